From an optimization exercise on the open Yosys and OpenROAD flow, aimed at small area, a short achievable clock period and few clock cycles; shortcuts taken in it are not production practice. At most, simulation tests tie the RTL to the original design; equivalence was not proved. Order is by start time. A run may have started before the one above it ended, and the first run may already hold edits. Not every run is shown, and edits may drop behaviour that the tests do not exercise. For runs 8, 9 and 11 to 14, only the layout was checked, not whether the RTL still works.

## design/flow/config.mk

```make
export PLATFORM = sky130hd
export DESIGN_NAME = Top_convolution
export DESIGN_NICKNAME = Top_convolution
export VERILOG_FILES = /design/flow/design.v
export SDC_FILE = /design/flow/constraint.sdc
export NUM_CORES = 4
export LEC_CHECK = 0
export CAP_MARGIN = 20
export CORE_MARGIN = 2
export CORE_UTILIZATION = 40
export SLEW_MARGIN = 20
```

## design/flow/constraint.sdc

```tcl
create_clock -name core_clock -period 11.0 [get_ports {clk}]
set_input_delay 2.2000 -clock core_clock [delete_from_list [all_inputs] [get_ports {clk}]]
set_output_delay 2.2000 -clock core_clock [all_outputs]
set_load 0.01 [all_outputs]
```

## design/flow/design.v

```verilog
`timescale 1ns / 1ps
module Filter(
  	input clk,
	input rst,
	input en,
	input [3:0] addr,
	output reg [8:0] out
    );
reg signed [8:0] sobel_val;
always @(*) begin
	case(addr)
		4'd1, 4'd3, 4'd5, 4'd7: sobel_val = -9'sd1;
		4'd4: sobel_val = 9'sd4;
		default: sobel_val = 9'sd0;
	endcase
end
always@(posedge clk) begin
		if(rst) begin
			out <= 0;
		end
		if(en) begin
			out <= sobel_val;
		end
	end
endmodule
`timescale 1ns / 1ps
module convolution(
  	input clk,
	input signed [8:0] in1,  
	input signed [8:0] in2,
	input [8:0] height,
	input [8:0] width,
	input rst,
	input en,
	input clear,
	output reg [20:0] out,
	output reg done
    );
	reg signed [26:0] data;
	reg [9:0] counter;
	always@(posedge clk) begin
		if(rst || clear)
			counter <= 0;
		else if(en) begin
			if(counter < (height*width)) begin
				counter <= counter + 1;
			end
			else begin
				counter <= 1;
			end
		end
	end
	always@(posedge clk) begin
		if(rst || clear) begin
			data <= 0;
			done <= 0;
		end
		else if(en) begin
			if(counter < (height*width)) begin
				data <= data + in1*in2;
				done <= 0;
			end
			else begin
				if(data > 1048575)
					out <= 1048575;
				else if (data < -1048576) 
					out <= -1048576;
				else
					out <= data; 
				data <= in1*in2;
				done <= 1; 
			end
		end
	end
endmodule
`timescale 1ns / 1ps
module maxpool(
   	input signed [20:0] in,
	input clk,
	input rst,
	input en,
	input [3:0] factor,
	output reg done,
	output reg [20:0] out,
	output [20:0] max
    );
	reg signed [20:0] cur_max;
	reg signed [20:0] abs_max;
	reg [7:0] counter;
	wire [7:0] size;
	wire [4:0] addr;
	wire [20:0] tempout;
	assign addr = counter;
	assign size = factor*factor;
	assign tempout = cur_max;
	assign max = abs_max;
	always@(posedge clk) begin
		if(rst) begin
			cur_max <= 21'b100000000000000000000;
			abs_max <= 0;
			counter <= 0;
			done <= 0;
		end
		else begin
		done <= 0;
		if(en) begin
			if(counter < size) begin
				counter <= counter + 1;
				if(in > cur_max) begin
					cur_max <= in;
				end
			end
			else begin
				done <= 1;
				counter <= 1;
				out <= cur_max;
				cur_max <= in;
			end
			if(in > abs_max) begin
				abs_max <= in;
			end
		end
		end
	end
endmodule
`timescale 1ns / 1ps
module address_l1(
  	input clk,
	input rst,
	input en,
	input [8:0] ht_sm,
	input [8:0] ht_lg,
	input [8:0] wt_sm,
	input [8:0] wt_lg,
	input [9:0] count,
	output [17:0] address_lg,
	output reg conv_done
    );
	wire [8:0] addrx, addry;
	reg [8:0] ADDRX, ADDRY;
	reg [8:0] OFFSET_X, OFFSET_Y;
	assign addrx = ADDRX + OFFSET_X;
	assign addry = ADDRY + OFFSET_Y;
	assign address_lg = addrx + addry*wt_lg;
	always@(posedge clk) begin
		if(rst) begin
			ADDRX <= 0;
			ADDRY <= 0;
			OFFSET_X <= 0;
			OFFSET_Y <= 0;
			conv_done <= 0;
		end
		else if(en) begin
			if(ADDRX < (wt_sm-1)) begin
				ADDRX <= ADDRX + 1;
				conv_done <= 0;
			end
			else begin
				ADDRX <= 0;
				if(ADDRY < (ht_sm-1)) begin
					ADDRY <= ADDRY + 1;
				end
				else begin
					ADDRY <= 0;
				end
			end
			if (count==(ht_sm*wt_sm-1)) begin
				if(OFFSET_X < (wt_lg-wt_sm)) begin
					OFFSET_X <= OFFSET_X + 1;
				end
				else begin
					OFFSET_X <= 0;
					if(OFFSET_Y < (ht_lg-ht_sm)) begin
						OFFSET_Y <= OFFSET_Y + 1;
					end
					else begin
						ADDRX <= 0;
						ADDRY <= 0;
						OFFSET_X <= 0;
						OFFSET_Y <= 0;
						conv_done <= 1;
					end
				end
			end
		end
	end
endmodule
`timescale 1ns / 1ps
module address_l2(
	input clk,
	input rst,
	input en,
	input [8:0] ht_sm,
	input [8:0] ht_lg,
	input [8:0] wt_sm,
	input [8:0] wt_lg,
	input [9:0] count1,
	input [8:0] factor,
	output [17:0] address_lg,
	output reg conv_done
    );
	wire [8:0] addrx, addry;
	reg [8:0] ADDRX, ADDRY;
	reg [8:0] OFFSET_X1, OFFSET_Y1, OFFSET_X2, OFFSET_Y2;
	wire [9:0] limit1;
	wire [9:0] limit2;
	assign limit1 = ht_sm*wt_sm-1;
	assign limit2 = factor*factor-1;
	assign addrx = ADDRX + OFFSET_X1 + OFFSET_X2;
	assign addry = ADDRY + OFFSET_Y1 + OFFSET_Y2;
	assign address_lg = addrx + addry*wt_lg;
	reg [9:0] count2;
	always @(posedge clk) begin
		if (rst) begin
			count2 <= 0;
		end
		else if (en) begin
			if(count1 == limit1) begin
				if(count2 < limit2) begin
					count2 <= count2 + 1;
				end
				else 
					count2 <= 0;
			end
		end
	end
	always@(posedge clk) begin
		if(rst) begin
			ADDRX <= 0;
			ADDRY <= 0;
			OFFSET_X1 <= 0;
			OFFSET_Y1 <= 0;
			OFFSET_X2 <= 0;
			OFFSET_Y2 <= 0;
			conv_done <= 0; 
		end
		else if(en) begin
			if(ADDRX < (wt_sm-1)) begin
				ADDRX <= ADDRX + 1;
				conv_done <= 0;
			end
			else begin
				ADDRX <= 0;
				if(ADDRY < (ht_sm-1)) begin
					ADDRY <= ADDRY + 1;
				end
				else begin
					ADDRY <= 0;
				end
			end
			if (count1==limit1) begin
				if(OFFSET_X1 < factor-1) begin
					OFFSET_X1 <= OFFSET_X1 + 1;
				end
				else begin
					OFFSET_X1 <= 0;
					if(OFFSET_Y1 < factor-1) begin
						OFFSET_Y1 <= OFFSET_Y1 + 1;
					end
					else begin
						OFFSET_X1 <= 0;
						OFFSET_Y1 <= 0;
					end
				end
				if (count2==limit2) begin
					if(OFFSET_X2 < (wt_lg-wt_sm-factor*2+1)) begin
						OFFSET_X2 <= OFFSET_X2 + factor;
					end
					else begin
						OFFSET_X2 <= 0;
						if(OFFSET_Y2 < (ht_lg-ht_sm-factor*2+1)) begin
							OFFSET_Y2 <= OFFSET_Y2 + factor;
						end
						else begin
							ADDRX <= 0;
							ADDRY <= 0;
							OFFSET_X1 <= 0;
							OFFSET_Y1 <= 0;
							OFFSET_Y2 <= 0;
							conv_done <= 1;
						end
					end
				end
			end
		end
	end
endmodule
`timescale 1ns / 1ps
module Top_convolution(
 input clk,
	input rst,
	input start,
	input en,
	input [12:0] addr,
	output [20:0] out,
	output [20:0] max_pl,
	output reg done,
	output pat_en,
	output [9:0] pat_addr,
	input [7:0] pat_dout,
	output img_en,
	output [17:0] img_addr,
	input [7:0] img_dout,
	output pc_en,
	output pc_we,
	output [9:0] pc_addr,
	output [10:0] pc_din,
	input [10:0] pc_dout,
	output ic_en,
	output ic_we,
	output [17:0] ic_addr,
	output [10:0] ic_din,
	input [10:0] ic_dout,
	output pl_en,
	output pl_we,
	output [12:0] pl_addr,
	output [20:0] pl_din,
	input [20:0] pl_dout
    );
	assign out = out_pl;
	reg [8:0] HT_SM, WT_SM;
	wire [8:0] ht_sm, wt_sm; 
	reg [8:0] HT_LG, WT_LG;
	wire [8:0] ht_lg, wt_lg;
	assign ht_sm = HT_SM;
	assign wt_sm = WT_SM;
	assign ht_lg = HT_LG;
	assign wt_lg = WT_LG;
	parameter [8:0] height_fil = 10, width_fil = 8, side_lap = 3, height_filpro = 8, width_filpro = 6,
	height_image = 48, width_image = 40, height_impro = 46, width_impro = 38, factor = 5;
	parameter [3:0] idle = 0, setup = 1, conv_p1 = 2, conv_p2 = 3, delay_p1 = 4, delay_p2 = 5, maxpl = 6, read = 15;
	reg [3:0] current_state, next_state;
	wire done_conv, done_maxpl;
	reg en_conv;
	wire en_maxpl;
	reg en_cnt_l1, en_cnt_l2, en_cnt_sm;
	reg clear;
	wire conv_done_l1, conv_done_l2;
	reg [1:0] conv_sel;
	assign en_maxpl = (conv_sel==3)? done_conv:0;
	wire signed [8:0] in1, in2;
	wire [20:0] out_conv;
	assign in1 = (conv_sel==2'b00)? 0: 
					(conv_sel==2'b01)? out_f: 
					(conv_sel==2'b10)? out_i:out_ip[10:2];
	assign in2 = (conv_sel==2'b00)? 0: 
					(conv_sel==2'b11)? out_fp[10:2]: out_lap;
	wire signed [20:0] in_maxpl, out_maxpl;
	assign in_maxpl = out_conv;
	reg [9:0] ADDR_SM;
	wire [17:0] addr_lg_l1;
	wire [17:0] addr_lg_l2;
	reg [17:0] ADDR_OUT;
	wire en_f, en_i, en_fp, en_ip, en_lap, en_pl;
	reg wr_ip, wr_fp, wr_pl;
	wire [9:0] addr_f;
	wire [17:0] addr_i;
	wire [9:0] addr_fp;
	wire [17:0] addr_ip;
	wire [12:0] addr_pl;
	wire [3:0] addr_lap;
	wire [10:0] in_fp, in_ip;
	wire [10:0] out_fp, out_ip;
	wire signed [20:0] in_pl;
	assign in_fp = out_conv[10:0];
	assign in_ip = out_conv[10:0];
	assign in_pl = out_maxpl;
	wire signed [8:0] out_lap;
	wire signed [7:0] out_i, out_f;	
	wire signed [20:0] out_pl;
	assign en_lap = (conv_sel==3||conv_sel==0)? 0:1;
	assign en_f = (conv_sel==1)? 1:0;
	assign en_i = (conv_sel==2)? 1:0;
	assign en_fp = (conv_sel==0)? 0:
						(conv_sel==1)? done_conv:
						(conv_sel==3)? 1:0;
	assign en_ip = (conv_sel==0)? 0:
						(conv_sel==2)? done_conv:
						(conv_sel==3)? 1:0;
	assign en_pl = (done)? en:done_maxpl;
	assign addr_f = (conv_sel==1)? addr_lg_l1:0;
	assign addr_i = (conv_sel==2)? addr_lg_l1:0;
	assign addr_lap = (conv_sel==0||conv_sel==3)? 0:ADDR_SM;
	assign addr_ip = (conv_sel==0)? 0: 
						  (conv_sel==3)? addr_lg_l2:ADDR_OUT; 
	assign addr_fp = (conv_sel==0)? 0: 
						  (conv_sel==1)? ADDR_OUT[9:0]:ADDR_SM;
	assign addr_pl = (done)? addr:ADDR_OUT[12:0];
	Filter Sobel (
    .clk(clk), 
    .rst(rst), 
    .en(en_lap), 
    .addr(addr_lap),  
    .out(out_lap)
    );
	assign pat_en = en_f;
	assign pat_addr = addr_f;
	assign out_f = pat_dout;
	assign img_en = en_i;
	assign img_addr = addr_i;
	assign out_i = img_dout;
	assign pc_en = en_fp;
	assign pc_we = wr_fp;
	assign pc_addr = addr_fp;
	assign pc_din = in_fp;
	assign out_fp = pc_dout;
	assign ic_en = en_ip;
	assign ic_we = wr_ip;
	assign ic_addr = addr_ip;
	assign ic_din = in_ip;
	assign out_ip = ic_dout;
	assign pl_en = en_pl;
	assign pl_we = wr_pl;
	assign pl_addr = addr_pl;
	assign pl_din = in_pl;
	assign out_pl = pl_dout;
	wire out_trig;
	assign out_trig = (conv_sel==2'b11)? done_maxpl:done_conv;
	always@(posedge clk) begin
		if(rst || clear) begin
			ADDR_OUT <= 0;
		end
		else if(out_trig) begin
			ADDR_OUT <= ADDR_OUT + 1;
		end	
	end
	address_l1 addr_l1 (
    .clk(clk), 
    .rst(rst||clear), 
    .en(en_cnt_l1), 
    .ht_sm(ht_sm), 
    .ht_lg(ht_lg), 
    .wt_sm(wt_sm), 
    .wt_lg(wt_lg), 
    .count(ADDR_SM), 
    .address_lg(addr_lg_l1), 
    .conv_done(conv_done_l1)
    );
	address_l2 addr_l2 (
    .clk(clk), 
    .rst(rst||clear), 
    .en(en_cnt_l2), 
    .ht_sm(ht_sm), 
    .ht_lg(ht_lg), 
    .wt_sm(wt_sm), 
    .wt_lg(wt_lg), 
	 .count1(ADDR_SM),
    .factor(factor), 
    .address_lg(addr_lg_l2), 
    .conv_done(conv_done_l2)
    );
	always@(posedge clk) begin
		if(rst||clear) begin
			ADDR_SM <= 0;
		end
		else if(en_cnt_l1||en_cnt_l2) begin
			if(ADDR_SM < (ht_sm*wt_sm-1)) begin
				ADDR_SM <= ADDR_SM + 1;
			end
			else begin
				ADDR_SM <= 0;
			end	
		end
	end
	convolution convolution (
	 .clk(clk),
    .in1(in1), 
    .in2(in2), 
    .height(ht_sm), 
    .width(wt_sm), 
    .rst(rst), 
    .en(en_conv), 
	 .clear(clear),
    .out(out_conv), 
    .done(done_conv)
    );
	maxpool maxpool (
    .in(in_maxpl), 
    .clk(clk), 
    .rst(rst), 
    .en(en_maxpl), 
    .factor(factor), 
    .done(done_maxpl), 
    .out(out_maxpl),
	 .max(max_pl)
    );
	always @(posedge clk) begin 
		if (rst) begin
			HT_SM <= 0;
			WT_SM <= 0;
			HT_LG <= 0;
			WT_SM <= 0;
			en_conv <= 0;
			en_cnt_l1 <= 0;
			en_cnt_l2 <= 0;
			wr_ip <= 0;
			wr_fp <= 0;
			wr_pl <= 0;
			clear <= 0;
			conv_sel <= 2'b00;
			done <= 0;
			current_state <= idle;
		end
		else
		case(current_state)
			idle: begin
				if(start)
					current_state <= setup;
				else
					current_state <= idle;
			end
			setup: begin
				case(conv_sel) 
					0: begin
						HT_SM <= side_lap;
						WT_SM <= side_lap;
						HT_LG <= height_fil;
						WT_LG <= width_fil;
						en_cnt_l1 <= 1;
						wr_fp <= 1;
						conv_sel <= 2'b01;
					end
					1: begin
						HT_SM <= side_lap;
						WT_SM <= side_lap;
						HT_LG <= height_image;
						WT_LG <= width_image;
						en_cnt_l1 <= 1;
						wr_ip <= 1;
						conv_sel <= 2'b10;
					end
					2: begin
						HT_SM <= height_filpro;
						WT_SM <= width_filpro;
						HT_LG <= height_impro;
						WT_LG <= width_impro;
						en_cnt_l2 <= 1;
						wr_pl <= 1;
						conv_sel <= 2'b11;
					end
				endcase
				current_state <= conv_p1;
			end
			conv_p1: begin
				en_conv <= 1;
				if(conv_done_l1) begin
					en_cnt_l1 <= 0;
					current_state <= conv_p2;
				end
				else if(conv_sel != 3)
					current_state <= conv_p1;
				else
					current_state <= maxpl;
			end
			conv_p2: begin
				en_conv <= 0;
				current_state <= delay_p1;
			end
			maxpl: begin
				if(conv_done_l2) begin
					en_cnt_l2 <= 0;
					current_state <= delay_p1;
				end
				else
					current_state <= maxpl;
			end
			delay_p1: begin
				if(conv_sel==3) begin
					if(done_maxpl) begin
						clear <= 1;
						wr_pl <= 0;
						current_state <= delay_p2;
					end
					else 
						current_state <= delay_p1;
				end
				else begin
					clear <= 1;
					wr_fp <= 0;
					wr_ip <= 0;
					current_state <= delay_p2;
				end
			end
			delay_p2: begin
				clear <= 0;
				if (conv_sel != 3) 
					current_state <= setup;
				else begin
					current_state <= read;
					conv_sel <= 2'b00;
				end
			end
			read: begin
				conv_sel <= 2'b00;
				done <= 1;
			end
		endcase
	end
endmodule
```

## design/flow/run.sh

```bash
#!/bin/bash
# synth_recipe.tcl (not shown) runs the flow's synth.tcl, then flattens the netlist and writes it again
# the make line also repeats each setting of config.mk as NAME=value (left out here)
make -C /OpenROAD-flow-scripts/flow DESIGN_CONFIG=/design/flow/config.mk WORK_HOME=/design/flow/orfs CLKGATE_MAP_FILE= SYNTH_SCRIPT=/design/flow/synth_recipe.tcl finish
```

==> flow_metrics.py, run 1 <==
metrics = {
    "status": {
        "status": "no timing/DRC/antenna violations",
    },
    "yosys": {
        "yosysWarnings": 6,
        "synth_top_family_by_area": "adder cells",
        "ys_types": 90,
        "synth_area_um2": 26480,
        "synth_xor_area_frac": 0.05986,
        "post_synth.cell_area_avg_um2": 8.644,
        "synthSimpleGateAreaFrac": 0.1855,
        "synthMuxAreaShare": 0.03690,
        "synth_compound_area_frac": 0.1332,
        "yosysSeqAreaShare": 0.2339,
        "synth-edff-count": 47,
        "synthArstFlopShare": 0,
        "ys_seq_elements": 286,
        "synthAdderAreaFrac": 0.2809,
        "synth_ff_type": "dfxtp_1",
        "syn-instance-count": 3064,
    },
    "sta": {
        "slew_headroom": 0.3519,
        "period_share": 0.8868,
        "finalClockSkew_ns": 0.02233,
        "hold_viol": 0,
        "setup_viol": 0,
        "drv_slew": 0,
        "tightestPinTransition_ns": 0.9710,
        "timing.fmax_mhz": 102.5,
        "tns_ns": 0,
        "post-route-min-period_ns": 9.754,
        "rsz0062_at_grt": "false",
    },
    "placement": {
        "dp_hpwl_um": 51870,
        "portBuffers": 190,
        "placed_area_um2": 28960,
        "place_congestion": 0.8517,
    },
    "clock_network": {
        "insertion_delay_ns": 0.60,
        "clkTransAtPathRegs_ns": 0.06,
        "postCtsHoldBufs": 0,
        "postCtsSetupBuffers": 0,
        "cts.repair.resized": 0,
        "cts_root_buf": "clkbuf_16",
        "cts_buffers": 31,
        "cts.sinks": 286,
        "tritoncts": "built",
        "htree_levels": 1,
        "clk_path_buf_depth": 3,
    },
    "die": {
        "die_w_um": 261.3,
        "start_util": 0.4035,
        "ios": 239,
        "core_area_um2": 65630,
        "rows": 94,
        "dieArea_um2": 68290,
        "die_h_um": 261.3,
    },
    "setup_path": {
        "path_buf_inv": 3,
        "critPathMostFrequentCell": "ha_1",
        "cp_max_fo": 8,
        "cp.required_ns": 8.80,
        "crit_family": "adder cells",
        "cp_slowest_cell": "xnor2_1",
        "slowest_delay_ns": 0.56,
        "end_kind": "output pin",
        "worstSetupPathType": "register to output pin",
        "crit_arrival_ns": 7.55,
        "startpoint_type": "register",
    },
    "routing": {
        "initialDrtViolationCount": 1175,
        "post_drt_wl_per_cell_um": 16.16,
        "avgViaCountPerCell": 5.220,
        "drc": 0,
        "postRouteWirelength_um": 65520,
        "vias": 21167,
        "ant_nets": 0,
        "first_pass_iters": 5,
    },
    "global_route": {
        "grt_pass1_wl_um": 105900,
        "antenna_found_initial": 0,
        "grt_pass1_vias": 20207,
        "grt-ovfl-total": 0,
        "track_usage": 0.1900,
        "grt_max_degree": 68,
    },
    "final_layout": {
        "n_fill_cell": 6469,
        "nets": 3758,
        "final_util": 0.4580,
        "design_area_um2": 30060,
        "antennaDiodeCount": 0,
        "drive_above_1_share": 0.04669,
        "synthToLayoutAreaGrowth_pct": 13.50,
    },
    "worst_hold_path": {
        "hold_path.class": "register to register",
    },
    "flow_run": {
        "drv_cap": 0,
    },
}
cell usage in the layout (no fill, tap or decap), types with 33 or more instances in the layout:
master,synthesis,final
clkdlybuf4s50_1,0,189
mux2i_1,83,83
and2_1,88,88
nand3_1,66,66
nand4_1,49,49
dfxtp_1,239,238
a21o_1,63,63
a21oi_1,162,162
fa_1,131,131
xnor2_1,109,109
ha_1,385,381
nor2b_1,33,33
nor2_1,317,314
xor2_1,72,72
edfxtp_1,47,47
o21ai_0,108,107
and3_1,49,49
inv_1,288,288
nor3_1,44,44
nand2_1,207,207
worst register-to-register path: cells and delay by family, from the launching register on:
kind | cells | cell delay (ns)
AO/OA/AOI/OAI | 8 | 1.87
flip-flops | 1 | 0.46
AND/OR/NAND/NOR | 9 | 2.65
buffers and inverters | 4 | 0.27
adder cells (fa/ha/maj) | 8 | 3.53
XOR/XNOR | 1 | 0.17
cell usage after synthesis (7+ instances only):
master	instances	share of area
inv_1	288	0.041
nor2b_1	33	0.0078
and3_1	49	0.012
nor3_1	44	0.0083
fa_1	131	0.099
mux2_2	13	0.0055
and2_1	88	0.021
xnor2_1	109	0.036
xor2_1	72	0.024
a31oi_1	26	0.0061
buf_4	48	0.014
nand3b_1	8	0.0023
o21ai_0	108	0.020
a21oi_1	162	0.031
nor3b_1	15	0.0043
nand3_1	66	0.012
buf_1	12	0.0017
clkbuf_1	82	0.012
nand4_1	49	0.012
nor4_1	21	0.0050
dfxtp_1	239	0.18
or2_2	17	0.0040
o21a_1	22	0.0062
o21bai_1	21	0.0060
o21ai_1	11	0.0021
nor4b_1	8	0.0026
or3_1	17	0.0040
a21o_1	63	0.018
nand2_1	207	0.029
ha_1	385	0.18
nor2_1	317	0.045
mux2i_1	83	0.031
o211ai_1	20	0.0057
edfxtp_1	47	0.053
a211o_1	7	0.0023
buf_2	9	0.0017
nand2b_1	26	0.0061
a211oi_1	32	0.0091
state kept, by name (all words and copies together), names as in the netlist, 10 cells and up:
signal,cells
ADDR_OUT,18
convolution.counter,10
maxpool.out,21
ADDR_SM,10
convolution.out,21
maxpool.cur_max,21
maxpool.abs_max,21
convolution.data,27
addr_l2.count2,10
final cells by class:
type	count	area, um2	share of cell area
Multi-Input combinational cell	2339	18490	0.6152
Sequential cell	286	6197	0.2062
Timing Repair Buffer	219	2115	0.07035
Inverter	289	1085	0.03609
Tap cell	864	1081	0.03596
Clock buffer	38	852.1	0.02835
Clock inverter	20	236.5	0.007867
per-stage QoR:
stage / setup WS (ns) / instances / hold WS [ns]
2_1_floorplan: 1.871 / 3065 / 0.4082
3_3_place_gp: 0.7181 / 3997 / 0.4434
3_5_place_dp: 0.7026 / 3997 / 0.4404
4_1_cts: 1.188 / 4055 / 0.4612
5_1_grt: 0.7592 / 4055 / 0.4712
6_report: 1.246 / 4055 / 0.4539
per-layer routing:
layer / GRT usage / up-vias / part of all wire
li1: - / 10725 / -
met5: 0 / - / 0
met3: 0.01558 / 73 / 0.039
met4: 0.04908 / 0 / 0.022
met2: 0.3020 / 379 / 0.43
met1: 0.2774 / 9990 / 0.51
path summary, 6_finish.rpt:
| check | to | slack (ns) | start | depth (start not counted) |
|---|---|---|---|---|
| worst max-delay path | ic_addr[12] | 1.25 | addr_l2.ADDRY[2] | 25 |
| worst min-delay path | maxpool.out[13] | 0.45 | maxpool.cur_max[13] | 0 |
| worst max register to register | convolution.data[26] | 1.95 | conv_sel[0] | 30 |
| worst min register to register | maxpool.out[13] | 0.45 | maxpool.cur_max[13] | 0 |
cells by family after synthesis:
| logic type | after synthesis |
|---|---|
| flip-flops | 286 |
| buffers and inverters | 440 |
| adder cells (fa/ha/maj) | 516 |
| multiplexers | 96 |
| other | 1 |
| XOR/XNOR | 181 |
| AND/OR/NAND/NOR | 994 |
| AO/OA/AOI/OAI | 550 |
Testbench counts, summed over its fixed seeds: cycles 1,599,120.
Power of run 1 is not shown: the default activity estimate is doubtful for this run.
==> run 2, diff against run 1 <==
==> design/flow/design.v (replaced) <==
module Filter(
	input [7:0] up,
	input [7:0] left,
	input [7:0] center,
	input [7:0] right,
	input [7:0] down,
	output [8:0] out
    );
	wire [10:0] lap = {1'b0, center, 2'b00} - {3'b0, up} - {3'b0, left} - {3'b0, right} - {3'b0, down};
	assign out = lap[10:2];
endmodule
module convolution(
	input clk,
	input signed [8:0] a,
	input signed [8:0] b,
	input restart,
	output reg signed [22:0] acc
    );
	reg signed [17:0] prod;
	always @(posedge clk) begin
		prod <= a * b;
		if (restart)
			acc <= {{5{prod[17]}}, prod};
		else
			acc <= acc + {{5{prod[17]}}, prod};
	end
endmodule
module maxpool(
	input signed [22:0] in,
	output [20:0] out
    );
	wire ovf = (in[22:20] != 3'b000) && (in[22:20] != 3'b111);
	assign out = ovf ? (in[22] ? 21'h100000 : 21'h0fffff) : in[20:0];
endmodule
`timescale 1ns / 1ps
module Top_convolution(
	input clk,
	input rst,
	input start,
	input en,
	input [12:0] addr,
	output [20:0] out,
	output [20:0] max_pl,
	output reg done,
	output reg pat_en,
	output [9:0] pat_addr,
	input [7:0] pat_dout,
	output reg img_en,
	output [17:0] img_addr,
	input [7:0] img_dout,
	output reg pc_en,
	output reg pc_we,
	output reg [9:0] pc_addr,
	output reg [10:0] pc_din,
	input [10:0] pc_dout,
	output reg ic_en,
	output reg ic_we,
	output reg [17:0] ic_addr,
	output reg [10:0] ic_din,
	input [10:0] ic_dout,
	output pl_en,
	output pl_we,
	output [12:0] pl_addr,
	output [20:0] pl_din,
	input [20:0] pl_dout
    );
	localparam [2:0] S_IDLE = 0, S_FILT = 1, S_DRAIN = 2, S_CORR = 3, S_FIN = 4, S_DONE = 5;
	reg [2:0] state;
	reg pl_en_r, pl_we_r;
	reg [12:0] pl_addr_r;
	reg [20:0] pl_din_r;
	assign pl_en = done ? en : pl_en_r;
	assign pl_addr = done ? addr : pl_addr_r;
	assign pl_we = pl_we_r;
	assign pl_din = pl_din_r;
	assign out = pl_dout;
	reg fph;               
	reg [4:0] fb;          
	reg [5:0] fr;          
	reg [1:0] fk;          
	reg [10:0] ra;         
	assign pat_addr = ra[9:0];
	assign img_addr = {7'b0, ra};
	wire [5:0] f_hlast = fph ? 6'd47 : 6'd9;
	wire [4:0] f_blast = fph ? 5'd18 : 5'd2;
	wire [5:0] f_wm3 = fph ? 6'd37 : 6'd5;
	reg t1_v, t1_ph, t1_k3;
	reg t2_v, t2_ph, t2_s, t2_rok;
	reg [4:0] t1_b, t2_b;
	reg [5:0] t1_r, t2_r;
	reg [1:0] t1_k;
	reg [7:0] sh0, sh1, sh2;       
	reg [7:0] m0, m1, m2, m3;      
	reg [7:0] u1, u2;              
	wire [7:0] pix = t1_ph ? img_dout : pat_dout;
	wire [8:0] fval;
	Filter lap (
		.up(t2_s ? u2 : u1),
		.left(t2_s ? m1 : m0),
		.center(t2_s ? m2 : m1),
		.right(t2_s ? m3 : m2),
		.down(sh2),
		.out(fval)
	);
	wire f_wr = t2_v && t2_rok;
	wire [5:0] f_col = {t2_b, t2_s};
	wire [5:0] f_row = t2_r - 6'd2;
	always @(posedge clk) begin
		if (t1_v) begin
			sh0 <= sh1; sh1 <= sh2; sh2 <= pix;
			if (t1_k3) begin
				m0 <= sh0; m1 <= sh1; m2 <= sh2; m3 <= pix;
				u1 <= m1; u2 <= m2;
			end
		end
	end
	reg [2:0] ci;          
	reg [2:0] cj;          
	reg [4:0] cx;          
	reg [5:0] cy;          
	reg gpass, flush;
	reg [1:0] pkind;       
	reg [5:0] cprev, yprev;
	wire [5:0] ccur = {1'b0, cx} + {3'b0, cj};
	wire [5:0] tailrow = yprev + 6'd8 + {3'b0, ci};
	wire ctail = ~ci[2];
	wire corr_issue = (state == S_CORR);
	reg c1_v, c2_v;
	reg [2:0] c1_i, c2_i, c3_i;
	reg [2:0] c1_l, c2_l, c3_l, c4_l;     
	reg [1:0] c1_k, c2_k, c3_k, c4_k;
	reg [1:0] pend_wr;     
	reg [5:0] blk;
	reg [20:0] wdata;
	wire pl_wr_now = pend_wr[0] && !(corr_issue && ctail);
	reg [2:0] dcnt;
	always @(posedge clk) begin
		if (rst) begin
			state <= S_IDLE;
			done <= 0;
			pat_en <= 0; img_en <= 0;
			fph <= 0; fb <= 0; fr <= 0; fk <= 0; ra <= 0;
			ci <= 0; cj <= 0; cx <= 0; cy <= 0; gpass <= 0; flush <= 0; pkind <= 0;
			dcnt <= 0;
		end else begin
			case (state)
			S_IDLE: if (start) begin
				state <= S_FILT;
				pat_en <= 1;
				fph <= 0; fb <= 0; fr <= 0; fk <= 0; ra <= 0;
			end
			S_FILT: begin
				if (fk != 2'd3) begin
					fk <= fk + 2'd1;
					ra <= ra + 11'd1;
				end else begin
					fk <= 0;
					if (fr != f_hlast) begin
						fr <= fr + 6'd1;
						ra <= ra + {5'b0, f_wm3};
					end else begin
						fr <= 0;
						if (fb != f_blast) begin
							fb <= fb + 5'd1;
							ra <= {5'b0, fb + 5'd1, 1'b0};
						end else begin
							fb <= 0;
							ra <= 0;
							if (!fph) begin
								fph <= 1;
								pat_en <= 0; img_en <= 1;
							end else begin
								img_en <= 0;
								state <= S_DRAIN;
								dcnt <= 0;
							end
						end
					end
				end
			end
			S_DRAIN: begin
				dcnt <= dcnt + 3'd1;
				if (dcnt == 3'd3) begin
					state <= S_CORR;
					ci <= 0; cj <= 0; cx <= 0; cy <= 0;
					gpass <= 1; flush <= 0; pkind <= 0;
				end
			end
			S_CORR: begin
				if (flush && ci == 3'd4) begin
					state <= S_FIN;
				end
				ci <= ci + 3'd1;
				if (ci == 3'd7) begin
					cprev <= ccur;
					yprev <= cy;
					if (cj != 3'd5)
						cj <= cj + 3'd1;
					else begin
						cj <= 0;
						if (gpass) begin
							gpass <= 0;
							pkind <= 2'd1;
						end else begin
							pkind <= 2'd2;
							if (cx != 5'd29)
								cx <= cx + 5'd1;
							else begin
								cx <= 0;
								if (cy != 6'd30)
									cy <= cy + 6'd5;
								else
									flush <= 1;
							end
						end
					end
				end
			end
			S_FIN: begin
				if (blk == 6'd42 && !pend_wr[0] && !pl_we_r)
					state <= S_DONE;
			end
			S_DONE: done <= 1;
			default: state <= S_IDLE;
			endcase
		end
	end
	always @(posedge clk) begin
		if (rst) begin
			t1_v <= 0; t2_v <= 0;
			c1_v <= 0; c2_v <= 0;
			c1_l <= 3'd7; c2_l <= 3'd7; c3_l <= 3'd7; c4_l <= 3'd7;
			c1_k <= 0; c2_k <= 0; c3_k <= 0; c4_k <= 0;
			pc_en <= 0; pc_we <= 0; ic_en <= 0; ic_we <= 0;
			pl_en_r <= 0; pl_we_r <= 0;
		end else begin
			t1_v <= (state == S_FILT);
			t1_ph <= fph; t1_b <= fb; t1_r <= fr; t1_k <= fk; t1_k3 <= (fk == 2'd3);
			t2_v <= t1_v && (t1_k == 2'd1 || t1_k == 2'd2);
			t2_ph <= t1_ph; t2_b <= t1_b; t2_r <= t1_r; t2_s <= (t1_k == 2'd2);
			t2_rok <= (t1_r >= 6'd2);
			c1_v <= corr_issue;
			c1_i <= ci;
			c1_l <= (corr_issue && cj == 3'd0 && ci <= 3'd4) ? ci : 3'd7;
			c1_k <= pkind;
			c2_v <= c1_v; c2_i <= c1_i; c2_l <= c1_l; c2_k <= c1_k;
			c3_i <= c2_i; c3_l <= c2_l; c3_k <= c2_k;
			c4_l <= c3_l; c4_k <= c3_k;
			if (f_wr) begin
				if (!t2_ph) begin
					pc_en <= 1; pc_we <= 1;
					pc_addr <= {4'b0, f_col[2:0], f_row[2:0]};
					pc_din <= {fval[8], fval[8], fval};
					ic_en <= 0; ic_we <= 0;
				end else begin
					pc_en <= 0; pc_we <= 0;
					ic_en <= 1; ic_we <= 1;
					ic_addr <= {6'b0, f_col, f_row};
					ic_din <= {fval[8], fval[8], fval};
				end
			end else if (corr_issue) begin
				pc_en <= 1; pc_we <= 0;
				ic_en <= 1; ic_we <= 0;
				if (gpass) begin
					pc_addr <= {6'b0, (cj != 3'd0 || ci != 3'd0), 3'b0};
					ic_addr <= {11'b0, (cj != 3'd0 || ci != 3'd0), 6'b0};
				end else begin
					pc_addr <= {4'b0, cj, ci};
					ic_addr <= {6'b0, ccur, cy + {3'b0, ci}};
				end
			end else begin
				pc_en <= 0; pc_we <= 0; ic_en <= 0; ic_we <= 0;
			end
			if (f_wr && t2_ph) begin
				pl_en_r <= 1; pl_we_r <= 1;
				pl_addr_r <= {1'b1, f_col, f_row};
				pl_din_r <= {{12{fval[8]}}, fval};
			end else if (corr_issue && ctail) begin
				pl_en_r <= 1; pl_we_r <= 0;
				pl_addr_r <= {1'b1, cprev, tailrow};
			end else if (pl_wr_now) begin
				pl_en_r <= 1; pl_we_r <= 1;
				pl_addr_r <= {7'b0, blk};
				pl_din_r <= wdata;
			end else begin
				pl_en_r <= 0; pl_we_r <= 0;
			end
		end
	end
	reg signed [8:0] icr, plr, pcr;
	reg signed [8:0] pch1, pch2, pch3, pch4;
	always @(posedge clk) begin
		icr <= ic_dout[8:0];
		plr <= pl_dout[8:0];
		pcr <= pc_dout[8:0];
		pch1 <= pcr; pch2 <= pch1; pch3 <= pch2; pch4 <= pch3;
	end
	wire signed [22:0] acc0, acc1, acc2, acc3, acc4;
	convolution lane0 (.clk(clk), .a(icr), .b(pcr), .restart(c4_l == 3'd0), .acc(acc0));
	convolution lane1 (.clk(clk), .a(c3_i < 3'd1 ? plr : icr), .b(pch1), .restart(c4_l == 3'd1), .acc(acc1));
	convolution lane2 (.clk(clk), .a(c3_i < 3'd2 ? plr : icr), .b(pch2), .restart(c4_l == 3'd2), .acc(acc2));
	convolution lane3 (.clk(clk), .a(c3_i < 3'd3 ? plr : icr), .b(pch3), .restart(c4_l == 3'd3), .acc(acc3));
	convolution lane4 (.clk(clk), .a(c3_i < 3'd4 ? plr : icr), .b(pch4), .restart(c4_l == 3'd4), .acc(acc4));
	reg signed [22:0] res;
	reg [2:0] r_l, s_l;
	reg [1:0] r_k, s_k;
	reg signed [20:0] sv;
	wire [20:0] satv;
	maxpool sat (.in(res), .out(satv));
	reg signed [20:0] cur_max, abs_max;
	reg [4:0] pcnt;
	assign max_pl = abs_max;
	wire s_blk = (s_k == 2'd2);
	wire s_abs = s_blk || (s_k == 2'd1 && s_l == 3'd0);
	wire signed [20:0] newmax = (pcnt == 5'd0 || sv > cur_max) ? sv : cur_max;
	always @(posedge clk) begin
		case (c4_l)
			3'd0: res <= acc0;
			3'd1: res <= acc1;
			3'd2: res <= acc2;
			3'd3: res <= acc3;
			default: res <= acc4;
		endcase
		sv <= satv;
		if (rst) begin
			r_l <= 3'd7; r_k <= 0; s_l <= 3'd7; s_k <= 0;
			pcnt <= 0; abs_max <= 0; pend_wr <= 0; blk <= 0;
		end else begin
			r_l <= c4_l; r_k <= (c4_l == 3'd7) ? 2'd0 : c4_k;
			s_l <= r_l; s_k <= r_k;
			if (s_blk) begin
				cur_max <= newmax;
				if (pcnt == 5'd24) begin
					pcnt <= 0;
					wdata <= newmax;
					pend_wr[0] <= 1;
				end else
					pcnt <= pcnt + 5'd1;
			end
			if (pl_wr_now && !(f_wr && t2_ph)) begin
				if (!(s_blk && pcnt == 5'd24))
					pend_wr[0] <= 0;
				blk <= blk + 6'd1;
			end
			if (s_abs && sv > abs_max)
				abs_max <= sv;
		end
	end
endmodule
==> run 2 against run 1 <==
- still clean on timing, DRC and antenna
- design area is 71% higher
- sequential share of layout area up 10 points
- clock skew up 0.0036 ns
- critical path depth down 3
- maximum frequency grew 40%
- cell count rose by 51%
- worst setup slack improved by 2.8 ns
- clock-buffer cell count rose by 72
- hold slack got worse by 0.047 ns
- via count up 44%
==> flow_metrics.py, run 2 <==
metrics = {
    "sta": {
        "tns_ns": 0,
        "timing.fmax_mhz": 143.7,
        "post-route-min-period_ns": 6.959,
        "period_share": 0.6327,
        "setup_viol": 0,
        "hold_viol": 0,
        "drv_slew": 0,
        "finalClockSkew_ns": 0.02593,
        "rsz0062_at_grt": "false",
        "tightestPinTransition_ns": 0.9972,
        "slew_headroom": 0.3162,
    },
    "global_route": {
        "antenna_found_initial": 2,
        "track_usage": 0.1771,
        "grt-ovfl-total": 0,
        "grt_pass1_wl_um": 165200,
        "grt_pass1_vias": 30475,
        "grt_max_degree": 60,
    },
    "setup_path": {
        "worstSetupPathType": "register to register",
        "crit_arrival_ns": 7.47,
        "path_depth": 22,
        "worst-r2r-cell-count": 22,
        "end_kind": "register",
        "crit_family": "adder cells",
        "crit_chain": "nor2_1 > mux2_2 > nand2_1 > fa_1 > fa_1 > inv_1 > ha_1 > inv_1 > fa_1 > inv_1 > ha_1 > ha_1 > fa_1 > a21o_1 > a21oi_1 > o21bai_1 > a21oi_1 > nor2b_1 > o21a_1 > o31a_1 > o41ai_1 > xnor2_1",
        "critPathMostFrequentCell": "fa_1",
        "cp.required_ns": 11.51,
        "cp_slowest_cell": "nor2_1",
        "cp_max_fo": 12,
        "path_buf_inv": 3,
        "startpoint_type": "register",
        "slowest_delay_ns": 0.84,
    },
    "status": {
        "status": "no timing/DRC/antenna violations",
    },
    "yosys": {
        "netlist_top_cells_area": "dfxtp_1, fa_1, edfxtp_1",
        "post_synth.cell_area_avg_um2": 10.29,
        "synth_area_um2": 45540,
        "syn-instance-count": 4427,
        "ys_top_cells_by_count": "inv_1, dfxtp_1, ha_1",
        "ys_types": 92,
        "synthMostInstantiatedCell": "inv_1",
        "synth_ff_type": "dfxtp_1",
        "synth_top_area_cell": "dfxtp_1",
        "synth-edff-count": 234,
        "ys_seq_elements": 672,
        "yosysWarnings": 2,
        "yosysSeqAreaShare": 0.3469,
        "synthArstFlopShare": 0,
        "synth_top_area_share": 0.1925,
    },
    "routing": {
        "first_pass_iters": 5,
        "dr_wl_met3_um": 4412,
        "drc": 0,
        "met2_length_um": 47220,
        "initialDrtViolationCount": 1745,
        "postRouteWirelength_um": 102900,
        "top_layer_used": "met4",
        "vias": 30537,
        "post_drt_wl_per_cell_um": 16.81,
        "ant_nets": 0,
        "drt-met1-wl_um": 48000,
        "avgViaCountPerCell": 4.990,
    },
    "die": {
        "rows": 123,
        "start_util": 0.4042,
        "die_w_um": 341.4,
        "die_h_um": 341.4,
        "core_area_um2": 112700,
        "dieArea_um2": 116600,
        "ios": 239,
    },
    "clock_network": {
        "cts.repair.resized": 0,
        "clk_path_buf_depth": 3,
        "tritoncts": "built",
        "cts.sinks": 672,
        "clkTransAtPathRegs_ns": 0.06,
        "postCtsSetupBuffers": 0,
        "insertion_delay_ns": 0.65,
        "postCtsHoldBufs": 0,
        "cts_buffers": 78,
        "htree_levels": 3,
        "cts_root_buf": "clkbuf_16",
    },
    "final_layout": {
        "drive_above_1_share": 0.08187,
        "final_util": 0.4563,
        "layout_common_cells": "inv_1, dfxtp_1, ha_1, fa_1, nand2_1",
        "final_common_cell": "inv_1",
        "nets": 5393,
        "synthToLayoutAreaGrowth_pct": 12.87,
    },
    "placement": {
        "dp_hpwl_um": 79680,
        "portBuffers": 193,
        "place_congestion": 0.8408,
    },
    "worst_hold_path": {
        "min_path_cells": 1,
        "hold_path.class": "register to register",
    },
    "flow_run": {
        "drv_cap": 0,
    },
}
run 2: layout make-up:
cell class                 instances  area (um2)
tap                             1500        1877
clock inverter                    33       439.2
inverter                         523        1963
antenna                            3       7.507
sequential                       672       15800
timing repair buffer             211        2068
fill                           10651       61250
clock buffer                     110        2277
multi-input combinational       3068       26970
run 2: cells by family after synthesis:
kind of cell / count (synthesis) / share of synthesized area
muxes: 191 / 0.05256
xor gates and xnor gates: 220 / 0.04231
buffers and inverters: 703 / 0.06306
DFF: 672 / 0.3469
other: 1 / 0.00008235
adders and majority gates: 764 / 0.2727
AOI/OAI and AO/OA: 646 / 0.09224
and+or+nand+nor: 1230 / 0.1302
run 2: path summary, 6_finish.rpt:
kind,startpoint,end,slack (ns)
min reg2reg,r_l[2],s_l[2],0.41
min,r_l[2],s_l[2],0.41
max,c3_i[2],lane2.prod[17],4.04
max reg2reg,c3_i[2],lane2.prod[17],4.04
run 2: metrics by stage:
stage          hold WS [ns]  cell area [um2]  setup WS (ns)  std cells
3_5_place_dp         0.3896            48660          4.140       5973
2_1_floorplan        0.3258            45600          4.988       4443
3_3_place_gp         0.3821            48660          4.238       5973
4_1_cts              0.4000            51370          4.101       6116
6_report             0.4066            51400          4.041       6120
5_1_grt              0.4154            51390          3.772       6117
run 2: per-layer routing:
metal,up-vias,global-route usage
met5,-,0
met4,0,0.05819
met3,151,0.02589
met2,588,0.2883
met1,14775,0.2420
li1,15023,-
run 2: worst reg2reg max path, delay by kind of cell, from the launching register on:
| kind | cells | cell delay, ns |
|---|---|---|
| AO/OA/AOI/OAI | 7 | 1.60 |
| XOR/XNOR | 1 | 0.14 |
| adder cells (fa/ha/maj) | 7 | 2.68 |
| buffers and inverters | 3 | 0.13 |
| flip-flops | 1 | 0.68 |
| multiplexers | 1 | 0.51 |
| AND/OR/NAND/NOR | 3 | 1.07 |
Testbench counts for the RTL of run 2, summed over its fixed seeds: cycles 333,984.
Power of run 2 is not shown: the default activity estimate is doubtful for this run.
==> run 3, diff against run 2 <==
==> design/flow/design.v (replaced) <==
module Filter(
	input [7:0] up,
	input [7:0] left,
	input [7:0] center,
	input [7:0] right,
	input [7:0] down,
	output [8:0] out
    );
	wire [10:0] lap = {1'b0, center, 2'b00} - ({3'b0, up} + {3'b0, left} + {3'b0, right} + {3'b0, down});
	assign out = lap[10:2];
endmodule
module convolution(
	input clk,
	input [8:0] a,
	input [8:0] b,
	input restart,
	output reg [22:0] s,
	output reg [22:0] c
    );
	wire [22:0] sa = restart ? 23'h206000 : s;
	wire [22:0] ca = restart ? 23'h0 : c;
	wire t0;
	wire t1;
	wire t2;
	wire t3;
	wire t4;
	wire t5;
	wire t6;
	wire t7;
	wire t8;
	wire t9;
	wire t10;
	wire t11;
	wire t12;
	wire t13;
	wire t14;
	wire t15;
	wire t16;
	wire t17;
	wire t18;
	wire t19;
	wire t20;
	wire t21;
	wire t22;
	wire t23;
	wire t24;
	wire t25;
	wire t26;
	wire t27;
	wire t28;
	wire t29;
	wire t30;
	wire t31;
	wire t32;
	wire t33;
	wire t34;
	wire t35;
	wire t36;
	wire t37;
	wire t38;
	wire t39;
	wire t40;
	wire t41;
	wire t42;
	wire t43;
	wire t44;
	wire t45;
	wire t46;
	wire t47;
	wire t48;
	wire t49;
	wire t50;
	wire t51;
	wire t52;
	wire t53;
	wire t54;
	wire t55;
	wire t56;
	wire t57;
	wire t58;
	wire t59;
	wire t60;
	wire t61;
	wire t62;
	wire t63;
	wire t64;
	wire t65;
	wire t66;
	wire t67;
	wire t68;
	wire t69;
	wire t70;
	wire t71;
	wire t72;
	wire t73;
	wire t74;
	wire t75;
	wire t76;
	wire t77;
	wire t78;
	wire t79;
	wire t80;
	wire t81;
	wire t82;
	wire t83;
	wire t84;
	wire t85;
	wire t86;
	wire t87;
	wire t88;
	wire t89;
	wire t90;
	wire t91;
	wire t92;
	wire t93;
	wire t94;
	wire t95;
	wire t96;
	wire t97;
	wire t98;
	wire t99;
	wire t100;
	wire t101;
	wire t102;
	wire t103;
	wire t104;
	wire t105;
	wire t106;
	wire t107;
	wire t108;
	wire t109;
	wire t110;
	wire t111;
	wire t112;
	wire t113;
	wire t114;
	wire t115;
	wire t116;
	wire t117;
	wire t118;
	wire t119;
	wire t120;
	wire t121;
	wire t122;
	wire t123;
	wire t124;
	wire t125;
	wire t126;
	wire t127;
	wire t128;
	wire t129;
	wire t130;
	wire t131;
	wire t132;
	wire t133;
	wire t134;
	wire t135;
	wire t136;
	wire t137;
	wire t138;
	wire t139;
	wire t140;
	wire t141;
	wire t142;
	wire t143;
	wire t144;
	wire t145;
	wire t146;
	wire t147;
	wire t148;
	wire t149;
	wire t150;
	wire t151;
	wire t152;
	wire t153;
	wire t154;
	wire t155;
	wire t156;
	wire t157;
	wire t158;
	wire t159;
	wire t160;
	wire t161;
	wire t162;
	wire t163;
	wire t164;
	wire t165;
	wire t166;
	wire t167;
	wire t168;
	wire t169;
	wire t170;
	wire t171;
	wire t172;
	wire t173;
	wire t174;
	wire t175;
	wire t176;
	wire t177;
	wire t178;
	wire t179;
	wire t180;
	wire t181;
	wire t182;
	wire t183;
	wire t184;
	wire t185;
	wire t186;
	wire t187;
	wire t188;
	wire t189;
	assign t0 = (a[0] & b[7]) ^ (a[1] & b[6]);
	assign t1 = (a[0] & b[7]) & (a[1] & b[6]);
	assign t2 = (a[1] & b[7]) ^ (a[2] & b[6]) ^ (a[3] & b[5]);
	assign t3 = ((a[1] & b[7]) & (a[2] & b[6])) | ((a[1] & b[7]) & (a[3] & b[5])) | ((a[2] & b[6]) & (a[3] & b[5]));
	assign t4 = (a[4] & b[4]) ^ (a[5] & b[3]);
	assign t5 = (a[4] & b[4]) & (a[5] & b[3]);
	assign t6 = (a[2] & b[7]) ^ (a[3] & b[6]) ^ (a[4] & b[5]);
	assign t7 = ((a[2] & b[7]) & (a[3] & b[6])) | ((a[2] & b[7]) & (a[4] & b[5])) | ((a[3] & b[6]) & (a[4] & b[5]));
	assign t8 = (a[5] & b[4]) ^ (a[6] & b[3]);
	assign t9 = (a[5] & b[4]) & (a[6] & b[3]);
	assign t10 = (a[3] & b[7]) ^ (a[4] & b[6]) ^ (a[5] & b[5]);
	assign t11 = ((a[3] & b[7]) & (a[4] & b[6])) | ((a[3] & b[7]) & (a[5] & b[5])) | ((a[4] & b[6]) & (a[5] & b[5]));
	assign t12 = (a[0] & b[4]) ^ (a[1] & b[3]);
	assign t13 = (a[0] & b[4]) & (a[1] & b[3]);
	assign t14 = (a[0] & b[5]) ^ (a[1] & b[4]) ^ (a[2] & b[3]);
	assign t15 = ((a[0] & b[5]) & (a[1] & b[4])) | ((a[0] & b[5]) & (a[2] & b[3])) | ((a[1] & b[4]) & (a[2] & b[3]));
	assign t16 = (a[3] & b[2]) ^ (a[4] & b[1]);
	assign t17 = (a[3] & b[2]) & (a[4] & b[1]);
	assign t18 = (a[0] & b[6]) ^ (a[1] & b[5]) ^ (a[2] & b[4]);
	assign t19 = ((a[0] & b[6]) & (a[1] & b[5])) | ((a[0] & b[6]) & (a[2] & b[4])) | ((a[1] & b[5]) & (a[2] & b[4]));
	assign t20 = (a[3] & b[3]) ^ (a[4] & b[2]) ^ (a[5] & b[1]);
	assign t21 = ((a[3] & b[3]) & (a[4] & b[2])) | ((a[3] & b[3]) & (a[5] & b[1])) | ((a[4] & b[2]) & (a[5] & b[1]));
	assign t22 = (a[6] & b[0]) ^ sa[6];
	assign t23 = (a[6] & b[0]) & sa[6];
	assign t24 = t0 ^ (a[2] & b[5]) ^ (a[3] & b[4]);
	assign t25 = (t0 & (a[2] & b[5])) | (t0 & (a[3] & b[4])) | ((a[2] & b[5]) & (a[3] & b[4]));
	assign t26 = (a[4] & b[3]) ^ (a[5] & b[2]) ^ (a[6] & b[1]);
	assign t27 = ((a[4] & b[3]) & (a[5] & b[2])) | ((a[4] & b[3]) & (a[6] & b[1])) | ((a[5] & b[2]) & (a[6] & b[1]));
	assign t28 = (a[7] & b[0]) ^ sa[7] ^ ca[7];
	assign t29 = ((a[7] & b[0]) & sa[7]) | ((a[7] & b[0]) & ca[7]) | (sa[7] & ca[7]);
	assign t30 = t1 ^ t2 ^ t4;
	assign t31 = (t1 & t2) | (t1 & t4) | (t2 & t4);
	assign t32 = (a[6] & b[2]) ^ (a[7] & b[1]) ^ ~(a[0] & b[8]);
	assign t33 = ((a[6] & b[2]) & (a[7] & b[1])) | ((a[6] & b[2]) & ~(a[0] & b[8])) | ((a[7] & b[1]) & ~(a[0] & b[8]));
	assign t34 = ~(a[8] & b[0]) ^ sa[8] ^ ca[8];
	assign t35 = (~(a[8] & b[0]) & sa[8]) | (~(a[8] & b[0]) & ca[8]) | (sa[8] & ca[8]);
	assign t36 = t3 ^ t5 ^ t6;
	assign t37 = (t3 & t5) | (t3 & t6) | (t5 & t6);
	assign t38 = t8 ^ (a[7] & b[2]) ^ ~(a[1] & b[8]);
	assign t39 = (t8 & (a[7] & b[2])) | (t8 & ~(a[1] & b[8])) | ((a[7] & b[2]) & ~(a[1] & b[8]));
	assign t40 = ~(a[8] & b[1]) ^ sa[9] ^ ca[9];
	assign t41 = (~(a[8] & b[1]) & sa[9]) | (~(a[8] & b[1]) & ca[9]) | (sa[9] & ca[9]);
	assign t42 = t7 ^ t9 ^ t10;
	assign t43 = (t7 & t9) | (t7 & t10) | (t9 & t10);
	assign t44 = (a[6] & b[4]) ^ (a[7] & b[3]) ^ ~(a[2] & b[8]);
	assign t45 = ((a[6] & b[4]) & (a[7] & b[3])) | ((a[6] & b[4]) & ~(a[2] & b[8])) | ((a[7] & b[3]) & ~(a[2] & b[8]));
	assign t46 = ~(a[8] & b[2]) ^ sa[10] ^ ca[10];
	assign t47 = (~(a[8] & b[2]) & sa[10]) | (~(a[8] & b[2]) & ca[10]) | (sa[10] & ca[10]);
	assign t48 = t11 ^ (a[4] & b[7]) ^ (a[5] & b[6]);
	assign t49 = (t11 & (a[4] & b[7])) | (t11 & (a[5] & b[6])) | ((a[4] & b[7]) & (a[5] & b[6]));
	assign t50 = (a[6] & b[5]) ^ (a[7] & b[4]) ^ ~(a[3] & b[8]);
	assign t51 = ((a[6] & b[5]) & (a[7] & b[4])) | ((a[6] & b[5]) & ~(a[3] & b[8])) | ((a[7] & b[4]) & ~(a[3] & b[8]));
	assign t52 = ~(a[8] & b[3]) ^ sa[11] ^ ca[11];
	assign t53 = (~(a[8] & b[3]) & sa[11]) | (~(a[8] & b[3]) & ca[11]) | (sa[11] & ca[11]);
	assign t54 = (a[5] & b[7]) ^ (a[6] & b[6]) ^ (a[7] & b[5]);
	assign t55 = ((a[5] & b[7]) & (a[6] & b[6])) | ((a[5] & b[7]) & (a[7] & b[5])) | ((a[6] & b[6]) & (a[7] & b[5]));
	assign t56 = ~(a[4] & b[8]) ^ ~(a[8] & b[4]) ^ sa[12];
	assign t57 = (~(a[4] & b[8]) & ~(a[8] & b[4])) | (~(a[4] & b[8]) & sa[12]) | (~(a[8] & b[4]) & sa[12]);
	assign t58 = (a[6] & b[7]) ^ (a[7] & b[6]) ^ ~(a[5] & b[8]);
	assign t59 = ((a[6] & b[7]) & (a[7] & b[6])) | ((a[6] & b[7]) & ~(a[5] & b[8])) | ((a[7] & b[6]) & ~(a[5] & b[8]));
	assign t60 = (a[0] & b[2]) ^ (a[1] & b[1]);
	assign t61 = (a[0] & b[2]) & (a[1] & b[1]);
	assign t62 = (a[0] & b[3]) ^ (a[1] & b[2]) ^ (a[2] & b[1]);
	assign t63 = ((a[0] & b[3]) & (a[1] & b[2])) | ((a[0] & b[3]) & (a[2] & b[1])) | ((a[1] & b[2]) & (a[2] & b[1]));
	assign t64 = (a[3] & b[0]) ^ sa[3];
	assign t65 = (a[3] & b[0]) & sa[3];
	assign t66 = t12 ^ (a[2] & b[2]) ^ (a[3] & b[1]);
	assign t67 = (t12 & (a[2] & b[2])) | (t12 & (a[3] & b[1])) | ((a[2] & b[2]) & (a[3] & b[1]));
	assign t68 = (a[4] & b[0]) ^ sa[4] ^ ca[4];
	assign t69 = ((a[4] & b[0]) & sa[4]) | ((a[4] & b[0]) & ca[4]) | (sa[4] & ca[4]);
	assign t70 = t13 ^ t14 ^ t16;
	assign t71 = (t13 & t14) | (t13 & t16) | (t14 & t16);
	assign t72 = (a[5] & b[0]) ^ sa[5] ^ ca[5];
	assign t73 = ((a[5] & b[0]) & sa[5]) | ((a[5] & b[0]) & ca[5]) | (sa[5] & ca[5]);
	assign t74 = t15 ^ t17 ^ t18;
	assign t75 = (t15 & t17) | (t15 & t18) | (t17 & t18);
	assign t76 = t20 ^ t22 ^ ca[6];
	assign t77 = (t20 & t22) | (t20 & ca[6]) | (t22 & ca[6]);
	assign t78 = t19 ^ t21 ^ t23;
	assign t79 = (t19 & t21) | (t19 & t23) | (t21 & t23);
	assign t80 = t24 ^ t26 ^ t28;
	assign t81 = (t24 & t26) | (t24 & t28) | (t26 & t28);
	assign t82 = t25 ^ t27 ^ t29;
	assign t83 = (t25 & t27) | (t25 & t29) | (t27 & t29);
	assign t84 = t30 ^ t32 ^ t34;
	assign t85 = (t30 & t32) | (t30 & t34) | (t32 & t34);
	assign t86 = t31 ^ t33 ^ t35;
	assign t87 = (t31 & t33) | (t31 & t35) | (t33 & t35);
	assign t88 = t36 ^ t38 ^ t40;
	assign t89 = (t36 & t38) | (t36 & t40) | (t38 & t40);
	assign t90 = t37 ^ t39 ^ t41;
	assign t91 = (t37 & t39) | (t37 & t41) | (t39 & t41);
	assign t92 = t42 ^ t44 ^ t46;
	assign t93 = (t42 & t44) | (t42 & t46) | (t44 & t46);
	assign t94 = t43 ^ t45 ^ t47;
	assign t95 = (t43 & t45) | (t43 & t47) | (t45 & t47);
	assign t96 = t48 ^ t50 ^ t52;
	assign t97 = (t48 & t50) | (t48 & t52) | (t50 & t52);
	assign t98 = t49 ^ t51 ^ t53;
	assign t99 = (t49 & t51) | (t49 & t53) | (t51 & t53);
	assign t100 = t54 ^ t56 ^ ca[12];
	assign t101 = (t54 & t56) | (t54 & ca[12]) | (t56 & ca[12]);
	assign t102 = t55 ^ t57 ^ t58;
	assign t103 = (t55 & t57) | (t55 & t58) | (t57 & t58);
	assign t104 = ~(a[8] & b[5]) ^ sa[13] ^ ca[13];
	assign t105 = (~(a[8] & b[5]) & sa[13]) | (~(a[8] & b[5]) & ca[13]) | (sa[13] & ca[13]);
	assign t106 = t59 ^ (a[7] & b[7]) ^ ~(a[6] & b[8]);
	assign t107 = (t59 & (a[7] & b[7])) | (t59 & ~(a[6] & b[8])) | ((a[7] & b[7]) & ~(a[6] & b[8]));
	assign t108 = ~(a[8] & b[6]) ^ sa[14] ^ ca[14];
	assign t109 = (~(a[8] & b[6]) & sa[14]) | (~(a[8] & b[6]) & ca[14]) | (sa[14] & ca[14]);
	assign t110 = ~(a[7] & b[8]) ^ ~(a[8] & b[7]) ^ sa[15];
	assign t111 = (~(a[7] & b[8]) & ~(a[8] & b[7])) | (~(a[7] & b[8]) & sa[15]) | (~(a[8] & b[7]) & sa[15]);
	assign t112 = (a[0] & b[1]) ^ (a[1] & b[0]);
	assign t113 = (a[0] & b[1]) & (a[1] & b[0]);
	assign t114 = t60 ^ (a[2] & b[0]) ^ sa[2];
	assign t115 = (t60 & (a[2] & b[0])) | (t60 & sa[2]) | ((a[2] & b[0]) & sa[2]);
	assign t116 = t61 ^ t62 ^ t64;
	assign t117 = (t61 & t62) | (t61 & t64) | (t62 & t64);
	assign t118 = t63 ^ t65 ^ t66;
	assign t119 = (t63 & t65) | (t63 & t66) | (t65 & t66);
	assign t120 = t67 ^ t69 ^ t70;
	assign t121 = (t67 & t69) | (t67 & t70) | (t69 & t70);
	assign t122 = t71 ^ t73 ^ t74;
	assign t123 = (t71 & t73) | (t71 & t74) | (t73 & t74);
	assign t124 = t75 ^ t77 ^ t78;
	assign t125 = (t75 & t77) | (t75 & t78) | (t77 & t78);
	assign t126 = t79 ^ t81 ^ t82;
	assign t127 = (t79 & t81) | (t79 & t82) | (t81 & t82);
	assign t128 = t83 ^ t85 ^ t86;
	assign t129 = (t83 & t85) | (t83 & t86) | (t85 & t86);
	assign t130 = t87 ^ t89 ^ t90;
	assign t131 = (t87 & t89) | (t87 & t90) | (t89 & t90);
	assign t132 = t91 ^ t93 ^ t94;
	assign t133 = (t91 & t93) | (t91 & t94) | (t93 & t94);
	assign t134 = t95 ^ t97 ^ t98;
	assign t135 = (t95 & t97) | (t95 & t98) | (t97 & t98);
	assign t136 = t99 ^ t101 ^ t102;
	assign t137 = (t99 & t101) | (t99 & t102) | (t101 & t102);
	assign t138 = t103 ^ t105 ^ t106;
	assign t139 = (t103 & t105) | (t103 & t106) | (t105 & t106);
	assign t140 = t107 ^ t109 ^ t110;
	assign t141 = (t107 & t109) | (t107 & t110) | (t109 & t110);
	assign t142 = t111 ^ (a[8] & b[8]) ^ sa[16];
	assign t143 = (t111 & (a[8] & b[8])) | (t111 & sa[16]) | ((a[8] & b[8]) & sa[16]);
	assign t144 = (a[0] & b[0]) ^ sa[0];
	assign t145 = (a[0] & b[0]) & sa[0];
	assign t146 = t112 ^ sa[1] ^ ca[1];
	assign t147 = (t112 & sa[1]) | (t112 & ca[1]) | (sa[1] & ca[1]);
	assign t148 = t113 ^ t114 ^ ca[2];
	assign t149 = (t113 & t114) | (t113 & ca[2]) | (t114 & ca[2]);
	assign t150 = t115 ^ t116 ^ ca[3];
	assign t151 = (t115 & t116) | (t115 & ca[3]) | (t116 & ca[3]);
	assign t152 = t117 ^ t118 ^ t68;
	assign t153 = (t117 & t118) | (t117 & t68) | (t118 & t68);
	assign t154 = t119 ^ t120 ^ t72;
	assign t155 = (t119 & t120) | (t119 & t72) | (t120 & t72);
	assign t156 = t121 ^ t122 ^ t76;
	assign t157 = (t121 & t122) | (t121 & t76) | (t122 & t76);
	assign t158 = t123 ^ t124 ^ t80;
	assign t159 = (t123 & t124) | (t123 & t80) | (t124 & t80);
	assign t160 = t125 ^ t126 ^ t84;
	assign t161 = (t125 & t126) | (t125 & t84) | (t126 & t84);
	assign t162 = t127 ^ t128 ^ t88;
	assign t163 = (t127 & t128) | (t127 & t88) | (t128 & t88);
	assign t164 = t129 ^ t130 ^ t92;
	assign t165 = (t129 & t130) | (t129 & t92) | (t130 & t92);
	assign t166 = t131 ^ t132 ^ t96;
	assign t167 = (t131 & t132) | (t131 & t96) | (t132 & t96);
	assign t168 = t133 ^ t134 ^ t100;
	assign t169 = (t133 & t134) | (t133 & t100) | (t134 & t100);
	assign t170 = t135 ^ t136 ^ t104;
	assign t171 = (t135 & t136) | (t135 & t104) | (t136 & t104);
	assign t172 = t137 ^ t138 ^ t108;
	assign t173 = (t137 & t138) | (t137 & t108) | (t138 & t108);
	assign t174 = t139 ^ t140 ^ ca[15];
	assign t175 = (t139 & t140) | (t139 & ca[15]) | (t140 & ca[15]);
	assign t176 = t141 ^ t142 ^ ca[16];
	assign t177 = (t141 & t142) | (t141 & ca[16]) | (t142 & ca[16]);
	assign t178 = t143 ^ sa[17] ^ ca[17];
	assign t179 = (t143 & sa[17]) | (t143 & ca[17]) | (sa[17] & ca[17]);
	assign t180 = sa[18] ^ ca[18];
	assign t181 = sa[18] & ca[18];
	assign t182 = sa[19] ^ ca[19];
	assign t183 = sa[19] & ca[19];
	assign t184 = sa[20] ^ ca[20];
	assign t185 = sa[20] & ca[20];
	assign t186 = sa[21] ^ ca[21];
	assign t187 = sa[21] & ca[21];
	assign t188 = sa[22] ^ ca[22];
	assign t189 = sa[22] & ca[22];
	always @(posedge clk) begin
		s <= {t187, t185, t183, t181, t179, t177, t175, t173, t171, t169, t167, t165, t163, t161, t159, t157, t155, t153, t151, t149, t147, t145, t144};
		c <= {t188, t186, t184, t182, t180, t178, t176, t174, t172, t170, t168, t166, t164, t162, t160, t158, t156, t154, t152, t150, t148, t146, ca[0]};
	end
endmodule
module maxpool(
	input signed [22:0] in,
	output [20:0] out
    );
	wire ovf = (in[22:20] != 3'b000) && (in[22:20] != 3'b111);
	assign out = ovf ? (in[22] ? 21'h100000 : 21'h0fffff) : in[20:0];
endmodule
`timescale 1ns / 1ps
module Top_convolution(
	input clk,
	input rst,
	input start,
	input en,
	input [12:0] addr,
	output [20:0] out,
	output [20:0] max_pl,
	output reg done,
	output reg pat_en,
	output [9:0] pat_addr,
	input [7:0] pat_dout,
	output reg img_en,
	output [17:0] img_addr,
	input [7:0] img_dout,
	output reg pc_en,
	output reg pc_we,
	output [9:0] pc_addr,
	output [10:0] pc_din,
	input [10:0] pc_dout,
	output reg ic_en,
	output reg ic_we,
	output [17:0] ic_addr,
	output [10:0] ic_din,
	input [10:0] ic_dout,
	output pl_en,
	output pl_we,
	output [12:0] pl_addr,
	output [20:0] pl_din,
	input [20:0] pl_dout
    );
	localparam [2:0] S_IDLE = 0, S_FILT = 1, S_DRAIN = 2, S_CORR = 3, S_FIN = 4, S_DONE = 5;
	reg [2:0] state;
	reg [5:0] pc_a;
	reg [11:0] ic_a;
	reg pl_en_r, pl_we_r, pl_res;
	reg [12:0] pl_a;
	reg [8:0] fr_d;                  
	reg signed [20:0] cur_max, abs_max;
	assign pc_addr = {4'b0, pc_a};
	assign ic_addr = {6'b0, ic_a};
	assign pc_din = {fr_d[8], fr_d[8], fr_d};
	assign ic_din = {fr_d[8], fr_d[8], fr_d};
	assign pl_en = done ? en : pl_en_r;
	assign pl_addr = done ? addr : pl_a;
	assign pl_we = pl_we_r;
	assign pl_din = {cur_max[20:9], pl_res ? cur_max[8:0] : fr_d};
	assign out = pl_dout;
	assign max_pl = abs_max;
	reg fph;               
	reg [2:0] fb;          
	reg [5:0] fr;          
	reg [2:0] fk;          
	reg [10:0] ra;         
	reg [5:0] fbase;       
	assign pat_addr = ra[9:0];
	assign img_addr = {7'b0, ra};
	wire [5:0] f_hlast = fph ? 6'd43 : 6'd9;
	wire [2:0] f_blast = fph ? 3'd6 : 3'd1;
	wire [5:0] f_wm6 = fph ? 6'd34 : 6'd2;
	reg t1_v, t1_ph, t1_rok;
	reg [2:0] t1_k;
	reg [5:0] t1_base, t1_r;
	reg t2_wr, t2_ph;
	reg [5:0] t2_col, t2_row;
	reg [119:0] T;
	wire [7:0] pix = t1_ph ? img_dout : pat_dout;
	always @(posedge clk)
		T <= {T[111:0], pix};
	wire [8:0] fval;
	Filter lap (
		.up(T[119:112]),
		.left(T[71:64]),
		.center(T[63:56]),
		.right(T[55:48]),
		.down(T[7:0]),
		.out(fval)
	);
	reg [2:0] ci;          
	reg [2:0] cj;          
	reg [4:0] cx;          
	reg [5:0] cy;          
	reg gpass, flush;
	reg [1:0] pkind;       
	reg [5:0] cprev, yprev;
	wire [5:0] ccur = {1'b0, cx} + {3'b0, cj};
	wire [5:0] tailrow = yprev + 6'd8 + {3'b0, ci};
	wire ctail = ~ci[2];
	wire corr_issue = (state == S_CORR);
	reg [2:0] c1_i, c2_i;
	reg [4:1] c3_sel;                   
	reg [2:0] c1_l, c2_l, c3_l;         
	reg [1:0] c1_k, c2_k, c3_k;
	reg pend;              
	reg [5:0] blk;
	wire pl_wr_now = pend && !(corr_issue && ctail);
	reg [1:0] dcnt;
	always @(posedge clk) begin
		if (rst) begin
			state <= S_IDLE;
			done <= 0;
			pat_en <= 0; img_en <= 0;
			fph <= 0; fb <= 0; fr <= 0; fk <= 0; ra <= 0; fbase <= 0;
			ci <= 0; cj <= 0; cx <= 0; cy <= 0; gpass <= 0; flush <= 0; pkind <= 0;
			dcnt <= 0;
		end else begin
			case (state)
			S_IDLE: if (start) begin
				state <= S_FILT;
				pat_en <= 1;
				fph <= 0; fb <= 0; fr <= 0; fk <= 0; ra <= 0; fbase <= 0;
			end
			S_FILT: begin
				if (fk != 3'd6) begin
					fk <= fk + 3'd1;
					ra <= ra + 11'd1;
				end else begin
					fk <= 0;
					if (fr != f_hlast) begin
						fr <= fr + 6'd1;
						ra <= ra + {5'b0, f_wm6};
					end else begin
						fr <= 0;
						if (fb != f_blast) begin
							fb <= fb + 3'd1;
							fbase <= fbase + 6'd5;
							ra <= {5'b0, fbase + 6'd5};
						end else begin
							fb <= 0;
							fbase <= 0;
							ra <= 0;
							if (!fph) begin
								fph <= 1;
								pat_en <= 0; img_en <= 1;
							end else begin
								img_en <= 0;
								state <= S_DRAIN;
								dcnt <= 0;
							end
						end
					end
				end
			end
			S_DRAIN: begin
				dcnt <= dcnt + 2'd1;
				if (dcnt == 2'd2) begin
					state <= S_CORR;
					ci <= 0; cj <= 0; cx <= 0; cy <= 0;
					gpass <= 1; flush <= 0; pkind <= 0;
				end
			end
			S_CORR: begin
				if (flush && ci == 3'd4)
					state <= S_FIN;
				ci <= ci + 3'd1;
				if (ci == 3'd7) begin
					cprev <= ccur;
					yprev <= cy;
					if (cj != 3'd5)
						cj <= cj + 3'd1;
					else begin
						cj <= 0;
						if (gpass) begin
							gpass <= 0;
							pkind <= 2'd1;
						end else begin
							pkind <= 2'd2;
							if (cx != 5'd29)
								cx <= cx + 5'd1;
							else begin
								cx <= 0;
								if (cy != 6'd30)
									cy <= cy + 6'd5;
								else
									flush <= 1;
							end
						end
					end
				end
			end
			S_FIN: begin
				if (blk == 6'd42 && !pend && !pl_we_r)
					state <= S_DONE;
			end
			S_DONE: done <= 1;
			default: state <= S_IDLE;
			endcase
		end
	end
	wire [5:0] t1_col = t1_base + {3'b0, t1_k} - 6'd1;
	always @(posedge clk) begin
		t1_ph <= fph; t1_base <= fbase; t1_r <= fr; t1_k <= fk;
		t1_rok <= (fr >= 6'd2);
		t2_ph <= t1_ph; t2_col <= t1_col; t2_row <= t1_r - 6'd2;
		c1_i <= ci; c2_i <= c1_i;
		c3_sel <= {c2_i < 3'd4, c2_i < 3'd3, c2_i < 3'd2, c2_i < 3'd1};
		c1_k <= pkind; c2_k <= c1_k; c3_k <= c2_k;
		if (rst) begin
			t1_v <= 0; t2_wr <= 0;
			c1_l <= 3'd7; c2_l <= 3'd7; c3_l <= 3'd7;
			pc_en <= 0; pc_we <= 0; ic_en <= 0; ic_we <= 0;
			pl_en_r <= 0; pl_we_r <= 0; pl_res <= 0;
		end else begin
			t1_v <= (state == S_FILT);
			t2_wr <= t1_v && t1_rok && (t1_k != 3'd0) && (t1_k != 3'd6) && (t1_ph || t1_col < 6'd6);
			c1_l <= (corr_issue && cj == 3'd0 && ci <= 3'd4) ? ci : 3'd7;
			c2_l <= c1_l; c3_l <= c2_l;
			fr_d <= fval;
			pl_res <= corr_issue || state == S_FIN;
			if (t2_wr) begin
				pc_en <= !t2_ph; pc_we <= !t2_ph;
				ic_en <= t2_ph; ic_we <= t2_ph;
				pc_a <= {t2_col[2:0], t2_row[2:0]};
				ic_a <= {t2_col, t2_row};
			end else begin
				pc_en <= corr_issue; pc_we <= 0;
				ic_en <= corr_issue; ic_we <= 0;
				if (gpass) begin
					pc_a <= {2'b0, (cj != 3'd0 || ci != 3'd0), 3'b0};
					ic_a <= {5'b0, (cj != 3'd0 || ci != 3'd0), 6'b0};
				end else begin
					pc_a <= {cj, ci};
					ic_a <= {ccur, cy + {3'b0, ci}};
				end
			end
			if (t2_wr) begin
				pl_en_r <= t2_ph; pl_we_r <= t2_ph;
				pl_a <= {1'b1, t2_col, t2_row};
			end else if (corr_issue && ctail) begin
				pl_en_r <= 1; pl_we_r <= 0;
				pl_a <= {1'b1, cprev, tailrow};
			end else begin
				pl_en_r <= pl_wr_now; pl_we_r <= pl_wr_now;
				pl_a <= {7'b0, blk};
			end
		end
	end
	reg [8:0] icr, plr, pcr;
	reg [8:0] pch1, pch2, pch3, pch4;
	always @(posedge clk) begin
		icr <= ic_dout[8:0];
		plr <= pl_dout[8:0];
		pcr <= pc_dout[8:0];
		pch1 <= pcr; pch2 <= pch1; pch3 <= pch2; pch4 <= pch3;
	end
	wire [22:0] s0, s1, s2, s3, s4, k0, k1, k2, k3, k4;
	convolution lane0 (.clk(clk), .a(icr), .b(pcr), .restart(c3_l == 3'd0), .s(s0), .c(k0));
	convolution lane1 (.clk(clk), .a(c3_sel[1] ? plr : icr), .b(pch1), .restart(c3_l == 3'd1), .s(s1), .c(k1));
	convolution lane2 (.clk(clk), .a(c3_sel[2] ? plr : icr), .b(pch2), .restart(c3_l == 3'd2), .s(s2), .c(k2));
	convolution lane3 (.clk(clk), .a(c3_sel[3] ? plr : icr), .b(pch3), .restart(c3_l == 3'd3), .s(s3), .c(k3));
	convolution lane4 (.clk(clk), .a(c3_sel[4] ? plr : icr), .b(pch4), .restart(c3_l == 3'd4), .s(s4), .c(k4));
	reg [22:0] ssel, csel;
	always @(*) begin
		case (c3_l)
			3'd0: begin ssel = s0; csel = k0; end
			3'd1: begin ssel = s1; csel = k1; end
			3'd2: begin ssel = s2; csel = k2; end
			3'd3: begin ssel = s3; csel = k3; end
			default: begin ssel = s4; csel = k4; end
		endcase
	end
	reg [22:0] res;
	reg [2:0] r_l;
	reg [1:0] r_k;
	wire [20:0] satv;
	maxpool sat (.in(res), .out(satv));
	wire signed [20:0] sv = satv;
	reg [4:0] pcnt;
	wire r_blk = (r_k == 2'd2);
	wire r_abs = r_blk || (r_k == 2'd1 && r_l == 3'd0);
	wire signed [20:0] newmax = (pcnt == 5'd0 || sv > cur_max) ? sv : cur_max;
	always @(posedge clk) begin
		res <= ssel + csel;
		if (rst) begin
			r_l <= 3'd7; r_k <= 0;
			pcnt <= 0; abs_max <= 0; pend <= 0; blk <= 0;
		end else begin
			r_l <= c3_l; r_k <= (c3_l == 3'd7) ? 2'd0 : c3_k;
			if (r_blk) begin
				cur_max <= newmax;
				pcnt <= (pcnt == 5'd24) ? 5'd0 : pcnt + 5'd1;
			end
			if (r_blk && pcnt == 5'd24)
				pend <= 1;
			else if (pl_wr_now && !t2_wr)
				pend <= 0;
			if (pl_wr_now && !t2_wr)
				blk <= blk + 6'd1;
			if (r_abs && sv > abs_max)
				abs_max <= sv;
		end
	end
endmodule
==> run 3 against run 2 <==
- via count down 22%
- cell count down 19%
- design area down 15%
- core utilization up 0.26 points
- global-route usage up 1.2 points
- clock skew up 0.026 ns
- hold slack worse by 0.10 ns
- sequential share of layout area up 1.6 points
- non-clock buffer count up 1
==> flow_metrics.py, run 3 <==
metrics = {
    "final_layout": {
        "synthToLayoutAreaGrowth_pct": 14.11,
        "final_common_cell": "dfxtp_1",
        "layout_common_cells": "dfxtp_1, inv_1, fa_1, and2_1, nand2_1",
        "largest_reg_flops": 120,
        "drive_above_1_share": 0.08730,
        "nets": 4326,
        "largest_register": "T",
    },
    "sta": {
        "finalClockSkew_ns": 0.05231,
        "setup_viol": 0,
        "hold_viol": 0,
        "post-route-min-period_ns": 5.557,
        "slew_headroom": 0.2613,
        "rsz0062_at_grt": "false",
        "period_share": 0.5052,
        "tightestPinTransition_ns": 1.077,
        "tns_ns": 0,
        "timing.fmax_mhz": 180.0,
        "drv_slew": 0,
    },
    "yosys": {
        "synth_top_area_cell": "dfxtp_1",
        "synth_ff_type": "dfxtp_1",
        "synthArstFlopShare": 0,
        "netlist_top_cells_area": "dfxtp_1, fa_1, ha_1",
        "yosysWarnings": 2,
        "post_synth.cell_area_avg_um2": 10.85,
        "syn-instance-count": 3510,
        "ys_types": 84,
        "synth-edff-count": 73,
        "yosysSeqAreaShare": 0.3687,
        "synth_area_um2": 38090,
        "synthMostInstantiatedCell": "dfxtp_1",
        "ys_seq_elements": 665,
        "synth_top_area_share": 0.3111,
        "ys_top_cells_by_count": "dfxtp_1, inv_1, fa_1",
    },
    "die": {
        "die_w_um": 312.6,
        "ios": 239,
        "start_util": 0.4021,
        "die_h_um": 312.6,
        "core_area_um2": 94730,
        "dieArea_um2": 97720,
        "rows": 113,
    },
    "global_route": {
        "grt-ovfl-total": 0,
        "antenna_found_initial": 4,
        "grt_pass1_vias": 25472,
        "track_usage": 0.1894,
        "grt_pass1_wl_um": 145300,
        "grt_max_degree": 61,
    },
    "flow_run": {
        "drv_cap": 0,
    },
    "worst_hold_path": {
        "hold_path.class": "register to register",
    },
    "clock_network": {
        "htree_levels": 3,
        "clkTransAtPathRegs_ns": 0.06,
        "cts_buffers": 75,
        "clk_path_buf_depth": 3,
        "insertion_delay_ns": 0.66,
        "cts_root_buf": "clkbuf_16",
        "tritoncts": "built",
        "cts.repair.resized": 0,
        "postCtsSetupBuffers": 0,
        "cts.sinks": 665,
        "postCtsHoldBufs": 0,
    },
    "placement": {
        "place_congestion": 0.8911,
        "dp_hpwl_um": 69430,
        "portBuffers": 193,
    },
    "setup_path": {
        "cp.required_ns": 8.80,
        "cp_slowest_cell": "clkdlybuf4s50_1",
        "crit_family": "buffers and inverters",
        "startpoint_type": "input port",
        "end_kind": "output pin",
        "critPathMostFrequentCell": "clkdlybuf4s50_1",
        "crit_chain": "clkdlybuf4s50_1 > mux2_2 > clkdlybuf4s50_1",
        "crit_arrival_ns": 3.36,
        "slowest_delay_ns": 0.48,
        "cp_max_fo": 1,
        "worstSetupPathType": "input port to output pin",
        "path_buf_inv": 2,
    },
    "status": {
        "status": "no timing/DRC/antenna violations",
    },
    "routing": {
        "vias": 23907,
        "drc": 0,
        "postRouteWirelength_um": 88940,
        "post_drt_wl_per_cell_um": 17.91,
        "first_pass_iters": 5,
        "avgViaCountPerCell": 4.814,
        "initialDrtViolationCount": 1312,
        "ant_nets": 0,
    },
}
[run 3: changes by cell type in the layout (fill, tap and decap cells not counted), sizes merged, moves of 104 or more]
| cell | change |
|---|---|
| nor2 | -175 |
| nand2 | -107 |
| dfxtp | +154 |
| and2 | +173 |
| edfxtp | -161 |
| ha | -195 |
| xnor2 | -104 |
[run 3: logic make-up (layout without fill, tap and decap cells)]
logic type | after synthesis | count (layout) | share of synthesized area
and+or+nand+nor | 1045 | 1045 | 0.1442
DFF | 665 | 665 | 0.3687
buffers and inverters | 640 | 814 | 0.07170
adders and majority gates | 608 | 608 | 0.2827
AOI/OAI and AO/OA | 290 | 290 | 0.04868
muxes | 182 | 182 | 0.06579
xor gates and xnor gates | 79 | 79 | 0.01816
other | 1 | 18 | 0.00009844
[run 3: layout make-up]
cell class / count / area, um2
Antenna cell: 1 / 2.502
Clock buffer: 100 / 2146
Clock inverter: 35 / 454.2
Fill cell: 8796 / 51260
Inverter: 467 / 1753
Multi-Input combinational cell: 2221 / 21390
Sequential cell: 665 / 14050
Tap cell: 1265 / 1583
Timing Repair Buffer: 212 / 2090
[run 3: per-layer routing]
layer,global-route usage,wire [um]
met3,0.02694,4304
met4,0.05165,1885
met5,0,0
met2,0.3096,41810
met1,0.2636,40940
[run 3: stage by stage]
stage,worst slack (ns),hold WS [ns],utilization,cell area [um2],cells
finish,5.443,0.3035,0.4589,43470,4966
global route,5.411,0.3163,0.4589,43470,4965
CTS,5.433,0.3017,0.4587,43450,4965
detailed placement,5.434,0.3121,0.4313,40850,4830
global placement,5.468,0.3097,0.4310,40830,4829
floorplan,6.325,0.3096,-,38150,3526
[run 3: worst paths after layout]
kind	start	to	slack, ns	cells after the start
max	addr[0]	pl_addr[0]	5.44	3
max reg2reg	c3_sel[4]	lane4.c[11]	6.50	9
min reg2reg	c1_k[1]	c2_k[1]	0.30	0
min	c1_k[1]	c2_k[1]	0.30	0
Testbench counts for the RTL of run 3, summed over its fixed seeds: cycles 298,584.
Power of run 3 is not shown: the default activity estimate is doubtful for this run.
==> run 4, diff against run 3 <==
--- a/design/flow/config.mk
+++ b/design/flow/config.mk
@@ -8,4 +8,4 @@
 export CAP_MARGIN = 20
 export CORE_MARGIN = 2
-export CORE_UTILIZATION = 40
+export CORE_UTILIZATION = 70
 export SLEW_MARGIN = 20
==> run 4 against run 3 <==
- first-iteration DRC count is 41% higher
- register-to-register slack worse by 0.07 ns
- clock skew is 0.031 ns lower
- design area is 2.2% lower
- worst setup slack worse by 0.020 ns
- global-route usage is 14 points higher
- sequential share of layout area is 0.71 points higher
- still clean on timing, DRC and antenna
- flip-flop and latch count stayed put
- core utilization is 33 points higher
- maximum frequency is 0.36% lower
==> flow_metrics.py, run 4 <==
metrics = {
    "placement": {
        "place_congestion": 0.9782,
        "pre_cts_ws_ns": 5.428,
        "portBuffers": 193,
        "dp_hpwl_um": 67100,
    },
    "yosys": {
        "ys_top_cells_by_count": "dfxtp_1, inv_1, fa_1",
        "yosysSeqAreaShare": 0.3687,
        "ys_types": 84,
        "post_synth.cell_area_avg_um2": 10.85,
        "ys_seq_elements": 665,
        "synth_area_um2": 38090,
        "synth_top_area_cell": "dfxtp_1",
        "synthArstFlopShare": 0,
        "syn-instance-count": 3510,
        "synth_top_area_share": 0.3111,
        "netlist_top_cells_area": "dfxtp_1, fa_1, ha_1",
        "yosysWarnings": 2,
        "synth-edff-count": 73,
        "synthMostInstantiatedCell": "dfxtp_1",
        "synth_ff_type": "dfxtp_1",
    },
    "setup_path": {
        "crit_family": "buffers and inverters",
        "worst-r2r-cell-count": 9,
        "end_kind": "output pin",
        "worstReg2RegStart": "c3_sel[2]",
        "rrSetupSlack_ns": 6.43,
        "cp_slowest_cell": "clkdlybuf4s50_1",
        "path_depth": 3,
        "cp.required_ns": 8.80,
        "critPathMostFrequentCell": "clkdlybuf4s50_1",
        "path_buf_inv": 2,
        "startpoint_type": "input port",
        "crit_start": "addr[2]",
        "r2r-end": "lane2.c[11]",
        "slowest_delay_ns": 0.50,
        "crit_arrival_ns": 3.38,
        "cp_max_fo": 1,
        "crit_chain": "clkdlybuf4s50_1 > mux2_2 > clkdlybuf4s50_1",
        "worstSetupPathType": "input port to output pin",
    },
    "clock_network": {
        "clk_path_buf_depth": 3,
        "cts.repair.resized": 0,
        "postCtsSetupBuffers": 0,
        "cts.sinks": 665,
        "insertion_delay_ns": 0.62,
        "htree_levels": 3,
        "cts_buffers": 71,
        "clkTransAtPathRegs_ns": 0.06,
        "tritoncts": "built",
        "cts_root_buf": "clkbuf_16",
        "postCtsHoldBufs": 0,
    },
    "worst_hold_path": {
        "hold_path.class": "register to register",
        "min_path_cells": 0,
        "holdPathEnd": "T[107]",
        "min_from": "T[99]",
    },
    "sta": {
        "period_share": 0.5070,
        "finalClockSkew_ns": 0.02158,
        "hold_viol": 0,
        "fin_ws_ns": 5.423,
        "tightestPinTransition_ns": 1.138,
        "setup_viol": 0,
        "drv_slew": 0,
        "timing.fmax_mhz": 179.3,
        "slew_headroom": 0.2199,
        "post-route-min-period_ns": 5.577,
        "rsz0062_at_grt": "false",
        "tns_ns": 0,
    },
    "die": {
        "die_h_um": 237.3,
        "ios": 239,
        "rows": 85,
        "core_area_um2": 53810,
        "dieArea_um2": 56300,
        "start_util": 0.7079,
        "die_w_um": 237.3,
    },
    "final_layout": {
        "layout_common_cells": "dfxtp_1, inv_1, fa_1, and2_1, nand2_1",
        "nets": 4318,
        "final_common_cell": "dfxtp_1",
        "n_fill_cell": 3406,
        "largest_reg_flops": 120,
        "synthToLayoutAreaGrowth_pct": 11.64,
        "drive_above_1_share": 0.08268,
        "largest_register": "T",
    },
    "routing": {
        "post_drt_wl_per_cell_um": 20.33,
        "avgViaCountPerCell": 5.750,
        "ant_nets": 0,
        "initialDrtViolationCount": 1847,
        "first_pass_iters": 5,
        "drc": 0,
        "vias": 25218,
        "postRouteWirelength_um": 89160,
    },
    "global_route": {
        "grt_pass1_vias": 26929,
        "grt-ovfl-total": 0,
        "antenna_found_initial": 6,
        "grt_pass1_wl_um": 144200,
        "track_usage": 0.3283,
        "grt_max_degree": 77,
    },
    "flow_run": {
        "drv_cap": 0,
    },
    "status": {
        "status": "no timing/DRC/antenna violations",
    },
}
-- run 4: cell counts after synthesis --
No cell type changed its count.
-- run 4: cells by family after synthesis --
family | synth area share
multiplexers | 0.06579
XOR/XNOR | 0.01816
other | 0.00009844
flip-flops | 0.3687
AO/OA/AOI/OAI | 0.04868
buffers and inverters | 0.07170
adder cells (fa/ha/maj) | 0.2827
AND/OR/NAND/NOR | 0.1442
-- run 4: stage by stage --
stage	hold WS (ns)	utilization	instance area, um2	std cells
final	0.3109	0.7903	42530	4386
after global routing	0.3248	0.7902	42520	4385
after CTS	0.3108	0.7901	42520	4385
after detailed placement	0.3121	0.7449	40090	4257
after global placement	0.3102	0.7449	40090	4257
after floorplan	0.3096	-	38150	3526
-- run 4: layout make-up --
type | instances | area (um2) | share of cell area
timing repair buffer | 208 | 2039 | 0.04796
sequential | 665 | 14050 | 0.3303
clock buffer | 98 | 2037 | 0.04790
inverter | 467 | 1753 | 0.04122
clock inverter | 30 | 391.6 | 0.009209
multi-input combinational | 2221 | 21390 | 0.5029
tap | 696 | 870.8 | 0.02048
antenna | 1 | 2.502 | 0.00005884
-- run 4: how the worst max path moves through the flow --
stage | slack [ns] | end
global route | 5.40 | pl_addr[10]
CTS | 5.42 | pl_addr[2]
finish | 5.42 | pl_addr[2]
detailed placement | 5.43 | pl_addr[2]
floorplan | 6.32 | pl_addr[0]
global placement | 5.44 | pl_addr[12]
-- run 4: routing by layer --
layer  global-route usage  vias up  share of wire
li1                     -    11347              -
met1               0.4524    12656           0.42
met2               0.5235     1017           0.46
met3              0.07943      194          0.089
met4              0.09434        4          0.027
met5                    0        -        0.00063
Power of run 4 is not shown: the default activity estimate is doubtful for this run.
==> run 5, diff against run 4 <==
==> design/flow/flow/run.sh (new file) <==
#!/bin/bash
# Standard layout, with the port buffers made from buf_2 cells.
cp standard.sh standard_sh_copy.log
cp config.mk config_mk_copy.log
export BUFFER_PORTS_ARGS="-buffer_cell sky130_fd_sc_hd__buf_2"
bash standard.sh > standard.log 2>&1
==> design/flow/standard.sh (new file) <==
#!/bin/bash
# synth_recipe.tcl (not shown) runs the flow's synth.tcl, then flattens the netlist and writes it again
# the make line also repeats each setting of config.mk as NAME=value (left out here)
make -C /OpenROAD-flow-scripts/flow DESIGN_CONFIG=/design/flow/config.mk WORK_HOME=/design/flow/orfs CLKGATE_MAP_FILE= SYNTH_SCRIPT=/design/flow/synth_recipe.tcl "${@:-finish}"
--- a/design/flow/config.mk
+++ b/design/flow/config.mk
@@ -8,4 +8,4 @@
 export CAP_MARGIN = 20
 export CORE_MARGIN = 2
-export CORE_UTILIZATION = 70
+export CORE_UTILIZATION = 40
 export SLEW_MARGIN = 20
removed: design/flow/run.sh
==> run 5 against run 4 <==
- register-to-register slack worse by 0.24 ns
- die area is 74% higher
- area after synthesis stayed put
- critical path type unchanged
- largest cell class unchanged
- highest routed layer unchanged
==> flow_metrics.py, run 5 <==
metrics = {
    "yosys": {
        "synthMostInstantiatedCell": "dfxtp_1",
        "synthAdderAreaFrac": 0.2827,
        "synthSimpleGateAreaFrac": 0.1442,
        "synth_ff_type": "dfxtp_1",
        "synth_area_um2": 38090,
        "synthMuxAreaShare": 0.06579,
        "syn-instance-count": 3510,
        "post_synth.cell_area_avg_um2": 10.85,
        "ys_top_cells_by_count": "dfxtp_1, inv_1, fa_1",
        "synth_top_area_share": 0.3111,
        "netlist_top_cells_area": "dfxtp_1, fa_1, ha_1",
        "synth_top_area_cell": "dfxtp_1",
        "yosysWarnings": 2,
        "synth_top_family_by_area": "adder cells",
        "ys_types": 84,
        "synth-edff-count": 73,
        "yosysSeqAreaShare": 0.3687,
        "synth_xor_area_frac": 0.01816,
        "synth_compound_area_frac": 0.04868,
        "synthArstFlopShare": 0,
        "ys_seq_elements": 665,
    },
    "setup_path": {
        "worstSetupPathType": "input port to output pin",
        "worst-r2r-cell-count": 12,
        "rrSetupSlack_ns": 6.19,
        "startpoint_type": "input port",
        "end_kind": "output pin",
        "cp.required_ns": 8.80,
        "crit_arrival_ns": 2.69,
        "worstReg2RegStart": "c3_l[1]",
        "cp_max_fo": 1,
        "r2r-end": "res[15]",
    },
    "final_layout": {
        "largest_register": "T",
        "final_common_cell": "dfxtp_1",
        "synthToLayoutAreaGrowth_pct": 11.57,
        "nets": 4326,
        "drive_above_1_share": 0.1399,
        "largest_reg_flops": 120,
        "layout_common_cells": "dfxtp_1, inv_1, fa_1, and2_1, nand2_1",
        "antennaDiodeCount": 0,
    },
    "clock_network": {
        "clk_path_buf_depth": 3,
        "tritoncts": "built",
        "cts.sinks": 665,
        "postCtsSetupBuffers": 0,
        "insertion_delay_ns": 0.65,
        "postCtsHoldBufs": 0,
        "htree_levels": 3,
        "cts.repair.resized": 0,
        "clkTransAtPathRegs_ns": 0.06,
        "cts_buffers": 76,
        "cts_root_buf": "clkbuf_16",
    },
    "die": {
        "rows": 113,
        "dieArea_um2": 97720,
        "start_util": 0.4021,
        "die_w_um": 312.6,
        "ios": 239,
        "core_area_um2": 94730,
        "die_h_um": 312.6,
    },
    "routing": {
        "ant_nets": 0,
        "vias": 23999,
        "post_drt_wl_per_cell_um": 17.82,
        "postRouteWirelength_um": 88520,
        "drc": 0,
        "initialDrtViolationCount": 1336,
        "first_pass_iters": 7,
        "avgViaCountPerCell": 4.831,
    },
    "global_route": {
        "grt-ovfl-total": 0,
        "track_usage": 0.1867,
        "antenna_found_initial": 4,
        "grt_pass1_vias": 25417,
        "grt_max_degree": 75,
        "grt_pass1_wl_um": 143400,
    },
    "worst_hold_path": {
        "min_from": "c1_i[0]",
        "hold_path.class": "register to register",
        "holdPathEnd": "c2_i[0]",
        "min_path_cells": 0,
    },
    "placement": {
        "portBuffers": 193,
        "place_congestion": 0.8953,
        "dp_hpwl_um": 68470,
    },
    "sta": {
        "timing.fmax_mhz": 204.5,
        "tns_ns": 0,
        "period_share": 0.4446,
        "drv_slew": 0,
        "finalClockSkew_ns": 0.03595,
        "whs_ns": 0.3129,
        "tightestPinTransition_ns": 1.128,
        "slew_headroom": 0.2267,
        "hold_viol": 0,
        "setup_viol": 0,
        "rsz0062_at_grt": "false",
        "post-route-min-period_ns": 4.891,
    },
    "flow_run": {
        "drv_cap": 0,
    },
    "status": {
        "status": "no timing/DRC/antenna violations",
    },
}
==> run 5: per-stage QoR <==
stage,instance area (um2),std cells,setup WS (ns),utilization
floorplan,38150,3526,6.325,-
global placement,39860,4828,6.122,0.4208
detailed placement,39870,4829,6.113,0.4209
CTS,42490,4968,6.109,0.4485
global route,42500,4968,6.044,0.4486
finish,42500,4968,6.109,0.4486
==> run 5: logic make-up after synthesis <==
logic type,Yosys count
compound gates,290
other cells,1
buf+inv,640
fa+ha+maj,608
flops,665
xor+xnor,79
simple gates,1045
mux,182
==> run 5: critical path: stages <==
cell	delay (ns)
buf_2	0.10
mux2_2	0.25
buf_2	0.14
==> run 5: how the worst max path moves through the flow <==
stage	start	slack, ns	cells past startpoint	endpoint
after detailed placement	addr[6]	6.11	3	pl_addr[6]
after global routing	c3_l[1]	6.04	12	res[15]
after floorplan	addr[0]	6.32	1	pl_addr[0]
after global placement	addr[9]	6.12	3	pl_addr[9]
final	addr[6]	6.11	3	pl_addr[6]
after CTS	addr[6]	6.11	3	pl_addr[6]
==> run 5: routing by layer <==
layer	vias up	track usage	wire length, um
met1	12007	0.2573	40450
li1	11367	-	-
met4	6	0.05502	2245
met3	128	0.03026	4286
met2	491	0.3034	41500
met5	-	0	35
==> run 5: cell type report <==
type | count | area, um2
timing repair buffer | 211 | 1101
tap | 1265 | 1583
clock inverter | 35 | 412.9
multi-input combinational | 2221 | 21390
inverter | 467 | 1753
sequential | 665 | 14050
fill | 8913 | 52230
clock buffer | 104 | 2208
Power of run 5 is not shown: the default activity estimate is doubtful for this run.
==> run 6, diff against run 5 <==
--- a/design/flow/design.v
+++ b/design/flow/design.v
@@ -463,5 +463,4 @@
 	assign max_pl = abs_max;
 	reg fph;               
-	reg [2:0] fb;          
 	reg [5:0] fr;          
 	reg [2:0] fk;          
@@ -471,5 +470,5 @@
 	assign img_addr = {7'b0, ra};
 	wire [5:0] f_hlast = fph ? 6'd43 : 6'd9;
-	wire [2:0] f_blast = fph ? 3'd6 : 3'd1;
+	wire [5:0] f_blast = fph ? 6'd30 : 6'd5;
 	wire [5:0] f_wm6 = fph ? 6'd34 : 6'd2;
 	reg t1_v, t1_ph, t1_rok;
@@ -504,5 +503,5 @@
 	reg [2:0] c1_i, c2_i;
 	reg [4:1] c3_sel;                   
-	reg [2:0] c1_l, c2_l, c3_l;         
+	reg [4:0] c1_l, c2_l, c3_l, c3_r;   
 	reg [1:0] c1_k, c2_k, c3_k;
 	reg pend;              
@@ -515,5 +514,5 @@
 			done <= 0;
 			pat_en <= 0; img_en <= 0;
-			fph <= 0; fb <= 0; fr <= 0; fk <= 0; ra <= 0; fbase <= 0;
+			fph <= 0; fr <= 0; fk <= 0; ra <= 0; fbase <= 0;
 			ci <= 0; cj <= 0; cx <= 0; cy <= 0; gpass <= 0; flush <= 0; pkind <= 0;
 			dcnt <= 0;
@@ -523,5 +522,5 @@
 				state <= S_FILT;
 				pat_en <= 1;
-				fph <= 0; fb <= 0; fr <= 0; fk <= 0; ra <= 0; fbase <= 0;
+				fph <= 0; fr <= 0; fk <= 0; ra <= 0; fbase <= 0;
 			end
 			S_FILT: begin
@@ -536,10 +535,8 @@
 					end else begin
 						fr <= 0;
-						if (fb != f_blast) begin
-							fb <= fb + 3'd1;
+						if (fbase != f_blast) begin
 							fbase <= fbase + 6'd5;
 							ra <= {5'b0, fbase + 6'd5};
 						end else begin
-							fb <= 0;
 							fbase <= 0;
 							ra <= 0;
@@ -612,5 +609,5 @@
 		if (rst) begin
 			t1_v <= 0; t2_wr <= 0;
-			c1_l <= 3'd7; c2_l <= 3'd7; c3_l <= 3'd7;
+			c1_l <= 0; c2_l <= 0; c3_l <= 0; c3_r <= 0;
 			pc_en <= 0; pc_we <= 0; ic_en <= 0; ic_we <= 0;
 			pl_en_r <= 0; pl_we_r <= 0; pl_res <= 0;
@@ -618,6 +615,6 @@
 			t1_v <= (state == S_FILT);
 			t2_wr <= t1_v && t1_rok && (t1_k != 3'd0) && (t1_k != 3'd6) && (t1_ph || t1_col < 6'd6);
-			c1_l <= (corr_issue && cj == 3'd0 && ci <= 3'd4) ? ci : 3'd7;
-			c2_l <= c1_l; c3_l <= c2_l;
+			c1_l <= (corr_issue && cj == 3'd0 && ci <= 3'd4) ? (5'd1 << ci) : 5'd0;
+			c2_l <= c1_l; c3_l <= c2_l; c3_r <= c2_l;
 			fr_d <= fval;
 			pl_res <= corr_issue || state == S_FIN;
@@ -659,21 +656,15 @@
 	end
 	wire [22:0] s0, s1, s2, s3, s4, k0, k1, k2, k3, k4;
-	convolution lane0 (.clk(clk), .a(icr), .b(pcr), .restart(c3_l == 3'd0), .s(s0), .c(k0));
-	convolution lane1 (.clk(clk), .a(c3_sel[1] ? plr : icr), .b(pch1), .restart(c3_l == 3'd1), .s(s1), .c(k1));
-	convolution lane2 (.clk(clk), .a(c3_sel[2] ? plr : icr), .b(pch2), .restart(c3_l == 3'd2), .s(s2), .c(k2));
-	convolution lane3 (.clk(clk), .a(c3_sel[3] ? plr : icr), .b(pch3), .restart(c3_l == 3'd3), .s(s3), .c(k3));
-	convolution lane4 (.clk(clk), .a(c3_sel[4] ? plr : icr), .b(pch4), .restart(c3_l == 3'd4), .s(s4), .c(k4));
-	reg [22:0] ssel, csel;
-	always @(*) begin
-		case (c3_l)
-			3'd0: begin ssel = s0; csel = k0; end
-			3'd1: begin ssel = s1; csel = k1; end
-			3'd2: begin ssel = s2; csel = k2; end
-			3'd3: begin ssel = s3; csel = k3; end
-			default: begin ssel = s4; csel = k4; end
-		endcase
-	end
+	convolution lane0 (.clk(clk), .a(icr), .b(pcr), .restart(c3_l[0]), .s(s0), .c(k0));
+	convolution lane1 (.clk(clk), .a(c3_sel[1] ? plr : icr), .b(pch1), .restart(c3_l[1]), .s(s1), .c(k1));
+	convolution lane2 (.clk(clk), .a(c3_sel[2] ? plr : icr), .b(pch2), .restart(c3_l[2]), .s(s2), .c(k2));
+	convolution lane3 (.clk(clk), .a(c3_sel[3] ? plr : icr), .b(pch3), .restart(c3_l[3]), .s(s3), .c(k3));
+	convolution lane4 (.clk(clk), .a(c3_sel[4] ? plr : icr), .b(pch4), .restart(c3_l[4]), .s(s4), .c(k4));
+	wire [22:0] ssel = ({23{c3_r[0]}} & s0) | ({23{c3_r[1]}} & s1) | ({23{c3_r[2]}} & s2) |
+	                   ({23{c3_r[3]}} & s3) | ({23{c3_r[4]}} & s4);
+	wire [22:0] csel = ({23{c3_r[0]}} & k0) | ({23{c3_r[1]}} & k1) | ({23{c3_r[2]}} & k2) |
+	                   ({23{c3_r[3]}} & k3) | ({23{c3_r[4]}} & k4);
 	reg [22:0] res;
-	reg [2:0] r_l;
+	reg r_l0;
 	reg [1:0] r_k;
 	wire [20:0] satv;
@@ -682,13 +673,13 @@
 	reg [4:0] pcnt;
 	wire r_blk = (r_k == 2'd2);
-	wire r_abs = r_blk || (r_k == 2'd1 && r_l == 3'd0);
+	wire r_abs = r_blk || (r_k == 2'd1 && r_l0);
 	wire signed [20:0] newmax = (pcnt == 5'd0 || sv > cur_max) ? sv : cur_max;
 	always @(posedge clk) begin
 		res <= ssel + csel;
 		if (rst) begin
-			r_l <= 3'd7; r_k <= 0;
+			r_l0 <= 0; r_k <= 0;
 			pcnt <= 0; abs_max <= 0; pend <= 0; blk <= 0;
 		end else begin
-			r_l <= c3_l; r_k <= (c3_l == 3'd7) ? 2'd0 : c3_k;
+			r_l0 <= c3_r[0]; r_k <= (c3_r == 5'd0) ? 2'd0 : c3_k;
 			if (r_blk) begin
 				cur_max <= newmax;
==> design/flow/flow/run.sh (replaced) <==
#!/bin/bash
# The standard layout (standard.sh), with the port buffers made from
# buf_2 cells instead of the buffer cell buffer_ports picks by default.
export BUFFER_PORTS_ARGS="-buffer_cell sky130_fd_sc_hd__buf_2"
bash standard.sh > standard.log 2>&1
==> run 6 against run 5 <==
- still clean on timing, DRC and antenna
- synthesized cell count grew 0.28%
- area after synthesis is 1.7% lower
- hold slack improved by 0.0043 ns
- flip-flop and latch count rose by 1
- non-clock buffer count is 1 higher
- clock-buffer cell count rose by 5
- cell count decreased by 0.20%
- global-route usage is 0.79 points higher
- wire length increased by 2.2%
- die area decreased by 1.6%
- critical path type unchanged
- highest routed layer unchanged
==> flow_metrics.py, run 6 <==
metrics = {
    "status": {
        "status": "no timing/DRC/antenna violations",
    },
    "worst_hold_path": {
        "hold_path.class": "register to register",
    },
    "final_layout": {
        "final_common_cell": "dfxtp_1",
        "multi_input_area_um2": 20780,
        "regArea_um2": 14070,
        "nets": 4323,
        "largest_register": "T",
        "synthToLayoutAreaGrowth_pct": 11.77,
        "final_util": 0.4500,
        "layout_common_cells": "dfxtp_1, inv_1, fa_1, nor2b_1, nand2_1",
        "drive_above_1_share": 0.1186,
        "n_fill_cell": 8834,
        "largest_reg_flops": 120,
    },
    "sta": {
        "finalClockSkew_ns": 0.03341,
        "rsz0062_at_grt": "false",
        "tightestPinTransition_ns": 1.080,
        "tns_ns": 0,
        "slew_headroom": 0.2592,
        "post-route-min-period_ns": 4.878,
        "hold_viol": 0,
        "timing.fmax_mhz": 205.0,
        "setup_viol": 0,
        "drv_slew": 0,
        "period_share": 0.4435,
    },
    "yosys": {
        "ys_seq_elements": 666,
        "synth_area_um2": 37460,
        "netlist_top_cells_area": "dfxtp_1, fa_1, ha_1",
        "post_synth.cell_area_avg_um2": 10.64,
        "yosysWarnings": 2,
        "ys_types": 75,
        "yosysSeqAreaShare": 0.3754,
        "syn-instance-count": 3520,
        "synth_top_area_cell": "dfxtp_1",
        "ys_top_cells_by_count": "dfxtp_1, inv_1, fa_1",
        "synthArstFlopShare": 0,
        "synth-edff-count": 73,
        "synth_ff_type": "dfxtp_1",
        "synth_top_area_share": 0.3169,
        "synthMostInstantiatedCell": "dfxtp_1",
    },
    "global_route": {
        "grt-ovfl-total": 0,
        "grt_max_degree": 80,
        "antenna_found_initial": 4,
        "grt_pass1_vias": 25132,
        "track_usage": 0.1947,
        "grt_pass1_wl_um": 144100,
    },
    "clock_network": {
        "insertion_delay_ns": 0.66,
        "clk_path_buf_depth": 3,
        "tritoncts": "built",
        "htree_levels": 3,
        "postCtsHoldBufs": 0,
        "clkTransAtPathRegs_ns": 0.06,
        "cts_buffers": 78,
        "cts.sinks": 666,
        "cts.repair.resized": 0,
        "cts_root_buf": "clkbuf_16",
        "postCtsSetupBuffers": 0,
    },
    "placement": {
        "portBuffers": 193,
        "dp_hpwl_um": 67510,
        "place_congestion": 0.8376,
    },
    "routing": {
        "initialDrtViolationCount": 1710,
        "avgViaCountPerCell": 4.869,
        "first_pass_iters": 8,
        "vias": 24139,
        "ant_nets": 0,
        "postRouteWirelength_um": 90500,
        "drc": 0,
        "post_drt_wl_per_cell_um": 18.25,
    },
    "flow_run": {
        "drv_cap": 0,
    },
    "die": {
        "start_util": 0.4026,
        "rows": 112,
        "die_w_um": 310.0,
        "die_h_um": 310.0,
        "core_area_um2": 93050,
        "dieArea_um2": 96110,
        "ios": 239,
    },
    "setup_path": {
        "crit_arrival_ns": 2.68,
        "worstSetupPathType": "input port to output pin",
        "cp_max_fo": 1,
        "startpoint_type": "input port",
        "cp.required_ns": 8.80,
        "end_kind": "output pin",
    },
}
-- run 6: cell count changes after synthesis, moves of 7 or more --
cell | before | now
a222oi_1 | 0 | 46
o21ai_0 | 70 | 61
buf_2 | 15 | 4
nor3_1 | 27 | 18
and2_1 | 335 | 176
nor2b_1 | 105 | 268
nand2b_1 | 51 | 72
xnor2_1 | 41 | 48
inv_1 | 466 | 449
mux2_2 | 97 | 56
a22oi_1 | 4 | 51
and3_1 | 8 | 17
clkbuf_1 | 76 | 96
mux4_2 | 44 | 0
-- run 6: stage by stage --
step	hold slack, ns	worst slack (ns)	instances	instance area, um2
finish	0.3173	6.122	4958	41870
global route	0.3261	6.096	4958	41870
global placement	0.3097	6.121	4813	39200
floorplan	0.3096	5.101	3536	37520
CTS	0.3263	6.118	4956	41850
detailed placement	0.3121	6.118	4813	39200
-- run 6: final timing paths --
path | from | to | slack (ns) | cells after the start
max | addr[8] | pl_addr[8] | 6.12 | 3
max reg2reg | c3_sel[3] | lane3.c[11] | 6.63 | 9
min reg2reg | c1_i[0] | c2_i[0] | 0.32 | 0
min | c1_i[0] | c2_i[0] | 0.32 | 0
-- run 6: area by class of cell --
cell class	count	area share
antenna	1	0.00005977
timing repair buffer	212	0.02666
clock inverter	34	0.008368
clock buffer	109	0.05478
tap	1254	0.03748
sequential	666	0.3361
multi-input combinational	2233	0.4963
inverter	449	0.04025
-- run 6: cell families (layout without fill, tap and decap cells) --
kind of cell / count (synthesis) / after routing / synth area share
and+or+nand+nor: 1070 / 1070 / 0.1506
adders and majority gates: 607 / 607 / 0.2871
buffers and inverters: 637 / 804 / 0.07188
muxes: 97 / 97 / 0.02789
xor gates and xnor gates: 82 / 82 / 0.01917
DFF: 666 / 666 / 0.3754
AOI/OAI and AO/OA: 360 / 360 / 0.06774
other: 1 / 18 / 0.0001001
-- run 6: metal layers --
layer	part of all wire	track usage	routed length [um]
met1	0.45	0.2633	40330
met2	0.47	0.3144	42440
met3	0.060	0.03835	5431
met4	0.025	0.06145	2288
met5	0.00018	0	16
-- run 6: worst max-delay path, stage by stage --
cell	delay (ns)
buf_2	0.09
mux2_2	0.25
buf_2	0.14
Testbench counts for the RTL of run 6, summed over its fixed seeds: cycles 298,584.
Power of run 6 is not shown: the default activity estimate is doubtful for this run.
==> run 7, diff against run 6 <==
--- a/design/flow/config.mk
+++ b/design/flow/config.mk
@@ -8,4 +8,6 @@
 export CAP_MARGIN = 20
 export CORE_MARGIN = 2
-export CORE_UTILIZATION = 40
+export CORE_UTILIZATION = 60
+export CTS_BUF_LIST = sky130_fd_sc_hd__clkbuf_8
+export CTS_CLUSTER_SIZE = 30
 export SLEW_MARGIN = 20
==> run 7 against run 6 <==
- clock-buffer cell count increased by 27
- maximum frequency shrank 0.36%
- synthesized cell count unchanged
- highest routed layer is now met4
- core utilization increased by 22 points
- worst setup slack got worse by 0.018 ns
- largest cell class unchanged
- sequential share of layout area grew 0.67 points
- hold slack lost 0.0066 ns
- critical path type unchanged
- cell count shrank 7.3%
==> flow_metrics.py, run 7 <==
metrics = {
    "sta": {
        "slew_headroom": 0.2302,
        "period_share": 0.4451,
        "tightestPinTransition_ns": 1.123,
        "hold_viol": 0,
        "rsz0062_at_grt": "false",
        "post-route-min-period_ns": 4.896,
        "setup_viol": 0,
        "fin_ws_ns": 6.104,
        "timing.fmax_mhz": 204.2,
        "tns_ns": 0,
        "drv_slew": 0,
        "whs_ns": 0.3106,
        "finalClockSkew_ns": 0.02954,
    },
    "routing": {
        "postRouteWirelength_um": 87770,
        "avgViaCountPerCell": 5.394,
        "post_drt_wl_per_cell_um": 19.10,
        "initialDrtViolationCount": 1597,
        "ant_nets": 0,
        "first_pass_iters": 7,
        "drc": 0,
        "vias": 24792,
    },
    "placement": {
        "place_congestion": 0.9090,
        "pre_cts_ws_ns": 6.103,
        "placedCellCount": 4393,
        "dp_hpwl_um": 66140,
        "portBuffers": 193,
    },
    "clock_network": {
        "postCtsHoldBufs": 0,
        "cts.sinks": 666,
        "tritoncts": "built",
        "clk_path_buf_depth": 3,
        "postCtsSetupBuffers": 0,
        "insertion_delay_ns": 0.71,
        "cts_buffers": 109,
        "cts_root_buf": "clkbuf_8",
        "clkTransAtPathRegs_ns": 0.06,
        "cts.repair.resized": 0,
        "htree_levels": 3,
    },
    "yosys": {
        "yosysWarnings": 2,
        "synthMuxAreaShare": 0.02789,
        "synthSimpleGateAreaFrac": 0.1506,
        "synth_top_area_cell": "dfxtp_1",
        "synth_ff_type": "dfxtp_1",
        "netlist_top_cells_area": "dfxtp_1, fa_1, ha_1",
        "post_synth.cell_area_avg_um2": 10.64,
        "synth_xor_area_frac": 0.01917,
        "synth_area_um2": 37460,
        "synth-edff-count": 73,
        "yosysSeqAreaShare": 0.3754,
        "synth_compound_area_frac": 0.06774,
        "syn-instance-count": 3520,
        "ys_top_cells_by_count": "dfxtp_1, inv_1, fa_1",
        "synthMostInstantiatedCell": "dfxtp_1",
        "ys_seq_elements": 666,
        "synthArstFlopShare": 0,
        "ys_types": 75,
        "synth_top_family_by_area": "adder cells",
        "synthAdderAreaFrac": 0.2871,
        "synth_top_area_share": 0.3169,
    },
    "global_route": {
        "grt-ovfl-total": 0,
        "grt_pass1_vias": 26083,
        "gr-usage-met2": 0.4539,
        "use_met3": 0.05408,
        "grt_max_degree": 81,
        "grt_pass1_wl_um": 140500,
        "busiest_layer": "met2",
        "met1_usage": 0.3889,
        "antenna_found_initial": 1,
        "track_usage": 0.2822,
    },
    "final_layout": {
        "final_common_cell": "dfxtp_1",
        "largest_register": "T",
        "synthToLayoutAreaGrowth_pct": 9.583,
        "drive_above_1_share": 0.1262,
        "n_fill_cell": 4857,
        "layout_common_cells": "dfxtp_1, inv_1, fa_1, nor2b_1, nand2_1",
        "final_cells": 4596,
        "nets": 4350,
        "largest_reg_flops": 120,
    },
    "die": {
        "rows": 91,
        "start_util": 0.6070,
        "dieArea_um2": 64440,
        "core_area_um2": 61710,
        "ios": 239,
        "die_w_um": 253.9,
        "die_h_um": 253.9,
    },
    "setup_path": {
        "cp_slowest_cell": "mux2_2",
        "cp_max_fo": 1,
        "worst-r2r-cell-count": 9,
        "startpoint_type": "input port",
        "worstSetupPathType": "input port to output pin",
        "end_kind": "output pin",
        "cp.required_ns": 8.80,
        "critPathMostFrequentCell": "buf_2",
        "crit_family": "multiplexers",
        "path_buf_inv": 2,
        "crit_arrival_ns": 2.70,
        "crit_chain": "buf_2 > mux2_2 > buf_2",
        "rrSetupSlack_ns": 6.56,
        "worstReg2RegStart": "c3_sel[2]",
        "path_depth": 3,
        "slowest_delay_ns": 0.26,
        "r2r-end": "lane2.c[11]",
    },
    "status": {
        "status": "no timing/DRC/antenna violations",
    },
    "worst_hold_path": {
        "min_path_cells": 0,
        "holdPathEnd": "T[91]",
        "hold_path.class": "register to register",
        "min_from": "T[83]",
    },
    "flow_run": {
        "drv_cap": 0,
    },
}
## run 7: cell counts after synthesis
No cell type changed its count.
## run 7: cell families (layout without fill, tap and decap cells)
kind of cell               after synthesis  after routing
buffers and inverters                  637            858
muxes                                   97             97
other                                    1             19
DFF                                    666            666
and+or+nand+nor                       1070           1070
adders and majority gates              607            607
xor gates and xnor gates                82             82
AOI/OAI and AO/OA                      360            360
## run 7: metal layers
layer | up-vias | part of all wire
met2 | 713 | 0.47
met3 | 165 | 0.064
li1 | 11480 | -
met1 | 12434 | 0.44
met5 | - | 0
met4 | 0 | 0.029
## run 7: final cells by class
type	count	area [um2]	share of cell area
Sequential cell	666	14070	0.3428
Timing Repair Buffer	208	1079	0.02627
Clock inverter	65	508.0	0.01238
Clock buffer	136	1872	0.04560
Multi-Input combinational cell	2233	20780	0.5063
Antenna cell	2	5.005	0.0001219
Tap cell	837	1047	0.02551
Inverter	449	1685	0.04106
## run 7: worst register-to-register path, delay by kind of cell, from the launching register on
| family | cells | cell delay, ns |
|---|---|---|
| buffers and inverters | 2 | 0.12 |
| and+or+nand+nor | 1 | 0.17 |
| muxes | 1 | 0.98 |
| DFF | 1 | 0.59 |
| adders and majority gates | 5 | 2.46 |
## run 7: through the flow
step / util / cell area [um2]
floorplan: - / 37520
global placement: 0.6264 / 38660
detailed placement: 0.6264 / 38660
CTS: 0.6650 / 41040
global route: 0.6651 / 41050
finish: 0.6652 / 41050
## run 7: how the worst max path moves through the flow
stage                        endpoint  startpoint  slack [ns]
after detailed placement  pl_addr[10]    addr[10]        6.10
final                     pl_addr[10]    addr[10]        6.10
after CTS                 pl_addr[10]    addr[10]        6.10
after global routing      pl_addr[10]    addr[10]        6.08
after global placement    pl_addr[10]    addr[10]        6.11
after floorplan            cur_max[0]         rst        5.10
Power of run 7 is not shown: the default activity estimate is doubtful for this run.
==> run 8, diff against run 7 <==
--- a/design/flow/design.v
+++ b/design/flow/design.v
@@ -422,8 +422,8 @@
 	output [20:0] max_pl,
 	output reg done,
-	output reg pat_en,
+	output pat_en,
 	output [9:0] pat_addr,
 	input [7:0] pat_dout,
-	output reg img_en,
+	output img_en,
 	output [17:0] img_addr,
 	input [7:0] img_dout,
@@ -444,50 +444,60 @@
 	input [20:0] pl_dout
     );
-	localparam [2:0] S_IDLE = 0, S_FILT = 1, S_DRAIN = 2, S_CORR = 3, S_FIN = 4, S_DONE = 5;
+	localparam [2:0] S_IDLE = 0, S_PRE = 1, S_WAIT = 2, S_CORR = 3, S_FIN = 4, S_DONE = 5;
 	reg [2:0] state;
 	reg [5:0] pc_a;
-	reg [11:0] ic_a;
+	reg [8:0] ic_a;
 	reg pl_en_r, pl_we_r, pl_res;
 	reg [12:0] pl_a;
-	reg [8:0] fr_d;                  
+	reg [17:0] fdat;                 
 	reg signed [20:0] cur_max, abs_max;
 	assign pc_addr = {4'b0, pc_a};
-	assign ic_addr = {6'b0, ic_a};
-	assign pc_din = {fr_d[8], fr_d[8], fr_d};
-	assign ic_din = {fr_d[8], fr_d[8], fr_d};
+	assign ic_addr = {9'b0, ic_a};
+	assign pc_din = {fdat[17], fdat[17], fdat[17:9]};
+	assign ic_din = {fdat[17], fdat[17], fdat[17:9]};
 	assign pl_en = done ? en : pl_en_r;
 	assign pl_addr = done ? addr : pl_a;
 	assign pl_we = pl_we_r;
-	assign pl_din = {cur_max[20:9], pl_res ? cur_max[8:0] : fr_d};
+	assign pl_din = {cur_max[20:18], pl_res ? cur_max[17:0] : fdat};
 	assign out = pl_dout;
 	assign max_pl = abs_max;
+	reg fact;              
 	reg fph;               
-	reg [5:0] fr;          
+	reg [2:0] fm;          
+	reg [5:0] fc;          
 	reg [2:0] fk;          
 	reg [10:0] ra;         
-	reg [5:0] fbase;       
 	assign pat_addr = ra[9:0];
 	assign img_addr = {7'b0, ra};
-	wire [5:0] f_hlast = fph ? 6'd43 : 6'd9;
-	wire [5:0] f_blast = fph ? 6'd30 : 6'd5;
-	wire [5:0] f_wm6 = fph ? 6'd34 : 6'd2;
-	reg t1_v, t1_ph, t1_rok;
-	reg [2:0] t1_k;
-	reg [5:0] t1_base, t1_r;
-	reg t2_wr, t2_ph;
+	assign pat_en = fact & ~fph;
+	assign img_en = fact & fph;
+	wire f_lastc = fph ? (fc == 6'd36) : (fc == 6'd7);
+	wire f_lastm = fph ? (fm == 3'd6) : (fm == 3'd1);
+	wire f_plw = fph && (fc >= 6'd2) && (fk != 3'd0) && (fk != 3'd7) && (fm != 3'd0 || fk != 3'd1);
+	wire ci_free;          
+	reg pend;              
+	wire f_over = fph && (fm >= 3'd2);           
+	wire f_go = fact && (!f_over || (state == S_CORR && (!f_plw || (ci_free && !pend))));
+	reg t1_v, t1_ph, t1_out, t1_xr;
+	reg [2:0] t1_k, t1_m;
+	reg [5:0] t1_col;
+	reg t2_out, t2_ph, t2_pw, t2_pwx, t2_icw;
 	reg [5:0] t2_col, t2_row;
-	reg [119:0] T;
+	reg [2:0] t2_m;
+	reg [135:0] T;
 	wire [7:0] pix = t1_ph ? img_dout : pat_dout;
 	always @(posedge clk)
-		T <= {T[111:0], pix};
+		if (t1_v)
+			T <= {T[127:0], pix};
 	wire [8:0] fval;
 	Filter lap (
-		.up(T[119:112]),
-		.left(T[71:64]),
-		.center(T[63:56]),
-		.right(T[55:48]),
-		.down(T[7:0]),
+		.up(T[79:72]),
+		.left(T[135:128]),
+		.center(T[71:64]),
+		.right(T[7:0]),
+		.down(T[63:56]),
 		.out(fval)
 	);
+	reg [8:0] fprev;       
 	reg [2:0] ci;          
 	reg [2:0] cj;          
@@ -498,62 +508,61 @@
 	reg [5:0] cprev, yprev;
 	wire [5:0] ccur = {1'b0, cx} + {3'b0, cj};
-	wire [5:0] tailrow = yprev + 6'd8 + {3'b0, ci};
-	wire ctail = ~ci[2];
 	wire corr_issue = (state == S_CORR);
+	wire c_rd = corr_issue && (gpass || ci[0] == 1'b0 || ci == 3'd1 || ci == 3'd7);
+	wire [5:0] c_row = (ci == 3'd7) ? cy + 6'd8 : (ci == 3'd1) ? yprev + 6'd10 : cy + {3'b0, ci};
+	wire [5:0] c_col = (ci == 3'd1) ? cprev : ccur;
+	assign ci_free = !gpass && (ci == 3'd1 || ci == 3'd3);
 	reg [2:0] c1_i, c2_i;
+	reg c1_g, c2_g, c3_g, c3_odd;
 	reg [4:1] c3_sel;                   
 	reg [4:0] c1_l, c2_l, c3_l, c3_r;   
 	reg [1:0] c1_k, c2_k, c3_k;
-	reg pend;              
 	reg [5:0] blk;
-	wire pl_wr_now = pend && !(corr_issue && ctail);
-	reg [1:0] dcnt;
+	wire pl_wr_now = pend && !t2_pw && !c_rd;
+	reg [2:0] dcnt;
 	always @(posedge clk) begin
 		if (rst) begin
 			state <= S_IDLE;
 			done <= 0;
-			pat_en <= 0; img_en <= 0;
-			fph <= 0; fr <= 0; fk <= 0; ra <= 0; fbase <= 0;
+			fact <= 0;
+			fph <= 0; fm <= 0; fc <= 0; fk <= 0; ra <= 0;
 			ci <= 0; cj <= 0; cx <= 0; cy <= 0; gpass <= 0; flush <= 0; pkind <= 0;
 			dcnt <= 0;
 		end else begin
-			case (state)
-			S_IDLE: if (start) begin
-				state <= S_FILT;
-				pat_en <= 1;
-				fph <= 0; fr <= 0; fk <= 0; ra <= 0; fbase <= 0;
-			end
-			S_FILT: begin
-				if (fk != 3'd6) begin
-					fk <= fk + 3'd1;
-					ra <= ra + 11'd1;
+			if (state == S_IDLE && start) begin
+				fact <= 1;
+				fph <= 0; fm <= 0; fc <= 0; fk <= 0; ra <= 0;
+			end else if (f_go) begin
+				fk <= fk + 3'd1;
+				if (fk != 3'd7)
+					ra <= ra + (fph ? 11'd40 : 11'd8);
+				else if (!f_lastc) begin
+					fc <= fc + 6'd1;
+					ra <= ra - (fph ? 11'd279 : 11'd55);
 				end else begin
-					fk <= 0;
-					if (fr != f_hlast) begin
-						fr <= fr + 6'd1;
-						ra <= ra + {5'b0, f_wm6};
+					fc <= 0;
+					if (!f_lastm) begin
+						fm <= fm + 3'd1;
+						ra <= ra - (fph ? 11'd76 : 11'd15);
 					end else begin
-						fr <= 0;
-						if (fbase != f_blast) begin
-							fbase <= fbase + 6'd5;
-							ra <= {5'b0, fbase + 6'd5};
-						end else begin
-							fbase <= 0;
-							ra <= 0;
-							if (!fph) begin
-								fph <= 1;
-								pat_en <= 0; img_en <= 1;
-							end else begin
-								img_en <= 0;
-								state <= S_DRAIN;
-								dcnt <= 0;
-							end
+						fm <= 0;
+						ra <= 0;
+						if (!fph)
+							fph <= 1;
+						else begin
+							fact <= 0;
 						end
 					end
 				end
 			end
-			S_DRAIN: begin
-				dcnt <= dcnt + 2'd1;
-				if (dcnt == 2'd2) begin
+			case (state)
+			S_IDLE: if (start) state <= S_PRE;
+			S_PRE: if (f_go && fph && fm == 3'd1 && fk == 3'd7 && f_lastc) begin
+				state <= S_WAIT;
+				dcnt <= 0;
+			end
+			S_WAIT: begin
+				dcnt <= dcnt + 3'd1;
+				if (dcnt == 3'd3) begin
 					state <= S_CORR;
 					ci <= 0; cj <= 0; cx <= 0; cy <= 0;
@@ -599,46 +608,57 @@
 		end
 	end
-	wire [5:0] t1_col = t1_base + {3'b0, t1_k} - 6'd1;
+	wire [5:0] t1_row = {t1_m, 1'b0} + {t1_m, 2'b0} + {3'b0, t1_k} - 6'd1;    
 	always @(posedge clk) begin
-		t1_ph <= fph; t1_base <= fbase; t1_r <= fr; t1_k <= fk;
-		t1_rok <= (fr >= 6'd2);
-		t2_ph <= t1_ph; t2_col <= t1_col; t2_row <= t1_r - 6'd2;
+		t1_ph <= fph; t1_k <= fk; t1_m <= fm; t1_col <= fc - 6'd2;
+		t1_out <= (fc >= 6'd2) && (fk != 3'd0) && (fk != 3'd7);
+		t1_xr <= f_plw && fk == 3'd1;
+		t2_ph <= t1_ph; t2_col <= t1_col; t2_row <= t1_row; t2_m <= t1_m;
 		c1_i <= ci; c2_i <= c1_i;
+		c1_g <= gpass; c2_g <= c1_g; c3_g <= c2_g;
+		c3_odd <= c2_i[0];
 		c3_sel <= {c2_i < 3'd4, c2_i < 3'd3, c2_i < 3'd2, c2_i < 3'd1};
 		c1_k <= pkind; c2_k <= c1_k; c3_k <= c2_k;
 		if (rst) begin
-			t1_v <= 0; t2_wr <= 0;
+			t1_v <= 0; t2_out <= 0; t2_pw <= 0; t2_pwx <= 0; t2_icw <= 0;
 			c1_l <= 0; c2_l <= 0; c3_l <= 0; c3_r <= 0;
 			pc_en <= 0; pc_we <= 0; ic_en <= 0; ic_we <= 0;
 			pl_en_r <= 0; pl_we_r <= 0; pl_res <= 0;
 		end else begin
-			t1_v <= (state == S_FILT);
-			t2_wr <= t1_v && t1_rok && (t1_k != 3'd0) && (t1_k != 3'd6) && (t1_ph || t1_col < 6'd6);
+			t1_v <= f_go;
+			t2_out <= t1_v && t1_out && (t1_ph || t1_row < 6'd8);
+			t2_pw <= t1_v && t1_out && t1_ph && !(t1_m == 3'd0 && t1_k == 3'd1);
+			t2_pwx <= t1_xr;
+			t2_icw <= t1_v && t1_out && t1_ph && t1_k == 3'd6;
 			c1_l <= (corr_issue && cj == 3'd0 && ci <= 3'd4) ? (5'd1 << ci) : 5'd0;
 			c2_l <= c1_l; c3_l <= c2_l; c3_r <= c2_l;
-			fr_d <= fval;
-			pl_res <= corr_issue || state == S_FIN;
-			if (t2_wr) begin
-				pc_en <= !t2_ph; pc_we <= !t2_ph;
-				ic_en <= t2_ph; ic_we <= t2_ph;
+			if (t2_out)
+				fprev <= fval;
+			fdat <= {fval, t2_pwx ? ic_dout[8:0] : fprev};
+			pl_res <= !t2_pw;
+			if (t2_out && !t2_ph) begin
+				pc_en <= 1; pc_we <= 1;
 				pc_a <= {t2_col[2:0], t2_row[2:0]};
-				ic_a <= {t2_col, t2_row};
 			end else begin
 				pc_en <= corr_issue; pc_we <= 0;
-				ic_en <= corr_issue; ic_we <= 0;
-				if (gpass) begin
-					pc_a <= {2'b0, (cj != 3'd0 || ci != 3'd0), 3'b0};
-					ic_a <= {5'b0, (cj != 3'd0 || ci != 3'd0), 6'b0};
-				end else begin
-					pc_a <= {cj, ci};
-					ic_a <= {ccur, cy + {3'b0, ci}};
-				end
+				pc_a <= gpass ? {2'b0, (cj != 3'd0 || ci != 3'd0), 3'b0} : {cj, ci};
 			end
-			if (t2_wr) begin
-				pl_en_r <= t2_ph; pl_we_r <= t2_ph;
-				pl_a <= {1'b1, t2_col, t2_row};
-			end else if (corr_issue && ctail) begin
+			if (t2_icw) begin
+				ic_en <= 1; ic_we <= 1;
+				ic_a <= {t2_col, t2_m};
+			end else if (f_go && f_plw && fk == 3'd1) begin
+				ic_en <= 1; ic_we <= 0;
+				ic_a <= {fc - 6'd2, fm - 3'd1};
+			end else begin
+				ic_en <= 0; ic_we <= 0;
+			end
+			if (t2_pw) begin
+				pl_en_r <= 1; pl_we_r <= 1;
+				pl_a <= {1'b1, t2_col, t2_row - 6'd1};
+			end else if (c_rd) begin
 				pl_en_r <= 1; pl_we_r <= 0;
-				pl_a <= {1'b1, cprev, tailrow};
+				if (gpass)
+					pl_a <= {6'b100000, (cj != 3'd0 || ci != 3'd0), 6'b0};
+				else
+					pl_a <= {1'b1, c_col, c_row};
 			end else begin
 				pl_en_r <= pl_wr_now; pl_we_r <= pl_wr_now;
@@ -647,18 +667,24 @@
 		end
 	end
-	reg [8:0] icr, plr, pcr;
+	reg [17:0] pq;                   
+	reg [8:0] hb, ta, tb2;
+	reg [8:0] pcr;
 	reg [8:0] pch1, pch2, pch3, pch4;
 	always @(posedge clk) begin
-		icr <= ic_dout[8:0];
-		plr <= pl_dout[8:0];
+		pq <= pl_dout[17:0];
+		hb <= pq[17:9];
+		ta <= pq[8:0];
+		tb2 <= hb;
 		pcr <= pc_dout[8:0];
 		pch1 <= pcr; pch2 <= pch1; pch3 <= pch2; pch4 <= pch3;
 	end
+	wire [8:0] curv = (c3_odd && !c3_g) ? hb : pq[8:0];
+	wire [8:0] tailv = c3_odd ? tb2 : ta;
 	wire [22:0] s0, s1, s2, s3, s4, k0, k1, k2, k3, k4;
-	convolution lane0 (.clk(clk), .a(icr), .b(pcr), .restart(c3_l[0]), .s(s0), .c(k0));
-	convolution lane1 (.clk(clk), .a(c3_sel[1] ? plr : icr), .b(pch1), .restart(c3_l[1]), .s(s1), .c(k1));
-	convolution lane2 (.clk(clk), .a(c3_sel[2] ? plr : icr), .b(pch2), .restart(c3_l[2]), .s(s2), .c(k2));
-	convolution lane3 (.clk(clk), .a(c3_sel[3] ? plr : icr), .b(pch3), .restart(c3_l[3]), .s(s3), .c(k3));
-	convolution lane4 (.clk(clk), .a(c3_sel[4] ? plr : icr), .b(pch4), .restart(c3_l[4]), .s(s4), .c(k4));
+	convolution lane0 (.clk(clk), .a(curv), .b(pcr), .restart(c3_l[0]), .s(s0), .c(k0));
+	convolution lane1 (.clk(clk), .a(c3_sel[1] ? tailv : curv), .b(pch1), .restart(c3_l[1]), .s(s1), .c(k1));
+	convolution lane2 (.clk(clk), .a(c3_sel[2] ? tailv : curv), .b(pch2), .restart(c3_l[2]), .s(s2), .c(k2));
+	convolution lane3 (.clk(clk), .a(c3_sel[3] ? tailv : curv), .b(pch3), .restart(c3_l[3]), .s(s3), .c(k3));
+	convolution lane4 (.clk(clk), .a(c3_sel[4] ? tailv : curv), .b(pch4), .restart(c3_l[4]), .s(s4), .c(k4));
 	wire [22:0] ssel = ({23{c3_r[0]}} & s0) | ({23{c3_r[1]}} & s1) | ({23{c3_r[2]}} & s2) |
 	                   ({23{c3_r[3]}} & s3) | ({23{c3_r[4]}} & s4);
@@ -688,7 +714,7 @@
 			if (r_blk && pcnt == 5'd24)
 				pend <= 1;
-			else if (pl_wr_now && !t2_wr)
+			else if (pl_wr_now)
 				pend <= 0;
-			if (pl_wr_now && !t2_wr)
+			if (pl_wr_now)
 				blk <= blk + 6'd1;
 			if (r_abs && sv > abs_max)
@@ -696,3 +722,5 @@
 		end
 	end
+	always @(posedge clk)
+		if (!rst && t2_pw && c_rd) $display("ERROR: PL port conflict at %0t", $time);
 endmodule
==> run 8 against run 7 <==
- maximum frequency down 16%
- clock-buffer cell count increased by 9
- via count increased by 9.3%
- worst setup slack worse by 0.94 ns
- flip-flop and latch count rose by 63
- sequential share of layout area increased by 2.8 points
- cell count is 7.1% higher
- critical path depth increased by 8
- clock skew rose by 0.0080 ns
==> flow_metrics.py, run 8 <==
metrics = {
    "sta": {
        "hold_viol": 0,
        "rsz0062_at_grt": "false",
        "slew_headroom": 0.2348,
        "period_share": 0.5307,
        "timing.fmax_mhz": 171.3,
        "post-route-min-period_ns": 5.838,
        "tns_ns": 0,
        "drv_slew": 0,
        "tightestPinTransition_ns": 1.116,
        "finalClockSkew_ns": 0.03751,
        "setup_viol": 0,
    },
    "placement": {
        "place_congestion": 0.9289,
        "portBuffers": 208,
        "dp_hpwl_um": 74720,
    },
    "global_route": {
        "gr-usage-met2": 0.4664,
        "track_usage": 0.2881,
        "busiest_layer": "met2",
        "antenna_found_initial": 2,
        "met1_usage": 0.3866,
        "grt_max_degree": 72,
        "grt_pass1_vias": 28454,
        "grt-ovfl-total": 0,
        "use_met3": 0.06781,
        "grt_pass1_wl_um": 157300,
    },
    "clock_network": {
        "postCtsHoldBufs": 0,
        "cts_buffers": 120,
        "tritoncts": "built",
        "postCtsSetupBuffers": 0,
        "clkTransAtPathRegs_ns": 0.06,
        "cts_root_buf": "clkbuf_8",
        "cts.sinks": 729,
        "clk_path_buf_depth": 3,
        "insertion_delay_ns": 0.76,
        "htree_levels": 3,
        "cts.repair.resized": 0,
    },
    "routing": {
        "initialDrtViolationCount": 1973,
        "vias": 27110,
        "post_drt_wl_per_cell_um": 20.42,
        "drc": 0,
        "first_pass_iters": 9,
        "ant_nets": 0,
        "postRouteWirelength_um": 100500,
        "avgViaCountPerCell": 5.507,
    },
    "setup_path": {
        "path_buf_inv": 1,
        "cp_slowest_cell": "a21oi_1",
        "end_kind": "register",
        "cp_max_fo": 13,
        "crit_arrival_ns": 6.44,
        "startpoint_type": "register",
        "crit_chain": "nor2b_1 > mux2_2 > nor2_1 > a21oi_1 > nand2_1 > fa_1 > fa_1 > fa_1 > fa_1 > inv_1 > fa_1",
        "critPathMostFrequentCell": "fa_1",
        "cp.required_ns": 11.60,
        "slowest_delay_ns": 0.79,
        "crit_family": "adder cells",
        "worstSetupPathType": "register to register",
    },
    "die": {
        "rows": 96,
        "start_util": 0.6054,
        "core_area_um2": 68470,
        "die_h_um": 266.8,
        "ios": 239,
        "die_w_um": 266.8,
        "dieArea_um2": 71200,
    },
    "yosys": {
        "synthMostInstantiatedCell": "dfxtp_1",
        "ys_top_cells_by_count": "dfxtp_1, inv_1, fa_1",
        "yosysSeqAreaShare": 0.4062,
        "synth_area_um2": 41450,
        "synth_top_area_share": 0.2439,
        "synth_top_area_cell": "dfxtp_1",
        "ys_types": 81,
        "yosysWarnings": 2,
        "syn-instance-count": 3785,
        "ys_seq_elements": 729,
        "netlist_top_cells_area": "dfxtp_1, fa_1, edfxtp_1",
        "synth_ff_type": "dfxtp_1",
        "synth-edff-count": 224,
        "synthArstFlopShare": 0,
        "post_synth.cell_area_avg_um2": 10.95,
    },
    "final_layout": {
        "drive_above_1_share": 0.1300,
        "nets": 4641,
        "layout_common_cells": "inv_1, dfxtp_1, fa_1, nand2_1, and2_1",
        "final_common_cell": "inv_1",
        "largest_reg_flops": 136,
        "n_fill_cell": 5392,
        "largest_register": "T",
        "synthToLayoutAreaGrowth_pct": 9.632,
    },
    "worst_hold_path": {
        "hold_path.class": "register to register",
    },
    "flow_run": {
        "drv_cap": 0,
    },
    "status": {
        "status": "no timing/DRC/antenna violations",
    },
}
-- run 8: final timing paths --
| path | start | endpoint | slack [ns] | cells past startpoint |
|---|---|---|---|---|
| max | c3_odd | lane4.c[9] | 5.16 | 11 |
| max reg2reg | c3_odd | lane4.c[9] | 5.16 | 11 |
| min | pq[10] | hb[1] | 0.32 | 0 |
| min reg2reg | pq[10] | hb[1] | 0.32 | 0 |
-- run 8: routing by layer --
layer  share of wire  wire length (um)  vias to the layer above
met5               0                 0                        -
met4           0.027              2729                        0
met3           0.069              6907                      195
met2            0.47             47700                      740
met1            0.43             43180                    13619
li1                -                 -                    12556
-- run 8: cell families after synthesis --
kind of cell	count (synthesis)	synth area share
AOI/OAI and AO/OA	441	0.07414
buffers and inverters	692	0.07073
muxes	100	0.02602
adders and majority gates	629	0.2665
xor gates and xnor gates	76	0.01606
DFF	729	0.4062
and+or+nand+nor	1117	0.1403
other	1	0.00009047
-- run 8: metrics by stage --
| step | setup WS (ns) | utilization | hold slack (ns) | cells | instance area, um2 |
|---|---|---|---|---|---|
| final | 5.162 | 0.6637 | 0.3162 | 4923 | 45440 |
| after global routing | 4.907 | 0.6637 | 0.3094 | 4922 | 45440 |
| after CTS | 5.222 | 0.6636 | 0.3224 | 4921 | 45430 |
| after detailed placement | 5.268 | 0.6235 | 0.3121 | 4696 | 42690 |
| after global placement | 5.287 | 0.6234 | 0.3103 | 4696 | 42680 |
| after floorplan | 4.744 | - | 0.3096 | 3804 | 41520 |
-- run 8: area by class of cell --
| cell class | count | area [um2] | area share |
|---|---|---|---|
| Tap cell | 882 | 1104 | 0.02428 |
| Timing Repair Buffer | 227 | 1184 | 0.02605 |
| Multi-Input combinational cell | 2383 | 21770 | 0.4792 |
| Inverter | 475 | 1783 | 0.03924 |
| Clock inverter | 80 | 750.7 | 0.01652 |
| Clock buffer | 145 | 1996 | 0.04392 |
| Sequential cell | 729 | 16850 | 0.3707 |
| Antenna cell | 2 | 5.005 | 0.0001101 |
Power of run 8 is not shown: the default activity estimate is doubtful for this run.
==> run 9, diff against run 8 <==
--- a/design/flow/design.v
+++ b/design/flow/design.v
@@ -506,6 +506,7 @@
 	reg gpass, flush;
 	reg [1:0] pkind;       
-	reg [5:0] cprev, yprev;
 	wire [5:0] ccur = {1'b0, cx} + {3'b0, cj};
+	wire [5:0] cprev = (cj != 3'd0) ? ccur - 6'd1 : (cx != 5'd0) ? {1'b0, cx} + 6'd4 : 6'd34;
+	wire [5:0] yprev = (cj == 3'd0 && cx == 5'd0 && !flush) ? cy - 6'd5 : cy;
 	wire corr_issue = (state == S_CORR);
 	wire c_rd = corr_issue && (gpass || ci[0] == 1'b0 || ci == 3'd1 || ci == 3'd7);
@@ -514,5 +515,5 @@
 	assign ci_free = !gpass && (ci == 3'd1 || ci == 3'd3);
 	reg [2:0] c1_i, c2_i;
-	reg c1_g, c2_g, c3_g, c3_odd;
+	reg c1_g, c2_g;
 	reg [4:1] c3_sel;                   
 	reg [4:0] c1_l, c2_l, c3_l, c3_r;   
@@ -575,6 +576,4 @@
 				ci <= ci + 3'd1;
 				if (ci == 3'd7) begin
-					cprev <= ccur;
-					yprev <= cy;
 					if (cj != 3'd5)
 						cj <= cj + 3'd1;
@@ -615,6 +614,5 @@
 		t2_ph <= t1_ph; t2_col <= t1_col; t2_row <= t1_row; t2_m <= t1_m;
 		c1_i <= ci; c2_i <= c1_i;
-		c1_g <= gpass; c2_g <= c1_g; c3_g <= c2_g;
-		c3_odd <= c2_i[0];
+		c1_g <= gpass; c2_g <= c1_g;
 		c3_sel <= {c2_i < 3'd4, c2_i < 3'd3, c2_i < 3'd2, c2_i < 3'd1};
 		c1_k <= pkind; c2_k <= c1_k; c3_k <= c2_k;
@@ -668,5 +666,6 @@
 	end
 	reg [17:0] pq;                   
-	reg [8:0] hb, ta, tb2;
+	reg [8:0] hb;                    
+	reg [8:0] curv, tailv;           
 	reg [8:0] pcr;
 	reg [8:0] pch1, pch2, pch3, pch4;
@@ -674,11 +673,9 @@
 		pq <= pl_dout[17:0];
 		hb <= pq[17:9];
-		ta <= pq[8:0];
-		tb2 <= hb;
+		curv <= (c2_i[0] && !c2_g) ? pq[17:9] : pl_dout[8:0];
+		tailv <= c2_i[0] ? hb : pq[8:0];
 		pcr <= pc_dout[8:0];
 		pch1 <= pcr; pch2 <= pch1; pch3 <= pch2; pch4 <= pch3;
 	end
-	wire [8:0] curv = (c3_odd && !c3_g) ? hb : pq[8:0];
-	wire [8:0] tailv = c3_odd ? tb2 : ta;
 	wire [22:0] s0, s1, s2, s3, s4, k0, k1, k2, k3, k4;
 	convolution lane0 (.clk(clk), .a(curv), .b(pcr), .restart(c3_l[0]), .s(s0), .c(k0));
==> run 9 against run 8 <==
- core utilization increased by 0.10 points
- hold slack got worse by 0.0039 ns
- worst setup slack improved by 0.93 ns
- critical path type is now input port to output pin
- highest routed layer unchanged
- flip-flop and latch count decreased by 14
- cell count increased by 1.9%
- critical path depth decreased by 8
- critical endpoint is now pl_addr[10]
- via count increased by 2.7%
- clock skew decreased by 0.0022 ns
- area after synthesis increased by 0.17%
==> flow_metrics.py, run 9 <==
metrics = {
    "status": {
        "status": "no timing/DRC/antenna violations",
    },
    "clock_network": {
        "postCtsSetupBuffers": 0,
        "cts.sinks": 715,
        "tritoncts": "built",
        "cts_buffers": 118,
        "htree_levels": 3,
        "clkTransAtPathRegs_ns": 0.06,
        "cts.repair.resized": 0,
        "insertion_delay_ns": 0.75,
        "postCtsHoldBufs": 0,
        "cts_root_buf": "clkbuf_8",
        "clk_path_buf_depth": 3,
    },
    "setup_path": {
        "crit_arrival_ns": 2.70,
        "worstReg2RegStart": "T[72]",
        "cp.required_ns": 8.80,
        "worstSetupPathType": "input port to output pin",
        "r2r-end": "fdat[16]",
        "cp_max_fo": 1,
        "end_kind": "output pin",
        "startpoint_type": "input port",
        "rrSetupSlack_ns": 6.55,
        "worst-r2r-cell-count": 17,
    },
    "global_route": {
        "antenna_found_initial": 2,
        "grt_pass1_wl_um": 161900,
        "grt_pass1_vias": 29632,
        "grt-ovfl-total": 0,
        "grt_max_degree": 86,
        "track_usage": 0.2959,
    },
    "sta": {
        "drv_slew": 0,
        "rsz0062_at_grt": "false",
        "post-route-min-period_ns": 4.904,
        "tightestPinTransition_ns": 1.065,
        "period_share": 0.4458,
        "finalClockSkew_ns": 0.03530,
        "slew_headroom": 0.2888,
        "hold_viol": 0,
        "tns_ns": 0,
        "timing.fmax_mhz": 203.9,
        "setup_viol": 0,
    },
    "yosys": {
        "synth_ff_type": "dfxtp_1",
        "synthArstFlopShare": 0,
        "syn-instance-count": 3845,
        "synth-edff-count": 212,
        "yosysSeqAreaShare": 0.3959,
        "yosysWarnings": 2,
        "synthMostInstantiatedCell": "inv_1",
        "ys_top_cells_by_count": "inv_1, dfxtp_1, fa_1",
        "ys_seq_elements": 715,
        "synth_top_area_share": 0.2425,
        "ys_types": 73,
        "netlist_top_cells_area": "dfxtp_1, fa_1, edfxtp_1",
        "synth_top_area_cell": "dfxtp_1",
        "post_synth.cell_area_avg_um2": 10.80,
        "synth_area_um2": 41520,
    },
    "final_layout": {
        "nets": 4689,
        "largest_register": "T",
        "design_area_um2": 45590,
        "final_common_cell": "inv_1",
        "largest_reg_flops": 136,
        "layout_common_cells": "inv_1, dfxtp_1, fa_1, nand2_1, and2_1",
        "drive_above_1_share": 0.1382,
        "synthToLayoutAreaGrowth_pct": 9.809,
    },
    "routing": {
        "vias": 27831,
        "initialDrtViolationCount": 2051,
        "post_drt_wl_per_cell_um": 20.47,
        "drc": 0,
        "first_pass_iters": 7,
        "postRouteWirelength_um": 102700,
        "ant_nets": 0,
        "avgViaCountPerCell": 5.550,
    },
    "placement": {
        "portBuffers": 208,
        "place_congestion": 0.9073,
        "dp_hpwl_um": 75980,
        "placed_area_um2": 42780,
    },
    "flow_run": {
        "drv_cap": 0,
    },
    "die": {
        "ios": 239,
        "start_util": 0.6054,
        "die_h_um": 267.1,
        "rows": 96,
        "die_w_um": 267.1,
        "dieArea_um2": 71320,
        "core_area_um2": 68590,
    },
    "worst_hold_path": {
        "holdPathEnd": "t2_col[4]",
        "hold_path.class": "register to register",
        "min_path_cells": 0,
        "min_from": "t1_col[4]",
    },
}
run 9: cell count changes in the layout (fill, tap and decap cells not counted), sizes merged, moves of 25 or more:
cell	change
a21oi	-35
and2	-27
inv	+39
mux2	+45
mux2i	-34
nand2	+25
nor2	-40
run 9: cells by family after synthesis:
family                     after synthesis  share of synthesized area
and+or+nand+nor                       1087                     0.1372
adders and majority gates              635                     0.2678
muxes                                  111                    0.02998
DFF                                    715                     0.3959
other                                    1                 0.00009032
buffers and inverters                  760                    0.07579
AOI/OAI and AO/OA                      457                    0.07657
xor gates and xnor gates                79                    0.01666
run 9: worst max path at each step:
stage                              to     start  slack [ns]
after floorplan            pl_addr[0]   addr[0]        6.32
after global placement    pl_addr[10]  addr[10]        6.10
after detailed placement   pl_addr[4]   addr[4]        6.10
after CTS                  pl_addr[4]   addr[4]        6.10
after global routing      pl_addr[10]  addr[10]        6.09
final                     pl_addr[10]  addr[10]        6.10
run 9: area by class of cell:
type | instances | area [um2]
Fill cell | 5407 | 22990
Clock inverter | 80 | 790.8
Multi-Input combinational cell | 2389 | 22030
Clock buffer | 144 | 1982
Timing Repair Buffer | 225 | 1189
Inverter | 529 | 1986
Tap cell | 931 | 1165
Sequential cell | 715 | 16450
Antenna cell | 2 | 5.005
run 9: layer usage:
| metal | wire length [um] | GRT usage | up-vias |
|---|---|---|---|
| li1 | - | - | 12710 |
| met1 | 43370 | 0.3988 | 14038 |
| met2 | 49470 | 0.4839 | 878 |
| met3 | 6487 | 0.05498 | 205 |
| met4 | 3335 | 0.1005 | 0 |
| met5 | 0 | 0 | - |
run 9: critical path, stage by stage:
cell and delay [ns]:
buf_2 0.09, mux2_2 0.27, buf_2 0.14
run 9: per-stage QoR:
step	setup WS, ns	hold slack, ns	util	std cells
after floorplan	6.325	0.3096	-	3864
after global placement	6.104	0.3126	0.6236	4788
after detailed placement	6.100	0.3143	0.6238	4788
after CTS	6.099	0.2967	0.6642	5012
after global routing	6.091	0.3012	0.6647	5014
final	6.096	0.3122	0.6648	5015
Power of run 9 is not shown: the default activity estimate is doubtful for this run.
==> run 10, diff against run 9 <==
==> design/flow/design.v: back to that of run 6 <==
==> design/flow/flow/run.sh (replaced) <==
#!/bin/bash
# The standard layout (standard.sh), with the port buffers made from
# buf_2 cells, and clock tree synthesis without dummy loads.
export BUFFER_PORTS_ARGS="-buffer_cell sky130_fd_sc_hd__buf_2"
export CTS_ARGS="-sink_clustering_enable -repair_clock_nets -dont_use_dummy_load -sink_clustering_size 30 -buf_list sky130_fd_sc_hd__clkbuf_8"
bash standard.sh > standard.log 2>&1
==> run 10 against run 9 <==
- clock skew rose by 0.043 ns
- highest routed layer unchanged
- core utilization fell by 1.4 points
- die area fell by 9.6%
- synthesized cell count fell by 8.5%
- maximum frequency rose by 0.11%
- design area fell by 12%
==> flow_metrics.py, run 10 <==
metrics = {
    "status": {
        "status": "no timing/DRC/antenna violations",
    },
    "yosys": {
        "synth_top_area_share": 0.3169,
        "ys_types": 75,
        "ys_seq_elements": 666,
        "synthArstFlopShare": 0,
        "synth-edff-count": 73,
        "syn-instance-count": 3520,
        "synth_ff_type": "dfxtp_1",
        "synthMostInstantiatedCell": "dfxtp_1",
        "yosysWarnings": 2,
        "yosysSeqAreaShare": 0.3754,
        "ys_top_cells_by_count": "dfxtp_1, inv_1, fa_1",
        "post_synth.cell_area_avg_um2": 10.64,
        "netlist_top_cells_area": "dfxtp_1, fa_1, ha_1",
        "synth_area_um2": 37460,
        "synth_top_area_cell": "dfxtp_1",
    },
    "routing": {
        "avgViaCountPerCell": 5.453,
        "post_drt_wl_per_cell_um": 19.33,
        "drc": 0,
        "ant_nets": 0,
        "postRouteWirelength_um": 87080,
        "initialDrtViolationCount": 1725,
        "first_pass_iters": 9,
        "vias": 24561,
    },
    "die": {
        "die_w_um": 253.9,
        "dieArea_um2": 64440,
        "start_util": 0.6070,
        "ios": 239,
        "die_h_um": 253.9,
        "rows": 91,
        "core_area_um2": 61710,
    },
    "clock_network": {
        "clkTransAtPathRegs_ns": 0.05,
        "cts_root_buf": "clkbuf_8",
        "postCtsHoldBufs": 0,
        "clk_path_buf_depth": 3,
        "insertion_delay_ns": 0.71,
        "htree_levels": 3,
        "cts.repair.resized": 0,
        "cts.sinks": 666,
        "tritoncts": "built",
        "postCtsSetupBuffers": 0,
        "cts_buffers": 109,
    },
    "setup_path": {
        "cp.required_ns": 8.80,
        "startpoint_type": "input port",
        "end_kind": "output pin",
        "critPathMostFrequentCell": "buf_2",
        "worst-r2r-cell-count": 9,
        "crit_arrival_ns": 2.70,
        "slowest_delay_ns": 0.26,
        "crit_family": "multiplexers",
        "crit_chain": "buf_2 > mux2_2 > buf_2",
        "path_depth": 3,
        "cp_slowest_cell": "mux2_2",
        "path_buf_inv": 2,
        "worstSetupPathType": "input port to output pin",
        "cp_max_fo": 1,
    },
    "placement": {
        "place_congestion": 0.9090,
        "dp_hpwl_um": 66140,
        "portBuffers": 193,
        "pre_cts_ws_ns": 6.103,
    },
    "final_layout": {
        "multi_input_area_um2": 20780,
        "regArea_um2": 14070,
        "drive_above_1_share": 0.1132,
        "final_util": 0.6509,
        "final_common_cell": "dfxtp_1",
        "largest_reg_flops": 120,
        "n_fill_cell": 4936,
        "largest_register": "T",
        "nets": 4350,
        "synthToLayoutAreaGrowth_pct": 7.235,
        "layout_common_cells": "dfxtp_1, inv_1, fa_1, nor2b_1, nand2_1",
    },
    "sta": {
        "tightestPinTransition_ns": 1.105,
        "setup_viol": 0,
        "whs_ns": 0.2881,
        "period_share": 0.4453,
        "hold_viol": 0,
        "post-route-min-period_ns": 4.898,
        "rsz0062_at_grt": "false",
        "drv_slew": 0,
        "finalClockSkew_ns": 0.07826,
        "slew_headroom": 0.2474,
        "tns_ns": 0,
        "timing.fmax_mhz": 204.2,
        "fin_ws_ns": 6.102,
    },
    "worst_hold_path": {
        "hold_path.class": "register to register",
        "min_path_cells": 0,
    },
    "global_route": {
        "grt-ovfl-total": 0,
        "grt_max_degree": 81,
        "grt_pass1_vias": 25943,
        "antenna_found_initial": 2,
        "track_usage": 0.2807,
        "grt_pass1_wl_um": 139700,
    },
    "flow_run": {
        "drv_cap": 0,
    },
}
## run 10: changes by cell type after synthesis, moves of 34 or more
cell,change
mux2_2,-51
dfxtp_1,+90
and2_1,-54
nor2b_1,+75
clkbuf_1,-34
mux2i_1,+36
nand2_1,-53
inv_1,-78
edfxtp_1,-139
## run 10: cell type report
class	count	share of cell area
antenna	2	0.0001246
multi-input combinational	2233	0.5174
inverter	449	0.04196
tap	837	0.02607
sequential	666	0.3503
timing repair buffer	208	0.02685
clock buffer	109	0.03735
## run 10: metal layers
| layer | global-route usage | up-vias | part of all wire |
|---|---|---|---|
| met5 | 0 | - | 0 |
| met4 | 0.08286 | 0 | 0.028 |
| met3 | 0.05377 | 157 | 0.062 |
| met2 | 0.4522 | 721 | 0.47 |
| met1 | 0.3875 | 12301 | 0.44 |
| li1 | - | 11382 | - |
## run 10: worst paths after layout
kind              from     endpoint  slack [ns]
max           addr[10]  pl_addr[10]        6.10
min              T[83]        T[91]        0.29
max reg2reg  c3_sel[2]  lane2.c[11]        6.64
min reg2reg      T[83]        T[91]        0.29
## run 10: worst register-to-register path, stage by stage (launching register included)
cell     delay (ns)
dfxtp_1        0.58
mux2i_1        0.92
nor2b_1        0.16
fa_1           0.48
fa_1           0.55
inv_1          0.07
fa_1           0.45
fa_1           0.52
inv_1          0.05
fa_1           0.45
## run 10: per-stage QoR
| stage | instance area (um2) | std cells |
|---|---|---|
| after floorplan | 37520 | 3536 |
| after global placement | 38660 | 4393 |
| after detailed placement | 38660 | 4393 |
| after CTS | 40160 | 4502 |
| after global routing | 40170 | 4503 |
| final | 40170 | 4504 |
## run 10: logic make-up after synthesis
| family | synth area share |
|---|---|
| AOI/OAI and AO/OA | 0.06774 |
| and+or+nand+nor | 0.1506 |
| adders and majority gates | 0.2871 |
| buffers and inverters | 0.07188 |
| muxes | 0.02789 |
| xor gates and xnor gates | 0.01917 |
| DFF | 0.3754 |
| other | 0.0001001 |
Testbench counts for the RTL of run 10, summed over its fixed seeds: cycles 298,584.
Power of run 10 is not shown: the default activity estimate is doubtful for this run.
==> run 11, diff against run 10 <==
==> design/flow/design.v (replaced) <==
module Filter(
	input [7:0] up,
	input [7:0] left,
	input [7:0] center,
	input [7:0] right,
	input [7:0] down,
	output [8:0] out
    );
	wire [10:0] lap = {1'b0, center, 2'b00} - ({3'b0, up} + {3'b0, left} + {3'b0, right} + {3'b0, down});
	assign out = lap[10:2];
endmodule
module convolution(
	input clk,
	input [8:0] a,
	input [8:0] b,
	input restart,
	output reg [22:0] s,
	output reg [22:0] c
    );
	wire [22:0] sa = restart ? 23'h206000 : s;
	wire [22:0] ca = restart ? 23'h0 : c;
	wire t0;
	wire t1;
	wire t2;
	wire t3;
	wire t4;
	wire t5;
	wire t6;
	wire t7;
	wire t8;
	wire t9;
	wire t10;
	wire t11;
	wire t12;
	wire t13;
	wire t14;
	wire t15;
	wire t16;
	wire t17;
	wire t18;
	wire t19;
	wire t20;
	wire t21;
	wire t22;
	wire t23;
	wire t24;
	wire t25;
	wire t26;
	wire t27;
	wire t28;
	wire t29;
	wire t30;
	wire t31;
	wire t32;
	wire t33;
	wire t34;
	wire t35;
	wire t36;
	wire t37;
	wire t38;
	wire t39;
	wire t40;
	wire t41;
	wire t42;
	wire t43;
	wire t44;
	wire t45;
	wire t46;
	wire t47;
	wire t48;
	wire t49;
	wire t50;
	wire t51;
	wire t52;
	wire t53;
	wire t54;
	wire t55;
	wire t56;
	wire t57;
	wire t58;
	wire t59;
	wire t60;
	wire t61;
	wire t62;
	wire t63;
	wire t64;
	wire t65;
	wire t66;
	wire t67;
	wire t68;
	wire t69;
	wire t70;
	wire t71;
	wire t72;
	wire t73;
	wire t74;
	wire t75;
	wire t76;
	wire t77;
	wire t78;
	wire t79;
	wire t80;
	wire t81;
	wire t82;
	wire t83;
	wire t84;
	wire t85;
	wire t86;
	wire t87;
	wire t88;
	wire t89;
	wire t90;
	wire t91;
	wire t92;
	wire t93;
	wire t94;
	wire t95;
	wire t96;
	wire t97;
	wire t98;
	wire t99;
	wire t100;
	wire t101;
	wire t102;
	wire t103;
	wire t104;
	wire t105;
	wire t106;
	wire t107;
	wire t108;
	wire t109;
	wire t110;
	wire t111;
	wire t112;
	wire t113;
	wire t114;
	wire t115;
	wire t116;
	wire t117;
	wire t118;
	wire t119;
	wire t120;
	wire t121;
	wire t122;
	wire t123;
	wire t124;
	wire t125;
	wire t126;
	wire t127;
	wire t128;
	wire t129;
	wire t130;
	wire t131;
	wire t132;
	wire t133;
	wire t134;
	wire t135;
	wire t136;
	wire t137;
	wire t138;
	wire t139;
	wire t140;
	wire t141;
	wire t142;
	wire t143;
	wire t144;
	wire t145;
	wire t146;
	wire t147;
	wire t148;
	wire t149;
	wire t150;
	wire t151;
	wire t152;
	wire t153;
	wire t154;
	wire t155;
	wire t156;
	wire t157;
	wire t158;
	wire t159;
	wire t160;
	wire t161;
	wire t162;
	wire t163;
	wire t164;
	wire t165;
	wire t166;
	wire t167;
	wire t168;
	wire t169;
	wire t170;
	wire t171;
	wire t172;
	wire t173;
	wire t174;
	wire t175;
	wire t176;
	wire t177;
	wire t178;
	wire t179;
	wire t180;
	wire t181;
	wire t182;
	wire t183;
	wire t184;
	wire t185;
	wire t186;
	wire t187;
	wire t188;
	wire t189;
	hadd u1 (.a((a[0] & b[7])), .b((a[1] & b[6])), .s(t0), .co(t1));
	fadd u2 (.a((a[1] & b[7])), .b((a[2] & b[6])), .c((a[3] & b[5])), .s(t2), .co(t3));
	hadd u3 (.a((a[4] & b[4])), .b((a[5] & b[3])), .s(t4), .co(t5));
	fadd u4 (.a((a[2] & b[7])), .b((a[3] & b[6])), .c((a[4] & b[5])), .s(t6), .co(t7));
	hadd u5 (.a((a[5] & b[4])), .b((a[6] & b[3])), .s(t8), .co(t9));
	fadd u6 (.a((a[3] & b[7])), .b((a[4] & b[6])), .c((a[5] & b[5])), .s(t10), .co(t11));
	hadd u7 (.a((a[0] & b[4])), .b((a[1] & b[3])), .s(t12), .co(t13));
	fadd u8 (.a((a[0] & b[5])), .b((a[1] & b[4])), .c((a[2] & b[3])), .s(t14), .co(t15));
	hadd u9 (.a((a[3] & b[2])), .b((a[4] & b[1])), .s(t16), .co(t17));
	fadd u10 (.a((a[0] & b[6])), .b((a[1] & b[5])), .c((a[2] & b[4])), .s(t18), .co(t19));
	fadd u11 (.a((a[3] & b[3])), .b((a[4] & b[2])), .c((a[5] & b[1])), .s(t20), .co(t21));
	hadd u12 (.a((a[6] & b[0])), .b(sa[6]), .s(t22), .co(t23));
	fadd u13 (.a(t0), .b((a[2] & b[5])), .c((a[3] & b[4])), .s(t24), .co(t25));
	fadd u14 (.a((a[4] & b[3])), .b((a[5] & b[2])), .c((a[6] & b[1])), .s(t26), .co(t27));
	fadd u15 (.a((a[7] & b[0])), .b(sa[7]), .c(ca[7]), .s(t28), .co(t29));
	fadd u16 (.a(t1), .b(t2), .c(t4), .s(t30), .co(t31));
	fadd u17 (.a((a[6] & b[2])), .b((a[7] & b[1])), .c(~(a[0] & b[8])), .s(t32), .co(t33));
	fadd u18 (.a(~(a[8] & b[0])), .b(sa[8]), .c(ca[8]), .s(t34), .co(t35));
	fadd u19 (.a(t3), .b(t5), .c(t6), .s(t36), .co(t37));
	fadd u20 (.a(t8), .b((a[7] & b[2])), .c(~(a[1] & b[8])), .s(t38), .co(t39));
	fadd u21 (.a(~(a[8] & b[1])), .b(sa[9]), .c(ca[9]), .s(t40), .co(t41));
	fadd u22 (.a(t7), .b(t9), .c(t10), .s(t42), .co(t43));
	fadd u23 (.a((a[6] & b[4])), .b((a[7] & b[3])), .c(~(a[2] & b[8])), .s(t44), .co(t45));
	fadd u24 (.a(~(a[8] & b[2])), .b(sa[10]), .c(ca[10]), .s(t46), .co(t47));
	fadd u25 (.a(t11), .b((a[4] & b[7])), .c((a[5] & b[6])), .s(t48), .co(t49));
	fadd u26 (.a((a[6] & b[5])), .b((a[7] & b[4])), .c(~(a[3] & b[8])), .s(t50), .co(t51));
	fadd u27 (.a(~(a[8] & b[3])), .b(sa[11]), .c(ca[11]), .s(t52), .co(t53));
	fadd u28 (.a((a[5] & b[7])), .b((a[6] & b[6])), .c((a[7] & b[5])), .s(t54), .co(t55));
	fadd u29 (.a(~(a[4] & b[8])), .b(~(a[8] & b[4])), .c(sa[12]), .s(t56), .co(t57));
	fadd u30 (.a((a[6] & b[7])), .b((a[7] & b[6])), .c(~(a[5] & b[8])), .s(t58), .co(t59));
	hadd u31 (.a((a[0] & b[2])), .b((a[1] & b[1])), .s(t60), .co(t61));
	fadd u32 (.a((a[0] & b[3])), .b((a[1] & b[2])), .c((a[2] & b[1])), .s(t62), .co(t63));
	hadd u33 (.a((a[3] & b[0])), .b(sa[3]), .s(t64), .co(t65));
	fadd u34 (.a(t12), .b((a[2] & b[2])), .c((a[3] & b[1])), .s(t66), .co(t67));
	fadd u35 (.a((a[4] & b[0])), .b(sa[4]), .c(ca[4]), .s(t68), .co(t69));
	fadd u36 (.a(t13), .b(t14), .c(t16), .s(t70), .co(t71));
	fadd u37 (.a((a[5] & b[0])), .b(sa[5]), .c(ca[5]), .s(t72), .co(t73));
	fadd u38 (.a(t15), .b(t17), .c(t18), .s(t74), .co(t75));
	fadd u39 (.a(t20), .b(t22), .c(ca[6]), .s(t76), .co(t77));
	fadd u40 (.a(t19), .b(t21), .c(t23), .s(t78), .co(t79));
	fadd u41 (.a(t24), .b(t26), .c(t28), .s(t80), .co(t81));
	fadd u42 (.a(t25), .b(t27), .c(t29), .s(t82), .co(t83));
	fadd u43 (.a(t30), .b(t32), .c(t34), .s(t84), .co(t85));
	fadd u44 (.a(t31), .b(t33), .c(t35), .s(t86), .co(t87));
	fadd u45 (.a(t36), .b(t38), .c(t40), .s(t88), .co(t89));
	fadd u46 (.a(t37), .b(t39), .c(t41), .s(t90), .co(t91));
	fadd u47 (.a(t42), .b(t44), .c(t46), .s(t92), .co(t93));
	fadd u48 (.a(t43), .b(t45), .c(t47), .s(t94), .co(t95));
	fadd u49 (.a(t48), .b(t50), .c(t52), .s(t96), .co(t97));
	fadd u50 (.a(t49), .b(t51), .c(t53), .s(t98), .co(t99));
	fadd u51 (.a(t54), .b(t56), .c(ca[12]), .s(t100), .co(t101));
	fadd u52 (.a(t55), .b(t57), .c(t58), .s(t102), .co(t103));
	fadd u53 (.a(~(a[8] & b[5])), .b(sa[13]), .c(ca[13]), .s(t104), .co(t105));
	fadd u54 (.a(t59), .b((a[7] & b[7])), .c(~(a[6] & b[8])), .s(t106), .co(t107));
	fadd u55 (.a(~(a[8] & b[6])), .b(sa[14]), .c(ca[14]), .s(t108), .co(t109));
	fadd u56 (.a(~(a[7] & b[8])), .b(~(a[8] & b[7])), .c(sa[15]), .s(t110), .co(t111));
	hadd u57 (.a((a[0] & b[1])), .b((a[1] & b[0])), .s(t112), .co(t113));
	fadd u58 (.a(t60), .b((a[2] & b[0])), .c(sa[2]), .s(t114), .co(t115));
	fadd u59 (.a(t61), .b(t62), .c(t64), .s(t116), .co(t117));
	fadd u60 (.a(t63), .b(t65), .c(t66), .s(t118), .co(t119));
	fadd u61 (.a(t67), .b(t69), .c(t70), .s(t120), .co(t121));
	fadd u62 (.a(t71), .b(t73), .c(t74), .s(t122), .co(t123));
	fadd u63 (.a(t75), .b(t77), .c(t78), .s(t124), .co(t125));
	fadd u64 (.a(t79), .b(t81), .c(t82), .s(t126), .co(t127));
	fadd u65 (.a(t83), .b(t85), .c(t86), .s(t128), .co(t129));
	fadd u66 (.a(t87), .b(t89), .c(t90), .s(t130), .co(t131));
	fadd u67 (.a(t91), .b(t93), .c(t94), .s(t132), .co(t133));
	fadd u68 (.a(t95), .b(t97), .c(t98), .s(t134), .co(t135));
	fadd u69 (.a(t99), .b(t101), .c(t102), .s(t136), .co(t137));
	fadd u70 (.a(t103), .b(t105), .c(t106), .s(t138), .co(t139));
	fadd u71 (.a(t107), .b(t109), .c(t110), .s(t140), .co(t141));
	fadd u72 (.a(t111), .b((a[8] & b[8])), .c(sa[16]), .s(t142), .co(t143));
	hadd u73 (.a((a[0] & b[0])), .b(sa[0]), .s(t144), .co(t145));
	fadd u74 (.a(t112), .b(sa[1]), .c(ca[1]), .s(t146), .co(t147));
	fadd u75 (.a(t113), .b(t114), .c(ca[2]), .s(t148), .co(t149));
	fadd u76 (.a(t115), .b(t116), .c(ca[3]), .s(t150), .co(t151));
	fadd u77 (.a(t117), .b(t118), .c(t68), .s(t152), .co(t153));
	fadd u78 (.a(t119), .b(t120), .c(t72), .s(t154), .co(t155));
	fadd u79 (.a(t121), .b(t122), .c(t76), .s(t156), .co(t157));
	fadd u80 (.a(t123), .b(t124), .c(t80), .s(t158), .co(t159));
	fadd u81 (.a(t125), .b(t126), .c(t84), .s(t160), .co(t161));
	fadd u82 (.a(t127), .b(t128), .c(t88), .s(t162), .co(t163));
	fadd u83 (.a(t129), .b(t130), .c(t92), .s(t164), .co(t165));
	fadd u84 (.a(t131), .b(t132), .c(t96), .s(t166), .co(t167));
	fadd u85 (.a(t133), .b(t134), .c(t100), .s(t168), .co(t169));
	fadd u86 (.a(t135), .b(t136), .c(t104), .s(t170), .co(t171));
	fadd u87 (.a(t137), .b(t138), .c(t108), .s(t172), .co(t173));
	fadd u88 (.a(t139), .b(t140), .c(ca[15]), .s(t174), .co(t175));
	fadd u89 (.a(t141), .b(t142), .c(ca[16]), .s(t176), .co(t177));
	fadd u90 (.a(t143), .b(sa[17]), .c(ca[17]), .s(t178), .co(t179));
	hadd u91 (.a(sa[18]), .b(ca[18]), .s(t180), .co(t181));
	hadd u92 (.a(sa[19]), .b(ca[19]), .s(t182), .co(t183));
	hadd u93 (.a(sa[20]), .b(ca[20]), .s(t184), .co(t185));
	hadd u94 (.a(sa[21]), .b(ca[21]), .s(t186), .co(t187));
	hadd u95 (.a(sa[22]), .b(ca[22]), .s(t188), .co(t189));
	always @(posedge clk) begin
		s <= {t187, t185, t183, t181, t179, t177, t175, t173, t171, t169, t167, t165, t163, t161, t159, t157, t155, t153, t151, t149, t147, t145, t144};
		c <= {t188, t186, t184, t182, t180, t178, t176, t174, t172, t170, t168, t166, t164, t162, t160, t158, t156, t154, t152, t150, t148, t146, ca[0]};
	end
endmodule
module fadd(input a, input b, input c, output s, output co);
	assign s = a ^ b ^ c;
	assign co = (a & b) | (a & c) | (b & c);
endmodule
module hadd(input a, input b, output s, output co);
	assign s = a ^ b;
	assign co = a & b;
endmodule
module maxpool(
	input signed [22:0] in,
	output [20:0] out
    );
	wire ovf = (in[22:20] != 3'b000) && (in[22:20] != 3'b111);
	assign out = ovf ? (in[22] ? 21'h100000 : 21'h0fffff) : in[20:0];
endmodule
`timescale 1ns / 1ps
module Top_convolution(
	input clk,
	input rst,
	input start,
	input en,
	input [12:0] addr,
	output [20:0] out,
	output [20:0] max_pl,
	output reg done,
	output pat_en,
	output [9:0] pat_addr,
	input [7:0] pat_dout,
	output img_en,
	output [17:0] img_addr,
	input [7:0] img_dout,
	output reg pc_en,
	output reg pc_we,
	output [9:0] pc_addr,
	output [10:0] pc_din,
	input [10:0] pc_dout,
	output reg ic_en,
	output reg ic_we,
	output [17:0] ic_addr,
	output [10:0] ic_din,
	input [10:0] ic_dout,
	output pl_en,
	output pl_we,
	output [12:0] pl_addr,
	output [20:0] pl_din,
	input [20:0] pl_dout
    );
	localparam [2:0] S_IDLE = 0, S_PRE = 1, S_WAIT = 2, S_CORR = 3, S_FIN = 4, S_DONE = 5;
	reg [2:0] state;
	reg [5:0] pc_a;
	reg [8:0] ic_a;
	reg pl_en_r, pl_we_r, pl_res;
	reg [12:0] pl_a;
	reg [17:0] fdat;                 
	reg signed [20:0] cur_max, abs_max;
	assign pc_addr = {4'b0, pc_a};
	assign ic_addr = {9'b0, ic_a};
	assign pc_din = {fdat[17], fdat[17], fdat[17:9]};
	assign ic_din = {fdat[17], fdat[17], fdat[17:9]};
	assign pl_en = done ? en : pl_en_r;
	assign pl_addr = done ? addr : pl_a;
	assign pl_we = pl_we_r;
	assign pl_din = {cur_max[20:18], pl_res ? cur_max[17:0] : fdat};
	assign out = pl_dout;
	assign max_pl = abs_max;
	reg fact;              
	reg fph;               
	reg [2:0] fm;          
	reg [5:0] fc;          
	reg [2:0] fk;          
	reg [10:0] ra;         
	assign pat_addr = ra[9:0];
	assign img_addr = {7'b0, ra};
	assign pat_en = fact & ~fph;
	assign img_en = fact & fph;
	wire f_lastc = fph ? (fc == 6'd36) : (fc == 6'd7);
	wire f_lastm = fph ? (fm == 3'd6) : (fm == 3'd1);
	wire f_plw = fph && (fc >= 6'd2) && (fk != 3'd0) && (fk != 3'd7) && (fm != 3'd0 || fk != 3'd1);
	wire ci_free;          
	reg pend;              
	wire f_over = fph && (fm >= 3'd2);           
	wire f_go = fact && (!f_over || (state == S_CORR && (!f_plw || (ci_free && !pend))));
	reg t1_v, t1_ph, t1_out, t1_xr;
	reg [2:0] t1_k, t1_m;
	reg [5:0] t1_col;
	reg t2_out, t2_ph, t2_pw, t2_pwx, t2_icw;
	reg [5:0] t2_col, t2_row;
	reg [2:0] t2_m;
	reg [135:0] T;
	wire [7:0] pix = t1_ph ? img_dout : pat_dout;
	always @(posedge clk)
		if (t1_v)
			T <= {T[127:0], pix};
	wire [8:0] fval;
	Filter lap (
		.up(T[79:72]),
		.left(T[135:128]),
		.center(T[71:64]),
		.right(T[7:0]),
		.down(T[63:56]),
		.out(fval)
	);
	reg [8:0] fprev;       
	reg [2:0] ci;          
	reg [2:0] cj;          
	reg [4:0] cx;          
	reg [5:0] cy;          
	reg gpass, flush;
	reg [1:0] pkind;       
	wire [5:0] ccur = {1'b0, cx} + {3'b0, cj};
	wire [5:0] cprev = (cj != 3'd0) ? ccur - 6'd1 : (cx != 5'd0) ? {1'b0, cx} + 6'd4 : 6'd34;
	wire [5:0] yprev = (cj == 3'd0 && cx == 5'd0 && !flush) ? cy - 6'd5 : cy;
	wire corr_issue = (state == S_CORR);
	wire c_rd = corr_issue && (gpass || ci[0] == 1'b0 || ci == 3'd1 || ci == 3'd7);
	wire [5:0] c_row = (ci == 3'd7) ? cy + 6'd8 : (ci == 3'd1) ? yprev + 6'd10 : cy + {3'b0, ci};
	wire [5:0] c_col = (ci == 3'd1) ? cprev : ccur;
	assign ci_free = !gpass && (ci == 3'd1 || ci == 3'd3);
	reg [2:0] c1_i, c2_i;
	reg c1_g, c2_g;
	reg [4:1] c3_sel;                   
	reg [4:0] c1_l, c2_l, c3_l, c3_r;   
	reg [1:0] c1_k, c2_k, c3_k;
	reg [5:0] blk;
	wire pl_wr_now = pend && !t2_pw && !c_rd;
	reg [2:0] dcnt;
	always @(posedge clk) begin
		if (rst) begin
			state <= S_IDLE;
			done <= 0;
			fact <= 0;
			fph <= 0; fm <= 0; fc <= 0; fk <= 0; ra <= 0;
			ci <= 0; cj <= 0; cx <= 0; cy <= 0; gpass <= 0; flush <= 0; pkind <= 0;
			dcnt <= 0;
		end else begin
			if (state == S_IDLE && start) begin
				fact <= 1;
				fph <= 0; fm <= 0; fc <= 0; fk <= 0; ra <= 0;
			end else if (f_go) begin
				fk <= fk + 3'd1;
				if (fk != 3'd7)
					ra <= ra + (fph ? 11'd40 : 11'd8);
				else if (!f_lastc) begin
					fc <= fc + 6'd1;
					ra <= ra - (fph ? 11'd279 : 11'd55);
				end else begin
					fc <= 0;
					if (!f_lastm) begin
						fm <= fm + 3'd1;
						ra <= ra - (fph ? 11'd76 : 11'd15);
					end else begin
						fm <= 0;
						ra <= 0;
						if (!fph)
							fph <= 1;
						else begin
							fact <= 0;
						end
					end
				end
			end
			case (state)
			S_IDLE: if (start) state <= S_PRE;
			S_PRE: if (f_go && fph && fm == 3'd1 && fk == 3'd7 && f_lastc) begin
				state <= S_WAIT;
				dcnt <= 0;
			end
			S_WAIT: begin
				dcnt <= dcnt + 3'd1;
				if (dcnt == 3'd3) begin
					state <= S_CORR;
					ci <= 0; cj <= 0; cx <= 0; cy <= 0;
					gpass <= 1; flush <= 0; pkind <= 0;
				end
			end
			S_CORR: begin
				if (flush && ci == 3'd4)
					state <= S_FIN;
				ci <= ci + 3'd1;
				if (ci == 3'd7) begin
					if (cj != 3'd5)
						cj <= cj + 3'd1;
					else begin
						cj <= 0;
						if (gpass) begin
							gpass <= 0;
							pkind <= 2'd1;
						end else begin
							pkind <= 2'd2;
							if (cx != 5'd29)
								cx <= cx + 5'd1;
							else begin
								cx <= 0;
								if (cy != 6'd30)
									cy <= cy + 6'd5;
								else
									flush <= 1;
							end
						end
					end
				end
			end
			S_FIN: begin
				if (blk == 6'd42 && !pend && !pl_we_r)
					state <= S_DONE;
			end
			S_DONE: done <= 1;
			default: state <= S_IDLE;
			endcase
		end
	end
	wire [5:0] t1_row = {t1_m, 1'b0} + {t1_m, 2'b0} + {3'b0, t1_k} - 6'd1;    
	always @(posedge clk) begin
		t1_ph <= fph; t1_k <= fk; t1_m <= fm; t1_col <= fc - 6'd2;
		t1_out <= (fc >= 6'd2) && (fk != 3'd0) && (fk != 3'd7);
		t1_xr <= f_plw && fk == 3'd1;
		t2_ph <= t1_ph; t2_col <= t1_col; t2_row <= t1_row; t2_m <= t1_m;
		c1_i <= ci; c2_i <= c1_i;
		c1_g <= gpass; c2_g <= c1_g;
		c3_sel <= {c2_i < 3'd4, c2_i < 3'd3, c2_i < 3'd2, c2_i < 3'd1};
		c1_k <= pkind; c2_k <= c1_k; c3_k <= c2_k;
		if (rst) begin
			t1_v <= 0; t2_out <= 0; t2_pw <= 0; t2_pwx <= 0; t2_icw <= 0;
			c1_l <= 0; c2_l <= 0; c3_l <= 0; c3_r <= 0;
			pc_en <= 0; pc_we <= 0; ic_en <= 0; ic_we <= 0;
			pl_en_r <= 0; pl_we_r <= 0; pl_res <= 0;
		end else begin
			t1_v <= f_go;
			t2_out <= t1_v && t1_out && (t1_ph || t1_row < 6'd8);
			t2_pw <= t1_v && t1_out && t1_ph && !(t1_m == 3'd0 && t1_k == 3'd1);
			t2_pwx <= t1_xr;
			t2_icw <= t1_v && t1_out && t1_ph && t1_k == 3'd6;
			c1_l <= (corr_issue && cj == 3'd0 && ci <= 3'd4) ? (5'd1 << ci) : 5'd0;
			c2_l <= c1_l; c3_l <= c2_l; c3_r <= c2_l;
			if (t2_out)
				fprev <= fval;
			fdat <= {fval, t2_pwx ? ic_dout[8:0] : fprev};
			pl_res <= !t2_pw;
			if (t2_out && !t2_ph) begin
				pc_en <= 1; pc_we <= 1;
				pc_a <= {t2_col[2:0], t2_row[2:0]};
			end else begin
				pc_en <= corr_issue; pc_we <= 0;
				pc_a <= gpass ? {2'b0, (cj != 3'd0 || ci != 3'd0), 3'b0} : {cj, ci};
			end
			if (t2_icw) begin
				ic_en <= 1; ic_we <= 1;
				ic_a <= {t2_col, t2_m};
			end else if (f_go && f_plw && fk == 3'd1) begin
				ic_en <= 1; ic_we <= 0;
				ic_a <= {fc - 6'd2, fm - 3'd1};
			end else begin
				ic_en <= 0; ic_we <= 0;
			end
			if (t2_pw) begin
				pl_en_r <= 1; pl_we_r <= 1;
				pl_a <= {1'b1, t2_col, t2_row - 6'd1};
			end else if (c_rd) begin
				pl_en_r <= 1; pl_we_r <= 0;
				if (gpass)
					pl_a <= {6'b100000, (cj != 3'd0 || ci != 3'd0), 6'b0};
				else
					pl_a <= {1'b1, c_col, c_row};
			end else begin
				pl_en_r <= pl_wr_now; pl_we_r <= pl_wr_now;
				pl_a <= {7'b0, blk};
			end
		end
	end
	reg [17:0] pq;                   
	reg [8:0] hb;                    
	reg [8:0] curv, tailv;           
	reg [8:0] pcr;
	reg [8:0] pch1, pch2, pch3, pch4;
	always @(posedge clk) begin
		pq <= pl_dout[17:0];
		hb <= pq[17:9];
		curv <= (c2_i[0] && !c2_g) ? pq[17:9] : pl_dout[8:0];
		tailv <= c2_i[0] ? hb : pq[8:0];
		pcr <= pc_dout[8:0];
		pch1 <= pcr; pch2 <= pch1; pch3 <= pch2; pch4 <= pch3;
	end
	wire [22:0] s0, s1, s2, s3, s4, k0, k1, k2, k3, k4;
	convolution lane0 (.clk(clk), .a(curv), .b(pcr), .restart(c3_l[0]), .s(s0), .c(k0));
	convolution lane1 (.clk(clk), .a(c3_sel[1] ? tailv : curv), .b(pch1), .restart(c3_l[1]), .s(s1), .c(k1));
	convolution lane2 (.clk(clk), .a(c3_sel[2] ? tailv : curv), .b(pch2), .restart(c3_l[2]), .s(s2), .c(k2));
	convolution lane3 (.clk(clk), .a(c3_sel[3] ? tailv : curv), .b(pch3), .restart(c3_l[3]), .s(s3), .c(k3));
	convolution lane4 (.clk(clk), .a(c3_sel[4] ? tailv : curv), .b(pch4), .restart(c3_l[4]), .s(s4), .c(k4));
	wire [22:0] ssel = ({23{c3_r[0]}} & s0) | ({23{c3_r[1]}} & s1) | ({23{c3_r[2]}} & s2) |
	                   ({23{c3_r[3]}} & s3) | ({23{c3_r[4]}} & s4);
	wire [22:0] csel = ({23{c3_r[0]}} & k0) | ({23{c3_r[1]}} & k1) | ({23{c3_r[2]}} & k2) |
	                   ({23{c3_r[3]}} & k3) | ({23{c3_r[4]}} & k4);
	reg [22:0] res;
	reg r_l0;
	reg [1:0] r_k;
	wire [20:0] satv;
	maxpool sat (.in(res), .out(satv));
	wire signed [20:0] sv = satv;
	reg [4:0] pcnt;
	wire r_blk = (r_k == 2'd2);
	wire r_abs = r_blk || (r_k == 2'd1 && r_l0);
	wire signed [20:0] newmax = (pcnt == 5'd0 || sv > cur_max) ? sv : cur_max;
	always @(posedge clk) begin
		res <= ssel + csel;
		if (rst) begin
			r_l0 <= 0; r_k <= 0;
			pcnt <= 0; abs_max <= 0; pend <= 0; blk <= 0;
		end else begin
			r_l0 <= c3_r[0]; r_k <= (c3_r == 5'd0) ? 2'd0 : c3_k;
			if (r_blk) begin
				cur_max <= newmax;
				pcnt <= (pcnt == 5'd24) ? 5'd0 : pcnt + 5'd1;
			end
			if (r_blk && pcnt == 5'd24)
				pend <= 1;
			else if (pl_wr_now)
				pend <= 0;
			if (pl_wr_now)
				blk <= blk + 6'd1;
			if (r_abs && sv > abs_max)
				abs_max <= sv;
		end
	end
	always @(posedge clk)
		if (!rst && t2_pw && c_rd) $display("ERROR: PL port conflict at %0t", $time);
endmodule
--- a/design/flow/config.mk
+++ b/design/flow/config.mk
@@ -12,2 +12,4 @@
 export CTS_CLUSTER_SIZE = 30
 export SLEW_MARGIN = 20
+export SYNTH_HIERARCHICAL = 1
+export SYNTH_MINIMUM_KEEP_SIZE = 0
==> run 11 against run 10 <==
- still clean on timing, DRC and antenna
- clock skew is 0.033 ns higher
- first-iteration DRC count increased by 19%
- hold slack improved by 0.027 ns
- core utilization down 0.25 points
==> flow_metrics.py, run 11 <==
metrics = {
    "status": {
        "status": "no timing/DRC/antenna violations",
    },
    "global_route": {
        "track_usage": 0.2908,
        "use_met3": 0.07862,
        "busiest_layer": "met2",
        "grt_pass1_wl_um": 159800,
        "grt_max_degree": 98,
        "grt-ovfl-total": 0,
        "gr-usage-met2": 0.4569,
        "antenna_found_initial": 2,
        "grt_pass1_vias": 28861,
        "met1_usage": 0.3882,
    },
    "yosys": {
        "post_synth.cell_area_avg_um2": 11.49,
        "yosysSeqAreaShare": 0.3930,
        "synth_area_um2": 41820,
        "synth_ff_type": "dfxtp_1",
        "synth_top_area_cell": "dfxtp_1",
        "synthMostInstantiatedCell": "dfxtp_1",
        "synth_top_area_share": 0.2408,
        "syn-instance-count": 3641,
        "ys_seq_elements": 715,
        "synth-edff-count": 212,
        "yosysWarnings": 8,
        "ys_types": 97,
        "ys_top_cells_by_count": "dfxtp_1, fa_1, and2_1",
        "netlist_top_cells_area": "dfxtp_1, fa_1, edfxtp_1",
        "synthArstFlopShare": 0,
    },
    "setup_path": {
        "worstSetupPathType": "input port to output pin",
        "slowest_delay_ns": 0.25,
        "cp.required_ns": 8.80,
        "crit_arrival_ns": 2.69,
        "path_buf_inv": 2,
        "crit_family": "multiplexers",
        "cp_slowest_cell": "mux2_2",
        "end_kind": "output pin",
        "crit_chain": "buf_2 > mux2_2 > buf_2",
        "critPathMostFrequentCell": "buf_2",
        "startpoint_type": "input port",
        "cp_max_fo": 1,
    },
    "clock_network": {
        "clk_path_buf_depth": 3,
        "cts.repair.resized": 0,
        "htree_levels": 3,
        "cts.sinks": 715,
        "tritoncts": "built",
        "clkTransAtPathRegs_ns": 0.06,
        "postCtsHoldBufs": 0,
        "insertion_delay_ns": 0.76,
        "cts_buffers": 119,
        "postCtsSetupBuffers": 0,
        "cts_root_buf": "clkbuf_8",
    },
    "routing": {
        "post_drt_wl_per_cell_um": 21.65,
        "avgViaCountPerCell": 5.779,
        "vias": 27250,
        "first_pass_iters": 7,
        "ant_nets": 0,
        "initialDrtViolationCount": 2060,
        "postRouteWirelength_um": 102100,
        "drc": 0,
    },
    "final_layout": {
        "final_util": 0.6484,
        "largest_register": "T",
        "drive_above_1_share": 0.1409,
        "nets": 4500,
        "layout_common_cells": "dfxtp_1, fa_1, and2_1, nor2b_1, nand2_1",
        "synthToLayoutAreaGrowth_pct": 6.717,
        "largest_reg_flops": 136,
        "final_common_cell": "dfxtp_1",
        "n_fill_cell": 5447,
    },
    "sta": {
        "whs_ns": 0.3153,
        "finalClockSkew_ns": 0.1111,
        "timing.fmax_mhz": 204.6,
        "tightestPinTransition_ns": 1.076,
        "rsz0062_at_grt": "false",
        "drv_slew": 0,
        "slew_headroom": 0.2826,
        "post-route-min-period_ns": 4.888,
        "tns_ns": 0,
        "fin_ws_ns": 6.112,
        "setup_viol": 0,
        "hold_viol": 0,
        "period_share": 0.4444,
    },
    "placement": {
        "place_congestion": 0.9205,
        "pre_cts_ws_ns": 6.111,
        "dp_hpwl_um": 75330,
        "portBuffers": 208,
    },
    "die": {
        "die_w_um": 268,
        "dieArea_um2": 71820,
        "die_h_um": 268,
        "start_util": 0.6076,
        "core_area_um2": 68830,
        "ios": 239,
        "rows": 96,
    },
    "worst_hold_path": {
        "hold_path.class": "register to register",
    },
    "flow_run": {
        "drv_cap": 0,
    },
}
[run 11: changes by cell type after synthesis, sizes merged, moves of 53 or more]
| cell | delta |
|---|---|
| buf | +57 |
| dfxtp | -90 |
| edfxtp | +139 |
| mux2 | +53 |
| inv | -279 |
| and2 | +160 |
| nand2b | -59 |
[run 11: through the flow]
step | cell area [um2] | cells
4_1_cts | 44610 | 4712
2_1_floorplan | 41890 | 3660
6_report | 44630 | 4715
3_5_place_dp | 42970 | 4593
3_3_place_gp | 42960 | 4593
5_1_grt | 44620 | 4714
[run 11: worst reg2reg max path, delay by kind of cell (launching register included)]
kind                     cells  cell delay (ns)
AO/OA/AOI/OAI                8             2.72
flip-flops                   1             0.91
adder cells (fa/ha/maj)      1             0.38
AND/OR/NAND/NOR              1             0.73
[run 11: cell type report]
class / count / area, um2 / share of cell area
Multi-Input combinational cell: 2551 / 23540 / 0.5276
Sequential cell: 715 / 16450 / 0.3685
Clock buffer: 119 / 1638 / 0.03670
Timing Repair Buffer: 226 / 1184 / 0.02652
Tap cell: 931 / 1165 / 0.02610
Inverter: 171 / 644.4 / 0.01444
Antenna cell: 2 / 5.005 / 0.0001121
[run 11: kinds of logic (layout without fill, tap and decap cells)]
family | Yosys count | after routing | share of synthesized area
muxes | 114 | 114 | 0.03055
buffers and inverters | 394 | 516 | 0.04578
and+or+nand+nor | 1204 | 1204 | 0.1566
other | 6 | 27 | 0.0005385
adders and majority gates | 640 | 640 | 0.2685
AOI/OAI and AO/OA | 500 | 500 | 0.09075
DFF | 715 | 715 | 0.3930
xor gates and xnor gates | 68 | 68 | 0.01424
[run 11: per-layer routing]
layer  routed length (um)  vias to the layer above  share of wire
met5                   13                        -        0.00013
met4                 3830                        2          0.038
met3                 7688                      221          0.075
met2                47090                      847           0.46
met1                43450                    13687           0.43
li1                     -                    12493              -
[run 11: modules after synthesis, one instance, submodules excluded]
module           cell area (um2)  cells inside
Top_convolution            22720          2079
convolution                 1694           179
Filter                      1050           120
maxpool                    633.1            72
fadd                       20.02             1
hadd                       12.51             1
[run 11: worst paths after layout]
kind                               from    endpoint  slack (ns)  cells past startpoint
worst max-delay path            addr[8]  pl_addr[8]        6.11                      3
worst min-delay path            c1_i[1]     c2_i[1]        0.32                      0
worst max register to register  res[22]  abs_max[2]        6.18                     10
worst min register to register  c1_i[1]     c2_i[1]        0.32                      0
Power of run 11 is not shown: the default activity estimate is doubtful for this run.
==> run 12, diff against run 11 <==
--- a/design/flow/design.v
+++ b/design/flow/design.v
@@ -335,8 +335,8 @@
 	output [20:0] max_pl,
 	output reg done,
-	output pat_en,
+	output reg pat_en,
 	output [9:0] pat_addr,
 	input [7:0] pat_dout,
-	output img_en,
+	output reg img_en,
 	output [17:0] img_addr,
 	input [7:0] img_dout,
@@ -357,60 +357,50 @@
 	input [20:0] pl_dout
     );
-	localparam [2:0] S_IDLE = 0, S_PRE = 1, S_WAIT = 2, S_CORR = 3, S_FIN = 4, S_DONE = 5;
+	localparam [2:0] S_IDLE = 0, S_FILT = 1, S_DRAIN = 2, S_CORR = 3, S_FIN = 4, S_DONE = 5;
 	reg [2:0] state;
 	reg [5:0] pc_a;
-	reg [8:0] ic_a;
+	reg [11:0] ic_a;
 	reg pl_en_r, pl_we_r, pl_res;
 	reg [12:0] pl_a;
-	reg [17:0] fdat;                 
+	reg [8:0] fr_d;                  
 	reg signed [20:0] cur_max, abs_max;
 	assign pc_addr = {4'b0, pc_a};
-	assign ic_addr = {9'b0, ic_a};
-	assign pc_din = {fdat[17], fdat[17], fdat[17:9]};
-	assign ic_din = {fdat[17], fdat[17], fdat[17:9]};
+	assign ic_addr = {6'b0, ic_a};
+	assign pc_din = {fr_d[8], fr_d[8], fr_d};
+	assign ic_din = {fr_d[8], fr_d[8], fr_d};
 	assign pl_en = done ? en : pl_en_r;
 	assign pl_addr = done ? addr : pl_a;
 	assign pl_we = pl_we_r;
-	assign pl_din = {cur_max[20:18], pl_res ? cur_max[17:0] : fdat};
+	assign pl_din = {cur_max[20:9], pl_res ? cur_max[8:0] : fr_d};
 	assign out = pl_dout;
 	assign max_pl = abs_max;
-	reg fact;              
 	reg fph;               
-	reg [2:0] fm;          
-	reg [5:0] fc;          
+	reg [5:0] fr;          
 	reg [2:0] fk;          
 	reg [10:0] ra;         
+	reg [5:0] fbase;       
 	assign pat_addr = ra[9:0];
 	assign img_addr = {7'b0, ra};
-	assign pat_en = fact & ~fph;
-	assign img_en = fact & fph;
-	wire f_lastc = fph ? (fc == 6'd36) : (fc == 6'd7);
-	wire f_lastm = fph ? (fm == 3'd6) : (fm == 3'd1);
-	wire f_plw = fph && (fc >= 6'd2) && (fk != 3'd0) && (fk != 3'd7) && (fm != 3'd0 || fk != 3'd1);
-	wire ci_free;          
-	reg pend;              
-	wire f_over = fph && (fm >= 3'd2);           
-	wire f_go = fact && (!f_over || (state == S_CORR && (!f_plw || (ci_free && !pend))));
-	reg t1_v, t1_ph, t1_out, t1_xr;
-	reg [2:0] t1_k, t1_m;
-	reg [5:0] t1_col;
-	reg t2_out, t2_ph, t2_pw, t2_pwx, t2_icw;
+	wire [5:0] f_hlast = fph ? 6'd43 : 6'd9;
+	wire [5:0] f_blast = fph ? 6'd30 : 6'd5;
+	wire [5:0] f_wm6 = fph ? 6'd34 : 6'd2;
+	reg t1_v, t1_ph, t1_rok;
+	reg [2:0] t1_k;
+	reg [5:0] t1_base, t1_r;
+	reg t2_wr, t2_ph;
 	reg [5:0] t2_col, t2_row;
-	reg [2:0] t2_m;
-	reg [135:0] T;
+	reg [119:0] T;
 	wire [7:0] pix = t1_ph ? img_dout : pat_dout;
 	always @(posedge clk)
-		if (t1_v)
-			T <= {T[127:0], pix};
+		T <= {T[111:0], pix};
 	wire [8:0] fval;
 	Filter lap (
-		.up(T[79:72]),
-		.left(T[135:128]),
-		.center(T[71:64]),
-		.right(T[7:0]),
-		.down(T[63:56]),
+		.up(T[119:112]),
+		.left(T[71:64]),
+		.center(T[63:56]),
+		.right(T[55:48]),
+		.down(T[7:0]),
 		.out(fval)
 	);
-	reg [8:0] fprev;       
 	reg [2:0] ci;          
 	reg [2:0] cj;          
@@ -419,64 +409,64 @@
 	reg gpass, flush;
 	reg [1:0] pkind;       
+	reg [5:0] cprev, yprev;
 	wire [5:0] ccur = {1'b0, cx} + {3'b0, cj};
-	wire [5:0] cprev = (cj != 3'd0) ? ccur - 6'd1 : (cx != 5'd0) ? {1'b0, cx} + 6'd4 : 6'd34;
-	wire [5:0] yprev = (cj == 3'd0 && cx == 5'd0 && !flush) ? cy - 6'd5 : cy;
+	wire [5:0] tailrow = yprev + 6'd8 + {3'b0, ci};
+	wire ctail = ~ci[2];
 	wire corr_issue = (state == S_CORR);
-	wire c_rd = corr_issue && (gpass || ci[0] == 1'b0 || ci == 3'd1 || ci == 3'd7);
-	wire [5:0] c_row = (ci == 3'd7) ? cy + 6'd8 : (ci == 3'd1) ? yprev + 6'd10 : cy + {3'b0, ci};
-	wire [5:0] c_col = (ci == 3'd1) ? cprev : ccur;
-	assign ci_free = !gpass && (ci == 3'd1 || ci == 3'd3);
 	reg [2:0] c1_i, c2_i;
-	reg c1_g, c2_g;
 	reg [4:1] c3_sel;                   
 	reg [4:0] c1_l, c2_l, c3_l, c3_r;   
 	reg [1:0] c1_k, c2_k, c3_k;
+	reg pend;              
 	reg [5:0] blk;
-	wire pl_wr_now = pend && !t2_pw && !c_rd;
-	reg [2:0] dcnt;
+	wire pl_wr_now = pend && !(corr_issue && ctail);
+	reg [1:0] dcnt;
 	always @(posedge clk) begin
 		if (rst) begin
 			state <= S_IDLE;
 			done <= 0;
-			fact <= 0;
-			fph <= 0; fm <= 0; fc <= 0; fk <= 0; ra <= 0;
+			pat_en <= 0; img_en <= 0;
+			fph <= 0; fr <= 0; fk <= 0; ra <= 0; fbase <= 0;
 			ci <= 0; cj <= 0; cx <= 0; cy <= 0; gpass <= 0; flush <= 0; pkind <= 0;
 			dcnt <= 0;
 		end else begin
-			if (state == S_IDLE && start) begin
-				fact <= 1;
-				fph <= 0; fm <= 0; fc <= 0; fk <= 0; ra <= 0;
-			end else if (f_go) begin
-				fk <= fk + 3'd1;
-				if (fk != 3'd7)
-					ra <= ra + (fph ? 11'd40 : 11'd8);
-				else if (!f_lastc) begin
-					fc <= fc + 6'd1;
-					ra <= ra - (fph ? 11'd279 : 11'd55);
+			case (state)
+			S_IDLE: if (start) begin
+				state <= S_FILT;
+				pat_en <= 1;
+				fph <= 0; fr <= 0; fk <= 0; ra <= 0; fbase <= 0;
+			end
+			S_FILT: begin
+				if (fk != 3'd6) begin
+					fk <= fk + 3'd1;
+					ra <= ra + 11'd1;
 				end else begin
-					fc <= 0;
-					if (!f_lastm) begin
-						fm <= fm + 3'd1;
-						ra <= ra - (fph ? 11'd76 : 11'd15);
+					fk <= 0;
+					if (fr != f_hlast) begin
+						fr <= fr + 6'd1;
+						ra <= ra + {5'b0, f_wm6};
 					end else begin
-						fm <= 0;
-						ra <= 0;
-						if (!fph)
-							fph <= 1;
-						else begin
-							fact <= 0;
+						fr <= 0;
+						if (fbase != f_blast) begin
+							fbase <= fbase + 6'd5;
+							ra <= {5'b0, fbase + 6'd5};
+						end else begin
+							fbase <= 0;
+							ra <= 0;
+							if (!fph) begin
+								fph <= 1;
+								pat_en <= 0; img_en <= 1;
+							end else begin
+								img_en <= 0;
+								state <= S_DRAIN;
+								dcnt <= 0;
+							end
 						end
 					end
 				end
 			end
-			case (state)
-			S_IDLE: if (start) state <= S_PRE;
-			S_PRE: if (f_go && fph && fm == 3'd1 && fk == 3'd7 && f_lastc) begin
-				state <= S_WAIT;
-				dcnt <= 0;
-			end
-			S_WAIT: begin
-				dcnt <= dcnt + 3'd1;
-				if (dcnt == 3'd3) begin
+			S_DRAIN: begin
+				dcnt <= dcnt + 2'd1;
+				if (dcnt == 2'd2) begin
 					state <= S_CORR;
 					ci <= 0; cj <= 0; cx <= 0; cy <= 0;
@@ -489,4 +479,6 @@
 				ci <= ci + 3'd1;
 				if (ci == 3'd7) begin
+					cprev <= ccur;
+					yprev <= cy;
 					if (cj != 3'd5)
 						cj <= cj + 3'd1;
@@ -520,56 +512,46 @@
 		end
 	end
-	wire [5:0] t1_row = {t1_m, 1'b0} + {t1_m, 2'b0} + {3'b0, t1_k} - 6'd1;    
+	wire [5:0] t1_col = t1_base + {3'b0, t1_k} - 6'd1;
 	always @(posedge clk) begin
-		t1_ph <= fph; t1_k <= fk; t1_m <= fm; t1_col <= fc - 6'd2;
-		t1_out <= (fc >= 6'd2) && (fk != 3'd0) && (fk != 3'd7);
-		t1_xr <= f_plw && fk == 3'd1;
-		t2_ph <= t1_ph; t2_col <= t1_col; t2_row <= t1_row; t2_m <= t1_m;
+		t1_ph <= fph; t1_base <= fbase; t1_r <= fr; t1_k <= fk;
+		t1_rok <= (fr >= 6'd2);
+		t2_ph <= t1_ph; t2_col <= t1_col; t2_row <= t1_r - 6'd2;
 		c1_i <= ci; c2_i <= c1_i;
-		c1_g <= gpass; c2_g <= c1_g;
 		c3_sel <= {c2_i < 3'd4, c2_i < 3'd3, c2_i < 3'd2, c2_i < 3'd1};
 		c1_k <= pkind; c2_k <= c1_k; c3_k <= c2_k;
 		if (rst) begin
-			t1_v <= 0; t2_out <= 0; t2_pw <= 0; t2_pwx <= 0; t2_icw <= 0;
+			t1_v <= 0; t2_wr <= 0;
 			c1_l <= 0; c2_l <= 0; c3_l <= 0; c3_r <= 0;
 			pc_en <= 0; pc_we <= 0; ic_en <= 0; ic_we <= 0;
 			pl_en_r <= 0; pl_we_r <= 0; pl_res <= 0;
 		end else begin
-			t1_v <= f_go;
-			t2_out <= t1_v && t1_out && (t1_ph || t1_row < 6'd8);
-			t2_pw <= t1_v && t1_out && t1_ph && !(t1_m == 3'd0 && t1_k == 3'd1);
-			t2_pwx <= t1_xr;
-			t2_icw <= t1_v && t1_out && t1_ph && t1_k == 3'd6;
+			t1_v <= (state == S_FILT);
+			t2_wr <= t1_v && t1_rok && (t1_k != 3'd0) && (t1_k != 3'd6) && (t1_ph || t1_col < 6'd6);
 			c1_l <= (corr_issue && cj == 3'd0 && ci <= 3'd4) ? (5'd1 << ci) : 5'd0;
 			c2_l <= c1_l; c3_l <= c2_l; c3_r <= c2_l;
-			if (t2_out)
-				fprev <= fval;
-			fdat <= {fval, t2_pwx ? ic_dout[8:0] : fprev};
-			pl_res <= !t2_pw;
-			if (t2_out && !t2_ph) begin
-				pc_en <= 1; pc_we <= 1;
+			fr_d <= fval;
+			pl_res <= corr_issue || state == S_FIN;
+			if (t2_wr) begin
+				pc_en <= !t2_ph; pc_we <= !t2_ph;
+				ic_en <= t2_ph; ic_we <= t2_ph;
 				pc_a <= {t2_col[2:0], t2_row[2:0]};
+				ic_a <= {t2_col, t2_row};
 			end else begin
 				pc_en <= corr_issue; pc_we <= 0;
-				pc_a <= gpass ? {2'b0, (cj != 3'd0 || ci != 3'd0), 3'b0} : {cj, ci};
-			end
-			if (t2_icw) begin
-				ic_en <= 1; ic_we <= 1;
-				ic_a <= {t2_col, t2_m};
-			end else if (f_go && f_plw && fk == 3'd1) begin
-				ic_en <= 1; ic_we <= 0;
-				ic_a <= {fc - 6'd2, fm - 3'd1};
-			end else begin
-				ic_en <= 0; ic_we <= 0;
+				ic_en <= corr_issue; ic_we <= 0;
+				if (gpass) begin
+					pc_a <= {2'b0, (cj != 3'd0 || ci != 3'd0), 3'b0};
+					ic_a <= {5'b0, (cj != 3'd0 || ci != 3'd0), 6'b0};
+				end else begin
+					pc_a <= {cj, ci};
+					ic_a <= {ccur, cy + {3'b0, ci}};
+				end
 			end
-			if (t2_pw) begin
-				pl_en_r <= 1; pl_we_r <= 1;
-				pl_a <= {1'b1, t2_col, t2_row - 6'd1};
-			end else if (c_rd) begin
+			if (t2_wr) begin
+				pl_en_r <= t2_ph; pl_we_r <= t2_ph;
+				pl_a <= {1'b1, t2_col, t2_row};
+			end else if (corr_issue && ctail) begin
 				pl_en_r <= 1; pl_we_r <= 0;
-				if (gpass)
-					pl_a <= {6'b100000, (cj != 3'd0 || ci != 3'd0), 6'b0};
-				else
-					pl_a <= {1'b1, c_col, c_row};
+				pl_a <= {1'b1, cprev, tailrow};
 			end else begin
 				pl_en_r <= pl_wr_now; pl_we_r <= pl_wr_now;
@@ -578,23 +560,18 @@
 		end
 	end
-	reg [17:0] pq;                   
-	reg [8:0] hb;                    
-	reg [8:0] curv, tailv;           
-	reg [8:0] pcr;
+	reg [8:0] icr, plr, pcr;
 	reg [8:0] pch1, pch2, pch3, pch4;
 	always @(posedge clk) begin
-		pq <= pl_dout[17:0];
-		hb <= pq[17:9];
-		curv <= (c2_i[0] && !c2_g) ? pq[17:9] : pl_dout[8:0];
-		tailv <= c2_i[0] ? hb : pq[8:0];
+		icr <= ic_dout[8:0];
+		plr <= pl_dout[8:0];
 		pcr <= pc_dout[8:0];
 		pch1 <= pcr; pch2 <= pch1; pch3 <= pch2; pch4 <= pch3;
 	end
 	wire [22:0] s0, s1, s2, s3, s4, k0, k1, k2, k3, k4;
-	convolution lane0 (.clk(clk), .a(curv), .b(pcr), .restart(c3_l[0]), .s(s0), .c(k0));
-	convolution lane1 (.clk(clk), .a(c3_sel[1] ? tailv : curv), .b(pch1), .restart(c3_l[1]), .s(s1), .c(k1));
-	convolution lane2 (.clk(clk), .a(c3_sel[2] ? tailv : curv), .b(pch2), .restart(c3_l[2]), .s(s2), .c(k2));
-	convolution lane3 (.clk(clk), .a(c3_sel[3] ? tailv : curv), .b(pch3), .restart(c3_l[3]), .s(s3), .c(k3));
-	convolution lane4 (.clk(clk), .a(c3_sel[4] ? tailv : curv), .b(pch4), .restart(c3_l[4]), .s(s4), .c(k4));
+	convolution lane0 (.clk(clk), .a(icr), .b(pcr), .restart(c3_l[0]), .s(s0), .c(k0));
+	convolution lane1 (.clk(clk), .a(c3_sel[1] ? plr : icr), .b(pch1), .restart(c3_l[1]), .s(s1), .c(k1));
+	convolution lane2 (.clk(clk), .a(c3_sel[2] ? plr : icr), .b(pch2), .restart(c3_l[2]), .s(s2), .c(k2));
+	convolution lane3 (.clk(clk), .a(c3_sel[3] ? plr : icr), .b(pch3), .restart(c3_l[3]), .s(s3), .c(k3));
+	convolution lane4 (.clk(clk), .a(c3_sel[4] ? plr : icr), .b(pch4), .restart(c3_l[4]), .s(s4), .c(k4));
 	wire [22:0] ssel = ({23{c3_r[0]}} & s0) | ({23{c3_r[1]}} & s1) | ({23{c3_r[2]}} & s2) |
 	                   ({23{c3_r[3]}} & s3) | ({23{c3_r[4]}} & s4);
@@ -624,7 +601,7 @@
 			if (r_blk && pcnt == 5'd24)
 				pend <= 1;
-			else if (pl_wr_now)
+			else if (pl_wr_now && !t2_wr)
 				pend <= 0;
-			if (pl_wr_now)
+			if (pl_wr_now && !t2_wr)
 				blk <= blk + 6'd1;
 			if (r_abs && sv > abs_max)
@@ -632,5 +609,3 @@
 		end
 	end
-	always @(posedge clk)
-		if (!rst && t2_pw && c_rd) $display("ERROR: PL port conflict at %0t", $time);
 endmodule
==> run 12 against run 11 <==
- still clean
- non-clock buffer count fell by 21
- cell count fell by 11%
- design area fell by 11%
- clock skew fell by 0.025 ns
- maximum frequency barely moved
- die area fell by 11%
- first-iteration DRC count fell by 27%
- flip-flop and latch count fell by 49
- clock-buffer cell count fell by 9
- register-to-register slack improved by 0.71 ns
- critical path type unchanged
==> flow_metrics.py, run 12 <==
metrics = {
    "status": {
        "status": "no timing/DRC/antenna violations",
    },
    "die": {
        "core_area_um2": 61480,
        "die_w_um": 252.9,
        "dieArea_um2": 63940,
        "die_h_um": 252.9,
        "start_util": 0.6044,
        "rows": 91,
        "ios": 239,
    },
    "yosys": {
        "ys_seq_elements": 666,
        "yosysWarnings": 8,
        "synth_area_um2": 37160,
        "synth_top_area_cell": "dfxtp_1",
        "netlist_top_cells_area": "dfxtp_1, fa_1, ha_1",
        "post_synth.cell_area_avg_um2": 11.40,
        "synth_ff_type": "dfxtp_1",
        "syn-instance-count": 3259,
        "synthSimpleGateAreaFrac": 0.1561,
        "ys_types": 79,
        "yosysSeqAreaShare": 0.3785,
        "synthArstFlopShare": 0,
        "ys_top_cells_by_count": "dfxtp_1, fa_1, and2_1",
        "synthMuxAreaShare": 0.02818,
        "synth-edff-count": 73,
        "synth_top_family_by_area": "adder cells",
        "synth_xor_area_frac": 0.01579,
        "synth_top_area_share": 0.3195,
        "synthAdderAreaFrac": 0.2923,
        "synth_compound_area_frac": 0.08307,
        "synthMostInstantiatedCell": "dfxtp_1",
    },
    "final_layout": {
        "largest_reg_flops": 120,
        "largest_register": "T",
        "layout_common_cells": "dfxtp_1, fa_1, and2_1, nor2b_1, nand2_1",
        "synthToLayoutAreaGrowth_pct": 6.778,
        "final_common_cell": "dfxtp_1",
        "nets": 4089,
        "drive_above_1_share": 0.1324,
    },
    "routing": {
        "avgViaCountPerCell": 5.651,
        "drc": 0,
        "first_pass_iters": 8,
        "post_drt_wl_per_cell_um": 20.30,
        "postRouteWirelength_um": 85060,
        "initialDrtViolationCount": 1506,
        "ant_nets": 0,
        "vias": 23677,
    },
    "clock_network": {
        "htree_levels": 3,
        "cts_root_buf": "clkbuf_8",
        "clk_path_buf_depth": 3,
        "insertion_delay_ns": 0.72,
        "cts.sinks": 666,
        "clkTransAtPathRegs_ns": 0.05,
        "postCtsHoldBufs": 0,
        "postCtsSetupBuffers": 0,
        "cts_buffers": 110,
        "cts.repair.resized": 0,
        "tritoncts": "built",
    },
    "setup_path": {
        "crit_arrival_ns": 2.69,
        "worstSetupPathType": "input port to output pin",
        "worst-r2r-cell-count": 12,
        "cp_max_fo": 1,
        "end_kind": "output pin",
        "startpoint_type": "input port",
        "rrSetupSlack_ns": 6.89,
        "cp.required_ns": 8.80,
    },
    "global_route": {
        "grt-ovfl-total": 0,
        "grt_max_degree": 93,
        "grt_pass1_vias": 25322,
        "track_usage": 0.2763,
        "grt_pass1_wl_um": 137400,
        "antenna_found_initial": 2,
    },
    "sta": {
        "rsz0062_at_grt": "false",
        "tns_ns": 0,
        "hold_viol": 0,
        "period_share": 0.4443,
        "finalClockSkew_ns": 0.08568,
        "tightestPinTransition_ns": 1.070,
        "slew_headroom": 0.2860,
        "timing.fmax_mhz": 204.6,
        "drv_slew": 0,
        "setup_viol": 0,
        "post-route-min-period_ns": 4.887,
    },
    "worst_hold_path": {
        "min_path_cells": 0,
        "hold_path.class": "register to register",
    },
    "placement": {
        "portBuffers": 193,
        "place_congestion": 0.9185,
        "dp_hpwl_um": 64730,
    },
    "flow_run": {
        "drv_cap": 0,
    },
}
## run 12: cell count changes after synthesis, moves of 17 or more
cell,before,now
nand2_1,229,212
edfxtp_1,212,73
ha_1,211,185
a211oi_1,29,8
mux2_2,109,69
o22ai_1,26,2
mux2i_1,5,27
dfxtp_1,503,593
nor2_1,183,145
nor2b_1,276,230
## run 12: metrics by stage
step                      hold slack [ns]  instances  setup WS [ns]  instance area, um2    util
after detailed placement           0.3121       4079          6.111               38160  0.6206
final                              0.2756       4190          6.113               39680  0.6453
after global placement             0.3097       4079          6.118               38160  0.6206
after floorplan                    0.3096       3275          6.066               37220       -
after CTS                          0.2721       4189          6.111               39670  0.6453
after global routing               0.2809       4190          6.090               39680  0.6453
## run 12: cells by family after synthesis
family                     count (synthesis)
and+or+nand+nor                         1067
DFF                                      666
adders and majority gates                612
AOI/OAI and AO/OA                        401
buffers and inverters                    344
muxes                                     96
xor gates and xnor gates                  67
other                                      6
## run 12: worst max-delay path, cell delays in order
cell and delay (ns):
buf_2 0.10, mux2_2 0.25, buf_2 0.14
## run 12: worst paths after layout
check / startpoint / endpoint
worst max-delay path: addr[1] / pl_addr[1]
worst min-delay path: T[46] / T[54]
worst max register to register: c3_r[1] / res[22]
worst min register to register: T[46] / T[54]
## run 12: final cells by class
type                            instances  area [um2]
Tap cell                              790       988.4
Sequential cell                       666       14070
Fill cell                            4948       21810
Timing Repair Buffer                  205        1056
Multi-Input combinational cell       2265       21470
Clock buffer                          110        1514
Inverter                              153       574.3
Antenna cell                            1       2.502
## run 12: layer usage
layer,global-route usage,wire length (um)
met2,0.4516,40980
met3,0.06116,5050
met4,0.07439,1976
met1,0.3735,37050
met5,0,0
## run 12: modules after synthesis, one instance, submodules excluded
module	flops+latches	cells
maxpool	0	72
Filter	0	120
fadd	0	1
Top_convolution	441	1697
convolution	45	179
hadd	0	1
Power of run 12 is not shown: the default activity estimate is doubtful for this run.
==> run 13, diff against run 12 <==
--- a/design/flow/design.v
+++ b/design/flow/design.v
@@ -335,8 +335,8 @@
 	output [20:0] max_pl,
 	output reg done,
-	output reg pat_en,
+	output pat_en,
 	output [9:0] pat_addr,
 	input [7:0] pat_dout,
-	output reg img_en,
+	output img_en,
 	output [17:0] img_addr,
 	input [7:0] img_dout,
@@ -357,50 +357,60 @@
 	input [20:0] pl_dout
     );
-	localparam [2:0] S_IDLE = 0, S_FILT = 1, S_DRAIN = 2, S_CORR = 3, S_FIN = 4, S_DONE = 5;
+	localparam [2:0] S_IDLE = 0, S_PRE = 1, S_WAIT = 2, S_CORR = 3, S_FIN = 4, S_DONE = 5;
 	reg [2:0] state;
 	reg [5:0] pc_a;
-	reg [11:0] ic_a;
+	reg [8:0] ic_a;
 	reg pl_en_r, pl_we_r, pl_res;
 	reg [12:0] pl_a;
-	reg [8:0] fr_d;                  
+	reg [17:0] fdat;                 
 	reg signed [20:0] cur_max, abs_max;
 	assign pc_addr = {4'b0, pc_a};
-	assign ic_addr = {6'b0, ic_a};
-	assign pc_din = {fr_d[8], fr_d[8], fr_d};
-	assign ic_din = {fr_d[8], fr_d[8], fr_d};
+	assign ic_addr = {9'b0, ic_a};
+	assign pc_din = {fdat[17], fdat[17], fdat[17:9]};
+	assign ic_din = {fdat[17], fdat[17], fdat[17:9]};
 	assign pl_en = done ? en : pl_en_r;
 	assign pl_addr = done ? addr : pl_a;
 	assign pl_we = pl_we_r;
-	assign pl_din = {cur_max[20:9], pl_res ? cur_max[8:0] : fr_d};
+	assign pl_din = {cur_max[20:18], pl_res ? cur_max[17:0] : fdat};
 	assign out = pl_dout;
 	assign max_pl = abs_max;
+	reg fact;              
 	reg fph;               
-	reg [5:0] fr;          
+	reg [2:0] fm;          
+	reg [5:0] fc;          
 	reg [2:0] fk;          
 	reg [10:0] ra;         
-	reg [5:0] fbase;       
 	assign pat_addr = ra[9:0];
 	assign img_addr = {7'b0, ra};
-	wire [5:0] f_hlast = fph ? 6'd43 : 6'd9;
-	wire [5:0] f_blast = fph ? 6'd30 : 6'd5;
-	wire [5:0] f_wm6 = fph ? 6'd34 : 6'd2;
-	reg t1_v, t1_ph, t1_rok;
-	reg [2:0] t1_k;
-	reg [5:0] t1_base, t1_r;
-	reg t2_wr, t2_ph;
+	assign pat_en = fact & ~fph;
+	assign img_en = fact & fph;
+	wire f_lastc = fph ? (fc == 6'd36) : (fc == 6'd7);
+	wire f_lastm = fph ? (fm == 3'd6) : (fm == 3'd1);
+	wire f_plw = fph && (fc >= 6'd2) && (fk != 3'd0) && (fk != 3'd7) && (fm != 3'd0 || fk != 3'd1);
+	wire ci_free;          
+	reg pend;              
+	wire f_over = fph && (fm >= 3'd2);           
+	wire f_go = fact && (!f_over || (state == S_CORR && (!f_plw || (ci_free && !pend))));
+	reg t1_v, t1_ph, t1_out, t1_xr;
+	reg [2:0] t1_k, t1_m;
+	reg [5:0] t1_col;
+	reg t2_out, t2_ph, t2_pw, t2_pwx, t2_icw;
 	reg [5:0] t2_col, t2_row;
-	reg [119:0] T;
+	reg [2:0] t2_m;
+	reg [135:0] T;
 	wire [7:0] pix = t1_ph ? img_dout : pat_dout;
 	always @(posedge clk)
-		T <= {T[111:0], pix};
+		if (t1_v)
+			T <= {T[127:0], pix};
 	wire [8:0] fval;
 	Filter lap (
-		.up(T[119:112]),
-		.left(T[71:64]),
-		.center(T[63:56]),
-		.right(T[55:48]),
-		.down(T[7:0]),
+		.up(T[79:72]),
+		.left(T[135:128]),
+		.center(T[71:64]),
+		.right(T[7:0]),
+		.down(T[63:56]),
 		.out(fval)
 	);
+	reg [8:0] fprev;       
 	reg [2:0] ci;          
 	reg [2:0] cj;          
@@ -409,64 +419,64 @@
 	reg gpass, flush;
 	reg [1:0] pkind;       
-	reg [5:0] cprev, yprev;
 	wire [5:0] ccur = {1'b0, cx} + {3'b0, cj};
-	wire [5:0] tailrow = yprev + 6'd8 + {3'b0, ci};
-	wire ctail = ~ci[2];
+	wire [5:0] cprev = (cj != 3'd0) ? ccur - 6'd1 : (cx != 5'd0) ? {1'b0, cx} + 6'd4 : 6'd34;
+	wire [5:0] yprev = (cj == 3'd0 && cx == 5'd0 && !flush) ? cy - 6'd5 : cy;
 	wire corr_issue = (state == S_CORR);
+	wire c_rd = corr_issue && (gpass || ci[0] == 1'b0 || ci == 3'd1 || ci == 3'd7);
+	wire [5:0] c_row = (ci == 3'd7) ? cy + 6'd8 : (ci == 3'd1) ? yprev + 6'd10 : cy + {3'b0, ci};
+	wire [5:0] c_col = (ci == 3'd1) ? cprev : ccur;
+	assign ci_free = !gpass && (ci == 3'd1 || ci == 3'd3);
 	reg [2:0] c1_i, c2_i;
+	reg c1_g, c2_g;
 	reg [4:1] c3_sel;                   
 	reg [4:0] c1_l, c2_l, c3_l, c3_r;   
 	reg [1:0] c1_k, c2_k, c3_k;
-	reg pend;              
 	reg [5:0] blk;
-	wire pl_wr_now = pend && !(corr_issue && ctail);
-	reg [1:0] dcnt;
+	wire pl_wr_now = pend && !t2_pw && !c_rd;
+	reg [2:0] dcnt;
 	always @(posedge clk) begin
 		if (rst) begin
 			state <= S_IDLE;
 			done <= 0;
-			pat_en <= 0; img_en <= 0;
-			fph <= 0; fr <= 0; fk <= 0; ra <= 0; fbase <= 0;
+			fact <= 0;
+			fph <= 0; fm <= 0; fc <= 0; fk <= 0; ra <= 0;
 			ci <= 0; cj <= 0; cx <= 0; cy <= 0; gpass <= 0; flush <= 0; pkind <= 0;
 			dcnt <= 0;
 		end else begin
-			case (state)
-			S_IDLE: if (start) begin
-				state <= S_FILT;
-				pat_en <= 1;
-				fph <= 0; fr <= 0; fk <= 0; ra <= 0; fbase <= 0;
-			end
-			S_FILT: begin
-				if (fk != 3'd6) begin
-					fk <= fk + 3'd1;
-					ra <= ra + 11'd1;
+			if (state == S_IDLE && start) begin
+				fact <= 1;
+				fph <= 0; fm <= 0; fc <= 0; fk <= 0; ra <= 0;
+			end else if (f_go) begin
+				fk <= fk + 3'd1;
+				if (fk != 3'd7)
+					ra <= ra + (fph ? 11'd40 : 11'd8);
+				else if (!f_lastc) begin
+					fc <= fc + 6'd1;
+					ra <= ra - (fph ? 11'd279 : 11'd55);
 				end else begin
-					fk <= 0;
-					if (fr != f_hlast) begin
-						fr <= fr + 6'd1;
-						ra <= ra + {5'b0, f_wm6};
+					fc <= 0;
+					if (!f_lastm) begin
+						fm <= fm + 3'd1;
+						ra <= ra - (fph ? 11'd76 : 11'd15);
 					end else begin
-						fr <= 0;
-						if (fbase != f_blast) begin
-							fbase <= fbase + 6'd5;
-							ra <= {5'b0, fbase + 6'd5};
-						end else begin
-							fbase <= 0;
-							ra <= 0;
-							if (!fph) begin
-								fph <= 1;
-								pat_en <= 0; img_en <= 1;
-							end else begin
-								img_en <= 0;
-								state <= S_DRAIN;
-								dcnt <= 0;
-							end
+						fm <= 0;
+						ra <= 0;
+						if (!fph)
+							fph <= 1;
+						else begin
+							fact <= 0;
 						end
 					end
 				end
 			end
-			S_DRAIN: begin
-				dcnt <= dcnt + 2'd1;
-				if (dcnt == 2'd2) begin
+			case (state)
+			S_IDLE: if (start) state <= S_PRE;
+			S_PRE: if (f_go && fph && fm == 3'd1 && fk == 3'd7 && f_lastc) begin
+				state <= S_WAIT;
+				dcnt <= 0;
+			end
+			S_WAIT: begin
+				dcnt <= dcnt + 3'd1;
+				if (dcnt == 3'd3) begin
 					state <= S_CORR;
 					ci <= 0; cj <= 0; cx <= 0; cy <= 0;
@@ -479,6 +489,4 @@
 				ci <= ci + 3'd1;
 				if (ci == 3'd7) begin
-					cprev <= ccur;
-					yprev <= cy;
 					if (cj != 3'd5)
 						cj <= cj + 3'd1;
@@ -512,46 +520,56 @@
 		end
 	end
-	wire [5:0] t1_col = t1_base + {3'b0, t1_k} - 6'd1;
+	wire [5:0] t1_row = {t1_m, 1'b0} + {t1_m, 2'b0} + {3'b0, t1_k} - 6'd1;    
 	always @(posedge clk) begin
-		t1_ph <= fph; t1_base <= fbase; t1_r <= fr; t1_k <= fk;
-		t1_rok <= (fr >= 6'd2);
-		t2_ph <= t1_ph; t2_col <= t1_col; t2_row <= t1_r - 6'd2;
+		t1_ph <= fph; t1_k <= fk; t1_m <= fm; t1_col <= fc - 6'd2;
+		t1_out <= (fc >= 6'd2) && (fk != 3'd0) && (fk != 3'd7);
+		t1_xr <= f_plw && fk == 3'd1;
+		t2_ph <= t1_ph; t2_col <= t1_col; t2_row <= t1_row; t2_m <= t1_m;
 		c1_i <= ci; c2_i <= c1_i;
+		c1_g <= gpass; c2_g <= c1_g;
 		c3_sel <= {c2_i < 3'd4, c2_i < 3'd3, c2_i < 3'd2, c2_i < 3'd1};
 		c1_k <= pkind; c2_k <= c1_k; c3_k <= c2_k;
 		if (rst) begin
-			t1_v <= 0; t2_wr <= 0;
+			t1_v <= 0; t2_out <= 0; t2_pw <= 0; t2_pwx <= 0; t2_icw <= 0;
 			c1_l <= 0; c2_l <= 0; c3_l <= 0; c3_r <= 0;
 			pc_en <= 0; pc_we <= 0; ic_en <= 0; ic_we <= 0;
 			pl_en_r <= 0; pl_we_r <= 0; pl_res <= 0;
 		end else begin
-			t1_v <= (state == S_FILT);
-			t2_wr <= t1_v && t1_rok && (t1_k != 3'd0) && (t1_k != 3'd6) && (t1_ph || t1_col < 6'd6);
+			t1_v <= f_go;
+			t2_out <= t1_v && t1_out && (t1_ph || t1_row < 6'd8);
+			t2_pw <= t1_v && t1_out && t1_ph && !(t1_m == 3'd0 && t1_k == 3'd1);
+			t2_pwx <= t1_xr;
+			t2_icw <= t1_v && t1_out && t1_ph && t1_k == 3'd6;
 			c1_l <= (corr_issue && cj == 3'd0 && ci <= 3'd4) ? (5'd1 << ci) : 5'd0;
 			c2_l <= c1_l; c3_l <= c2_l; c3_r <= c2_l;
-			fr_d <= fval;
-			pl_res <= corr_issue || state == S_FIN;
-			if (t2_wr) begin
-				pc_en <= !t2_ph; pc_we <= !t2_ph;
-				ic_en <= t2_ph; ic_we <= t2_ph;
+			if (t2_out)
+				fprev <= fval;
+			fdat <= {fval, t2_pwx ? ic_dout[8:0] : fprev};
+			pl_res <= !t2_pw;
+			if (t2_out && !t2_ph) begin
+				pc_en <= 1; pc_we <= 1;
 				pc_a <= {t2_col[2:0], t2_row[2:0]};
-				ic_a <= {t2_col, t2_row};
 			end else begin
 				pc_en <= corr_issue; pc_we <= 0;
-				ic_en <= corr_issue; ic_we <= 0;
-				if (gpass) begin
-					pc_a <= {2'b0, (cj != 3'd0 || ci != 3'd0), 3'b0};
-					ic_a <= {5'b0, (cj != 3'd0 || ci != 3'd0), 6'b0};
-				end else begin
-					pc_a <= {cj, ci};
-					ic_a <= {ccur, cy + {3'b0, ci}};
-				end
+				pc_a <= gpass ? {2'b0, (cj != 3'd0 || ci != 3'd0), 3'b0} : {cj, ci};
 			end
-			if (t2_wr) begin
-				pl_en_r <= t2_ph; pl_we_r <= t2_ph;
-				pl_a <= {1'b1, t2_col, t2_row};
-			end else if (corr_issue && ctail) begin
+			if (t2_icw) begin
+				ic_en <= 1; ic_we <= 1;
+				ic_a <= {t2_col, t2_m};
+			end else if (f_go && f_plw && fk == 3'd1) begin
+				ic_en <= 1; ic_we <= 0;
+				ic_a <= {fc - 6'd2, fm - 3'd1};
+			end else begin
+				ic_en <= 0; ic_we <= 0;
+			end
+			if (t2_pw) begin
+				pl_en_r <= 1; pl_we_r <= 1;
+				pl_a <= {1'b1, t2_col, t2_row - 6'd1};
+			end else if (c_rd) begin
 				pl_en_r <= 1; pl_we_r <= 0;
-				pl_a <= {1'b1, cprev, tailrow};
+				if (gpass)
+					pl_a <= {6'b100000, (cj != 3'd0 || ci != 3'd0), 6'b0};
+				else
+					pl_a <= {1'b1, c_col, c_row};
 			end else begin
 				pl_en_r <= pl_wr_now; pl_we_r <= pl_wr_now;
@@ -560,18 +578,23 @@
 		end
 	end
-	reg [8:0] icr, plr, pcr;
+	reg [17:0] pq;                   
+	reg [8:0] hb;                    
+	reg [8:0] curv, tailv;           
+	reg [8:0] pcr;
 	reg [8:0] pch1, pch2, pch3, pch4;
 	always @(posedge clk) begin
-		icr <= ic_dout[8:0];
-		plr <= pl_dout[8:0];
+		pq <= pl_dout[17:0];
+		hb <= pq[17:9];
+		curv <= (c2_i[0] && !c2_g) ? pq[17:9] : pl_dout[8:0];
+		tailv <= c2_i[0] ? hb : pq[8:0];
 		pcr <= pc_dout[8:0];
 		pch1 <= pcr; pch2 <= pch1; pch3 <= pch2; pch4 <= pch3;
 	end
 	wire [22:0] s0, s1, s2, s3, s4, k0, k1, k2, k3, k4;
-	convolution lane0 (.clk(clk), .a(icr), .b(pcr), .restart(c3_l[0]), .s(s0), .c(k0));
-	convolution lane1 (.clk(clk), .a(c3_sel[1] ? plr : icr), .b(pch1), .restart(c3_l[1]), .s(s1), .c(k1));
-	convolution lane2 (.clk(clk), .a(c3_sel[2] ? plr : icr), .b(pch2), .restart(c3_l[2]), .s(s2), .c(k2));
-	convolution lane3 (.clk(clk), .a(c3_sel[3] ? plr : icr), .b(pch3), .restart(c3_l[3]), .s(s3), .c(k3));
-	convolution lane4 (.clk(clk), .a(c3_sel[4] ? plr : icr), .b(pch4), .restart(c3_l[4]), .s(s4), .c(k4));
+	convolution lane0 (.clk(clk), .a(curv), .b(pcr), .restart(c3_l[0]), .s(s0), .c(k0));
+	convolution lane1 (.clk(clk), .a(c3_sel[1] ? tailv : curv), .b(pch1), .restart(c3_l[1]), .s(s1), .c(k1));
+	convolution lane2 (.clk(clk), .a(c3_sel[2] ? tailv : curv), .b(pch2), .restart(c3_l[2]), .s(s2), .c(k2));
+	convolution lane3 (.clk(clk), .a(c3_sel[3] ? tailv : curv), .b(pch3), .restart(c3_l[3]), .s(s3), .c(k3));
+	convolution lane4 (.clk(clk), .a(c3_sel[4] ? tailv : curv), .b(pch4), .restart(c3_l[4]), .s(s4), .c(k4));
 	wire [22:0] ssel = ({23{c3_r[0]}} & s0) | ({23{c3_r[1]}} & s1) | ({23{c3_r[2]}} & s2) |
 	                   ({23{c3_r[3]}} & s3) | ({23{c3_r[4]}} & s4);
@@ -586,10 +609,11 @@
 	reg [4:0] pcnt;
 	wire r_blk = (r_k == 2'd2);
-	wire r_abs = r_blk || (r_k == 2'd1 && r_l0);
+	wire r_g = (r_k == 2'd1 && r_l0);    
+	reg blkdone;
 	wire signed [20:0] newmax = (pcnt == 5'd0 || sv > cur_max) ? sv : cur_max;
 	always @(posedge clk) begin
 		res <= ssel + csel;
 		if (rst) begin
-			r_l0 <= 0; r_k <= 0;
+			r_l0 <= 0; r_k <= 0; blkdone <= 0;
 			pcnt <= 0; abs_max <= 0; pend <= 0; blk <= 0;
 		end else begin
@@ -601,11 +625,16 @@
 			if (r_blk && pcnt == 5'd24)
 				pend <= 1;
-			else if (pl_wr_now && !t2_wr)
+			else if (pl_wr_now)
 				pend <= 0;
-			if (pl_wr_now && !t2_wr)
+			if (pl_wr_now)
 				blk <= blk + 6'd1;
-			if (r_abs && sv > abs_max)
-				abs_max <= sv;
+			blkdone <= r_blk && pcnt == 5'd24;
+			if (r_g)
+				abs_max <= sv[20] ? 21'd0 : sv;
+			else if (blkdone && cur_max > abs_max)
+				abs_max <= cur_max;
 		end
 	end
+	always @(posedge clk)
+		if (!rst && t2_pw && c_rd) $display("ERROR: PL port conflict at %0t", $time);
 endmodule
==> run 13 against run 12 <==
- global-route usage increased by 1.8 points
- still clean
- clock-buffer cell count grew 6
- critical path type unchanged
- via count increased by 14%
- highest routed layer is now met5
- register-to-register slack lost 0.29 ns
- hold slack improved by 0.042 ns
- flip-flop and latch count is 50 higher
- critical endpoint is now pl_addr[9]
- wire length increased by 21%
- synthesized cell count increased by 9.7%
- die area grew 11%
- sequential share of layout area rose by 1.8 points
- cell count increased by 10%
- design area up 11%
==> flow_metrics.py, run 13 <==
metrics = {
    "placement": {
        "placedCellCount": 4496,
        "placed_area_um2": 42590,
        "dp_hpwl_um": 76930,
        "portBuffers": 208,
        "place_congestion": 0.8992,
    },
    "routing": {
        "met2_length_um": 47070,
        "dr_wl_met3_um": 6763,
        "ant_nets": 0,
        "postRouteWirelength_um": 102700,
        "initialDrtViolationCount": 2137,
        "avgViaCountPerCell": 5.852,
        "first_pass_iters": 6,
        "post_drt_wl_per_cell_um": 22.25,
        "vias": 27006,
        "drt-met1-wl_um": 45340,
        "top_layer_used": "met5",
        "drc": 0,
    },
    "clock_network": {
        "insertion_delay_ns": 0.75,
        "cts.repair.resized": 0,
        "tritoncts": "built",
        "cts_buffers": 116,
        "postCtsHoldBufs": 0,
        "cts.sinks": 716,
        "htree_levels": 3,
        "clkTransAtPathRegs_ns": 0.06,
        "postCtsSetupBuffers": 0,
        "clk_path_buf_depth": 3,
        "cts_root_buf": "clkbuf_8",
    },
    "setup_path": {
        "cp_slowest_cell": "mux2_2",
        "cp_max_fo": 1,
        "crit_chain": "buf_2 > mux2_2 > buf_2",
        "worstSetupPathType": "input port to output pin",
        "critPathMostFrequentCell": "buf_2",
        "end_kind": "output pin",
        "path_depth": 3,
        "crit_arrival_ns": 2.69,
        "worstReg2RegStart": "c3_r[2]",
        "worst-r2r-cell-count": 12,
        "startpoint_type": "input port",
        "crit_family": "multiplexers",
        "slowest_delay_ns": 0.25,
        "cp.required_ns": 8.80,
        "crit_start": "addr[9]",
        "path_buf_inv": 2,
    },
    "yosys": {
        "syn-instance-count": 3574,
        "synth_ff_type": "dfxtp_1",
        "netlist_top_cells_area": "dfxtp_1, fa_1, edfxtp_1",
        "yosysSeqAreaShare": 0.3979,
        "synthArstFlopShare": 0,
        "ys_types": 86,
        "ys_top_cells_by_count": "dfxtp_1, fa_1, and2_1",
        "post_synth.cell_area_avg_um2": 11.57,
        "yosysWarnings": 8,
        "synth_top_area_share": 0.2440,
        "synth_area_um2": 41350,
        "synth-edff-count": 212,
        "synth_top_area_cell": "dfxtp_1",
        "synthMostInstantiatedCell": "dfxtp_1",
        "ys_seq_elements": 716,
    },
    "sta": {
        "setup_viol": 0,
        "finalClockSkew_ns": 0.08313,
        "hold_viol": 0,
        "rsz0062_at_grt": "false",
        "tns_ns": 0,
        "post-route-min-period_ns": 4.890,
        "period_share": 0.4445,
        "slew_headroom": 0.2684,
        "drv_slew": 0,
        "whs_ns": 0.3173,
        "timing.fmax_mhz": 204.5,
        "tightestPinTransition_ns": 1.070,
    },
    "status": {
        "status": "no timing/DRC/antenna violations",
    },
    "global_route": {
        "grt_max_degree": 93,
        "grt_pass1_vias": 28242,
        "grt_pass1_wl_um": 159900,
        "track_usage": 0.2946,
        "grt-ovfl-total": 0,
        "antenna_found_initial": 4,
    },
    "die": {
        "die_w_um": 266.5,
        "die_h_um": 266.5,
        "core_area_um2": 68470,
        "dieArea_um2": 71040,
        "rows": 96,
        "ios": 239,
        "start_util": 0.6040,
    },
    "final_layout": {
        "largest_register": "T",
        "synthToLayoutAreaGrowth_pct": 6.895,
        "nets": 4449,
        "n_fill_cell": 5372,
        "final_cells": 4615,
        "layout_common_cells": "dfxtp_1, fa_1, and2_1, nand2_1, nor2b_1",
        "design_area_um2": 44210,
        "drive_above_1_share": 0.1431,
        "largest_reg_flops": 136,
        "final_common_cell": "dfxtp_1",
    },
    "flow_run": {
        "drv_cap": 0,
    },
    "worst_hold_path": {
        "hold_path.class": "register to register",
        "min_path_cells": 0,
        "min_from": "c1_i[2]",
    },
}
-- run 13: cell count changes after synthesis, moves of 25 or more --
| cell | before | now |
|---|---|---|
| ha_1 | 185 | 211 |
| mux2_2 | 69 | 107 |
| nand2_1 | 212 | 255 |
| edfxtp_1 | 73 | 212 |
| dfxtp_1 | 593 | 504 |
| mux2i_1 | 27 | 2 |
-- run 13: per-module statistics from Yosys (local to each module, per instance) --
module / flip-flops and latches / times used / cells
convolution: 45 / 5 / 179
maxpool: 0 / 1 / 72
fadd: 0 / 400 / 1
Filter: 0 / 1 / 120
hadd: 0 / 75 / 1
Top_convolution: 491 / 1 / 2012
-- run 13: worst register-to-register path: stages (launching register included) --
cell       delay [ns]
dfxtp_2          0.60
buf_4            0.65
a22oi_1          0.47
nand4_1          0.25
inv_1            0.08
fa_1             0.46
nor2b_1          0.18
o2111ai_1        0.16
a31oi_1          0.31
a221oi_1         0.24
a211oi_1         0.50
nor4_1           0.09
nor4bb_1         0.26
-- run 13: cells by family after synthesis --
kind of cell             count (synthesis)  synth area share
AO/OA/AOI/OAI                          475           0.08711
XOR/XNOR                                66           0.01398
adder cells (fa/ha/maj)                640            0.2715
buffers and inverters                  379           0.04411
flip-flops                             716            0.3979
multiplexers                           110           0.02989
other                                    6         0.0005446
AND/OR/NAND/NOR                       1182            0.1549
-- run 13: layout make-up --
type / count / area, um2 / area share
Multi-Input combinational cell: 2498 / 23170 / 0.5242
Sequential cell: 716 / 16470 / 0.3725
Clock buffer: 116 / 1597 / 0.03612
Timing Repair Buffer: 234 / 1236 / 0.02796
Tap cell: 882 / 1104 / 0.02496
Inverter: 167 / 626.9 / 0.01418
Antenna cell: 2 / 5.005 / 0.0001132
-- run 13: path summary, 6_finish.rpt --
path                endpoint  slack (ns)
setup / recovery  pl_addr[9]        6.11
setup reg to reg     res[22]        6.60
hold reg to reg      c2_i[2]        0.32
hold / removal       c2_i[2]        0.32
-- run 13: metal layers --
layer,vias to the layer above,GRT usage
li1,12338,-
met4,2,0.1049
met2,837,0.4536
met5,-,0
met3,198,0.06228
met1,13631,0.4146
-- run 13: through the flow --
step | util | worst slack (ns)
floorplan | - | 5.823
global placement | 0.6220 | 6.120
detailed placement | 0.6220 | 6.108
CTS | 0.6453 | 6.108
global route | 0.6457 | 6.089
finish | 0.6457 | 6.110
Power of run 13 is not shown: the default activity estimate is doubtful for this run.
==> run 14, diff against run 13 <==
--- a/design/flow/design.v
+++ b/design/flow/design.v
@@ -543,21 +543,14 @@
 			c1_l <= (corr_issue && cj == 3'd0 && ci <= 3'd4) ? (5'd1 << ci) : 5'd0;
 			c2_l <= c1_l; c3_l <= c2_l; c3_r <= c2_l;
-			if (t2_out)
-				fprev <= fval;
-			fdat <= {fval, t2_pwx ? ic_dout[8:0] : fprev};
 			pl_res <= !t2_pw;
 			if (t2_out && !t2_ph) begin
 				pc_en <= 1; pc_we <= 1;
-				pc_a <= {t2_col[2:0], t2_row[2:0]};
 			end else begin
 				pc_en <= corr_issue; pc_we <= 0;
-				pc_a <= gpass ? {2'b0, (cj != 3'd0 || ci != 3'd0), 3'b0} : {cj, ci};
 			end
 			if (t2_icw) begin
 				ic_en <= 1; ic_we <= 1;
-				ic_a <= {t2_col, t2_m};
 			end else if (f_go && f_plw && fk == 3'd1) begin
 				ic_en <= 1; ic_we <= 0;
-				ic_a <= {fc - 6'd2, fm - 3'd1};
 			end else begin
 				ic_en <= 0; ic_we <= 0;
@@ -565,17 +558,30 @@
 			if (t2_pw) begin
 				pl_en_r <= 1; pl_we_r <= 1;
-				pl_a <= {1'b1, t2_col, t2_row - 6'd1};
 			end else if (c_rd) begin
 				pl_en_r <= 1; pl_we_r <= 0;
-				if (gpass)
-					pl_a <= {6'b100000, (cj != 3'd0 || ci != 3'd0), 6'b0};
-				else
-					pl_a <= {1'b1, c_col, c_row};
 			end else begin
 				pl_en_r <= pl_wr_now; pl_we_r <= pl_wr_now;
-				pl_a <= {7'b0, blk};
 			end
 		end
 	end
+	always @(posedge clk) begin
+		if (t2_out)
+			fprev <= fval;
+		fdat <= {fval, t2_pwx ? ic_dout[8:0] : fprev};
+		if (t2_out && !t2_ph)
+			pc_a <= {t2_col[2:0], t2_row[2:0]};
+		else
+			pc_a <= gpass ? {2'b0, (cj != 3'd0 || ci != 3'd0), 3'b0} : {cj, ci};
+		if (t2_icw)
+			ic_a <= {t2_col, t2_m};
+		else
+			ic_a <= {fc - 6'd2, fm - 3'd1};
+		if (t2_pw)
+			pl_a <= {1'b1, t2_col, t2_row - 6'd1};
+		else if (c_rd)
+			pl_a <= gpass ? {6'b100000, (cj != 3'd0 || ci != 3'd0), 6'b0} : {1'b1, c_col, c_row};
+		else
+			pl_a <= {7'b0, blk};
+	end
 	reg [17:0] pq;                   
 	reg [8:0] hb;                    
==> run 14 against run 13 <==
- worst setup slack got worse by 0.011 ns
- flip-flop and latch count unchanged
- critical path depth unchanged
- non-clock buffer count decreased by 11
- via count decreased by 2.3%
- design area decreased by 1.5%
- cell count decreased by 1.3%
- register-to-register slack improved by 0.23 ns
- sequential share of layout area decreased by 0.50 points
- maximum frequency decreased by 0.23%
- wire length decreased by 3.4%
- global-route usage decreased by 0.53 points
- highest routed layer is now met4
==> flow_metrics.py, run 14 <==
metrics = {
    "sta": {
        "tightestPinTransition_ns": 1.050,
        "drv_slew": 0,
        "period_share": 0.4455,
        "setup_viol": 0,
        "finalClockSkew_ns": 0.1268,
        "slew_headroom": 0.2850,
        "timing.fmax_mhz": 204.1,
        "rsz0062_at_grt": "false",
        "tns_ns": 0,
        "hold_viol": 0,
        "post-route-min-period_ns": 4.901,
    },
    "final_layout": {
        "layout_common_cells": "dfxtp_1, fa_1, and2_1, nand2_1, nor2b_1",
        "final_common_cell": "dfxtp_1",
        "largest_register": "T",
        "largest_reg_flops": 136,
        "drive_above_1_share": 0.1420,
        "nets": 4400,
        "synthToLayoutAreaGrowth_pct": 6.744,
        "n_fill_cell": 5351,
    },
    "clock_network": {
        "postCtsHoldBufs": 0,
        "tritoncts": "built",
        "postCtsSetupBuffers": 0,
        "cts_buffers": 117,
        "htree_levels": 3,
        "cts.sinks": 716,
        "clk_path_buf_depth": 3,
        "cts_root_buf": "clkbuf_8",
        "cts.repair.resized": 0,
        "clkTransAtPathRegs_ns": 0.06,
        "insertion_delay_ns": 0.74,
    },
    "flow_run": {
        "drv_cap": 0,
    },
    "global_route": {
        "grt_max_degree": 85,
        "antenna_found_initial": 1,
        "track_usage": 0.2893,
        "grt-ovfl-total": 0,
        "grt_pass1_vias": 27815,
        "grt_pass1_wl_um": 156400,
    },
    "routing": {
        "postRouteWirelength_um": 99160,
        "first_pass_iters": 6,
        "ant_nets": 0,
        "post_drt_wl_per_cell_um": 21.77,
        "vias": 26387,
        "drc": 0,
        "initialDrtViolationCount": 1906,
        "avgViaCountPerCell": 5.792,
    },
    "yosys": {
        "synth_top_area_share": 0.2699,
        "netlist_top_cells_area": "dfxtp_1, fa_1, edfxtp_1",
        "synth_ff_type": "dfxtp_1",
        "synthMostInstantiatedCell": "dfxtp_1",
        "synthArstFlopShare": 0,
        "syn-instance-count": 3533,
        "ys_types": 88,
        "yosysWarnings": 8,
        "post_synth.cell_area_avg_um2": 11.55,
        "ys_top_cells_by_count": "dfxtp_1, fa_1, and2_1",
        "synth_area_um2": 40800,
        "synth_top_area_cell": "dfxtp_1",
        "ys_seq_elements": 716,
        "synth-edff-count": 166,
        "yosysSeqAreaShare": 0.3921,
    },
    "setup_path": {
        "worstSetupPathType": "input port to output pin",
        "cp.required_ns": 8.80,
        "startpoint_type": "input port",
        "end_kind": "output pin",
        "crit_arrival_ns": 2.70,
        "cp_max_fo": 1,
    },
    "placement": {
        "portBuffers": 208,
        "dp_hpwl_um": 74640,
        "place_congestion": 0.9137,
    },
    "status": {
        "status": "no timing/DRC/antenna violations",
    },
    "die": {
        "die_w_um": 264.8,
        "dieArea_um2": 70100,
        "ios": 239,
        "start_util": 0.6064,
        "core_area_um2": 67280,
        "die_h_um": 264.8,
        "rows": 95,
    },
    "worst_hold_path": {
        "hold_path.class": "register to register",
    },
}
## run 14: cell types whose count changed after synthesis, moves of 15 or more
cell,change
dfxtp_1,+46
edfxtp_1,-46
mux2i_1,+30
o21ai_0,+28
nand4_1,-25
o211ai_1,-20
nor3_1,-18
clkbuf_1,-15
## run 14: worst max-delay path, cell delays in order
cell and delay (ns):
buf_2 0.10, mux2_2 0.26, buf_2 0.14
## run 14: Yosys stat by module (local to each module, per instance)
module | cells | flops+latches
convolution | 179 | 45
hadd | 1 | 0
Top_convolution | 1971 | 491
maxpool | 72 | 0
fadd | 1 | 0
Filter | 120 | 0
## run 14: kinds of logic (layout without fill, tap and decap cells)
kind of cell             count (synthesis)  count (layout)  synth area share
AND/OR/NAND/NOR                       1130            1130            0.1516
flip-flops                             716             716            0.3921
adder cells (fa/ha/maj)                640             640            0.2752
AO/OA/AOI/OAI                          458             458           0.08376
buffers and inverters                  378             508           0.04536
multiplexers                           138             138           0.03711
XOR/XNOR                                67              67           0.01438
other                                    6              26         0.0005520
## run 14: routing by layer
metal,share of wire,routed length [um],up-vias,track usage
li1,-,-,12056,-
met1,0.45,44470,13319,0.4083
met3,0.064,6387,169,0.05555
met4,0.026,2625,0,0.09116
met5,0,0,-,0
met2,0.46,45680,843,0.4549
## run 14: area by class of cell
class                           count  area, um2  area share
Tap cell                          873       1092     0.02508
Clock buffer                      117       1610     0.03698
Inverter                          168      630.6     0.01448
Sequential cell                   716      16010      0.3676
Multi-Input combinational cell   2458      23050      0.5294
Timing Repair Buffer              223       1154     0.02649
Antenna cell                        1      2.502  0.00005746
## run 14: worst paths after layout
| check | from | to | slack, ns | cells past startpoint |
|---|---|---|---|---|
| max | en | pl_en | 6.10 | 3 |
| max reg2reg | curv[2] | lane1.c[9] | 6.83 | 7 |
| min | t1_col[2] | t2_col[2] | 0.30 | 0 |
| min reg2reg | t1_col[2] | t2_col[2] | 0.30 | 0 |
## run 14: per-stage QoR
step                area (um2)  worst slack [ns]  hold slack, ns  cells  utilization
floorplan                40870             6.325          0.3096   3552            -
global route             43550             6.090          0.3115   4556       0.6473
CTS                      43550             6.100          0.2967   4555       0.6473
global placement         41930             6.119          0.3114   4438       0.6232
detailed placement       41940             6.102          0.3121   4438       0.6233
finish                   43550             6.099          0.3012   4556       0.6473
Power of run 14 is not shown: the default activity estimate is doubtful for this run.
==> run 15, diff against run 14 <==
--- a/design/flow/design.v
+++ b/design/flow/design.v
@@ -543,14 +543,21 @@
 			c1_l <= (corr_issue && cj == 3'd0 && ci <= 3'd4) ? (5'd1 << ci) : 5'd0;
 			c2_l <= c1_l; c3_l <= c2_l; c3_r <= c2_l;
+			if (t2_out)
+				fprev <= fval;
+			fdat <= {fval, t2_pwx ? ic_dout[8:0] : fprev};
 			pl_res <= !t2_pw;
 			if (t2_out && !t2_ph) begin
 				pc_en <= 1; pc_we <= 1;
+				pc_a <= {t2_col[2:0], t2_row[2:0]};
 			end else begin
 				pc_en <= corr_issue; pc_we <= 0;
+				pc_a <= gpass ? {2'b0, (cj != 3'd0 || ci != 3'd0), 3'b0} : {cj, ci};
 			end
 			if (t2_icw) begin
 				ic_en <= 1; ic_we <= 1;
+				ic_a <= {t2_col, t2_m};
 			end else if (f_go && f_plw && fk == 3'd1) begin
 				ic_en <= 1; ic_we <= 0;
+				ic_a <= {fc - 6'd2, fm - 3'd1};
 			end else begin
 				ic_en <= 0; ic_we <= 0;
@@ -558,30 +565,17 @@
 			if (t2_pw) begin
 				pl_en_r <= 1; pl_we_r <= 1;
+				pl_a <= {1'b1, t2_col, t2_row - 6'd1};
 			end else if (c_rd) begin
 				pl_en_r <= 1; pl_we_r <= 0;
+				if (gpass)
+					pl_a <= {6'b100000, (cj != 3'd0 || ci != 3'd0), 6'b0};
+				else
+					pl_a <= {1'b1, c_col, c_row};
 			end else begin
 				pl_en_r <= pl_wr_now; pl_we_r <= pl_wr_now;
+				pl_a <= {7'b0, blk};
 			end
 		end
 	end
-	always @(posedge clk) begin
-		if (t2_out)
-			fprev <= fval;
-		fdat <= {fval, t2_pwx ? ic_dout[8:0] : fprev};
-		if (t2_out && !t2_ph)
-			pc_a <= {t2_col[2:0], t2_row[2:0]};
-		else
-			pc_a <= gpass ? {2'b0, (cj != 3'd0 || ci != 3'd0), 3'b0} : {cj, ci};
-		if (t2_icw)
-			ic_a <= {t2_col, t2_m};
-		else
-			ic_a <= {fc - 6'd2, fm - 3'd1};
-		if (t2_pw)
-			pl_a <= {1'b1, t2_col, t2_row - 6'd1};
-		else if (c_rd)
-			pl_a <= gpass ? {6'b100000, (cj != 3'd0 || ci != 3'd0), 6'b0} : {1'b1, c_col, c_row};
-		else
-			pl_a <= {7'b0, blk};
-	end
 	reg [17:0] pq;                   
 	reg [8:0] hb;                    
@@ -642,5 +636,3 @@
 		end
 	end
-	always @(posedge clk)
-		if (!rst && t2_pw && c_rd) $display("ERROR: PL port conflict at %0t", $time);
 endmodule
==> run 15 against run 14 <==
- still clean on timing, DRC and antenna
- global-route usage fell by 0.38 points
- area after synthesis up 0.75%
- critical path depth stayed put
- via count is 0.35% lower
- non-clock buffer count unchanged
- clock-buffer cell count grew 1
- highest routed layer unchanged
==> flow_metrics.py, run 15 <==
metrics = {
    "status": {
        "status": "no timing/DRC/antenna violations",
    },
    "yosys": {
        "synth_area_um2": 41100,
        "ys_types": 99,
        "synth_top_area_cell": "dfxtp_1",
        "ys_seq_elements": 716,
        "post_synth.cell_area_avg_um2": 11.69,
        "netlist_top_cells_area": "dfxtp_1, fa_1, edfxtp_1",
        "synthArstFlopShare": 0,
        "synth_top_area_share": 0.2455,
        "synth_ff_type": "dfxtp_1",
        "syn-instance-count": 3516,
        "yosysSeqAreaShare": 0.4003,
        "synthMostInstantiatedCell": "dfxtp_1",
        "ys_top_cells_by_count": "dfxtp_1, fa_1, and2_1",
        "yosysWarnings": 8,
        "synth-edff-count": 212,
    },
    "routing": {
        "initialDrtViolationCount": 1946,
        "first_pass_iters": 7,
        "drc": 0,
        "vias": 26294,
        "postRouteWirelength_um": 97890,
        "ant_nets": 0,
        "avgViaCountPerCell": 5.784,
        "post_drt_wl_per_cell_um": 21.53,
    },
    "final_layout": {
        "largest_reg_flops": 136,
        "final_common_cell": "dfxtp_1",
        "n_fill_cell": 5318,
        "synthToLayoutAreaGrowth_pct": 6.764,
        "largest_register": "T",
        "drive_above_1_share": 0.1417,
        "nets": 4387,
        "layout_common_cells": "dfxtp_1, fa_1, and2_1, nor2b_1, nand2_1",
    },
    "setup_path": {
        "cp_slowest_cell": "mux2_2",
        "crit_arrival_ns": 2.71,
        "crit_chain": "buf_2 > mux2_2 > buf_2",
        "slowest_delay_ns": 0.26,
        "worstReg2RegStart": "c3_r[4]",
        "cp.required_ns": 8.80,
        "worstSetupPathType": "input port to output pin",
        "end_kind": "output pin",
        "critPathMostFrequentCell": "buf_2",
        "cp_max_fo": 1,
        "worst-r2r-cell-count": 11,
        "crit_end": "pl_addr[11]",
        "r2r-end": "res[22]",
        "crit_start": "addr[11]",
        "startpoint_type": "input port",
        "rrSetupSlack_ns": 6.68,
    },
    "sta": {
        "slew_headroom": 0.2967,
        "post-route-min-period_ns": 4.907,
        "tns_ns": 0,
        "setup_viol": 0,
        "rsz0062_at_grt": "false",
        "period_share": 0.4461,
        "whs_ns": 0.3236,
        "timing.fmax_mhz": 203.8,
        "hold_viol": 0,
        "tightestPinTransition_ns": 1.047,
        "drv_slew": 0,
        "finalClockSkew_ns": 0.09085,
    },
    "placement": {
        "dp_hpwl_um": 74640,
        "portBuffers": 208,
        "place_congestion": 0.9401,
    },
    "clock_network": {
        "cts_root_buf": "clkbuf_8",
        "clkTransAtPathRegs_ns": 0.06,
        "postCtsHoldBufs": 0,
        "cts_buffers": 118,
        "tritoncts": "built",
        "htree_levels": 3,
        "postCtsSetupBuffers": 0,
        "cts.repair.resized": 0,
        "clk_path_buf_depth": 3,
        "cts.sinks": 716,
        "insertion_delay_ns": 0.73,
    },
    "flow_run": {
        "drv_cap": 0,
    },
    "global_route": {
        "grt_pass1_wl_um": 156200,
        "grt-ovfl-total": 0,
        "track_usage": 0.2854,
        "grt_max_degree": 74,
        "grt_pass1_vias": 27910,
        "antenna_found_initial": 3,
    },
    "die": {
        "start_util": 0.6088,
        "ios": 239,
        "die_w_um": 265.7,
        "core_area_um2": 67510,
        "die_h_um": 265.7,
        "dieArea_um2": 70620,
        "rows": 95,
    },
    "worst_hold_path": {
        "hold_path.class": "register to register",
    },
}
## run 15: cell types whose count changed in the layout (fill, tap and decap cells not counted), sizes merged, moves of 8 or more
cell / previous run / this run
a31oi: 19 / 10
nor3: 22 / 32
inv: 167 / 175
o21bai: 2 / 11
edfxtp: 166 / 212
nand3: 34 / 26
dfxtp: 550 / 504
mux2i: 32 / 22
## run 15: metal layers
metal / up-vias / GRT usage / share of wire
li1: 12043 / - / -
met2: 712 / 0.4571 / 0.47
met3: 170 / 0.05813 / 0.058
met1: 13369 / 0.3965 / 0.44
met5: - / 0 / 0
met4: 0 / 0.08230 / 0.028
## run 15: stage by stage
stage | area, um2 | util | cells | setup slack, ns
floorplan | 41180 | - | 3535 | 6.325
global placement | 42250 | 0.6258 | 4425 | 6.119
detailed placement | 42250 | 0.6258 | 4425 | 6.096
CTS | 43880 | 0.6499 | 4543 | 6.094
global route | 43880 | 0.6500 | 4545 | 6.088
finish | 43880 | 0.6500 | 4546 | 6.093
## run 15: how the worst min path moves through the flow
stage                          from         to  slack [ns]  cells past startpoint
after global routing      t1_col[0]  t2_col[0]        0.33                      0
after detailed placement    c1_k[1]    c2_k[1]        0.31                      0
after global placement    t1_col[1]  t2_col[1]        0.31                      0
after floorplan                c1_g       c2_g        0.31                      0
after CTS                 t1_col[1]  t2_col[1]        0.32                      0
final                       c1_k[1]    c2_k[1]        0.32                      0
## run 15: area by class of cell
| class | count | area, um2 | area share |
|---|---|---|---|
| well taps | 873 | 1092 | 0.02489 |
| diodes | 3 | 7.507 | 0.0001711 |
| multi-input cells | 2438 | 22880 | 0.5214 |
| clock buffers | 118 | 1624 | 0.03701 |
| repair buffers | 223 | 1154 | 0.02629 |
| flip-flops and latches | 716 | 16470 | 0.3753 |
| inverters | 175 | 656.9 | 0.01497 |
## run 15: cell families (layout without fill, tap and decap cells)
logic type                 count (synthesis)  after routing  share of synthesized area
DFF                                      716            716                     0.4003
muxes                                    129            129                    0.03467
other                                      6             28                  0.0005479
and+or+nand+nor                         1114           1114                     0.1477
AOI/OAI and AO/OA                        462            462                    0.08404
adders and majority gates                639            639                     0.2729
xor gates and xnor gates                  69             69                    0.01470
buffers and inverters                    381            516                    0.04514
## run 15: modules after synthesis (local to each module, per instance)
module           area (um2)  flops+latches
Filter                 1050              0
Top_convolution       22000            491
convolution            1694             45
fadd                  20.02              0
hadd                  12.51              0
maxpool               633.1              0
## run 15: critical path: cells and delay by family
| family | cells | cell delay [ns] |
|---|---|---|
| buffers and inverters | 2 | 0.24 |
| muxes | 1 | 0.26 |
Testbench counts for the RTL of run 15, summed over its fixed seeds: cycles 260,784.
Power of run 15 is not shown: the default activity estimate is doubtful for this run.
==> run 16, diff against run 15 <==
--- a/design/flow/design.v
+++ b/design/flow/design.v
@@ -360,5 +360,5 @@
 	reg [2:0] state;
 	reg [5:0] pc_a;
-	reg [8:0] ic_a;
+	reg [9:0] ic_a;
 	reg pl_en_r, pl_we_r, pl_res;
 	reg [12:0] pl_a;
@@ -366,5 +366,5 @@
 	reg signed [20:0] cur_max, abs_max;
 	assign pc_addr = {4'b0, pc_a};
-	assign ic_addr = {9'b0, ic_a};
+	assign ic_addr = {8'b0, ic_a};
 	assign pc_din = {fdat[17], fdat[17], fdat[17:9]};
 	assign ic_din = {fdat[17], fdat[17], fdat[17:9]};
@@ -377,5 +377,5 @@
 	reg fact;              
 	reg fph;               
-	reg [2:0] fm;          
+	reg [3:0] fm;          
 	reg [5:0] fc;          
 	reg [2:0] fk;          
@@ -386,28 +386,29 @@
 	assign img_en = fact & fph;
 	wire f_lastc = fph ? (fc == 6'd36) : (fc == 6'd7);
-	wire f_lastm = fph ? (fm == 3'd6) : (fm == 3'd1);
-	wire f_plw = fph && (fc >= 6'd2) && (fk != 3'd0) && (fk != 3'd7) && (fm != 3'd0 || fk != 3'd1);
+	wire f_lastm = fph ? (fm == 4'd10) : (fm == 4'd1);
+	wire f_plw = fph && (fc >= 6'd2) && (fk != 3'd0) && (fk != 3'd5) && (fm != 4'd0 || fk != 3'd1);
 	wire ci_free;          
 	reg pend;              
-	wire f_over = fph && (fm >= 3'd2);           
+	wire f_over = fph && (fm >= 4'd3);           
 	wire f_go = fact && (!f_over || (state == S_CORR && (!f_plw || (ci_free && !pend))));
 	reg t1_v, t1_ph, t1_out, t1_xr;
-	reg [2:0] t1_k, t1_m;
+	reg [2:0] t1_k;
+	reg [3:0] t1_m;
 	reg [5:0] t1_col;
 	reg t2_out, t2_ph, t2_pw, t2_pwx, t2_icw;
 	reg [5:0] t2_col, t2_row;
-	reg [2:0] t2_m;
-	reg [135:0] T;
+	reg [3:0] t2_m;
+	reg [103:0] T;
 	wire [7:0] pix = t1_ph ? img_dout : pat_dout;
 	always @(posedge clk)
 		if (t1_v)
-			T <= {T[127:0], pix};
+			T <= {T[95:0], pix};
 	wire [8:0] fval;
 	Filter lap (
-		.up(T[79:72]),
-		.left(T[135:128]),
-		.center(T[71:64]),
+		.up(T[63:56]),
+		.left(T[103:96]),
+		.center(T[55:48]),
 		.right(T[7:0]),
-		.down(T[63:56]),
+		.down(T[47:40]),
 		.out(fval)
 	);
@@ -448,14 +449,14 @@
 				fph <= 0; fm <= 0; fc <= 0; fk <= 0; ra <= 0;
 			end else if (f_go) begin
-				fk <= fk + 3'd1;
-				if (fk != 3'd7)
+				fk <= (fk == 3'd5) ? 3'd0 : fk + 3'd1;
+				if (fk != 3'd5)
 					ra <= ra + (fph ? 11'd40 : 11'd8);
 				else if (!f_lastc) begin
 					fc <= fc + 6'd1;
-					ra <= ra - (fph ? 11'd279 : 11'd55);
+					ra <= ra - (fph ? 11'd199 : 11'd39);
 				end else begin
 					fc <= 0;
 					if (!f_lastm) begin
-						fm <= fm + 3'd1;
+						fm <= fm + 4'd1;
 						ra <= ra - (fph ? 11'd76 : 11'd15);
 					end else begin
@@ -472,5 +473,5 @@
 			case (state)
 			S_IDLE: if (start) state <= S_PRE;
-			S_PRE: if (f_go && fph && fm == 3'd1 && fk == 3'd7 && f_lastc) begin
+			S_PRE: if (f_go && fph && fm == 4'd2 && fk == 3'd5 && f_lastc) begin
 				state <= S_WAIT;
 				dcnt <= 0;
@@ -520,8 +521,8 @@
 		end
 	end
-	wire [5:0] t1_row = {t1_m, 1'b0} + {t1_m, 2'b0} + {3'b0, t1_k} - 6'd1;    
+	wire [5:0] t1_row = {t1_m, 2'b0} + {3'b0, t1_k} - 6'd1;    
 	always @(posedge clk) begin
 		t1_ph <= fph; t1_k <= fk; t1_m <= fm; t1_col <= fc - 6'd2;
-		t1_out <= (fc >= 6'd2) && (fk != 3'd0) && (fk != 3'd7);
+		t1_out <= (fc >= 6'd2) && (fk != 3'd0) && (fk != 3'd5);
 		t1_xr <= f_plw && fk == 3'd1;
 		t2_ph <= t1_ph; t2_col <= t1_col; t2_row <= t1_row; t2_m <= t1_m;
@@ -538,26 +539,19 @@
 			t1_v <= f_go;
 			t2_out <= t1_v && t1_out && (t1_ph || t1_row < 6'd8);
-			t2_pw <= t1_v && t1_out && t1_ph && !(t1_m == 3'd0 && t1_k == 3'd1);
+			t2_pw <= t1_v && t1_out && t1_ph && !(t1_m == 4'd0 && t1_k == 3'd1);
 			t2_pwx <= t1_xr;
-			t2_icw <= t1_v && t1_out && t1_ph && t1_k == 3'd6;
+			t2_icw <= t1_v && t1_out && t1_ph && t1_k == 3'd4;
 			c1_l <= (corr_issue && cj == 3'd0 && ci <= 3'd4) ? (5'd1 << ci) : 5'd0;
 			c2_l <= c1_l; c3_l <= c2_l; c3_r <= c2_l;
-			if (t2_out)
-				fprev <= fval;
-			fdat <= {fval, t2_pwx ? ic_dout[8:0] : fprev};
 			pl_res <= !t2_pw;
 			if (t2_out && !t2_ph) begin
 				pc_en <= 1; pc_we <= 1;
-				pc_a <= {t2_col[2:0], t2_row[2:0]};
 			end else begin
 				pc_en <= corr_issue; pc_we <= 0;
-				pc_a <= gpass ? {2'b0, (cj != 3'd0 || ci != 3'd0), 3'b0} : {cj, ci};
 			end
 			if (t2_icw) begin
 				ic_en <= 1; ic_we <= 1;
-				ic_a <= {t2_col, t2_m};
 			end else if (f_go && f_plw && fk == 3'd1) begin
 				ic_en <= 1; ic_we <= 0;
-				ic_a <= {fc - 6'd2, fm - 3'd1};
 			end else begin
 				ic_en <= 0; ic_we <= 0;
@@ -565,17 +559,30 @@
 			if (t2_pw) begin
 				pl_en_r <= 1; pl_we_r <= 1;
-				pl_a <= {1'b1, t2_col, t2_row - 6'd1};
 			end else if (c_rd) begin
 				pl_en_r <= 1; pl_we_r <= 0;
-				if (gpass)
-					pl_a <= {6'b100000, (cj != 3'd0 || ci != 3'd0), 6'b0};
-				else
-					pl_a <= {1'b1, c_col, c_row};
 			end else begin
 				pl_en_r <= pl_wr_now; pl_we_r <= pl_wr_now;
-				pl_a <= {7'b0, blk};
 			end
 		end
 	end
+	always @(posedge clk) begin
+		if (t2_out)
+			fprev <= fval;
+		fdat <= {fval, t2_pwx ? ic_dout[8:0] : fprev};
+		if (t2_out && !t2_ph)
+			pc_a <= {t2_col[2:0], t2_row[2:0]};
+		else
+			pc_a <= gpass ? {2'b0, (cj != 3'd0 || ci != 3'd0), 3'b0} : {cj, ci};
+		if (t2_icw)
+			ic_a <= {t2_col, t2_m};
+		else
+			ic_a <= {fc - 6'd2, fm - 4'd1};
+		if (t2_pw)
+			pl_a <= {1'b1, t2_col, t2_row - 6'd1};
+		else if (c_rd)
+			pl_a <= gpass ? {6'b100000, (cj != 3'd0 || ci != 3'd0), 6'b0} : {1'b1, c_col, c_row};
+		else
+			pl_a <= {7'b0, blk};
+	end
 	reg [17:0] pq;                   
 	reg [8:0] hb;                    
--- a/design/flow/config.mk
+++ b/design/flow/config.mk
@@ -8,7 +8,5 @@
 export CAP_MARGIN = 20
 export CORE_MARGIN = 2
-export CORE_UTILIZATION = 60
-export CTS_BUF_LIST = sky130_fd_sc_hd__clkbuf_8
-export CTS_CLUSTER_SIZE = 30
+export CORE_UTILIZATION = 72
 export SLEW_MARGIN = 20
 export SYNTH_HIERARCHICAL = 1
==> run 16 against run 15 <==
- register-to-register slack gained 0.18 ns
- cell count shrank 2.1%
- worst setup slack lost 0.013 ns
- sequential share of layout area shrank 2.0 points
- die area shrank 19%
- flip-flop and latch count shrank 28
- critical path depth is the same
- design area shrank 3.0%
- area after synthesis shrank 2.6%
- clock-buffer cell count shrank 7
- via count grew 3.1%
- non-clock buffer count grew 2
- critical endpoint is now pl_en
- largest cell class unchanged
- highest routed layer unchanged
==> flow_metrics.py, run 16 <==
metrics = {
    "yosys": {
        "synth_compound_area_frac": 0.09412,
        "ys_types": 83,
        "synth_top_family_by_area": "adder cells",
        "synthMostInstantiatedCell": "dfxtp_1",
        "post_synth.cell_area_avg_um2": 11.24,
        "ys_top_cells_by_count": "dfxtp_1, fa_1, and2_1",
        "yosysWarnings": 8,
        "synth_ff_type": "dfxtp_1",
        "synthMuxAreaShare": 0.03237,
        "synthAdderAreaFrac": 0.2778,
        "synthSimpleGateAreaFrac": 0.1564,
        "synth_xor_area_frac": 0.01597,
        "synthArstFlopShare": 0,
        "yosysSeqAreaShare": 0.3775,
        "synth_top_area_cell": "dfxtp_1",
        "syn-instance-count": 3562,
        "netlist_top_cells_area": "dfxtp_1, fa_1, edfxtp_1",
        "ys_seq_elements": 688,
        "synth_area_um2": 40040,
        "synth-edff-count": 134,
        "synth_top_area_share": 0.2770,
    },
    "global_route": {
        "antenna_found_initial": 2,
        "grt_pass1_wl_um": 152800,
        "grt_pass1_vias": 28149,
        "grt_max_degree": 80,
        "track_usage": 0.3457,
        "grt-ovfl-total": 0,
    },
    "worst_hold_path": {
        "min_from": "t1_col[4]",
        "holdPathEnd": "t2_col[4]",
        "min_path_cells": 0,
        "hold_path.class": "register to register",
    },
    "routing": {
        "ant_nets": 0,
        "vias": 27107,
        "drc": 0,
        "post_drt_wl_per_cell_um": 21.81,
        "first_pass_iters": 9,
        "avgViaCountPerCell": 6.093,
        "initialDrtViolationCount": 1968,
        "postRouteWirelength_um": 97020,
    },
    "clock_network": {
        "postCtsSetupBuffers": 0,
        "tritoncts": "built",
        "postCtsHoldBufs": 0,
        "cts.repair.resized": 0,
        "htree_levels": 3,
        "clk_path_buf_depth": 3,
        "insertion_delay_ns": 0.71,
        "cts_buffers": 111,
        "cts_root_buf": "clkbuf_8",
        "cts.sinks": 688,
        "clkTransAtPathRegs_ns": 0.06,
    },
    "final_layout": {
        "final_util": 0.7726,
        "largest_reg_flops": 104,
        "layout_common_cells": "dfxtp_1, fa_1, and2_1, nand2_1, nor2b_1",
        "antennaDiodeCount": 0,
        "final_common_cell": "dfxtp_1",
        "drive_above_1_share": 0.1386,
        "largest_register": "T",
        "synthToLayoutAreaGrowth_pct": 6.306,
        "nets": 4412,
    },
    "sta": {
        "fin_ws_ns": 6.080,
        "post-route-min-period_ns": 4.920,
        "slew_headroom": 0.2794,
        "tightestPinTransition_ns": 1.069,
        "timing.fmax_mhz": 203.3,
        "rsz0062_at_grt": "false",
        "finalClockSkew_ns": 0.06542,
        "period_share": 0.4473,
        "drv_slew": 0,
        "whs_ns": 0.3221,
        "tns_ns": 0,
        "hold_viol": 0,
        "setup_viol": 0,
    },
    "placement": {
        "dp_hpwl_um": 72510,
        "place_congestion": 0.9790,
        "pre_cts_ws_ns": 6.087,
        "portBuffers": 209,
    },
    "setup_path": {
        "end_kind": "output pin",
        "worstReg2RegStart": "curv[4]",
        "rrSetupSlack_ns": 6.86,
        "crit_arrival_ns": 2.72,
        "cp.required_ns": 8.80,
        "worstSetupPathType": "input port to output pin",
        "cp_max_fo": 1,
        "r2r-end": "lane2.c[11]",
        "worst-r2r-cell-count": 7,
        "startpoint_type": "input port",
    },
    "die": {
        "ios": 239,
        "die_w_um": 239.8,
        "rows": 86,
        "core_area_um2": 55090,
        "start_util": 0.7268,
        "die_h_um": 239.8,
        "dieArea_um2": 57520,
    },
    "status": {
        "status": "no timing/DRC/antenna violations",
    },
    "flow_run": {
        "drv_cap": 0,
    },
}
-- run 16: kinds of logic (layout without fill, tap and decap cells) --
logic type / after synthesis / count (layout)
compound gates: 521 / 521
buf+inv: 374 / 495
xor+xnor: 73 / 73
fa+ha+maj: 633 / 633
mux: 116 / 116
simple gates: 1151 / 1151
other cells: 6 / 24
flops: 688 / 688
-- run 16: final cells by class --
class	instances	area, um2
multi-input combinational	2518	23220
sequential	688	15120
fill	3728	12530
clock buffer	111	1528
timing repair buffer	225	1166
tap	748	935.9
inverter	159	596.8
-- run 16: how the worst max path moves through the flow --
stage / startpoint / end / slack, ns / cells after the start
5_1_grt: en / pl_en / 6.07 / 3
4_1_cts: en / pl_en / 6.08 / 3
6_report: en / pl_en / 6.08 / 3
3_3_place_gp: en / pl_en / 6.08 / 3
2_1_floorplan: addr[0] / pl_addr[0] / 6.32 / 1
3_5_place_dp: en / pl_en / 6.09 / 3
-- run 16: per-module statistics from Yosys (local to each module, per instance) --
module / area [um2] / cells / times used
convolution: 1694 / 179 / 5
hadd: 12.51 / 1 / 75
Top_convolution: 20940 / 2000 / 1
maxpool: 633.1 / 72 / 1
fadd: 20.02 / 1 / 400
Filter: 1050 / 120 / 1
-- run 16: routing by layer --
layer	share of wire	track usage	wire length (um)
met1	0.41	0.4772	40030
met2	0.47	0.5479	45820
met3	0.080	0.06765	7782
met4	0.035	0.1261	3390
met5	0	0	0
-- run 16: through the flow --
stage | instance area, um2 | instances
6_report | 42570 | 4449
5_1_grt | 42570 | 4449
4_1_cts | 42570 | 4449
3_5_place_dp | 41040 | 4338
3_3_place_gp | 41020 | 4338
2_1_floorplan | 40110 | 3580
-- run 16: critical path, cell delays in order --
cell    delay [ns]
buf_2         0.10
mux2_2        0.28
buf_2         0.14
Testbench counts for the RTL of run 16, summed over its fixed seeds: cycles 261,792.
Power of run 16 is not shown: the default activity estimate is doubtful for this run.
==> run 17, diff against run 16 <==
--- a/design/flow/config.mk
+++ b/design/flow/config.mk
@@ -8,5 +8,7 @@
 export CAP_MARGIN = 20
 export CORE_MARGIN = 2
-export CORE_UTILIZATION = 72
+export CORE_UTILIZATION = 60
+export CTS_BUF_LIST = sky130_fd_sc_hd__clkbuf_8
+export CTS_CLUSTER_SIZE = 30
 export SLEW_MARGIN = 20
 export SYNTH_HIERARCHICAL = 1
==> run 17 against run 16 <==
- still clean
- design area up 0.51%
- area after synthesis unchanged
- sequential share of layout area down 0.18 points
- clock skew up 0.0079 ns
- first-iteration DRC count down 2.6%
- cell count increased by 2.8%
- maximum frequency grew 0.73%
- critical path depth did not move
- hold slack got worse by 0.0063 ns
- critical path type unchanged
- largest cell class unchanged
==> flow_metrics.py, run 17 <==
metrics = {
    "status": {
        "status": "no timing/DRC/antenna violations",
    },
    "routing": {
        "ant_nets": 0,
        "avgViaCountPerCell": 5.798,
        "postRouteWirelength_um": 98450,
        "first_pass_iters": 6,
        "initialDrtViolationCount": 1916,
        "drc": 0,
        "post_drt_wl_per_cell_um": 21.53,
        "vias": 26512,
    },
    "placement": {
        "place_congestion": 0.9049,
        "portBuffers": 209,
        "dp_hpwl_um": 74010,
        "placed_area_um2": 41180,
        "placedCellCount": 4455,
    },
    "yosys": {
        "ys_top_cells_by_count": "dfxtp_1, fa_1, and2_1",
        "synthAdderAreaFrac": 0.2778,
        "synthSimpleGateAreaFrac": 0.1564,
        "synth_top_area_share": 0.2770,
        "synth_ff_type": "dfxtp_1",
        "ys_types": 83,
        "synth_area_um2": 40040,
        "synth_top_area_cell": "dfxtp_1",
        "synth-edff-count": 134,
        "synthArstFlopShare": 0,
        "ys_seq_elements": 688,
        "synthMuxAreaShare": 0.03237,
        "synth_compound_area_frac": 0.09412,
        "yosysWarnings": 8,
        "synthMostInstantiatedCell": "dfxtp_1",
        "synth_xor_area_frac": 0.01597,
        "yosysSeqAreaShare": 0.3775,
        "synth_top_family_by_area": "adder cells",
        "post_synth.cell_area_avg_um2": 11.24,
        "netlist_top_cells_area": "dfxtp_1, fa_1, edfxtp_1",
        "syn-instance-count": 3562,
    },
    "die": {
        "die_h_um": 262.3,
        "start_util": 0.6080,
        "dieArea_um2": 68820,
        "rows": 94,
        "core_area_um2": 65860,
        "die_w_um": 262.3,
        "ios": 239,
    },
    "final_layout": {
        "largest_reg_flops": 104,
        "final_util": 0.6496,
        "synthToLayoutAreaGrowth_pct": 6.852,
        "final_cells": 4573,
        "drive_above_1_share": 0.1400,
        "final_common_cell": "dfxtp_1",
        "regArea_um2": 15120,
        "multi_input_area_um2": 23220,
        "largest_register": "T",
        "nets": 4417,
        "n_fill_cell": 5173,
        "design_area_um2": 42790,
        "layout_common_cells": "dfxtp_1, fa_1, and2_1, nand2_1, nor2b_1",
    },
    "sta": {
        "tns_ns": 0,
        "period_share": 0.4440,
        "drv_slew": 0,
        "post-route-min-period_ns": 4.884,
        "finalClockSkew_ns": 0.07332,
        "timing.fmax_mhz": 204.7,
        "hold_viol": 0,
        "tightestPinTransition_ns": 1.029,
        "rsz0062_at_grt": "false",
        "slew_headroom": 0.3065,
        "setup_viol": 0,
    },
    "setup_path": {
        "cp_max_fo": 1,
        "cp.required_ns": 8.80,
        "startpoint_type": "input port",
        "crit_arrival_ns": 2.68,
        "worstSetupPathType": "input port to output pin",
        "path_buf_inv": 2,
        "cp_slowest_cell": "mux2_2",
        "crit_family": "multiplexers",
        "critPathMostFrequentCell": "buf_2",
        "end_kind": "output pin",
        "crit_chain": "buf_2 > mux2_2 > buf_2",
        "slowest_delay_ns": 0.25,
    },
    "flow_run": {
        "drv_cap": 0,
    },
    "global_route": {
        "antenna_found_initial": 3,
        "grt-ovfl-total": 0,
        "track_usage": 0.2899,
        "grt_pass1_vias": 28194,
        "grt_pass1_wl_um": 156700,
        "grt_max_degree": 93,
    },
    "worst_hold_path": {
        "hold_path.class": "register to register",
    },
    "clock_network": {
        "cts_root_buf": "clkbuf_8",
        "cts.sinks": 688,
        "cts.repair.resized": 0,
        "htree_levels": 3,
        "postCtsHoldBufs": 0,
        "clk_path_buf_depth": 3,
        "cts_buffers": 115,
        "postCtsSetupBuffers": 0,
        "tritoncts": "built",
        "clkTransAtPathRegs_ns": 0.05,
        "insertion_delay_ns": 0.72,
    },
}
[run 17: cell counts after synthesis]
Identical to the previous run, type by type.
[run 17: metal layers]
layer  GRT usage  part of all wire  routed length (um)
met3     0.04929             0.063                6173
met5           0           0.00013                  13
met4      0.1096             0.034                3354
met1      0.4047              0.44               43390
met2      0.4562              0.46               45510
[run 17: per-module statistics from Yosys, one instance, submodules excluded]
| module | cells | cell area [um2] | copies in the design |
|---|---|---|---|
| maxpool | 72 | 633.1 | 1 |
| convolution | 179 | 1694 | 5 |
| Top_convolution | 2000 | 20940 | 1 |
| fadd | 1 | 20.02 | 400 |
| Filter | 120 | 1050 | 1 |
| hadd | 1 | 12.51 | 75 |
[run 17: final cells by class]
class | instances | area share
inverter | 159 | 0.01395
multi-input combinational | 2518 | 0.5427
clock buffer | 115 | 0.03699
timing repair buffer | 226 | 0.02743
antenna | 3 | 0.0001755
tap | 864 | 0.02527
sequential | 688 | 0.3535
[run 17: cell families (layout without fill, tap and decap cells)]
logic type	count (synthesis)	after routing
flops	688	688
xor+xnor	73	73
compound gates	521	521
buf+inv	374	500
mux	116	116
fa+ha+maj	633	633
other cells	6	27
simple gates	1151	1151
[run 17: path summary, 6_finish.rpt]
| path | cells after the start | slack [ns] | to | start |
|---|---|---|---|---|
| max | 3 | 6.12 | pl_addr[6] | addr[6] |
| min reg2reg | 0 | 0.32 | c2_i[0] | c1_i[0] |
| min | 0 | 0.32 | c2_i[0] | c1_i[0] |
| max reg2reg | 7 | 6.86 | lane1.c[11] | curv[4] |
[run 17: worst reg2reg max path, cell delays in order (launching register included)]
cell	delay [ns]
dfxtp_1	0.97
mux2_2	0.46
and2_1	0.19
fa_1	0.44
fa_1	0.48
fa_1	0.45
fa_1	0.55
fa_1	0.42
[run 17: metrics by stage]
step | hold WS, ns | setup WS (ns)
final | 0.3158 | 6.116
after CTS | 0.3172 | 6.111
after floorplan | 0.3096 | 6.325
after global placement | 0.3115 | 6.119
after detailed placement | 0.3121 | 6.113
after global routing | 0.3185 | 6.092
Power of run 17 is not shown: the default activity estimate is doubtful for this run.
==> run 18, diff against run 17 <==
--- a/design/flow/design.v
+++ b/design/flow/design.v
@@ -387,4 +387,6 @@
 	wire f_lastc = fph ? (fc == 6'd36) : (fc == 6'd7);
 	wire f_lastm = fph ? (fm == 4'd10) : (fm == 4'd1);
+	wire [10:0] ra_inc = (fk != 3'd5) ? (fph ? 11'd40 : 11'd8) :
+	                     !f_lastc ? (fph ? 11'd1849 : 11'd2009) : (fph ? 11'd1972 : 11'd2033);
 	wire f_plw = fph && (fc >= 6'd2) && (fk != 3'd0) && (fk != 3'd5) && (fm != 4'd0 || fk != 3'd1);
 	wire ci_free;          
@@ -420,11 +422,11 @@
 	reg gpass, flush;
 	reg [1:0] pkind;       
-	wire [5:0] ccur = {1'b0, cx} + {3'b0, cj};
-	wire [5:0] cprev = (cj != 3'd0) ? ccur - 6'd1 : (cx != 5'd0) ? {1'b0, cx} + 6'd4 : 6'd34;
-	wire [5:0] yprev = (cj == 3'd0 && cx == 5'd0 && !flush) ? cy - 6'd5 : cy;
+	wire c_newstrip = (cj == 3'd0 && cx == 5'd0 && !flush);
+	wire [2:0] c_coff = (ci != 3'd1) ? cj : (cj != 3'd0) ? cj - 3'd1 : 3'd4;
+	wire [5:0] c_col = (ci == 3'd1 && cj == 3'd0 && cx == 5'd0) ? 6'd34 : {1'b0, cx} + {3'b0, c_coff};
 	wire corr_issue = (state == S_CORR);
 	wire c_rd = corr_issue && (gpass || ci[0] == 1'b0 || ci == 3'd1 || ci == 3'd7);
-	wire [5:0] c_row = (ci == 3'd7) ? cy + 6'd8 : (ci == 3'd1) ? yprev + 6'd10 : cy + {3'b0, ci};
-	wire [5:0] c_col = (ci == 3'd1) ? cprev : ccur;
+	wire [3:0] c_roff = (ci == 3'd7) ? 4'd9 : (ci == 3'd1) ? (c_newstrip ? 4'd6 : 4'd11) : {1'b0, ci} + 4'd1;
+	wire [5:0] c_row = cy + {2'b0, c_roff};
 	assign ci_free = !gpass && (ci == 3'd1 || ci == 3'd3);
 	reg [2:0] c1_i, c2_i;
@@ -450,14 +452,12 @@
 			end else if (f_go) begin
 				fk <= (fk == 3'd5) ? 3'd0 : fk + 3'd1;
-				if (fk != 3'd5)
-					ra <= ra + (fph ? 11'd40 : 11'd8);
-				else if (!f_lastc) begin
+				if (fk != 3'd5 || !f_lastc || !f_lastm)
+					ra <= ra + ra_inc;
+				if (fk == 3'd5 && !f_lastc)
 					fc <= fc + 6'd1;
-					ra <= ra - (fph ? 11'd199 : 11'd39);
-				end else begin
+				else if (fk == 3'd5) begin
 					fc <= 0;
 					if (!f_lastm) begin
 						fm <= fm + 4'd1;
-						ra <= ra - (fph ? 11'd76 : 11'd15);
 					end else begin
 						fm <= 0;
@@ -579,7 +579,7 @@
 			ic_a <= {fc - 6'd2, fm - 4'd1};
 		if (t2_pw)
-			pl_a <= {1'b1, t2_col, t2_row - 6'd1};
+			pl_a <= {1'b1, t2_col, t2_row};
 		else if (c_rd)
-			pl_a <= gpass ? {6'b100000, (cj != 3'd0 || ci != 3'd0), 6'b0} : {1'b1, c_col, c_row};
+			pl_a <= gpass ? {6'b100000, (cj != 3'd0 || ci != 3'd0), 6'b1} : {1'b1, c_col, c_row};
 		else
 			pl_a <= {7'b0, blk};
==> run 18 against run 17 <==
- clock skew fell by 0.013 ns
- synthesized cell count fell by 6.0%
- sequential share of layout area rose by 0.94 points
- critical endpoint is now pl_addr[0]
==> flow_metrics.py, run 18 <==
metrics = {
    "status": {
        "status": "no timing/DRC/antenna violations",
    },
    "routing": {
        "vias": 24522,
        "first_pass_iters": 6,
        "postRouteWirelength_um": 90840,
        "post_drt_wl_per_cell_um": 20.80,
        "avgViaCountPerCell": 5.614,
        "ant_nets": 0,
        "drc": 0,
        "initialDrtViolationCount": 1841,
    },
    "yosys": {
        "synthArstFlopShare": 0,
        "synth_top_area_share": 0.2851,
        "synth_area_um2": 38900,
        "yosysWarnings": 8,
        "netlist_top_cells_area": "dfxtp_1, fa_1, edfxtp_1",
        "synth_ff_type": "dfxtp_1",
        "syn-instance-count": 3350,
        "synth-edff-count": 134,
        "ys_top_cells_by_count": "dfxtp_1, fa_1, and2_1",
        "synthMostInstantiatedCell": "dfxtp_1",
        "post_synth.cell_area_avg_um2": 11.61,
        "yosysSeqAreaShare": 0.3885,
        "ys_seq_elements": 688,
        "ys_types": 80,
        "synth_top_area_cell": "dfxtp_1",
    },
    "global_route": {
        "grt_pass1_wl_um": 146000,
        "grt-ovfl-total": 0,
        "grt_pass1_vias": 26375,
        "track_usage": 0.2800,
        "antenna_found_initial": 1,
        "grt_max_degree": 80,
    },
    "placement": {
        "place_congestion": 0.9259,
        "portBuffers": 209,
        "dp_hpwl_um": 70290,
        "pre_cts_ws_ns": 6.097,
    },
    "sta": {
        "fin_ws_ns": 6.102,
        "drv_slew": 0,
        "tns_ns": 0,
        "setup_viol": 0,
        "slew_headroom": 0.2775,
        "rsz0062_at_grt": "false",
        "post-route-min-period_ns": 4.898,
        "timing.fmax_mhz": 204.1,
        "tightestPinTransition_ns": 1.067,
        "finalClockSkew_ns": 0.06054,
        "period_share": 0.4453,
        "hold_viol": 0,
    },
    "clock_network": {
        "postCtsHoldBufs": 0,
        "clk_path_buf_depth": 3,
        "cts.sinks": 688,
        "postCtsSetupBuffers": 0,
        "clkTransAtPathRegs_ns": 0.05,
        "htree_levels": 3,
        "cts.repair.resized": 0,
        "cts_root_buf": "clkbuf_8",
        "cts_buffers": 116,
        "tritoncts": "built",
        "insertion_delay_ns": 0.72,
    },
    "setup_path": {
        "slowest_delay_ns": 0.26,
        "cp_slowest_cell": "mux2_2",
        "worst-r2r-cell-count": 13,
        "worstSetupPathType": "input port to output pin",
        "path_buf_inv": 2,
        "crit_arrival_ns": 2.70,
        "startpoint_type": "input port",
        "cp_max_fo": 1,
        "cp.required_ns": 8.80,
        "path_depth": 3,
        "crit_chain": "buf_2 > mux2_2 > buf_2",
        "end_kind": "output pin",
        "critPathMostFrequentCell": "buf_2",
        "crit_family": "multiplexers",
    },
    "die": {
        "die_h_um": 258.6,
        "die_w_um": 258.6,
        "start_util": 0.6057,
        "ios": 239,
        "rows": 93,
        "core_area_um2": 64230,
        "dieArea_um2": 66890,
    },
    "final_layout": {
        "largest_reg_flops": 104,
        "largest_register": "T",
        "n_fill_cell": 5166,
        "drive_above_1_share": 0.1484,
        "synthToLayoutAreaGrowth_pct": 7.140,
        "layout_common_cells": "dfxtp_1, fa_1, and2_1, nor2b_1, buf_2",
        "final_common_cell": "dfxtp_1",
        "nets": 4213,
    },
    "worst_hold_path": {
        "hold_path.class": "register to register",
        "min_path_cells": 0,
    },
    "flow_run": {
        "drv_cap": 0,
    },
}
[run 18: changes by cell type in the layout (fill, tap and decap cells not counted), moves of 11 or more]
cell / previous run / this run
a211oi_1: 13 / 25
o31ai_1: 27 / 7
mux2i_1: 8 / 22
nand2_1: 243 / 198
nand3_1: 40 / 18
o21ai_0: 78 / 48
a22oi_1: 49 / 60
a21oi_1: 139 / 90
[run 18: cell type report]
cell class                      instances  area [um2]  share of cell area
Clock buffer                          116        1597             0.03830
Inverter                              155       581.8             0.01396
Timing Repair Buffer                  226        1174             0.02816
Antenna cell                            3       7.507           0.0001801
Tap cell                              855        1070             0.02566
Sequential cell                       688       15120              0.3629
Multi-Input combinational cell       2325       22130              0.5309
[run 18: path summary, 6_finish.rpt]
kind	start	endpoint	slack [ns]
setup / recovery	addr[0]	pl_addr[0]	6.10
hold reg to reg	t1_col[2]	t2_col[2]	0.32
hold / removal	t1_col[2]	t2_col[2]	0.32
setup reg to reg	c3_r[0]	res[21]	6.25
[run 18: routing by layer]
layer	track usage	share of wire
met5	0	0
met2	0.4274	0.45
met1	0.4014	0.46
met4	0.08269	0.028
met3	0.06416	0.061
[run 18: logic make-up after synthesis]
logic type,after synthesis,synth area share
AND/OR/NAND/NOR,1056,0.1482
flip-flops,688,0.3885
adder cells (fa/ha/maj),625,0.2832
AO/OA/AOI/OAI,417,0.08137
buffers and inverters,355,0.04474
multiplexers,131,0.03721
XOR/XNOR,72,0.01621
other,6,0.0005788
[run 18: stage by stage]
stage	hold slack (ns)	util	instance area, um2	instances
after floorplan	0.3096	-	38970	3368
after global placement	0.3101	0.6239	40070	4249
after detailed placement	0.3121	0.6240	40080	4249
after CTS	0.3244	0.6488	41680	4365
after global routing	0.3306	0.6489	41680	4367
final	0.3237	0.6489	41680	4368
[run 18: Yosys stat by module, one instance, submodules excluded]
module / copies in the design / flip-flops and latches / area [um2] / cells inside
Top_convolution: 1 / 463 / 19810 / 1788
maxpool: 1 / 0 / 633.1 / 72
convolution: 5 / 45 / 1694 / 179
hadd: 75 / 0 / 12.51 / 1
fadd: 400 / 0 / 20.02 / 1
Filter: 1 / 0 / 1050 / 120
Testbench counts for the RTL of run 18, summed over its fixed seeds: cycles 261,792.
Power of run 18 is not shown: the default activity estimate is doubtful for this run.
==> run 19, diff against run 18 <==
==> design/flow/flow/run.sh (replaced) <==
#!/bin/bash
# The standard layout (standard.sh), with the port buffers made from
# buf_2 cells, and clock tree synthesis without dummy loads.
export BUFFER_PORTS_ARGS="-buffer_cell sky130_fd_sc_hd__buf_2"
export CTS_ARGS="-sink_clustering_enable -repair_clock_nets -dont_use_dummy_load -sink_clustering_size 20 -sink_clustering_max_diameter 100 -buf_list sky130_fd_sc_hd__clkbuf_16"
bash standard.sh > standard.log 2>&1
==> run 19 against run 18 <==
- still clean on timing, DRC and antenna
- cell count down 1.8%
- via count down 1.5%
- area after synthesis unchanged
- flip-flop and latch count unchanged
- critical path depth unchanged
- clock skew down 0.00058 ns
- critical path type unchanged
- critical endpoint unchanged
==> flow_metrics.py, run 19 <==
metrics = {
    "sta": {
        "setup_viol": 0,
        "slew_headroom": 0.3183,
        "drv_slew": 0,
        "timing.fmax_mhz": 204.2,
        "finalClockSkew_ns": 0.05996,
        "tns_ns": 0,
        "hold_viol": 0,
        "post-route-min-period_ns": 4.896,
        "rsz0062_at_grt": "false",
        "tightestPinTransition_ns": 1.007,
        "fin_ws_ns": 6.104,
        "period_share": 0.4451,
    },
    "clock_network": {
        "postCtsHoldBufs": 0,
        "cts.sinks": 688,
        "cts_root_buf": "clkbuf_16",
        "postCtsSetupBuffers": 0,
        "cts_buffers": 40,
        "htree_levels": 2,
        "tritoncts": "built",
        "clk_path_buf_depth": 3,
        "insertion_delay_ns": 0.60,
        "clkTransAtPathRegs_ns": 0.08,
        "cts.repair.resized": 0,
    },
    "yosys": {
        "synth-edff-count": 134,
        "synth_top_area_cell": "dfxtp_1",
        "netlist_top_cells_area": "dfxtp_1, fa_1, edfxtp_1",
        "ys_top_cells_by_count": "dfxtp_1, fa_1, and2_1",
        "yosysWarnings": 8,
        "yosysSeqAreaShare": 0.3885,
        "ys_seq_elements": 688,
        "synth_top_area_share": 0.2851,
        "ys_types": 80,
        "synthMostInstantiatedCell": "dfxtp_1",
        "synthArstFlopShare": 0,
        "synth_area_um2": 38900,
        "synth_ff_type": "dfxtp_1",
        "post_synth.cell_area_avg_um2": 11.61,
        "syn-instance-count": 3350,
    },
    "setup_path": {
        "critPathMostFrequentCell": "buf_2",
        "startpoint_type": "input port",
        "crit_family": "multiplexers",
        "end_kind": "output pin",
        "worstSetupPathType": "input port to output pin",
        "crit_arrival_ns": 2.70,
        "cp.required_ns": 8.80,
        "path_depth": 3,
        "worst-r2r-cell-count": 13,
        "path_buf_inv": 2,
        "cp_max_fo": 1,
        "slowest_delay_ns": 0.26,
        "cp_slowest_cell": "mux2_2",
        "crit_chain": "buf_2 > mux2_2 > buf_2",
    },
    "routing": {
        "postRouteWirelength_um": 89580,
        "initialDrtViolationCount": 1933,
        "drc": 0,
        "first_pass_iters": 6,
        "post_drt_wl_per_cell_um": 20.88,
        "avgViaCountPerCell": 5.632,
        "ant_nets": 0,
        "vias": 24162,
    },
    "die": {
        "die_h_um": 258.6,
        "die_w_um": 258.6,
        "rows": 93,
        "start_util": 0.6057,
        "core_area_um2": 64230,
        "ios": 239,
        "dieArea_um2": 66890,
    },
    "global_route": {
        "met1_usage": 0.4044,
        "grt_pass1_wl_um": 144200,
        "antenna_found_initial": 1,
        "use_met3": 0.04969,
        "track_usage": 0.2760,
        "grt_max_degree": 80,
        "grt_pass1_vias": 25709,
        "grt-ovfl-total": 0,
        "gr-usage-met2": 0.4286,
        "busiest_layer": "met2",
    },
    "flow_run": {
        "drv_cap": 0,
    },
    "status": {
        "status": "no timing/DRC/antenna violations",
    },
    "worst_hold_path": {
        "hold_path.class": "register to register",
        "min_path_cells": 0,
    },
    "final_layout": {
        "largest_register": "T",
        "final_common_cell": "dfxtp_1",
        "nets": 4137,
        "design_area_um2": 41080,
        "synthToLayoutAreaGrowth_pct": 5.596,
        "largest_reg_flops": 104,
        "drive_above_1_share": 0.1296,
        "layout_common_cells": "dfxtp_1, fa_1, and2_1, nor2b_1, buf_2",
    },
    "placement": {
        "place_congestion": 0.9259,
        "placed_area_um2": 40080,
        "pre_cts_ws_ns": 6.097,
        "dp_hpwl_um": 70290,
        "portBuffers": 209,
    },
}
-- run 19: cell families after synthesis --
logic type	synth area share
AOI/OAI and AO/OA	0.08137
xor gates and xnor gates	0.01621
adders and majority gates	0.2832
buffers and inverters	0.04474
DFF	0.3885
muxes	0.03721
other	0.0005788
and+or+nand+nor	0.1482
-- run 19: through the flow --
stage	instances	hold slack, ns	utilization
after floorplan	3368	0.3096	-
after global placement	4249	0.3101	0.6239
after detailed placement	4249	0.3121	0.6240
after CTS	4289	0.3307	0.6396
after global routing	4289	0.3396	0.6396
final	4290	0.3282	0.6396
-- run 19: final cells by class --
class,instances,area (um2)
Clock buffer,40,1001
Fill cell,5212,23150
Antenna cell,1,2.502
Inverter,155,581.8
Timing Repair Buffer,226,1174
Sequential cell,688,15120
Multi-Input combinational cell,2325,22130
Tap cell,855,1070
-- run 19: Yosys stat by module (local to each module, per instance) --
module / cells / area (um2) / flip-flops and latches
Filter: 120 / 1050 / 0
Top_convolution: 1788 / 19810 / 463
convolution: 179 / 1694 / 45
fadd: 1 / 20.02 / 0
hadd: 1 / 12.51 / 0
maxpool: 72 / 633.1 / 0
-- run 19: routing by layer --
metal  share of wire  up-vias
met5               0        -
met4           0.023        0
met3           0.057      127
met2            0.46      594
met1            0.46    12199
li1                -    11242
-- run 19: worst paths after layout --
kind,startpoint,end,slack (ns)
setup / recovery,addr[0],pl_addr[0],6.10
hold / removal,t1_col[2],t2_col[2],0.33
setup reg to reg,c3_r[0],res[21],6.37
hold reg to reg,t1_col[2],t2_col[2],0.33
-- run 19: worst register-to-register path: stages, from the launching register on --
cell	delay [ns]
dfxtp_2	0.31
buf_4	0.29
buf_4	0.38
a222oi_1	0.61
nand2_1	0.10
ha_1	0.37
a21oi_1	0.16
nor2b_1	0.06
a311o_1	0.38
o311ai_1	0.85
a2111oi_0	0.28
a211o_1	0.37
o41ai_2	0.27
xnor2_1	0.15
Power of run 19 is not shown: the default activity estimate is doubtful for this run.
==> run 20, diff against run 19 <==
==> design/flow/flow/run.sh (replaced) <==
#!/bin/bash
# The standard layout (standard.sh), with the port buffers made from
# buf_2 cells, and clock tree synthesis without dummy loads.
export BUFFER_PORTS_ARGS="-buffer_cell sky130_fd_sc_hd__buf_2"
export CTS_ARGS="-sink_clustering_enable -repair_clock_nets -dont_use_dummy_load -sink_clustering_size 28 -sink_clustering_max_diameter 120 -buf_list sky130_fd_sc_hd__clkbuf_16"
bash standard.sh > standard.log 2>&1
==> run 20 against run 19 <==
- flip-flop and latch count did not move
- largest cell class unchanged
- global-route usage fell by 0.30 points
- via count fell by 0.64%
- clock-buffer cell count fell by 12
- hold slack improved by 0.0065 ns
- die area did not move
- critical path type unchanged
- clock skew fell by 0.011 ns
- wire length fell by 0.81%
- cell count fell by 0.30%
==> flow_metrics.py, run 20 <==
metrics = {
    "status": {
        "status": "no timing/DRC/antenna violations",
    },
    "die": {
        "die_w_um": 258.6,
        "dieArea_um2": 66890,
        "start_util": 0.6057,
        "core_area_um2": 64230,
        "rows": 93,
        "die_h_um": 258.6,
        "ios": 239,
    },
    "yosys": {
        "ys_types": 80,
        "yosysSeqAreaShare": 0.3885,
        "syn-instance-count": 3350,
        "ys_top_cells_by_count": "dfxtp_1, fa_1, and2_1",
        "yosysWarnings": 8,
        "synth_top_area_share": 0.2851,
        "synth_area_um2": 38900,
        "synth_ff_type": "dfxtp_1",
        "synth-edff-count": 134,
        "synthMostInstantiatedCell": "dfxtp_1",
        "post_synth.cell_area_avg_um2": 11.61,
        "netlist_top_cells_area": "dfxtp_1, fa_1, edfxtp_1",
        "synth_top_area_cell": "dfxtp_1",
        "ys_seq_elements": 688,
        "synthArstFlopShare": 0,
    },
    "setup_path": {
        "worstSetupPathType": "input port to output pin",
        "crit_chain": "buf_2 > mux2_2 > buf_2",
        "startpoint_type": "input port",
        "critPathMostFrequentCell": "buf_2",
        "cp_slowest_cell": "mux2_2",
        "worst-r2r-cell-count": 13,
        "end_kind": "output pin",
        "r2r-end": "res[21]",
        "worstReg2RegStart": "c3_r[0]",
        "crit_arrival_ns": 2.70,
        "rrSetupSlack_ns": 6.32,
        "slowest_delay_ns": 0.26,
        "cp.required_ns": 8.80,
        "cp_max_fo": 1,
    },
    "final_layout": {
        "layout_common_cells": "dfxtp_1, fa_1, and2_1, nor2b_1, buf_2",
        "antennaDiodeCount": 0,
        "design_area_um2": 40780,
        "final_common_cell": "dfxtp_1",
        "synthToLayoutAreaGrowth_pct": 4.818,
        "drive_above_1_share": 0.1265,
        "n_fill_cell": 5235,
        "final_util": 0.6349,
        "largest_register": "T",
        "nets": 4125,
        "largest_reg_flops": 104,
    },
    "placement": {
        "place_congestion": 0.9259,
        "placed_area_um2": 40080,
        "dp_hpwl_um": 70290,
        "portBuffers": 209,
    },
    "global_route": {
        "grt_pass1_wl_um": 143400,
        "antenna_found_initial": 1,
        "grt_max_degree": 80,
        "grt_pass1_vias": 25574,
        "track_usage": 0.2731,
        "grt-ovfl-total": 0,
    },
    "flow_run": {
        "drv_cap": 0,
    },
    "sta": {
        "finalClockSkew_ns": 0.04854,
        "drv_slew": 0,
        "timing.fmax_mhz": 204.2,
        "period_share": 0.4453,
        "rsz0062_at_grt": "false",
        "tightestPinTransition_ns": 1.049,
        "hold_viol": 0,
        "tns_ns": 0,
        "post-route-min-period_ns": 4.898,
        "setup_viol": 0,
        "slew_headroom": 0.2895,
    },
    "clock_network": {
        "postCtsHoldBufs": 0,
        "clk_path_buf_depth": 3,
        "cts_buffers": 28,
        "insertion_delay_ns": 0.64,
        "htree_levels": 1,
        "tritoncts": "built",
        "cts.sinks": 688,
        "clkTransAtPathRegs_ns": 0.10,
        "cts.repair.resized": 0,
        "postCtsSetupBuffers": 0,
        "cts_root_buf": "clkbuf_16",
    },
    "routing": {
        "post_drt_wl_per_cell_um": 20.77,
        "drc": 0,
        "initialDrtViolationCount": 1878,
        "avgViaCountPerCell": 5.613,
        "postRouteWirelength_um": 88850,
        "first_pass_iters": 7,
        "vias": 24007,
        "ant_nets": 0,
    },
    "worst_hold_path": {
        "min_from": "pq[13]",
        "holdPathEnd": "hb[4]",
        "hold_path.class": "register to register",
        "min_path_cells": 0,
    },
}
-- run 20: cell counts after synthesis --
No cell type changed its count.
-- run 20: critical path: cells and delay by family --
kind,cells,cell delay [ns]
mux,1,0.26
buf+inv,2,0.23
-- run 20: Yosys stat by module, one instance, submodules excluded --
| module | area, um2 | copies in the design |
|---|---|---|
| fadd | 20.02 | 400 |
| hadd | 12.51 | 75 |
| Top_convolution | 19810 | 1 |
| maxpool | 633.1 | 1 |
| convolution | 1694 | 5 |
| Filter | 1050 | 1 |
-- run 20: kinds of logic after synthesis --
| group | Yosys count | synth area share |
|---|---|---|
| buffers and inverters | 355 | 0.04474 |
| other | 6 | 0.0005788 |
| DFF | 688 | 0.3885 |
| muxes | 131 | 0.03721 |
| adders and majority gates | 625 | 0.2832 |
| and+or+nand+nor | 1056 | 0.1482 |
| xor gates and xnor gates | 72 | 0.01621 |
| AOI/OAI and AO/OA | 417 | 0.08137 |
-- run 20: cell type report --
type / count / area, um2 / area share
inverter: 155 / 581.8 / 0.01427
multi-input combinational: 2325 / 22130 / 0.5426
timing repair buffer: 226 / 1174 / 0.02878
sequential: 688 / 15120 / 0.3709
clock buffer: 28 / 700.7 / 0.01718
tap: 855 / 1070 / 0.02623
-- run 20: metrics by stage --
| stage | instances | hold slack, ns | setup slack [ns] |
|---|---|---|---|
| final | 4277 | 0.3346 | 6.102 |
| after global routing | 4277 | 0.3451 | 6.081 |
| after CTS | 4277 | 0.3351 | 6.096 |
| after detailed placement | 4249 | 0.3121 | 6.097 |
| after global placement | 4249 | 0.3101 | 6.119 |
| after floorplan | 3368 | 0.3096 | 6.325 |
-- run 20: worst max path at each step --
stage	endpoint	startpoint	depth (start not counted)
finish	pl_addr[0]	addr[0]	3
global route	pl_addr[0]	addr[0]	3
CTS	pl_addr[0]	addr[0]	3
detailed placement	pl_addr[0]	addr[0]	3
global placement	pl_addr[3]	addr[3]	3
floorplan	pl_addr[0]	addr[0]	1
-- run 20: routing by layer --
| metal | global-route usage | part of all wire | vias to the layer above |
|---|---|---|---|
| li1 | - | - | 11213 |
| met1 | 0.4038 | 0.47 | 12152 |
| met2 | 0.4259 | 0.46 | 538 |
| met3 | 0.04675 | 0.056 | 104 |
| met4 | 0.05668 | 0.020 | 0 |
| met5 | 0 | 0 | - |
Power of run 20 is not shown: the default activity estimate is doubtful for this run.
==> run 21, diff against run 20 <==
--- a/design/flow/design.v
+++ b/design/flow/design.v
@@ -392,5 +392,5 @@
 	wire ci_free;          
 	reg pend;              
-	wire f_over = fph && (fm >= 4'd3);           
+	wire f_over = (state != S_PRE);              
 	wire f_go = fact && (!f_over || (state == S_CORR && (!f_plw || (ci_free && !pend))));
 	reg t1_v, t1_ph, t1_out, t1_xr;
@@ -473,5 +473,5 @@
 			case (state)
 			S_IDLE: if (start) state <= S_PRE;
-			S_PRE: if (f_go && fph && fm == 4'd2 && fk == 3'd5 && f_lastc) begin
+			S_PRE: if (f_go && fph && fm == 4'd2 && fk == 3'd5 && fc == 6'd6) begin
 				state <= S_WAIT;
 				dcnt <= 0;
==> design/flow/flow/run.sh (replaced) <==
#!/bin/bash
# The standard layout (standard.sh), with the port buffers made from
# buf_2 cells, and clock tree synthesis without dummy loads.
export BUFFER_PORTS_ARGS="-buffer_cell sky130_fd_sc_hd__buf_2"
export CTS_ARGS="-sink_clustering_enable -repair_clock_nets -dont_use_dummy_load -sink_clustering_size 20 -sink_clustering_max_diameter 100 -buf_list sky130_fd_sc_hd__clkbuf_16"
bash standard.sh > standard.log 2>&1
==> run 21 against run 20 <==
- area after synthesis decreased by 0.20%
- worst setup slack got worse by 0.0036 ns
- flip-flop and latch count unchanged
- via count increased by 0.36%
- maximum frequency about the same
- first-iteration DRC count decreased by 10%
- cell count increased by 0.33%
- sequential share of layout area decreased by 0.23 points
- highest routed layer unchanged
==> flow_metrics.py, run 21 <==
metrics = {
    "sta": {
        "finalClockSkew_ns": 0.07497,
        "timing.fmax_mhz": 204.0,
        "hold_viol": 0,
        "tightestPinTransition_ns": 0.9735,
        "setup_viol": 0,
        "period_share": 0.4456,
        "post-route-min-period_ns": 4.901,
        "rsz0062_at_grt": "false",
        "tns_ns": 0,
        "drv_slew": 0,
        "slew_headroom": 0.3503,
    },
    "global_route": {
        "track_usage": 0.2778,
        "grt-ovfl-total": 0,
        "grt_pass1_wl_um": 143800,
        "antenna_found_initial": 0,
        "grt_max_degree": 65,
        "grt_pass1_vias": 25608,
    },
    "setup_path": {
        "cp_max_fo": 1,
        "cp_slowest_cell": "mux2_2",
        "worstSetupPathType": "input port to output pin",
        "slowest_delay_ns": 0.26,
        "end_kind": "output pin",
        "crit_chain": "buf_2 > mux2_2 > buf_2",
        "critPathMostFrequentCell": "buf_2",
        "cp.required_ns": 8.80,
        "startpoint_type": "input port",
        "crit_arrival_ns": 2.70,
    },
    "yosys": {
        "synth_top_area_share": 0.2856,
        "ys_types": 87,
        "yosysWarnings": 8,
        "netlist_top_cells_area": "dfxtp_1, fa_1, edfxtp_1",
        "synth-edff-count": 134,
        "synthMostInstantiatedCell": "dfxtp_1",
        "yosysSeqAreaShare": 0.3893,
        "synth_top_area_cell": "dfxtp_1",
        "post_synth.cell_area_avg_um2": 11.60,
        "ys_top_cells_by_count": "dfxtp_1, fa_1, and2_1",
        "syn-instance-count": 3346,
        "synthArstFlopShare": 0,
        "synth_area_um2": 38830,
        "synth_ff_type": "dfxtp_1",
        "ys_seq_elements": 688,
    },
    "die": {
        "dieArea_um2": 66760,
        "core_area_um2": 64230,
        "rows": 93,
        "ios": 239,
        "die_w_um": 258.4,
        "start_util": 0.6045,
        "die_h_um": 258.4,
    },
    "final_layout": {
        "antennaDiodeCount": 0,
        "layout_common_cells": "dfxtp_1, fa_1, and2_1, nor2b_1, nand2_1",
        "final_common_cell": "dfxtp_1",
        "largest_reg_flops": 104,
        "nets": 4139,
        "drive_above_1_share": 0.1315,
        "largest_register": "T",
        "multi_input_area_um2": 22050,
        "design_area_um2": 41030,
        "synthToLayoutAreaGrowth_pct": 5.675,
        "regArea_um2": 15120,
        "n_fill_cell": 5196,
        "final_util": 0.6388,
    },
    "status": {
        "status": "no timing/DRC/antenna violations",
    },
    "placement": {
        "portBuffers": 209,
        "place_congestion": 0.9096,
        "dp_hpwl_um": 69560,
        "placed_area_um2": 40000,
    },
    "clock_network": {
        "cts_buffers": 41,
        "postCtsHoldBufs": 0,
        "cts.sinks": 688,
        "tritoncts": "built",
        "postCtsSetupBuffers": 0,
        "cts.repair.resized": 0,
        "clk_path_buf_depth": 3,
        "insertion_delay_ns": 0.60,
        "cts_root_buf": "clkbuf_16",
        "htree_levels": 2,
        "clkTransAtPathRegs_ns": 0.08,
    },
    "routing": {
        "first_pass_iters": 5,
        "initialDrtViolationCount": 1691,
        "postRouteWirelength_um": 90130,
        "post_drt_wl_per_cell_um": 21.01,
        "ant_nets": 0,
        "vias": 24094,
        "avgViaCountPerCell": 5.615,
        "drc": 0,
    },
    "worst_hold_path": {
        "hold_path.class": "register to register",
    },
    "flow_run": {
        "drv_cap": 0,
    },
}
==> run 21: routing by layer <==
metal | vias up | global-route usage | wire length, um
met2 | 559 | 0.4378 | 41970
li1 | 11174 | - | -
met5 | - | 0 | 0
met4 | 0 | 0.07579 | 2416
met3 | 143 | 0.04176 | 4782
met1 | 12218 | 0.4035 | 40960
==> run 21: final cells by class <==
class / count / share of cell area
inverter: 159 / 0.01455
sequential: 688 / 0.3686
tap: 855 / 0.02607
timing repair buffer: 225 / 0.02842
multi-input combinational: 2323 / 0.5373
clock buffer: 41 / 0.02501
==> run 21: path summary, 6_finish.rpt <==
check | to | slack [ns] | cells after the start | startpoint
worst min register to register | c2_k[1] | 0.33 | 0 | c1_k[1]
worst max register to register | res[22] | 6.80 | 13 | c3_r[0]
worst min-delay path | c2_k[1] | 0.33 | 0 | c1_k[1]
worst max-delay path | pl_addr[3] | 6.10 | 3 | addr[3]
==> run 21: critical path: cells and delay by family <==
family	cells	cell delay [ns]
buffers and inverters	2	0.24
muxes	1	0.26
==> run 21: cells by family after synthesis <==
kind of cell	after synthesis	synth area share
simple gates	1074	0.1517
flops	688	0.3893
fa+ha+maj	625	0.2838
compound gates	394	0.07541
buf+inv	353	0.04508
mux	131	0.03722
xor+xnor	75	0.01692
other cells	6	0.0005800
==> run 21: modules after synthesis (local to each module, per instance) <==
module	cell area, um2	flip-flops and latches	cells inside	times used
maxpool	633.1	0	72	1
Top_convolution	19730	463	1784	1
hadd	12.51	0	1	75
fadd	20.02	0	1	400
Filter	1050	0	120	1
convolution	1694	45	179	5
==> run 21: through the flow <==
stage,hold slack (ns),setup slack [ns],cells
floorplan,0.3096,4.462,3364
global placement,0.3126,6.112,4250
detailed placement,0.3121,6.105,4250
CTS,0.3253,6.102,4291
global route,0.3381,6.084,4291
finish,0.3268,6.099,4291
Testbench counts for the RTL of run 21, summed over its fixed seeds: cycles 257,472.
Power of run 21 is not shown: the default activity estimate is doubtful for this run.
==> run 22, diff against run 21 <==
==> design/flow/flow/run.sh (replaced) <==
#!/bin/bash
# The standard layout (standard.sh), with the port buffers made from
# buf_2 cells, and clock tree synthesis without dummy loads.
export BUFFER_PORTS_ARGS="-buffer_cell sky130_fd_sc_hd__buf_2"
export CTS_ARGS="-sink_clustering_enable -repair_clock_nets -dont_use_dummy_load -sink_clustering_size 24 -sink_clustering_max_diameter 110 -buf_list sky130_fd_sc_hd__clkbuf_16"
bash standard.sh > standard.log 2>&1
==> run 22 against run 21 <==
- global-route usage is essentially flat
- flip-flop and latch count is the same
- non-clock buffer count is the same
- register-to-register slack gained 0.07 ns
- area after synthesis is the same
- critical path type unchanged
- clock-buffer cell count shrank 7
- first-iteration DRC count grew 16%
- clock skew shrank 0.037 ns
- cell count shrank 0.16%
- die area is the same
- still clean
==> flow_metrics.py, run 22 <==
metrics = {
    "yosys": {
        "synthMostInstantiatedCell": "dfxtp_1",
        "synth_top_area_share": 0.2856,
        "synth-edff-count": 134,
        "yosysSeqAreaShare": 0.3893,
        "netlist_top_cells_area": "dfxtp_1, fa_1, edfxtp_1",
        "ys_top_cells_by_count": "dfxtp_1, fa_1, and2_1",
        "ys_types": 87,
        "synth_top_area_cell": "dfxtp_1",
        "yosysWarnings": 8,
        "synth_ff_type": "dfxtp_1",
        "synthArstFlopShare": 0,
        "post_synth.cell_area_avg_um2": 11.60,
        "synth_area_um2": 38830,
        "ys_seq_elements": 688,
        "syn-instance-count": 3346,
    },
    "worst_hold_path": {
        "hold_path.class": "register to register",
        "min_path_cells": 0,
        "holdPathEnd": "c2_k[0]",
        "min_from": "c1_k[0]",
    },
    "clock_network": {
        "htree_levels": 2,
        "clk_path_buf_depth": 3,
        "tritoncts": "built",
        "postCtsHoldBufs": 0,
        "postCtsSetupBuffers": 0,
        "clkTransAtPathRegs_ns": 0.09,
        "insertion_delay_ns": 0.59,
        "cts_root_buf": "clkbuf_16",
        "cts.repair.resized": 0,
        "cts.sinks": 688,
        "cts_buffers": 34,
    },
    "global_route": {
        "grt_max_degree": 65,
        "antenna_found_initial": 0,
        "grt_pass1_vias": 25426,
        "use_met3": 0.03824,
        "met1_usage": 0.4073,
        "gr-usage-met2": 0.4352,
        "grt_pass1_wl_um": 143600,
        "busiest_layer": "met2",
        "track_usage": 0.2777,
        "grt-ovfl-total": 0,
    },
    "final_layout": {
        "final_common_cell": "dfxtp_1",
        "synthToLayoutAreaGrowth_pct": 5.224,
        "drive_above_1_share": 0.1298,
        "antennaDiodeCount": 0,
        "nets": 4132,
        "largest_reg_flops": 104,
        "largest_register": "T",
        "layout_common_cells": "dfxtp_1, fa_1, and2_1, nor2b_1, nand2_1",
        "multi_input_area_um2": 22050,
        "regArea_um2": 15120,
        "n_fill_cell": 5222,
    },
    "sta": {
        "tns_ns": 0,
        "rsz0062_at_grt": "false",
        "finalClockSkew_ns": 0.03835,
        "post-route-min-period_ns": 4.901,
        "timing.fmax_mhz": 204.1,
        "period_share": 0.4455,
        "slew_headroom": 0.3460,
        "hold_viol": 0,
        "drv_slew": 0,
        "setup_viol": 0,
        "tightestPinTransition_ns": 0.9799,
    },
    "status": {
        "status": "no timing/DRC/antenna violations",
    },
    "setup_path": {
        "r2r-end": "res[22]",
        "startpoint_type": "input port",
        "critPathMostFrequentCell": "buf_2",
        "end_kind": "output pin",
        "cp.required_ns": 8.80,
        "worst-r2r-cell-count": 13,
        "rrSetupSlack_ns": 6.87,
        "slowest_delay_ns": 0.26,
        "crit_chain": "buf_2 > mux2_2 > buf_2",
        "worstReg2RegStart": "c3_r[0]",
        "cp_slowest_cell": "mux2_2",
        "worstSetupPathType": "input port to output pin",
        "cp_max_fo": 1,
        "crit_arrival_ns": 2.70,
    },
    "die": {
        "core_area_um2": 64230,
        "die_w_um": 258.4,
        "die_h_um": 258.4,
        "ios": 239,
        "dieArea_um2": 66760,
        "start_util": 0.6045,
        "rows": 93,
    },
    "placement": {
        "place_congestion": 0.9096,
        "portBuffers": 209,
        "dp_hpwl_um": 69560,
    },
    "routing": {
        "vias": 24111,
        "drc": 0,
        "post_drt_wl_per_cell_um": 21.09,
        "ant_nets": 0,
        "postRouteWirelength_um": 90360,
        "avgViaCountPerCell": 5.628,
        "first_pass_iters": 7,
        "initialDrtViolationCount": 1957,
    },
    "flow_run": {
        "drv_cap": 0,
    },
}
[run 22: layout make-up]
cell class,count,area share
multi-input cells,2323,0.5396
flip-flops and latches,688,0.3702
inverters,159,0.01461
repair buffers,225,0.02854
well taps,855,0.02619
clock buffers,34,0.02083
[run 22: metrics by stage]
step	worst slack [ns]	util	hold WS (ns)	instance area, um2	cells
finish	6.099	0.6360	0.3336	40850	4284
global placement	6.112	0.6227	0.3126	40000	4250
global route	6.084	0.6360	0.3406	40850	4284
detailed placement	6.105	0.6228	0.3121	40000	4250
CTS	6.102	0.6360	0.3340	40850	4284
floorplan	4.462	-	0.3096	38890	3364
[run 22: cells by family after synthesis]
| group | Yosys count | share of synthesized area |
|---|---|---|
| flops | 688 | 0.3893 |
| compound gates | 394 | 0.07541 |
| mux | 131 | 0.03722 |
| other cells | 6 | 0.0005800 |
| buf+inv | 353 | 0.04508 |
| xor+xnor | 75 | 0.01692 |
| simple gates | 1074 | 0.1517 |
| fa+ha+maj | 625 | 0.2838 |
[run 22: worst max-delay path: cells and delay by family]
family                 cells  cell delay, ns
buffers and inverters      2            0.24
muxes                      1            0.26
[run 22: how the worst max path moves through the flow]
stage	slack, ns	depth (start not counted)	endpoint	start
2_1_floorplan	4.46	3	cur_max[0]	rst
3_3_place_gp	6.11	3	pl_addr[4]	addr[4]
3_5_place_dp	6.10	3	pl_addr[3]	addr[3]
4_1_cts	6.10	3	pl_addr[3]	addr[3]
5_1_grt	6.08	3	pl_addr[3]	addr[3]
6_report	6.10	3	pl_addr[3]	addr[3]
[run 22: per-module statistics from Yosys (local to each module, per instance)]
module	cells	flip-flops and latches	area, um2
Filter	120	0	1050
Top_convolution	1784	463	19730
convolution	179	45	1694
fadd	1	0	20.02
hadd	1	0	12.51
maxpool	72	0	633.1
[run 22: routing by layer]
metal | up-vias | wire [um]
met5 | - | 0
met4 | 0 | 2558
met3 | 135 | 4784
met2 | 562 | 41710
met1 | 12255 | 41300
li1 | 11159 | -
Power of run 22 is not shown: the default activity estimate is doubtful for this run.
==> run 23, diff against run 22 <==
--- a/design/flow/design.v
+++ b/design/flow/design.v
@@ -369,6 +369,6 @@
 	assign pc_din = {fdat[17], fdat[17], fdat[17:9]};
 	assign ic_din = {fdat[17], fdat[17], fdat[17:9]};
-	assign pl_en = done ? en : pl_en_r;
-	assign pl_addr = done ? addr : pl_a;
+	assign pl_en = (done & en) | pl_en_r;
+	assign pl_addr = ({13{done}} & addr) | pl_a;
 	assign pl_we = pl_we_r;
 	assign pl_din = {cur_max[20:18], pl_res ? cur_max[17:0] : fdat};
@@ -583,5 +583,5 @@
 			pl_a <= gpass ? {6'b100000, (cj != 3'd0 || ci != 3'd0), 6'b1} : {1'b1, c_col, c_row};
 		else
-			pl_a <= {7'b0, blk};
+			pl_a <= (state == S_DONE) ? 13'd0 : {7'b0, blk};
 	end
 	reg [17:0] pq;                   
==> run 23 against run 22 <==
- still clean
- worst setup slack better by 0.099 ns
- register-to-register slack got worse by 0.44 ns
- flip-flop and latch count did not move
- first-iteration DRC count fell by 11%
- synthesized cell count is essentially flat
- critical path depth did not move
- cell count unchanged
- die area hardly changed
- clock skew grew 0.057 ns
- core utilization hardly changed
- maximum frequency increased by 2.1%
- critical path type unchanged
- largest cell class unchanged
==> flow_metrics.py, run 23 <==
metrics = {
    "status": {
        "status": "no timing/DRC/antenna violations",
    },
    "sta": {
        "tightestPinTransition_ns": 0.9828,
        "drv_slew": 0,
        "slew_headroom": 0.3448,
        "timing.fmax_mhz": 208.3,
        "setup_viol": 0,
        "post-route-min-period_ns": 4.801,
        "rsz0062_at_grt": "false",
        "period_share": 0.4365,
        "finalClockSkew_ns": 0.09511,
        "tns_ns": 0,
        "hold_viol": 0,
    },
    "routing": {
        "drc": 0,
        "avgViaCountPerCell": 5.692,
        "ant_nets": 0,
        "post_drt_wl_per_cell_um": 21.71,
        "first_pass_iters": 6,
        "postRouteWirelength_um": 93010,
        "vias": 24383,
        "initialDrtViolationCount": 1748,
    },
    "setup_path": {
        "cp_max_fo": 1,
        "r2r-end": "res[22]",
        "startpoint_type": "input port",
        "end_kind": "output pin",
        "rrSetupSlack_ns": 6.43,
        "worstReg2RegStart": "c3_r[0]",
        "cp.required_ns": 8.80,
        "worstSetupPathType": "input port to output pin",
        "worst-r2r-cell-count": 12,
        "crit_arrival_ns": 2.60,
    },
    "final_layout": {
        "drive_above_1_share": 0.1228,
        "regArea_um2": 15120,
        "largest_register": "T",
        "multi_input_area_um2": 22080,
        "largest_reg_flops": 104,
        "final_common_cell": "dfxtp_1",
        "synthToLayoutAreaGrowth_pct": 5.240,
        "nets": 4131,
        "n_fill_cell": 5153,
        "layout_common_cells": "dfxtp_1, fa_1, and2_1, nor2b_1",
    },
    "yosys": {
        "synth-edff-count": 134,
        "synth_top_area_share": 0.2855,
        "synth_ff_type": "dfxtp_1",
        "ys_seq_elements": 688,
        "syn-instance-count": 3349,
        "netlist_top_cells_area": "dfxtp_1, fa_1, edfxtp_1",
        "synthMostInstantiatedCell": "dfxtp_1",
        "ys_top_cells_by_count": "dfxtp_1, fa_1, and2_1",
        "post_synth.cell_area_avg_um2": 11.60,
        "yosysWarnings": 8,
        "yosysSeqAreaShare": 0.3891,
        "ys_types": 74,
        "synth_top_area_cell": "dfxtp_1",
        "synth_area_um2": 38850,
        "synthArstFlopShare": 0,
    },
    "flow_run": {
        "drv_cap": 0,
    },
    "die": {
        "die_h_um": 258.5,
        "ios": 239,
        "die_w_um": 258.5,
        "dieArea_um2": 66800,
        "core_area_um2": 64230,
        "start_util": 0.6048,
        "rows": 93,
    },
    "clock_network": {
        "clk_path_buf_depth": 3,
        "tritoncts": "built",
        "cts.sinks": 688,
        "cts_buffers": 35,
        "clkTransAtPathRegs_ns": 0.09,
        "insertion_delay_ns": 0.60,
        "postCtsHoldBufs": 0,
        "cts_root_buf": "clkbuf_16",
        "postCtsSetupBuffers": 0,
        "cts.repair.resized": 0,
        "htree_levels": 2,
    },
    "worst_hold_path": {
        "min_path_cells": 0,
        "holdPathEnd": "t2_col[4]",
        "hold_path.class": "register to register",
        "min_from": "t1_col[4]",
    },
    "placement": {
        "portBuffers": 209,
        "place_congestion": 0.9008,
        "dp_hpwl_um": 71200,
    },
    "global_route": {
        "track_usage": 0.2873,
        "antenna_found_initial": 2,
        "grt-ovfl-total": 0,
        "grt_pass1_wl_um": 147900,
        "grt_pass1_vias": 26214,
        "grt_max_degree": 78,
    },
}
[run 23: area by class of cell]
cell class | count | area share
tap | 855 | 0.02617
inverter | 153 | 0.01405
multi-input combinational | 2328 | 0.5400
antenna | 1 | 0.00006121
timing repair buffer | 224 | 0.02834
clock buffer | 35 | 0.02142
sequential | 688 | 0.3699
[run 23: cell families (layout without fill, tap and decap cells)]
family,after synthesis,count (layout),synth area share
fa+ha+maj,625,625,0.2836
flops,688,688,0.3891
other cells,6,25,0.0005797
buf+inv,351,412,0.04454
compound gates,426,426,0.08313
xor+xnor,79,79,0.01781
mux,118,118,0.03346
simple gates,1056,1056,0.1478
[run 23: routing by layer]
layer	up-vias	global-route usage	wire length [um]
met5	-	0	8
met4	2	0.08028	2568
met3	133	0.05135	5213
met2	552	0.4715	44700
met1	12464	0.3946	40510
li1	11232	-	-
[run 23: worst max-delay path by stage]
stage	startpoint	to	slack [ns]	depth (start not counted)
2_1_floorplan	addr[0]	pl_addr[0]	6.41	1
3_3_place_gp	en	pl_en	6.20	3
3_5_place_dp	addr[11]	pl_addr[11]	6.20	3
4_1_cts	en	pl_en	6.20	3
5_1_grt	c3_r[0]	res[22]	6.14	12
6_report	en	pl_en	6.20	3
[run 23: per-module statistics from Yosys (local to each module, per instance)]
| module | times used | cell area (um2) |
|---|---|---|
| Filter | 1 | 1050 |
| Top_convolution | 1 | 19750 |
| fadd | 400 | 20.02 |
| maxpool | 1 | 633.1 |
| convolution | 5 | 1694 |
| hadd | 75 | 12.51 |
[run 23: per-stage QoR]
step | util | std cells | hold slack (ns) | instance area, um2 | setup WS (ns)
floorplan | - | 3367 | 0.3096 | 38910 | 6.413
global placement | 0.6228 | 4248 | 0.3119 | 40000 | 6.205
detailed placement | 0.6228 | 4248 | 0.3132 | 40000 | 6.203
CTS | 0.6364 | 4283 | 0.3345 | 40880 | 6.201
global route | 0.6365 | 4283 | 0.3374 | 40880 | 6.145
finish | 0.6365 | 4284 | 0.3285 | 40880 | 6.199
[run 23: critical path: stages]
cell	delay (ns)
buf_2	0.09
a21o_1	0.17
buf_2	0.14
Testbench counts for the RTL of run 23, summed over its fixed seeds: cycles 257,472.
Power of run 23 is not shown: the default activity estimate is doubtful for this run.

[static timing again, ports no longer ideal]
The results above use ideal ports. As a check the final layouts listed here were re-extracted and re-timed, cells and wires unchanged.
Step 1, drivers: a clkbuf_16 drives clk and a buf_2 each remaining input, both assumed.
Step 2 times the ports against the registers' clock, not the clock port: input delays grow and output delays shrink by t, the midpoint of the rising clock arrivals with the driver on.
a / b / c = ideal ports / drivers / drivers and shift; a / b = the first two.
run | shift t [ns] | setup slack, ns | clock arrival spread, ns | worst register clock-pin slew, ns | cell pins on the clock port's net
run 1 | 0.646 | 1.246 / 1.186 / 0.744 | 0.027 / 0.028 | 0.07 / 0.07 | 1
run 2 | 0.705 | 4.041 / 4.041 / 4.041 | 0.028 / 0.028 | 0.07 / 0.07 | 1
run 3 | 0.701 | 5.443 / 5.421 / 5.421 | 0.057 / 0.057 | 0.07 / 0.07 | 1
run 4 | 0.673 | 5.423 / 5.399 / 5.399 | 0.024 / 0.024 | 0.07 / 0.07 | 1
run 5 | 0.707 | 6.109 / 6.090 / 6.090 | 0.046 / 0.046 | 0.07 / 0.07 | 1
run 6 | 0.708 | 6.122 / 6.099 / 6.099 | 0.038 / 0.037 | 0.07 / 0.07 | 1
run 7 | 0.766 | 6.104 / 6.084 / 6.084 | 0.039 / 0.039 | 0.07 / 0.07 | 1
run 8 | 0.801 | 5.162 / 5.162 / 5.162 | 0.041 / 0.041 | 0.08 / 0.08 | 1
run 9 | 0.802 | 6.096 / 6.075 / 6.075 | 0.041 / 0.041 | 0.07 / 0.07 | 1
run 10 | 0.727 | 6.102 / 6.082 / 6.082 | 0.088 / 0.088 | 0.06 / 0.06 | 1
run 11 | 0.773 | 6.112 / 6.081 / 6.081 | 0.119 / 0.120 | 0.07 / 0.07 | 1
run 12 | 0.738 | 6.113 / 6.089 / 6.089 | 0.098 / 0.099 | 0.06 / 0.06 | 1
run 13 | 0.772 | 6.110 / 6.092 / 6.092 | 0.100 / 0.100 | 0.06 / 0.06 | 1
run 14 | 0.742 | 6.099 / 6.075 / 6.075 | 0.129 / 0.129 | 0.06 / 0.06 | 1
run 15 | 0.748 | 6.093 / 6.065 / 6.065 | 0.093 / 0.093 | 0.06 / 0.06 | 1
run 16 | 0.739 | 6.080 / 6.057 / 6.057 | 0.075 / 0.074 | 0.07 / 0.07 | 1
run 17 | 0.749 | 6.116 / 6.091 / 6.091 | 0.075 / 0.076 | 0.06 / 0.06 | 1
run 18 | 0.751 | 6.102 / 6.080 / 6.080 | 0.062 / 0.062 | 0.06 / 0.06 | 1
run 19 | 0.639 | 6.104 / 6.082 / 6.082 | 0.064 / 0.064 | 0.09 / 0.09 | 1
run 20 | 0.681 | 6.102 / 6.080 / 6.080 | 0.051 / 0.051 | 0.12 / 0.12 | 1
run 21 | 0.625 | 6.099 / 6.076 / 6.076 | 0.081 / 0.081 | 0.09 / 0.09 | 1
run 22 | 0.639 | 6.099 / 6.077 / 6.077 | 0.043 / 0.044 | 0.11 / 0.11 | 1
run 23 | 0.617 | 6.199 / 6.173 / 6.173 | 0.101 / 0.101 | 0.10 / 0.10 | 1
After both steps setup and hold are still met in every run listed. For run 1, which loses most, drivers alone change the setup slack by -0.060 ns; drivers and shift together by -0.502 ns.
